This design comes from an exercise in tuning for small area and a short achievable clock period on the open sky130 flow, not from production work. At most, simulation tests tie the RTL to the original design; equivalence was not proved. The runs stand in the order in which they began. Some may have run side by side, so a run need not build on the results above it, and the first need not be the original design. The series may have gaps, and a smaller design here may also do less where the tests do not look. Function not checked in runs 8, 12 and 15 to 17: the RTL went through the layout flow alone.

<file path="flow/run.sh">
#!/bin/bash
# synth_recipe.tcl (not shown) runs the flow's synth.tcl, then flattens the netlist and writes it again
# the make line also repeats each setting of config.mk as NAME=value (left out here)
make -C /OpenROAD-flow-scripts/flow DESIGN_CONFIG=/design/flow/config.mk WORK_HOME=/design/flow/orfs CLKGATE_MAP_FILE= SYNTH_SCRIPT=/design/flow/synth_recipe.tcl finish
</file>
<file path="flow/config.mk">
export PLATFORM = sky130hd
export DESIGN_NAME = processor
export DESIGN_NICKNAME = processor
export VERILOG_FILES = /design/flow/design.v
export SDC_FILE = /design/flow/constraint.sdc
export NUM_CORES = 4
export LEC_CHECK = 0
export CAP_MARGIN = 20
export CORE_MARGIN = 2
export CORE_UTILIZATION = 40
export SLEW_MARGIN = 20
</file>
<file path="flow/constraint.sdc">
create_clock -name core_clock -period 10.0 [get_ports {clk}]
set_input_delay 2.0000 -clock core_clock [delete_from_list [all_inputs] [get_ports {clk}]]
set_output_delay 2.0000 -clock core_clock [all_outputs]
set_load 0.01 [all_outputs]
</file>
<file path="flow/design.v">
module alumux
#(
	parameter DATA_WIDTH = 32,
	parameter OP_WIDTH	 = 3
)
(
	input 				[  OP_WIDTH-1:0] 	op,
	input 		signed 	[DATA_WIDTH-1:0] 	op1,
	input 		signed 	[DATA_WIDTH-1:0] 	op2,
	input 		signed 	[DATA_WIDTH-1:0] 	sum,
	input 		signed 	[DATA_WIDTH-1:0] 	mul,
	input      								equ,	
	input									grt,
	input 				[DATA_WIDTH-1:0]	inv,
	output	reg	signed	[DATA_WIDTH-1:0]	out_mux
);
always @ (*) begin
	case (op)
		3'd0	: out_mux <= op2;
		3'd1 	: out_mux <= op1;
		3'd2 	: out_mux <= sum;
		3'd3 	: out_mux <= mul;
		3'd4 	: out_mux <= equ;
		3'd5 	: out_mux <= grt;
		3'd6 	: out_mux <= inv;
		default:  out_mux <= {DATA_WIDTH{1'd0}};
	endcase
end
endmodule
module alu
#(
	parameter DATA_WIDTH = 32,
	parameter OP_WIDTH   = 3
)
(
	input             [  OP_WIDTH-1:0] op,
	input      signed [DATA_WIDTH-1:0] in1, in2,
	output reg signed [DATA_WIDTH-1:0] out_alu
);
wire signed [DATA_WIDTH/2-1:0] pr1 = in1[DATA_WIDTH/2-1:0];
wire signed [DATA_WIDTH/2-1:0] pr2 = in2[DATA_WIDTH/2-1:0];
wire signed [DATA_WIDTH-1:0]   sum = in1+in2;
wire signed [DATA_WIDTH-1:0]   mul = pr1*pr2;
wire						   equ = (in1==in2);
wire						   grt = (in1<in2);
wire		[DATA_WIDTH-1:0]   inv = ~in2;
wire signed [DATA_WIDTH-1:0]  w_out_alu;
alumux #(.DATA_WIDTH(DATA_WIDTH), 
		 .OP_WIDTH(OP_WIDTH)) mux(.op(op),
		   						  .op1(in1),.op2(in2),
		   						  .sum(sum),.mul(mul),
		   						  .equ(equ),.grt(grt),
		   						  .inv(inv),
		   						  .out_mux(w_out_alu));
always @ (*) begin
	out_alu <= w_out_alu;
end
endmodule 
module instr_decoder
#(
	parameter DATA_WIDTH   = 32,
	parameter OPCODE_WIDTH = 4,
	parameter ALU_OP_WIDTH = 3
)
(
	input      		[OPCODE_WIDTH-1:0]	opcode,
	input signed	[  DATA_WIDTH-1:0] 	acc,
	output reg 		[ALU_OP_WIDTH-1:0] 	alu_op,
	output reg      					pc_load,
	output reg       					mem_wr,
	output reg 							data_sp_push,
	output reg  						data_sp_pop
);
wire nzero = acc != {DATA_WIDTH{1'b0}};
always @ (*) begin
	case (opcode)
		4'b0000:  begin                     
						alu_op 			<= 3'd0;
						pc_load  		<= 1'b0;
						mem_wr 			<= 1'b0;
						data_sp_push 	<= 1'b0;
						data_sp_pop 	<= 1'b0;
					end
		4'b0001:  begin                     
						alu_op 			<= 3'd1;
						pc_load  		<= 1'b0;
						mem_wr 			<= 1'b0;
						data_sp_push 	<= 1'b0;
						data_sp_pop 	<= 1'b0;						
					end					
		4'b0010:  begin                     
						alu_op 			<= 3'd0;
						pc_load  		<= 1'b0;
						mem_wr 			<= 1'b1;
						data_sp_push 	<= 1'b0;
						data_sp_pop 	<= 1'b0;						
					end				
		4'b0011:  begin                     
						alu_op 			<= 3'd2;
						pc_load  		<= 1'b0;
						mem_wr 			<= 1'b0;
						data_sp_push 	<= 1'b0;
						data_sp_pop 	<= 1'b0;			
					end										
		4'b0100:  begin                     
						alu_op 			<= 3'd3;
						pc_load  		<= 1'b0;
						mem_wr 			<= 1'b0;
						data_sp_push 	<= 1'b0;
						data_sp_pop 	<= 1'b0;						
					end					
		4'b0101:  begin                     
						alu_op 			<= 3'd0;
						pc_load  		<= nzero;
						mem_wr 			<= 1'b0;
						data_sp_push 	<= 1'b0;
						data_sp_pop 	<= 1'b0;						
					end				
		4'b0110:  begin                     
						alu_op 			<= 3'd0;
						pc_load  		<= !nzero;
						mem_wr 			<= 1'b0;
						data_sp_push 	<= 1'b0;
						data_sp_pop 	<= 1'b0;						
					end		
		4'b0111:  begin                     
						alu_op 			<= 3'd0;
						pc_load  		<= 1'b1;
						mem_wr 			<= 1'b0;
						data_sp_push 	<= 1'b0;
						data_sp_pop 	<= 1'b0;						
					end
		4'b1000:  begin                     
						alu_op 			<= 3'd0;
						pc_load  		<= 1'b0;
						mem_wr 			<= 1'b1;
						data_sp_push 	<= 1'b1;
						data_sp_pop 	<= 1'b0;						
					end					
		4'b1001:  begin                     
						alu_op 			<= 3'd1;
						pc_load  		<= 1'b0;
						mem_wr 			<= 1'b0;
						data_sp_push 	<= 1'b0;
						data_sp_pop 	<= 1'b1;						
					end		
		4'b1010:  begin                     
						alu_op 			<= 3'd2;
						pc_load  		<= 1'b0;
						mem_wr 			<= 1'b0;
						data_sp_push 	<= 1'b0;
						data_sp_pop 	<= 1'b1;						
					end
		4'b1011:  begin                     
						alu_op 			<= 3'd3;
						pc_load  		<= 1'b0;
						mem_wr 			<= 1'b0;
						data_sp_push 	<= 1'b0;
						data_sp_pop 	<= 1'b1;						
					end																							
		default:  begin                     
						alu_op 			<= 3'd0;
						pc_load  		<= 1'b0;
						mem_wr 			<= 1'b0;
						data_sp_push 	<= 1'b0;
						data_sp_pop 	<= 1'b0;				
					end					
	endcase
end
endmodule 
module pc
#(
	parameter INSADDR_WIDTH = 32
)
(
	input       			   clk, rst,
	input 		 			   load,
	input  [INSADDR_WIDTH-1:0] data,
	output [INSADDR_WIDTH-1:0] addr
);
reg [INSADDR_WIDTH-1:0] cnt;
always @ (posedge clk or posedge rst) begin
	if (rst)
		cnt <= 0;
	else
		cnt <= (load) ? data : cnt + {{INSADDR_WIDTH-1{1'b0}},{1'b1}};
end
assign addr = cnt;
endmodule 
module stack_pointer
#(
	parameter ADDR_WIDTH = 8
)
(
	input        			clk, rst,
	input        			push, pop,
	output [ADDR_WIDTH-1:0] addr
);
reg         [ADDR_WIDTH-1:0] cnt;
wire signed [ADDR_WIDTH-1:0] pm  = (push) ? -{{ADDR_WIDTH-1{1'b0}},{1'b1}} : {{ADDR_WIDTH{1'b0}},{1'b1}};
always @ (posedge clk or posedge rst) begin
	if (rst)
		cnt <= {ADDR_WIDTH{1'b1}};
	else if (push | pop)
		cnt <= cnt + pm;
end
assign addr = (push) ? cnt : cnt + pm;
endmodule 
module processor
#(
	parameter DATA_WIDTH 	= 32,						    
	parameter OPCODE_WIDTH 	= 4, 						    
	parameter ALU_OP_WIDTH  = 3,						    
	parameter DATAMEM_WIDTH = 8, 						    
	parameter INSADDR_WIDTH	= 8, 						    
	parameter INS_WIDTH		= OPCODE_WIDTH + DATAMEM_WIDTH  
)
(
	input          clk, rst,
	input          [	INS_WIDTH-1:0] 	instr,
	output         [INSADDR_WIDTH-1:0] 	instr_addr,
	output         mem_wr,
	output         [ DATAMEM_WIDTH-1:0]	mem_addr,
	input  signed  [	DATA_WIDTH-1:0] mem_data_in,
	output signed  [	DATA_WIDTH-1:0] mem_data_out
);
wire signed	[  DATA_WIDTH-1:0]	id_nzero = mem_data_out;
wire    	[ALU_OP_WIDTH-1:0] 	id_alu_op;
wire    						id_pc_load;
wire    						id_mem_wr;
wire  							id_data_sp_push;
wire  							id_data_sp_pop;	
instr_decoder #(.DATA_WIDTH(DATA_WIDTH), 
				.OPCODE_WIDTH(OPCODE_WIDTH), 
				.ALU_OP_WIDTH(ALU_OP_WIDTH)) id(.opcode(instr[INS_WIDTH-1:INS_WIDTH-OPCODE_WIDTH]), 
												.acc(id_nzero), 
												.alu_op(id_alu_op),
												.pc_load(id_pc_load), 
												.mem_wr(id_mem_wr),
												.data_sp_push(id_data_sp_push),
												.data_sp_pop(id_data_sp_pop));
wire signed [DATA_WIDTH-1:0] alu_in1 = mem_data_in;
wire signed [DATA_WIDTH-1:0] alu_in2;
wire signed [DATA_WIDTH-1:0] alu_out;
alu #(.DATA_WIDTH(DATA_WIDTH), 
	  .OP_WIDTH(ALU_OP_WIDTH)) alu(.op(id_alu_op), 
	  								.in1(alu_in1), 
									.in2(alu_in2), 
									.out_alu(alu_out));
reg signed [DATA_WIDTH-1:0] acc;
always @ (posedge clk or posedge rst) begin
	if (rst)
		acc <= 0;
	else
		acc <= alu_out;
end
assign alu_in2 = acc;
wire 					  pc_load = id_pc_load;
wire [INSADDR_WIDTH-1:0]  pc_data = instr[INSADDR_WIDTH-1:0];
pc #(.INSADDR_WIDTH(INSADDR_WIDTH)) pc(.clk(clk), 
								 	   .rst(rst), 
								 	   .load(pc_load), 
								 	   .data(pc_data), 
								 	   .addr(instr_addr));
wire       				 data_sp_push = id_data_sp_push;
wire       				 data_sp_pop  = id_data_sp_pop;
wire [DATAMEM_WIDTH-1:0] data_sp_addr;
stack_pointer #(.ADDR_WIDTH(DATAMEM_WIDTH)) data_sp(.clk(clk), 
													.rst(rst), 
					  								.push(data_sp_push), 
													.pop(data_sp_pop), 
					  								.addr(data_sp_addr));
wire 	pup_pop 		= data_sp_push | data_sp_pop;
assign 	mem_data_out 	= acc;
assign 	mem_addr    	= (pup_pop) ? data_sp_addr : instr[DATAMEM_WIDTH-1:0];
assign 	mem_wr       	= id_mem_wr;
endmodule 
</file>
==> results of run 1 <==
-- cell families (layout without fill, tap and decap cells) --
family	count (synthesis)	count (layout)	share of synthesized area (%)
adder cells (fa/ha/maj)	385	385	48.5
XOR/XNOR	79	79	4.93
flip-flops	48	48	8.63
AO/OA/AOI/OAI	291	291	13.3
buffers and inverters	375	440	10.1
AND/OR/NAND/NOR	425	425	14.6
multiplexers	1	1	0.0803
-- routing by layer --
layer | share of wire (%) | global-route usage (%) | up-vias
li1 | - | - | 5198
met1 | 44 | 31.7 | 5728
met2 | 50 | 40.0 | 321
met3 | 4.8 | 1.91 | 51
met4 | 1.8 | 4.59 | 0
met5 | 0 | 0 | -
-- per-stage QoR --
stage	worst slack, ns	instances	cell area (sq um)
4_1_cts	1.24	2124	15700
6_report	1.16	2124	15700
5_1_grt	0.767	2124	15700
2_1_floorplan	1.85	1604	14000
3_5_place_dp	0.951	2116	15500
3_3_place_gp	1.06	2116	15500
-- layout by cell type (no fill, tap or decap), drive strengths merged, types with 3 or more instances in the layout --
master         Yosys  final
a211oi             9      9
a21o              21     21
a21oi             76     76
a221oi             5      5
a31oi             12     12
and2             118    118
and3               5      5
buf                3     20
clkbuf            54      6
clkdlybuf4s50      0     94
dfrtp             40     40
dfstp              8      8
fa               264    264
ha               121    121
inv              318    318
nand2            168    168
nand2b            11     11
nand3             13     13
nand4              6      6
nor2              67     67
nor2b              5      5
nor3              15     15
nor4              10     10
o211ai             9      9
o21a              22     22
o21ai             87     87
o21bai            12     12
o221ai            15     15
o31ai              3      3
xnor2             44     44
xor2              35     35
-- area by class of cell --
cell class / count / share of cell area, %
clock inverter: 2 / 0.248
sequential: 48 / 7.74
multi-input combinational: 1181 / 72.9
tap: 455 / 3.64
inverter: 318 / 7.62
timing repair buffer: 114 / 6.97
clock buffer: 6 / 0.887
-- worst paths after layout --
| kind | cells after the start | from | slack (ns) | end |
|---|---|---|---|---|
| setup / recovery | 22 | mem_data_in[15] | 1.16 | acc[31]$_DFFE_PP0P_ |
| hold / removal | 2 | data_sp.cnt[2]$_DFFE_PP1N_ | 0.49 | data_sp.cnt[2]$_DFFE_PP1N_ |
| setup reg to reg | 21 | acc[6]$_DFFE_PP0P_ | 2.87 | acc[31]$_DFFE_PP0P_ |
| hold reg to reg | 2 | data_sp.cnt[2]$_DFFE_PP1N_ | 0.49 | data_sp.cnt[2]$_DFFE_PP1N_ |
| max in group asynchronous | 3 | rst | 7.36 | acc[23]$_DFFE_PP0P_ |
| min in group asynchronous | 3 | rst | 2.18 | acc[1]$_DFFE_PP0P_ |
-- state kept, by name, summed over array words and instances (netlist names) --
signal and count:
pc.cnt 8, data_sp.cnt 8, acc 32
-- critical path, cell delays in order --
cell	delay, ns
clkdlybuf4s50_1	0.76
nand2_1	0.17
inv_1	0.16
fa_1	0.55
fa_1	0.92
fa_1	0.53
fa_1	0.51
fa_1	0.50
inv_1	0.05
fa_1	0.47
inv_1	0.04
ha_1	0.35
and4_1	0.28
nand4_1	0.19
nor2_1	0.29
o211ai_1	0.29
a31oi_1	0.24
a21oi_1	0.10
xnor2_1	0.17
o21ai_2	0.08
o21a_1	0.19
o22a_1	0.17
==> summary.txt, run 1 <==
CP startpoint kind - primary input
Antenna diodes - 0
Hold_buf cts - 0
Post-DP HPWL - 31,900 um
Synth area leaders - fa_1 (38%), ha_1 (11%), inv_1 (8.5%)
Synth cell types - 58
Sequential area share after synthesis - 8.63%
Mapped Nets - 2,035
Synthesized instance count - 1,604
Grt ovf - 0
WL final - 40,000 um
Largest net degree at the start of global routing - 49
Fin util - 45.3%
Iter 0 DRT Violations - 672
Syn Std Cell Area - 14,000 sq um
Clk slew on worst S/H paths - 0.07 ns
Hold Vio Cnt, Final - 0
#FFs+latches synth - 48
Drc violations - 0
Synth async-reset ratio - 100%
Hold crit path type - flip-flop to flip-flop
Final period util - 88.4%
Die Area - 36,600 sq um
Post-route ant nets - 0
Ports - 95
Setup bufs post-CTS - 0
Top cells by count, synth - inv_1 (318), fa_1 (264), nand2_1 (168), ha_1 (121), and2_1 (117)
Worst setup path class - primary input to flip-flop
Vias in the first global route - 12,100
CTS Buf Count - 5
Clock Path Buffers - 2
Num rows - 68
Fillers - 3,489
EDFF count, synth - 0
Antenna violations before repair - 0
Post-Route Skew - 0.00409 ns
CTS tree - built
WL per Instance - 18.8 um
CTS H-tree depth - 2
Most common cell in the netlist - inv_1
YS warnings - 6
CP Data Required Time - 10.19 ns
# resized after CTS - 0
Synth Flop Type - dfrtp_1
CP Capture Type - flip-flop
Vias - 11,300
Total track usage - 23.1%
Final setup viols - 0
Worst-Margin Slew - 1.00 ns
Num Clock Sinks - 48
First-pass GRT wire length - 65,700 um
Worst-Skew Late Latency - 0.30 ns
Die height - 191 um
Core Area - 34,500 sq um
Slew Limit Headroom - 33.3%
WP data arrival - 9.03 ns
# nets final - 2,099
Run status - finished clean
Largest area contributor in the netlist - fa_1
Fmax - 113 MHz
GPL Wtd Cong - 0.913
Min cycle time layout - 8.84 ns
Routed vias/inst - 5.32
Die width - 191 um
FF+latch area - 1210 sq um
Buffers on Ports - 94
Share of cells above drive strength 1 - 3.30%
Multi-input combinational cell area - 11,400 sq um
Syn avg cell area - 8.75 sq um
Area fraction of the dominant cell type after synthesis - 37.7%
Total negative setup slack - 0 ns
RSZ-0062 raised after global routing - no
Drt pass-1 iters - 5
Area Growth Syn to Fin - 11.6%
Crit Path Max Fanout - 10
Final Max Tran Viols - 0
Starting density of the core - 40.6%
Hold WS - 0.493 ns
Max cap viols - 0
Root Driver - clkbuf_16
Power of run 1 is left out: the tool's default activity adds up to more than one toggle a clock period on the data nets, which glitch-free logic cannot reach.
==> run 2: changes to the inputs <==
==> flow/design.v (replaced) <==
module alu (
    input  [31:0] m,       
    input  [31:0] acc,     
    input         sel_mul,  
    input         sel_m,    
    input         sel_a,    
    output [31:0] result
);
wire [17:0] b = {acc[15:0], 1'b0};
wire [7:0] one, two, ng;
genvar k;
generate for (k = 0; k < 8; k = k + 1) begin : enc
  assign one[k] = b[2*k+1] ^ b[2*k];
  assign two[k] = (b[2*k+2] & ~b[2*k+1] & ~b[2*k]) | (~b[2*k+2] & b[2*k+1] & b[2*k]);
  assign ng[k]  = b[2*k+2];
end endgenerate
wire [17:0] mx = {m[15], m[15:0], 1'b0};
wire pp0_0 = ((one[0] & mx[1]) | (two[0] & mx[0])) ^ ng[0];
wire pp0_1 = ((one[0] & mx[2]) | (two[0] & mx[1])) ^ ng[0];
wire pp0_2 = ((one[0] & mx[3]) | (two[0] & mx[2])) ^ ng[0];
wire pp0_3 = ((one[0] & mx[4]) | (two[0] & mx[3])) ^ ng[0];
wire pp0_4 = ((one[0] & mx[5]) | (two[0] & mx[4])) ^ ng[0];
wire pp0_5 = ((one[0] & mx[6]) | (two[0] & mx[5])) ^ ng[0];
wire pp0_6 = ((one[0] & mx[7]) | (two[0] & mx[6])) ^ ng[0];
wire pp0_7 = ((one[0] & mx[8]) | (two[0] & mx[7])) ^ ng[0];
wire pp0_8 = ((one[0] & mx[9]) | (two[0] & mx[8])) ^ ng[0];
wire pp0_9 = ((one[0] & mx[10]) | (two[0] & mx[9])) ^ ng[0];
wire pp0_10 = ((one[0] & mx[11]) | (two[0] & mx[10])) ^ ng[0];
wire pp0_11 = ((one[0] & mx[12]) | (two[0] & mx[11])) ^ ng[0];
wire pp0_12 = ((one[0] & mx[13]) | (two[0] & mx[12])) ^ ng[0];
wire pp0_13 = ((one[0] & mx[14]) | (two[0] & mx[13])) ^ ng[0];
wire pp0_14 = ((one[0] & mx[15]) | (two[0] & mx[14])) ^ ng[0];
wire pp0_15 = ((one[0] & mx[16]) | (two[0] & mx[15])) ^ ng[0];
wire pp0_16 = ~(((one[0] & mx[17]) | (two[0] & mx[16])) ^ ng[0]);
wire pp1_0 = ((one[1] & mx[1]) | (two[1] & mx[0])) ^ ng[1];
wire pp1_1 = ((one[1] & mx[2]) | (two[1] & mx[1])) ^ ng[1];
wire pp1_2 = ((one[1] & mx[3]) | (two[1] & mx[2])) ^ ng[1];
wire pp1_3 = ((one[1] & mx[4]) | (two[1] & mx[3])) ^ ng[1];
wire pp1_4 = ((one[1] & mx[5]) | (two[1] & mx[4])) ^ ng[1];
wire pp1_5 = ((one[1] & mx[6]) | (two[1] & mx[5])) ^ ng[1];
wire pp1_6 = ((one[1] & mx[7]) | (two[1] & mx[6])) ^ ng[1];
wire pp1_7 = ((one[1] & mx[8]) | (two[1] & mx[7])) ^ ng[1];
wire pp1_8 = ((one[1] & mx[9]) | (two[1] & mx[8])) ^ ng[1];
wire pp1_9 = ((one[1] & mx[10]) | (two[1] & mx[9])) ^ ng[1];
wire pp1_10 = ((one[1] & mx[11]) | (two[1] & mx[10])) ^ ng[1];
wire pp1_11 = ((one[1] & mx[12]) | (two[1] & mx[11])) ^ ng[1];
wire pp1_12 = ((one[1] & mx[13]) | (two[1] & mx[12])) ^ ng[1];
wire pp1_13 = ((one[1] & mx[14]) | (two[1] & mx[13])) ^ ng[1];
wire pp1_14 = ((one[1] & mx[15]) | (two[1] & mx[14])) ^ ng[1];
wire pp1_15 = ((one[1] & mx[16]) | (two[1] & mx[15])) ^ ng[1];
wire pp1_16 = ~(((one[1] & mx[17]) | (two[1] & mx[16])) ^ ng[1]);
wire pp2_0 = ((one[2] & mx[1]) | (two[2] & mx[0])) ^ ng[2];
wire pp2_1 = ((one[2] & mx[2]) | (two[2] & mx[1])) ^ ng[2];
wire pp2_2 = ((one[2] & mx[3]) | (two[2] & mx[2])) ^ ng[2];
wire pp2_3 = ((one[2] & mx[4]) | (two[2] & mx[3])) ^ ng[2];
wire pp2_4 = ((one[2] & mx[5]) | (two[2] & mx[4])) ^ ng[2];
wire pp2_5 = ((one[2] & mx[6]) | (two[2] & mx[5])) ^ ng[2];
wire pp2_6 = ((one[2] & mx[7]) | (two[2] & mx[6])) ^ ng[2];
wire pp2_7 = ((one[2] & mx[8]) | (two[2] & mx[7])) ^ ng[2];
wire pp2_8 = ((one[2] & mx[9]) | (two[2] & mx[8])) ^ ng[2];
wire pp2_9 = ((one[2] & mx[10]) | (two[2] & mx[9])) ^ ng[2];
wire pp2_10 = ((one[2] & mx[11]) | (two[2] & mx[10])) ^ ng[2];
wire pp2_11 = ((one[2] & mx[12]) | (two[2] & mx[11])) ^ ng[2];
wire pp2_12 = ((one[2] & mx[13]) | (two[2] & mx[12])) ^ ng[2];
wire pp2_13 = ((one[2] & mx[14]) | (two[2] & mx[13])) ^ ng[2];
wire pp2_14 = ((one[2] & mx[15]) | (two[2] & mx[14])) ^ ng[2];
wire pp2_15 = ((one[2] & mx[16]) | (two[2] & mx[15])) ^ ng[2];
wire pp2_16 = ~(((one[2] & mx[17]) | (two[2] & mx[16])) ^ ng[2]);
wire pp3_0 = ((one[3] & mx[1]) | (two[3] & mx[0])) ^ ng[3];
wire pp3_1 = ((one[3] & mx[2]) | (two[3] & mx[1])) ^ ng[3];
wire pp3_2 = ((one[3] & mx[3]) | (two[3] & mx[2])) ^ ng[3];
wire pp3_3 = ((one[3] & mx[4]) | (two[3] & mx[3])) ^ ng[3];
wire pp3_4 = ((one[3] & mx[5]) | (two[3] & mx[4])) ^ ng[3];
wire pp3_5 = ((one[3] & mx[6]) | (two[3] & mx[5])) ^ ng[3];
wire pp3_6 = ((one[3] & mx[7]) | (two[3] & mx[6])) ^ ng[3];
wire pp3_7 = ((one[3] & mx[8]) | (two[3] & mx[7])) ^ ng[3];
wire pp3_8 = ((one[3] & mx[9]) | (two[3] & mx[8])) ^ ng[3];
wire pp3_9 = ((one[3] & mx[10]) | (two[3] & mx[9])) ^ ng[3];
wire pp3_10 = ((one[3] & mx[11]) | (two[3] & mx[10])) ^ ng[3];
wire pp3_11 = ((one[3] & mx[12]) | (two[3] & mx[11])) ^ ng[3];
wire pp3_12 = ((one[3] & mx[13]) | (two[3] & mx[12])) ^ ng[3];
wire pp3_13 = ((one[3] & mx[14]) | (two[3] & mx[13])) ^ ng[3];
wire pp3_14 = ((one[3] & mx[15]) | (two[3] & mx[14])) ^ ng[3];
wire pp3_15 = ((one[3] & mx[16]) | (two[3] & mx[15])) ^ ng[3];
wire pp3_16 = ~(((one[3] & mx[17]) | (two[3] & mx[16])) ^ ng[3]);
wire pp4_0 = ((one[4] & mx[1]) | (two[4] & mx[0])) ^ ng[4];
wire pp4_1 = ((one[4] & mx[2]) | (two[4] & mx[1])) ^ ng[4];
wire pp4_2 = ((one[4] & mx[3]) | (two[4] & mx[2])) ^ ng[4];
wire pp4_3 = ((one[4] & mx[4]) | (two[4] & mx[3])) ^ ng[4];
wire pp4_4 = ((one[4] & mx[5]) | (two[4] & mx[4])) ^ ng[4];
wire pp4_5 = ((one[4] & mx[6]) | (two[4] & mx[5])) ^ ng[4];
wire pp4_6 = ((one[4] & mx[7]) | (two[4] & mx[6])) ^ ng[4];
wire pp4_7 = ((one[4] & mx[8]) | (two[4] & mx[7])) ^ ng[4];
wire pp4_8 = ((one[4] & mx[9]) | (two[4] & mx[8])) ^ ng[4];
wire pp4_9 = ((one[4] & mx[10]) | (two[4] & mx[9])) ^ ng[4];
wire pp4_10 = ((one[4] & mx[11]) | (two[4] & mx[10])) ^ ng[4];
wire pp4_11 = ((one[4] & mx[12]) | (two[4] & mx[11])) ^ ng[4];
wire pp4_12 = ((one[4] & mx[13]) | (two[4] & mx[12])) ^ ng[4];
wire pp4_13 = ((one[4] & mx[14]) | (two[4] & mx[13])) ^ ng[4];
wire pp4_14 = ((one[4] & mx[15]) | (two[4] & mx[14])) ^ ng[4];
wire pp4_15 = ((one[4] & mx[16]) | (two[4] & mx[15])) ^ ng[4];
wire pp4_16 = ~(((one[4] & mx[17]) | (two[4] & mx[16])) ^ ng[4]);
wire pp5_0 = ((one[5] & mx[1]) | (two[5] & mx[0])) ^ ng[5];
wire pp5_1 = ((one[5] & mx[2]) | (two[5] & mx[1])) ^ ng[5];
wire pp5_2 = ((one[5] & mx[3]) | (two[5] & mx[2])) ^ ng[5];
wire pp5_3 = ((one[5] & mx[4]) | (two[5] & mx[3])) ^ ng[5];
wire pp5_4 = ((one[5] & mx[5]) | (two[5] & mx[4])) ^ ng[5];
wire pp5_5 = ((one[5] & mx[6]) | (two[5] & mx[5])) ^ ng[5];
wire pp5_6 = ((one[5] & mx[7]) | (two[5] & mx[6])) ^ ng[5];
wire pp5_7 = ((one[5] & mx[8]) | (two[5] & mx[7])) ^ ng[5];
wire pp5_8 = ((one[5] & mx[9]) | (two[5] & mx[8])) ^ ng[5];
wire pp5_9 = ((one[5] & mx[10]) | (two[5] & mx[9])) ^ ng[5];
wire pp5_10 = ((one[5] & mx[11]) | (two[5] & mx[10])) ^ ng[5];
wire pp5_11 = ((one[5] & mx[12]) | (two[5] & mx[11])) ^ ng[5];
wire pp5_12 = ((one[5] & mx[13]) | (two[5] & mx[12])) ^ ng[5];
wire pp5_13 = ((one[5] & mx[14]) | (two[5] & mx[13])) ^ ng[5];
wire pp5_14 = ((one[5] & mx[15]) | (two[5] & mx[14])) ^ ng[5];
wire pp5_15 = ((one[5] & mx[16]) | (two[5] & mx[15])) ^ ng[5];
wire pp5_16 = ~(((one[5] & mx[17]) | (two[5] & mx[16])) ^ ng[5]);
wire pp6_0 = ((one[6] & mx[1]) | (two[6] & mx[0])) ^ ng[6];
wire pp6_1 = ((one[6] & mx[2]) | (two[6] & mx[1])) ^ ng[6];
wire pp6_2 = ((one[6] & mx[3]) | (two[6] & mx[2])) ^ ng[6];
wire pp6_3 = ((one[6] & mx[4]) | (two[6] & mx[3])) ^ ng[6];
wire pp6_4 = ((one[6] & mx[5]) | (two[6] & mx[4])) ^ ng[6];
wire pp6_5 = ((one[6] & mx[6]) | (two[6] & mx[5])) ^ ng[6];
wire pp6_6 = ((one[6] & mx[7]) | (two[6] & mx[6])) ^ ng[6];
wire pp6_7 = ((one[6] & mx[8]) | (two[6] & mx[7])) ^ ng[6];
wire pp6_8 = ((one[6] & mx[9]) | (two[6] & mx[8])) ^ ng[6];
wire pp6_9 = ((one[6] & mx[10]) | (two[6] & mx[9])) ^ ng[6];
wire pp6_10 = ((one[6] & mx[11]) | (two[6] & mx[10])) ^ ng[6];
wire pp6_11 = ((one[6] & mx[12]) | (two[6] & mx[11])) ^ ng[6];
wire pp6_12 = ((one[6] & mx[13]) | (two[6] & mx[12])) ^ ng[6];
wire pp6_13 = ((one[6] & mx[14]) | (two[6] & mx[13])) ^ ng[6];
wire pp6_14 = ((one[6] & mx[15]) | (two[6] & mx[14])) ^ ng[6];
wire pp6_15 = ((one[6] & mx[16]) | (two[6] & mx[15])) ^ ng[6];
wire pp6_16 = ~(((one[6] & mx[17]) | (two[6] & mx[16])) ^ ng[6]);
wire pp7_0 = ((one[7] & mx[1]) | (two[7] & mx[0])) ^ ng[7];
wire pp7_1 = ((one[7] & mx[2]) | (two[7] & mx[1])) ^ ng[7];
wire pp7_2 = ((one[7] & mx[3]) | (two[7] & mx[2])) ^ ng[7];
wire pp7_3 = ((one[7] & mx[4]) | (two[7] & mx[3])) ^ ng[7];
wire pp7_4 = ((one[7] & mx[5]) | (two[7] & mx[4])) ^ ng[7];
wire pp7_5 = ((one[7] & mx[6]) | (two[7] & mx[5])) ^ ng[7];
wire pp7_6 = ((one[7] & mx[7]) | (two[7] & mx[6])) ^ ng[7];
wire pp7_7 = ((one[7] & mx[8]) | (two[7] & mx[7])) ^ ng[7];
wire pp7_8 = ((one[7] & mx[9]) | (two[7] & mx[8])) ^ ng[7];
wire pp7_9 = ((one[7] & mx[10]) | (two[7] & mx[9])) ^ ng[7];
wire pp7_10 = ((one[7] & mx[11]) | (two[7] & mx[10])) ^ ng[7];
wire pp7_11 = ((one[7] & mx[12]) | (two[7] & mx[11])) ^ ng[7];
wire pp7_12 = ((one[7] & mx[13]) | (two[7] & mx[12])) ^ ng[7];
wire pp7_13 = ((one[7] & mx[14]) | (two[7] & mx[13])) ^ ng[7];
wire pp7_14 = ((one[7] & mx[15]) | (two[7] & mx[14])) ^ ng[7];
wire pp7_15 = ((one[7] & mx[16]) | (two[7] & mx[15])) ^ ng[7];
wire pp7_16 = ~(((one[7] & mx[17]) | (two[7] & mx[16])) ^ ng[7]);
wire s5 = ng[2] ^ pp0_4 ^ pp1_2;
wire c6 = (ng[2] & pp0_4) | (ng[2] & pp1_2) | (pp0_4 & pp1_2);
wire s9 = pp0_5 ^ pp1_3 ^ pp2_1;
wire c10 = (pp0_5 & pp1_3) | (pp0_5 & pp2_1) | (pp1_3 & pp2_1);
wire s13 = ng[3] ^ pp0_6 ^ pp1_4;
wire c14 = (ng[3] & pp0_6) | (ng[3] & pp1_4) | (pp0_6 & pp1_4);
wire s15 = pp2_2 ^ pp3_0 ^ c10;
wire c16 = (pp2_2 & pp3_0) | (pp2_2 & c10) | (pp3_0 & c10);
wire s19 = pp0_7 ^ pp1_5 ^ pp2_3;
wire c20 = (pp0_7 & pp1_5) | (pp0_7 & pp2_3) | (pp1_5 & pp2_3);
wire s21 = pp3_1 ^ c14 ^ s19;
wire c22 = (pp3_1 & c14) | (pp3_1 & s19) | (c14 & s19);
wire s25 = ng[4] ^ pp0_8 ^ pp1_6;
wire c26 = (ng[4] & pp0_8) | (ng[4] & pp1_6) | (pp0_8 & pp1_6);
wire s27 = pp2_4 ^ pp3_2 ^ pp4_0;
wire c28 = (pp2_4 & pp3_2) | (pp2_4 & pp4_0) | (pp3_2 & pp4_0);
wire s29 = c20 ^ s25 ^ s27;
wire c30 = (c20 & s25) | (c20 & s27) | (s25 & s27);
wire s33 = pp0_9 ^ pp1_7 ^ pp2_5;
wire c34 = (pp0_9 & pp1_7) | (pp0_9 & pp2_5) | (pp1_7 & pp2_5);
wire s35 = pp3_3 ^ pp4_1 ^ c26;
wire c36 = (pp3_3 & pp4_1) | (pp3_3 & c26) | (pp4_1 & c26);
wire s37 = c28 ^ s33 ^ c30;
wire c38 = (c28 & s33) | (c28 & c30) | (s33 & c30);
wire s41 = ng[5] ^ pp0_10 ^ pp1_8;
wire c42 = (ng[5] & pp0_10) | (ng[5] & pp1_8) | (pp0_10 & pp1_8);
wire s43 = pp2_6 ^ pp3_4 ^ pp4_2;
wire c44 = (pp2_6 & pp3_4) | (pp2_6 & pp4_2) | (pp3_4 & pp4_2);
wire s45 = pp5_0 ^ c34 ^ s41;
wire c46 = (pp5_0 & c34) | (pp5_0 & s41) | (c34 & s41);
wire s47 = s43 ^ c36 ^ s45;
wire c48 = (s43 & c36) | (s43 & s45) | (c36 & s45);
wire s51 = pp0_11 ^ pp1_9 ^ pp2_7;
wire c52 = (pp0_11 & pp1_9) | (pp0_11 & pp2_7) | (pp1_9 & pp2_7);
wire s53 = pp3_5 ^ pp4_3 ^ pp5_1;
wire c54 = (pp3_5 & pp4_3) | (pp3_5 & pp5_1) | (pp4_3 & pp5_1);
wire s55 = c42 ^ c44 ^ s51;
wire c56 = (c42 & c44) | (c42 & s51) | (c44 & s51);
wire s57 = s53 ^ c46 ^ s55;
wire c58 = (s53 & c46) | (s53 & s55) | (c46 & s55);
wire s61 = ng[6] ^ pp0_12 ^ pp1_10;
wire c62 = (ng[6] & pp0_12) | (ng[6] & pp1_10) | (pp0_12 & pp1_10);
wire s63 = pp2_8 ^ pp3_6 ^ pp4_4;
wire c64 = (pp2_8 & pp3_6) | (pp2_8 & pp4_4) | (pp3_6 & pp4_4);
wire s65 = pp5_2 ^ pp6_0 ^ c52;
wire c66 = (pp5_2 & pp6_0) | (pp5_2 & c52) | (pp6_0 & c52);
wire s67 = c54 ^ s61 ^ s63;
wire c68 = (c54 & s61) | (c54 & s63) | (s61 & s63);
wire s69 = c56 ^ s65 ^ s67;
wire c70 = (c56 & s65) | (c56 & s67) | (s65 & s67);
wire s73 = pp0_13 ^ pp1_11 ^ pp2_9;
wire c74 = (pp0_13 & pp1_11) | (pp0_13 & pp2_9) | (pp1_11 & pp2_9);
wire s75 = pp3_7 ^ pp4_5 ^ pp5_3;
wire c76 = (pp3_7 & pp4_5) | (pp3_7 & pp5_3) | (pp4_5 & pp5_3);
wire s77 = pp6_1 ^ c62 ^ c64;
wire c78 = (pp6_1 & c62) | (pp6_1 & c64) | (c62 & c64);
wire s79 = s73 ^ s75 ^ c66;
wire c80 = (s73 & s75) | (s73 & c66) | (s75 & c66);
wire s81 = c68 ^ s77 ^ s79;
wire c82 = (c68 & s77) | (c68 & s79) | (s77 & s79);
wire s85 = ng[7] ^ pp0_14 ^ pp1_12;
wire c86 = (ng[7] & pp0_14) | (ng[7] & pp1_12) | (pp0_14 & pp1_12);
wire s87 = pp2_10 ^ pp3_8 ^ pp4_6;
wire c88 = (pp2_10 & pp3_8) | (pp2_10 & pp4_6) | (pp3_8 & pp4_6);
wire s89 = pp5_4 ^ pp6_2 ^ pp7_0;
wire c90 = (pp5_4 & pp6_2) | (pp5_4 & pp7_0) | (pp6_2 & pp7_0);
wire s91 = c74 ^ c76 ^ s85;
wire c92 = (c74 & c76) | (c74 & s85) | (c76 & s85);
wire s93 = s87 ^ s89 ^ c78;
wire c94 = (s87 & s89) | (s87 & c78) | (s89 & c78);
wire s95 = s91 ^ c80 ^ s93;
wire c96 = (s91 & c80) | (s91 & s93) | (c80 & s93);
wire s99 = pp0_15 ^ pp1_13 ^ pp2_11;
wire c100 = (pp0_15 & pp1_13) | (pp0_15 & pp2_11) | (pp1_13 & pp2_11);
wire s101 = pp3_9 ^ pp4_7 ^ pp5_5;
wire c102 = (pp3_9 & pp4_7) | (pp3_9 & pp5_5) | (pp4_7 & pp5_5);
wire s103 = pp6_3 ^ pp7_1 ^ c86;
wire c104 = (pp6_3 & pp7_1) | (pp6_3 & c86) | (pp7_1 & c86);
wire s105 = c88 ^ c90 ^ s99;
wire c106 = (c88 & c90) | (c88 & s99) | (c90 & s99);
wire s107 = s101 ^ c92 ^ s103;
wire c108 = (s101 & c92) | (s101 & s103) | (c92 & s103);
wire s109 = s105 ^ c94 ^ s107;
wire c110 = (s105 & c94) | (s105 & s107) | (c94 & s107);
wire s113 = 1'b1 ^ pp0_16 ^ pp1_14;
wire c114 = (1'b1 & pp0_16) | (1'b1 & pp1_14) | (pp0_16 & pp1_14);
wire s115 = pp2_12 ^ pp3_10 ^ pp4_8;
wire c116 = (pp2_12 & pp3_10) | (pp2_12 & pp4_8) | (pp3_10 & pp4_8);
wire s117 = pp5_6 ^ pp6_4 ^ pp7_2;
wire c118 = (pp5_6 & pp6_4) | (pp5_6 & pp7_2) | (pp6_4 & pp7_2);
wire s119 = c100 ^ c102 ^ s113;
wire c120 = (c100 & c102) | (c100 & s113) | (c102 & s113);
wire s121 = s115 ^ s117 ^ c104;
wire c122 = (s115 & s117) | (s115 & c104) | (s117 & c104);
wire s123 = c106 ^ s119 ^ c108;
wire c124 = (c106 & s119) | (c106 & c108) | (s119 & c108);
wire s125 = s121 ^ c110 ^ s123;
wire c126 = (s121 & c110) | (s121 & s123) | (c110 & s123);
wire s127 = 1'b1 ^ pp1_15 ^ pp2_13;
wire c128 = (1'b1 & pp1_15) | (1'b1 & pp2_13) | (pp1_15 & pp2_13);
wire s129 = pp3_11 ^ pp4_9 ^ pp5_7;
wire c130 = (pp3_11 & pp4_9) | (pp3_11 & pp5_7) | (pp4_9 & pp5_7);
wire s131 = pp6_5 ^ pp7_3 ^ c114;
wire c132 = (pp6_5 & pp7_3) | (pp6_5 & c114) | (pp7_3 & c114);
wire s133 = c116 ^ c118 ^ s127;
wire c134 = (c116 & c118) | (c116 & s127) | (c118 & s127);
wire s135 = s129 ^ c120 ^ s131;
wire c136 = (s129 & c120) | (s129 & s131) | (c120 & s131);
wire s137 = s133 ^ c122 ^ s135;
wire c138 = (s133 & c122) | (s133 & s135) | (c122 & s135);
wire s141 = pp1_16 ^ pp2_14 ^ pp3_12;
wire c142 = (pp1_16 & pp2_14) | (pp1_16 & pp3_12) | (pp2_14 & pp3_12);
wire s143 = pp4_10 ^ pp5_8 ^ pp6_6;
wire c144 = (pp4_10 & pp5_8) | (pp4_10 & pp6_6) | (pp5_8 & pp6_6);
wire s145 = pp7_4 ^ c128 ^ c130;
wire c146 = (pp7_4 & c128) | (pp7_4 & c130) | (c128 & c130);
wire s147 = s141 ^ s143 ^ c132;
wire c148 = (s141 & s143) | (s141 & c132) | (s143 & c132);
wire s149 = c134 ^ s145 ^ c136;
wire c150 = (c134 & s145) | (c134 & c136) | (s145 & c136);
wire s151 = s147 ^ c138 ^ s149;
wire c152 = (s147 & c138) | (s147 & s149) | (c138 & s149);
wire s153 = 1'b1 ^ pp2_15 ^ pp3_13;
wire c154 = (1'b1 & pp2_15) | (1'b1 & pp3_13) | (pp2_15 & pp3_13);
wire s155 = pp4_11 ^ pp5_9 ^ pp6_7;
wire c156 = (pp4_11 & pp5_9) | (pp4_11 & pp6_7) | (pp5_9 & pp6_7);
wire s157 = pp7_5 ^ c142 ^ c144;
wire c158 = (pp7_5 & c142) | (pp7_5 & c144) | (c142 & c144);
wire s159 = s153 ^ s155 ^ c146;
wire c160 = (s153 & s155) | (s153 & c146) | (s155 & c146);
wire s161 = s157 ^ c148 ^ s159;
wire c162 = (s157 & c148) | (s157 & s159) | (c148 & s159);
wire s165 = pp2_16 ^ pp3_14 ^ pp4_12;
wire c166 = (pp2_16 & pp3_14) | (pp2_16 & pp4_12) | (pp3_14 & pp4_12);
wire s167 = pp5_10 ^ pp6_8 ^ pp7_6;
wire c168 = (pp5_10 & pp6_8) | (pp5_10 & pp7_6) | (pp6_8 & pp7_6);
wire s169 = c154 ^ c156 ^ s165;
wire c170 = (c154 & c156) | (c154 & s165) | (c156 & s165);
wire s171 = s167 ^ c158 ^ s169;
wire c172 = (s167 & c158) | (s167 & s169) | (c158 & s169);
wire s173 = c160 ^ s171 ^ c162;
wire c174 = (c160 & s171) | (c160 & c162) | (s171 & c162);
wire s175 = 1'b1 ^ pp3_15 ^ pp4_13;
wire c176 = (1'b1 & pp3_15) | (1'b1 & pp4_13) | (pp3_15 & pp4_13);
wire s177 = pp5_11 ^ pp6_9 ^ pp7_7;
wire c178 = (pp5_11 & pp6_9) | (pp5_11 & pp7_7) | (pp6_9 & pp7_7);
wire s179 = c166 ^ c168 ^ s175;
wire c180 = (c166 & c168) | (c166 & s175) | (c168 & s175);
wire s181 = s177 ^ c170 ^ s179;
wire c182 = (s177 & c170) | (s177 & s179) | (c170 & s179);
wire s185 = pp3_16 ^ pp4_14 ^ pp5_12;
wire c186 = (pp3_16 & pp4_14) | (pp3_16 & pp5_12) | (pp4_14 & pp5_12);
wire s187 = pp6_10 ^ pp7_8 ^ c176;
wire c188 = (pp6_10 & pp7_8) | (pp6_10 & c176) | (pp7_8 & c176);
wire s189 = c178 ^ s185 ^ c180;
wire c190 = (c178 & s185) | (c178 & c180) | (s185 & c180);
wire s191 = s187 ^ s189 ^ c182;
wire c192 = (s187 & s189) | (s187 & c182) | (s189 & c182);
wire s193 = 1'b1 ^ pp4_15 ^ pp5_13;
wire c194 = (1'b1 & pp4_15) | (1'b1 & pp5_13) | (pp4_15 & pp5_13);
wire s195 = pp6_11 ^ pp7_9 ^ c186;
wire c196 = (pp6_11 & pp7_9) | (pp6_11 & c186) | (pp7_9 & c186);
wire s197 = s193 ^ c188 ^ s195;
wire c198 = (s193 & c188) | (s193 & s195) | (c188 & s195);
wire s201 = pp4_16 ^ pp5_14 ^ pp6_12;
wire c202 = (pp4_16 & pp5_14) | (pp4_16 & pp6_12) | (pp5_14 & pp6_12);
wire s203 = pp7_10 ^ c194 ^ s201;
wire c204 = (pp7_10 & c194) | (pp7_10 & s201) | (c194 & s201);
wire s205 = c196 ^ s203 ^ c198;
wire c206 = (c196 & s203) | (c196 & c198) | (s203 & c198);
wire s207 = 1'b1 ^ pp5_15 ^ pp6_13;
wire c208 = (1'b1 & pp5_15) | (1'b1 & pp6_13) | (pp5_15 & pp6_13);
wire s209 = pp7_11 ^ c202 ^ s207;
wire c210 = (pp7_11 & c202) | (pp7_11 & s207) | (c202 & s207);
wire s213 = pp5_16 ^ pp6_14 ^ pp7_12;
wire c214 = (pp5_16 & pp6_14) | (pp5_16 & pp7_12) | (pp6_14 & pp7_12);
wire s215 = c208 ^ s213 ^ c210;
wire c216 = (c208 & s213) | (c208 & c210) | (s213 & c210);
wire s217 = 1'b1 ^ pp6_15 ^ pp7_13;
wire c218 = (1'b1 & pp6_15) | (1'b1 & pp7_13) | (pp6_15 & pp7_13);
wire s221 = pp6_16 ^ pp7_14 ^ c218;
wire c222 = (pp6_16 & pp7_14) | (pp6_16 & c218) | (pp7_14 & c218);
wire s1 = ng[1] ^ pp0_2;
wire c2 = ng[1] & pp0_2;
wire s3 = pp0_3 ^ pp1_1;
wire c4 = pp0_3 & pp1_1;
wire s7 = pp2_0 ^ c4;
wire c8 = pp2_0 & c4;
wire s11 = c6 ^ s9;
wire c12 = c6 & s9;
wire s17 = s13 ^ c12;
wire c18 = s13 & c12;
wire s23 = c16 ^ s21;
wire c24 = c16 & s21;
wire s31 = c22 ^ s29;
wire c32 = c22 & s29;
wire s39 = s35 ^ c32;
wire c40 = s35 & c32;
wire s49 = c38 ^ s47;
wire c50 = c38 & s47;
wire s59 = c48 ^ s57;
wire c60 = c48 & s57;
wire s71 = c58 ^ s69;
wire c72 = c58 & s69;
wire s83 = c70 ^ c72;
wire c84 = c70 & c72;
wire s97 = c82 ^ s95;
wire c98 = c82 & s95;
wire s111 = c96 ^ s109;
wire c112 = c96 & s109;
wire s139 = c124 ^ s137;
wire c140 = c124 & s137;
wire s163 = c150 ^ s161;
wire c164 = c150 & s161;
wire s183 = c172 ^ s181;
wire c184 = c172 & s181;
wire s199 = c190 ^ s197;
wire c200 = c190 & s197;
wire s211 = c204 ^ s209;
wire c212 = c204 & s209;
wire s219 = c214 ^ s217;
wire c220 = c214 & s217;
wire s223 = 1'b1 ^ pp7_15;
wire c224 = 1'b1 & pp7_15;
wire [31:0] tx = {1'b1, pp7_16, c222, c220, c216, c212, c206, c200, c192, c184, c174, c164, c152, c140, c126, c112, c98, c84, s81, c60, c50, c40, s37, c24, c18, s15, c8, s5, c2, pp1_0, pp0_1, pp0_0};
wire [31:0] ty = {1'b0, c224, s223, s221, s219, s215, s211, s205, s199, s191, s183, s173, s163, s151, s139, s125, s111, s97, s83, s71, s59, s49, s39, s31, s23, s17, s11, s7, s3, s1, 1'b0, ng[0]};
wire [31:0] x = sel_mul ? tx : (m & {32{sel_m}});
wire [31:0] y = sel_mul ? ty : (acc & {32{sel_a}});
assign result = x + y;
endmodule
module instr_decoder
(
	input  [3:0] opcode,
	input        nzero,      
	output       sel_mul,    
	output       sel_m,      
	output       sel_a,      
	output       pc_load,
	output       mem_wr,
	output       push,
	output       pop
);
wire [15:0] d = 16'd1 << opcode;
assign sel_mul = d[4] | d[11];
assign sel_m   = d[1] | d[3] | d[9] | d[10];
assign sel_a   = ~(d[1] | d[9] | d[4] | d[11]);
assign pc_load = d[7] | (d[5] & nzero) | (d[6] & ~nzero);
assign mem_wr  = d[2] | d[8];
assign push    = d[8];
assign pop     = d[9] | d[10] | d[11];
endmodule
module pc
(
	input        clk, rst,
	input        load,
	input  [7:0] data,
	output [7:0] addr
);
reg [7:0] cnt;
always @ (posedge clk or posedge rst) begin
	if (rst)
		cnt <= 8'd0;
	else
		cnt <= load ? data : cnt + 8'd1;
end
assign addr = cnt;
endmodule
module stack_pointer
(
	input        clk, rst,
	input        push, pop,
	output [7:0] addr
);
reg  [7:0] cnt;
wire [7:0] nxt = cnt + (push ? 8'hff : 8'h01);
always @ (posedge clk or posedge rst) begin
	if (rst)
		cnt <= 8'hff;
	else if (push | pop)
		cnt <= nxt;
end
assign addr = push ? cnt : nxt;
endmodule
module processor
#(
	parameter DATA_WIDTH 	= 32,
	parameter OPCODE_WIDTH 	= 4,
	parameter ALU_OP_WIDTH  = 3,
	parameter DATAMEM_WIDTH = 8,
	parameter INSADDR_WIDTH	= 8,
	parameter INS_WIDTH		= OPCODE_WIDTH + DATAMEM_WIDTH
)
(
	input          clk, rst,
	input          [	INS_WIDTH-1:0] 	instr,
	output         [INSADDR_WIDTH-1:0] 	instr_addr,
	output         mem_wr,
	output         [ DATAMEM_WIDTH-1:0]	mem_addr,
	input  signed  [	DATA_WIDTH-1:0] mem_data_in,
	output signed  [	DATA_WIDTH-1:0] mem_data_out
);
wire sel_mul, sel_m, sel_a, pc_load, sp_push, sp_pop;
reg [DATA_WIDTH-1:0] acc;
instr_decoder id (.opcode(instr[11:8]), .nzero(|acc),
                  .sel_mul(sel_mul), .sel_m(sel_m), .sel_a(sel_a),
                  .pc_load(pc_load), .mem_wr(mem_wr),
                  .push(sp_push), .pop(sp_pop));
wire [DATA_WIDTH-1:0] alu_out;
alu alu (.m(mem_data_in), .acc(acc), .sel_mul(sel_mul), .sel_m(sel_m),
         .sel_a(sel_a), .result(alu_out));
always @ (posedge clk or posedge rst) begin
	if (rst)
		acc <= 0;
	else
		acc <= alu_out;
end
pc pc (.clk(clk), .rst(rst), .load(pc_load), .data(instr[7:0]), .addr(instr_addr));
wire [7:0] sp_addr;
stack_pointer data_sp (.clk(clk), .rst(rst), .push(sp_push), .pop(sp_pop), .addr(sp_addr));
assign mem_data_out = acc;
assign mem_addr     = (sp_push | sp_pop) ? sp_addr : instr[7:0];
endmodule
==> summary.txt, run 2 <==
Run status - finished clean
Hold crit path type - flip-flop to flip-flop
Most common cell in the netlist - nand2_1
Total track usage - 26.1% (+3.0 points)
Vias in the first global route - 11,000 (-9.3%)
CP cell instances - clkdlybuf4s50_1 -> nor2_1 -> nand2_1 -> inv_1 -> ha_1 -> a21o_1 -> a21oi_1 -> o21ai_1 -> a2111oi_0 -> nor4_1 -> xnor2_1 -> o21ai_1 -> clkdlybuf4s50_1
Die width - 173 um (-9.7%)
CP delay by family, top - buffers and inverters
Ports - 95 (unchanged)
First-pass GRT wire length - 63,200 um (-3.9%)
Mapped Nets - 1,759 (-14%)
Clk slew on worst S/H paths - 0.07 ns (about the same)
Max FFs per register - 32 (unchanged)
Largest area contributor in the netlist - fa_1
Iter 0 DRT Violations - 1,472 (+120%)
Commonest non-fill, non-tap cells in the layout - nand2_1 (211), a21oi_1 (142), o21ai_0 (112), nor2_1 (103), clkdlybuf4s50_1 (94)
Die height - 173 um (-9.7%)
WL per Instance - 20.7 um (+10%)
Vias - 11,600 (+2.9%)
Num Clock Sinks - 48 (unchanged)
WL final - 39,600 um (-1.1%)
Worst setup path class - primary input to output pin
Antenna violations before repair - 0 (unchanged)
Sequential area share after synthesis - 10.6% (+2.0 points)
#FFs+latches synth - 48 (unchanged)
Synthesized instance count - 1,562 (-2.6%)
Grt ovf - 0 (unchanged)
CP max stage cell - nor2_1
Regs by FF count - acc x32, data_sp.cnt x8, pc.cnt x8
Final setup viols - 0 (unchanged)
Die Area - 29,800 sq um (-18%)
Num rows - 61 (-10%)
Clock Path Buffers - 2 (unchanged)
Share of cells above drive strength 1 - 6.01% (+2.7 points)
Routed vias/inst - 6.10 (+15%)
Area Growth Syn to Fin - 10.6%
Setup bufs post-CTS - 0 (unchanged)
WP data arrival - 6.19 ns (-2.84 ns)
Synth cell types - 74 (+28%)
Crit Path Max Fanout - 16 (+6)
YS warnings - 3 (-3)
CTS Buf Count - 5 (unchanged)
Fmax - 122 MHz (+7.8%)
Syn Std Cell Area - 11,400 sq um (-19%)
CP Capture Type - output pin
Core Area - 27,900 sq um (-19%)
Largest net degree at the start of global routing - 65 (+33%)
Final period util - 81.9% (-6.4 points)
Drc violations - 0 (unchanged)
Syn avg cell area - 7.29 sq um (-17%)
Antenna diodes - 0 (unchanged)
CTS H-tree depth - 2 (unchanged)
Final Max Tran Viols - 0 (unchanged)
Hold_buf cts - 0 (unchanged)
Total negative setup slack - 0 ns (unchanged)
Worst-Skew Late Latency - 0.30 ns (about the same)
Crit path largest cell delay - 0.82 ns (-0.10 ns)
CP startpoint kind - primary input
Top cells by count, synth - nand2_1 (211), a21oi_1 (142), clkbuf_1 (132), o21ai_0 (112), nor2_1 (107)
Starting density of the core - 40.8% (+0.13 points)
Max cap viols - 0 (unchanged)
CP Data Required Time - 8.00 ns (-2.19 ns)
RSZ-0062 raised after global routing - no
Buffers on Ports - 94 (unchanged)
Synth async-reset ratio - 100% (unchanged)
Drt pass-1 iters - 5 (unchanged)
CP Buf/Inv Count - 3 (-1)
Synth area leaders - fa_1 (15%), dfrtp_1 (8.8%), ha_1 (7.1%)
Post-DP HPWL - 28,600 um (-10%)
Post-Route Skew - 0.0111 ns (+0.00704 ns)
Root Driver - clkbuf_16
# resized after CTS - 0 (unchanged)
EDFF count, synth - 0 (unchanged)
# nets final - 1,726 (-18%)
GPL Wtd Cong - 0.918 (+0.60%)
Synth Flop Type - dfrtp_1
Commonest non-fill, non-tap cell in the layout - nand2_1
Hold Vio Cnt, Final - 0 (unchanged)
Area fraction of the dominant cell type after synthesis - 15.1% (-23 points)
CTS tree - built
Largest Register - acc
Post-route ant nets - 0 (unchanged)
Slew Limit Headroom - 29.3% (-4.0 points)
Worst-Margin Slew - 1.06 ns (+0.0570 ns)
Min cycle time layout - 8.19 ns (-0.642 ns)
-- run 2: changes by cell type in the layout (fill, tap and decap cells not counted), sizes merged, moves of 56 or more --
cell,previous run,this run
ha,121,65
inv,318,93
a21oi,76,149
fa,264,86
and2,118,14
a22oi,0,57
-- run 2: kinds of logic (layout without fill, tap and decap cells) --
logic type               after synthesis  count (layout)  synth area share, %
XOR/XNOR                              59              59                 4.54
buffers and inverters                268             236                 9.05
multiplexers                          16              16                 1.43
AND/OR/NAND/NOR                      426             426                 16.5
flip-flops                            48              48                 10.6
adder cells (fa/ha/maj)              186             186                 25.3
AO/OA/AOI/OAI                        559             559                 32.5
-- run 2: area by class of cell --
type,count,area (sq um)
Fill cell,2864,15300
Multi-Input combinational cell,1246,9170
Timing Repair Buffer,133,1230
Sequential cell,48,1210
Tap cell,378,473
Inverter,95,357
Clock buffer,6,129
Clock inverter,2,12.5
-- run 2: metal layers --
layer | vias up | part of all wire [%] | global-route usage, %
met4 | 0 | 1.6 | 6.36
met1 | 5573 | 46 | 38.7
met2 | 535 | 44 | 40.1
li1 | 5473 | - | -
met3 | 50 | 8.3 | 3.52
met5 | - | 0 | 0
-- run 2: per-stage QoR --
stage	setup slack [ns]	util (%)	std cells	hold slack, ns	instance area (sq um)
3_5_place_dp	1.87	44.5	1900	0.485	12400
5_1_grt	1.20	45.1	1908	0.509	12600
4_1_cts	1.85	45.0	1908	0.492	12600
6_report	1.81	45.1	1908	0.490	12600
3_3_place_gp	1.94	44.5	1900	0.478	12400
2_1_floorplan	2.89	-	1562	0.464	11400
-- run 2: worst reg2reg max path: stages, from the launching register on --
cell      delay [ns]
dfrtp_2         0.74
buf_4           0.45
inv_1           0.19
nor2_1          0.54
nand2_1         0.11
a21oi_1         0.15
nor2_1          0.05
a221oi_1        0.44
fa_1            0.53
fa_1            0.59
fa_1            0.43
ha_1            0.29
a22o_1          0.21
ha_1            0.39
a21oi_1         0.24
o221a_2         0.22
o21a_1          0.12
o41ai_2         0.11
a2111o_1        0.45
a2111o_1        0.39
o211ai_2        0.08
-- run 2: path summary, 6_finish.rpt --
| path | from | end | slack [ns] | depth (start not counted) |
|---|---|---|---|---|
| hold / removal | data_sp.cnt[6]$_DFFE_PP1N_ | data_sp.cnt[6]$_DFFE_PP1N_ | 0.49 | 2 |
| setup reg to reg | acc[5]$_DFF_PP0_ | acc[28]$_DFF_PP0_ | 3.18 | 20 |
| min in group asynchronous | rst | acc[1]$_DFF_PP0_ | 2.18 | 3 |
| hold reg to reg | data_sp.cnt[6]$_DFFE_PP1N_ | data_sp.cnt[6]$_DFFE_PP1N_ | 0.49 | 2 |
| setup / recovery | instr[8] | mem_addr[7] | 1.81 | 13 |
| max in group asynchronous | rst | acc[13]$_DFF_PP0_ | 7.31 | 3 |
Power of run 2 is left out for the same reason.
==> run 3: changes to the inputs <==
--- a/flow/design.v
+++ b/flow/design.v
@@ -151,188 +151,279 @@
 wire pp7_14 = ((one[7] & mx[15]) | (two[7] & mx[14])) ^ ng[7];
 wire pp7_15 = ((one[7] & mx[16]) | (two[7] & mx[15])) ^ ng[7];
 wire pp7_16 = ~(((one[7] & mx[17]) | (two[7] & mx[16])) ^ ng[7]);
-wire s5 = ng[2] ^ pp0_4 ^ pp1_2;
-wire c6 = (ng[2] & pp0_4) | (ng[2] & pp1_2) | (pp0_4 & pp1_2);
-wire s9 = pp0_5 ^ pp1_3 ^ pp2_1;
-wire c10 = (pp0_5 & pp1_3) | (pp0_5 & pp2_1) | (pp1_3 & pp2_1);
-wire s13 = ng[3] ^ pp0_6 ^ pp1_4;
-wire c14 = (ng[3] & pp0_6) | (ng[3] & pp1_4) | (pp0_6 & pp1_4);
-wire s15 = pp2_2 ^ pp3_0 ^ c10;
-wire c16 = (pp2_2 & pp3_0) | (pp2_2 & c10) | (pp3_0 & c10);
-wire s19 = pp0_7 ^ pp1_5 ^ pp2_3;
-wire c20 = (pp0_7 & pp1_5) | (pp0_7 & pp2_3) | (pp1_5 & pp2_3);
-wire s21 = pp3_1 ^ c14 ^ s19;
-wire c22 = (pp3_1 & c14) | (pp3_1 & s19) | (c14 & s19);
-wire s25 = ng[4] ^ pp0_8 ^ pp1_6;
-wire c26 = (ng[4] & pp0_8) | (ng[4] & pp1_6) | (pp0_8 & pp1_6);
-wire s27 = pp2_4 ^ pp3_2 ^ pp4_0;
-wire c28 = (pp2_4 & pp3_2) | (pp2_4 & pp4_0) | (pp3_2 & pp4_0);
-wire s29 = c20 ^ s25 ^ s27;
-wire c30 = (c20 & s25) | (c20 & s27) | (s25 & s27);
-wire s33 = pp0_9 ^ pp1_7 ^ pp2_5;
-wire c34 = (pp0_9 & pp1_7) | (pp0_9 & pp2_5) | (pp1_7 & pp2_5);
-wire s35 = pp3_3 ^ pp4_1 ^ c26;
-wire c36 = (pp3_3 & pp4_1) | (pp3_3 & c26) | (pp4_1 & c26);
-wire s37 = c28 ^ s33 ^ c30;
-wire c38 = (c28 & s33) | (c28 & c30) | (s33 & c30);
-wire s41 = ng[5] ^ pp0_10 ^ pp1_8;
-wire c42 = (ng[5] & pp0_10) | (ng[5] & pp1_8) | (pp0_10 & pp1_8);
-wire s43 = pp2_6 ^ pp3_4 ^ pp4_2;
-wire c44 = (pp2_6 & pp3_4) | (pp2_6 & pp4_2) | (pp3_4 & pp4_2);
-wire s45 = pp5_0 ^ c34 ^ s41;
-wire c46 = (pp5_0 & c34) | (pp5_0 & s41) | (c34 & s41);
-wire s47 = s43 ^ c36 ^ s45;
-wire c48 = (s43 & c36) | (s43 & s45) | (c36 & s45);
-wire s51 = pp0_11 ^ pp1_9 ^ pp2_7;
-wire c52 = (pp0_11 & pp1_9) | (pp0_11 & pp2_7) | (pp1_9 & pp2_7);
-wire s53 = pp3_5 ^ pp4_3 ^ pp5_1;
-wire c54 = (pp3_5 & pp4_3) | (pp3_5 & pp5_1) | (pp4_3 & pp5_1);
-wire s55 = c42 ^ c44 ^ s51;
-wire c56 = (c42 & c44) | (c42 & s51) | (c44 & s51);
-wire s57 = s53 ^ c46 ^ s55;
-wire c58 = (s53 & c46) | (s53 & s55) | (c46 & s55);
-wire s61 = ng[6] ^ pp0_12 ^ pp1_10;
-wire c62 = (ng[6] & pp0_12) | (ng[6] & pp1_10) | (pp0_12 & pp1_10);
-wire s63 = pp2_8 ^ pp3_6 ^ pp4_4;
-wire c64 = (pp2_8 & pp3_6) | (pp2_8 & pp4_4) | (pp3_6 & pp4_4);
-wire s65 = pp5_2 ^ pp6_0 ^ c52;
-wire c66 = (pp5_2 & pp6_0) | (pp5_2 & c52) | (pp6_0 & c52);
-wire s67 = c54 ^ s61 ^ s63;
-wire c68 = (c54 & s61) | (c54 & s63) | (s61 & s63);
-wire s69 = c56 ^ s65 ^ s67;
-wire c70 = (c56 & s65) | (c56 & s67) | (s65 & s67);
-wire s73 = pp0_13 ^ pp1_11 ^ pp2_9;
-wire c74 = (pp0_13 & pp1_11) | (pp0_13 & pp2_9) | (pp1_11 & pp2_9);
-wire s75 = pp3_7 ^ pp4_5 ^ pp5_3;
-wire c76 = (pp3_7 & pp4_5) | (pp3_7 & pp5_3) | (pp4_5 & pp5_3);
-wire s77 = pp6_1 ^ c62 ^ c64;
-wire c78 = (pp6_1 & c62) | (pp6_1 & c64) | (c62 & c64);
-wire s79 = s73 ^ s75 ^ c66;
-wire c80 = (s73 & s75) | (s73 & c66) | (s75 & c66);
-wire s81 = c68 ^ s77 ^ s79;
-wire c82 = (c68 & s77) | (c68 & s79) | (s77 & s79);
-wire s85 = ng[7] ^ pp0_14 ^ pp1_12;
-wire c86 = (ng[7] & pp0_14) | (ng[7] & pp1_12) | (pp0_14 & pp1_12);
-wire s87 = pp2_10 ^ pp3_8 ^ pp4_6;
-wire c88 = (pp2_10 & pp3_8) | (pp2_10 & pp4_6) | (pp3_8 & pp4_6);
-wire s89 = pp5_4 ^ pp6_2 ^ pp7_0;
-wire c90 = (pp5_4 & pp6_2) | (pp5_4 & pp7_0) | (pp6_2 & pp7_0);
-wire s91 = c74 ^ c76 ^ s85;
-wire c92 = (c74 & c76) | (c74 & s85) | (c76 & s85);
-wire s93 = s87 ^ s89 ^ c78;
-wire c94 = (s87 & s89) | (s87 & c78) | (s89 & c78);
-wire s95 = s91 ^ c80 ^ s93;
-wire c96 = (s91 & c80) | (s91 & s93) | (c80 & s93);
-wire s99 = pp0_15 ^ pp1_13 ^ pp2_11;
-wire c100 = (pp0_15 & pp1_13) | (pp0_15 & pp2_11) | (pp1_13 & pp2_11);
-wire s101 = pp3_9 ^ pp4_7 ^ pp5_5;
-wire c102 = (pp3_9 & pp4_7) | (pp3_9 & pp5_5) | (pp4_7 & pp5_5);
-wire s103 = pp6_3 ^ pp7_1 ^ c86;
-wire c104 = (pp6_3 & pp7_1) | (pp6_3 & c86) | (pp7_1 & c86);
-wire s105 = c88 ^ c90 ^ s99;
-wire c106 = (c88 & c90) | (c88 & s99) | (c90 & s99);
-wire s107 = s101 ^ c92 ^ s103;
-wire c108 = (s101 & c92) | (s101 & s103) | (c92 & s103);
-wire s109 = s105 ^ c94 ^ s107;
-wire c110 = (s105 & c94) | (s105 & s107) | (c94 & s107);
-wire s113 = 1'b1 ^ pp0_16 ^ pp1_14;
-wire c114 = (1'b1 & pp0_16) | (1'b1 & pp1_14) | (pp0_16 & pp1_14);
-wire s115 = pp2_12 ^ pp3_10 ^ pp4_8;
-wire c116 = (pp2_12 & pp3_10) | (pp2_12 & pp4_8) | (pp3_10 & pp4_8);
-wire s117 = pp5_6 ^ pp6_4 ^ pp7_2;
-wire c118 = (pp5_6 & pp6_4) | (pp5_6 & pp7_2) | (pp6_4 & pp7_2);
-wire s119 = c100 ^ c102 ^ s113;
-wire c120 = (c100 & c102) | (c100 & s113) | (c102 & s113);
-wire s121 = s115 ^ s117 ^ c104;
-wire c122 = (s115 & s117) | (s115 & c104) | (s117 & c104);
-wire s123 = c106 ^ s119 ^ c108;
-wire c124 = (c106 & s119) | (c106 & c108) | (s119 & c108);
-wire s125 = s121 ^ c110 ^ s123;
-wire c126 = (s121 & c110) | (s121 & s123) | (c110 & s123);
-wire s127 = 1'b1 ^ pp1_15 ^ pp2_13;
-wire c128 = (1'b1 & pp1_15) | (1'b1 & pp2_13) | (pp1_15 & pp2_13);
-wire s129 = pp3_11 ^ pp4_9 ^ pp5_7;
-wire c130 = (pp3_11 & pp4_9) | (pp3_11 & pp5_7) | (pp4_9 & pp5_7);
-wire s131 = pp6_5 ^ pp7_3 ^ c114;
-wire c132 = (pp6_5 & pp7_3) | (pp6_5 & c114) | (pp7_3 & c114);
-wire s133 = c116 ^ c118 ^ s127;
-wire c134 = (c116 & c118) | (c116 & s127) | (c118 & s127);
-wire s135 = s129 ^ c120 ^ s131;
-wire c136 = (s129 & c120) | (s129 & s131) | (c120 & s131);
-wire s137 = s133 ^ c122 ^ s135;
-wire c138 = (s133 & c122) | (s133 & s135) | (c122 & s135);
-wire s141 = pp1_16 ^ pp2_14 ^ pp3_12;
-wire c142 = (pp1_16 & pp2_14) | (pp1_16 & pp3_12) | (pp2_14 & pp3_12);
-wire s143 = pp4_10 ^ pp5_8 ^ pp6_6;
-wire c144 = (pp4_10 & pp5_8) | (pp4_10 & pp6_6) | (pp5_8 & pp6_6);
-wire s145 = pp7_4 ^ c128 ^ c130;
-wire c146 = (pp7_4 & c128) | (pp7_4 & c130) | (c128 & c130);
-wire s147 = s141 ^ s143 ^ c132;
-wire c148 = (s141 & s143) | (s141 & c132) | (s143 & c132);
-wire s149 = c134 ^ s145 ^ c136;
-wire c150 = (c134 & s145) | (c134 & c136) | (s145 & c136);
-wire s151 = s147 ^ c138 ^ s149;
-wire c152 = (s147 & c138) | (s147 & s149) | (c138 & s149);
-wire s153 = 1'b1 ^ pp2_15 ^ pp3_13;
-wire c154 = (1'b1 & pp2_15) | (1'b1 & pp3_13) | (pp2_15 & pp3_13);
-wire s155 = pp4_11 ^ pp5_9 ^ pp6_7;
-wire c156 = (pp4_11 & pp5_9) | (pp4_11 & pp6_7) | (pp5_9 & pp6_7);
-wire s157 = pp7_5 ^ c142 ^ c144;
-wire c158 = (pp7_5 & c142) | (pp7_5 & c144) | (c142 & c144);
-wire s159 = s153 ^ s155 ^ c146;
-wire c160 = (s153 & s155) | (s153 & c146) | (s155 & c146);
-wire s161 = s157 ^ c148 ^ s159;
-wire c162 = (s157 & c148) | (s157 & s159) | (c148 & s159);
-wire s165 = pp2_16 ^ pp3_14 ^ pp4_12;
-wire c166 = (pp2_16 & pp3_14) | (pp2_16 & pp4_12) | (pp3_14 & pp4_12);
-wire s167 = pp5_10 ^ pp6_8 ^ pp7_6;
-wire c168 = (pp5_10 & pp6_8) | (pp5_10 & pp7_6) | (pp6_8 & pp7_6);
-wire s169 = c154 ^ c156 ^ s165;
-wire c170 = (c154 & c156) | (c154 & s165) | (c156 & s165);
-wire s171 = s167 ^ c158 ^ s169;
-wire c172 = (s167 & c158) | (s167 & s169) | (c158 & s169);
-wire s173 = c160 ^ s171 ^ c162;
-wire c174 = (c160 & s171) | (c160 & c162) | (s171 & c162);
-wire s175 = 1'b1 ^ pp3_15 ^ pp4_13;
-wire c176 = (1'b1 & pp3_15) | (1'b1 & pp4_13) | (pp3_15 & pp4_13);
-wire s177 = pp5_11 ^ pp6_9 ^ pp7_7;
-wire c178 = (pp5_11 & pp6_9) | (pp5_11 & pp7_7) | (pp6_9 & pp7_7);
-wire s179 = c166 ^ c168 ^ s175;
-wire c180 = (c166 & c168) | (c166 & s175) | (c168 & s175);
-wire s181 = s177 ^ c170 ^ s179;
-wire c182 = (s177 & c170) | (s177 & s179) | (c170 & s179);
-wire s185 = pp3_16 ^ pp4_14 ^ pp5_12;
-wire c186 = (pp3_16 & pp4_14) | (pp3_16 & pp5_12) | (pp4_14 & pp5_12);
-wire s187 = pp6_10 ^ pp7_8 ^ c176;
-wire c188 = (pp6_10 & pp7_8) | (pp6_10 & c176) | (pp7_8 & c176);
-wire s189 = c178 ^ s185 ^ c180;
-wire c190 = (c178 & s185) | (c178 & c180) | (s185 & c180);
-wire s191 = s187 ^ s189 ^ c182;
-wire c192 = (s187 & s189) | (s187 & c182) | (s189 & c182);
-wire s193 = 1'b1 ^ pp4_15 ^ pp5_13;
-wire c194 = (1'b1 & pp4_15) | (1'b1 & pp5_13) | (pp4_15 & pp5_13);
-wire s195 = pp6_11 ^ pp7_9 ^ c186;
-wire c196 = (pp6_11 & pp7_9) | (pp6_11 & c186) | (pp7_9 & c186);
-wire s197 = s193 ^ c188 ^ s195;
-wire c198 = (s193 & c188) | (s193 & s195) | (c188 & s195);
-wire s201 = pp4_16 ^ pp5_14 ^ pp6_12;
-wire c202 = (pp4_16 & pp5_14) | (pp4_16 & pp6_12) | (pp5_14 & pp6_12);
-wire s203 = pp7_10 ^ c194 ^ s201;
-wire c204 = (pp7_10 & c194) | (pp7_10 & s201) | (c194 & s201);
-wire s205 = c196 ^ s203 ^ c198;
-wire c206 = (c196 & s203) | (c196 & c198) | (s203 & c198);
-wire s207 = 1'b1 ^ pp5_15 ^ pp6_13;
-wire c208 = (1'b1 & pp5_15) | (1'b1 & pp6_13) | (pp5_15 & pp6_13);
-wire s209 = pp7_11 ^ c202 ^ s207;
-wire c210 = (pp7_11 & c202) | (pp7_11 & s207) | (c202 & s207);
-wire s213 = pp5_16 ^ pp6_14 ^ pp7_12;
-wire c214 = (pp5_16 & pp6_14) | (pp5_16 & pp7_12) | (pp6_14 & pp7_12);
-wire s215 = c208 ^ s213 ^ c210;
-wire c216 = (c208 & s213) | (c208 & c210) | (s213 & c210);
-wire s217 = 1'b1 ^ pp6_15 ^ pp7_13;
-wire c218 = (1'b1 & pp6_15) | (1'b1 & pp7_13) | (pp6_15 & pp7_13);
-wire s221 = pp6_16 ^ pp7_14 ^ c218;
-wire c222 = (pp6_16 & pp7_14) | (pp6_16 & c218) | (pp7_14 & c218);
+wire ts5 = ng[2] ^ pp0_4;
+wire s5 = ts5 ^ pp1_2;
+wire c6 = (ng[2] & pp0_4) | (ts5 & pp1_2);
+wire ts9 = pp0_5 ^ pp1_3;
+wire s9 = ts9 ^ pp2_1;
+wire c10 = (pp0_5 & pp1_3) | (ts9 & pp2_1);
+wire ts13 = ng[3] ^ pp0_6;
+wire s13 = ts13 ^ pp1_4;
+wire c14 = (ng[3] & pp0_6) | (ts13 & pp1_4);
+wire ts15 = pp2_2 ^ pp3_0;
+wire s15 = ts15 ^ c10;
+wire c16 = (pp2_2 & pp3_0) | (ts15 & c10);
+wire ts19 = pp0_7 ^ pp1_5;
+wire s19 = ts19 ^ pp2_3;
+wire c20 = (pp0_7 & pp1_5) | (ts19 & pp2_3);
+wire ts21 = pp3_1 ^ c14;
+wire s21 = ts21 ^ s19;
+wire c22 = (pp3_1 & c14) | (ts21 & s19);
+wire ts25 = ng[4] ^ pp0_8;
+wire s25 = ts25 ^ pp1_6;
+wire c26 = (ng[4] & pp0_8) | (ts25 & pp1_6);
+wire ts27 = pp2_4 ^ pp3_2;
+wire s27 = ts27 ^ pp4_0;
+wire c28 = (pp2_4 & pp3_2) | (ts27 & pp4_0);
+wire ts29 = c20 ^ s25;
+wire s29 = ts29 ^ s27;
+wire c30 = (c20 & s25) | (ts29 & s27);
+wire ts33 = pp0_9 ^ pp1_7;
+wire s33 = ts33 ^ pp2_5;
+wire c34 = (pp0_9 & pp1_7) | (ts33 & pp2_5);
+wire ts35 = pp3_3 ^ pp4_1;
+wire s35 = ts35 ^ c26;
+wire c36 = (pp3_3 & pp4_1) | (ts35 & c26);
+wire ts37 = c28 ^ s33;
+wire s37 = ts37 ^ c30;
+wire c38 = (c28 & s33) | (ts37 & c30);
+wire ts41 = ng[5] ^ pp0_10;
+wire s41 = ts41 ^ pp1_8;
+wire c42 = (ng[5] & pp0_10) | (ts41 & pp1_8);
+wire ts43 = pp2_6 ^ pp3_4;
+wire s43 = ts43 ^ pp4_2;
+wire c44 = (pp2_6 & pp3_4) | (ts43 & pp4_2);
+wire ts45 = pp5_0 ^ c34;
+wire s45 = ts45 ^ s41;
+wire c46 = (pp5_0 & c34) | (ts45 & s41);
+wire ts47 = s43 ^ c36;
+wire s47 = ts47 ^ s45;
+wire c48 = (s43 & c36) | (ts47 & s45);
+wire ts51 = pp0_11 ^ pp1_9;
+wire s51 = ts51 ^ pp2_7;
+wire c52 = (pp0_11 & pp1_9) | (ts51 & pp2_7);
+wire ts53 = pp3_5 ^ pp4_3;
+wire s53 = ts53 ^ pp5_1;
+wire c54 = (pp3_5 & pp4_3) | (ts53 & pp5_1);
+wire ts55 = c42 ^ c44;
+wire s55 = ts55 ^ s51;
+wire c56 = (c42 & c44) | (ts55 & s51);
+wire ts57 = s53 ^ c46;
+wire s57 = ts57 ^ s55;
+wire c58 = (s53 & c46) | (ts57 & s55);
+wire ts61 = ng[6] ^ pp0_12;
+wire s61 = ts61 ^ pp1_10;
+wire c62 = (ng[6] & pp0_12) | (ts61 & pp1_10);
+wire ts63 = pp2_8 ^ pp3_6;
+wire s63 = ts63 ^ pp4_4;
+wire c64 = (pp2_8 & pp3_6) | (ts63 & pp4_4);
+wire ts65 = pp5_2 ^ pp6_0;
+wire s65 = ts65 ^ c52;
+wire c66 = (pp5_2 & pp6_0) | (ts65 & c52);
+wire ts67 = c54 ^ s61;
+wire s67 = ts67 ^ s63;
+wire c68 = (c54 & s61) | (ts67 & s63);
+wire ts69 = c56 ^ s65;
+wire s69 = ts69 ^ s67;
+wire c70 = (c56 & s65) | (ts69 & s67);
+wire ts73 = pp0_13 ^ pp1_11;
+wire s73 = ts73 ^ pp2_9;
+wire c74 = (pp0_13 & pp1_11) | (ts73 & pp2_9);
+wire ts75 = pp3_7 ^ pp4_5;
+wire s75 = ts75 ^ pp5_3;
+wire c76 = (pp3_7 & pp4_5) | (ts75 & pp5_3);
+wire ts77 = pp6_1 ^ c62;
+wire s77 = ts77 ^ c64;
+wire c78 = (pp6_1 & c62) | (ts77 & c64);
+wire ts79 = s73 ^ s75;
+wire s79 = ts79 ^ c66;
+wire c80 = (s73 & s75) | (ts79 & c66);
+wire ts81 = c68 ^ s77;
+wire s81 = ts81 ^ s79;
+wire c82 = (c68 & s77) | (ts81 & s79);
+wire ts85 = ng[7] ^ pp0_14;
+wire s85 = ts85 ^ pp1_12;
+wire c86 = (ng[7] & pp0_14) | (ts85 & pp1_12);
+wire ts87 = pp2_10 ^ pp3_8;
+wire s87 = ts87 ^ pp4_6;
+wire c88 = (pp2_10 & pp3_8) | (ts87 & pp4_6);
+wire ts89 = pp5_4 ^ pp6_2;
+wire s89 = ts89 ^ pp7_0;
+wire c90 = (pp5_4 & pp6_2) | (ts89 & pp7_0);
+wire ts91 = c74 ^ c76;
+wire s91 = ts91 ^ s85;
+wire c92 = (c74 & c76) | (ts91 & s85);
+wire ts93 = s87 ^ s89;
+wire s93 = ts93 ^ c78;
+wire c94 = (s87 & s89) | (ts93 & c78);
+wire ts95 = s91 ^ c80;
+wire s95 = ts95 ^ s93;
+wire c96 = (s91 & c80) | (ts95 & s93);
+wire ts99 = pp0_15 ^ pp1_13;
+wire s99 = ts99 ^ pp2_11;
+wire c100 = (pp0_15 & pp1_13) | (ts99 & pp2_11);
+wire ts101 = pp3_9 ^ pp4_7;
+wire s101 = ts101 ^ pp5_5;
+wire c102 = (pp3_9 & pp4_7) | (ts101 & pp5_5);
+wire ts103 = pp6_3 ^ pp7_1;
+wire s103 = ts103 ^ c86;
+wire c104 = (pp6_3 & pp7_1) | (ts103 & c86);
+wire ts105 = c88 ^ c90;
+wire s105 = ts105 ^ s99;
+wire c106 = (c88 & c90) | (ts105 & s99);
+wire ts107 = s101 ^ c92;
+wire s107 = ts107 ^ s103;
+wire c108 = (s101 & c92) | (ts107 & s103);
+wire ts109 = s105 ^ c94;
+wire s109 = ts109 ^ s107;
+wire c110 = (s105 & c94) | (ts109 & s107);
+wire ts113 = 1'b1 ^ pp0_16;
+wire s113 = ts113 ^ pp1_14;
+wire c114 = (1'b1 & pp0_16) | (ts113 & pp1_14);
+wire ts115 = pp2_12 ^ pp3_10;
+wire s115 = ts115 ^ pp4_8;
+wire c116 = (pp2_12 & pp3_10) | (ts115 & pp4_8);
+wire ts117 = pp5_6 ^ pp6_4;
+wire s117 = ts117 ^ pp7_2;
+wire c118 = (pp5_6 & pp6_4) | (ts117 & pp7_2);
+wire ts119 = c100 ^ c102;
+wire s119 = ts119 ^ s113;
+wire c120 = (c100 & c102) | (ts119 & s113);
+wire ts121 = s115 ^ s117;
+wire s121 = ts121 ^ c104;
+wire c122 = (s115 & s117) | (ts121 & c104);
+wire ts123 = c106 ^ s119;
+wire s123 = ts123 ^ c108;
+wire c124 = (c106 & s119) | (ts123 & c108);
+wire ts125 = s121 ^ c110;
+wire s125 = ts125 ^ s123;
+wire c126 = (s121 & c110) | (ts125 & s123);
+wire ts127 = 1'b1 ^ pp1_15;
+wire s127 = ts127 ^ pp2_13;
+wire c128 = (1'b1 & pp1_15) | (ts127 & pp2_13);
+wire ts129 = pp3_11 ^ pp4_9;
+wire s129 = ts129 ^ pp5_7;
+wire c130 = (pp3_11 & pp4_9) | (ts129 & pp5_7);
+wire ts131 = pp6_5 ^ pp7_3;
+wire s131 = ts131 ^ c114;
+wire c132 = (pp6_5 & pp7_3) | (ts131 & c114);
+wire ts133 = c116 ^ c118;
+wire s133 = ts133 ^ s127;
+wire c134 = (c116 & c118) | (ts133 & s127);
+wire ts135 = s129 ^ c120;
+wire s135 = ts135 ^ s131;
+wire c136 = (s129 & c120) | (ts135 & s131);
+wire ts137 = s133 ^ c122;
+wire s137 = ts137 ^ s135;
+wire c138 = (s133 & c122) | (ts137 & s135);
+wire ts141 = pp1_16 ^ pp2_14;
+wire s141 = ts141 ^ pp3_12;
+wire c142 = (pp1_16 & pp2_14) | (ts141 & pp3_12);
+wire ts143 = pp4_10 ^ pp5_8;
+wire s143 = ts143 ^ pp6_6;
+wire c144 = (pp4_10 & pp5_8) | (ts143 & pp6_6);
+wire ts145 = pp7_4 ^ c128;
+wire s145 = ts145 ^ c130;
+wire c146 = (pp7_4 & c128) | (ts145 & c130);
+wire ts147 = s141 ^ s143;
+wire s147 = ts147 ^ c132;
+wire c148 = (s141 & s143) | (ts147 & c132);
+wire ts149 = c134 ^ s145;
+wire s149 = ts149 ^ c136;
+wire c150 = (c134 & s145) | (ts149 & c136);
+wire ts151 = s147 ^ c138;
+wire s151 = ts151 ^ s149;
+wire c152 = (s147 & c138) | (ts151 & s149);
+wire ts153 = 1'b1 ^ pp2_15;
+wire s153 = ts153 ^ pp3_13;
+wire c154 = (1'b1 & pp2_15) | (ts153 & pp3_13);
+wire ts155 = pp4_11 ^ pp5_9;
+wire s155 = ts155 ^ pp6_7;
+wire c156 = (pp4_11 & pp5_9) | (ts155 & pp6_7);
+wire ts157 = pp7_5 ^ c142;
+wire s157 = ts157 ^ c144;
+wire c158 = (pp7_5 & c142) | (ts157 & c144);
+wire ts159 = s153 ^ s155;
+wire s159 = ts159 ^ c146;
+wire c160 = (s153 & s155) | (ts159 & c146);
+wire ts161 = s157 ^ c148;
+wire s161 = ts161 ^ s159;
+wire c162 = (s157 & c148) | (ts161 & s159);
+wire ts165 = pp2_16 ^ pp3_14;
+wire s165 = ts165 ^ pp4_12;
+wire c166 = (pp2_16 & pp3_14) | (ts165 & pp4_12);
+wire ts167 = pp5_10 ^ pp6_8;
+wire s167 = ts167 ^ pp7_6;
+wire c168 = (pp5_10 & pp6_8) | (ts167 & pp7_6);
+wire ts169 = c154 ^ c156;
+wire s169 = ts169 ^ s165;
+wire c170 = (c154 & c156) | (ts169 & s165);
+wire ts171 = s167 ^ c158;
+wire s171 = ts171 ^ s169;
+wire c172 = (s167 & c158) | (ts171 & s169);
+wire ts173 = c160 ^ s171;
+wire s173 = ts173 ^ c162;
+wire c174 = (c160 & s171) | (ts173 & c162);
+wire ts175 = 1'b1 ^ pp3_15;
+wire s175 = ts175 ^ pp4_13;
+wire c176 = (1'b1 & pp3_15) | (ts175 & pp4_13);
+wire ts177 = pp5_11 ^ pp6_9;
+wire s177 = ts177 ^ pp7_7;
+wire c178 = (pp5_11 & pp6_9) | (ts177 & pp7_7);
+wire ts179 = c166 ^ c168;
+wire s179 = ts179 ^ s175;
+wire c180 = (c166 & c168) | (ts179 & s175);
+wire ts181 = s177 ^ c170;
+wire s181 = ts181 ^ s179;
+wire c182 = (s177 & c170) | (ts181 & s179);
+wire ts185 = pp3_16 ^ pp4_14;
+wire s185 = ts185 ^ pp5_12;
+wire c186 = (pp3_16 & pp4_14) | (ts185 & pp5_12);
+wire ts187 = pp6_10 ^ pp7_8;
+wire s187 = ts187 ^ c176;
+wire c188 = (pp6_10 & pp7_8) | (ts187 & c176);
+wire ts189 = c178 ^ s185;
+wire s189 = ts189 ^ c180;
+wire c190 = (c178 & s185) | (ts189 & c180);
+wire ts191 = s187 ^ s189;
+wire s191 = ts191 ^ c182;
+wire c192 = (s187 & s189) | (ts191 & c182);
+wire ts193 = 1'b1 ^ pp4_15;
+wire s193 = ts193 ^ pp5_13;
+wire c194 = (1'b1 & pp4_15) | (ts193 & pp5_13);
+wire ts195 = pp6_11 ^ pp7_9;
+wire s195 = ts195 ^ c186;
+wire c196 = (pp6_11 & pp7_9) | (ts195 & c186);
+wire ts197 = s193 ^ c188;
+wire s197 = ts197 ^ s195;
+wire c198 = (s193 & c188) | (ts197 & s195);
+wire ts201 = pp4_16 ^ pp5_14;
+wire s201 = ts201 ^ pp6_12;
+wire c202 = (pp4_16 & pp5_14) | (ts201 & pp6_12);
+wire ts203 = pp7_10 ^ c194;
+wire s203 = ts203 ^ s201;
+wire c204 = (pp7_10 & c194) | (ts203 & s201);
+wire ts205 = c196 ^ s203;
+wire s205 = ts205 ^ c198;
+wire c206 = (c196 & s203) | (ts205 & c198);
+wire ts207 = 1'b1 ^ pp5_15;
+wire s207 = ts207 ^ pp6_13;
+wire c208 = (1'b1 & pp5_15) | (ts207 & pp6_13);
+wire ts209 = pp7_11 ^ c202;
+wire s209 = ts209 ^ s207;
+wire c210 = (pp7_11 & c202) | (ts209 & s207);
+wire ts213 = pp5_16 ^ pp6_14;
+wire s213 = ts213 ^ pp7_12;
+wire c214 = (pp5_16 & pp6_14) | (ts213 & pp7_12);
+wire ts215 = c208 ^ s213;
+wire s215 = ts215 ^ c210;
+wire c216 = (c208 & s213) | (ts215 & c210);
+wire ts217 = 1'b1 ^ pp6_15;
+wire s217 = ts217 ^ pp7_13;
+wire c218 = (1'b1 & pp6_15) | (ts217 & pp7_13);
+wire ts221 = pp6_16 ^ pp7_14;
+wire s221 = ts221 ^ c218;
+wire c222 = (pp6_16 & pp7_14) | (ts221 & c218);
 wire s1 = ng[1] ^ pp0_2;
 wire c2 = ng[1] & pp0_2;
 wire s3 = pp0_3 ^ pp1_1;
@@ -379,7 +470,126 @@
 wire [31:0] ty = {1'b0, c224, s223, s221, s219, s215, s211, s205, s199, s191, s183, s173, s163, s151, s139, s125, s111, s97, s83, s71, s59, s49, s39, s31, s23, s17, s11, s7, s3, s1, 1'b0, ng[0]};
 wire [31:0] x = sel_mul ? tx : (m & {32{sel_m}});
 wire [31:0] y = sel_mul ? ty : (acc & {32{sel_a}});
-assign result = x + y;
+wire [31:0] g = x & y;
+wire [31:0] p = x ^ y;
+wire [32:0] cy;
+assign cy[0] = 1'b0;
+assign cy[1] = g[0] | (p[0] & cy[0]);
+assign cy[2] = g[1] | (p[1] & cy[1]);
+assign cy[3] = g[2] | (p[2] & cy[2]);
+assign cy[4] = g[3] | (p[3] & cy[3]);
+assign cy[5] = g[4] | (p[4] & cy[4]);
+assign cy[6] = g[5] | (p[5] & cy[5]);
+wire G1_0 = g[7] | (p[7] & g[6]);
+wire P1_0 = p[7] & p[6];
+wire G3_2 = g[9] | (p[9] & g[8]);
+wire P3_2 = p[9] & p[8];
+wire G5_4 = g[11] | (p[11] & g[10]);
+wire P5_4 = p[11] & p[10];
+wire G7_6 = g[13] | (p[13] & g[12]);
+wire P7_6 = p[13] & p[12];
+wire G9_8 = g[15] | (p[15] & g[14]);
+wire P9_8 = p[15] & p[14];
+wire G11_10 = g[17] | (p[17] & g[16]);
+wire P11_10 = p[17] & p[16];
+wire G13_12 = g[19] | (p[19] & g[18]);
+wire P13_12 = p[19] & p[18];
+wire G15_14 = g[21] | (p[21] & g[20]);
+wire P15_14 = p[21] & p[20];
+wire G17_16 = g[23] | (p[23] & g[22]);
+wire P17_16 = p[23] & p[22];
+wire G19_18 = g[25] | (p[25] & g[24]);
+wire P19_18 = p[25] & p[24];
+wire G21_20 = g[27] | (p[27] & g[26]);
+wire P21_20 = p[27] & p[26];
+wire G23_22 = g[29] | (p[29] & g[28]);
+wire P23_22 = p[29] & p[28];
+wire G3_0 = G3_2 | (P3_2 & G1_0);
+wire P3_0 = P3_2 & P1_0;
+wire G7_4 = G7_6 | (P7_6 & G5_4);
+wire P7_4 = P7_6 & P5_4;
+wire G11_8 = G11_10 | (P11_10 & G9_8);
+wire P11_8 = P11_10 & P9_8;
+wire G15_12 = G15_14 | (P15_14 & G13_12);
+wire P15_12 = P15_14 & P13_12;
+wire G19_16 = G19_18 | (P19_18 & G17_16);
+wire P19_16 = P19_18 & P17_16;
+wire G23_20 = G23_22 | (P23_22 & G21_20);
+wire P23_20 = P23_22 & P21_20;
+wire G7_0 = G7_4 | (P7_4 & G3_0);
+wire P7_0 = P7_4 & P3_0;
+wire G15_8 = G15_12 | (P15_12 & G11_8);
+wire P15_8 = P15_12 & P11_8;
+wire G23_16 = G23_20 | (P23_20 & G19_16);
+wire P23_16 = P23_20 & P19_16;
+wire G15_0 = G15_8 | (P15_8 & G7_0);
+wire P15_0 = P15_8 & P7_0;
+wire G23_0 = G23_16 | (P23_16 & G15_0);
+wire P23_0 = P23_16 & P15_0;
+wire G11_0 = G11_8 | (P11_8 & G7_0);
+wire P11_0 = P11_8 & P7_0;
+wire G19_0 = G19_16 | (P19_16 & G15_0);
+wire P19_0 = P19_16 & P15_0;
+wire G5_0 = G5_4 | (P5_4 & G3_0);
+wire P5_0 = P5_4 & P3_0;
+wire G9_0 = G9_8 | (P9_8 & G7_0);
+wire P9_0 = P9_8 & P7_0;
+wire G13_0 = G13_12 | (P13_12 & G11_0);
+wire P13_0 = P13_12 & P11_0;
+wire G17_0 = G17_16 | (P17_16 & G15_0);
+wire P17_0 = P17_16 & P15_0;
+wire G21_0 = G21_20 | (P21_20 & G19_0);
+wire P21_0 = P21_20 & P19_0;
+wire G2_0 = g[8] | (p[8] & G1_0);
+wire P2_0 = p[8] & P1_0;
+wire G4_0 = g[10] | (p[10] & G3_0);
+wire P4_0 = p[10] & P3_0;
+wire G6_0 = g[12] | (p[12] & G5_0);
+wire P6_0 = p[12] & P5_0;
+wire G8_0 = g[14] | (p[14] & G7_0);
+wire P8_0 = p[14] & P7_0;
+wire G10_0 = g[16] | (p[16] & G9_0);
+wire P10_0 = p[16] & P9_0;
+wire G12_0 = g[18] | (p[18] & G11_0);
+wire P12_0 = p[18] & P11_0;
+wire G14_0 = g[20] | (p[20] & G13_0);
+wire P14_0 = p[20] & P13_0;
+wire G16_0 = g[22] | (p[22] & G15_0);
+wire P16_0 = p[22] & P15_0;
+wire G18_0 = g[24] | (p[24] & G17_0);
+wire P18_0 = p[24] & P17_0;
+wire G20_0 = g[26] | (p[26] & G19_0);
+wire P20_0 = p[26] & P19_0;
+wire G22_0 = g[28] | (p[28] & G21_0);
+wire P22_0 = p[28] & P21_0;
+wire G24_0 = g[30] | (p[30] & G23_0);
+wire P24_0 = p[30] & P23_0;
+assign cy[7] = g[6] | (p[6] & cy[6]);
+assign cy[8] = G1_0 | (P1_0 & cy[6]);
+assign cy[9] = G2_0 | (P2_0 & cy[6]);
+assign cy[10] = G3_0 | (P3_0 & cy[6]);
+assign cy[11] = G4_0 | (P4_0 & cy[6]);
+assign cy[12] = G5_0 | (P5_0 & cy[6]);
+assign cy[13] = G6_0 | (P6_0 & cy[6]);
+assign cy[14] = G7_0 | (P7_0 & cy[6]);
+assign cy[15] = G8_0 | (P8_0 & cy[6]);
+assign cy[16] = G9_0 | (P9_0 & cy[6]);
+assign cy[17] = G10_0 | (P10_0 & cy[6]);
+assign cy[18] = G11_0 | (P11_0 & cy[6]);
+assign cy[19] = G12_0 | (P12_0 & cy[6]);
+assign cy[20] = G13_0 | (P13_0 & cy[6]);
+assign cy[21] = G14_0 | (P14_0 & cy[6]);
+assign cy[22] = G15_0 | (P15_0 & cy[6]);
+assign cy[23] = G16_0 | (P16_0 & cy[6]);
+assign cy[24] = G17_0 | (P17_0 & cy[6]);
+assign cy[25] = G18_0 | (P18_0 & cy[6]);
+assign cy[26] = G19_0 | (P19_0 & cy[6]);
+assign cy[27] = G20_0 | (P20_0 & cy[6]);
+assign cy[28] = G21_0 | (P21_0 & cy[6]);
+assign cy[29] = G22_0 | (P22_0 & cy[6]);
+assign cy[30] = G23_0 | (P23_0 & cy[6]);
+assign cy[31] = G24_0 | (P24_0 & cy[6]);
+assign result = p ^ cy[31:0];
 endmodule
 module instr_decoder
 (
@@ -424,15 +634,18 @@
 	input        push, pop,
 	output [7:0] addr
 );
-reg  [7:0] cnt;
-wire [7:0] nxt = cnt + (push ? 8'hff : 8'h01);
+reg  [7:0] top;                  
+wire [7:0] top_dec = top - 8'd1;  
+wire [7:0] top_inc = top + 8'd1;  
 always @ (posedge clk or posedge rst) begin
 	if (rst)
-		cnt <= 8'hff;
-	else if (push | pop)
-		cnt <= nxt;
+		top <= 8'd0;             
+	else if (push)
+		top <= top_dec;
+	else if (pop)
+		top <= top_inc;
 end
-assign addr = push ? cnt : nxt;
+assign addr = push ? top_dec : top;
 endmodule
 module processor
 #(
--- a/flow/config.mk
+++ b/flow/config.mk
@@ -5,6 +5,7 @@
 export SDC_FILE = /design/flow/constraint.sdc
 export NUM_CORES = 4
 export LEC_CHECK = 0
+export ABC_AREA = 1
 export CAP_MARGIN = 20
 export CORE_MARGIN = 2
 export CORE_UTILIZATION = 40
==> summary.txt, run 3 <==
Run status - finished clean
Die width - 150 um (-13%)
Synth async-reset ratio - 100% (unchanged)
Commonest non-fill, non-tap cell in the layout - nand2_1
Grt ovf - 0 (unchanged)
Regs by FF count - acc x32, data_sp.top x8, pc.cnt x8
Area Growth Syn to Fin - 15.3%
Top cells by count, synth - nand2_1 (171), xor2_1 (150), inv_1 (141), o22ai_1 (122), fa_1 (90)
Max FFs per register - 32 (unchanged)
Final setup viols - 0 (unchanged)
Worst setup path class - primary input to flip-flop
Root Driver - clkbuf_16
Hold endpoint - pc.cnt[7]$_DFF_PP0_
CTS Buf Count - 5 (unchanged)
EDFF count, synth - 0 (unchanged)
Fin cells - 1,401 (-27%)
Syn Std Cell Area - 8580 sq um (-25%)
Hold crit path type - flip-flop to flip-flop
Largest net degree at the start of global routing - 49 (-25%)
Hold WS - 0.617 ns (+0.126 ns)
CTS H-tree depth - 2 (unchanged)
Met2 WL - 12,500 um (-28%)
Antenna diodes - 0 (unchanged)
Synthesized instance count - 1,074 (-31%)
Starting density of the core - 40.8% (+0.080 points)
Final period util - 74.7% (-7.3 points)
Clock Path Buffers - 2 (unchanged)
CP startpoint kind - primary input
CP max stage cell - inv_1
# nets final - 1,319 (-24%)
Crit Path Max Fanout - 47 (+31)
Most common cell in the netlist - nand2_1
WL per Instance - 19.5 um (-5.7%)
RSZ-0062 raised after global routing - no
Final Max Tran Viols - 0 (unchanged)
Max cap viols - 0 (unchanged)
YS warnings - 3 (unchanged)
Crit path largest cell delay - 0.49 ns (-0.33 ns)
Placed Cells - 1,393 (-27%)
Total track usage - 25.1% (-0.97 points)
First-pass GRT wire length - 44,000 um (-30%)
CP Capture Type - flip-flop
Slew Limit Headroom - 29.3% (+0.043 points)
Most common cell on crit path - nand2_1
Routed vias/inst - 5.66 (-7.2%)
Antenna violations before repair - 0 (unchanged)
CP Data Required Time - 10.20 ns (+2.20 ns)
Post-DP HPWL - 20,000 um (-30%)
Die Area - 22,600 sq um (-24%)
Drt pass-1 iters - 5 (unchanged)
Buffers on Ports - 94 (unchanged)
Vias in the first global route - 7,916 (-28%)
Synth Flop Type - dfrtp_1
Metal3 WL - 2310 um (-29%)
Crit Reg-Reg Startpoint - acc[13]$_DFF_PP0_
Syn avg cell area - 7.99 sq um (+9.7%)
Worst R2R Path Depth - 24 (+20%)
Num rows - 53 (-13%)
# resized after CTS - 0 (unchanged)
WL final - 27,400 um (-31%)
Ports - 95 (unchanged)
Hold Path Cell Cnt - 3 (+1)
#FFs+latches synth - 48 (unchanged)
Mapped Nets - 1,268 (-28%)
Iter 0 DRT Violations - 821 (-44%)
Worst-Skew Late Latency - 0.30 ns (about the same)
Fmax - 134 MHz (+9.8%)
Uppermost layer routed - met4
WP data arrival - 7.66 ns (+1.47 ns)
Commonest non-fill, non-tap cells in the layout - nand2_1 (171), xor2_1 (150), inv_1 (140), o22ai_1 (122), clkdlybuf4s50_1 (94)
WL met1 - 12,000 um (-34%)
Die height - 150 um (-13%)
R2R setup slack - 3.73 ns (+0.55 ns)
Largest area contributor in the netlist - fa_1
Hold_buf cts - 0 (unchanged)
Num Clock Sinks - 48 (unchanged)
Vias - 7,923 (-32%)
Hold Vio Cnt, Final - 0 (unchanged)
GPL Wtd Cong - 0.880 (-4.2%)
Sequential area share after synthesis - 14.0% (+3.4 points)
Post-route ant nets - 0 (unchanged)
Fillers - 2,082 (-27%)
Clk slew on worst S/H paths - 0.07 ns (about the same)
Post-Route Skew - 0.00689 ns (-0.00424 ns)
Drc violations - 0 (unchanged)
Area fraction of the dominant cell type after synthesis - 21.0% (+5.9 points)
Core Area - 21,000 sq um (-25%)
Worst-Margin Slew - 1.06 ns (+0.00149 ns)
Share of cells above drive strength 1 - 3.91% (-2.1 points)
Reg-to-Reg End - acc[31]$_DFF_PP0_
Total negative setup slack - 0 ns (unchanged)
Min cycle time layout - 7.47 ns (-0.729 ns)
Synth area leaders - fa_1 (21%), xor2_1 (15%), dfrtp_1 (14%)
CTS tree - built
Setup bufs post-CTS - 0 (unchanged)
Largest Register - acc
Hold_sp - pc.cnt[7]$_DFF_PP0_
Synth cell types - 44 (-41%)
## run 3: cell count changes in the layout (fill, tap and decap cells not counted), moves of 18 or more
cell	previous run	this run
a21oi_1	142	17
xor2_1	34	150
o22ai_1	45	122
nor2_1	103	30
o21ai_0	112	55
a22oi_1	57	2
inv_1	91	140
nand2_1	211	171
a22o_1	50	12
maj3_1	35	0
a221oi_1	34	0
buf_4	39	11
nor2b_1	24	0
a21o_1	19	1
## run 3: cell families after synthesis
kind of cell             synth area share (%)
buffers and inverters                    10.2
flip-flops                               14.0
adder cells (fa/ha/maj)                  29.4
XOR/XNOR                                 16.2
AO/OA/AOI/OAI                            18.1
AND/OR/NAND/NOR                          12.0
## run 3: final cells by class
class,instances,area [sq um],share of cell area [%]
Multi-Input combinational cell,803,6520,65.9
Sequential cell,48,1200,12.1
Timing Repair Buffer,105,1020,10.3
Inverter,162,616,6.22
Tap cell,275,344,3.48
Clock buffer,5,125,1.26
Clock inverter,3,68.8,0.695
## run 3: critical path: cells and delay by family
family | cells | cell delay (ns)
fa+ha+maj | 6 | 1.66
buf+inv | 8 | 1.75
simple gates | 16 | 1.52
compound gates | 3 | 0.67
## run 3: how the worst max path moves through the flow
stage                     from                 to  cells past startpoint  slack [ns]
4_1_cts              instr[10]  acc[29]$_DFF_PP0_                     33        2.60
5_1_grt              instr[10]  acc[29]$_DFF_PP0_                     33        2.12
3_5_place_dp         instr[10]  acc[29]$_DFF_PP0_                     33        2.29
6_report             instr[10]  acc[31]$_DFF_PP0_                     33        2.53
2_1_floorplan  mem_data_in[13]  acc[31]$_DFF_PP0_                     23        3.60
3_3_place_gp         instr[10]  acc[31]$_DFF_PP0_                     33        2.32
## run 3: per-stage QoR
step | setup WS [ns] | instance area, sq um | utilization (%)
floorplan | 3.60 | 8580 | -
global route | 2.12 | 9900 | 47.1
finish | 2.53 | 9900 | 47.1
global placement | 2.32 | 9700 | 46.2
detailed placement | 2.29 | 9700 | 46.2
CTS | 2.60 | 9900 | 47.1
## run 3: routing by layer
metal	vias up	global-route usage, %
met5	-	0
met4	0	6.65
met3	49	3.33
met2	387	39.6
met1	3822	36.4
li1	3665	-
Power of run 3 is left out for the same reason.
==> run 4: changes to the inputs <==
--- a/flow/config.mk
+++ b/flow/config.mk
@@ -9,4 +9,5 @@
 export CAP_MARGIN = 20
 export CORE_MARGIN = 2
 export CORE_UTILIZATION = 40
+export SETUP_SLACK_MARGIN = 3
 export SLEW_MARGIN = 20
==> summary.txt, run 4 <==
Total track usage - 25.2% (+0.097 points)
Fillers - 2,081 (-0.048%)
Worst-Skew Late Latency - 0.30 ns (about the same)
Post-DP HPWL - 20,000 um (unchanged)
WL final - 27,700 um (+1.3%)
Clock Path Buffers - 2 (unchanged)
Starting density of the core - 40.8% (unchanged)
Regs by FF count - acc x32, data_sp.top x8, pc.cnt x8
WP data arrival - 6.92 ns (-0.74 ns)
CP Data Required Time - 10.19 ns (about the same)
RSZ-0062 raised after global routing - no
Total negative setup slack - 0 ns (unchanged)
CP startpoint kind - primary input
Hold crit path type - flip-flop to flip-flop
Worst setup path class - primary input to flip-flop
Largest Register - acc
Slew Limit Headroom - 28.0% (-1.4 points)
CP Capture Type - flip-flop
Area fraction of the dominant cell type after synthesis - 21.0% (unchanged)
Fmax - 149 MHz (+11%)
Drt pass-1 iters - 5 (unchanged)
Max FFs per register - 32 (unchanged)
Final period util - 67.2% (-7.4 points)
Synthesized instance count - 1,074 (unchanged)
Hold Vio Cnt, Final - 0 (unchanged)
Area Growth Syn to Fin - 18.0%
Synth Flop Type - dfrtp_1
Mapped Nets - 1,268 (unchanged)
Top cells by count, synth - nand2_1 (171), xor2_1 (150), inv_1 (141), o22ai_1 (122), fa_1 (90)
Root Driver - clkbuf_16
Worst-Margin Slew - 1.08 ns (+0.0204 ns)
Hold WS - 0.616 ns (-0.000446 ns)
# nets final - 1,335 (+1.2%)
EDFF count, synth - 0 (unchanged)
Ports - 95 (unchanged)
Drc violations - 0 (unchanged)
Min cycle time layout - 6.72 ns (-0.743 ns)
Syn avg cell area - 7.99 sq um (unchanged)
Synth async-reset ratio - 100% (unchanged)
Largest net degree at the start of global routing - 49 (unchanged)
Grt ovf - 0 (unchanged)
Syn Std Cell Area - 8580 sq um (unchanged)
#FFs+latches synth - 48 (unchanged)
Core Area - 21,000 sq um (unchanged)
Share of cells above drive strength 1 - 7.36% (+3.4 points)
Num rows - 53 (unchanged)
Buffers on Ports - 94 (unchanged)
Crit Path Max Fanout - 17 (-64%)
Hold_buf cts - 0 (unchanged)
GPL Wtd Cong - 0.880 (unchanged)
Synth cell types - 44 (unchanged)
Sequential area share after synthesis - 14.0% (unchanged)
YS warnings - 3 (unchanged)
Fin cells - 1,417 (+1.1%)
WL per Instance - 19.6 um (+0.16%)
Vias in the first global route - 7,931 (+0.19%)
Die height - 150 um (unchanged)
First-pass GRT wire length - 44,200 um (+0.34%)
Die Area - 22,600 sq um (unchanged)
Die width - 150 um (unchanged)
Commonest non-fill, non-tap cell in the layout - nand2_1
Final setup viols - 0 (unchanged)
CTS tree - built
Post-route ant nets - 0 (unchanged)
Routed vias/inst - 5.62 (-0.67%)
Antenna violations before repair - 0 (unchanged)
Largest area contributor in the netlist - fa_1
Vias - 7,960 (+0.47%)
Placed Cells - 1,393 (unchanged)
CTS H-tree depth - 2 (unchanged)
Post-Route Skew - 0.00841 ns (+0.00152 ns)
Run status - finished clean
Clk slew on worst S/H paths - 0.07 ns (about the same)
Final Max Tran Viols - 0 (unchanged)
Antenna diodes - 0 (unchanged)
Commonest non-fill, non-tap cells in the layout - nand2_1 (169), xor2_1 (150), inv_1 (138), o22ai_1 (120), clkdlybuf4s50_1 (93)
Iter 0 DRT Violations - 878 (+6.9%)
Num Clock Sinks - 48 (unchanged)
Max cap viols - 0 (unchanged)
Synth area leaders - fa_1 (21%), xor2_1 (15%), dfrtp_1 (14%)
CTS Buf Count - 5 (unchanged)
Most common cell in the netlist - nand2_1
==> run 4: cell types whose count changed in the layout (fill, tap and decap cells not counted), moves of 3 or more <==
cell        previous run  this run
fa_1                  90        87
fa_2                   0         3
clkinv_1              16         1
o21ai_0               55        52
inv_4                  1        14
o21ai_1                3         6
buf_4                 11        23
clkinvlp_4             0         3
==> run 4: final timing paths <==
check	startpoint	end	slack, ns	depth (start not counted)
max	mem_data_in[14]	acc[31]$_DFF_PP0_	3.28	26
min	pc.cnt[7]$_DFF_PP0_	pc.cnt[7]$_DFF_PP0_	0.62	3
max reg2reg	acc[3]$_DFF_PP0_	acc[31]$_DFF_PP0_	3.86	29
min reg2reg	pc.cnt[7]$_DFF_PP0_	pc.cnt[7]$_DFF_PP0_	0.62	3
max in group asynchronous	rst	acc[22]$_DFF_PP0_	7.34	3
min in group asynchronous	rst	data_sp.top[1]$_DFFE_PP0N_	2.19	3
==> run 4: final cells by class <==
cell class	count	area, sq um	share of cell area [%]
Clock buffer	5	125	1.24
Clock inverter	3	68.8	0.679
Inverter	162	664	6.56
Multi-Input combinational cell	803	6550	64.7
Sequential cell	48	1200	11.9
Tap cell	275	344	3.40
Timing Repair Buffer	120	1170	11.6
Timing Repair inverter	1	5.00	0.0494
==> run 4: worst max-delay path: stages <==
cell	delay [ns]
clkdlybuf4s50_1	0.49
inv_4	0.20
o22ai_2	0.12
xor2_1	0.18
fa_1	0.54
inv_1	0.05
fa_1	0.41
fa_1	0.50
fa_2	0.54
inv_1	0.06
ha_1	0.27
nand2_1	0.06
o21ai_0	0.08
ha_1	0.32
buf_4	0.12
nand4_1	0.11
nor3_1	0.16
nand2_1	0.09
nand2_2	0.12
nand2_1	0.07
nand2_2	0.10
nand2_1	0.06
nand2_1	0.08
nand2_1	0.07
nand3_1	0.07
nand2_1	0.05
==> run 4: cell families after synthesis <==
family	Yosys count	share of synthesized area [%]
buffers and inverters	223	10.2
and+or+nand+nor	250	12.0
AOI/OAI and AO/OA	246	18.1
xor gates and xnor gates	159	16.2
adders and majority gates	148	29.4
DFF	48	14.0
==> run 4: timing repair <==
action                     in CTS  in global routing
setup endpoints to repair      18                 16
pin swaps                       0                  3
gates resized for setup        16                 33
setup buffers                   2                 12
cloned                          0                  2
==> run 4: stage by stage <==
stage / instance area (sq um) / utilization [%] / setup WS, ns
2_1_floorplan: 8580 / - / 3.60
3_3_place_gp: 9700 / 46.2 / 2.32
3_5_place_dp: 9700 / 46.2 / 2.29
4_1_cts: 9940 / 47.3 / 3.00
5_1_grt: 10100 / 48.2 / 3.00
6_report: 10100 / 48.2 / 3.28
==> run 4: per-layer routing <==
metal  wire length, um  share of wire [%]  vias up  global-route usage [%]
met5                 0                  0        -                       0
met4               571                2.1        0                    6.89
met3              2100                7.6       43                    3.45
met2             12700                 46      364                    39.5
met1             12400                 45     3863                    36.5
li1                  -                  -     3690                       -
Power of run 4 is left out for the same reason.
==> run 5: changes to the inputs <==
--- a/flow/config.mk
+++ b/flow/config.mk
@@ -9,5 +9,5 @@
 export CAP_MARGIN = 20
 export CORE_MARGIN = 2
 export CORE_UTILIZATION = 40
-export SETUP_SLACK_MARGIN = 3
+export SETUP_SLACK_MARGIN = 5
 export SLEW_MARGIN = 20
==> summary.txt, run 5 <==
Placed Cells - 1,392 (-0.072%)
Hold crit path type - flip-flop to flip-flop
Hold WS - 0.601 ns (-0.0155 ns)
Post-route ant nets - 0 (unchanged)
Hold_sp - pc.cnt[7]$_DFF_PP0_
Commonest non-fill, non-tap cell in the layout - xor2_1
Synth async-reset ratio - 100% (unchanged)
Grt ovf - 0 (unchanged)
Clock Path Buffers - 2 (unchanged)
RSZ-0062 raised after global routing - yes
Crit path largest cell delay - 0.55 ns (about the same)
Iter 0 DRT Violations - 693 (-21%)
Total negative setup slack - 0 ns (unchanged)
WL per Instance - 20.1 um (+2.8%)
CP Buf/Inv Count - 5 (unchanged)
Vias - 8,578 (+7.8%)
Crit Path Max Fanout - 5 (-12)
YS warnings - 3 (unchanged)
Area fraction of the dominant cell type after synthesis - 21.0% (unchanged)
Starting density of the core - 40.8% (unchanged)
Area Growth Syn to Fin - 40.8%
Regs by FF count - acc x32, data_sp.top x8, pc.cnt x8
Largest Register - acc
Run status - finished clean
R2R setup slack - 3.92 ns (+0.06 ns)
CP startpoint kind - primary input
Routed vias/inst - 5.60 (-0.26%)
Final setup viols - 0 (unchanged)
Worst-Skew Late Latency - 0.31 ns (about the same)
Vias in the first global route - 8,659 (+9.2%)
Buffers on Ports - 94 (unchanged)
Final period util - 61.3% (-5.9 points)
Max FFs per register - 32 (unchanged)
Post-Route Skew - 0.0115 ns (+0.00313 ns)
# nets final - 1,449 (+8.5%)
Slew Limit Headroom - 35.5% (+7.5 points)
Core Area - 21,000 sq um (unchanged)
Worst-Margin Slew - 0.965 ns (-0.114 ns)
Drt pass-1 iters - 5 (unchanged)
Synth Flop Type - dfrtp_1
CP Data Required Time - 10.19 ns (about the same)
CTS Buf Count - 5 (unchanged)
Syn avg cell area - 7.99 sq um (unchanged)
Synthesized instance count - 1,074 (unchanged)
Most common cell on crit path - nand2_2
CP Capture Type - flip-flop
CP cell instances - clkdlybuf4s15_2 -> clkinv_4 -> buf_4 -> buf_4 -> o22ai_2 -> xor2_1 -> fa_1 -> fa_1 -> fa_2 -> inv_2 -> ha_4 -> a22o_1 -> ha_4 -> nand4_1 -> nor3_4 -> nand2_2 -> nand2_4 -> nand2_2 -> nand2_4 -> nand2_2 -> nand2_2 -> nand2_2 -> nand3_2 -> nand2_1
Ports - 95 (unchanged)
Hold Path Cell Cnt - 3 (unchanged)
WL met1 - 12,900 um (+4.4%)
CP delay by family, top - adder cells
Crit Reg-Reg Startpoint - acc[3]$_DFF_PP0_
Antenna violations before repair - 1 (+1)
Largest area contributor in the netlist - fa_1
Syn Std Cell Area - 8580 sq um (unchanged)
Metal3 WL - 2750 um (+31%)
Clk slew on worst S/H paths - 0.07 ns (about the same)
Die height - 150 um (unchanged)
First-pass GRT wire length - 47,000 um (+6.4%)
CTS tree - built
Synth cell types - 44 (unchanged)
Hold endpoint - pc.cnt[7]$_DFF_PP0_
Final Max Tran Viols - 0 (unchanged)
GPL Wtd Cong - 0.892 (+1.4%)
Die Area - 22,600 sq um (unchanged)
Synth area leaders - fa_1 (21%), xor2_1 (15%), dfrtp_1 (14%)
Worst setup path class - primary input to flip-flop
Num rows - 53 (unchanged)
WL final - 30,800 um (+11%)
Top cells by count, synth - nand2_1 (171), xor2_1 (150), inv_1 (141), o22ai_1 (122), fa_1 (90)
Drc violations - 0 (unchanged)
Most common cell in the netlist - nand2_1
Fin cells - 1,531 (+8.0%)
Root Driver - clkbuf_16
Total track usage - 27.0% (+1.7 points)
Min cycle time layout - 6.13 ns (-0.590 ns)
Post-DP HPWL - 19,500 um (-2.4%)
Reg-to-Reg End - acc[29]$_DFF_PP0_
CTS H-tree depth - 2 (unchanged)
Share of cells above drive strength 1 - 31.9% (+25 points)
Met2 WL - 14,200 um (+12%)
CP max stage cell - fa_2
Commonest non-fill, non-tap cells in the layout - xor2_1 (141), nand2_1 (132), inv_1 (122), buf_4 (98), o22ai_1 (86)
WP data arrival - 6.33 ns (-0.59 ns)
Uppermost layer routed - met5
#FFs+latches synth - 48 (unchanged)
Num Clock Sinks - 48 (unchanged)
Fmax - 163 MHz (+9.6%)
Mapped Nets - 1,268 (unchanged)
Largest net degree at the start of global routing - 49 (unchanged)
Fillers - 1,890 (-9.2%)
Hold Vio Cnt, Final - 0 (unchanged)
Die width - 150 um (unchanged)
EDFF count, synth - 0 (unchanged)
Worst R2R Path Depth - 26 (-10%)
Antenna diodes - 0 (unchanged)
Sequential area share after synthesis - 14.0% (unchanged)
Max cap viols - 0 (unchanged)
run 5: worst reg2reg max path, delay by kind of cell (launching register included):
family,cells,cell delay (ns)
AO/OA/AOI/OAI,2,0.36
XOR/XNOR,1,0.13
adder cells (fa/ha/maj),6,2.56
buffers and inverters,2,0.58
flip-flops,1,0.38
AND/OR/NAND/NOR,15,1.96
run 5: stage by stage:
stage / utilization (%) / setup slack [ns] / instance area [sq um]
global placement: 46.9 / 2.71 / 9870
CTS: 54.5 / 3.91 / 11500
floorplan: - / 3.95 / 8910
global route: 57.5 / 3.66 / 12100
detailed placement: 46.9 / 2.69 / 9870
finish: 57.5 / 3.87 / 12100
run 5: worst max path at each step:
stage	startpoint	endpoint	slack (ns)	cells past startpoint
global placement	mem_data_in[15]	acc[29]$_DFF_PP0_	2.71	25
global route	mem_data_in[8]	acc[29]$_DFF_PP0_	3.66	26
detailed placement	instr[10]	acc[29]$_DFF_PP0_	2.69	33
CTS	mem_data_in[8]	acc[31]$_DFF_PP0_	3.91	25
finish	mem_data_in[3]	acc[29]$_DFF_PP0_	3.87	24
floorplan	mem_data_in[9]	acc[29]$_DFF_PP0_	3.95	27
run 5: layer usage:
metal | global-route usage (%) | vias to the layer above
li1 | - | 3905
met1 | 36.6 | 4215
met2 | 42.8 | 381
met4 | 8.44 | 2
met3 | 6.06 | 75
met5 | 0 | -
run 5: what timing repair did:
item,in CTS,in global routing
resized for setup,265,107
buffers inserted,104,21
hold buffers,0,0
endpoints found under the setup margin,39,35
gates cloned,5,1
pin swaps,94,70
run 5: logic make-up (layout without fill, tap and decap cells):
family                     count (synthesis)  after routing  share of synthesized area (%)
AOI/OAI and AO/OA                        246            246                           18.1
xor gates and xnor gates                 159            159                           16.2
DFF                                       48             48                           14.0
and+or+nand+nor                          250            250                           12.0
adders and majority gates                148            148                           29.4
buffers and inverters                    223            405                           10.2
run 5: cell type report:
class | instances | area [sq um] | share of cell area (%)
Multi-Input combinational cell | 803 | 7460 | 61.7
Timing Repair inverter | 3 | 18.8 | 0.155
Sequential cell | 48 | 1200 | 9.95
Inverter | 162 | 754 | 6.24
Clock buffer | 6 | 139 | 1.15
Timing Repair Buffer | 232 | 2150 | 17.8
Tap cell | 275 | 344 | 2.85
Clock inverter | 2 | 15.0 | 0.124
Power of run 5 is left out for the same reason.
==> run 6: changes to the inputs <==
--- a/flow/design.v
+++ b/flow/design.v
@@ -151,323 +151,323 @@
 wire pp7_14 = ((one[7] & mx[15]) | (two[7] & mx[14])) ^ ng[7];
 wire pp7_15 = ((one[7] & mx[16]) | (two[7] & mx[15])) ^ ng[7];
 wire pp7_16 = ~(((one[7] & mx[17]) | (two[7] & mx[16])) ^ ng[7]);
-wire ts5 = ng[2] ^ pp0_4;
-wire s5 = ts5 ^ pp1_2;
-wire c6 = (ng[2] & pp0_4) | (ts5 & pp1_2);
-wire ts9 = pp0_5 ^ pp1_3;
-wire s9 = ts9 ^ pp2_1;
-wire c10 = (pp0_5 & pp1_3) | (ts9 & pp2_1);
-wire ts13 = ng[3] ^ pp0_6;
-wire s13 = ts13 ^ pp1_4;
-wire c14 = (ng[3] & pp0_6) | (ts13 & pp1_4);
-wire ts15 = pp2_2 ^ pp3_0;
-wire s15 = ts15 ^ c10;
-wire c16 = (pp2_2 & pp3_0) | (ts15 & c10);
-wire ts19 = pp0_7 ^ pp1_5;
-wire s19 = ts19 ^ pp2_3;
-wire c20 = (pp0_7 & pp1_5) | (ts19 & pp2_3);
-wire ts21 = pp3_1 ^ c14;
-wire s21 = ts21 ^ s19;
-wire c22 = (pp3_1 & c14) | (ts21 & s19);
-wire ts25 = ng[4] ^ pp0_8;
-wire s25 = ts25 ^ pp1_6;
-wire c26 = (ng[4] & pp0_8) | (ts25 & pp1_6);
-wire ts27 = pp2_4 ^ pp3_2;
-wire s27 = ts27 ^ pp4_0;
-wire c28 = (pp2_4 & pp3_2) | (ts27 & pp4_0);
-wire ts29 = c20 ^ s25;
-wire s29 = ts29 ^ s27;
-wire c30 = (c20 & s25) | (ts29 & s27);
-wire ts33 = pp0_9 ^ pp1_7;
-wire s33 = ts33 ^ pp2_5;
-wire c34 = (pp0_9 & pp1_7) | (ts33 & pp2_5);
-wire ts35 = pp3_3 ^ pp4_1;
-wire s35 = ts35 ^ c26;
-wire c36 = (pp3_3 & pp4_1) | (ts35 & c26);
-wire ts37 = c28 ^ s33;
-wire s37 = ts37 ^ c30;
-wire c38 = (c28 & s33) | (ts37 & c30);
-wire ts41 = ng[5] ^ pp0_10;
-wire s41 = ts41 ^ pp1_8;
-wire c42 = (ng[5] & pp0_10) | (ts41 & pp1_8);
-wire ts43 = pp2_6 ^ pp3_4;
-wire s43 = ts43 ^ pp4_2;
-wire c44 = (pp2_6 & pp3_4) | (ts43 & pp4_2);
-wire ts45 = pp5_0 ^ c34;
-wire s45 = ts45 ^ s41;
-wire c46 = (pp5_0 & c34) | (ts45 & s41);
-wire ts47 = s43 ^ c36;
-wire s47 = ts47 ^ s45;
-wire c48 = (s43 & c36) | (ts47 & s45);
-wire ts51 = pp0_11 ^ pp1_9;
-wire s51 = ts51 ^ pp2_7;
-wire c52 = (pp0_11 & pp1_9) | (ts51 & pp2_7);
-wire ts53 = pp3_5 ^ pp4_3;
-wire s53 = ts53 ^ pp5_1;
-wire c54 = (pp3_5 & pp4_3) | (ts53 & pp5_1);
-wire ts55 = c42 ^ c44;
-wire s55 = ts55 ^ s51;
-wire c56 = (c42 & c44) | (ts55 & s51);
-wire ts57 = s53 ^ c46;
-wire s57 = ts57 ^ s55;
-wire c58 = (s53 & c46) | (ts57 & s55);
-wire ts61 = ng[6] ^ pp0_12;
-wire s61 = ts61 ^ pp1_10;
-wire c62 = (ng[6] & pp0_12) | (ts61 & pp1_10);
-wire ts63 = pp2_8 ^ pp3_6;
-wire s63 = ts63 ^ pp4_4;
-wire c64 = (pp2_8 & pp3_6) | (ts63 & pp4_4);
-wire ts65 = pp5_2 ^ pp6_0;
-wire s65 = ts65 ^ c52;
-wire c66 = (pp5_2 & pp6_0) | (ts65 & c52);
-wire ts67 = c54 ^ s61;
-wire s67 = ts67 ^ s63;
-wire c68 = (c54 & s61) | (ts67 & s63);
-wire ts69 = c56 ^ s65;
-wire s69 = ts69 ^ s67;
-wire c70 = (c56 & s65) | (ts69 & s67);
-wire ts73 = pp0_13 ^ pp1_11;
-wire s73 = ts73 ^ pp2_9;
-wire c74 = (pp0_13 & pp1_11) | (ts73 & pp2_9);
-wire ts75 = pp3_7 ^ pp4_5;
-wire s75 = ts75 ^ pp5_3;
-wire c76 = (pp3_7 & pp4_5) | (ts75 & pp5_3);
-wire ts77 = pp6_1 ^ c62;
-wire s77 = ts77 ^ c64;
-wire c78 = (pp6_1 & c62) | (ts77 & c64);
-wire ts79 = s73 ^ s75;
-wire s79 = ts79 ^ c66;
-wire c80 = (s73 & s75) | (ts79 & c66);
-wire ts81 = c68 ^ s77;
-wire s81 = ts81 ^ s79;
-wire c82 = (c68 & s77) | (ts81 & s79);
-wire ts85 = ng[7] ^ pp0_14;
-wire s85 = ts85 ^ pp1_12;
-wire c86 = (ng[7] & pp0_14) | (ts85 & pp1_12);
-wire ts87 = pp2_10 ^ pp3_8;
-wire s87 = ts87 ^ pp4_6;
-wire c88 = (pp2_10 & pp3_8) | (ts87 & pp4_6);
-wire ts89 = pp5_4 ^ pp6_2;
-wire s89 = ts89 ^ pp7_0;
-wire c90 = (pp5_4 & pp6_2) | (ts89 & pp7_0);
-wire ts91 = c74 ^ c76;
-wire s91 = ts91 ^ s85;
-wire c92 = (c74 & c76) | (ts91 & s85);
-wire ts93 = s87 ^ s89;
-wire s93 = ts93 ^ c78;
-wire c94 = (s87 & s89) | (ts93 & c78);
-wire ts95 = s91 ^ c80;
-wire s95 = ts95 ^ s93;
-wire c96 = (s91 & c80) | (ts95 & s93);
-wire ts99 = pp0_15 ^ pp1_13;
-wire s99 = ts99 ^ pp2_11;
-wire c100 = (pp0_15 & pp1_13) | (ts99 & pp2_11);
-wire ts101 = pp3_9 ^ pp4_7;
-wire s101 = ts101 ^ pp5_5;
-wire c102 = (pp3_9 & pp4_7) | (ts101 & pp5_5);
-wire ts103 = pp6_3 ^ pp7_1;
-wire s103 = ts103 ^ c86;
-wire c104 = (pp6_3 & pp7_1) | (ts103 & c86);
-wire ts105 = c88 ^ c90;
-wire s105 = ts105 ^ s99;
-wire c106 = (c88 & c90) | (ts105 & s99);
-wire ts107 = s101 ^ c92;
-wire s107 = ts107 ^ s103;
-wire c108 = (s101 & c92) | (ts107 & s103);
-wire ts109 = s105 ^ c94;
-wire s109 = ts109 ^ s107;
-wire c110 = (s105 & c94) | (ts109 & s107);
-wire ts113 = 1'b1 ^ pp0_16;
-wire s113 = ts113 ^ pp1_14;
-wire c114 = (1'b1 & pp0_16) | (ts113 & pp1_14);
-wire ts115 = pp2_12 ^ pp3_10;
-wire s115 = ts115 ^ pp4_8;
-wire c116 = (pp2_12 & pp3_10) | (ts115 & pp4_8);
-wire ts117 = pp5_6 ^ pp6_4;
-wire s117 = ts117 ^ pp7_2;
-wire c118 = (pp5_6 & pp6_4) | (ts117 & pp7_2);
-wire ts119 = c100 ^ c102;
-wire s119 = ts119 ^ s113;
-wire c120 = (c100 & c102) | (ts119 & s113);
-wire ts121 = s115 ^ s117;
-wire s121 = ts121 ^ c104;
-wire c122 = (s115 & s117) | (ts121 & c104);
-wire ts123 = c106 ^ s119;
-wire s123 = ts123 ^ c108;
-wire c124 = (c106 & s119) | (ts123 & c108);
-wire ts125 = s121 ^ c110;
-wire s125 = ts125 ^ s123;
-wire c126 = (s121 & c110) | (ts125 & s123);
-wire ts127 = 1'b1 ^ pp1_15;
-wire s127 = ts127 ^ pp2_13;
-wire c128 = (1'b1 & pp1_15) | (ts127 & pp2_13);
-wire ts129 = pp3_11 ^ pp4_9;
-wire s129 = ts129 ^ pp5_7;
-wire c130 = (pp3_11 & pp4_9) | (ts129 & pp5_7);
-wire ts131 = pp6_5 ^ pp7_3;
-wire s131 = ts131 ^ c114;
-wire c132 = (pp6_5 & pp7_3) | (ts131 & c114);
-wire ts133 = c116 ^ c118;
-wire s133 = ts133 ^ s127;
-wire c134 = (c116 & c118) | (ts133 & s127);
-wire ts135 = s129 ^ c120;
-wire s135 = ts135 ^ s131;
-wire c136 = (s129 & c120) | (ts135 & s131);
-wire ts137 = s133 ^ c122;
-wire s137 = ts137 ^ s135;
-wire c138 = (s133 & c122) | (ts137 & s135);
-wire ts141 = pp1_16 ^ pp2_14;
-wire s141 = ts141 ^ pp3_12;
-wire c142 = (pp1_16 & pp2_14) | (ts141 & pp3_12);
-wire ts143 = pp4_10 ^ pp5_8;
-wire s143 = ts143 ^ pp6_6;
-wire c144 = (pp4_10 & pp5_8) | (ts143 & pp6_6);
-wire ts145 = pp7_4 ^ c128;
-wire s145 = ts145 ^ c130;
-wire c146 = (pp7_4 & c128) | (ts145 & c130);
-wire ts147 = s141 ^ s143;
-wire s147 = ts147 ^ c132;
-wire c148 = (s141 & s143) | (ts147 & c132);
-wire ts149 = c134 ^ s145;
-wire s149 = ts149 ^ c136;
-wire c150 = (c134 & s145) | (ts149 & c136);
-wire ts151 = s147 ^ c138;
-wire s151 = ts151 ^ s149;
-wire c152 = (s147 & c138) | (ts151 & s149);
-wire ts153 = 1'b1 ^ pp2_15;
-wire s153 = ts153 ^ pp3_13;
-wire c154 = (1'b1 & pp2_15) | (ts153 & pp3_13);
-wire ts155 = pp4_11 ^ pp5_9;
-wire s155 = ts155 ^ pp6_7;
-wire c156 = (pp4_11 & pp5_9) | (ts155 & pp6_7);
-wire ts157 = pp7_5 ^ c142;
-wire s157 = ts157 ^ c144;
-wire c158 = (pp7_5 & c142) | (ts157 & c144);
-wire ts159 = s153 ^ s155;
-wire s159 = ts159 ^ c146;
-wire c160 = (s153 & s155) | (ts159 & c146);
-wire ts161 = s157 ^ c148;
-wire s161 = ts161 ^ s159;
-wire c162 = (s157 & c148) | (ts161 & s159);
-wire ts165 = pp2_16 ^ pp3_14;
-wire s165 = ts165 ^ pp4_12;
-wire c166 = (pp2_16 & pp3_14) | (ts165 & pp4_12);
-wire ts167 = pp5_10 ^ pp6_8;
-wire s167 = ts167 ^ pp7_6;
-wire c168 = (pp5_10 & pp6_8) | (ts167 & pp7_6);
-wire ts169 = c154 ^ c156;
-wire s169 = ts169 ^ s165;
-wire c170 = (c154 & c156) | (ts169 & s165);
-wire ts171 = s167 ^ c158;
-wire s171 = ts171 ^ s169;
-wire c172 = (s167 & c158) | (ts171 & s169);
-wire ts173 = c160 ^ s171;
-wire s173 = ts173 ^ c162;
-wire c174 = (c160 & s171) | (ts173 & c162);
-wire ts175 = 1'b1 ^ pp3_15;
-wire s175 = ts175 ^ pp4_13;
-wire c176 = (1'b1 & pp3_15) | (ts175 & pp4_13);
-wire ts177 = pp5_11 ^ pp6_9;
-wire s177 = ts177 ^ pp7_7;
-wire c178 = (pp5_11 & pp6_9) | (ts177 & pp7_7);
-wire ts179 = c166 ^ c168;
-wire s179 = ts179 ^ s175;
-wire c180 = (c166 & c168) | (ts179 & s175);
-wire ts181 = s177 ^ c170;
-wire s181 = ts181 ^ s179;
-wire c182 = (s177 & c170) | (ts181 & s179);
-wire ts185 = pp3_16 ^ pp4_14;
-wire s185 = ts185 ^ pp5_12;
-wire c186 = (pp3_16 & pp4_14) | (ts185 & pp5_12);
-wire ts187 = pp6_10 ^ pp7_8;
-wire s187 = ts187 ^ c176;
-wire c188 = (pp6_10 & pp7_8) | (ts187 & c176);
-wire ts189 = c178 ^ s185;
-wire s189 = ts189 ^ c180;
-wire c190 = (c178 & s185) | (ts189 & c180);
-wire ts191 = s187 ^ s189;
-wire s191 = ts191 ^ c182;
-wire c192 = (s187 & s189) | (ts191 & c182);
-wire ts193 = 1'b1 ^ pp4_15;
-wire s193 = ts193 ^ pp5_13;
-wire c194 = (1'b1 & pp4_15) | (ts193 & pp5_13);
-wire ts195 = pp6_11 ^ pp7_9;
-wire s195 = ts195 ^ c186;
-wire c196 = (pp6_11 & pp7_9) | (ts195 & c186);
-wire ts197 = s193 ^ c188;
-wire s197 = ts197 ^ s195;
-wire c198 = (s193 & c188) | (ts197 & s195);
-wire ts201 = pp4_16 ^ pp5_14;
-wire s201 = ts201 ^ pp6_12;
-wire c202 = (pp4_16 & pp5_14) | (ts201 & pp6_12);
-wire ts203 = pp7_10 ^ c194;
-wire s203 = ts203 ^ s201;
-wire c204 = (pp7_10 & c194) | (ts203 & s201);
-wire ts205 = c196 ^ s203;
-wire s205 = ts205 ^ c198;
-wire c206 = (c196 & s203) | (ts205 & c198);
-wire ts207 = 1'b1 ^ pp5_15;
-wire s207 = ts207 ^ pp6_13;
-wire c208 = (1'b1 & pp5_15) | (ts207 & pp6_13);
-wire ts209 = pp7_11 ^ c202;
-wire s209 = ts209 ^ s207;
-wire c210 = (pp7_11 & c202) | (ts209 & s207);
-wire ts213 = pp5_16 ^ pp6_14;
-wire s213 = ts213 ^ pp7_12;
-wire c214 = (pp5_16 & pp6_14) | (ts213 & pp7_12);
-wire ts215 = c208 ^ s213;
-wire s215 = ts215 ^ c210;
-wire c216 = (c208 & s213) | (ts215 & c210);
-wire ts217 = 1'b1 ^ pp6_15;
-wire s217 = ts217 ^ pp7_13;
-wire c218 = (1'b1 & pp6_15) | (ts217 & pp7_13);
+wire ts5 = ng[6] ^ pp0_12;
+wire s5 = ts5 ^ pp1_10;
+wire c6 = (ng[6] & pp0_12) | (ts5 & pp1_10);
+wire ts9 = pp0_13 ^ pp1_11;
+wire s9 = ts9 ^ pp2_9;
+wire c10 = (pp0_13 & pp1_11) | (ts9 & pp2_9);
+wire ts13 = ng[7] ^ pp0_14;
+wire s13 = ts13 ^ pp1_12;
+wire c14 = (ng[7] & pp0_14) | (ts13 & pp1_12);
+wire ts15 = pp2_10 ^ pp3_8;
+wire s15 = ts15 ^ pp4_6;
+wire c16 = (pp2_10 & pp3_8) | (ts15 & pp4_6);
+wire ts19 = pp0_15 ^ pp1_13;
+wire s19 = ts19 ^ pp2_11;
+wire c20 = (pp0_15 & pp1_13) | (ts19 & pp2_11);
+wire ts21 = pp3_9 ^ pp4_7;
+wire s21 = ts21 ^ pp5_5;
+wire c22 = (pp3_9 & pp4_7) | (ts21 & pp5_5);
+wire ts25 = 1'b1 ^ pp0_16;
+wire s25 = ts25 ^ pp1_14;
+wire c26 = (1'b1 & pp0_16) | (ts25 & pp1_14);
+wire ts27 = pp2_12 ^ pp3_10;
+wire s27 = ts27 ^ pp4_8;
+wire c28 = (pp2_12 & pp3_10) | (ts27 & pp4_8);
+wire ts29 = pp5_6 ^ pp6_4;
+wire s29 = ts29 ^ pp7_2;
+wire c30 = (pp5_6 & pp6_4) | (ts29 & pp7_2);
+wire ts31 = 1'b1 ^ pp1_15;
+wire s31 = ts31 ^ pp2_13;
+wire c32 = (1'b1 & pp1_15) | (ts31 & pp2_13);
+wire ts33 = pp3_11 ^ pp4_9;
+wire s33 = ts33 ^ pp5_7;
+wire c34 = (pp3_11 & pp4_9) | (ts33 & pp5_7);
+wire ts37 = pp1_16 ^ pp2_14;
+wire s37 = ts37 ^ pp3_12;
+wire c38 = (pp1_16 & pp2_14) | (ts37 & pp3_12);
+wire ts39 = pp4_10 ^ pp5_8;
+wire s39 = ts39 ^ pp6_6;
+wire c40 = (pp4_10 & pp5_8) | (ts39 & pp6_6);
+wire ts41 = 1'b1 ^ pp2_15;
+wire s41 = ts41 ^ pp3_13;
+wire c42 = (1'b1 & pp2_15) | (ts41 & pp3_13);
+wire ts45 = pp2_16 ^ pp3_14;
+wire s45 = ts45 ^ pp4_12;
+wire c46 = (pp2_16 & pp3_14) | (ts45 & pp4_12);
+wire ts53 = ng[4] ^ pp0_8;
+wire s53 = ts53 ^ pp1_6;
+wire c54 = (ng[4] & pp0_8) | (ts53 & pp1_6);
+wire ts57 = pp0_9 ^ pp1_7;
+wire s57 = ts57 ^ pp2_5;
+wire c58 = (pp0_9 & pp1_7) | (ts57 & pp2_5);
+wire ts61 = pp1_8 ^ pp2_6;
+wire s61 = ts61 ^ pp3_4;
+wire c62 = (pp1_8 & pp2_6) | (ts61 & pp3_4);
+wire ts63 = pp4_2 ^ pp5_0;
+wire s63 = ts63 ^ s1;
+wire c64 = (pp4_2 & pp5_0) | (ts63 & s1);
+wire ts65 = pp2_7 ^ pp3_5;
+wire s65 = ts65 ^ pp4_3;
+wire c66 = (pp2_7 & pp3_5) | (ts65 & pp4_3);
+wire ts67 = pp5_1 ^ c2;
+wire s67 = ts67 ^ s3;
+wire c68 = (pp5_1 & c2) | (ts67 & s3);
+wire ts69 = pp4_4 ^ pp5_2;
+wire s69 = ts69 ^ pp6_0;
+wire c70 = (pp4_4 & pp5_2) | (ts69 & pp6_0);
+wire ts71 = c4 ^ s7;
+wire s71 = ts71 ^ s5;
+wire c72 = (c4 & s7) | (ts71 & s5);
+wire ts73 = pp5_3 ^ pp6_1;
+wire s73 = ts73 ^ c8;
+wire c74 = (pp5_3 & pp6_1) | (ts73 & c8);
+wire ts75 = s11 ^ c6;
+wire s75 = ts75 ^ s9;
+wire c76 = (s11 & c6) | (ts75 & s9);
+wire ts77 = pp7_0 ^ c12;
+wire s77 = ts77 ^ s17;
+wire c78 = (pp7_0 & c12) | (ts77 & s17);
+wire ts79 = c10 ^ s13;
+wire s79 = ts79 ^ s15;
+wire c80 = (c10 & s13) | (ts79 & s15);
+wire ts81 = c18 ^ s23;
+wire s81 = ts81 ^ c14;
+wire c82 = (c18 & s23) | (ts81 & c14);
+wire ts83 = c16 ^ s19;
+wire s83 = ts83 ^ s21;
+wire c84 = (c16 & s19) | (ts83 & s21);
+wire ts85 = c24 ^ c20;
+wire s85 = ts85 ^ c22;
+wire c86 = (c24 & c20) | (ts85 & c22);
+wire ts87 = s25 ^ s27;
+wire s87 = ts87 ^ s29;
+wire c88 = (s25 & s27) | (ts87 & s29);
+wire ts89 = s35 ^ c26;
+wire s89 = ts89 ^ c28;
+wire c90 = (s35 & c26) | (ts89 & c28);
+wire ts91 = c30 ^ s31;
+wire s91 = ts91 ^ s33;
+wire c92 = (c30 & s31) | (ts91 & s33);
+wire ts93 = pp7_4 ^ c36;
+wire s93 = ts93 ^ c32;
+wire c94 = (pp7_4 & c36) | (ts93 & c32);
+wire ts95 = c34 ^ s37;
+wire s95 = ts95 ^ s39;
+wire c96 = (c34 & s37) | (ts95 & s39);
+wire ts97 = pp6_7 ^ pp7_5;
+wire s97 = ts97 ^ s43;
+wire c98 = (pp6_7 & pp7_5) | (ts97 & s43);
+wire ts99 = c38 ^ c40;
+wire s99 = ts99 ^ s41;
+wire c100 = (c38 & c40) | (ts99 & s41);
+wire ts101 = pp5_10 ^ pp6_8;
+wire s101 = ts101 ^ pp7_6;
+wire c102 = (pp5_10 & pp6_8) | (ts101 & pp7_6);
+wire ts103 = c44 ^ c42;
+wire s103 = ts103 ^ s45;
+wire c104 = (c44 & c42) | (ts103 & s45);
+wire ts105 = pp4_13 ^ pp5_11;
+wire s105 = ts105 ^ pp6_9;
+wire c106 = (pp4_13 & pp5_11) | (ts105 & pp6_9);
+wire ts107 = pp7_7 ^ s47;
+wire s107 = ts107 ^ c46;
+wire c108 = (pp7_7 & s47) | (ts107 & c46);
+wire ts109 = pp3_16 ^ pp4_14;
+wire s109 = ts109 ^ pp5_12;
+wire c110 = (pp3_16 & pp4_14) | (ts109 & pp5_12);
+wire ts111 = pp6_10 ^ pp7_8;
+wire s111 = ts111 ^ c48;
+wire c112 = (pp6_10 & pp7_8) | (ts111 & c48);
+wire ts113 = 1'b1 ^ pp4_15;
+wire s113 = ts113 ^ pp5_13;
+wire c114 = (1'b1 & pp4_15) | (ts113 & pp5_13);
+wire ts117 = pp4_16 ^ pp5_14;
+wire s117 = ts117 ^ pp6_12;
+wire c118 = (pp4_16 & pp5_14) | (ts117 & pp6_12);
+wire ts125 = pp1_4 ^ pp2_2;
+wire s125 = ts125 ^ pp3_0;
+wire c126 = (pp1_4 & pp2_2) | (ts125 & pp3_0);
+wire ts127 = pp2_3 ^ pp3_1;
+wire s127 = ts127 ^ c50;
+wire c128 = (pp2_3 & pp3_1) | (ts127 & c50);
+wire ts129 = pp4_0 ^ c52;
+wire s129 = ts129 ^ s55;
+wire c130 = (pp4_0 & c52) | (ts129 & s55);
+wire ts131 = c56 ^ s59;
+wire s131 = ts131 ^ c54;
+wire c132 = (c56 & s59) | (ts131 & c54);
+wire ts133 = c60 ^ c58;
+wire s133 = ts133 ^ s61;
+wire c134 = (c60 & c58) | (ts133 & s61);
+wire ts135 = c62 ^ s65;
+wire s135 = ts135 ^ c64;
+wire c136 = (c62 & s65) | (ts135 & c64);
+wire ts137 = c66 ^ s69;
+wire s137 = ts137 ^ c68;
+wire c138 = (c66 & s69) | (ts137 & c68);
+wire ts139 = c70 ^ s73;
+wire s139 = ts139 ^ c72;
+wire c140 = (c70 & s73) | (ts139 & c72);
+wire ts141 = c74 ^ s77;
+wire s141 = ts141 ^ c76;
+wire c142 = (c74 & s77) | (ts141 & c76);
+wire ts143 = c78 ^ c80;
+wire s143 = ts143 ^ s81;
+wire c144 = (c78 & c80) | (ts143 & s81);
+wire ts145 = c82 ^ c84;
+wire s145 = ts145 ^ s85;
+wire c146 = (c82 & c84) | (ts145 & s85);
+wire ts147 = c86 ^ c88;
+wire s147 = ts147 ^ s89;
+wire c148 = (c86 & c88) | (ts147 & s89);
+wire ts149 = c90 ^ c92;
+wire s149 = ts149 ^ s93;
+wire c150 = (c90 & c92) | (ts149 & s93);
+wire ts151 = s97 ^ c94;
+wire s151 = ts151 ^ c96;
+wire c152 = (s97 & c94) | (ts151 & c96);
+wire ts153 = s101 ^ c98;
+wire s153 = ts153 ^ c100;
+wire c154 = (s101 & c98) | (ts153 & c100);
+wire ts155 = c102 ^ s105;
+wire s155 = ts155 ^ c104;
+wire c156 = (c102 & s105) | (ts155 & c104);
+wire ts157 = c106 ^ s109;
+wire s157 = ts157 ^ s111;
+wire c158 = (c106 & s109) | (ts157 & s111);
+wire ts159 = s115 ^ c110;
+wire s159 = ts159 ^ s113;
+wire c160 = (s115 & c110) | (ts159 & s113);
+wire ts161 = pp7_10 ^ c116;
+wire s161 = ts161 ^ c114;
+wire c162 = (pp7_10 & c116) | (ts161 & c114);
+wire ts163 = pp6_13 ^ pp7_11;
+wire s163 = ts163 ^ s119;
+wire c164 = (pp6_13 & pp7_11) | (ts163 & s119);
+wire ts165 = pp5_16 ^ pp6_14;
+wire s165 = ts165 ^ pp7_12;
+wire c166 = (pp5_16 & pp6_14) | (ts165 & pp7_12);
+wire ts173 = pp1_2 ^ pp2_0;
+wire s173 = ts173 ^ s121;
+wire c174 = (pp1_2 & pp2_0) | (ts173 & s121);
+wire ts175 = pp2_1 ^ c122;
+wire s175 = ts175 ^ s123;
+wire c176 = (pp2_1 & c122) | (ts175 & s123);
+wire ts177 = c124 ^ s49;
+wire s177 = ts177 ^ s125;
+wire c178 = (c124 & s49) | (ts177 & s125);
+wire ts179 = s51 ^ c126;
+wire s179 = ts179 ^ s127;
+wire c180 = (s51 & c126) | (ts179 & s127);
+wire ts181 = s53 ^ c128;
+wire s181 = ts181 ^ s129;
+wire c182 = (s53 & c128) | (ts181 & s129);
+wire ts183 = s57 ^ c130;
+wire s183 = ts183 ^ s131;
+wire c184 = (s57 & c130) | (ts183 & s131);
+wire ts185 = s63 ^ c132;
+wire s185 = ts185 ^ s133;
+wire c186 = (s63 & c132) | (ts185 & s133);
+wire ts187 = s67 ^ c134;
+wire s187 = ts187 ^ s135;
+wire c188 = (s67 & c134) | (ts187 & s135);
+wire ts189 = s71 ^ c136;
+wire s189 = ts189 ^ s137;
+wire c190 = (s71 & c136) | (ts189 & s137);
+wire ts191 = s75 ^ c138;
+wire s191 = ts191 ^ s139;
+wire c192 = (s75 & c138) | (ts191 & s139);
+wire ts193 = s79 ^ c140;
+wire s193 = ts193 ^ s141;
+wire c194 = (s79 & c140) | (ts193 & s141);
+wire ts195 = s83 ^ c142;
+wire s195 = ts195 ^ s143;
+wire c196 = (s83 & c142) | (ts195 & s143);
+wire ts197 = s87 ^ c144;
+wire s197 = ts197 ^ s145;
+wire c198 = (s87 & c144) | (ts197 & s145);
+wire ts199 = s91 ^ c146;
+wire s199 = ts199 ^ s147;
+wire c200 = (s91 & c146) | (ts199 & s147);
+wire ts201 = s95 ^ c148;
+wire s201 = ts201 ^ s149;
+wire c202 = (s95 & c148) | (ts201 & s149);
+wire ts203 = s99 ^ c150;
+wire s203 = ts203 ^ s151;
+wire c204 = (s99 & c150) | (ts203 & s151);
+wire ts205 = s103 ^ c152;
+wire s205 = ts205 ^ s153;
+wire c206 = (s103 & c152) | (ts205 & s153);
+wire ts207 = s107 ^ c154;
+wire s207 = ts207 ^ s155;
+wire c208 = (s107 & c154) | (ts207 & s155);
+wire ts209 = c108 ^ s157;
+wire s209 = ts209 ^ c156;
+wire c210 = (c108 & s157) | (ts209 & c156);
+wire ts211 = c112 ^ s159;
+wire s211 = ts211 ^ c158;
+wire c212 = (c112 & s159) | (ts211 & c158);
+wire ts213 = s117 ^ c160;
+wire s213 = ts213 ^ s161;
+wire c214 = (s117 & c160) | (ts213 & s161);
+wire ts215 = c118 ^ s163;
+wire s215 = ts215 ^ c162;
+wire c216 = (c118 & s163) | (ts215 & c162);
+wire ts217 = c120 ^ s165;
+wire s217 = ts217 ^ c164;
+wire c218 = (c120 & s165) | (ts217 & c164);
+wire ts219 = pp7_13 ^ s167;
+wire s219 = ts219 ^ c166;
+wire c220 = (pp7_13 & s167) | (ts219 & c166);
 wire ts221 = pp6_16 ^ pp7_14;
-wire s221 = ts221 ^ c218;
-wire c222 = (pp6_16 & pp7_14) | (ts221 & c218);
-wire s1 = ng[1] ^ pp0_2;
-wire c2 = ng[1] & pp0_2;
-wire s3 = pp0_3 ^ pp1_1;
-wire c4 = pp0_3 & pp1_1;
-wire s7 = pp2_0 ^ c4;
-wire c8 = pp2_0 & c4;
-wire s11 = c6 ^ s9;
-wire c12 = c6 & s9;
-wire s17 = s13 ^ c12;
-wire c18 = s13 & c12;
-wire s23 = c16 ^ s21;
-wire c24 = c16 & s21;
-wire s31 = c22 ^ s29;
-wire c32 = c22 & s29;
-wire s39 = s35 ^ c32;
-wire c40 = s35 & c32;
-wire s49 = c38 ^ s47;
-wire c50 = c38 & s47;
-wire s59 = c48 ^ s57;
-wire c60 = c48 & s57;
-wire s71 = c58 ^ s69;
-wire c72 = c58 & s69;
-wire s83 = c70 ^ c72;
-wire c84 = c70 & c72;
-wire s97 = c82 ^ s95;
-wire c98 = c82 & s95;
-wire s111 = c96 ^ s109;
-wire c112 = c96 & s109;
-wire s139 = c124 ^ s137;
-wire c140 = c124 & s137;
-wire s163 = c150 ^ s161;
-wire c164 = c150 & s161;
-wire s183 = c172 ^ s181;
-wire c184 = c172 & s181;
-wire s199 = c190 ^ s197;
-wire c200 = c190 & s197;
-wire s211 = c204 ^ s209;
-wire c212 = c204 & s209;
-wire s219 = c214 ^ s217;
-wire c220 = c214 & s217;
+wire s221 = ts221 ^ c168;
+wire c222 = (pp6_16 & pp7_14) | (ts221 & c168);
+wire s1 = ng[5] ^ pp0_10;
+wire c2 = ng[5] & pp0_10;
+wire s3 = pp0_11 ^ pp1_9;
+wire c4 = pp0_11 & pp1_9;
+wire s7 = pp2_8 ^ pp3_6;
+wire c8 = pp2_8 & pp3_6;
+wire s11 = pp3_7 ^ pp4_5;
+wire c12 = pp3_7 & pp4_5;
+wire s17 = pp5_4 ^ pp6_2;
+wire c18 = pp5_4 & pp6_2;
+wire s23 = pp6_3 ^ pp7_1;
+wire c24 = pp6_3 & pp7_1;
+wire s35 = pp6_5 ^ pp7_3;
+wire c36 = pp6_5 & pp7_3;
+wire s43 = pp4_11 ^ pp5_9;
+wire c44 = pp4_11 & pp5_9;
+wire s47 = 1'b1 ^ pp3_15;
+wire c48 = 1'b1 & pp3_15;
+wire s49 = ng[3] ^ pp0_6;
+wire c50 = ng[3] & pp0_6;
+wire s51 = pp0_7 ^ pp1_5;
+wire c52 = pp0_7 & pp1_5;
+wire s55 = pp2_4 ^ pp3_2;
+wire c56 = pp2_4 & pp3_2;
+wire s59 = pp3_3 ^ pp4_1;
+wire c60 = pp3_3 & pp4_1;
+wire s115 = pp6_11 ^ pp7_9;
+wire c116 = pp6_11 & pp7_9;
+wire s119 = 1'b1 ^ pp5_15;
+wire c120 = 1'b1 & pp5_15;
+wire s121 = ng[2] ^ pp0_4;
+wire c122 = ng[2] & pp0_4;
+wire s123 = pp0_5 ^ pp1_3;
+wire c124 = pp0_5 & pp1_3;
+wire s167 = 1'b1 ^ pp6_15;
+wire c168 = 1'b1 & pp6_15;
+wire s169 = ng[1] ^ pp0_2;
+wire c170 = ng[1] & pp0_2;
+wire s171 = pp0_3 ^ pp1_1;
+wire c172 = pp0_3 & pp1_1;
 wire s223 = 1'b1 ^ pp7_15;
 wire c224 = 1'b1 & pp7_15;
-wire [31:0] tx = {1'b1, pp7_16, c222, c220, c216, c212, c206, c200, c192, c184, c174, c164, c152, c140, c126, c112, c98, c84, s81, c60, c50, c40, s37, c24, c18, s15, c8, s5, c2, pp1_0, pp0_1, pp0_0};
-wire [31:0] ty = {1'b0, c224, s223, s221, s219, s215, s211, s205, s199, s191, s183, s173, s163, s151, s139, s125, s111, s97, s83, s71, s59, s49, s39, s31, s23, s17, s11, s7, s3, s1, 1'b0, ng[0]};
+wire [31:0] tx = {1'b1, c224, c222, c220, c218, c216, c214, c212, c210, c208, c206, c204, c202, c200, c198, c196, c194, c192, c190, c188, c186, c184, c182, c180, c178, c176, c174, c172, c170, s169, pp0_1, ng[0]};
+wire [31:0] ty = {1'b0, pp7_16, s223, s221, s219, s217, s215, s213, s211, s209, s207, s205, s203, s201, s199, s197, s195, s193, s191, s189, s187, s185, s183, s181, s179, s177, s175, s173, s171, pp1_0, 1'b0, pp0_0};
 wire [31:0] x = sel_mul ? tx : (m & {32{sel_m}});
 wire [31:0] y = sel_mul ? ty : (acc & {32{sel_a}});
 wire [31:0] g = x & y;
==> flow/flow/run.sh (new file) <==
#!/bin/bash
# Layout flow: the standard flow (standard.sh: ORFS synthesis to final
# layout, unchanged), with the port buffers made of plain buffers
# (sky130_fd_sc_hd__buf_N) instead of the delay buffer the resizer picks by
# default. Every input and output port still gets its own buffer.
export BUFFER_PORTS_ARGS="-buffer_cell sky130_fd_sc_hd__buf_${PORT_BUF:-2}"
bash standard.sh > standard.log 2>&1
==> flow/standard.sh (new file) <==
#!/bin/bash
# synth_recipe.tcl (not shown) runs the flow's synth.tcl, then flattens the netlist and writes it again
# the make line also repeats each setting of config.mk as NAME=value (left out here)
make -C /OpenROAD-flow-scripts/flow DESIGN_CONFIG=/design/flow/config.mk WORK_HOME=/design/flow/orfs CLKGATE_MAP_FILE= SYNTH_SCRIPT=/design/flow/synth_recipe.tcl "${@:-finish}"
--- a/flow/config.mk
+++ b/flow/config.mk
@@ -9,5 +9,6 @@
 export CAP_MARGIN = 20
 export CORE_MARGIN = 2
 export CORE_UTILIZATION = 40
-export SETUP_SLACK_MARGIN = 5
+export CTS_BUF_LIST = sky130_fd_sc_hd__clkbuf_4 sky130_fd_sc_hd__clkbuf_8
+export SETUP_SLACK_MARGIN = 3
 export SLEW_MARGIN = 20
removed: flow/run.sh
==> summary.txt, run 6 <==
Post-DP HPWL - 19,500 um (about the same)
EDFF count, synth - 0 (unchanged)
Num Clock Sinks - 48 (unchanged)
Crit path largest cell delay - 0.54 ns (about the same)
CP startpoint kind - primary input
Drc violations - 0 (unchanged)
Starting density of the core - 40.7% (-0.12 points)
Area Growth Syn to Fin - 8.89%
Die width - 150 um (-0.29%)
Top cells by count, synth - o22ai_1 (150), xor2_1 (150), nand2_1 (147), inv_1 (130), fa_1 (93)
Total track usage - 23.9% (-3.1 points)
Worst-Margin Slew - 0.901 ns (-0.0636 ns)
Synth async-reset ratio - 100% (unchanged)
Synthesized instance count - 1,047 (-2.5%)
Commonest non-fill, non-tap cells in the layout - o22ai_1 (150), xor2_1 (150), nand2_1 (147), inv_1 (129), buf_2 (94)
Syn Std Cell Area - 8530 sq um (-0.60%)
# nets final - 1,285 (-11%)
Largest area contributor in the netlist - fa_1
CTS tree - built
Root Driver - clkbuf_8
Final period util - 66.4% (+5.1 points)
CTS Buf Count - 5 (unchanged)
Vias - 7,739 (-9.8%)
Run status - finished clean
Min cycle time layout - 6.64 ns (+0.508 ns)
RSZ-0062 raised after global routing - no
Fmax - 151 MHz (-7.7%)
Die height - 150 um (-0.29%)
Crit Reg-Reg Startpoint - acc[3]$_DFF_PP0_
Post-Route Skew - 0.0219 ns (+0.0103 ns)
Mapped Nets - 1,238 (-2.4%)
WP data arrival - 6.91 ns (+0.58 ns)
GPL Wtd Cong - 0.881 (-1.2%)
Grt ovf - 0 (unchanged)
Worst setup path class - primary input to flip-flop
Crit Path Max Fanout - 17 (+12)
WL final - 26,000 um (-15%)
Clock Path Buffers - 2 (unchanged)
Max cap viols - 0 (unchanged)
Vias in the first global route - 7,626 (-12%)
CP Data Required Time - 10.27 ns (+0.08 ns)
Hold_sp - pc.cnt[7]$_DFF_PP0_
Buffers on Ports - 94 (unchanged)
Regs by FF count - acc x32, data_sp.top x8, pc.cnt x8
Total negative setup slack - 0 ns (unchanged)
Routed vias/inst - 5.65 (+0.82%)
Hold crit path type - flip-flop to flip-flop
Synth area leaders - fa_1 (22%), xor2_1 (15%), dfrtp_1 (14%)
Synth Flop Type - dfrtp_1
Worst-Skew Late Latency - 0.36 ns (+0.05 ns)
Drt pass-1 iters - 7 (+2)
Synth cell types - 42 (-4.5%)
CP Launch Point - mem_data_in[12]
First-pass GRT wire length - 41,700 um (-11%)
Die Area - 22,500 sq um (-0.58%)
#FFs+latches synth - 48 (unchanged)
Iter 0 DRT Violations - 695 (+0.29%)
Antenna diodes - 0 (unchanged)
Core Area - 21,000 sq um (-0.32%)
CTS H-tree depth - 2 (unchanged)
Final Max Tran Viols - 0 (unchanged)
Most common cell on crit path - nand2_1
Final setup viols - 0 (unchanged)
Ports - 95 (unchanged)
Post-route ant nets - 0 (unchanged)
YS warnings - 3 (unchanged)
Sequential area share after synthesis - 14.1% (+0.084 points)
Area fraction of the dominant cell type after synthesis - 21.8% (+0.83 points)
WL per Instance - 19.0 um (-5.5%)
Slew Limit Headroom - 39.9% (+4.4 points)
Antenna violations before repair - 0 (-1)
Largest net degree at the start of global routing - 49 (unchanged)
Num rows - 53 (unchanged)
Syn avg cell area - 8.15 sq um (+2.0%)
Clk slew on worst S/H paths - 0.12 ns (+0.05 ns)
Largest Register - acc
CP max stage cell - fa_1
CP cell instances - buf_2 -> clkinv_1 -> o22ai_1 -> xor2_1 -> fa_1 -> inv_1 -> fa_1 -> fa_1 -> fa_1 -> o22ai_1 -> ha_1 -> nand2_1 -> nor2_1 -> nand2_1 -> nand3_1 -> nand2_1 -> nand2_1 -> nand2_1 -> nand2_1 -> nand2_1 -> nand2_1 -> nand2_1 -> nand3_1 -> nand2_1
CP Capture Type - flip-flop
Hold Vio Cnt, Final - 0 (unchanged)
Max FFs per register - 32 (unchanged)
Share of cells above drive strength 1 - 13.1% (-19 points)
## run 6: cell types whose count changed in the layout (fill, tap and decap cells not counted), moves of 25 or more
cell / before / now
buf_4: 98 / 8
buf_2: 21 / 94
clkdlybuf4s50_1: 65 / 0
o22ai_1: 86 / 150
nand2_2: 38 / 4
buf_6: 32 / 1
o22ai_2: 30 / 0
fa_1: 65 / 93
fa_2: 25 / 0
## run 6: critical path, delay by kind of cell
| kind | cells | cell delay, ns |
|---|---|---|
| and+or+nand+nor | 13 | 1.37 |
| AOI/OAI and AO/OA | 2 | 0.48 |
| buffers and inverters | 3 | 0.62 |
| xor gates and xnor gates | 1 | 0.13 |
| adders and majority gates | 5 | 2.28 |
## run 6: worst paths after layout
| kind | endpoint | slack [ns] | cells after the start |
|---|---|---|---|
| setup / recovery | acc[31]$_DFF_PP0_ | 3.36 | 24 |
| hold / removal | pc.cnt[7]$_DFF_PP0_ | 0.60 | 3 |
| setup reg to reg | acc[29]$_DFF_PP0_ | 3.67 | 24 |
| hold reg to reg | pc.cnt[7]$_DFF_PP0_ | 0.60 | 3 |
| max in group asynchronous | acc[9]$_DFF_PP0_ | 7.71 | 3 |
| min in group asynchronous | acc[25]$_DFF_PP0_ | 1.80 | 3 |
## run 6: timing repair
item,4_1_cts,5_1_grt
endpoints found under the setup margin,18,17
buffers inserted,0,3
hold buffers,0,0
gates resized for setup,2,3
endpoints found under the hold margin,0,0
pin swaps,1,1
## run 6: kinds of logic (layout without fill, tap and decap cells)
group	after synthesis	after routing	share of synthesized area, %
and+or+nand+nor	231	231	11.6
adders and majority gates	145	145	29.4
DFF	48	48	14.1
buffers and inverters	216	264	10.4
xor gates and xnor gates	160	160	16.4
AOI/OAI and AO/OA	247	247	18.1
## run 6: final cells by class
| cell class | count | area, sq um |
|---|---|---|
| Inverter | 153 | 603 |
| Sequential cell | 48 | 1200 |
| Fill cell | 2201 | 11700 |
| Multi-Input combinational cell | 783 | 6460 |
| Tap cell | 275 | 344 |
| Timing Repair Buffer | 103 | 542 |
| Clock inverter | 3 | 68.8 |
| Clock buffer | 5 | 68.8 |
## run 6: metrics by stage
step | utilization [%] | instances | hold WS [ns] | worst slack, ns | area (sq um)
floorplan | - | 1047 | 0.563 | 3.94 | 8530
global placement | 43.5 | 1359 | 0.574 | 2.26 | 9100
detailed placement | 43.5 | 1359 | 0.584 | 2.14 | 9100
CTS | 44.2 | 1367 | 0.610 | 3.01 | 9250
global route | 44.3 | 1370 | 0.671 | 3.02 | 9290
finish | 44.3 | 1370 | 0.604 | 3.36 | 9290
## run 6: routing by layer
metal | global-route usage, % | part of all wire, % | wire length (um)
met4 | 6.56 | 2.0 | 508
met3 | 4.39 | 8.4 | 2200
met1 | 34.0 | 44 | 11600
met2 | 37.1 | 45 | 11800
met5 | 0 | 0 | 0
Power of run 6 is left out for the same reason.
==> run 7: changes to the inputs <==
==> flow/flow/run.sh (replaced) <==
#!/bin/bash
# Layout flow: the standard flow (standard.sh: ORFS synthesis to final
# layout, unchanged), with the port buffers made of plain buffers
# (sky130_fd_sc_hd__buf_N) instead of the delay buffer the resizer picks by
# default. Every input and output port still gets its own buffer.
export BUFFER_PORTS_ARGS="-buffer_cell sky130_fd_sc_hd__buf_1"
bash standard.sh > standard.log 2>&1
==> summary.txt, run 7 <==
Run status - finished clean
CP startpoint kind - primary input
Share of cells above drive strength 1 - 4.21% (-8.9 points)
Regs by FF count - acc x32, data_sp.top x8, pc.cnt x8
Iter 0 DRT Violations - 719 (+3.5%)
WP data arrival - 6.89 ns (-0.02 ns)
Area fraction of the dominant cell type after synthesis - 21.8% (unchanged)
Hold Vio Cnt, Final - 0 (unchanged)
Starting density of the core - 40.7% (unchanged)
CTS tree - built
Die width - 150 um (unchanged)
Post-DP HPWL - 19,400 um (-0.36%)
Max cap viols - 0 (unchanged)
Ports - 95 (unchanged)
Worst R2R Path Depth - 22 (-8.3%)
Vias - 7,723 (-0.21%)
Clock Path Buffers - 2 (unchanged)
Clk slew on worst S/H paths - 0.11 ns (about the same)
Area Growth Syn to Fin - 6.89%
Hold_buf cts - 0 (unchanged)
GPL Wtd Cong - 0.911 (+3.3%)
Post-route ant nets - 0 (unchanged)
WL final - 26,000 um (-0.28%)
Syn avg cell area - 8.15 sq um (unchanged)
Mapped Nets - 1,238 (unchanged)
Hold_sp - pc.cnt[7]$_DFF_PP0_
CP Data Required Time - 10.26 ns (about the same)
Synth cell types - 42 (unchanged)
Root Driver - clkbuf_8
Core Area - 21,000 sq um (unchanged)
Routed vias/inst - 5.64 (-0.13%)
Largest net degree at the start of global routing - 49 (unchanged)
CP Capture Type - flip-flop
Commonest non-fill, non-tap cells in the layout - o22ai_1 (150), xor2_1 (150), nand2_1 (147), inv_1 (129), buf_1 (94)
YS warnings - 3 (unchanged)
Placed Cells - 1,359 (unchanged)
Hold crit path type - flip-flop to flip-flop
Fin cells - 1,369 (-0.073%)
Buffers on Ports - 94 (unchanged)
Synth area leaders - fa_1 (22%), xor2_1 (15%), dfrtp_1 (14%)
First-pass GRT wire length - 41,700 um (+0.13%)
Reg-to-Reg End - acc[29]$_DFF_PP0_
Synth async-reset ratio - 100% (unchanged)
Slew Limit Headroom - 35.0% (-4.9 points)
CTS Buf Count - 5 (unchanged)
Num Clock Sinks - 48 (unchanged)
Crit Reg-Reg Startpoint - acc[3]$_DFF_PP0_
CP endpoint - acc[29]$_DFF_PP0_
WL per Instance - 19.0 um (-0.21%)
Min cycle time layout - 6.63 ns (-0.0146 ns)
CTS H-tree depth - 2 (unchanged)
Die height - 150 um (unchanged)
Synthesized instance count - 1,047 (unchanged)
#FFs+latches synth - 48 (unchanged)
Top cells by count, synth - o22ai_1 (150), xor2_1 (150), nand2_1 (147), inv_1 (130), fa_1 (93)
Crit Path Max Fanout - 15 (-2)
Max FFs per register - 32 (unchanged)
Final setup viols - 0 (unchanged)
Total negative setup slack - 0 ns (unchanged)
Drt pass-1 iters - 5 (-2)
Syn Std Cell Area - 8530 sq um (unchanged)
Antenna violations before repair - 0 (unchanged)
# nets final - 1,283 (-0.16%)
Fmax - 151 MHz (+0.22%)
Synth Flop Type - dfrtp_1
Grt ovf - 0 (unchanged)
RSZ-0062 raised after global routing - no
Die Area - 22,500 sq um (unchanged)
Final Max Tran Viols - 0 (unchanged)
Worst-Margin Slew - 0.975 ns (+0.0734 ns)
Num rows - 53 (unchanged)
CP Launch Point - mem_data_in[15]
Sequential area share after synthesis - 14.1% (unchanged)
R2R setup slack - 3.66 ns (about the same)
Worst setup path class - primary input to flip-flop
Final period util - 66.3% (-0.15 points)
Largest area contributor in the netlist - fa_1
Post-Route Skew - 0.0183 ns (-0.00355 ns)
Drc violations - 0 (unchanged)
EDFF count, synth - 0 (unchanged)
Total track usage - 24.0% (+0.093 points)
Largest Register - acc
Vias in the first global route - 7,608 (-0.24%)
Worst-Skew Late Latency - 0.36 ns (about the same)
-- run 7: cell type report --
cell class | count | area, sq um
fillers | 2211 | 11800
multi-input cells | 783 | 6450
flip-flops and latches | 48 | 1200
inverters | 153 | 597
repair buffers | 101 | 405
well taps | 275 | 344
clock buffers | 5 | 68.8
clock inverters | 3 | 46.3
diodes | 1 | 2.50
-- run 7: worst max-delay path, stage by stage --
cell and delay [ns]:
buf_1 0.47, clkinv_1 0.51, o21ai_0 0.36, inv_1 0.09, ha_1 0.34, fa_1 0.46, fa_1 0.49, fa_1 0.49
o22ai_1 0.09, ha_1 0.41, nand4_1 0.13, nor3_1 0.16, nand2_1 0.08, nand2_1 0.20, nand2_1 0.08, nand2_1 0.15
nand2_1 0.08, nand2_1 0.09, nand2_1 0.07, nand3_1 0.07, nand2_1 0.05
-- run 7: how the worst min path moves through the flow --
stage / endpoint / slack (ns) / depth (start not counted)
after global routing: data_sp.top[7]$_DFFE_PP0N_ / 0.66 / 3
after detailed placement: pc.cnt[7]$_DFF_PP0_ / 0.59 / 3
after floorplan: data_sp.top[7]$_DFFE_PP0N_ / 0.56 / 3
final: pc.cnt[7]$_DFF_PP0_ / 0.60 / 3
after CTS: pc.cnt[7]$_DFF_PP0_ / 0.61 / 3
after global placement: pc.cnt[7]$_DFF_PP0_ / 0.58 / 3
-- run 7: repair_timing --
action,CTS,global route
setup buffers,0,1
gates resized for setup,0,1
setup endpoints to repair,0,7
-- run 7: logic make-up (layout without fill, tap and decap cells) --
kind of cell,after synthesis,count (layout),synth area share [%]
fa+ha+maj,145,145,29.4
simple gates,231,231,11.6
flops,48,48,14.1
xor+xnor,160,160,16.4
buf+inv,216,262,10.4
compound gates,247,247,18.1
other cells,0,1,0
-- run 7: through the flow --
stage	setup WS (ns)	cell area (sq um)	util [%]	hold slack, ns
2_1_floorplan	3.94	8530	-	0.563
3_3_place_gp	2.82	8990	42.9	0.576
3_5_place_dp	2.76	8990	42.9	0.588
4_1_cts	3.14	9100	43.4	0.612
5_1_grt	3.08	9120	43.5	0.659
6_report	3.37	9120	43.5	0.600
-- run 7: layer usage --
| layer | track usage (%) | vias up | routed length, um |
|---|---|---|---|
| met1 | 34.3 | 3735 | 11600 |
| li1 | - | 3580 | - |
| met3 | 4.66 | 30 | 2300 |
| met2 | 37.1 | 378 | 11600 |
| met5 | 0 | - | 0 |
| met4 | 5.99 | 0 | 397 |
Power of run 7 is left out for the same reason.
==> run 8: changes to the inputs <==
--- a/flow/design.v
+++ b/flow/design.v
@@ -504,66 +504,90 @@
 wire P21_20 = p[27] & p[26];
 wire G23_22 = g[29] | (p[29] & g[28]);
 wire P23_22 = p[29] & p[28];
+wire G2_0 = g[8] | (p[8] & G1_0);
+wire P2_0 = p[8] & P1_0;
 wire G3_0 = G3_2 | (P3_2 & G1_0);
 wire P3_0 = P3_2 & P1_0;
+wire G6_4 = g[12] | (p[12] & G5_4);
+wire P6_4 = p[12] & P5_4;
 wire G7_4 = G7_6 | (P7_6 & G5_4);
 wire P7_4 = P7_6 & P5_4;
+wire G10_8 = g[16] | (p[16] & G9_8);
+wire P10_8 = p[16] & P9_8;
 wire G11_8 = G11_10 | (P11_10 & G9_8);
 wire P11_8 = P11_10 & P9_8;
+wire G14_12 = g[20] | (p[20] & G13_12);
+wire P14_12 = p[20] & P13_12;
 wire G15_12 = G15_14 | (P15_14 & G13_12);
 wire P15_12 = P15_14 & P13_12;
+wire G18_16 = g[24] | (p[24] & G17_16);
+wire P18_16 = p[24] & P17_16;
 wire G19_16 = G19_18 | (P19_18 & G17_16);
 wire P19_16 = P19_18 & P17_16;
+wire G22_20 = g[28] | (p[28] & G21_20);
+wire P22_20 = p[28] & P21_20;
 wire G23_20 = G23_22 | (P23_22 & G21_20);
 wire P23_20 = P23_22 & P21_20;
+wire G4_0 = g[10] | (p[10] & G3_0);
+wire P4_0 = p[10] & P3_0;
+wire G5_0 = G5_4 | (P5_4 & G3_0);
+wire P5_0 = P5_4 & P3_0;
+wire G6_0 = G6_4 | (P6_4 & G3_0);
+wire P6_0 = P6_4 & P3_0;
 wire G7_0 = G7_4 | (P7_4 & G3_0);
 wire P7_0 = P7_4 & P3_0;
+wire G12_8 = g[18] | (p[18] & G11_8);
+wire P12_8 = p[18] & P11_8;
+wire G13_8 = G13_12 | (P13_12 & G11_8);
+wire P13_8 = P13_12 & P11_8;
+wire G14_8 = G14_12 | (P14_12 & G11_8);
+wire P14_8 = P14_12 & P11_8;
 wire G15_8 = G15_12 | (P15_12 & G11_8);
 wire P15_8 = P15_12 & P11_8;
+wire G20_16 = g[26] | (p[26] & G19_16);
+wire P20_16 = p[26] & P19_16;
+wire G21_16 = G21_20 | (P21_20 & G19_16);
+wire P21_16 = P21_20 & P19_16;
+wire G22_16 = G22_20 | (P22_20 & G19_16);
+wire P22_16 = P22_20 & P19_16;
 wire G23_16 = G23_20 | (P23_20 & G19_16);
 wire P23_16 = P23_20 & P19_16;
-wire G15_0 = G15_8 | (P15_8 & G7_0);
-wire P15_0 = P15_8 & P7_0;
-wire G23_0 = G23_16 | (P23_16 & G15_0);
-wire P23_0 = P23_16 & P15_0;
-wire G11_0 = G11_8 | (P11_8 & G7_0);
-wire P11_0 = P11_8 & P7_0;
-wire G19_0 = G19_16 | (P19_16 & G15_0);
-wire P19_0 = P19_16 & P15_0;
-wire G5_0 = G5_4 | (P5_4 & G3_0);
-wire P5_0 = P5_4 & P3_0;
-wire G9_0 = G9_8 | (P9_8 & G7_0);
-wire P9_0 = P9_8 & P7_0;
-wire G13_0 = G13_12 | (P13_12 & G11_0);
-wire P13_0 = P13_12 & P11_0;
-wire G17_0 = G17_16 | (P17_16 & G15_0);
-wire P17_0 = P17_16 & P15_0;
-wire G21_0 = G21_20 | (P21_20 & G19_0);
-wire P21_0 = P21_20 & P19_0;
-wire G2_0 = g[8] | (p[8] & G1_0);
-wire P2_0 = p[8] & P1_0;
-wire G4_0 = g[10] | (p[10] & G3_0);
-wire P4_0 = p[10] & P3_0;
-wire G6_0 = g[12] | (p[12] & G5_0);
-wire P6_0 = p[12] & P5_0;
 wire G8_0 = g[14] | (p[14] & G7_0);
 wire P8_0 = p[14] & P7_0;
-wire G10_0 = g[16] | (p[16] & G9_0);
-wire P10_0 = p[16] & P9_0;
-wire G12_0 = g[18] | (p[18] & G11_0);
-wire P12_0 = p[18] & P11_0;
-wire G14_0 = g[20] | (p[20] & G13_0);
-wire P14_0 = p[20] & P13_0;
+wire G9_0 = G9_8 | (P9_8 & G7_0);
+wire P9_0 = P9_8 & P7_0;
+wire G10_0 = G10_8 | (P10_8 & G7_0);
+wire P10_0 = P10_8 & P7_0;
+wire G11_0 = G11_8 | (P11_8 & G7_0);
+wire P11_0 = P11_8 & P7_0;
+wire G12_0 = G12_8 | (P12_8 & G7_0);
+wire P12_0 = P12_8 & P7_0;
+wire G13_0 = G13_8 | (P13_8 & G7_0);
+wire P13_0 = P13_8 & P7_0;
+wire G14_0 = G14_8 | (P14_8 & G7_0);
+wire P14_0 = P14_8 & P7_0;
+wire G15_0 = G15_8 | (P15_8 & G7_0);
+wire P15_0 = P15_8 & P7_0;
+wire G24_16 = g[30] | (p[30] & G23_16);
+wire P24_16 = p[30] & P23_16;
 wire G16_0 = g[22] | (p[22] & G15_0);
 wire P16_0 = p[22] & P15_0;
-wire G18_0 = g[24] | (p[24] & G17_0);
-wire P18_0 = p[24] & P17_0;
-wire G20_0 = g[26] | (p[26] & G19_0);
-wire P20_0 = p[26] & P19_0;
-wire G22_0 = g[28] | (p[28] & G21_0);
-wire P22_0 = p[28] & P21_0;
-wire G24_0 = g[30] | (p[30] & G23_0);
-wire P24_0 = p[30] & P23_0;
+wire G17_0 = G17_16 | (P17_16 & G15_0);
+wire P17_0 = P17_16 & P15_0;
+wire G18_0 = G18_16 | (P18_16 & G15_0);
+wire P18_0 = P18_16 & P15_0;
+wire G19_0 = G19_16 | (P19_16 & G15_0);
+wire P19_0 = P19_16 & P15_0;
+wire G20_0 = G20_16 | (P20_16 & G15_0);
+wire P20_0 = P20_16 & P15_0;
+wire G21_0 = G21_16 | (P21_16 & G15_0);
+wire P21_0 = P21_16 & P15_0;
+wire G22_0 = G22_16 | (P22_16 & G15_0);
+wire P22_0 = P22_16 & P15_0;
+wire G23_0 = G23_16 | (P23_16 & G15_0);
+wire P23_0 = P23_16 & P15_0;
+wire G24_0 = G24_16 | (P24_16 & G15_0);
+wire P24_0 = P24_16 & P15_0;
 assign cy[7] = g[6] | (p[6] & cy[6]);
 assign cy[8] = G1_0 | (P1_0 & cy[6]);
 assign cy[9] = G2_0 | (P2_0 & cy[6]);
==> flow/flow/run.sh (replaced) <==
#!/bin/bash
# Layout flow: the standard flow (standard.sh: ORFS synthesis to final
# layout, unchanged), with the port buffers made of plain buffers
# (sky130_fd_sc_hd__buf_N) instead of the delay buffer the resizer picks by
# default. Every input and output port still gets its own buffer.
export BUFFER_PORTS_ARGS="-buffer_cell sky130_fd_sc_hd__buf_${PORT_BUF:-2}"
bash standard.sh > standard.log 2>&1
==> summary.txt, run 8 <==
CP max stage cell - clkinv_1
Worst-Margin Slew - 0.844 ns (-0.131 ns)
#FFs+latches synth - 48 (unchanged)
Mapped Nets - 1,350 (+9.0%)
Fillers - 2,170 (-1.9%)
Total track usage - 24.9% (+0.97 points)
Slew Limit Headroom - 43.7% (+8.7 points)
Setup bufs post-CTS - 0 (unchanged)
Largest net degree at the start of global routing - 49 (unchanged)
Die height - 154 um (+2.8%)
# nets final - 1,392 (+8.5%)
Hold_sp - pc.cnt[0]$_DFF_PP0_
Drt pass-1 iters - 7 (+2)
Buffers on Ports - 94 (unchanged)
Final period util - 65.3% (-0.96 points)
Num rows - 54 (+1.9%)
CTS H-tree depth - 2 (unchanged)
Worst R2R Path Depth - 21 (-4.5%)
Synth async-reset ratio - 100% (unchanged)
R2R setup slack - 3.78 ns (+0.12 ns)
CP delay by family, top - adder cells
Die Area - 23,800 sq um (+5.7%)
Post-DP HPWL - 21,500 um (+11%)
Iter 0 DRT Violations - 669 (-7.0%)
Total negative setup slack - 0 ns (unchanged)
Hold endpoint - pc.cnt[0]$_DFF_PP0_
Ports - 95 (unchanged)
Clock Path Buffers - 2 (unchanged)
Fmax - 153 MHz (+1.5%)
Core Area - 22,000 sq um (+4.8%)
Starting density of the core - 41.1% (+0.41 points)
Area fraction of the dominant cell type after synthesis - 20.6% (-1.2 points)
YS warnings - 3 (unchanged)
Worst setup path class - primary input to flip-flop
Synthesized instance count - 1,159 (+11%)
Reg-to-Reg End - acc[24]$_DFF_PP0_
Die width - 154 um (+2.8%)
CP Capture Type - flip-flop
Grt ovf - 0 (unchanged)
Max cap viols - 0 (unchanged)
WP data arrival - 6.76 ns (-0.13 ns)
Largest Register - acc
Crit path largest cell delay - 0.52 ns (about the same)
Worst-Skew Late Latency - 0.33 ns (-0.03 ns)
Post-Route Skew - 0.0109 ns (-0.00738 ns)
Antenna diodes - 0 (-1)
Hold_buf cts - 0 (unchanged)
Clk slew on worst S/H paths - 0.10 ns (about the same)
CP Buf/Inv Count - 5 (+2)
Vias in the first global route - 8,565 (+13%)
Final Max Tran Viols - 0 (unchanged)
Top cells by count, synth - nand2_1 (184), o22ai_1 (143), xor2_1 (141), inv_1 (138), fa_1 (93)
Most common cell in the netlist - nand2_1
Sequential area share after synthesis - 13.3% (-0.78 points)
Run status - finished clean
Most common cell on crit path - nand2_1
Hold crit path type - flip-flop to flip-flop
Syn Std Cell Area - 9030 sq um (+5.8%)
WL per Instance - 19.3 um (+1.8%)
CTS Buf Count - 5 (unchanged)
Antenna violations before repair - 0 (unchanged)
Regs by FF count - acc x32, data_sp.top x8, pc.cnt x8
Share of cells above drive strength 1 - 12.6% (+8.4 points)
GPL Wtd Cong - 0.891 (-2.1%)
# resized after CTS - 0 (unchanged)
CP cell instances - buf_2 -> clkinv_1 -> o22ai_1 -> xor2_1 -> fa_1 -> inv_1 -> fa_1 -> fa_1 -> inv_1 -> fa_1 -> nand2_1 -> o21ai_0 -> ha_1 -> nand2_1 -> inv_1 -> a21oi_1 -> nand2_1 -> nand2_1 -> nand3_4 -> nand2_1 -> nand2_1 -> nand2_1 -> nand2_1
CP Data Required Time - 10.22 ns (-0.04 ns)
Synth Flop Type - dfrtp_1
WL final - 28,600 um (+10%)
Crit Path Max Fanout - 17 (+2)
Commonest non-fill, non-tap cells in the layout - nand2_1 (184), o22ai_1 (143), xor2_1 (141), inv_1 (137), buf_2 (94)
Num Clock Sinks - 48 (unchanged)
Synth cell types - 47 (+12%)
Hold Vio Cnt, Final - 0 (unchanged)
Commonest non-fill, non-tap cell in the layout - nand2_1
Area Growth Syn to Fin - 7.15%
EDFF count, synth - 0 (unchanged)
CP Launch Point - mem_data_in[12]
First-pass GRT wire length - 47,000 um (+13%)
Largest area contributor in the netlist - fa_1
Routed vias/inst - 5.71 (+1.2%)
CTS tree - built
Final setup viols - 0 (unchanged)
Drc violations - 0 (unchanged)
CP startpoint kind - primary input
Vias - 8,458 (+9.5%)
Root Driver - clkbuf_8
Post-route ant nets - 0 (unchanged)
Min cycle time layout - 6.53 ns (-0.0963 ns)
Syn avg cell area - 7.79 sq um (-4.4%)
RSZ-0062 raised after global routing - no
Synth area leaders - fa_1 (21%), xor2_1 (14%), dfrtp_1 (13%)
Crit Reg-Reg Startpoint - acc[13]$_DFF_PP0_
Hold Path Cell Cnt - 3 (unchanged)
Max FFs per register - 32 (unchanged)
[run 8: cell types whose count changed in the layout (fill, tap and decap cells not counted), sizes merged, moves of 11 or more]
cell	previous run	this run
nor2	31	59
a21oi	20	31
nand2	154	199
inv	138	149
nand3	25	59
o221ai	12	1
[run 8: worst register-to-register path, delay by kind of cell, from the launching register on]
family / cells / cell delay (ns)
AO/OA/AOI/OAI: 3 / 1.11
XOR/XNOR: 1 / 0.26
adder cells (fa/ha/maj): 5 / 2.22
buffers and inverters: 2 / 0.61
flip-flops: 1 / 0.86
AND/OR/NAND/NOR: 10 / 1.06
[run 8: layer usage]
layer | vias to the layer above | part of all wire, % | track usage (%)
met4 | 0 | 2.9 | 7.41
met5 | - | 0 | 0
met1 | 4072 | 43 | 34.3
met3 | 53 | 8.7 | 4.76
li1 | 3920 | - | -
met2 | 413 | 46 | 40.1
[run 8: logic make-up (layout without fill, tap and decap cells)]
family                   count (synthesis)  count (layout)  share of synthesized area (%)
multiplexers                             1               1                          0.111
AO/OA/AOI/OAI                          254             254                           17.0
XOR/XNOR                               148             148                           14.4
adder cells (fa/ha/maj)                145             145                           27.8
buffers and inverters                  227             270                           10.4
flip-flops                              48              48                           13.3
AND/OR/NAND/NOR                        336             336                           17.0
[run 8: how the worst max path moves through the flow]
| stage | to | slack (ns) | depth (start not counted) |
|---|---|---|---|
| after global routing | acc[30]$_DFF_PP0_ | 3.15 | 23 |
| after global placement | acc[28]$_DFF_PP0_ | 3.23 | 21 |
| after floorplan | acc[24]$_DFF_PP0_ | 4.05 | 21 |
| after detailed placement | acc[28]$_DFF_PP0_ | 3.21 | 21 |
| final | acc[24]$_DFF_PP0_ | 3.47 | 23 |
| after CTS | acc[28]$_DFF_PP0_ | 3.55 | 21 |
[run 8: layout make-up]
type | instances | area, sq um | area share (%)
clock inverter | 3 | 47.5 | 0.491
inverter | 165 | 627 | 6.48
tap | 280 | 350 | 3.62
multi-input combinational | 884 | 6890 | 71.2
sequential | 48 | 1200 | 12.4
clock buffer | 5 | 68.8 | 0.711
timing repair buffer | 97 | 493 | 5.10
[run 8: stage by stage]
stage          utilization [%]  instance area [sq um]  hold slack, ns  instances  worst slack (ns)
2_1_floorplan                -                   9030           0.565       1159              4.05
3_3_place_gp              43.5                   9560           0.562       1474              3.23
3_5_place_dp              43.5                   9560           0.568       1474              3.21
4_1_cts                   44.1                   9680           0.585       1482              3.55
5_1_grt                   44.1                   9680           0.657       1482              3.15
6_report                  44.1                   9680           0.578       1482              3.47
Power of run 8 is left out for the same reason.
==> run 9: changes to the inputs <==
==> flow/design.v: back to that of run 6 <==
--- a/flow/config.mk
+++ b/flow/config.mk
@@ -10,5 +10,5 @@
 export CORE_MARGIN = 2
 export CORE_UTILIZATION = 40
 export CTS_BUF_LIST = sky130_fd_sc_hd__clkbuf_4 sky130_fd_sc_hd__clkbuf_8
-export SETUP_SLACK_MARGIN = 3
+export SETUP_SLACK_MARGIN = 4.5
 export SLEW_MARGIN = 20
==> summary.txt, run 9 <==
CP Buf/Inv Count - 5 (unchanged)
Hold crit path type - flip-flop to flip-flop
Drt pass-1 iters - 5 (-2)
Area Growth Syn to Fin - 30.3%
Regs by FF count - acc x32, data_sp.top x8, pc.cnt x8
Post-Route Skew - 0.00853 ns (-0.00241 ns)
CTS H-tree depth - 2 (unchanged)
Post-route cell area - 11,100 sq um (+15%)
Hold Path Cell Cnt - 3 (unchanged)
CTS Buf Count - 5 (unchanged)
Slew Limit Headroom - 37.2% (-6.6 points)
YS warnings - 3 (unchanged)
Mapped Nets - 1,238 (-8.3%)
Sequential area share after synthesis - 14.1% (+0.78 points)
CP max stage cell - fa_1
Worst setup path class - primary input to flip-flop
Max cap viols - 0 (unchanged)
Total track usage - 26.6% (+1.7 points)
Busiest layer in global routing - met2
Crit Path Max Fanout - 7 (-10)
Iter 0 DRT Violations - 709 (+6.0%)
Worst-Margin Slew - 0.940 ns (+0.0963 ns)
Final Max Tran Viols - 0 (unchanged)
Hold_sp - pc.cnt[7]$_DFF_PP0_
Fmax - 175 MHz (+14%)
Grt ovf - 0 (unchanged)
Core Area - 21,000 sq um (-4.6%)
Fillers - 2,023 (-6.8%)
Synth cell types - 42 (-11%)
RSZ-0062 raised after global routing - yes
Run status - finished clean
Synthesized instance count - 1,047 (-9.7%)
Syn avg cell area - 8.15 sq um (+4.6%)
Final period util - 57.1% (-8.2 points)
WP data arrival - 5.92 ns (-0.84 ns)
First-pass GRT wire length - 46,300 um (-1.4%)
Hold Vio Cnt, Final - 0 (unchanged)
Synth area leaders - fa_1 (22%), xor2_1 (15%), dfrtp_1 (14%)
R2R setup slack - 4.36 ns (+0.58 ns)
Crit Reg-Reg Startpoint - acc[0]$_DFF_PP0_
Commonest non-fill, non-tap cell in the layout - xor2_1
Largest area contributor in the netlist - fa_1
Post-DP HPWL - 19,200 um (-11%)
Worst-Skew Late Latency - 0.32 ns (about the same)
GPL Wtd Cong - 0.904 (+1.5%)
Min cycle time layout - 5.71 ns (-0.824 ns)
Die Area - 22,500 sq um (-5.4%)
Fin util - 53.0% (+9.0 points)
Syn Std Cell Area - 8530 sq um (-5.5%)
Post-route ant nets - 0 (unchanged)
Num rows - 53 (-1.9%)
Die height - 150 um (-2.7%)
Drc violations - 0 (unchanged)
Total negative setup slack - 0 ns (unchanged)
Routed vias/inst - 5.75 (+0.70%)
EDFF count, synth - 0 (unchanged)
Crit path largest cell delay - 0.58 ns (+0.06 ns)
Largest Register - acc
Synth Flop Type - dfrtp_1
Placed inst area - 9460 sq um (-1.0%)
Root Driver - clkbuf_8
Clock Path Buffers - 2 (unchanged)
CP startpoint kind - primary input
Commonest non-fill, non-tap cells in the layout - xor2_1 (131), nand2_1 (119), inv_1 (119), o22ai_1 (100), buf_2 (82)
CP Data Required Time - 10.22 ns (about the same)
Vias - 8,310 (-1.7%)
Num Clock Sinks - 48 (unchanged)
Antenna violations before repair - 0 (unchanged)
Global-route met1 utilization - 36.6% (+2.3 points)
Top cells by count, synth - o22ai_1 (150), xor2_1 (150), nand2_1 (147), inv_1 (130), fa_1 (93)
Reg-to-Reg End - acc[21]$_DFF_PP0_
# nets final - 1,362 (-2.2%)
#FFs+latches synth - 48 (unchanged)
Buffers on Ports - 94 (unchanged)
CTS tree - built
Met2 Usage GRT - 42.2% (+2.1 points)
Most common cell on crit path - nand2_1
Largest net degree at the start of global routing - 49 (unchanged)
Hold_buf cts - 0 (unchanged)
Area fraction of the dominant cell type after synthesis - 21.8% (+1.2 points)
CP delay by family, top - adder cells
Final setup viols - 0 (unchanged)
WL final - 29,400 um (+2.6%)
Clk slew on worst S/H paths - 0.11 ns (about the same)
Met3 Use GR - 5.34% (+0.57 points)
Ports - 95 (unchanged)
Share of cells above drive strength 1 - 34.0% (+21 points)
Starting density of the core - 40.7% (-0.41 points)
Worst R2R Path Depth - 21 (unchanged)
Hold endpoint - pc.cnt[7]$_DFF_PP0_
Antenna diodes - 0 (unchanged)
WL per Instance - 20.3 um (+5.2%)
Max FFs per register - 32 (unchanged)
CP Capture Type - flip-flop
Vias in the first global route - 8,236 (-3.8%)
Synth async-reset ratio - 100% (unchanged)
Die width - 150 um (-2.7%)
[run 9: cell count changes after synthesis, moves of 9 or more]
cell / delta
nand3_1: -33
buf_2: -19
nor2_1: -17
clkbuf_1: +17
xor2_1: +9
nand2_1: -37
o221ai_1: +11
a21oi_1: -11
[run 9: worst max-delay path by stage]
stage / from / to / slack (ns) / depth (start not counted)
detailed placement: instr[10] / acc[29]$_DFF_PP0_ / 2.97 / 30
finish: mem_data_in[8] / acc[31]$_DFF_PP0_ / 4.29 / 25
floorplan: mem_data_in[9] / acc[29]$_DFF_PP0_ / 4.24 / 25
CTS: mem_data_in[10] / acc[31]$_DFF_PP0_ / 4.26 / 25
global route: mem_data_in[9] / acc[31]$_DFF_PP0_ / 4.13 / 22
global placement: instr[10] / acc[29]$_DFF_PP0_ / 3.07 / 30
[run 9: layout make-up]
type | count | area [sq um] | area share (%)
inverters | 153 | 826 | 7.43
multi-input cells | 783 | 7330 | 65.9
clock buffers | 5 | 68.8 | 0.619
flip-flops and latches | 48 | 1210 | 10.9
repair inverters | 5 | 42.5 | 0.383
well taps | 275 | 344 | 3.10
clock inverters | 2 | 12.5 | 0.113
repair buffers | 175 | 1290 | 11.6
[run 9: layer usage]
metal,vias up,share of wire [%]
met5,-,0
met4,0,3.4
met3,62,9.5
met2,427,47
met1,4100,41
li1,3721,-
[run 9: cells by family (layout without fill, tap and decap cells)]
logic type	Yosys count	after routing	share of synthesized area, %
xor+xnor	160	160	16.4
compound gates	247	247	18.1
simple gates	231	231	11.6
buf+inv	216	340	10.4
fa+ha+maj	145	145	29.4
flops	48	48	14.1
[run 9: worst register-to-register path, cell delays in order, from the launching register on]
cell and delay [ns]:
dfrtp_1 0.72, clkinvlp_4 0.57, nand2_2 0.49, o22ai_4 0.13
xor2_2 0.17, fa_1 0.51, inv_1 0.06, fa_2 0.33
fa_1 0.46, fa_1 0.52, o22ai_2 0.08, ha_1 0.35
nand2_2 0.13, a21oi_2 0.05, nor2_2 0.15, nand3_4 0.14
buf_6 0.16, a21oi_4 0.16, o21bai_1 0.12, nand2_1 0.07
nand2_1 0.06, xor2_1 0.13
[run 9: what timing repair did]
item	CTS	global route
setup endpoints to repair	34	22
pin swaps	67	55
gates cloned	6	0
buffers inserted	53	23
resized for setup	102	100
[run 9: stage by stage]
step	hold slack, ns	setup WS [ns]	std cells
after global placement	0.575	3.07	1357
final	0.591	4.29	1446
after CTS	0.598	4.26	1423
after floorplan	0.563	4.24	1047
after detailed placement	0.583	2.97	1357
after global routing	0.631	4.13	1446
Power of run 9 is left out for the same reason.
==> run 10: changes to the inputs <==
--- a/flow/config.mk
+++ b/flow/config.mk
@@ -8,7 +8,7 @@
 export ABC_AREA = 1
 export CAP_MARGIN = 20
 export CORE_MARGIN = 2
-export CORE_UTILIZATION = 40
+export CORE_UTILIZATION = 60
 export CTS_BUF_LIST = sky130_fd_sc_hd__clkbuf_4 sky130_fd_sc_hd__clkbuf_8
-export SETUP_SLACK_MARGIN = 4.5
+export SETUP_SLACK_MARGIN = 4
 export SLEW_MARGIN = 20
==> summary.txt, run 10 <==
Min cycle time layout - 5.97 ns (+0.266 ns)
Placed Cells - 1,262 (-7.0%)
Max FFs per register - 32 (unchanged)
First-pass GRT wire length - 40,900 um (-12%)
Die Area - 15,200 sq um (-33%)
Total negative setup slack - 0 ns (unchanged)
Synth area leaders - fa_1 (22%), xor2_1 (15%), dfrtp_1 (14%)
Run status - finished clean
Syn Std Cell Area - 8530 sq um (unchanged)
Antenna violations before repair - 0 (unchanged)
Crit path largest cell delay - 0.56 ns (-0.02 ns)
Post-route ant nets - 0 (unchanged)
Fillers - 1,122 (-45%)
WL met1 - 11,500 um (-3.3%)
Crit Reg-Reg Startpoint - acc[5]$_DFF_PP0_
Post-DP HPWL - 18,500 um (-3.8%)
Worst R2R Path Depth - 25 (+19%)
Clock Path Buffers - 2 (unchanged)
Synthesized instance count - 1,047 (unchanged)
Worst-Margin Slew - 0.947 ns (+0.00672 ns)
CP cell instances - buf_2 -> inv_8 -> o22ai_2 -> xor2_1 -> fa_1 -> fa_2 -> fa_1 -> fa_1 -> o22ai_1 -> ha_1 -> buf_4 -> nand3_1 -> nand2_1 -> a21oi_2 -> nand2_2 -> nand2_1 -> nand2_2 -> nand2_1 -> nand2_2 -> nand2_1 -> nand2_1 -> nand2_1 -> nand2_1
Share of cells above drive strength 1 - 24.6% (-9.4 points)
Clk slew on worst S/H paths - 0.10 ns (about the same)
Buffers on Ports - 94 (unchanged)
Vias in the first global route - 7,424 (-9.9%)
CP delay by family, top - adder cells
Hold Vio Cnt, Final - 0 (unchanged)
Sequential area share after synthesis - 14.1% (unchanged)
Routed vias/inst - 6.22 (+8.3%)
Vias - 8,288 (-0.26%)
YS warnings - 3 (unchanged)
Final Max Tran Viols - 0 (unchanged)
Synth cell types - 42 (unchanged)
Die width - 123 um (-18%)
CP Capture Type - flip-flop
Synth async-reset ratio - 100% (unchanged)
Metal3 WL - 2880 um (+2.9%)
Regs by FF count - acc x32, data_sp.top x8, pc.cnt x8
CP Data Required Time - 10.21 ns (about the same)
Reg-to-Reg End - acc[29]$_DFF_PP0_
Num Clock Sinks - 48 (unchanged)
RSZ-0062 raised after global routing - yes
Met2 WL - 12,000 um (-12%)
CTS tree - built
Antenna diodes - 0 (unchanged)
Commonest non-fill, non-tap cell in the layout - xor2_1
Worst path depth - 23 (-8.0%)
Fin cells - 1,332 (-7.9%)
WL per Instance - 20.6 um (+1.6%)
Commonest non-fill, non-tap cells in the layout - xor2_1 (142), nand2_1 (137), inv_1 (125), o22ai_1 (123), buf_2 (90)
Starting density of the core - 61.5% (+21 points)
Worst setup path class - primary input to flip-flop
Die height - 123 um (-18%)
Final setup viols - 0 (unchanged)
Hold Path Cell Cnt - 3 (unchanged)
Mapped Nets - 1,238 (unchanged)
Post-Route Skew - 0.0112 ns (+0.00264 ns)
Iter 0 DRT Violations - 927 (+31%)
WL final - 27,500 um (-6.4%)
Uppermost layer routed - met4
Total track usage - 35.3% (+8.7 points)
R2R setup slack - 4.11 ns (-0.25 ns)
Drt pass-1 iters - 6 (+1)
EDFF count, synth - 0 (unchanged)
Root Driver - clkbuf_8
Area Growth Syn to Fin - 18.5%
Drc violations - 0 (unchanged)
#FFs+latches synth - 48 (unchanged)
Crit Path Max Fanout - 17 (+10)
Area fraction of the dominant cell type after synthesis - 21.8% (unchanged)
FF+latch area - 1200 sq um (-0.21%)
Hold_sp - pc.cnt[0]$_DFF_PP0_
Core Area - 13,900 sq um (-34%)
Synth Flop Type - dfrtp_1
# nets final - 1,342 (-1.5%)
Slew Limit Headroom - 36.7% (-0.45 points)
Hold endpoint - pc.cnt[0]$_DFF_PP0_
CP max stage cell - fa_1
Worst-Skew Late Latency - 0.32 ns (about the same)
Final period util - 59.7% (+2.7 points)
GPL Wtd Cong - 0.881 (-2.6%)
CP Buf/Inv Count - 3 (-2)
Multi-input combinational cell area - 6800 sq um (-7.2%)
Largest area contributor in the netlist - fa_1
Top cells by count, synth - o22ai_1 (150), xor2_1 (150), nand2_1 (147), inv_1 (130), fa_1 (93)
Grt ovf - 0 (unchanged)
Fmax - 167 MHz (-4.4%)
WP data arrival - 6.18 ns (+0.26 ns)
Most common cell on crit path - nand2_1
Hold_buf cts - 0 (unchanged)
CTS H-tree depth - 2 (unchanged)
Num rows - 43 (-19%)
CTS Buf Count - 5 (unchanged)
Hold crit path type - flip-flop to flip-flop
Largest Register - acc
CP startpoint kind - primary input
Max cap viols - 0 (unchanged)
Largest net degree at the start of global routing - 49 (unchanged)
Ports - 95 (unchanged)
Syn avg cell area - 8.15 sq um (unchanged)
run 10: cell counts after synthesis:
No cell type changed its count.
run 10: layout make-up:
cell class                      instances  area share, %
Timing Repair Buffer                  158           9.99
Timing Repair inverter                  2          0.136
Clock buffer                            6          0.817
Sequential cell                        48           11.9
Multi-Input combinational cell        783           67.2
Inverter                              153           7.53
Tap cell                              180           2.23
Clock inverter                          2          0.136
run 10: metal layers:
layer	global-route usage, %	up-vias
met5	0	-
met4	12.4	0
met3	5.90	104
met2	52.4	551
met1	52.2	3941
li1	-	3692
run 10: repair_timing:
item,in CTS,in global routing
gates resized for setup,48,97
setup endpoints to repair,20,17
pin swaps,5,38
cloned,1,2
buffers inserted,4,55
run 10: worst reg2reg max path: stages, from the launching register on:
cell and delay, ns:
dfrtp_1 0.71, inv_6 0.21, nand2_2 0.16, nand2_1 0.06
nand2_1 0.70, o22ai_4 0.16, xor2_2 0.23, fa_1 0.51
fa_2 0.43, fa_1 0.50, fa_1 0.56, o22ai_1 0.11
ha_1 0.35, buf_4 0.17, nand3_1 0.08, nand2_1 0.10
a21oi_2 0.15, nand2_2 0.08, nand2_1 0.07, nand2_2 0.07
nand2_1 0.09, nand2_2 0.06, nand2_1 0.08, nand2_1 0.06
nand2_1 0.05, nand2_1 0.04
run 10: cell families after synthesis:
family / count (synthesis) / share of synthesized area, %
AOI/OAI and AO/OA: 247 / 18.1
xor gates and xnor gates: 160 / 16.4
adders and majority gates: 145 / 29.4
buffers and inverters: 216 / 10.4
DFF: 48 / 14.1
and+or+nand+nor: 231 / 11.6
run 10: stage by stage:
step	hold WS [ns]	worst slack (ns)	area [sq um]	utilization, %
final	0.603	4.03	10100	72.8
after global routing	0.636	3.88	10100	72.8
after CTS	0.600	4.00	9260	66.7
after detailed placement	0.583	3.12	8970	64.6
after global placement	0.574	3.17	8970	64.6
after floorplan	0.563	4.01	8540	-
run 10: worst max path at each step:
stage | endpoint | from
after CTS | acc[29]$_DFF_PP0_ | mem_data_in[8]
after floorplan | acc[29]$_DFF_PP0_ | mem_data_in[10]
after detailed placement | acc[29]$_DFF_PP0_ | instr[11]
final | acc[29]$_DFF_PP0_ | mem_data_in[2]
after global routing | acc[29]$_DFF_PP0_ | mem_data_in[2]
after global placement | acc[29]$_DFF_PP0_ | instr[11]
Power of run 10 is left out for the same reason.
==> run 11: changes to the inputs <==
--- a/flow/config.mk
+++ b/flow/config.mk
@@ -8,7 +8,7 @@
 export ABC_AREA = 1
 export CAP_MARGIN = 20
 export CORE_MARGIN = 2
-export CORE_UTILIZATION = 60
+export CORE_UTILIZATION = 40
 export CTS_BUF_LIST = sky130_fd_sc_hd__clkbuf_4 sky130_fd_sc_hd__clkbuf_8
 export SETUP_SLACK_MARGIN = 4
 export SLEW_MARGIN = 20
==> summary.txt, run 11 <==
Iter 0 DRT Violations - 700 (-24%)
Hold_buf cts - 0 (unchanged)
Crit Reg-Reg Startpoint - acc[13]$_DFF_PP0_
Final worst slack - 4.16 ns (+0.133 ns)
Synth cell types - 42 (unchanged)
Worst-Margin Slew - 1.05 ns (+0.108 ns)
Hold Path Cell Cnt - 3 (unchanged)
CP startpoint kind - primary input
Most common cell on crit path - nand2_1
CTS Buf Count - 5 (unchanged)
Mapped Nets - 1,238 (unchanged)
Commonest non-fill, non-tap cells in the layout - xor2_1 (145), nand2_1 (139), inv_1 (126), o22ai_1 (126), buf_2 (92)
WL per Instance - 19.5 um (-5.7%)
Largest net degree at the start of global routing - 49 (unchanged)
Reg-to-Reg End - acc[25]$_DFF_PP0_
Die height - 150 um (+22%)
Sequential area share after synthesis - 14.1% (unchanged)
Num rows - 53 (+23%)
Synth area leaders - fa_1 (22%), xor2_1 (15%), dfrtp_1 (14%)
Commonest non-fill, non-tap cell in the layout - xor2_1
Vias - 7,923 (-4.4%)
Metal3 WL - 2180 um (-24%)
Run status - finished clean
Syn avg cell area - 8.15 sq um (unchanged)
Total track usage - 24.5% (-11 points)
Uppermost layer routed - met4
Worst-Skew Late Latency - 0.35 ns (+0.03 ns)
Drt pass-1 iters - 5 (-1)
WP data arrival - 6.07 ns (-0.11 ns)
CP Buf/Inv Count - 5 (+2)
YS warnings - 3 (unchanged)
Antenna violations before repair - 0 (unchanged)
CP delay by family, top - adder cells
Slew Limit Headroom - 29.2% (-7.5 points)
Antenna diodes - 0 (unchanged)
Regs by FF count - acc x32, data_sp.top x8, pc.cnt x8
CP max stage cell - fa_1
CP Capture Type - flip-flop
WL met1 - 11,800 um (+2.9%)
Die width - 150 um (+22%)
Root Driver - clkbuf_8
Min cycle time layout - 5.84 ns (-0.133 ns)
Fin cells - 1,389 (+4.3%)
Fmax - 171 MHz (+2.3%)
Worst setup path class - primary input to flip-flop
CTS H-tree depth - 2 (unchanged)
Placed Cells - 1,360 (+7.8%)
Post-route ant nets - 0 (unchanged)
WL final - 27,000 um (-1.7%)
Share of cells above drive strength 1 - 21.0% (-3.6 points)
Largest Register - acc
Clock Path Buffers - 2 (unchanged)
#FFs+latches synth - 48 (unchanged)
R2R setup slack - 4.30 ns (+0.19 ns)
Multi-input combinational cell area - 6740 sq um (-0.88%)
Post-Route Skew - 0.0200 ns (+0.00881 ns)
Hold endpoint - pc.cnt[7]$_DFF_PP0_
Final period util - 58.4% (-1.3 points)
Max cap viols - 0 (unchanged)
Fillers - 2,130 (+90%)
Post-route cell area - 9880 sq um (-2.3%)
Routed vias/inst - 5.70 (-8.3%)
Vias in the first global route - 7,836 (+5.5%)
FF+latch area - 1200 sq um (-0.10%)
Post-DP HPWL - 19,200 um (+4.0%)
CP cell instances - buf_2 -> inv_8 -> o22ai_2 -> xor2_1 -> fa_1 -> inv_1 -> fa_2 -> fa_1 -> fa_1 -> o22ai_2 -> ha_1 -> nand2_2 -> a21oi_1 -> nor2_1 -> nand3_2 -> buf_4 -> nand2_1 -> inv_1 -> o21ai_0 -> nand2_1 -> nand2_1 -> a21o_1 -> nand2_1
Synthesized instance count - 1,047 (unchanged)
Largest area contributor in the netlist - fa_1
Post-Place Setup Slack - 2.47 ns (-0.656 ns)
Worst R2R Path Depth - 22 (-12%)
Final Max Tran Viols - 0 (unchanged)
Crit Path Max Fanout - 16 (-1)
EDFF count, synth - 0 (unchanged)
Ports - 95 (unchanged)
Clk slew on worst S/H paths - 0.11 ns (about the same)
Total negative setup slack - 0 ns (unchanged)
Crit path largest cell delay - 0.51 ns (-0.05 ns)
Hold_sp - pc.cnt[7]$_DFF_PP0_
Top cells by count, synth - o22ai_1 (150), xor2_1 (150), nand2_1 (147), inv_1 (130), fa_1 (93)
Max FFs per register - 32 (unchanged)
Final setup viols - 0 (unchanged)
Synth async-reset ratio - 100% (unchanged)
First-pass GRT wire length - 43,000 um (+5.1%)
Drc violations - 0 (unchanged)
Area fraction of the dominant cell type after synthesis - 21.8% (unchanged)
Synth Flop Type - dfrtp_1
Syn Std Cell Area - 8530 sq um (unchanged)
Hold Vio Cnt, Final - 0 (unchanged)
Buffers on Ports - 94 (unchanged)
Starting density of the core - 40.7% (-21 points)
Area Growth Syn to Fin - 15.8%
RSZ-0062 raised after global routing - yes
Num Clock Sinks - 48 (unchanged)
GPL Wtd Cong - 0.930 (+5.6%)
Grt ovf - 0 (unchanged)
Die Area - 22,500 sq um (+48%)
# nets final - 1,304 (-2.8%)
Core Area - 21,000 sq um (+51%)
CP Data Required Time - 10.23 ns (+0.02 ns)
CTS tree - built
Placed inst area - 9110 sq um (+1.6%)
Met2 WL - 12,500 um (+4.2%)
Hold crit path type - flip-flop to flip-flop
run 11: cell types whose count changed in the layout (fill, tap and decap cells not counted), moves of 3 or more:
cell	delta
xor2_2	-3
clkinv_4	+3
xor2_1	+3
clkinv_8	-5
o21ai_0	+4
o22ai_4	-3
buf_4	-41
o22ai_1	+3
clkbuf_4	-3
inv_4	+3
o21ai_1	-4
run 11: what timing repair did:
action	in CTS	in global routing
cloned	3	2
buffers inserted	3	13
setup endpoints to repair	26	15
resized for setup	42	74
pin swaps	1	28
run 11: cell families after synthesis:
kind of cell | count (synthesis) | share of synthesized area, %
AO/OA/AOI/OAI | 247 | 18.1
AND/OR/NAND/NOR | 231 | 11.6
buffers and inverters | 216 | 10.4
XOR/XNOR | 160 | 16.4
adder cells (fa/ha/maj) | 145 | 29.4
flip-flops | 48 | 14.1
run 11: worst max path at each step:
stage	to	cells after the start	start
3_5_place_dp	acc[31]$_DFF_PP0_	30	instr[10]
5_1_grt	acc[31]$_DFF_PP0_	24	mem_data_in[7]
6_report	acc[17]$_DFF_PP0_	23	mem_data_in[11]
4_1_cts	acc[29]$_DFF_PP0_	30	instr[10]
2_1_floorplan	acc[29]$_DFF_PP0_	23	mem_data_in[10]
3_3_place_gp	acc[31]$_DFF_PP0_	30	instr[10]
run 11: worst register-to-register path: stages (launching register included):
cell	delay (ns)
dfrtp_1	0.40
inv_1	0.58
nand2_1	0.27
nand2_1	0.64
o22ai_4	0.15
xor2_2	0.20
fa_1	0.44
fa_1	0.46
fa_1	0.42
fa_1	0.52
o22ai_2	0.08
ha_1	0.34
a21o_1	0.20
nand2_1	0.05
nand2_1	0.07
a21oi_2	0.13
nand2_2	0.11
buf_4	0.16
nand3_1	0.06
nand2_1	0.08
nand2_1	0.07
nand2_1	0.06
xor2_1	0.13
run 11: final cells by class:
class / instances / area share, %
clock buffers: 5 / 0.697
well taps: 275 / 3.48
clock inverters: 3 / 0.697
repair inverters: 4 / 0.266
inverters: 153 / 7.20
multi-input cells: 783 / 68.2
flip-flops and latches: 48 / 12.2
repair buffers: 118 / 7.26
run 11: metrics by stage:
stage	utilization (%)	hold slack [ns]
after floorplan	-	0.563
after global placement	43.5	0.576
after detailed placement	43.5	0.579
after CTS	45.0	0.602
after global routing	47.1	0.636
final	47.1	0.602
run 11: metal layers:
layer	global-route usage, %	up-vias
li1	-	3622
met1	34.3	3881
met2	39.6	370
met3	3.87	50
met4	6.56	0
met5	0	-
Power of run 11 is left out for the same reason.
==> run 12: changes to the inputs <==
==> flow/design.v: back to that of run 8 <==
==> summary.txt, run 12 <==
Largest net degree at the start of global routing - 49 (unchanged)
Vias in the first global route - 8,648 (+10%)
Synth async-reset ratio - 100% (unchanged)
Buffers on Ports - 94 (unchanged)
Placed inst area - 9560 sq um (+4.9%)
Die height - 154 um (+2.8%)
CTS H-tree depth - 2 (unchanged)
WL final - 30,100 um (+11%)
Final setup viols - 0 (unchanged)
Area Growth Syn to Fin - 14.4%
Vias - 8,640 (+9.0%)
CTS Buf Count - 5 (unchanged)
Final worst slack - 4.16 ns (-0.00352 ns)
Hold Vio Cnt, Final - 0 (unchanged)
# nets final - 1,421 (+9.0%)
GPL Wtd Cong - 0.891 (-4.2%)
Num rows - 54 (+1.9%)
RSZ-0062 raised after global routing - no
Final period util - 58.4% (about the same)
CP endpoint - acc[29]$_DFF_PP0_
Share of cells above drive strength 1 - 19.8% (-1.2 points)
Total negative setup slack - 0 ns (unchanged)
Regs by FF count - acc x32, data_sp.top x8, pc.cnt x8
Min cycle time layout - 5.84 ns (+0.00352 ns)
Largest area contributor in the netlist - fa_1
Grt ovf - 0 (unchanged)
Post-Synth Simple-Gate Area - 17.0% (+5.4 points)
Synth Area in Compound Gates - 17.0% (-1.1 points)
Syn avg cell area - 7.79 sq um (-4.4%)
Crit Path Max Fanout - 17 (+1)
Crit Reg-Reg Startpoint - acc[7]$_DFF_PP0_
Synth Flop Type - dfrtp_1
Drc violations - 0 (unchanged)
CTS tree - built
Crit path largest cell delay - 0.53 ns (+0.02 ns)
Post-DP HPWL - 21,500 um (+12%)
Mapped Nets - 1,350 (+9.0%)
Total track usage - 25.4% (+0.84 points)
Clk slew on worst S/H paths - 0.10 ns (about the same)
Post-Route Skew - 0.0147 ns (-0.00528 ns)
Synth cell types - 47 (+12%)
Commonest non-fill, non-tap cells in the layout - nand2_1 (173), xor2_1 (135), inv_1 (134), o22ai_1 (125), buf_2 (92)
Placed Cells - 1,474 (+8.4%)
Worst-Margin Slew - 0.925 ns (-0.130 ns)
Drt pass-1 iters - 5 (unchanged)
Post-route cell area - 10,300 sq um (+4.6%)
Largest family of logic cells by synthesized area - adder cells
Run status - finished clean
Num Clock Sinks - 48 (unchanged)
Adder-Cell Fraction of Synth Area - 27.8% (-1.6 points)
Worst-Skew Late Latency - 0.33 ns (-0.02 ns)
Syn Std Cell Area - 9030 sq um (+5.8%)
CP delay by family, top - adder cells
CP max stage cell - fa_1
CP Data Required Time - 10.21 ns (-0.02 ns)
Fmax - 171 MHz (about the same)
Worst path depth - 21 (-8.7%)
Routed vias/inst - 5.72 (+0.24%)
Slew Limit Headroom - 38.4% (+9.2 points)
Max FFs per register - 32 (unchanged)
Antenna diodes - 0 (unchanged)
Clock Path Buffers - 2 (unchanged)
Most common cell in the netlist - nand2_1
Largest Register - acc
Ports - 95 (unchanged)
Multiplexer share of the synthesized area - 0.111% (+0.11 points)
EDFF count, synth - 0 (unchanged)
Die Area - 23,800 sq um (+5.7%)
Max cap viols - 0 (unchanged)
Area fraction of the dominant cell type after synthesis - 20.6% (-1.2 points)
Die width - 154 um (+2.8%)
Post-route ant nets - 0 (unchanged)
Reg-to-Reg End - acc[29]$_DFF_PP0_
Xor and xnor area share after synthesis - 14.4% (-2.1 points)
Core Area - 22,000 sq um (+4.8%)
CP Launch Point - mem_data_in[8]
First-pass GRT wire length - 47,800 um (+11%)
CP startpoint kind - primary input
Most common cell on crit path - nand2_1
Top cells by count, synth - nand2_1 (184), o22ai_1 (143), xor2_1 (141), inv_1 (138), fa_1 (93)
Final Max Tran Viols - 0 (unchanged)
Synthesized instance count - 1,159 (+11%)
Hold crit path type - flip-flop to flip-flop
Iter 0 DRT Violations - 739 (+5.6%)
Sequential area share after synthesis - 13.3% (-0.78 points)
YS warnings - 3 (unchanged)
Fin cells - 1,511 (+8.8%)
CP cell instances - buf_2 -> inv_8 -> o22ai_1 -> xor2_1 -> fa_1 -> fa_1 -> fa_1 -> inv_1 -> fa_1 -> a22o_1 -> ha_1 -> nand2_2 -> nor2_4 -> nand2_1 -> nor2_2 -> nor2_4 -> nand3_4 -> nand2_1 -> nand2_1 -> nand2_1 -> nand2_1
WL per Instance - 19.9 um (+2.4%)
Post-Place Setup Slack - 3.21 ns (+0.745 ns)
#FFs+latches synth - 48 (unchanged)
Worst setup path class - primary input to flip-flop
WP data arrival - 6.06 ns (about the same)
Starting density of the core - 41.1% (+0.41 points)
CP Buf/Inv Count - 3 (-2)
Worst R2R Path Depth - 22 (unchanged)
Antenna violations before repair - 0 (unchanged)
R2R setup slack - 4.23 ns (-0.07 ns)
CP Capture Type - flip-flop
Synth area leaders - fa_1 (21%), xor2_1 (14%), dfrtp_1 (13%)
Root Driver - clkbuf_8
Commonest non-fill, non-tap cell in the layout - nand2_1
run 12: through the flow:
step | hold slack [ns] | util [%]
detailed placement | 0.568 | 43.5
global placement | 0.562 | 43.5
global route | 0.657 | 47.1
CTS | 0.585 | 44.7
floorplan | 0.565 | -
finish | 0.579 | 47.1
run 12: logic make-up after synthesis:
logic type | Yosys count
AO/OA/AOI/OAI | 254
adder cells (fa/ha/maj) | 145
AND/OR/NAND/NOR | 336
flip-flops | 48
XOR/XNOR | 148
multiplexers | 1
buffers and inverters | 227
run 12: tightest hold or removal path, delay by kind of cell (launching register included):
family	cells	cell delay, ns
buffers and inverters	1	0.06
flip-flops	1	0.40
AND/OR/NAND/NOR	2	0.10
run 12: repair_timing:
action | in CTS | in global routing
cloned | 2 | 3
hold buffers | 0 | 0
endpoints found under the hold margin | 0 | 0
resized for setup | 33 | 80
setup buffers | 2 | 22
endpoints found under the setup margin | 19 | 19
pin swaps | 2 | 23
run 12: how the worst min path moves through the flow:
stage          cells after the start  slack (ns)                         end                  startpoint
3_3_place_gp                       3        0.56         pc.cnt[7]$_DFF_PP0_         pc.cnt[7]$_DFF_PP0_
3_5_place_dp                       3        0.57         pc.cnt[7]$_DFF_PP0_         pc.cnt[7]$_DFF_PP0_
2_1_floorplan                      2        0.57  data_sp.top[1]$_DFFE_PP0N_  data_sp.top[1]$_DFFE_PP0N_
4_1_cts                            3        0.58         pc.cnt[7]$_DFF_PP0_         pc.cnt[7]$_DFF_PP0_
5_1_grt                            3        0.66         pc.cnt[7]$_DFF_PP0_         pc.cnt[7]$_DFF_PP0_
6_report                           3        0.58         pc.cnt[0]$_DFF_PP0_         pc.cnt[0]$_DFF_PP0_
run 12: final cells by class:
type	count	area (sq um)
timing repair inverter	1	5.00
fill	2126	11600
clock inverter	3	47.5
clock buffer	5	68.8
multi-input combinational	888	7250
tap	280	350
sequential	48	1200
timing repair buffer	121	687
inverter	165	726
run 12: metal layers:
| layer | up-vias | global-route usage, % | share of wire, % |
|---|---|---|---|
| li1 | 3974 | - | - |
| met1 | 4182 | 34.8 | 42 |
| met2 | 426 | 41.0 | 47 |
| met3 | 58 | 4.93 | 8.4 |
| met4 | 0 | 7.58 | 2.8 |
| met5 | - | 0 | 0 |
Power of run 12 is left out for the same reason.
==> run 13: changes to the inputs <==
==> flow/design.v: back to that of run 6 <==
--- a/flow/config.mk
+++ b/flow/config.mk
@@ -10,5 +10,5 @@
 export CORE_MARGIN = 2
 export CORE_UTILIZATION = 40
 export CTS_BUF_LIST = sky130_fd_sc_hd__clkbuf_4 sky130_fd_sc_hd__clkbuf_8
-export SETUP_SLACK_MARGIN = 4
+export SETUP_SLACK_MARGIN = 3.6
 export SLEW_MARGIN = 20
==> summary.txt, run 13 <==
Mapped Nets - 1,238 (-8.3%)
Core Area - 21,000 sq um (-4.6%)
Share of cells above drive strength 1 - 16.8% (-3.0 points)
Hold_sp - pc.cnt[7]$_DFF_PP0_
CP Buf/Inv Count - 2 (-1)
Hold endpoint - pc.cnt[7]$_DFF_PP0_
Crit path largest cell delay - 0.50 ns (-0.03 ns)
Hold_buf cts - 0 (unchanged)
Ports - 95 (unchanged)
YS warnings - 3 (unchanged)
Sequential area share after synthesis - 14.1% (+0.78 points)
Iter 0 DRT Violations - 623 (-16%)
Post-DP HPWL - 19,500 um (-9.4%)
Hold crit path type - flip-flop to flip-flop
Largest area contributor in the netlist - fa_1
Hold Vio Cnt, Final - 0 (unchanged)
Starting density of the core - 40.7% (-0.41 points)
Post-route ant nets - 0 (unchanged)
Drc violations - 0 (unchanged)
Post-Place Setup Slack - 2.14 ns (-1.07 ns)
Vias - 7,858 (-9.1%)
GPL Wtd Cong - 0.881 (-1.1%)
Clock Path Buffers - 2 (unchanged)
Synth cell types - 42 (-11%)
Worst R2R Path Depth - 25 (+14%)
Die Area - 22,500 sq um (-5.4%)
Slew Limit Headroom - 40.8% (+2.4 points)
Reg-to-Reg End - acc[29]$_DFF_PP0_
Top cells by count, synth - o22ai_1 (150), xor2_1 (150), nand2_1 (147), inv_1 (130), fa_1 (93)
Routed vias/inst - 5.64 (-1.4%)
Max cap viols - 0 (unchanged)
WL final - 26,600 um (-12%)
Die height - 150 um (-2.7%)
Most common cell on crit path - nand2_1
# nets final - 1,309 (-7.9%)
First-pass GRT wire length - 41,800 um (-13%)
WP data arrival - 6.36 ns (+0.30 ns)
Fmax - 164 MHz (-4.0%)
CP max stage cell - fa_1
CP Launch Point - mem_data_in[5]
Max FFs per register - 32 (unchanged)
CTS Buf Count - 5 (unchanged)
Root Driver - clkbuf_8
Final Max Tran Viols - 0 (unchanged)
CP Data Required Time - 10.27 ns (+0.06 ns)
Largest net degree at the start of global routing - 49 (unchanged)
CTS tree - built
Total track usage - 23.9% (-1.5 points)
Die width - 150 um (-2.7%)
R2R setup slack - 4.06 ns (-0.17 ns)
Total negative setup slack - 0 ns (unchanged)
Vias in the first global route - 7,682 (-11%)
#FFs+latches synth - 48 (unchanged)
Syn avg cell area - 8.15 sq um (+4.6%)
CP Capture Type - flip-flop
Num rows - 53 (-1.9%)
Final worst slack - 3.91 ns (-0.245 ns)
Antenna violations before repair - 0 (unchanged)
Worst-Skew Late Latency - 0.36 ns (+0.03 ns)
Grt ovf - 0 (unchanged)
Final period util - 60.9% (+2.5 points)
Largest Register - acc
Post-Route Skew - 0.0253 ns (+0.0106 ns)
CP startpoint kind - primary input
Worst setup path class - primary input to flip-flop
Synth area leaders - fa_1 (22%), xor2_1 (15%), dfrtp_1 (14%)
Fin util - 45.6% (-1.4 points)
Antenna diodes - 0 (unchanged)
RSZ-0062 raised after global routing - no
Run status - finished clean
CP cell instances - buf_2 -> clkinvlp_4 -> o22ai_1 -> xor2_1 -> fa_1 -> fa_1 -> fa_1 -> fa_1 -> o22ai_1 -> ha_1 -> nand2_1 -> nand2_1 -> nand3_1 -> nand2_1 -> a21oi_1 -> nand2_2 -> nand2_1 -> nand2_1 -> nand2_1 -> nand2_1 -> nand2_1 -> nand2_1 -> nand2_1 -> nand2_1
Synth async-reset ratio - 100% (unchanged)
Drt pass-1 iters - 5 (unchanged)
Hold WS - 0.602 ns (+0.0237 ns)
Final setup viols - 0 (unchanged)
CTS H-tree depth - 2 (unchanged)
Synthesized instance count - 1,047 (-9.7%)
Hold Path Cell Cnt - 3 (unchanged)
Clk slew on worst S/H paths - 0.13 ns (+0.03 ns)
Worst-Margin Slew - 0.886 ns (-0.0387 ns)
EDFF count, synth - 0 (unchanged)
Syn Std Cell Area - 8530 sq um (-5.5%)
Crit Reg-Reg Startpoint - acc[13]$_DFF_PP0_
Worst path depth - 24 (+14%)
Num Clock Sinks - 48 (unchanged)
Crit Path Max Fanout - 14 (-3)
Buffers on Ports - 94 (unchanged)
Area Growth Syn to Fin - 12.1%
WL per Instance - 19.1 um (-4.4%)
Min cycle time layout - 6.09 ns (+0.245 ns)
Area fraction of the dominant cell type after synthesis - 21.8% (+1.2 points)
Regs by FF count - acc x32, data_sp.top x8, pc.cnt x8
Commonest non-fill, non-tap cells in the layout - o22ai_1 (150), xor2_1 (150), nand2_1 (146), inv_1 (126), buf_2 (94)
Synth Flop Type - dfrtp_1
CP delay by family, top - adder cells
run 13: changes by cell type in the layout (fill, tap and decap cells not counted), moves of 11 or more:
cell | previous run | this run
nand3_1 | 58 | 24
nand2_1 | 173 | 146
o22ai_1 | 125 | 150
o22ai_2 | 16 | 0
xor2_1 | 135 | 150
nand2_2 | 18 | 5
nor2_1 | 43 | 30
nor2_4 | 11 | 0
o221ai_1 | 1 | 12
run 13: timing repair:
action                     4_1_cts  5_1_grt
pin swaps                        1        0
setup endpoints to repair       26       13
resized for setup               12       25
cloned                           0        1
setup buffers                    2       24
hold endpoints to repair         0        0
run 13: worst min-delay path: cells and delay by family, from the launching register on:
family,cells,cell delay [ns]
xor+xnor,1,0.08
simple gates,1,0.07
flops,1,0.38
compound gates,1,0.05
run 13: final cells by class:
class                      instances  area [sq um]
fill                            2182         11400
inverter                         153           659
clock inverter                     3          68.8
timing repair buffer             126           743
timing repair inverter             1          5.00
sequential                        48          1200
multi-input combinational        783          6470
tap                              275           344
clock buffer                       5          68.8
run 13: worst max-delay path by stage:
stage	endpoint	slack, ns
finish	acc[29]$_DFF_PP0_	3.91
global route	acc[31]$_DFF_PP0_	3.62
CTS	acc[31]$_DFF_PP0_	3.60
detailed placement	acc[31]$_DFF_PP0_	2.14
global placement	acc[29]$_DFF_PP0_	2.26
floorplan	acc[31]$_DFF_PP0_	3.94
run 13: cell families after synthesis:
logic type | share of synthesized area (%)
compound gates | 18.1
xor+xnor | 16.4
fa+ha+maj | 29.4
buf+inv | 10.4
flops | 14.1
simple gates | 11.6
run 13: through the flow:
stage / area [sq um] / std cells
2_1_floorplan: 8530 / 1047
5_1_grt: 9570 / 1394
3_5_place_dp: 9100 / 1359
3_3_place_gp: 9100 / 1359
4_1_cts: 9290 / 1369
6_report: 9570 / 1394
run 13: layer usage:
layer / wire length (um) / vias to the layer above / GRT usage, %
met3: 2330 / 40 / 4.66
li1: - / 3627 / -
met4: 552 / 0 / 6.79
met1: 11600 / 3835 / 33.8
met5: 0 / - / 0
met2: 12000 / 356 / 37.1
Power of run 13 is left out for the same reason.
==> run 14: changes to the inputs <==
==> flow/flow/run.sh (replaced) <==
#!/bin/bash
# Layout flow: the standard flow (standard.sh: ORFS synthesis to final
# layout, unchanged), with the port buffers made of plain buffers
# (sky130_fd_sc_hd__buf_N) instead of the delay buffer the resizer picks by
# default. Every input and output port still gets its own buffer.
export BUFFER_PORTS_ARGS="-buffer_cell sky130_fd_sc_hd__buf_1"
bash standard.sh > standard.log 2>&1
--- a/flow/config.mk
+++ b/flow/config.mk
@@ -10,5 +10,5 @@
 export CORE_MARGIN = 2
 export CORE_UTILIZATION = 40
 export CTS_BUF_LIST = sky130_fd_sc_hd__clkbuf_4 sky130_fd_sc_hd__clkbuf_8
-export SETUP_SLACK_MARGIN = 3.6
+export SETUP_SLACK_MARGIN = 4
 export SLEW_MARGIN = 20
==> summary.txt, run 14 <==
Run status - finished clean
Largest net degree at the start of global routing - 49 (unchanged)
CP Buf/Inv Count - 3 (+1)
Starting density of the core - 40.7% (unchanged)
Mapped Nets - 1,238 (unchanged)
Worst-Margin Slew - 0.984 ns (+0.0981 ns)
Max FFs per register - 32 (unchanged)
Crit Reg-Reg Startpoint - acc[5]$_DFF_PP0_
Synth Flop Type - dfrtp_1
Post-route ant nets - 0 (unchanged)
Ports - 95 (unchanged)
Worst setup path class - primary input to flip-flop
YS warnings - 3 (unchanged)
Num rows - 53 (unchanged)
Area fraction of the dominant cell type after synthesis - 21.8% (unchanged)
Vias in the first global route - 7,848 (+2.2%)
Post-Route Skew - 0.0171 ns (-0.00821 ns)
Clk slew on worst S/H paths - 0.11 ns (-0.02 ns)
CP Capture Type - flip-flop
Uppermost layer routed - met4
Num Clock Sinks - 48 (unchanged)
Worst-Skew Late Latency - 0.36 ns (about the same)
WL met1 - 12,100 um (+4.2%)
Drc violations - 0 (unchanged)
Commonest non-fill, non-tap cells in the layout - xor2_1 (147), nand2_1 (138), inv_1 (124), o22ai_1 (120), buf_4 (79)
Final period util - 58.0% (-2.9 points)
Fillers - 2,065 (-5.4%)
Die width - 150 um (unchanged)
Vias - 8,339 (+6.1%)
Hold crit path type - flip-flop to flip-flop
Iter 0 DRT Violations - 1,008 (+62%)
Synth async-reset ratio - 100% (unchanged)
Syn Std Cell Area - 8530 sq um (unchanged)
Grt ovf - 0 (unchanged)
Antenna diodes - 0 (unchanged)
Hold Vio Cnt, Final - 0 (unchanged)
Met2 WL - 13,400 um (+11%)
Commonest non-fill, non-tap cell in the layout - xor2_1
CP Data Required Time - 10.25 ns (-0.02 ns)
Metal3 WL - 2810 um (+21%)
Total track usage - 24.8% (+0.95 points)
EDFF count, synth - 0 (unchanged)
Clock Path Buffers - 2 (unchanged)
Fmax - 173 MHz (+5.0%)
CTS H-tree depth - 2 (unchanged)
Synth cell types - 42 (unchanged)
Crit path largest cell delay - 0.55 ns (+0.05 ns)
Share of cells above drive strength 1 - 20.2% (+3.4 points)
Area Growth Syn to Fin - 21.6%
Drt pass-1 iters - 6 (+1)
Regs by FF count - acc x32, data_sp.top x8, pc.cnt x8
WP data arrival - 6.05 ns (-0.31 ns)
Crit Path Max Fanout - 8 (-6)
CTS tree - built
CP max stage cell - fa_2
First-pass GRT wire length - 43,200 um (+3.5%)
CP delay by family, top - adder cells
CP startpoint kind - primary input
Sequential area share after synthesis - 14.1% (unchanged)
Hold WS - 0.597 ns (-0.00576 ns)
Die height - 150 um (unchanged)
Syn avg cell area - 8.15 sq um (unchanged)
Fin cells - 1,455 (+4.4%)
GPL Wtd Cong - 0.933 (+5.9%)
Largest area contributor in the netlist - fa_1
# nets final - 1,370 (+4.7%)
Antenna violations before repair - 0 (unchanged)
RSZ-0062 raised after global routing - no
Hold_buf cts - 0 (unchanged)
#FFs+latches synth - 48 (unchanged)
Synthesized instance count - 1,047 (unchanged)
CP cell instances - clkbuf_2 -> clkinv_4 -> buf_4 -> o22ai_2 -> xor2_1 -> fa_2 -> fa_2 -> fa_2 -> fa_1 -> o22ai_1 -> ha_1 -> nand3_1 -> nand2_2 -> a21oi_2 -> nand2_2 -> nand2_2 -> nand2_2 -> nand2_1 -> nand2_1 -> nand2_1 -> nand2_1 -> nand2_1 -> nand2_1
Placed Cells - 1,359 (unchanged)
Final Max Tran Viols - 0 (unchanged)
Min cycle time layout - 5.80 ns (-0.291 ns)
Total negative setup slack - 0 ns (unchanged)
Buffers on Ports - 94 (unchanged)
Routed vias/inst - 5.73 (+1.7%)
Top cells by count, synth - o22ai_1 (150), xor2_1 (150), nand2_1 (147), inv_1 (130), fa_1 (93)
Synth area leaders - fa_1 (22%), xor2_1 (15%), dfrtp_1 (14%)
WL per Instance - 20.1 um (+5.5%)
Final setup viols - 0 (unchanged)
WL final - 29,300 um (+10%)
Hold_sp - pc.cnt[7]$_DFF_PP0_
Largest Register - acc
Slew Limit Headroom - 34.0% (-6.8 points)
Core Area - 21,000 sq um (unchanged)
Die Area - 22,500 sq um (unchanged)
CP Launch Point - mem_data_in[6]
Root Driver - clkbuf_8
Most common cell on crit path - nand2_1
CTS Buf Count - 5 (unchanged)
Post-DP HPWL - 19,200 um (-1.3%)
Max cap viols - 0 (unchanged)
[run 14: metal layers]
layer | up-vias | GRT usage (%)
met5 | - | 0
met4 | 0 | 7.55
met3 | 71 | 5.24
met2 | 456 | 39.0
met1 | 4049 | 34.3
li1 | 3763 | -
[run 14: path summary, 6_finish.rpt]
| kind | cells after the start | slack, ns | to |
|---|---|---|---|
| setup / recovery | 23 | 4.20 | acc[29]$_DFF_PP0_ |
| hold / removal | 3 | 0.60 | pc.cnt[7]$_DFF_PP0_ |
| setup reg to reg | 28 | 4.32 | acc[29]$_DFF_PP0_ |
| hold reg to reg | 3 | 0.60 | pc.cnt[7]$_DFF_PP0_ |
| max in group asynchronous | 3 | 7.70 | acc[3]$_DFF_PP0_ |
| min in group asynchronous | 3 | 1.80 | acc[31]$_DFF_PP0_ |
[run 14: final cells by class]
cell class	instances	area (sq um)	area share (%)
tap	275	344	3.32
multi-input combinational	783	6810	65.6
timing repair buffer	176	1080	10.4
clock buffer	5	68.8	0.663
inverter	153	728	7.02
sequential	48	1200	11.6
timing repair inverter	12	71.3	0.687
clock inverter	3	68.8	0.663
[run 14: repair_timing]
action,in CTS,in global routing
setup endpoints to repair,26,17
pin swaps,1,47
cloned,1,12
buffers inserted,12,63
gates resized for setup,44,138
[run 14: worst reg2reg max path, delay by kind of cell, from the launching register on]
family / cells / cell delay [ns]
AND/OR/NAND/NOR: 15 / 1.74
buffers and inverters: 4 / 0.38
flip-flops: 1 / 0.78
adder cells (fa/ha/maj): 5 / 2.04
XOR/XNOR: 1 / 0.19
AO/OA/AOI/OAI: 3 / 0.44
[run 14: logic make-up after synthesis]
logic type,Yosys count,share of synthesized area (%)
simple gates,231,11.6
xor+xnor,160,16.4
flops,48,14.1
fa+ha+maj,145,29.4
buf+inv,216,10.4
compound gates,247,18.1
[run 14: through the flow]
step / util, % / setup WS [ns] / instance area, sq um
after global routing: 49.5 / 3.95 / 10400
after detailed placement: 42.9 / 2.42 / 8990
final: 49.5 / 4.20 / 10400
after floorplan: - / 4.01 / 8540
after global placement: 42.9 / 2.49 / 8990
after CTS: 44.7 / 4.00 / 9370
Power of run 14 is left out for the same reason.
==> run 15: changes to the inputs <==
--- a/flow/design.v
+++ b/flow/design.v
@@ -480,30 +480,31 @@
 assign cy[4] = g[3] | (p[3] & cy[3]);
 assign cy[5] = g[4] | (p[4] & cy[4]);
 assign cy[6] = g[5] | (p[5] & cy[5]);
-wire G1_0 = g[7] | (p[7] & g[6]);
-wire P1_0 = p[7] & p[6];
-wire G3_2 = g[9] | (p[9] & g[8]);
-wire P3_2 = p[9] & p[8];
-wire G5_4 = g[11] | (p[11] & g[10]);
-wire P5_4 = p[11] & p[10];
-wire G7_6 = g[13] | (p[13] & g[12]);
-wire P7_6 = p[13] & p[12];
-wire G9_8 = g[15] | (p[15] & g[14]);
-wire P9_8 = p[15] & p[14];
-wire G11_10 = g[17] | (p[17] & g[16]);
-wire P11_10 = p[17] & p[16];
-wire G13_12 = g[19] | (p[19] & g[18]);
-wire P13_12 = p[19] & p[18];
-wire G15_14 = g[21] | (p[21] & g[20]);
-wire P15_14 = p[21] & p[20];
-wire G17_16 = g[23] | (p[23] & g[22]);
-wire P17_16 = p[23] & p[22];
-wire G19_18 = g[25] | (p[25] & g[24]);
-wire P19_18 = p[25] & p[24];
-wire G21_20 = g[27] | (p[27] & g[26]);
-wire P21_20 = p[27] & p[26];
-wire G23_22 = g[29] | (p[29] & g[28]);
-wire P23_22 = p[29] & p[28];
+assign cy[7] = g[6] | (p[6] & cy[6]);
+assign cy[8] = g[7] | (p[7] & cy[7]);
+assign cy[9] = g[8] | (p[8] & cy[8]);
+wire G1_0 = g[10] | (p[10] & g[9]);
+wire P1_0 = p[10] & p[9];
+wire G3_2 = g[12] | (p[12] & g[11]);
+wire P3_2 = p[12] & p[11];
+wire G5_4 = g[14] | (p[14] & g[13]);
+wire P5_4 = p[14] & p[13];
+wire G7_6 = g[16] | (p[16] & g[15]);
+wire P7_6 = p[16] & p[15];
+wire G9_8 = g[18] | (p[18] & g[17]);
+wire P9_8 = p[18] & p[17];
+wire G11_10 = g[20] | (p[20] & g[19]);
+wire P11_10 = p[20] & p[19];
+wire G13_12 = g[22] | (p[22] & g[21]);
+wire P13_12 = p[22] & p[21];
+wire G15_14 = g[24] | (p[24] & g[23]);
+wire P15_14 = p[24] & p[23];
+wire G17_16 = g[26] | (p[26] & g[25]);
+wire P17_16 = p[26] & p[25];
+wire G19_18 = g[28] | (p[28] & g[27]);
+wire P19_18 = p[28] & p[27];
+wire G21_20 = g[30] | (p[30] & g[29]);
+wire P21_20 = p[30] & p[29];
 wire G3_0 = G3_2 | (P3_2 & G1_0);
 wire P3_0 = P3_2 & P1_0;
 wire G7_4 = G7_6 | (P7_6 & G5_4);
@@ -514,18 +515,12 @@
 wire P15_12 = P15_14 & P13_12;
 wire G19_16 = G19_18 | (P19_18 & G17_16);
 wire P19_16 = P19_18 & P17_16;
-wire G23_20 = G23_22 | (P23_22 & G21_20);
-wire P23_20 = P23_22 & P21_20;
 wire G7_0 = G7_4 | (P7_4 & G3_0);
 wire P7_0 = P7_4 & P3_0;
 wire G15_8 = G15_12 | (P15_12 & G11_8);
 wire P15_8 = P15_12 & P11_8;
-wire G23_16 = G23_20 | (P23_20 & G19_16);
-wire P23_16 = P23_20 & P19_16;
 wire G15_0 = G15_8 | (P15_8 & G7_0);
 wire P15_0 = P15_8 & P7_0;
-wire G23_0 = G23_16 | (P23_16 & G15_0);
-wire P23_0 = P23_16 & P15_0;
 wire G11_0 = G11_8 | (P11_8 & G7_0);
 wire P11_0 = P11_8 & P7_0;
 wire G19_0 = G19_16 | (P19_16 & G15_0);
@@ -540,55 +535,48 @@
 wire P17_0 = P17_16 & P15_0;
 wire G21_0 = G21_20 | (P21_20 & G19_0);
 wire P21_0 = P21_20 & P19_0;
-wire G2_0 = g[8] | (p[8] & G1_0);
-wire P2_0 = p[8] & P1_0;
-wire G4_0 = g[10] | (p[10] & G3_0);
-wire P4_0 = p[10] & P3_0;
-wire G6_0 = g[12] | (p[12] & G5_0);
-wire P6_0 = p[12] & P5_0;
-wire G8_0 = g[14] | (p[14] & G7_0);
-wire P8_0 = p[14] & P7_0;
-wire G10_0 = g[16] | (p[16] & G9_0);
-wire P10_0 = p[16] & P9_0;
-wire G12_0 = g[18] | (p[18] & G11_0);
-wire P12_0 = p[18] & P11_0;
-wire G14_0 = g[20] | (p[20] & G13_0);
-wire P14_0 = p[20] & P13_0;
-wire G16_0 = g[22] | (p[22] & G15_0);
-wire P16_0 = p[22] & P15_0;
-wire G18_0 = g[24] | (p[24] & G17_0);
-wire P18_0 = p[24] & P17_0;
-wire G20_0 = g[26] | (p[26] & G19_0);
-wire P20_0 = p[26] & P19_0;
-wire G22_0 = g[28] | (p[28] & G21_0);
-wire P22_0 = p[28] & P21_0;
-wire G24_0 = g[30] | (p[30] & G23_0);
-wire P24_0 = p[30] & P23_0;
-assign cy[7] = g[6] | (p[6] & cy[6]);
-assign cy[8] = G1_0 | (P1_0 & cy[6]);
-assign cy[9] = G2_0 | (P2_0 & cy[6]);
-assign cy[10] = G3_0 | (P3_0 & cy[6]);
-assign cy[11] = G4_0 | (P4_0 & cy[6]);
-assign cy[12] = G5_0 | (P5_0 & cy[6]);
-assign cy[13] = G6_0 | (P6_0 & cy[6]);
-assign cy[14] = G7_0 | (P7_0 & cy[6]);
-assign cy[15] = G8_0 | (P8_0 & cy[6]);
-assign cy[16] = G9_0 | (P9_0 & cy[6]);
-assign cy[17] = G10_0 | (P10_0 & cy[6]);
-assign cy[18] = G11_0 | (P11_0 & cy[6]);
-assign cy[19] = G12_0 | (P12_0 & cy[6]);
-assign cy[20] = G13_0 | (P13_0 & cy[6]);
-assign cy[21] = G14_0 | (P14_0 & cy[6]);
-assign cy[22] = G15_0 | (P15_0 & cy[6]);
-assign cy[23] = G16_0 | (P16_0 & cy[6]);
-assign cy[24] = G17_0 | (P17_0 & cy[6]);
-assign cy[25] = G18_0 | (P18_0 & cy[6]);
-assign cy[26] = G19_0 | (P19_0 & cy[6]);
-assign cy[27] = G20_0 | (P20_0 & cy[6]);
-assign cy[28] = G21_0 | (P21_0 & cy[6]);
-assign cy[29] = G22_0 | (P22_0 & cy[6]);
-assign cy[30] = G23_0 | (P23_0 & cy[6]);
-assign cy[31] = G24_0 | (P24_0 & cy[6]);
+wire G2_0 = g[11] | (p[11] & G1_0);
+wire P2_0 = p[11] & P1_0;
+wire G4_0 = g[13] | (p[13] & G3_0);
+wire P4_0 = p[13] & P3_0;
+wire G6_0 = g[15] | (p[15] & G5_0);
+wire P6_0 = p[15] & P5_0;
+wire G8_0 = g[17] | (p[17] & G7_0);
+wire P8_0 = p[17] & P7_0;
+wire G10_0 = g[19] | (p[19] & G9_0);
+wire P10_0 = p[19] & P9_0;
+wire G12_0 = g[21] | (p[21] & G11_0);
+wire P12_0 = p[21] & P11_0;
+wire G14_0 = g[23] | (p[23] & G13_0);
+wire P14_0 = p[23] & P13_0;
+wire G16_0 = g[25] | (p[25] & G15_0);
+wire P16_0 = p[25] & P15_0;
+wire G18_0 = g[27] | (p[27] & G17_0);
+wire P18_0 = p[27] & P17_0;
+wire G20_0 = g[29] | (p[29] & G19_0);
+wire P20_0 = p[29] & P19_0;
+assign cy[10] = g[9] | (p[9] & cy[9]);
+assign cy[11] = G1_0 | (P1_0 & cy[9]);
+assign cy[12] = G2_0 | (P2_0 & cy[9]);
+assign cy[13] = G3_0 | (P3_0 & cy[9]);
+assign cy[14] = G4_0 | (P4_0 & cy[9]);
+assign cy[15] = G5_0 | (P5_0 & cy[9]);
+assign cy[16] = G6_0 | (P6_0 & cy[9]);
+assign cy[17] = G7_0 | (P7_0 & cy[9]);
+assign cy[18] = G8_0 | (P8_0 & cy[9]);
+assign cy[19] = G9_0 | (P9_0 & cy[9]);
+assign cy[20] = G10_0 | (P10_0 & cy[9]);
+assign cy[21] = G11_0 | (P11_0 & cy[9]);
+assign cy[22] = G12_0 | (P12_0 & cy[9]);
+assign cy[23] = G13_0 | (P13_0 & cy[9]);
+assign cy[24] = G14_0 | (P14_0 & cy[9]);
+assign cy[25] = G15_0 | (P15_0 & cy[9]);
+assign cy[26] = G16_0 | (P16_0 & cy[9]);
+assign cy[27] = G17_0 | (P17_0 & cy[9]);
+assign cy[28] = G18_0 | (P18_0 & cy[9]);
+assign cy[29] = G19_0 | (P19_0 & cy[9]);
+assign cy[30] = G20_0 | (P20_0 & cy[9]);
+assign cy[31] = G21_0 | (P21_0 & cy[9]);
 assign result = p ^ cy[31:0];
 endmodule
 module instr_decoder
==> flow/flow/run.sh (replaced) <==
#!/bin/bash
# Layout flow: the standard flow (standard.sh: ORFS synthesis to final
# layout, unchanged), with the port buffers made of plain buffers
# (sky130_fd_sc_hd__buf_N) instead of the delay buffer the resizer picks by
# default. Every input and output port still gets its own buffer.
export BUFFER_PORTS_ARGS="-buffer_cell sky130_fd_sc_hd__buf_${PORT_BUF:-2}"
bash standard.sh > standard.log 2>&1
==> summary.txt, run 15 <==
First-pass GRT wire length - 44,800 um (+3.7%)
Syn Std Cell Area - 8610 sq um (+0.89%)
Drt pass-1 iters - 5 (-1)
Synth cell types - 48 (+14%)
Max FFs per register - 32 (unchanged)
CP startpoint kind - primary input
Die height - 151 um (+0.44%)
Worst setup path class - primary input to flip-flop
RSZ-0062 raised after global routing - yes
# nets final - 1,345 (-1.8%)
Slew Limit Headroom - 39.7% (+5.8 points)
Hold crit path type - flip-flop to flip-flop
Area fraction of the dominant cell type after synthesis - 22.3% (+0.50 points)
Final Max Tran Viols - 0 (unchanged)
Ports - 95 (unchanged)
Post-Route Skew - 0.0104 ns (-0.00675 ns)
Largest net degree at the start of global routing - 49 (unchanged)
Global-route met1 utilization - 35.8% (+1.5 points)
Synth area leaders - fa_1 (22%), xor2_1 (15%), dfrtp_1 (14%)
WL per Instance - 20.1 um (about the same)
Regs by FF count - acc x32, data_sp.top x8, pc.cnt x8
#FFs+latches synth - 48 (unchanged)
Synthesized instance count - 1,068 (+2.0%)
Commonest non-fill, non-tap cell in the layout - nand2_1
Antenna diodes - 0 (unchanged)
Mapped Nets - 1,259 (+1.7%)
Starting density of the core - 40.8% (+0.11 points)
CP Data Required Time - 10.20 ns (-0.05 ns)
CTS Buf Count - 5 (unchanged)
Synth async-reset ratio - 100% (unchanged)
YS warnings - 3 (unchanged)
Buffers on Ports - 94 (unchanged)
Iter 0 DRT Violations - 723 (-28%)
Met3 Use GR - 3.48% (-1.8 points)
CP Capture Type - flip-flop
Clock Path Buffers - 2 (unchanged)
Num Clock Sinks - 48 (unchanged)
Final period util - 60.2% (+2.2 points)
Worst R2R Path Depth - 23 (-18%)
Die Area - 22,700 sq um (+0.88%)
Fmax - 166 MHz (-3.7%)
Hold WS - 0.596 ns (-0.00108 ns)
Largest Register - acc
Area Growth Syn to Fin - 17.0%
Total negative setup slack - 0 ns (unchanged)
Routed vias/inst - 5.67 (-1.1%)
Hold Path Cell Cnt - 3 (unchanged)
Hold Vio Cnt, Final - 0 (unchanged)
Busiest layer in global routing - met2
Most common cell in the netlist - nand2_1
Run status - finished clean
Commonest non-fill, non-tap cells in the layout - nand2_1 (148), xor2_1 (144), o22ai_1 (139), inv_1 (109), buf_2 (89)
GPL Wtd Cong - 0.884 (-5.3%)
Sequential area share after synthesis - 14.0% (-0.12 points)
Clk slew on worst S/H paths - 0.08 ns (-0.03 ns)
CTS tree - built
Antenna violations before repair - 0 (unchanged)
Num rows - 53 (unchanged)
Share of cells above drive strength 1 - 21.6% (+1.4 points)
EDFF count, synth - 0 (unchanged)
Top cells by count, synth - nand2_1 (164), xor2_1 (145), o22ai_1 (141), inv_1 (117), fa_1 (96)
Total track usage - 25.8% (+0.97 points)
Synth Flop Type - dfrtp_1
Largest area contributor in the netlist - fa_1
Met2 Usage GRT - 42.3% (+3.3 points)
Vias in the first global route - 8,073 (+2.9%)
Crit path largest cell delay - 0.37 ns (-0.18 ns)
Most common cell on crit path - fa_2
Drc violations - 0 (unchanged)
CP max stage cell - fa_2
Grt ovf - 0 (unchanged)
Final setup viols - 0 (unchanged)
WP data arrival - 6.22 ns (+0.17 ns)
Root Driver - clkbuf_8
WL final - 28,800 um (-1.7%)
Syn avg cell area - 8.06 sq um (-1.1%)
CTS H-tree depth - 2 (unchanged)
Worst-Skew Late Latency - 0.31 ns (-0.05 ns)
Max cap viols - 0 (unchanged)
Post-DP HPWL - 20,200 um (+4.9%)
Min cycle time layout - 6.02 ns (+0.224 ns)
Post-route ant nets - 0 (unchanged)
Worst-Margin Slew - 0.904 ns (-0.0800 ns)
Die width - 151 um (+0.44%)
Vias - 8,104 (-2.8%)
Placed Cells - 1,381 (+1.6%)
Fin cells - 1,430 (-1.7%)
Core Area - 21,100 sq um (+0.63%)
Crit Path Max Fanout - 6 (-2)
==> run 15: cells by family after synthesis <==
| family | count (synthesis) | share of synthesized area (%) |
|---|---|---|
| AND/OR/NAND/NOR | 271 | 14.1 |
| AO/OA/AOI/OAI | 245 | 17.2 |
| buffers and inverters | 207 | 9.90 |
| XOR/XNOR | 152 | 15.5 |
| adder cells (fa/ha/maj) | 145 | 29.4 |
| flip-flops | 48 | 14.0 |
==> run 15: stage by stage <==
stage,cell area [sq um],util [%],worst slack (ns)
3_3_place_gp,9250,43.9,2.85
2_1_floorplan,8720,-,3.65
3_5_place_dp,9250,43.9,2.83
4_1_cts,9790,46.4,4.00
6_report,10100,47.8,3.98
5_1_grt,10100,47.8,3.81
==> run 15: final cells by class <==
cell class	instances	area, sq um
inverter	145	657
fill	2091	11000
sequential	48	1200
clock buffer	8	97.6
timing repair buffer	140	968
multi-input combinational	814	6800
tap	275	344
==> run 15: final timing paths <==
path                                startpoint                         end  slack [ns]
max                                   instr[9]           acc[31]$_DFF_PP0_        3.98
min                        pc.cnt[7]$_DFF_PP0_         pc.cnt[7]$_DFF_PP0_        0.60
max reg2reg                   acc[5]$_DFF_PP0_           acc[31]$_DFF_PP0_        4.25
min reg2reg                pc.cnt[7]$_DFF_PP0_         pc.cnt[7]$_DFF_PP0_        0.60
max in group asynchronous                  rst           acc[13]$_DFF_PP0_        7.59
min in group asynchronous                  rst  data_sp.top[6]$_DFFE_PP0N_        1.83
==> run 15: worst max-delay path, delay by kind of cell <==
| family | cells | cell delay [ns] |
|---|---|---|
| AOI/OAI and AO/OA | 1 | 0.06 |
| adders and majority gates | 9 | 2.64 |
| buffers and inverters | 5 | 0.39 |
| and+or+nand+nor | 14 | 1.12 |
==> run 15: what timing repair did <==
item | in CTS | in global routing
gates resized for setup | 60 | 41
pin swaps | 11 | 15
setup endpoints to repair | 24 | 18
hold buffers | 0 | 0
setup buffers | 21 | 17
gates cloned | 3 | 0
==> run 15: per-layer routing <==
metal	routed length (um)	up-vias
met2	13600	353
met5	0	-
met3	1980	53
met4	798	0
met1	12400	3965
li1	-	3733
Power of run 15 is left out for the same reason.
==> run 16: changes to the inputs <==
--- a/flow/design.v
+++ b/flow/design.v
@@ -1,10 +1,10 @@
 module alu (
-    input  [31:0] m,       
-    input  [31:0] acc,     
+    input  [31:0] m,        
+    input  [31:0] acc,      
     input         sel_mul,  
     input         sel_m,    
     input         sel_a,    
-    output [31:0] result
+    output [31:0] nx, ny
 );
 wire [17:0] b = {acc[15:0], 1'b0};
 wire [7:0] one, two, ng;
@@ -468,172 +468,177 @@
 wire c224 = 1'b1 & pp7_15;
 wire [31:0] tx = {1'b1, c224, c222, c220, c218, c216, c214, c212, c210, c208, c206, c204, c202, c200, c198, c196, c194, c192, c190, c188, c186, c184, c182, c180, c178, c176, c174, c172, c170, s169, pp0_1, ng[0]};
 wire [31:0] ty = {1'b0, pp7_16, s223, s221, s219, s217, s215, s213, s211, s209, s207, s205, s203, s201, s199, s197, s195, s193, s191, s189, s187, s185, s183, s181, s179, s177, s175, s173, s171, pp1_0, 1'b0, pp0_0};
-wire [31:0] x = sel_mul ? tx : (m & {32{sel_m}});
-wire [31:0] y = sel_mul ? ty : (acc & {32{sel_a}});
-wire [31:0] g = x & y;
-wire [31:0] p = x ^ y;
-wire [32:0] cy;
+assign nx = sel_mul ? tx : (m & {32{sel_m}});
+assign ny = sel_mul ? ty : (acc & {32{sel_a}});
+endmodule
+module add32 (
+    input  [31:0] a, b,
+    output [31:0] s
+);
+wire [31:0] g = a & b;
+wire [31:0] p = a ^ b;
+wire [31:0] cy;    
 assign cy[0] = 1'b0;
-assign cy[1] = g[0] | (p[0] & cy[0]);
-assign cy[2] = g[1] | (p[1] & cy[1]);
-assign cy[3] = g[2] | (p[2] & cy[2]);
-assign cy[4] = g[3] | (p[3] & cy[3]);
-assign cy[5] = g[4] | (p[4] & cy[4]);
-assign cy[6] = g[5] | (p[5] & cy[5]);
-assign cy[7] = g[6] | (p[6] & cy[6]);
-assign cy[8] = g[7] | (p[7] & cy[7]);
-assign cy[9] = g[8] | (p[8] & cy[8]);
-wire G1_0 = g[10] | (p[10] & g[9]);
-wire P1_0 = p[10] & p[9];
-wire G3_2 = g[12] | (p[12] & g[11]);
-wire P3_2 = p[12] & p[11];
-wire G5_4 = g[14] | (p[14] & g[13]);
-wire P5_4 = p[14] & p[13];
-wire G7_6 = g[16] | (p[16] & g[15]);
-wire P7_6 = p[16] & p[15];
-wire G9_8 = g[18] | (p[18] & g[17]);
-wire P9_8 = p[18] & p[17];
-wire G11_10 = g[20] | (p[20] & g[19]);
-wire P11_10 = p[20] & p[19];
-wire G13_12 = g[22] | (p[22] & g[21]);
-wire P13_12 = p[22] & p[21];
-wire G15_14 = g[24] | (p[24] & g[23]);
-wire P15_14 = p[24] & p[23];
-wire G17_16 = g[26] | (p[26] & g[25]);
-wire P17_16 = p[26] & p[25];
-wire G19_18 = g[28] | (p[28] & g[27]);
-wire P19_18 = p[28] & p[27];
-wire G21_20 = g[30] | (p[30] & g[29]);
-wire P21_20 = p[30] & p[29];
-wire G3_0 = G3_2 | (P3_2 & G1_0);
-wire P3_0 = P3_2 & P1_0;
-wire G7_4 = G7_6 | (P7_6 & G5_4);
-wire P7_4 = P7_6 & P5_4;
+wire G14_13 = g[14] | (p[14] & g[13]);
+wire P14_13 = p[14] & p[13];
+wire G13_12 = g[13] | (p[13] & g[12]);
+wire P13_12 = p[13] & p[12];
+wire G12_11 = g[12] | (p[12] & g[11]);
+wire P12_11 = p[12] & p[11];
+wire G11_10 = g[11] | (p[11] & g[10]);
+wire P11_10 = p[11] & p[10];
+wire G10_9 = g[10] | (p[10] & g[9]);
+wire P10_9 = p[10] & p[9];
+wire G9_8 = g[9] | (p[9] & g[8]);
+wire P9_8 = p[9] & p[8];
+wire G8_7 = g[8] | (p[8] & g[7]);
+wire P8_7 = p[8] & p[7];
+wire G7_6 = g[7] | (p[7] & g[6]);
+wire P7_6 = p[7] & p[6];
+wire G6_5 = g[6] | (p[6] & g[5]);
+wire P6_5 = p[6] & p[5];
+wire G5_4 = g[5] | (p[5] & g[4]);
+wire P5_4 = p[5] & p[4];
+wire G4_3 = g[4] | (p[4] & g[3]);
+wire P4_3 = p[4] & p[3];
+wire G3_2 = g[3] | (p[3] & g[2]);
+wire P3_2 = p[3] & p[2];
+wire G2_1 = g[2] | (p[2] & g[1]);
+wire P2_1 = p[2] & p[1];
+wire G1_0 = g[1] | (p[1] & g[0]);
+wire G14_11 = G14_13 | (P14_13 & G12_11);
+wire P14_11 = P14_13 & P12_11;
+wire G13_10 = G13_12 | (P13_12 & G11_10);
+wire P13_10 = P13_12 & P11_10;
+wire G12_9 = G12_11 | (P12_11 & G10_9);
+wire P12_9 = P12_11 & P10_9;
 wire G11_8 = G11_10 | (P11_10 & G9_8);
 wire P11_8 = P11_10 & P9_8;
-wire G15_12 = G15_14 | (P15_14 & G13_12);
-wire P15_12 = P15_14 & P13_12;
-wire G19_16 = G19_18 | (P19_18 & G17_16);
-wire P19_16 = P19_18 & P17_16;
+wire G10_7 = G10_9 | (P10_9 & G8_7);
+wire P10_7 = P10_9 & P8_7;
+wire G9_6 = G9_8 | (P9_8 & G7_6);
+wire P9_6 = P9_8 & P7_6;
+wire G8_5 = G8_7 | (P8_7 & G6_5);
+wire P8_5 = P8_7 & P6_5;
+wire G7_4 = G7_6 | (P7_6 & G5_4);
+wire P7_4 = P7_6 & P5_4;
+wire G6_3 = G6_5 | (P6_5 & G4_3);
+wire P6_3 = P6_5 & P4_3;
+wire G5_2 = G5_4 | (P5_4 & G3_2);
+wire P5_2 = P5_4 & P3_2;
+wire G4_1 = G4_3 | (P4_3 & G2_1);
+wire P4_1 = P4_3 & P2_1;
+wire G3_0 = G3_2 | (P3_2 & G1_0);
+wire G2_0 = G2_1 | (P2_1 & g[0]);
+wire G14_7 = G14_11 | (P14_11 & G10_7);
+wire P14_7 = P14_11 & P10_7;
+wire G13_6 = G13_10 | (P13_10 & G9_6);
+wire P13_6 = P13_10 & P9_6;
+wire G12_5 = G12_9 | (P12_9 & G8_5);
+wire P12_5 = P12_9 & P8_5;
+wire G11_4 = G11_8 | (P11_8 & G7_4);
+wire P11_4 = P11_8 & P7_4;
+wire G10_3 = G10_7 | (P10_7 & G6_3);
+wire P10_3 = P10_7 & P6_3;
+wire G9_2 = G9_6 | (P9_6 & G5_2);
+wire P9_2 = P9_6 & P5_2;
+wire G8_1 = G8_5 | (P8_5 & G4_1);
+wire P8_1 = P8_5 & P4_1;
 wire G7_0 = G7_4 | (P7_4 & G3_0);
-wire P7_0 = P7_4 & P3_0;
-wire G15_8 = G15_12 | (P15_12 & G11_8);
-wire P15_8 = P15_12 & P11_8;
-wire G15_0 = G15_8 | (P15_8 & G7_0);
-wire P15_0 = P15_8 & P7_0;
-wire G11_0 = G11_8 | (P11_8 & G7_0);
-wire P11_0 = P11_8 & P7_0;
-wire G19_0 = G19_16 | (P19_16 & G15_0);
-wire P19_0 = P19_16 & P15_0;
-wire G5_0 = G5_4 | (P5_4 & G3_0);
-wire P5_0 = P5_4 & P3_0;
-wire G9_0 = G9_8 | (P9_8 & G7_0);
-wire P9_0 = P9_8 & P7_0;
-wire G13_0 = G13_12 | (P13_12 & G11_0);
-wire P13_0 = P13_12 & P11_0;
-wire G17_0 = G17_16 | (P17_16 & G15_0);
-wire P17_0 = P17_16 & P15_0;
-wire G21_0 = G21_20 | (P21_20 & G19_0);
-wire P21_0 = P21_20 & P19_0;
-wire G2_0 = g[11] | (p[11] & G1_0);
-wire P2_0 = p[11] & P1_0;
-wire G4_0 = g[13] | (p[13] & G3_0);
-wire P4_0 = p[13] & P3_0;
-wire G6_0 = g[15] | (p[15] & G5_0);
-wire P6_0 = p[15] & P5_0;
-wire G8_0 = g[17] | (p[17] & G7_0);
-wire P8_0 = p[17] & P7_0;
-wire G10_0 = g[19] | (p[19] & G9_0);
-wire P10_0 = p[19] & P9_0;
-wire G12_0 = g[21] | (p[21] & G11_0);
-wire P12_0 = p[21] & P11_0;
-wire G14_0 = g[23] | (p[23] & G13_0);
-wire P14_0 = p[23] & P13_0;
-wire G16_0 = g[25] | (p[25] & G15_0);
-wire P16_0 = p[25] & P15_0;
-wire G18_0 = g[27] | (p[27] & G17_0);
-wire P18_0 = p[27] & P17_0;
-wire G20_0 = g[29] | (p[29] & G19_0);
-wire P20_0 = p[29] & P19_0;
-assign cy[10] = g[9] | (p[9] & cy[9]);
-assign cy[11] = G1_0 | (P1_0 & cy[9]);
-assign cy[12] = G2_0 | (P2_0 & cy[9]);
-assign cy[13] = G3_0 | (P3_0 & cy[9]);
-assign cy[14] = G4_0 | (P4_0 & cy[9]);
-assign cy[15] = G5_0 | (P5_0 & cy[9]);
-assign cy[16] = G6_0 | (P6_0 & cy[9]);
-assign cy[17] = G7_0 | (P7_0 & cy[9]);
-assign cy[18] = G8_0 | (P8_0 & cy[9]);
-assign cy[19] = G9_0 | (P9_0 & cy[9]);
-assign cy[20] = G10_0 | (P10_0 & cy[9]);
-assign cy[21] = G11_0 | (P11_0 & cy[9]);
-assign cy[22] = G12_0 | (P12_0 & cy[9]);
-assign cy[23] = G13_0 | (P13_0 & cy[9]);
-assign cy[24] = G14_0 | (P14_0 & cy[9]);
-assign cy[25] = G15_0 | (P15_0 & cy[9]);
-assign cy[26] = G16_0 | (P16_0 & cy[9]);
-assign cy[27] = G17_0 | (P17_0 & cy[9]);
-assign cy[28] = G18_0 | (P18_0 & cy[9]);
-assign cy[29] = G19_0 | (P19_0 & cy[9]);
-assign cy[30] = G20_0 | (P20_0 & cy[9]);
-assign cy[31] = G21_0 | (P21_0 & cy[9]);
-assign result = p ^ cy[31:0];
-endmodule
-module instr_decoder
-(
-	input  [3:0] opcode,
-	input        nzero,      
-	output       sel_mul,    
-	output       sel_m,      
-	output       sel_a,      
-	output       pc_load,
-	output       mem_wr,
-	output       push,
-	output       pop
-);
-wire [15:0] d = 16'd1 << opcode;
-assign sel_mul = d[4] | d[11];
-assign sel_m   = d[1] | d[3] | d[9] | d[10];
-assign sel_a   = ~(d[1] | d[9] | d[4] | d[11]);
-assign pc_load = d[7] | (d[5] & nzero) | (d[6] & ~nzero);
-assign mem_wr  = d[2] | d[8];
-assign push    = d[8];
-assign pop     = d[9] | d[10] | d[11];
-endmodule
-module pc
-(
-	input        clk, rst,
-	input        load,
-	input  [7:0] data,
-	output [7:0] addr
-);
-reg [7:0] cnt;
-always @ (posedge clk or posedge rst) begin
-	if (rst)
-		cnt <= 8'd0;
-	else
-		cnt <= load ? data : cnt + 8'd1;
-end
-assign addr = cnt;
-endmodule
-module stack_pointer
-(
-	input        clk, rst,
-	input        push, pop,
-	output [7:0] addr
-);
-reg  [7:0] top;                  
-wire [7:0] top_dec = top - 8'd1;  
-wire [7:0] top_inc = top + 8'd1;  
-always @ (posedge clk or posedge rst) begin
-	if (rst)
-		top <= 8'd0;             
-	else if (push)
-		top <= top_dec;
-	else if (pop)
-		top <= top_inc;
-end
-assign addr = push ? top_dec : top;
+wire G6_0 = G6_3 | (P6_3 & G2_0);
+wire G5_0 = G5_2 | (P5_2 & G1_0);
+wire G4_0 = G4_1 | (P4_1 & g[0]);
+wire G14_0 = G14_7 | (P14_7 & G6_0);
+wire G13_0 = G13_6 | (P13_6 & G5_0);
+wire G12_0 = G12_5 | (P12_5 & G4_0);
+wire G11_0 = G11_4 | (P11_4 & G3_0);
+wire G10_0 = G10_3 | (P10_3 & G2_0);
+wire G9_0 = G9_2 | (P9_2 & G1_0);
+wire G8_0 = G8_1 | (P8_1 & g[0]);
+assign cy[1] = g[0];
+assign cy[2] = G1_0;
+assign cy[3] = G2_0;
+assign cy[4] = G3_0;
+assign cy[5] = G4_0;
+assign cy[6] = G5_0;
+assign cy[7] = G6_0;
+assign cy[8] = G7_0;
+assign cy[9] = G8_0;
+assign cy[10] = G9_0;
+assign cy[11] = G10_0;
+assign cy[12] = G11_0;
+assign cy[13] = G12_0;
+assign cy[14] = G13_0;
+assign cy[15] = G14_0;
+wire H1_0 = g[16] | (p[16] & g[15]);
+wire Q1_0 = p[16] & p[15];
+wire H3_2 = g[18] | (p[18] & g[17]);
+wire Q3_2 = p[18] & p[17];
+wire H5_4 = g[20] | (p[20] & g[19]);
+wire Q5_4 = p[20] & p[19];
+wire H7_6 = g[22] | (p[22] & g[21]);
+wire Q7_6 = p[22] & p[21];
+wire H9_8 = g[24] | (p[24] & g[23]);
+wire Q9_8 = p[24] & p[23];
+wire H11_10 = g[26] | (p[26] & g[25]);
+wire Q11_10 = p[26] & p[25];
+wire H13_12 = g[28] | (p[28] & g[27]);
+wire Q13_12 = p[28] & p[27];
+wire H15_14 = g[30] | (p[30] & g[29]);
+wire Q15_14 = p[30] & p[29];
+wire H3_0 = H3_2 | (Q3_2 & H1_0);
+wire Q3_0 = Q3_2 & Q1_0;
+wire H7_4 = H7_6 | (Q7_6 & H5_4);
+wire Q7_4 = Q7_6 & Q5_4;
+wire H11_8 = H11_10 | (Q11_10 & H9_8);
+wire Q11_8 = Q11_10 & Q9_8;
+wire H15_12 = H15_14 | (Q15_14 & H13_12);
+wire Q15_12 = Q15_14 & Q13_12;
+wire H7_0 = H7_4 | (Q7_4 & H3_0);
+wire Q7_0 = Q7_4 & Q3_0;
+wire H15_8 = H15_12 | (Q15_12 & H11_8);
+wire Q15_8 = Q15_12 & Q11_8;
+wire H15_0 = H15_8 | (Q15_8 & H7_0);
+wire Q15_0 = Q15_8 & Q7_0;
+wire H11_0 = H11_8 | (Q11_8 & H7_0);
+wire Q11_0 = Q11_8 & Q7_0;
+wire H5_0 = H5_4 | (Q5_4 & H3_0);
+wire Q5_0 = Q5_4 & Q3_0;
+wire H9_0 = H9_8 | (Q9_8 & H7_0);
+wire Q9_0 = Q9_8 & Q7_0;
+wire H13_0 = H13_12 | (Q13_12 & H11_0);
+wire Q13_0 = Q13_12 & Q11_0;
+wire H2_0 = g[17] | (p[17] & H1_0);
+wire Q2_0 = p[17] & Q1_0;
+wire H4_0 = g[19] | (p[19] & H3_0);
+wire Q4_0 = p[19] & Q3_0;
+wire H6_0 = g[21] | (p[21] & H5_0);
+wire Q6_0 = p[21] & Q5_0;
+wire H8_0 = g[23] | (p[23] & H7_0);
+wire Q8_0 = p[23] & Q7_0;
+wire H10_0 = g[25] | (p[25] & H9_0);
+wire Q10_0 = p[25] & Q9_0;
+wire H12_0 = g[27] | (p[27] & H11_0);
+wire Q12_0 = p[27] & Q11_0;
+wire H14_0 = g[29] | (p[29] & H13_0);
+wire Q14_0 = p[29] & Q13_0;
+assign cy[16] = g[15] | (p[15] & cy[15]);
+assign cy[17] = H1_0 | (Q1_0 & cy[15]);
+assign cy[18] = H2_0 | (Q2_0 & cy[15]);
+assign cy[19] = H3_0 | (Q3_0 & cy[15]);
+assign cy[20] = H4_0 | (Q4_0 & cy[15]);
+assign cy[21] = H5_0 | (Q5_0 & cy[15]);
+assign cy[22] = H6_0 | (Q6_0 & cy[15]);
+assign cy[23] = H7_0 | (Q7_0 & cy[15]);
+assign cy[24] = H8_0 | (Q8_0 & cy[15]);
+assign cy[25] = H9_0 | (Q9_0 & cy[15]);
+assign cy[26] = H10_0 | (Q10_0 & cy[15]);
+assign cy[27] = H11_0 | (Q11_0 & cy[15]);
+assign cy[28] = H12_0 | (Q12_0 & cy[15]);
+assign cy[29] = H13_0 | (Q13_0 & cy[15]);
+assign cy[30] = H14_0 | (Q14_0 & cy[15]);
+assign cy[31] = H15_0 | (Q15_0 & cy[15]);
+assign s = p ^ cy;
 endmodule
 module processor
 #(
@@ -653,24 +658,51 @@
 	input  signed  [	DATA_WIDTH-1:0] mem_data_in,
 	output signed  [	DATA_WIDTH-1:0] mem_data_out
 );
-wire sel_mul, sel_m, sel_a, pc_load, sp_push, sp_pop;
-reg [DATA_WIDTH-1:0] acc;
-instr_decoder id (.opcode(instr[11:8]), .nzero(|acc),
-                  .sel_mul(sel_mul), .sel_m(sel_m), .sel_a(sel_a),
-                  .pc_load(pc_load), .mem_wr(mem_wr),
-                  .push(sp_push), .pop(sp_pop));
-wire [DATA_WIDTH-1:0] alu_out;
+wire [3:0]  op      = instr[11:8];
+wire [7:0]  operand = instr[7:0];
+wire [15:0] d = 16'd1 << op;
+wire sel_mul = d[4] | d[11];
+wire sel_m   = d[1] | d[3] | d[9] | d[10];
+wire sel_a   = ~(d[1] | d[9] | d[4] | d[11]);
+wire push    = d[8];
+wire pop     = d[9] | d[10] | d[11];
+reg  [DATA_WIDTH-1:0] acc_x, acc_y;    
+wire [DATA_WIDTH-1:0] acc;
+wire [DATA_WIDTH-1:0] nx, ny;
+add32 acc_add (.a(acc_x), .b(acc_y), .s(acc));
 alu alu (.m(mem_data_in), .acc(acc), .sel_mul(sel_mul), .sel_m(sel_m),
-         .sel_a(sel_a), .result(alu_out));
+         .sel_a(sel_a), .nx(nx), .ny(ny));
+always @ (posedge clk or posedge rst) begin
+	if (rst) begin
+		acc_x <= 0;
+		acc_y <= 0;
+	end else begin
+		acc_x <= nx;
+		acc_y <= ny;
+	end
+end
+wire nzero   = |acc;
+wire pc_load = d[7] | (d[5] & nzero) | (d[6] & ~nzero);
+reg [7:0] pc;
 always @ (posedge clk or posedge rst) begin
 	if (rst)
-		acc <= 0;
+		pc <= 8'd0;
 	else
-		acc <= alu_out;
+		pc <= pc_load ? operand : pc + 8'd1;
+end
+reg  [7:0] top;                   
+wire [7:0] top_dec = top - 8'd1;  
+wire [7:0] top_inc = top + 8'd1;  
+always @ (posedge clk or posedge rst) begin
+	if (rst)
+		top <= 8'd0;              
+	else if (push)
+		top <= top_dec;
+	else if (pop)
+		top <= top_inc;
 end
-pc pc (.clk(clk), .rst(rst), .load(pc_load), .data(instr[7:0]), .addr(instr_addr));
-wire [7:0] sp_addr;
-stack_pointer data_sp (.clk(clk), .rst(rst), .push(sp_push), .pop(sp_pop), .addr(sp_addr));
+assign instr_addr   = pc;
 assign mem_data_out = acc;
-assign mem_addr     = (sp_push | sp_pop) ? sp_addr : instr[7:0];
+assign mem_wr       = d[2] | d[8];
+assign mem_addr     = op[3] ? ((op[1] | op[0]) ? top : top_dec) : operand;
 endmodule
--- a/flow/config.mk
+++ b/flow/config.mk
@@ -10,5 +10,5 @@
 export CORE_MARGIN = 2
 export CORE_UTILIZATION = 40
 export CTS_BUF_LIST = sky130_fd_sc_hd__clkbuf_4 sky130_fd_sc_hd__clkbuf_8
-export SETUP_SLACK_MARGIN = 4
+export SETUP_SLACK_MARGIN = 5
 export SLEW_MARGIN = 20
==> summary.txt, run 16 <==
Run status - finished clean
Die height - 165 um (+9.3%)
Regs by FF count - acc_x x32, acc_y x32
Worst path depth - 7 (-76%)
Crit Reg-Reg Startpoint - acc_y[0]$_DFF_PP0_
Die Area - 27,100 sq um (+19%)
CTS tree - built
Routed vias/inst - 5.58 (-1.5%)
Share of cells above drive strength 1 - 23.0% (+1.4 points)
CP max stage cell - buf_4
Post-route cell area - 12,200 sq um (+21%)
RSZ-0062 raised after global routing - yes
CTS Buf Count - 9 (+4)
Area Growth Syn to Fin - 18.4%
Hold endpoint - top[0]$_DFFE_PP0P_
Drc violations - 0 (unchanged)
Min cycle time layout - 4.96 ns (-1.06 ns)
CP startpoint kind - primary input
Sequential area share after synthesis - 19.4% (+5.4 points)
WP data arrival - 2.96 ns (-3.26 ns)
#FFs+latches synth - 80 (+67%)
Most common cell on crit path - buf_2
Metal3 WL - 2750 um (+39%)
WL final - 33,700 um (+17%)
Synthesized instance count - 1,267 (+19%)
Worst-Margin Slew - 0.813 ns (-0.0913 ns)
Met2 WL - 15,400 um (+14%)
Die width - 165 um (+9.3%)
Hold crit path type - flip-flop to flip-flop
Most common cell in the netlist - nand2_1
Fmax - 202 MHz (+21%)
Final period util - 49.6% (-11 points)
Uppermost layer routed - met4
Synth cell types - 54 (+13%)
CTS H-tree depth - 3 (+1)
EDFF count, synth - 0 (unchanged)
Largest area contributor in the netlist - dfrtp_1
Iter 0 DRT Violations - 827 (+14%)
Root Driver - clkbuf_8
Reg-to-Reg End - acc_y[15]$_DFF_PP0_
Hold_sp - top[0]$_DFFE_PP0P_
Core Area - 25,300 sq um (+20%)
Total track usage - 25.1% (-0.70 points)
Vias in the first global route - 9,383 (+16%)
CP delay by family, top - buffers and inverters
CP Data Required Time - 8.00 ns (-2.20 ns)
Worst R2R Path Depth - 19 (-17%)
Post-Route Skew - 0.0298 ns (+0.0194 ns)
Drt pass-1 iters - 5 (unchanged)
Total negative setup slack - 0 ns (unchanged)
Vias - 9,619 (+19%)
Max cap viols - 0 (unchanged)
Crit path largest cell delay - 0.22 ns (-0.15 ns)
Area fraction of the dominant cell type after synthesis - 19.4% (-2.9 points)
Worst-Skew Late Latency - 0.39 ns (+0.08 ns)
Post-DP HPWL - 24,100 um (+20%)
Clk slew on worst S/H paths - 0.10 ns (+0.02 ns)
Fin cells - 1,724 (+21%)
Largest net degree at the start of global routing - 61 (+24%)
Syn avg cell area - 8.15 sq um (+1.1%)
CP cell instances - buf_2 -> nor2_4 -> buf_4 -> nand3_1 -> o211ai_1 -> nand2_1 -> buf_2
Final setup viols - 0 (unchanged)
Placed inst area - 11,000 sq um (+19%)
Clock Path Buffers - 2 (unchanged)
Final Max Tran Viols - 0 (unchanged)
Synth area leaders - dfrtp_1 (19%), fa_1 (17%), xor2_1 (12%)
# nets final - 1,586 (+18%)
Antenna violations before repair - 0 (unchanged)
Hold_buf cts - 0 (unchanged)
Commonest non-fill, non-tap cell in the layout - nand2_1
Num Clock Sinks - 80 (+67%)
Slew Limit Headroom - 45.8% (+6.1 points)
CP Capture Type - output pin
Syn Std Cell Area - 10,300 sq um (+20%)
Synth Flop Type - dfrtp_1
Commonest non-fill, non-tap cells in the layout - nand2_1 (234), xor2_1 (139), inv_1 (136), o22ai_1 (115), buf_2 (94)
YS warnings - 1 (-2)
Starting density of the core - 40.9% (+0.053 points)
Top cells by count, synth - nand2_1 (238), inv_1 (146), xor2_1 (144), o22ai_1 (117), fa_1 (89)
Post-Place Setup Slack - 3.81 ns (+0.986 ns)
Crit Path Max Fanout - 16 (+10)
Synth async-reset ratio - 100% (unchanged)
CP Buf/Inv Count - 3 (-2)
WL met1 - 14,100 um (+14%)
Num rows - 58 (+9.4%)
Placed Cells - 1,638 (+19%)
Mapped Nets - 1,464 (+16%)
Worst setup path class - primary input to output pin
Final worst slack - 5.04 ns (+1.06 ns)
GPL Wtd Cong - 0.884 (about the same)
Antenna diodes - 0 (unchanged)
Ports - 95 (unchanged)
Grt ovf - 0 (unchanged)
First-pass GRT wire length - 51,700 um (+15%)
Post-route ant nets - 0 (unchanged)
Hold Vio Cnt, Final - 0 (unchanged)
WL per Instance - 19.5 um (-2.9%)
Buffers on Ports - 94 (unchanged)
Hold Path Cell Cnt - 1 (-2)
R2R setup slack - 5.14 ns (+0.89 ns)
## run 16: cell count changes after synthesis, moves of 13 or more
cell     change
nand2_1     +74
inv_1       +29
buf_2       -14
nor2_1      +14
o22ai_1     -24
nand2_2     +17
o22ai_2     +15
nand3_1     +36
dfrtp_1     +32
ha_1        +13
## run 16: through the flow
step / utilization [%] / hold WS (ns)
floorplan: - / 0.506
global placement: 43.6 / 0.547
detailed placement: 43.6 / 0.538
CTS: 46.5 / 0.556
global route: 48.4 / 0.588
finish: 48.4 / 0.553
## run 16: timing repair
item / in CTS / in global routing
gates resized for setup: 42 / 41
setup buffers: 38 / 31
endpoints found under the setup margin: 49 / 24
pin swaps: 13 / 17
gates cloned: 0 / 1
## run 16: how the worst max path moves through the flow
stage	endpoint	slack (ns)	start
2_1_floorplan	mem_addr[1]	5.02	instr[9]
3_3_place_gp	acc_y[17]$_DFF_PP0_	3.97	acc_y[2]$_DFF_PP0_
3_5_place_dp	acc_y[17]$_DFF_PP0_	3.81	acc_y[2]$_DFF_PP0_
4_1_cts	mem_wr	5.02	instr[11]
5_1_grt	acc_y[14]$_DFF_PP0_	4.95	acc_y[1]$_DFF_PP0_
6_report	mem_addr[5]	5.04	instr[8]
## run 16: final cells by class
cell class | instances | area (sq um)
multi-input combinational | 965 | 7790
timing repair inverter | 1 | 5.00
inverter | 159 | 641
timing repair buffer | 173 | 1120
fill | 2475 | 13000
clock inverter | 7 | 128
clock buffer | 9 | 124
sequential | 80 | 2000
tap | 330 | 413
## run 16: routing by layer
metal | vias up | track usage [%]
li1 | 4421 | -
met1 | 4677 | 34.5
met2 | 433 | 39.9
met3 | 88 | 3.34
met4 | 0 | 10.5
met5 | - | 0
## run 16: kinds of logic (layout without fill, tap and decap cells)
logic type	count (synthesis)	count (layout)	share of synthesized area (%)
AOI/OAI and AO/OA	246	246	15.4
xor gates and xnor gates	159	159	14.4
adders and majority gates	151	151	24.8
buffers and inverters	222	349	8.56
DFF	80	80	19.4
and+or+nand+nor	409	409	17.5
Power of run 16 is left out for the same reason.
==> run 17: changes to the inputs <==
--- a/flow/config.mk
+++ b/flow/config.mk
@@ -8,7 +8,7 @@
 export ABC_AREA = 1
 export CAP_MARGIN = 20
 export CORE_MARGIN = 2
-export CORE_UTILIZATION = 40
+export CORE_UTILIZATION = 55
 export CTS_BUF_LIST = sky130_fd_sc_hd__clkbuf_4 sky130_fd_sc_hd__clkbuf_8
 export SETUP_SLACK_MARGIN = 5
 export SLEW_MARGIN = 20
==> summary.txt, run 17 <==
Run status - finished clean
YS warnings - 1 (unchanged)
Area fraction of the dominant cell type after synthesis - 19.4% (unchanged)
WL final - 32,500 um (-3.4%)
Syn Std Cell Area - 10,300 sq um (unchanged)
Vias - 9,610 (-0.094%)
Synthesized instance count - 1,267 (unchanged)
Final setup viols - 0 (unchanged)
Worst-Margin Slew - 0.884 ns (+0.0712 ns)
# nets final - 1,606 (+1.3%)
WP data arrival - 2.95 ns (about the same)
Iter 0 DRT Violations - 874 (+5.7%)
Grt ovf - 0 (unchanged)
Top cells by count, synth - nand2_1 (238), inv_1 (146), xor2_1 (144), o22ai_1 (117), fa_1 (89)
CTS tree - built
Sequential area share after synthesis - 19.4% (unchanged)
CTS H-tree depth - 3 (unchanged)
Die width - 141 um (-14%)
CP startpoint kind - primary input
Max cap viols - 0 (unchanged)
Synth area leaders - dfrtp_1 (19%), fa_1 (17%), xor2_1 (12%)
CP Capture Type - output pin
Final Max Tran Viols - 0 (unchanged)
Final period util - 49.5% (-0.11 points)
Clk slew on worst S/H paths - 0.10 ns (about the same)
Largest family of logic cells by synthesized area - adder cells
FF+latch area - 2000 sq um (unchanged)
Final worst slack - 5.05 ns (+0.0115 ns)
Synth Area in Compound Gates - 15.4% (unchanged)
GPL Wtd Cong - 0.861 (-2.5%)
Total track usage - 32.9% (+7.8 points)
Xor and xnor area share after synthesis - 14.4% (unchanged)
#FFs+latches synth - 80 (unchanged)
Regs by FF count - acc_x x32, acc_y x32
First-pass GRT wire length - 50,300 um (-2.6%)
Antenna violations before repair - 0 (unchanged)
Share of cells above drive strength 1 - 24.4% (+1.4 points)
Fmax - 202 MHz (+0.23%)
Worst setup path class - primary input to output pin
Post-Route Skew - 0.0203 ns (-0.00954 ns)
Starting density of the core - 55.6% (+15 points)
Buffers on Ports - 94 (unchanged)
Fillers - 1,639 (-34%)
Mapped Nets - 1,464 (unchanged)
Commonest non-fill, non-tap cells in the layout - nand2_1 (234), xor2_1 (138), inv_1 (135), o22ai_1 (113), buf_2 (94)
Total negative setup slack - 0 ns (unchanged)
Drt pass-1 iters - 5 (unchanged)
Worst-Skew Late Latency - 0.39 ns (about the same)
Slew Limit Headroom - 41.1% (-4.7 points)
EDFF count, synth - 0 (unchanged)
Hold_buf cts - 0 (unchanged)
Post-route ant nets - 0 (unchanged)
Post-DP HPWL - 22,900 um (-5.1%)
Post-Synth Simple-Gate Area - 17.5% (unchanged)
WL per Instance - 19.7 um (+1.0%)
Post-Place Setup Slack - 3.77 ns (-0.0459 ns)
Syn avg cell area - 8.15 sq um (unchanged)
Commonest non-fill, non-tap cell in the layout - nand2_1
Adder-Cell Fraction of Synth Area - 24.8% (unchanged)
Synth cell types - 54 (unchanged)
Die Area - 19,900 sq um (-27%)
Die height - 141 um (-14%)
Largest net degree at the start of global routing - 70 (+15%)
Num Clock Sinks - 80 (unchanged)
Routed vias/inst - 5.83 (+4.5%)
Num rows - 50 (-14%)
Drc violations - 0 (unchanged)
Fin util - 66.1% (+18 points)
Synth Flop Type - dfrtp_1
Synth async-reset ratio - 100% (unchanged)
Clock Path Buffers - 2 (unchanged)
Area Growth Syn to Fin - 19.0%
Min cycle time layout - 4.95 ns (-0.0115 ns)
Multiplexer share of the synthesized area - 0% (unchanged)
Root Driver - clkbuf_8
Hold crit path type - flip-flop to flip-flop
Multi-input combinational cell area - 7870 sq um (+1.1%)
Ports - 95 (unchanged)
RSZ-0062 raised after global routing - yes
Hold Vio Cnt, Final - 0 (unchanged)
Antenna diodes - 0 (unchanged)
Largest area contributor in the netlist - dfrtp_1
Core Area - 18,600 sq um (-26%)
Crit Path Max Fanout - 16 (unchanged)
CP Data Required Time - 8.00 ns (about the same)
Vias in the first global route - 9,197 (-2.0%)
Most common cell in the netlist - nand2_1
CTS Buf Count - 9 (unchanged)
-- run 17: changes by cell type in the layout (fill, tap and decap cells not counted), moves of 3 or more --
cell,delta
o22ai_2,+3
buf_4,+21
clkinv_4,-3
clkinvlp_4,+5
ha_4,+4
-- run 17: cell families (layout without fill, tap and decap cells) --
group,Yosys count,after routing
adder cells (fa/ha/maj),151,151
AO/OA/AOI/OAI,246,247
buffers and inverters,222,368
flip-flops,80,80
AND/OR/NAND/NOR,409,409
XOR/XNOR,159,159
-- run 17: timing repair --
item | 4_1_cts | 5_1_grt
gates cloned | 1 | 2
endpoints found under the setup margin | 50 | 33
setup buffers | 35 | 53
pin swaps | 10 | 19
gates resized for setup | 37 | 59
-- run 17: layer usage --
metal	part of all wire [%]	vias up	track usage, %
met3	8.0	84	5.60
met5	0	-	0
met1	42	4608	45.6
met2	46	471	52.4
li1	-	4447	-
met4	3.6	0	12.2
-- run 17: worst max-delay path, cell delays in order --
cell,delay [ns]
buf_2,0.15
nor2_4,0.13
buf_4,0.22
nand3_1,0.13
a22o_1,0.19
buf_2,0.14
-- run 17: per-stage QoR --
stage | hold slack [ns] | cell area (sq um) | cells
floorplan | 0.506 | 10300 | 1267
global placement | 0.536 | 10900 | 1541
detailed placement | 0.546 | 10900 | 1541
CTS | 0.567 | 11600 | 1593
global route | 0.589 | 12300 | 1648
finish | 0.566 | 12300 | 1648
-- run 17: path summary, 6_finish.rpt --
check	startpoint	endpoint	slack, ns	depth (start not counted)
min in group asynchronous	rst	acc_x[11]$_DFF_PP0_	1.51	2
worst min-delay path	top[0]$_DFFE_PP0P_	top[0]$_DFFE_PP0P_	0.57	1
worst min register to register	top[0]$_DFFE_PP0P_	top[0]$_DFFE_PP0P_	0.57	1
worst max-delay path	instr[8]	mem_addr[3]	5.05	6
max in group asynchronous	rst	acc_x[26]$_DFF_PP0_	7.37	3
worst max register to register	acc_y[0]$_DFF_PP0_	acc_y[21]$_DFF_PP0_	5.17	18
-- run 17: cell type report --
type,count,share of cell area [%]
multi-input cells,966,64.1
flip-flops and latches,80,16.3
repair buffers,191,9.91
inverters,159,5.31
well taps,234,2.38
clock buffers,9,1.01
clock inverters,7,0.896
repair inverters,2,0.122
Power of run 17 is left out for the same reason.
==> run 18: changes to the inputs <==
--- a/flow/design.v
+++ b/flow/design.v
@@ -471,14 +471,15 @@
 assign nx = sel_mul ? tx : (m & {32{sel_m}});
 assign ny = sel_mul ? ty : (acc & {32{sel_a}});
 endmodule
-module add32 (
-    input  [31:0] a, b,
-    output [31:0] s
+module add16 (
+    input  [15:0] a, b,
+    output [15:0] s,
+    output        co
 );
-wire [31:0] g = a & b;
-wire [31:0] p = a ^ b;
-wire [31:0] cy;    
-assign cy[0] = 1'b0;
+wire [15:0] g = a & b;
+wire [15:0] p = a ^ b;
+wire G15_14 = g[15] | (p[15] & g[14]);
+wire P15_14 = p[15] & p[14];
 wire G14_13 = g[14] | (p[14] & g[13]);
 wire P14_13 = p[14] & p[13];
 wire G13_12 = g[13] | (p[13] & g[12]);
@@ -506,6 +507,9 @@
 wire G2_1 = g[2] | (p[2] & g[1]);
 wire P2_1 = p[2] & p[1];
 wire G1_0 = g[1] | (p[1] & g[0]);
+wire P1_0 = p[1] & p[0];
+wire G15_12 = G15_14 | (P15_14 & G13_12);
+wire P15_12 = P15_14 & P13_12;
 wire G14_11 = G14_13 | (P14_13 & G12_11);
 wire P14_11 = P14_13 & P12_11;
 wire G13_10 = G13_12 | (P13_12 & G11_10);
@@ -529,7 +533,11 @@
 wire G4_1 = G4_3 | (P4_3 & G2_1);
 wire P4_1 = P4_3 & P2_1;
 wire G3_0 = G3_2 | (P3_2 & G1_0);
+wire P3_0 = P3_2 & P1_0;
 wire G2_0 = G2_1 | (P2_1 & g[0]);
+wire P2_0 = P2_1 & p[0];
+wire G15_8 = G15_12 | (P15_12 & G11_8);
+wire P15_8 = P15_12 & P11_8;
 wire G14_7 = G14_11 | (P14_11 & G10_7);
 wire P14_7 = P14_11 & P10_7;
 wire G13_6 = G13_10 | (P13_10 & G9_6);
@@ -545,16 +553,31 @@
 wire G8_1 = G8_5 | (P8_5 & G4_1);
 wire P8_1 = P8_5 & P4_1;
 wire G7_0 = G7_4 | (P7_4 & G3_0);
+wire P7_0 = P7_4 & P3_0;
 wire G6_0 = G6_3 | (P6_3 & G2_0);
+wire P6_0 = P6_3 & P2_0;
 wire G5_0 = G5_2 | (P5_2 & G1_0);
+wire P5_0 = P5_2 & P1_0;
 wire G4_0 = G4_1 | (P4_1 & g[0]);
+wire P4_0 = P4_1 & p[0];
+wire G15_0 = G15_8 | (P15_8 & G7_0);
+wire P15_0 = P15_8 & P7_0;
 wire G14_0 = G14_7 | (P14_7 & G6_0);
+wire P14_0 = P14_7 & P6_0;
 wire G13_0 = G13_6 | (P13_6 & G5_0);
+wire P13_0 = P13_6 & P5_0;
 wire G12_0 = G12_5 | (P12_5 & G4_0);
+wire P12_0 = P12_5 & P4_0;
 wire G11_0 = G11_4 | (P11_4 & G3_0);
+wire P11_0 = P11_4 & P3_0;
 wire G10_0 = G10_3 | (P10_3 & G2_0);
+wire P10_0 = P10_3 & P2_0;
 wire G9_0 = G9_2 | (P9_2 & G1_0);
+wire P9_0 = P9_2 & P1_0;
 wire G8_0 = G8_1 | (P8_1 & g[0]);
+wire P8_0 = P8_1 & p[0];
+wire [16:0] cy;
+assign cy[0] = 1'b0;
 assign cy[1] = g[0];
 assign cy[2] = G1_0;
 assign cy[3] = G2_0;
@@ -570,75 +593,88 @@
 assign cy[13] = G12_0;
 assign cy[14] = G13_0;
 assign cy[15] = G14_0;
-wire H1_0 = g[16] | (p[16] & g[15]);
-wire Q1_0 = p[16] & p[15];
-wire H3_2 = g[18] | (p[18] & g[17]);
-wire Q3_2 = p[18] & p[17];
-wire H5_4 = g[20] | (p[20] & g[19]);
-wire Q5_4 = p[20] & p[19];
-wire H7_6 = g[22] | (p[22] & g[21]);
-wire Q7_6 = p[22] & p[21];
-wire H9_8 = g[24] | (p[24] & g[23]);
-wire Q9_8 = p[24] & p[23];
-wire H11_10 = g[26] | (p[26] & g[25]);
-wire Q11_10 = p[26] & p[25];
-wire H13_12 = g[28] | (p[28] & g[27]);
-wire Q13_12 = p[28] & p[27];
-wire H15_14 = g[30] | (p[30] & g[29]);
-wire Q15_14 = p[30] & p[29];
-wire H3_0 = H3_2 | (Q3_2 & H1_0);
-wire Q3_0 = Q3_2 & Q1_0;
-wire H7_4 = H7_6 | (Q7_6 & H5_4);
-wire Q7_4 = Q7_6 & Q5_4;
-wire H11_8 = H11_10 | (Q11_10 & H9_8);
-wire Q11_8 = Q11_10 & Q9_8;
-wire H15_12 = H15_14 | (Q15_14 & H13_12);
-wire Q15_12 = Q15_14 & Q13_12;
-wire H7_0 = H7_4 | (Q7_4 & H3_0);
-wire Q7_0 = Q7_4 & Q3_0;
-wire H15_8 = H15_12 | (Q15_12 & H11_8);
-wire Q15_8 = Q15_12 & Q11_8;
-wire H15_0 = H15_8 | (Q15_8 & H7_0);
-wire Q15_0 = Q15_8 & Q7_0;
-wire H11_0 = H11_8 | (Q11_8 & H7_0);
-wire Q11_0 = Q11_8 & Q7_0;
-wire H5_0 = H5_4 | (Q5_4 & H3_0);
-wire Q5_0 = Q5_4 & Q3_0;
-wire H9_0 = H9_8 | (Q9_8 & H7_0);
-wire Q9_0 = Q9_8 & Q7_0;
-wire H13_0 = H13_12 | (Q13_12 & H11_0);
-wire Q13_0 = Q13_12 & Q11_0;
-wire H2_0 = g[17] | (p[17] & H1_0);
-wire Q2_0 = p[17] & Q1_0;
-wire H4_0 = g[19] | (p[19] & H3_0);
-wire Q4_0 = p[19] & Q3_0;
-wire H6_0 = g[21] | (p[21] & H5_0);
-wire Q6_0 = p[21] & Q5_0;
-wire H8_0 = g[23] | (p[23] & H7_0);
-wire Q8_0 = p[23] & Q7_0;
-wire H10_0 = g[25] | (p[25] & H9_0);
-wire Q10_0 = p[25] & Q9_0;
-wire H12_0 = g[27] | (p[27] & H11_0);
-wire Q12_0 = p[27] & Q11_0;
-wire H14_0 = g[29] | (p[29] & H13_0);
-wire Q14_0 = p[29] & Q13_0;
-assign cy[16] = g[15] | (p[15] & cy[15]);
-assign cy[17] = H1_0 | (Q1_0 & cy[15]);
-assign cy[18] = H2_0 | (Q2_0 & cy[15]);
-assign cy[19] = H3_0 | (Q3_0 & cy[15]);
-assign cy[20] = H4_0 | (Q4_0 & cy[15]);
-assign cy[21] = H5_0 | (Q5_0 & cy[15]);
-assign cy[22] = H6_0 | (Q6_0 & cy[15]);
-assign cy[23] = H7_0 | (Q7_0 & cy[15]);
-assign cy[24] = H8_0 | (Q8_0 & cy[15]);
-assign cy[25] = H9_0 | (Q9_0 & cy[15]);
-assign cy[26] = H10_0 | (Q10_0 & cy[15]);
-assign cy[27] = H11_0 | (Q11_0 & cy[15]);
-assign cy[28] = H12_0 | (Q12_0 & cy[15]);
-assign cy[29] = H13_0 | (Q13_0 & cy[15]);
-assign cy[30] = H14_0 | (Q14_0 & cy[15]);
-assign cy[31] = H15_0 | (Q15_0 & cy[15]);
-assign s = p ^ cy;
+assign cy[16] = G15_0;
+assign s = p ^ cy[15:0];
+assign co = cy[16];
+endmodule
+module add16c (
+    input  [15:0] a, b,
+    input         ci,
+    output [15:0] s
+);
+wire [15:0] g = a & b;
+wire [15:0] p = a ^ b;
+wire G1_0 = g[1] | (p[1] & g[0]);
+wire P1_0 = p[1] & p[0];
+wire G3_2 = g[3] | (p[3] & g[2]);
+wire P3_2 = p[3] & p[2];
+wire G5_4 = g[5] | (p[5] & g[4]);
+wire P5_4 = p[5] & p[4];
+wire G7_6 = g[7] | (p[7] & g[6]);
+wire P7_6 = p[7] & p[6];
+wire G9_8 = g[9] | (p[9] & g[8]);
+wire P9_8 = p[9] & p[8];
+wire G11_10 = g[11] | (p[11] & g[10]);
+wire P11_10 = p[11] & p[10];
+wire G13_12 = g[13] | (p[13] & g[12]);
+wire P13_12 = p[13] & p[12];
+wire G15_14 = g[15] | (p[15] & g[14]);
+wire P15_14 = p[15] & p[14];
+wire G3_0 = G3_2 | (P3_2 & G1_0);
+wire P3_0 = P3_2 & P1_0;
+wire G7_4 = G7_6 | (P7_6 & G5_4);
+wire P7_4 = P7_6 & P5_4;
+wire G11_8 = G11_10 | (P11_10 & G9_8);
+wire P11_8 = P11_10 & P9_8;
+wire G15_12 = G15_14 | (P15_14 & G13_12);
+wire P15_12 = P15_14 & P13_12;
+wire G7_0 = G7_4 | (P7_4 & G3_0);
+wire P7_0 = P7_4 & P3_0;
+wire G15_8 = G15_12 | (P15_12 & G11_8);
+wire P15_8 = P15_12 & P11_8;
+wire G15_0 = G15_8 | (P15_8 & G7_0);
+wire P15_0 = P15_8 & P7_0;
+wire G11_0 = G11_8 | (P11_8 & G7_0);
+wire P11_0 = P11_8 & P7_0;
+wire G5_0 = G5_4 | (P5_4 & G3_0);
+wire P5_0 = P5_4 & P3_0;
+wire G9_0 = G9_8 | (P9_8 & G7_0);
+wire P9_0 = P9_8 & P7_0;
+wire G13_0 = G13_12 | (P13_12 & G11_0);
+wire P13_0 = P13_12 & P11_0;
+wire G2_0 = g[2] | (p[2] & G1_0);
+wire P2_0 = p[2] & P1_0;
+wire G4_0 = g[4] | (p[4] & G3_0);
+wire P4_0 = p[4] & P3_0;
+wire G6_0 = g[6] | (p[6] & G5_0);
+wire P6_0 = p[6] & P5_0;
+wire G8_0 = g[8] | (p[8] & G7_0);
+wire P8_0 = p[8] & P7_0;
+wire G10_0 = g[10] | (p[10] & G9_0);
+wire P10_0 = p[10] & P9_0;
+wire G12_0 = g[12] | (p[12] & G11_0);
+wire P12_0 = p[12] & P11_0;
+wire G14_0 = g[14] | (p[14] & G13_0);
+wire P14_0 = p[14] & P13_0;
+wire [16:0] cy;
+assign cy[0] = ci;
+assign cy[1] = g[0] | (p[0] & ci);
+assign cy[2] = G1_0 | (P1_0 & ci);
+assign cy[3] = G2_0 | (P2_0 & ci);
+assign cy[4] = G3_0 | (P3_0 & ci);
+assign cy[5] = G4_0 | (P4_0 & ci);
+assign cy[6] = G5_0 | (P5_0 & ci);
+assign cy[7] = G6_0 | (P6_0 & ci);
+assign cy[8] = G7_0 | (P7_0 & ci);
+assign cy[9] = G8_0 | (P8_0 & ci);
+assign cy[10] = G9_0 | (P9_0 & ci);
+assign cy[11] = G10_0 | (P10_0 & ci);
+assign cy[12] = G11_0 | (P11_0 & ci);
+assign cy[13] = G12_0 | (P12_0 & ci);
+assign cy[14] = G13_0 | (P13_0 & ci);
+assign cy[15] = G14_0 | (P14_0 & ci);
+assign cy[16] = G15_0 | (P15_0 & ci);
+assign s = p ^ cy[15:0];
 endmodule
 module processor
 #(
@@ -666,19 +702,29 @@
 wire sel_a   = ~(d[1] | d[9] | d[4] | d[11]);
 wire push    = d[8];
 wire pop     = d[9] | d[10] | d[11];
-reg  [DATA_WIDTH-1:0] acc_x, acc_y;    
-wire [DATA_WIDTH-1:0] acc;
+reg  [15:0] acc_lo;            
+reg  [15:0] acc_hx, acc_hy;    
+reg         acc_hc;
+wire [15:0] acc_hi;
+wire [DATA_WIDTH-1:0] acc = {acc_hi, acc_lo};
+add16c acc_add (.a(acc_hx), .b(acc_hy), .ci(acc_hc), .s(acc_hi));
 wire [DATA_WIDTH-1:0] nx, ny;
-add32 acc_add (.a(acc_x), .b(acc_y), .s(acc));
 alu alu (.m(mem_data_in), .acc(acc), .sel_mul(sel_mul), .sel_m(sel_m),
          .sel_a(sel_a), .nx(nx), .ny(ny));
+wire [15:0] lo_sum;
+wire        lo_carry;
+add16 lo_add (.a(nx[15:0]), .b(ny[15:0]), .s(lo_sum), .co(lo_carry));
 always @ (posedge clk or posedge rst) begin
 	if (rst) begin
-		acc_x <= 0;
-		acc_y <= 0;
+		acc_lo <= 16'd0;
+		acc_hx <= 16'd0;
+		acc_hy <= 16'd0;
+		acc_hc <= 1'b0;
 	end else begin
-		acc_x <= nx;
-		acc_y <= ny;
+		acc_lo <= lo_sum;
+		acc_hx <= nx[31:16];
+		acc_hy <= ny[31:16];
+		acc_hc <= lo_carry;
 	end
 end
 wire nzero   = |acc;
--- a/flow/config.mk
+++ b/flow/config.mk
@@ -8,7 +8,7 @@
 export ABC_AREA = 1
 export CAP_MARGIN = 20
 export CORE_MARGIN = 2
-export CORE_UTILIZATION = 55
+export CORE_UTILIZATION = 40
 export CTS_BUF_LIST = sky130_fd_sc_hd__clkbuf_4 sky130_fd_sc_hd__clkbuf_8
-export SETUP_SLACK_MARGIN = 5
+export SETUP_SLACK_MARGIN = 4.5
 export SLEW_MARGIN = 20
==> summary.txt, run 18 <==
Run status - finished clean
Syn Std Cell Area - 9290 sq um (-10%)
Slew Limit Headroom - 44.9% (+3.9 points)
Final worst slack - 4.55 ns (-0.499 ns)
Num Clock Sinks - 65 (-19%)
Synth Flop Type - dfrtp_1
Sequential area share after synthesis - 17.5% (-1.9 points)
Vias in the first global route - 8,285 (-9.9%)
Area Growth Syn to Fin - 12.8%
# nets final - 1,398 (-13%)
Fmax - 184 MHz (-9.2%)
Worst setup path class - primary input to flip-flop
Antenna diodes - 0 (unchanged)
R2R setup slack - 4.72 ns (-0.45 ns)
CP startpoint kind - primary input
Worst-Skew Late Latency - 0.36 ns (-0.03 ns)
Largest area contributor in the netlist - fa_1
Reg-to-Reg End - acc_lo[15]$_DFF_PP0_
GPL Wtd Cong - 0.913 (+5.9%)
WL final - 30,500 um (-6.3%)
Fin cells - 1,498 (-9.1%)
Vias - 8,529 (-11%)
Starting density of the core - 40.9% (-15 points)
Hold Vio Cnt, Final - 0 (unchanged)
CP Data Required Time - 10.24 ns (+2.24 ns)
Crit path largest cell delay - 0.54 ns (+0.32 ns)
Synth async-reset ratio - 100% (unchanged)
Routed vias/inst - 5.69 (-2.4%)
Hold_sp - top[0]$_DFFE_PP0P_
Antenna violations before repair - 0 (unchanged)
Root Driver - clkbuf_8
Die Area - 24,500 sq um (+23%)
CP Buf/Inv Count - 4 (+1)
Multi-input combinational cell area - 6920 sq um (-12%)
WP data arrival - 5.69 ns (+2.74 ns)
Crit Reg-Reg Startpoint - acc_lo[3]$_DFF_PP0_
Area fraction of the dominant cell type after synthesis - 19.2% (-0.21 points)
EDFF count, synth - 0 (unchanged)
Syn avg cell area - 8.11 sq um (-0.51%)
Most common cell on crit path - fa_1
Die width - 156 um (+11%)
Final period util - 54.5% (+5.0 points)
Buffers on Ports - 94 (unchanged)
Post-route ant nets - 0 (unchanged)
CTS Buf Count - 9 (unchanged)
CP cell instances - buf_2 -> clkinv_8 -> o22ai_2 -> xor2_1 -> fa_1 -> inv_1 -> fa_1 -> fa_1 -> inv_1 -> fa_1 -> a22o_1 -> ha_4 -> nand2_1 -> nor2_2 -> nand2_1 -> nand3_1 -> a31oi_2 -> xnor2_1
Largest net degree at the start of global routing - 66 (-5.7%)
Crit Path Max Fanout - 8 (-8)
Ports - 95 (unchanged)
Final Max Tran Viols - 0 (unchanged)
Fillers - 2,282 (+39%)
Most common cell in the netlist - nand2_1
Drc violations - 0 (unchanged)
Final setup viols - 0 (unchanged)
Post-DP HPWL - 22,200 um (-2.9%)
Hold crit path type - flip-flop to flip-flop
CTS H-tree depth - 3 (unchanged)
Clk slew on worst S/H paths - 0.07 ns (-0.03 ns)
FF+latch area - 1630 sq um (-19%)
Worst R2R Path Depth - 19 (+1)
CP delay by family, top - adder cells
Commonest non-fill, non-tap cell in the layout - nand2_1
YS warnings - 1 (unchanged)
Clock Path Buffers - 2 (unchanged)
Synth area leaders - fa_1 (19%), dfrtp_1 (18%), xor2_1 (14%)
#FFs+latches synth - 65 (-19%)
Synthesized instance count - 1,146 (-9.6%)
Max cap viols - 0 (unchanged)
Worst-Margin Slew - 0.826 ns (-0.0581 ns)
CP max stage cell - fa_1
Hold endpoint - top[0]$_DFFE_PP0P_
Commonest non-fill, non-tap cells in the layout - nand2_1 (157), xor2_1 (147), o22ai_1 (141), inv_1 (122), buf_2 (93)
First-pass GRT wire length - 46,900 um (-6.7%)
Regs by FF count - acc_hx x16, acc_hy x16, acc_lo x16
Core Area - 22,700 sq um (+22%)
Total negative setup slack - 0 ns (unchanged)
Iter 0 DRT Violations - 797 (-8.8%)
Synth cell types - 45 (-17%)
Total track usage - 25.1% (-7.8 points)
WL per Instance - 20.3 um (+3.1%)
CP Capture Type - flip-flop
Placed Cells - 1,470 (-4.6%)
Post-Route Skew - 0.0137 ns (-0.00656 ns)
Post-Place Setup Slack - 3.03 ns (-0.741 ns)
Hold Path Cell Cnt - 1 (unchanged)
RSZ-0062 raised after global routing - yes
Top cells by count, synth - nand2_1 (160), xor2_1 (148), o22ai_1 (147), inv_1 (126), fa_1 (89)
Drt pass-1 iters - 5 (unchanged)
Share of cells above drive strength 1 - 17.6% (-6.8 points)
Die height - 156 um (+11%)
Grt ovf - 0 (unchanged)
CTS tree - built
Min cycle time layout - 5.45 ns (+0.499 ns)
Num rows - 55 (+10%)
Mapped Nets - 1,336 (-8.7%)
[run 18: repair_timing]
| item | in CTS | in global routing |
|---|---|---|
| setup endpoints to repair | 19 | 8 |
| resized for setup | 33 | 47 |
| pin swaps | 0 | 8 |
| hold buffers | 0 | 0 |
| buffers inserted | 1 | 11 |
[run 18: final cells by class]
type	instances	share of cell area [%]
Inverter	151	6.69
Timing Repair Buffer	116	6.28
Sequential cell	65	15.5
Clock buffer	12	1.58
Multi-Input combinational cell	865	66.0
Clock inverter	4	0.478
Tap cell	285	3.40
[run 18: routing by layer]
layer / vias up / GRT usage [%] / part of all wire [%]
met3: 54 / 3.96 / 8.6
met1: 4118 / 37.0 / 45
li1: 3957 / - / -
met5: - / 0 / 0
met4: 0 / 6.29 / 2.1
met2: 400 / 38.4 / 44
[run 18: stage by stage]
step                      cell area, sq um  hold slack, ns  utilization (%)
after floorplan                       9340           0.489                -
after global placement                9920           0.550             43.7
after detailed placement              9920           0.550             43.7
after CTS                            10200           0.561             45.0
after global routing                 10500           0.575             46.1
final                                10500           0.569             46.1
[run 18: worst max path at each step]
stage,startpoint,to,slack [ns],depth (start not counted)
after floorplan,mem_data_in[11],acc_lo[15]$_DFF_PP0_,4.52,17
after global placement,instr[9],acc_lo[14]$_DFF_PP0_,3.17,24
after detailed placement,instr[11],acc_lo[14]$_DFF_PP0_,3.03,25
after CTS,mem_data_in[0],acc_lo[13]$_DFF_PP0_,4.51,14
after global routing,mem_data_in[12],acc_lo[15]$_DFF_PP0_,4.39,18
final,mem_data_in[12],acc_lo[15]$_DFF_PP0_,4.55,18
[run 18: cells by family (layout without fill, tap and decap cells)]
family                     count (synthesis)  after routing  share of synthesized area [%]
adders and majority gates                144            144                           26.6
DFF                                       65             65                           17.5
xor gates and xnor gates                 157            157                           14.8
buffers and inverters                    216            283                           9.32
and+or+nand+nor                          301            301                           14.8
AOI/OAI and AO/OA                        263            263                           17.0
Power of run 18 is left out for the same reason.
==> run 19: changes to the inputs <==
--- a/flow/config.mk
+++ b/flow/config.mk
@@ -10,5 +10,5 @@
 export CORE_MARGIN = 2
 export CORE_UTILIZATION = 40
 export CTS_BUF_LIST = sky130_fd_sc_hd__clkbuf_4 sky130_fd_sc_hd__clkbuf_8
-export SETUP_SLACK_MARGIN = 4.5
+export SETUP_SLACK_MARGIN = 4.75
 export SLEW_MARGIN = 20
==> summary.txt, run 19 <==
Worst setup path class - primary input to flip-flop
Area fraction of the dominant cell type after synthesis - 19.2% (unchanged)
Synth cell types - 45 (unchanged)
Core Area - 22,700 sq um (unchanged)
Vias - 8,750 (+2.6%)
CP Data Required Time - 10.24 ns (about the same)
Grt ovf - 0 (unchanged)
WL final - 31,000 um (+1.8%)
Drc violations - 0 (unchanged)
Mapped Nets - 1,336 (unchanged)
Drt pass-1 iters - 5 (unchanged)
Clock Path Buffers - 2 (unchanged)
Synth Flop Type - dfrtp_1
Fillers - 2,214 (-3.0%)
Hold WS - 0.561 ns (-0.00735 ns)
Crit Path Max Fanout - 17 (+9)
Hold crit path type - flip-flop to flip-flop
Antenna violations before repair - 2 (+2)
Synthesized instance count - 1,146 (unchanged)
Share of cells above drive strength 1 - 22.2% (+4.7 points)
Num rows - 55 (unchanged)
Starting density of the core - 40.9% (unchanged)
Syn avg cell area - 8.11 sq um (unchanged)
CP Capture Type - flip-flop
Total negative setup slack - 0 ns (unchanged)
CP max stage cell - fa_1
Ports - 95 (unchanged)
Fmax - 191 MHz (+3.8%)
Min cycle time layout - 5.25 ns (-0.198 ns)
Die Area - 24,500 sq um (unchanged)
Run status - finished clean
Max cap viols - 0 (unchanged)
CP startpoint kind - primary input
Final setup viols - 0 (unchanged)
Crit path largest cell delay - 0.52 ns (-0.02 ns)
Iter 0 DRT Violations - 777 (-2.5%)
Synth area leaders - fa_1 (19%), dfrtp_1 (18%), xor2_1 (14%)
Commonest non-fill, non-tap cells in the layout - nand2_1 (153), xor2_1 (144), o22ai_1 (131), inv_1 (119), fa_1 (85)
Die width - 156 um (unchanged)
Antenna diodes - 0 (unchanged)
YS warnings - 1 (unchanged)
Routed vias/inst - 5.72 (+0.38%)
Syn Std Cell Area - 9290 sq um (unchanged)
WL per Instance - 20.3 um (-0.41%)
Post-route ant nets - 0 (unchanged)
Buffers on Ports - 94 (unchanged)
Final period util - 52.5% (-2.0 points)
Commonest non-fill, non-tap cell in the layout - nand2_1
#FFs+latches synth - 65 (unchanged)
RSZ-0062 raised after global routing - yes
Vias in the first global route - 8,612 (+3.9%)
Regs by FF count - acc_hx x16, acc_hy x16, acc_lo x16
Worst-Skew Late Latency - 0.35 ns (about the same)
Post-DP HPWL - 22,300 um (+0.37%)
Num Clock Sinks - 65 (unchanged)
EDFF count, synth - 0 (unchanged)
GPL Wtd Cong - 0.937 (+2.7%)
Most common cell on crit path - fa_1
# nets final - 1,431 (+2.4%)
First-pass GRT wire length - 47,900 um (+2.1%)
Die height - 156 um (unchanged)
CTS Buf Count - 9 (unchanged)
Sequential area share after synthesis - 17.5% (unchanged)
Worst-Margin Slew - 0.839 ns (+0.0132 ns)
Top cells by count, synth - nand2_1 (160), xor2_1 (148), o22ai_1 (147), inv_1 (126), fa_1 (89)
Post-Route Skew - 0.0115 ns (-0.00218 ns)
Area Growth Syn to Fin - 19.4%
Most common cell in the netlist - nand2_1
CTS tree - built
Largest net degree at the start of global routing - 66 (unchanged)
Total track usage - 25.8% (+0.66 points)
WP data arrival - 5.49 ns (-0.20 ns)
Largest area contributor in the netlist - fa_1
Slew Limit Headroom - 44.1% (-0.88 points)
CP cell instances - buf_2 -> inv_8 -> o22ai_2 -> xor2_1 -> ha_1 -> fa_1 -> inv_2 -> fa_1 -> inv_2 -> fa_1 -> a22o_1 -> ha_4 -> nand2_2 -> nor2_2 -> nand2_1 -> nand3_1 -> a31oi_1 -> xnor2_1
CTS H-tree depth - 3 (unchanged)
Hold_buf cts - 0 (unchanged)
Final Max Tran Viols - 0 (unchanged)
Synth async-reset ratio - 100% (unchanged)
Root Driver - clkbuf_8
Hold Vio Cnt, Final - 0 (unchanged)
Clk slew on worst S/H paths - 0.07 ns (about the same)
-- run 19: cell counts after synthesis --
No cell type changed its count.
-- run 19: logic make-up after synthesis --
group,Yosys count,synth area share (%)
and+or+nand+nor,301,14.8
xor gates and xnor gates,157,14.8
adders and majority gates,144,26.6
AOI/OAI and AO/OA,263,17.0
buffers and inverters,216,9.32
DFF,65,17.5
-- run 19: path summary, 6_finish.rpt --
path | startpoint | end | slack [ns] | cells past startpoint
worst max register to register | acc_lo[11]$_DFF_PP0_ | acc_lo[15]$_DFF_PP0_ | 4.90 | 19
worst min-delay path | top[0]$_DFFE_PP0P_ | top[0]$_DFFE_PP0P_ | 0.56 | 1
max in group asynchronous | rst | acc_lo[7]$_DFF_PP0_ | 7.54 | 3
worst min register to register | top[0]$_DFFE_PP0P_ | top[0]$_DFFE_PP0P_ | 0.56 | 1
min in group asynchronous | rst | acc_lo[5]$_DFF_PP0_ | 1.89 | 3
worst max-delay path | mem_data_in[7] | acc_lo[15]$_DFF_PP0_ | 4.75 | 18
-- run 19: area by class of cell --
class	count	area (sq um)	area share, %
multi-input combinational	865	7100	64.0
sequential	65	1630	14.7
timing repair buffer	149	1020	9.23
inverter	151	776	6.99
tap	285	357	3.22
clock buffer	11	151	1.37
clock inverter	5	53.8	0.485
-- run 19: routing by layer --
layer / GRT usage [%] / vias to the layer above / part of all wire [%]
met3: 4.90 / 50 / 9.0
met2: 39.9 / 411 / 45
met1: 36.6 / 4264 / 44
li1: - / 4021 / -
met4: 7.60 / 4 / 2.1
met5: 0 / - / 0.077
-- run 19: repair_timing --
item / 4_1_cts / 5_1_grt
endpoints found under the setup margin: 22 / 7
gates resized for setup: 54 / 75
buffers inserted: 30 / 12
gates cloned: 0 / 2
pin swaps: 13 / 18
-- run 19: worst max-delay path: cells and delay by family --
kind            cells  cell delay, ns
simple gates        4            0.29
fa+ha+maj           5            2.08
buf+inv             4            0.35
compound gates      3            0.45
xor+xnor            2            0.31
-- run 19: metrics by stage --
stage               setup slack (ns)  std cells  cell area, sq um  utilization (%)
floorplan                       4.59       1146              9490                -
global placement                3.21       1471             10000             44.0
detailed placement              3.07       1471             10000             44.0
CTS                             4.74       1517             10700             46.9
global route                    4.63       1531             11100             48.8
finish                          4.75       1531             11100             48.8
Power of run 19 is left out for the same reason.
==> run 20: changes to the inputs <==
--- a/flow/design.v
+++ b/flow/design.v
@@ -471,21 +471,13 @@
 assign nx = sel_mul ? tx : (m & {32{sel_m}});
 assign ny = sel_mul ? ty : (acc & {32{sel_a}});
 endmodule
-module add16 (
-    input  [15:0] a, b,
-    output [15:0] s,
+module add12 (
+    input  [11:0] a, b,
+    output [11:0] s,
     output        co
 );
-wire [15:0] g = a & b;
-wire [15:0] p = a ^ b;
-wire G15_14 = g[15] | (p[15] & g[14]);
-wire P15_14 = p[15] & p[14];
-wire G14_13 = g[14] | (p[14] & g[13]);
-wire P14_13 = p[14] & p[13];
-wire G13_12 = g[13] | (p[13] & g[12]);
-wire P13_12 = p[13] & p[12];
-wire G12_11 = g[12] | (p[12] & g[11]);
-wire P12_11 = p[12] & p[11];
+wire [11:0] g = a & b;
+wire [11:0] p = a ^ b;
 wire G11_10 = g[11] | (p[11] & g[10]);
 wire P11_10 = p[11] & p[10];
 wire G10_9 = g[10] | (p[10] & g[9]);
@@ -508,14 +500,6 @@
 wire P2_1 = p[2] & p[1];
 wire G1_0 = g[1] | (p[1] & g[0]);
 wire P1_0 = p[1] & p[0];
-wire G15_12 = G15_14 | (P15_14 & G13_12);
-wire P15_12 = P15_14 & P13_12;
-wire G14_11 = G14_13 | (P14_13 & G12_11);
-wire P14_11 = P14_13 & P12_11;
-wire G13_10 = G13_12 | (P13_12 & G11_10);
-wire P13_10 = P13_12 & P11_10;
-wire G12_9 = G12_11 | (P12_11 & G10_9);
-wire P12_9 = P12_11 & P10_9;
 wire G11_8 = G11_10 | (P11_10 & G9_8);
 wire P11_8 = P11_10 & P9_8;
 wire G10_7 = G10_9 | (P10_9 & G8_7);
@@ -536,14 +520,6 @@
 wire P3_0 = P3_2 & P1_0;
 wire G2_0 = G2_1 | (P2_1 & g[0]);
 wire P2_0 = P2_1 & p[0];
-wire G15_8 = G15_12 | (P15_12 & G11_8);
-wire P15_8 = P15_12 & P11_8;
-wire G14_7 = G14_11 | (P14_11 & G10_7);
-wire P14_7 = P14_11 & P10_7;
-wire G13_6 = G13_10 | (P13_10 & G9_6);
-wire P13_6 = P13_10 & P9_6;
-wire G12_5 = G12_9 | (P12_9 & G8_5);
-wire P12_5 = P12_9 & P8_5;
 wire G11_4 = G11_8 | (P11_8 & G7_4);
 wire P11_4 = P11_8 & P7_4;
 wire G10_3 = G10_7 | (P10_7 & G6_3);
@@ -560,14 +536,6 @@
 wire P5_0 = P5_2 & P1_0;
 wire G4_0 = G4_1 | (P4_1 & g[0]);
 wire P4_0 = P4_1 & p[0];
-wire G15_0 = G15_8 | (P15_8 & G7_0);
-wire P15_0 = P15_8 & P7_0;
-wire G14_0 = G14_7 | (P14_7 & G6_0);
-wire P14_0 = P14_7 & P6_0;
-wire G13_0 = G13_6 | (P13_6 & G5_0);
-wire P13_0 = P13_6 & P5_0;
-wire G12_0 = G12_5 | (P12_5 & G4_0);
-wire P12_0 = P12_5 & P4_0;
 wire G11_0 = G11_4 | (P11_4 & G3_0);
 wire P11_0 = P11_4 & P3_0;
 wire G10_0 = G10_3 | (P10_3 & G2_0);
@@ -576,7 +544,7 @@
 wire P9_0 = P9_2 & P1_0;
 wire G8_0 = G8_1 | (P8_1 & g[0]);
 wire P8_0 = P8_1 & p[0];
-wire [16:0] cy;
+wire [12:0] cy;
 assign cy[0] = 1'b0;
 assign cy[1] = g[0];
 assign cy[2] = G1_0;
@@ -590,20 +558,16 @@
 assign cy[10] = G9_0;
 assign cy[11] = G10_0;
 assign cy[12] = G11_0;
-assign cy[13] = G12_0;
-assign cy[14] = G13_0;
-assign cy[15] = G14_0;
-assign cy[16] = G15_0;
-assign s = p ^ cy[15:0];
-assign co = cy[16];
+assign s = p ^ cy[11:0];
+assign co = cy[12];
 endmodule
-module add16c (
-    input  [15:0] a, b,
+module add20c (
+    input  [19:0] a, b,
     input         ci,
-    output [15:0] s
+    output [19:0] s
 );
-wire [15:0] g = a & b;
-wire [15:0] p = a ^ b;
+wire [19:0] g = a & b;
+wire [19:0] p = a ^ b;
 wire G1_0 = g[1] | (p[1] & g[0]);
 wire P1_0 = p[1] & p[0];
 wire G3_2 = g[3] | (p[3] & g[2]);
@@ -620,6 +584,10 @@
 wire P13_12 = p[13] & p[12];
 wire G15_14 = g[15] | (p[15] & g[14]);
 wire P15_14 = p[15] & p[14];
+wire G17_16 = g[17] | (p[17] & g[16]);
+wire P17_16 = p[17] & p[16];
+wire G19_18 = g[19] | (p[19] & g[18]);
+wire P19_18 = p[19] & p[18];
 wire G3_0 = G3_2 | (P3_2 & G1_0);
 wire P3_0 = P3_2 & P1_0;
 wire G7_4 = G7_6 | (P7_6 & G5_4);
@@ -628,6 +596,8 @@
 wire P11_8 = P11_10 & P9_8;
 wire G15_12 = G15_14 | (P15_14 & G13_12);
 wire P15_12 = P15_14 & P13_12;
+wire G19_16 = G19_18 | (P19_18 & G17_16);
+wire P19_16 = P19_18 & P17_16;
 wire G7_0 = G7_4 | (P7_4 & G3_0);
 wire P7_0 = P7_4 & P3_0;
 wire G15_8 = G15_12 | (P15_12 & G11_8);
@@ -636,12 +606,16 @@
 wire P15_0 = P15_8 & P7_0;
 wire G11_0 = G11_8 | (P11_8 & G7_0);
 wire P11_0 = P11_8 & P7_0;
+wire G19_0 = G19_16 | (P19_16 & G15_0);
+wire P19_0 = P19_16 & P15_0;
 wire G5_0 = G5_4 | (P5_4 & G3_0);
 wire P5_0 = P5_4 & P3_0;
 wire G9_0 = G9_8 | (P9_8 & G7_0);
 wire P9_0 = P9_8 & P7_0;
 wire G13_0 = G13_12 | (P13_12 & G11_0);
 wire P13_0 = P13_12 & P11_0;
+wire G17_0 = G17_16 | (P17_16 & G15_0);
+wire P17_0 = P17_16 & P15_0;
 wire G2_0 = g[2] | (p[2] & G1_0);
 wire P2_0 = p[2] & P1_0;
 wire G4_0 = g[4] | (p[4] & G3_0);
@@ -656,7 +630,11 @@
 wire P12_0 = p[12] & P11_0;
 wire G14_0 = g[14] | (p[14] & G13_0);
 wire P14_0 = p[14] & P13_0;
-wire [16:0] cy;
+wire G16_0 = g[16] | (p[16] & G15_0);
+wire P16_0 = p[16] & P15_0;
+wire G18_0 = g[18] | (p[18] & G17_0);
+wire P18_0 = p[18] & P17_0;
+wire [20:0] cy;
 assign cy[0] = ci;
 assign cy[1] = g[0] | (p[0] & ci);
 assign cy[2] = G1_0 | (P1_0 & ci);
@@ -674,7 +652,11 @@
 assign cy[14] = G13_0 | (P13_0 & ci);
 assign cy[15] = G14_0 | (P14_0 & ci);
 assign cy[16] = G15_0 | (P15_0 & ci);
-assign s = p ^ cy[15:0];
+assign cy[17] = G16_0 | (P16_0 & ci);
+assign cy[18] = G17_0 | (P17_0 & ci);
+assign cy[19] = G18_0 | (P18_0 & ci);
+assign cy[20] = G19_0 | (P19_0 & ci);
+assign s = p ^ cy[19:0];
 endmodule
 module processor
 #(
@@ -702,28 +684,28 @@
 wire sel_a   = ~(d[1] | d[9] | d[4] | d[11]);
 wire push    = d[8];
 wire pop     = d[9] | d[10] | d[11];
-reg  [15:0] acc_lo;            
-reg  [15:0] acc_hx, acc_hy;    
+reg  [11:0] acc_lo;            
+reg  [19:0] acc_hx, acc_hy;    
 reg         acc_hc;
-wire [15:0] acc_hi;
+wire [19:0] acc_hi;
 wire [DATA_WIDTH-1:0] acc = {acc_hi, acc_lo};
-add16c acc_add (.a(acc_hx), .b(acc_hy), .ci(acc_hc), .s(acc_hi));
+add20c acc_add (.a(acc_hx), .b(acc_hy), .ci(acc_hc), .s(acc_hi));
 wire [DATA_WIDTH-1:0] nx, ny;
 alu alu (.m(mem_data_in), .acc(acc), .sel_mul(sel_mul), .sel_m(sel_m),
          .sel_a(sel_a), .nx(nx), .ny(ny));
-wire [15:0] lo_sum;
+wire [11:0] lo_sum;
 wire        lo_carry;
-add16 lo_add (.a(nx[15:0]), .b(ny[15:0]), .s(lo_sum), .co(lo_carry));
+add12 lo_add (.a(nx[11:0]), .b(ny[11:0]), .s(lo_sum), .co(lo_carry));
 always @ (posedge clk or posedge rst) begin
 	if (rst) begin
-		acc_lo <= 16'd0;
-		acc_hx <= 16'd0;
-		acc_hy <= 16'd0;
+		acc_lo <= 12'd0;
+		acc_hx <= 20'd0;
+		acc_hy <= 20'd0;
 		acc_hc <= 1'b0;
 	end else begin
 		acc_lo <= lo_sum;
-		acc_hx <= nx[31:16];
-		acc_hy <= ny[31:16];
+		acc_hx <= nx[31:12];
+		acc_hy <= ny[31:12];
 		acc_hc <= lo_carry;
 	end
 end
--- a/flow/config.mk
+++ b/flow/config.mk
@@ -10,5 +10,5 @@
 export CORE_MARGIN = 2
 export CORE_UTILIZATION = 40
 export CTS_BUF_LIST = sky130_fd_sc_hd__clkbuf_4 sky130_fd_sc_hd__clkbuf_8
-export SETUP_SLACK_MARGIN = 4.75
+export SETUP_SLACK_MARGIN = 4.8
 export SLEW_MARGIN = 20
==> summary.txt, run 20 <==
Die height - 157 um (+0.19%)
Adder-Cell Fraction of Synth Area - 26.5% (-0.10 points)
Synth area leaders - fa_1 (19%), dfrtp_1 (19%), xor2_1 (14%)
Synth cell types - 43 (-4.4%)
Starting density of the core - 40.9% (about the same)
Buffers on Ports - 94 (unchanged)
CTS tree - built
Area Growth Syn to Fin - 12.2%
Syn Std Cell Area - 9330 sq um (+0.39%)
Regs by FF count - acc_hx x20, acc_hy x20, acc_lo x12
Post-Synth Simple-Gate Area - 15.3% (+0.53 points)
YS warnings - 1 (unchanged)
Final worst slack - 4.92 ns (+0.170 ns)
Placed inst area - 10,000 sq um (+0.36%)
Largest family of logic cells by synthesized area - adder cells
Largest area contributor in the netlist - fa_1
First-pass GRT wire length - 46,200 um (-3.5%)
Drt pass-1 iters - 5 (unchanged)
Clock Path Buffers - 2 (unchanged)
Post-Place Setup Slack - 3.03 ns (-0.0408 ns)
Ports - 95 (unchanged)
Reg-to-Reg End - acc_hy[5]$_DFF_PP0_
Routed vias/inst - 5.52 (-3.4%)
Crit Reg-Reg Startpoint - acc_hc$_DFF_PP0_
Root Driver - clkbuf_8
Antenna violations before repair - 0 (-2)
Final period util - 50.8% (-1.7 points)
Min cycle time layout - 5.08 ns (-0.170 ns)
Most common cell in the netlist - nand2_1
Worst setup path class - primary input to flip-flop
Synth async-reset ratio - 100% (unchanged)
Hold Vio Cnt, Final - 0 (unchanged)
Num rows - 55 (unchanged)
Post-route ant nets - 0 (unchanged)
WL final - 29,200 um (-5.9%)
Slew Limit Headroom - 40.2% (-3.9 points)
Max cap viols - 0 (unchanged)
Vias - 8,568 (-2.1%)
CP startpoint kind - primary input
Grt ovf - 0 (unchanged)
Largest net degree at the start of global routing - 70 (+6.1%)
Final Max Tran Viols - 0 (unchanged)
Worst-Margin Slew - 0.897 ns (+0.0579 ns)
Clk slew on worst S/H paths - 0.08 ns (about the same)
Total negative setup slack - 0 ns (unchanged)
Hold endpoint - top[0]$_DFFE_PP0P_
Die Area - 24,600 sq um (+0.38%)
Worst R2R Path Depth - 13 (-6)
Syn avg cell area - 8.00 sq um (-1.2%)
Total track usage - 24.4% (-1.4 points)
R2R setup slack - 5.19 ns (+0.29 ns)
Hold Path Cell Cnt - 1 (unchanged)
RSZ-0062 raised after global routing - yes
Run status - finished clean
WL per Instance - 18.8 um (-7.2%)
Post-route cell area - 10,500 sq um (-5.6%)
Sequential area share after synthesis - 18.5% (+1.0 points)
EDFF count, synth - 0 (unchanged)
Hold crit path type - flip-flop to flip-flop
Drc violations - 0 (unchanged)
Antenna diodes - 0 (unchanged)
Hold_sp - top[0]$_DFFE_PP0P_
Multiplexer share of the synthesized area - 0% (unchanged)
Iter 0 DRT Violations - 835 (+7.5%)
Die width - 157 um (+0.19%)
Worst-Skew Late Latency - 0.36 ns (about the same)
WP data arrival - 5.36 ns (-0.13 ns)
Area fraction of the dominant cell type after synthesis - 19.1% (-0.075 points)
GPL Wtd Cong - 0.905 (-3.5%)
Xor and xnor area share after synthesis - 14.3% (-0.46 points)
Synth Area in Compound Gates - 16.6% (-0.40 points)
Top cells by count, synth - nand2_1 (188), xor2_1 (145), o22ai_1 (137), inv_1 (128), fa_1 (89)
Vias in the first global route - 8,454 (-1.8%)
Synth Flop Type - dfrtp_1
Commonest non-fill, non-tap cells in the layout - nand2_1 (187), xor2_1 (145), o22ai_1 (137), inv_1 (124), buf_2 (93)
CP Capture Type - flip-flop
#FFs+latches synth - 69 (+6.2%)
CP Data Required Time - 10.28 ns (+0.04 ns)
Num Clock Sinks - 69 (+6.2%)
Mapped Nets - 1,355 (+1.4%)
Synthesized instance count - 1,165 (+1.7%)
Core Area - 22,800 sq um (+0.30%)
Post-Route Skew - 0.0157 ns (+0.00415 ns)
# nets final - 1,424 (-0.49%)
Fmax - 197 MHz (+3.3%)
Post-DP HPWL - 21,300 um (-4.5%)
Final setup viols - 0 (unchanged)
CTS H-tree depth - 3 (unchanged)
Crit Path Max Fanout - 17 (unchanged)
Commonest non-fill, non-tap cell in the layout - nand2_1
CTS Buf Count - 9 (unchanged)
Share of cells above drive strength 1 - 15.8% (-6.4 points)
run 20: how the worst max path moves through the flow:
| stage | from | end | slack (ns) | cells after the start |
|---|---|---|---|---|
| final | mem_data_in[12] | acc_hy[5]$_DFF_PP0_ | 4.92 | 9 |
| after global routing | instr[11] | acc_hc$_DFF_PP0_ | 4.75 | 23 |
| after floorplan | mem_data_in[3] | acc_lo[11]$_DFF_PP0_ | 4.80 | 18 |
| after CTS | mem_data_in[10] | acc_lo[11]$_DFF_PP0_ | 4.80 | 14 |
| after global placement | instr[11] | acc_lo[11]$_DFF_PP0_ | 3.22 | 22 |
| after detailed placement | instr[11] | acc_lo[11]$_DFF_PP0_ | 3.03 | 22 |
run 20: repair_timing:
item / in CTS / in global routing
buffers inserted: 8 / 7
resized for setup: 16 / 25
cloned: 0 / 0
endpoints found under the setup margin: 27 / 9
pin swaps: 2 / 0
hold buffers: 0 / 0
run 20: worst max-delay path, cell delays in order:
cell and delay [ns]:
buf_2 0.08, clkinv_1 0.53, o22ai_1 0.41, xor2_1 0.24, fa_1 0.49, fa_1 0.46, fa_1 0.54, fa_1 0.43
o22ai_1 0.17
run 20: routing by layer:
layer	global-route usage, %	vias to the layer above	wire length [um]
li1	-	4010	-
met1	34.4	4082	12900
met2	37.3	428	12800
met3	5.04	48	2730
met4	8.13	0	756
met5	0	-	0
run 20: layout make-up:
class	count	area [sq um]
Sequential cell	69	1730
Clock buffer	13	173
Tap cell	313	392
Clock inverter	3	42.5
Multi-Input combinational cell	881	6820
Timing Repair Buffer	121	696
Inverter	152	622
Fill cell	2287	12300
run 20: cell families after synthesis:
logic type               Yosys count
AO/OA/AOI/OAI                    259
XOR/XNOR                         151
adder cells (fa/ha/maj)          144
buffers and inverters            215
flip-flops                        69
AND/OR/NAND/NOR                  327
run 20: metrics by stage:
| stage | cells | hold slack (ns) | util [%] |
|---|---|---|---|
| after CTS | 1545 | 0.552 | 45.4 |
| after floorplan | 1165 | 0.489 | - |
| final | 1552 | 0.555 | 45.9 |
| after global routing | 1552 | 0.589 | 45.9 |
| after detailed placement | 1521 | 0.540 | 44.1 |
| after global placement | 1521 | 0.539 | 44.1 |
Power of run 20 is left out for the same reason.
==> run 21: changes to the inputs <==
--- a/flow/config.mk
+++ b/flow/config.mk
@@ -10,5 +10,5 @@
 export CORE_MARGIN = 2
 export CORE_UTILIZATION = 40
 export CTS_BUF_LIST = sky130_fd_sc_hd__clkbuf_4 sky130_fd_sc_hd__clkbuf_8
-export SETUP_SLACK_MARGIN = 4.8
+export SETUP_SLACK_MARGIN = 5
 export SLEW_MARGIN = 20
==> summary.txt, run 21 <==
Slew Limit Headroom - 39.2% (-0.96 points)
Worst-Margin Slew - 0.911 ns (+0.0144 ns)
Run status - finished clean
Final Max Tran Viols - 0 (unchanged)
WL per Instance - 18.8 um (about the same)
Total negative setup slack - 0 ns (unchanged)
Synthesized instance count - 1,165 (unchanged)
Syn avg cell area - 8.00 sq um (unchanged)
CTS H-tree depth - 3 (unchanged)
CP startpoint kind - primary input
Post-Route Skew - 0.0106 ns (-0.00503 ns)
Root Driver - clkbuf_8
Post-route ant nets - 0 (unchanged)
Grt ovf - 0 (unchanged)
Vias in the first global route - 8,340 (-1.3%)
WP data arrival - 2.92 ns (-2.44 ns)
YS warnings - 1 (unchanged)
Ports - 95 (unchanged)
Share of cells above drive strength 1 - 16.7% (+0.89 points)
Largest net degree at the start of global routing - 70 (unchanged)
Core Area - 22,800 sq um (unchanged)
Commonest non-fill, non-tap cell in the layout - nand2_1
Regs by FF count - acc_hx x20, acc_hy x20, acc_lo x12
Fillers - 2,269 (-0.79%)
Mapped Nets - 1,355 (unchanged)
Sequential area share after synthesis - 18.5% (unchanged)
Most common cell on crit path - buf_2
Commonest non-fill, non-tap cells in the layout - nand2_1 (185), xor2_1 (144), o22ai_1 (135), inv_1 (122), buf_2 (93)
Hold WS - 0.550 ns (-0.00470 ns)
Die width - 157 um (unchanged)
Placed Cells - 1,520 (-0.066%)
Min cycle time layout - 4.92 ns (-0.163 ns)
CP Buf/Inv Count - 3 (+1)
Final period util - 49.2% (-1.6 points)
WL final - 29,200 um (+0.15%)
# nets final - 1,424 (unchanged)
Hold crit path type - flip-flop to flip-flop
Fin cells - 1,553 (+0.064%)
Area Growth Syn to Fin - 13.2%
Vias - 8,542 (-0.30%)
Final setup viols - 0 (unchanged)
CP Data Required Time - 8.00 ns (-2.28 ns)
Post-DP HPWL - 21,400 um (+0.36%)
Antenna violations before repair - 0 (unchanged)
Syn Std Cell Area - 9330 sq um (unchanged)
CTS Buf Count - 9 (unchanged)
Most common cell in the netlist - nand2_1
Largest area contributor in the netlist - fa_1
Clock Path Buffers - 2 (unchanged)
First-pass GRT wire length - 46,200 um (about the same)
Total track usage - 24.3% (-0.051 points)
Drt pass-1 iters - 7 (+2)
CP max stage cell - buf_8
Synth area leaders - fa_1 (19%), dfrtp_1 (19%), xor2_1 (14%)
Drc violations - 0 (unchanged)
EDFF count, synth - 0 (unchanged)
CP delay by family, top - buffers and inverters
Worst-Skew Late Latency - 0.36 ns (about the same)
Worst path depth - 7 (-2)
Crit Path Max Fanout - 15 (-2)
Iter 0 DRT Violations - 799 (-4.3%)
Die Area - 24,600 sq um (unchanged)
Synth Flop Type - dfrtp_1
Starting density of the core - 40.9% (unchanged)
RSZ-0062 raised after global routing - yes
#FFs+latches synth - 69 (unchanged)
Max cap viols - 0 (unchanged)
Fmax - 203 MHz (+3.3%)
Synth async-reset ratio - 100% (unchanged)
CP cell instances - buf_2 -> nor2_4 -> buf_8 -> nand3_1 -> o211ai_1 -> nand2_1 -> buf_2
Buffers on Ports - 94 (unchanged)
CTS tree - built
Worst setup path class - primary input to output pin
Num Clock Sinks - 69 (unchanged)
Crit path largest cell delay - 0.16 ns (-0.38 ns)
Hold Vio Cnt, Final - 0 (unchanged)
Top cells by count, synth - nand2_1 (188), xor2_1 (145), o22ai_1 (137), inv_1 (128), fa_1 (89)
Die height - 157 um (unchanged)
GPL Wtd Cong - 0.921 (+1.8%)
CP Capture Type - output pin
Routed vias/inst - 5.50 (-0.37%)
Area fraction of the dominant cell type after synthesis - 19.1% (unchanged)
Synth cell types - 43 (unchanged)
Worst R2R Path Depth - 18 (+5)
Num rows - 55 (unchanged)
Clk slew on worst S/H paths - 0.09 ns (about the same)
Hold Path Cell Cnt - 1 (unchanged)
## run 21: cell counts after synthesis
No cell type changed its count.
## run 21: final cells by class
class                           instances  area [sq um]  area share, %
Tap cell                              313           392           3.71
Multi-Input combinational cell        881          6850           64.9
Clock buffer                            9           124           1.17
Inverter                              152           656           6.21
Sequential cell                        69          1730           16.4
Antenna cell                            1          2.50         0.0237
Timing Repair Buffer                  121           703           6.66
Clock inverter                          7           100          0.948
## run 21: stage by stage
stage               setup slack (ns)  cell area [sq um]  util (%)
floorplan                       4.97               9350         -
global placement                3.18              10000      44.0
detailed placement              3.03              10000      44.0
CTS                             4.92              10400      45.6
global route                    4.88              10600      46.3
finish                          5.08              10600      46.3
## run 21: routing by layer
layer / GRT usage, % / up-vias / share of wire (%)
met3: 4.29 / 42 / 8.7
li1: - / 4007 / -
met2: 37.9 / 380 / 45
met4: 6.12 / 0 / 1.5
met1: 35.0 / 4113 / 45
met5: 0 / - / 0
## run 21: worst paths after layout
path	startpoint	to	slack (ns)
worst max register to register	acc_lo[5]$_DFF_PP0_	acc_lo[11]$_DFF_PP0_	5.19
worst max-delay path	instr[8]	mem_addr[5]	5.08
worst min-delay path	top[0]$_DFFE_PP0P_	top[0]$_DFFE_PP0P_	0.55
min in group asynchronous	rst	acc_lo[7]$_DFF_PP0_	1.89
worst min register to register	top[0]$_DFFE_PP0P_	top[0]$_DFFE_PP0P_	0.55
max in group asynchronous	rst	acc_hx[6]$_DFF_PP0_	7.49
## run 21: cell families (layout without fill, tap and decap cells)
logic type | after synthesis | after routing | share of synthesized area, %
flops | 69 | 69 | 18.5
buf+inv | 215 | 289 | 8.75
other cells | 0 | 1 | 0
fa+ha+maj | 144 | 144 | 26.5
compound gates | 259 | 259 | 16.6
simple gates | 327 | 327 | 15.3
xor+xnor | 151 | 151 | 14.3
## run 21: what timing repair did
item	CTS	global route
buffers inserted	8	8
setup endpoints to repair	34	20
resized for setup	25	37
pin swaps	2	2
gates cloned	0	0
hold buffers	0	0
Power of run 21 is left out for the same reason.
==> run 22: changes to the inputs <==
--- a/flow/design.v
+++ b/flow/design.v
@@ -471,21 +471,13 @@
 assign nx = sel_mul ? tx : (m & {32{sel_m}});
 assign ny = sel_mul ? ty : (acc & {32{sel_a}});
 endmodule
-module add12 (
-    input  [11:0] a, b,
-    output [11:0] s,
+module add8 (
+    input  [7:0] a, b,
+    output [7:0] s,
     output        co
 );
-wire [11:0] g = a & b;
-wire [11:0] p = a ^ b;
-wire G11_10 = g[11] | (p[11] & g[10]);
-wire P11_10 = p[11] & p[10];
-wire G10_9 = g[10] | (p[10] & g[9]);
-wire P10_9 = p[10] & p[9];
-wire G9_8 = g[9] | (p[9] & g[8]);
-wire P9_8 = p[9] & p[8];
-wire G8_7 = g[8] | (p[8] & g[7]);
-wire P8_7 = p[8] & p[7];
+wire [7:0] g = a & b;
+wire [7:0] p = a ^ b;
 wire G7_6 = g[7] | (p[7] & g[6]);
 wire P7_6 = p[7] & p[6];
 wire G6_5 = g[6] | (p[6] & g[5]);
@@ -500,14 +492,6 @@
 wire P2_1 = p[2] & p[1];
 wire G1_0 = g[1] | (p[1] & g[0]);
 wire P1_0 = p[1] & p[0];
-wire G11_8 = G11_10 | (P11_10 & G9_8);
-wire P11_8 = P11_10 & P9_8;
-wire G10_7 = G10_9 | (P10_9 & G8_7);
-wire P10_7 = P10_9 & P8_7;
-wire G9_6 = G9_8 | (P9_8 & G7_6);
-wire P9_6 = P9_8 & P7_6;
-wire G8_5 = G8_7 | (P8_7 & G6_5);
-wire P8_5 = P8_7 & P6_5;
 wire G7_4 = G7_6 | (P7_6 & G5_4);
 wire P7_4 = P7_6 & P5_4;
 wire G6_3 = G6_5 | (P6_5 & G4_3);
@@ -520,14 +504,6 @@
 wire P3_0 = P3_2 & P1_0;
 wire G2_0 = G2_1 | (P2_1 & g[0]);
 wire P2_0 = P2_1 & p[0];
-wire G11_4 = G11_8 | (P11_8 & G7_4);
-wire P11_4 = P11_8 & P7_4;
-wire G10_3 = G10_7 | (P10_7 & G6_3);
-wire P10_3 = P10_7 & P6_3;
-wire G9_2 = G9_6 | (P9_6 & G5_2);
-wire P9_2 = P9_6 & P5_2;
-wire G8_1 = G8_5 | (P8_5 & G4_1);
-wire P8_1 = P8_5 & P4_1;
 wire G7_0 = G7_4 | (P7_4 & G3_0);
 wire P7_0 = P7_4 & P3_0;
 wire G6_0 = G6_3 | (P6_3 & G2_0);
@@ -536,15 +512,7 @@
 wire P5_0 = P5_2 & P1_0;
 wire G4_0 = G4_1 | (P4_1 & g[0]);
 wire P4_0 = P4_1 & p[0];
-wire G11_0 = G11_4 | (P11_4 & G3_0);
-wire P11_0 = P11_4 & P3_0;
-wire G10_0 = G10_3 | (P10_3 & G2_0);
-wire P10_0 = P10_3 & P2_0;
-wire G9_0 = G9_2 | (P9_2 & G1_0);
-wire P9_0 = P9_2 & P1_0;
-wire G8_0 = G8_1 | (P8_1 & g[0]);
-wire P8_0 = P8_1 & p[0];
-wire [12:0] cy;
+wire [8:0] cy;
 assign cy[0] = 1'b0;
 assign cy[1] = g[0];
 assign cy[2] = G1_0;
@@ -554,20 +522,16 @@
 assign cy[6] = G5_0;
 assign cy[7] = G6_0;
 assign cy[8] = G7_0;
-assign cy[9] = G8_0;
-assign cy[10] = G9_0;
-assign cy[11] = G10_0;
-assign cy[12] = G11_0;
-assign s = p ^ cy[11:0];
-assign co = cy[12];
+assign s = p ^ cy[7:0];
+assign co = cy[8];
 endmodule
-module add20c (
-    input  [19:0] a, b,
+module add24c (
+    input  [23:0] a, b,
     input         ci,
-    output [19:0] s
+    output [23:0] s
 );
-wire [19:0] g = a & b;
-wire [19:0] p = a ^ b;
+wire [23:0] g = a & b;
+wire [23:0] p = a ^ b;
 wire G1_0 = g[1] | (p[1] & g[0]);
 wire P1_0 = p[1] & p[0];
 wire G3_2 = g[3] | (p[3] & g[2]);
@@ -588,6 +552,10 @@
 wire P17_16 = p[17] & p[16];
 wire G19_18 = g[19] | (p[19] & g[18]);
 wire P19_18 = p[19] & p[18];
+wire G21_20 = g[21] | (p[21] & g[20]);
+wire P21_20 = p[21] & p[20];
+wire G23_22 = g[23] | (p[23] & g[22]);
+wire P23_22 = p[23] & p[22];
 wire G3_0 = G3_2 | (P3_2 & G1_0);
 wire P3_0 = P3_2 & P1_0;
 wire G7_4 = G7_6 | (P7_6 & G5_4);
@@ -598,12 +566,18 @@
 wire P15_12 = P15_14 & P13_12;
 wire G19_16 = G19_18 | (P19_18 & G17_16);
 wire P19_16 = P19_18 & P17_16;
+wire G23_20 = G23_22 | (P23_22 & G21_20);
+wire P23_20 = P23_22 & P21_20;
 wire G7_0 = G7_4 | (P7_4 & G3_0);
 wire P7_0 = P7_4 & P3_0;
 wire G15_8 = G15_12 | (P15_12 & G11_8);
 wire P15_8 = P15_12 & P11_8;
+wire G23_16 = G23_20 | (P23_20 & G19_16);
+wire P23_16 = P23_20 & P19_16;
 wire G15_0 = G15_8 | (P15_8 & G7_0);
 wire P15_0 = P15_8 & P7_0;
+wire G23_0 = G23_16 | (P23_16 & G15_0);
+wire P23_0 = P23_16 & P15_0;
 wire G11_0 = G11_8 | (P11_8 & G7_0);
 wire P11_0 = P11_8 & P7_0;
 wire G19_0 = G19_16 | (P19_16 & G15_0);
@@ -616,6 +590,8 @@
 wire P13_0 = P13_12 & P11_0;
 wire G17_0 = G17_16 | (P17_16 & G15_0);
 wire P17_0 = P17_16 & P15_0;
+wire G21_0 = G21_20 | (P21_20 & G19_0);
+wire P21_0 = P21_20 & P19_0;
 wire G2_0 = g[2] | (p[2] & G1_0);
 wire P2_0 = p[2] & P1_0;
 wire G4_0 = g[4] | (p[4] & G3_0);
@@ -634,7 +610,11 @@
 wire P16_0 = p[16] & P15_0;
 wire G18_0 = g[18] | (p[18] & G17_0);
 wire P18_0 = p[18] & P17_0;
-wire [20:0] cy;
+wire G20_0 = g[20] | (p[20] & G19_0);
+wire P20_0 = p[20] & P19_0;
+wire G22_0 = g[22] | (p[22] & G21_0);
+wire P22_0 = p[22] & P21_0;
+wire [24:0] cy;
 assign cy[0] = ci;
 assign cy[1] = g[0] | (p[0] & ci);
 assign cy[2] = G1_0 | (P1_0 & ci);
@@ -656,7 +636,11 @@
 assign cy[18] = G17_0 | (P17_0 & ci);
 assign cy[19] = G18_0 | (P18_0 & ci);
 assign cy[20] = G19_0 | (P19_0 & ci);
-assign s = p ^ cy[19:0];
+assign cy[21] = G20_0 | (P20_0 & ci);
+assign cy[22] = G21_0 | (P21_0 & ci);
+assign cy[23] = G22_0 | (P22_0 & ci);
+assign cy[24] = G23_0 | (P23_0 & ci);
+assign s = p ^ cy[23:0];
 endmodule
 module processor
 #(
@@ -684,28 +668,28 @@
 wire sel_a   = ~(d[1] | d[9] | d[4] | d[11]);
 wire push    = d[8];
 wire pop     = d[9] | d[10] | d[11];
-reg  [11:0] acc_lo;            
-reg  [19:0] acc_hx, acc_hy;    
+reg  [7:0] acc_lo;            
+reg  [23:0] acc_hx, acc_hy;    
 reg         acc_hc;
-wire [19:0] acc_hi;
+wire [23:0] acc_hi;
 wire [DATA_WIDTH-1:0] acc = {acc_hi, acc_lo};
-add20c acc_add (.a(acc_hx), .b(acc_hy), .ci(acc_hc), .s(acc_hi));
+add24c acc_add (.a(acc_hx), .b(acc_hy), .ci(acc_hc), .s(acc_hi));
 wire [DATA_WIDTH-1:0] nx, ny;
 alu alu (.m(mem_data_in), .acc(acc), .sel_mul(sel_mul), .sel_m(sel_m),
          .sel_a(sel_a), .nx(nx), .ny(ny));
-wire [11:0] lo_sum;
+wire [7:0] lo_sum;
 wire        lo_carry;
-add12 lo_add (.a(nx[11:0]), .b(ny[11:0]), .s(lo_sum), .co(lo_carry));
+add8 lo_add (.a(nx[7:0]), .b(ny[7:0]), .s(lo_sum), .co(lo_carry));
 always @ (posedge clk or posedge rst) begin
 	if (rst) begin
-		acc_lo <= 12'd0;
-		acc_hx <= 20'd0;
-		acc_hy <= 20'd0;
+		acc_lo <= 8'd0;
+		acc_hx <= 24'd0;
+		acc_hy <= 24'd0;
 		acc_hc <= 1'b0;
 	end else begin
 		acc_lo <= lo_sum;
-		acc_hx <= nx[31:12];
-		acc_hy <= ny[31:12];
+		acc_hx <= nx[31:8];
+		acc_hy <= ny[31:8];
 		acc_hc <= lo_carry;
 	end
 end
==> summary.txt, run 22 <==
CP startpoint kind - primary input
Post-route cell area - 10,700 sq um (+1.8%)
Post-Route Skew - 0.0225 ns (+0.0119 ns)
EDFF count, synth - 0 (unchanged)
Top cells by count, synth - nand2_1 (196), o22ai_1 (156), inv_1 (139), xor2_1 (138), fa_1 (89)
Synth area leaders - dfrtp_1 (19%), fa_1 (19%), xor2_1 (13%)
Total track usage - 24.2% (-0.15 points)
Total negative setup slack - 0 ns (unchanged)
Clk slew on worst S/H paths - 0.09 ns (about the same)
Placed inst area - 10,200 sq um (+1.6%)
Die Area - 25,000 sq um (+1.9%)
CTS H-tree depth - 3 (unchanged)
Synth Flop Type - dfrtp_1
Hold_buf cts - 0 (unchanged)
Post-route ant nets - 0 (unchanged)
Area Growth Syn to Fin - 13.0%
Drc violations - 0 (unchanged)
CP Capture Type - output pin
#FFs+latches synth - 73 (+5.8%)
Share of cells above drive strength 1 - 16.0% (-0.70 points)
Routed vias/inst - 5.59 (+1.7%)
Largest net degree at the start of global routing - 74 (+5.7%)
Run status - finished clean
Mapped Nets - 1,377 (+1.6%)
Max cap viols - 0 (unchanged)
Fin util - 45.9% (-0.41 points)
Num rows - 56 (+1.8%)
RSZ-0062 raised after global routing - yes
First-pass GRT wire length - 46,200 um (-0.11%)
# nets final - 1,441 (+1.2%)
Antenna violations before repair - 0 (unchanged)
Syn avg cell area - 8.01 sq um (+0.11%)
Vias - 8,807 (+3.1%)
Drt pass-1 iters - 7 (unchanged)
Worst setup path class - primary input to output pin
Most common cell in the netlist - nand2_1
Starting density of the core - 40.6% (-0.30 points)
Syn Std Cell Area - 9510 sq um (+2.0%)
Regs by FF count - acc_hx x24, acc_hy x24
YS warnings - 1 (unchanged)
Crit Path Max Fanout - 14 (-1)
Clock Path Buffers - 2 (unchanged)
Ports - 95 (unchanged)
Hold Vio Cnt, Final - 0 (unchanged)
Post-DP HPWL - 21,500 um (+0.55%)
WL final - 30,400 um (+4.0%)
Commonest non-fill, non-tap cells in the layout - nand2_1 (191), o22ai_1 (156), inv_1 (138), xor2_1 (138), buf_2 (91)
Fin cells - 1,575 (+1.4%)
WP data arrival - 2.96 ns (+0.04 ns)
Final Max Tran Viols - 0 (unchanged)
CTS tree - built
Core Area - 23,400 sq um (+2.7%)
Commonest non-fill, non-tap cell in the layout - nand2_1
Hold crit path type - flip-flop to flip-flop
CP Data Required Time - 8.00 ns (about the same)
Antenna diodes - 0 (-1)
Placed Cells - 1,545 (+1.6%)
Worst-Skew Late Latency - 0.39 ns (+0.03 ns)
Largest area contributor in the netlist - dfrtp_1
WL per Instance - 19.3 um (+2.5%)
Fillers - 2,391 (+5.4%)
Sequential area share after synthesis - 19.2% (+0.69 points)
Vias in the first global route - 8,452 (+1.3%)
Final period util - 49.6% (+0.44 points)
Synth async-reset ratio - 100% (unchanged)
Grt ovf - 0 (unchanged)
Worst-Margin Slew - 0.972 ns (+0.0607 ns)
Slew Limit Headroom - 35.2% (-4.0 points)
Final setup viols - 0 (unchanged)
Root Driver - clkbuf_8
Area fraction of the dominant cell type after synthesis - 19.2% (+0.099 points)
Die height - 158 um (+0.97%)
Die width - 158 um (+0.97%)
Synth cell types - 44 (+2.3%)
Num Clock Sinks - 73 (+5.8%)
Synthesized instance count - 1,187 (+1.9%)
Iter 0 DRT Violations - 810 (+1.4%)
Fmax - 202 MHz (-0.88%)
Min cycle time layout - 4.96 ns (+0.0437 ns)
CTS Buf Count - 9 (unchanged)
Buffers on Ports - 94 (unchanged)
GPL Wtd Cong - 0.889 (-3.4%)
run 22: cell types whose count changed after synthesis, moves of 6 or more:
cell,before,now
xor2_1,145,138
o21ai_0,67,40
inv_1,128,139
nand3_1,31,41
nand2_1,188,196
o22ai_1,137,156
nor2_1,57,46
nand3b_1,3,9
run 22: logic make-up (layout without fill, tap and decap cells):
| group | after synthesis | count (layout) | share of synthesized area [%] |
|---|---|---|---|
| AO/OA/AOI/OAI | 254 | 254 | 16.2 |
| XOR/XNOR | 140 | 140 | 12.9 |
| adder cells (fa/ha/maj) | 144 | 144 | 26.0 |
| buffers and inverters | 234 | 303 | 9.51 |
| flip-flops | 73 | 73 | 19.2 |
| AND/OR/NAND/NOR | 342 | 342 | 16.2 |
run 22: stage by stage:
stage                     hold slack [ns]  worst slack, ns
after global placement              0.549             4.00
after CTS                           0.564             4.98
after floorplan                     0.507             5.05
after detailed placement            0.547             3.82
final                               0.560             5.04
after global routing                0.574             4.98
run 22: worst paths after layout:
check	slack, ns	cells after the start	to	start
max	5.04	8	mem_addr[3]	instr[8]
max in group asynchronous	7.40	3	acc_lo[1]$_DFF_PP0_	rst
min reg2reg	0.56	1	top[0]$_DFFE_PP0P_	top[0]$_DFFE_PP0P_
min	0.56	1	top[0]$_DFFE_PP0P_	top[0]$_DFFE_PP0P_
min in group asynchronous	1.89	3	acc_hy[3]$_DFF_PP0_	rst
max reg2reg	5.19	14	acc_hy[11]$_DFF_PP0_	acc_hc$_DFF_PP0_
run 22: critical path, stage by stage:
cell	delay, ns
buf_4	0.14
nor2_4	0.08
buf_6	0.13
buf_12	0.13
nand3_1	0.12
o211ai_1	0.13
nand2_1	0.08
buf_2	0.14
run 22: cell type report:
cell class | count | area, sq um | area share (%)
clock buffer | 10 | 131 | 1.22
clock inverter | 6 | 115 | 1.07
inverter | 169 | 718 | 6.68
multi-input combinational | 880 | 6840 | 63.7
sequential | 73 | 1830 | 17.0
tap | 319 | 399 | 3.71
timing repair buffer | 117 | 704 | 6.55
timing repair inverter | 1 | 8.76 | 0.0815
run 22: routing by layer:
| metal | part of all wire (%) | vias up | GRT usage, % |
|---|---|---|---|
| li1 | - | 4072 | - |
| met2 | 46 | 424 | 38.0 |
| met3 | 8.1 | 71 | 4.05 |
| met1 | 43 | 4240 | 33.3 |
| met4 | 2.9 | 0 | 9.35 |
| met5 | 0 | - | 0 |
run 22: what timing repair did:
action / CTS / global route
setup buffers: 3 / 9
gates resized for setup: 18 / 39
pin swaps: 1 / 4
setup endpoints to repair: 24 / 29
cloned: 0 / 2
Power of run 22 is left out for the same reason.
==> run 23: changes to the inputs <==
==> flow/flow/run.sh (replaced) <==
#!/bin/bash
# Layout flow: the standard flow (standard.sh: ORFS synthesis to final
# layout, unchanged), with the port buffers made of plain buffers
# (sky130_fd_sc_hd__buf_N) instead of the delay buffer the resizer picks by
# default. Every input and output port still gets its own buffer.
export BUFFER_PORTS_ARGS="-buffer_cell sky130_fd_sc_hd__buf_1"
bash standard.sh > standard.log 2>&1
==> summary.txt, run 23 <==
Regs by FF count - acc_hx x24, acc_hy x24
Root Driver - clkbuf_8
Multiplexer share of the synthesized area - 0% (unchanged)
Worst setup path class - primary input to output pin
First-pass GRT wire length - 46,700 um (+1.1%)
Most common cell in the netlist - nand2_1
WL final - 30,300 um (-0.46%)
Synth cell types - 44 (unchanged)
CP Data Required Time - 8.00 ns (about the same)
Mapped Nets - 1,377 (unchanged)
Vias in the first global route - 8,581 (+1.5%)
CTS Buf Count - 9 (unchanged)
Area Growth Syn to Fin - 11.2%
Vias - 8,774 (-0.37%)
# nets final - 1,442 (+0.069%)
Worst-Skew Late Latency - 0.39 ns (about the same)
Num rows - 56 (unchanged)
Largest net degree at the start of global routing - 74 (unchanged)
Post-DP HPWL - 21,500 um (about the same)
YS warnings - 1 (unchanged)
Synth area leaders - dfrtp_1 (19%), fa_1 (19%), xor2_1 (13%)
Worst-Margin Slew - 0.884 ns (-0.0885 ns)
Commonest non-fill, non-tap cell in the layout - nand2_1
CTS H-tree depth - 3 (unchanged)
Clock Path Buffers - 2 (unchanged)
Ports - 95 (unchanged)
WP data arrival - 2.96 ns (about the same)
Post-route cell area - 10,600 sq um (-1.5%)
Final Max Tran Viols - 0 (unchanged)
Top cells by count, synth - nand2_1 (196), o22ai_1 (156), inv_1 (139), xor2_1 (138), fa_1 (89)
Sequential area share after synthesis - 19.2% (unchanged)
Min cycle time layout - 4.96 ns (+0.00480 ns)
Starting density of the core - 40.6% (unchanged)
Area fraction of the dominant cell type after synthesis - 19.2% (unchanged)
Hold crit path type - flip-flop to flip-flop
RSZ-0062 raised after global routing - yes
Total negative setup slack - 0 ns (unchanged)
Antenna violations before repair - 0 (unchanged)
Crit Path Max Fanout - 10 (-4)
Post-Synth Simple-Gate Area - 16.2% (unchanged)
Adder-Cell Fraction of Synth Area - 26.0% (unchanged)
Slew Limit Headroom - 40.7% (+5.5 points)
Synthesized instance count - 1,187 (unchanged)
Share of cells above drive strength 1 - 9.31% (-6.7 points)
Hold_buf cts - 0 (unchanged)
Max cap viols - 0 (unchanged)
Final setup viols - 0 (unchanged)
Commonest non-fill, non-tap cells in the layout - nand2_1 (191), o22ai_1 (156), inv_1 (138), xor2_1 (138), fa_1 (89)
Fmax - 201 MHz (about the same)
Core Area - 23,400 sq um (unchanged)
Drt pass-1 iters - 6 (-1)
Drc violations - 0 (unchanged)
Synth Flop Type - dfrtp_1
GPL Wtd Cong - 0.894 (+0.54%)
Clk slew on worst S/H paths - 0.09 ns (about the same)
Final period util - 49.6% (about the same)
Hold Vio Cnt, Final - 0 (unchanged)
Largest family of logic cells by synthesized area - adder cells
Syn avg cell area - 8.01 sq um (unchanged)
Synth async-reset ratio - 100% (unchanged)
Xor and xnor area share after synthesis - 12.9% (unchanged)
Grt ovf - 0 (unchanged)
Final worst slack - 5.04 ns (-0.00480 ns)
Iter 0 DRT Violations - 738 (-8.9%)
Post-Place Setup Slack - 3.36 ns (-0.465 ns)
#FFs+latches synth - 73 (unchanged)
CP Capture Type - output pin
Die height - 158 um (unchanged)
Run status - finished clean
Num Clock Sinks - 73 (unchanged)
Hold WS - 0.574 ns (+0.0141 ns)
Routed vias/inst - 5.56 (-0.50%)
Total track usage - 24.3% (+0.12 points)
EDFF count, synth - 0 (unchanged)
Placed inst area - 10,100 sq um (-1.1%)
WL per Instance - 19.2 um (-0.58%)
Syn Std Cell Area - 9510 sq um (unchanged)
Synth Area in Compound Gates - 16.2% (unchanged)
CP startpoint kind - primary input
Die Area - 25,000 sq um (unchanged)
Largest area contributor in the netlist - dfrtp_1
Fillers - 2,417 (+1.1%)
CTS tree - built
Post-route ant nets - 0 (unchanged)
Post-Route Skew - 0.0182 ns (-0.00432 ns)
Die width - 158 um (unchanged)
Buffers on Ports - 94 (unchanged)
## run 23: cell counts after synthesis
Identical to the previous run, type by type.
## run 23: metrics by stage
step	utilization (%)	std cells
2_1_floorplan	-	1187
3_3_place_gp	43.1	1546
3_5_place_dp	43.1	1546
4_1_cts	44.2	1564
5_1_grt	45.2	1576
6_report	45.2	1577
## run 23: kinds of logic (layout without fill, tap and decap cells)
group / Yosys count / in the layout
AND/OR/NAND/NOR: 342 / 342
AO/OA/AOI/OAI: 254 / 254
buffers and inverters: 234 / 304
adder cells (fa/ha/maj): 144 / 144
XOR/XNOR: 140 / 140
flip-flops: 73 / 73
other: 0 / 1
## run 23: layout make-up
cell class / instances / area (sq um) / share of cell area [%]
clock inverter: 6 / 43.8 / 0.414
timing repair buffer: 118 / 614 / 5.81
timing repair inverter: 1 / 8.76 / 0.0828
inverter: 169 / 711 / 6.72
multi-input combinational: 880 / 6840 / 64.7
tap: 319 / 399 / 3.77
clock buffer: 10 / 131 / 1.24
antenna: 1 / 2.50 / 0.0236
sequential: 73 / 1830 / 17.3
## run 23: worst paths after layout
kind | from | to | slack, ns | cells after the start
min in group asynchronous | rst | acc_hy[4]$_DFF_PP0_ | 1.62 | 3
worst min register to register | top[0]$_DFFE_PP0P_ | top[0]$_DFFE_PP0P_ | 0.57 | 1
worst max register to register | acc_hc$_DFF_PP0_ | acc_hy[8]$_DFF_PP0_ | 5.17 | 14
max in group asynchronous | rst | acc_lo[1]$_DFF_PP0_ | 7.80 | 4
worst max-delay path | instr[8] | mem_addr[2] | 5.04 | 9
worst min-delay path | top[0]$_DFFE_PP0P_ | top[0]$_DFFE_PP0P_ | 0.57 | 1
## run 23: what timing repair did
item                                   in CTS  in global routing
setup buffers                               2                  9
gates cloned                                0                  2
pin swaps                                   3                  3
setup endpoints to repair                  30                 22
endpoints found under the hold margin       0                  0
resized for setup                          30                 31
## run 23: critical path, cell delays in order
cell and delay, ns:
buf_6 0.11, nor2_4 0.10, buf_6 0.12, inv_6 0.05, a21oi_2 0.13, o21ai_2 0.08, o211ai_1 0.13, nand2_1 0.09
buf_2 0.14
## run 23: layer usage
layer  share of wire (%)  wire length, um  global-route usage [%]
met1                  44            13200                    33.0
met2                  46            13800                    39.0
met3                 7.6             2310                    3.81
met4                 3.0              897                    9.14
met5                   0                0                       0
Power of run 23 is left out for the same reason.
==> run 24: changes to the inputs <==
==> flow/design.v: back to that of run 20 <==
==> summary.txt, run 24 <==
EDFF count, synth - 0 (unchanged)
Drt pass-1 iters - 5 (-1)
CTS tree - built
Root Driver - clkbuf_8
Most common cell in the netlist - nand2_1
Min cycle time layout - 4.93 ns (-0.0355 ns)
Top cells by count, synth - nand2_1 (188), xor2_1 (145), o22ai_1 (137), inv_1 (128), fa_1 (89)
Commonest non-fill, non-tap cells in the layout - nand2_1 (185), xor2_1 (144), o22ai_1 (134), inv_1 (122), fa_1 (89)
Multi-input combinational cell area - 6880 sq um (+0.55%)
Antenna violations before repair - 0 (unchanged)
Clk slew on worst S/H paths - 0.07 ns (-0.02 ns)
Fmax - 203 MHz (+0.72%)
Post-DP HPWL - 21,400 um (-0.43%)
Ports - 95 (unchanged)
Core Area - 22,800 sq um (-2.7%)
WL final - 29,800 um (-1.4%)
Crit path largest cell delay - 0.17 ns (+0.03 ns)
Total track usage - 24.5% (+0.27 points)
Total negative setup slack - 0 ns (unchanged)
Worst-Skew Late Latency - 0.36 ns (-0.03 ns)
YS warnings - 1 (unchanged)
Met2 Usage GRT - 36.7% (-2.3 points)
Synth area leaders - fa_1 (19%), dfrtp_1 (19%), xor2_1 (14%)
Area Growth Syn to Fin - 13.5%
Fillers - 2,307 (-4.6%)
Mapped Nets - 1,355 (-1.6%)
Iter 0 DRT Violations - 822 (+11%)
Final period util - 49.3% (-0.35 points)
Largest area contributor in the netlist - fa_1
#FFs+latches synth - 69 (-5.5%)
Hold_sp - top[0]$_DFFE_PP0P_
Die height - 157 um (-0.96%)
Hold endpoint - top[0]$_DFFE_PP0P_
Fin util - 46.4% (+1.2 points)
CTS Buf Count - 9 (unchanged)
Largest net degree at the start of global routing - 70 (-5.4%)
CP Capture Type - output pin
Area fraction of the dominant cell type after synthesis - 19.1% (-0.099 points)
CP max stage cell - nor2_4
WP data arrival - 2.93 ns (-0.03 ns)
Hold crit path type - flip-flop to flip-flop
Vias - 8,694 (-0.91%)
Commonest non-fill, non-tap cell in the layout - nand2_1
Clock Path Buffers - 2 (unchanged)
Routed vias/inst - 5.53 (-0.53%)
R2R setup slack - 5.28 ns (+0.11 ns)
Worst R2R Path Depth - 19 (+5)
Busiest layer in global routing - met2
Synth cell types - 43 (-2.3%)
RSZ-0062 raised after global routing - yes
Num Clock Sinks - 69 (-5.5%)
CTS H-tree depth - 3 (unchanged)
Worst setup path class - primary input to output pin
Met3 Use GR - 5.57% (+1.8 points)
Sequential area share after synthesis - 18.5% (-0.69 points)
CP Data Required Time - 8.00 ns (about the same)
Starting density of the core - 40.9% (+0.30 points)
Drc violations - 0 (unchanged)
CP startpoint kind - primary input
Hold_buf cts - 0 (unchanged)
Crit Path Max Fanout - 15 (+5)
Global-route met1 utilization - 35.8% (+2.8 points)
Die width - 157 um (-0.96%)
Vias in the first global route - 8,289 (-3.4%)
Syn Std Cell Area - 9330 sq um (-2.0%)
FF+latch area - 1730 sq um (-5.4%)
GPL Wtd Cong - 0.884 (-1.1%)
WL per Instance - 19.0 um (-1.1%)
Antenna diodes - 0 (-1)
Buffers on Ports - 94 (unchanged)
Share of cells above drive strength 1 - 11.5% (+2.2 points)
Run status - finished clean
Slew Limit Headroom - 41.3% (+0.59 points)
Grt ovf - 0 (unchanged)
Hold Vio Cnt, Final - 0 (unchanged)
Post-Route Skew - 0.0137 ns (-0.00451 ns)
Synth Flop Type - dfrtp_1
Num rows - 55 (-1.8%)
Final Max Tran Viols - 0 (unchanged)
Syn avg cell area - 8.00 sq um (-0.11%)
Max cap viols - 0 (unchanged)
CP cell instances - buf_6 -> clkinv_4 -> nor2_4 -> buf_4 -> nand2_1 -> nand2_1 -> buf_1
Synthesized instance count - 1,165 (-1.9%)
Hold Path Cell Cnt - 1 (unchanged)
Regs by FF count - acc_hx x20, acc_hy x20, acc_lo x12
Synth async-reset ratio - 100% (unchanged)
Die Area - 24,600 sq um (-1.9%)
Most common cell on crit path - nand2_1
First-pass GRT wire length - 46,400 um (-0.56%)
Worst-Margin Slew - 0.881 ns (-0.00296 ns)
Crit Reg-Reg Startpoint - acc_lo[3]$_DFF_PP0_
Post-route ant nets - 0 (unchanged)
Hold WS - 0.542 ns (-0.0318 ns)
Reg-to-Reg End - acc_lo[11]$_DFF_PP0_
# nets final - 1,443 (+0.069%)
Final setup viols - 0 (unchanged)
## run 24: cell types whose count changed after synthesis, sizes merged, moves of 4 or more
| cell | change |
|---|---|
| nor2 | +9 |
| a21oi | -5 |
| a22o | +5 |
| nand3b | -5 |
| o21ai | +27 |
| nand2 | -4 |
| buf | -6 |
| o22ai | -19 |
| xor2 | +8 |
| inv | -14 |
| clkbuf | +4 |
| nand3 | -13 |
| dfrtp | -4 |
## run 24: cell type report
type	instances	share of cell area, %
Timing Repair Buffer	139	6.88
Timing Repair inverter	1	0.0473
Inverter	152	6.10
Clock buffer	12	1.44
Sequential cell	69	16.3
Tap cell	313	3.70
Clock inverter	4	0.449
Multi-Input combinational cell	881	65.0
## run 24: worst max-delay path by stage
stage                         from                   end  slack (ns)
global route             instr[10]      acc_hc$_DFF_PP0_        4.82
finish                   instr[11]                mem_wr        5.07
floorplan                 instr[9]      acc_hc$_DFF_PP0_        4.97
detailed placement       instr[11]  acc_lo[11]$_DFF_PP0_        2.67
global placement         instr[11]      acc_hc$_DFF_PP0_        2.80
CTS                 mem_data_in[3]  acc_lo[11]$_DFF_PP0_        4.95
## run 24: repair_timing
| item | CTS | global route |
|---|---|---|
| pin swaps | 2 | 7 |
| gates resized for setup | 29 | 46 |
| setup endpoints to repair | 38 | 30 |
| gates cloned | 0 | 1 |
| setup buffers | 12 | 23 |
## run 24: cells by family (layout without fill, tap and decap cells)
family                   Yosys count  after routing  synth area share, %
flip-flops                        69             69                 18.5
adder cells (fa/ha/maj)          144            144                 26.5
XOR/XNOR                         151            151                 14.3
AO/OA/AOI/OAI                    259            259                 16.6
AND/OR/NAND/NOR                  327            327                 15.3
buffers and inverters            215            308                 8.75
## run 24: worst max-delay path: cells and delay by family
kind / cells / cell delay (ns)
simple gates: 3 / 0.37
buf+inv: 4 / 0.55
## run 24: stage by stage
step / area [sq um] / cells / setup WS, ns
global placement: 9900 / 1519 / 2.80
detailed placement: 9900 / 1519 / 2.67
floorplan: 9350 / 1165 / 4.97
finish: 10600 / 1571 / 5.07
global route: 10600 / 1571 / 4.82
CTS: 10300 / 1547 / 4.95
## run 24: metal layers
layer / vias to the layer above / wire (um)
met5: - / 0
met4: 0 / 527
met3: 35 / 2720
met2: 431 / 13300
met1: 4175 / 13200
li1: 4053 / -
Power of run 24 is left out for the same reason.
==> run 25: changes to the inputs <==
==> flow/flow/run.sh (replaced) <==
#!/bin/bash
# Layout flow: the standard flow (standard.sh: ORFS synthesis to final
# layout, unchanged), with the port buffers made of plain buffers
# (sky130_fd_sc_hd__buf_N) instead of the delay buffer the resizer picks by
# default. Every input and output port still gets its own buffer.
export BUFFER_PORTS_ARGS="-buffer_cell sky130_fd_sc_hd__buf_${PORT_BUF:-2}"
bash standard.sh > standard.log 2>&1
--- a/flow/config.mk
+++ b/flow/config.mk
@@ -8,7 +8,7 @@
 export ABC_AREA = 1
 export CAP_MARGIN = 20
 export CORE_MARGIN = 2
-export CORE_UTILIZATION = 40
+export CORE_UTILIZATION = 50
 export CTS_BUF_LIST = sky130_fd_sc_hd__clkbuf_4 sky130_fd_sc_hd__clkbuf_8
 export SETUP_SLACK_MARGIN = 5
 export SLEW_MARGIN = 20
==> summary.txt, run 25 <==
Run status - finished clean
Die width - 141 um (-10%)
Hold crit path type - flip-flop to flip-flop
Antenna diodes - 0 (unchanged)
Die Area - 19,800 sq um (-20%)
Met2 WL - 13,100 um (-2.0%)
WL met1 - 12,800 um (-3.5%)
Max cap viols - 0 (unchanged)
Post-Place Setup Slack - 3.05 ns (+0.378 ns)
Min cycle time layout - 4.97 ns (+0.0424 ns)
Grt ovf - 0 (unchanged)
Iter 0 DRT Violations - 698 (-15%)
Hold_buf cts - 0 (unchanged)
Largest family of logic cells by synthesized area - adder cells
Hold_sp - top[0]$_DFFE_PP0P_
Hold endpoint - top[0]$_DFFE_PP0P_
Drc violations - 0 (unchanged)
Post-route cell area - 10,400 sq um (-1.6%)
Num rows - 49 (-11%)
Worst R2R Path Depth - 17 (-2)
Synth Flop Type - dfrtp_1
Commonest non-fill, non-tap cell in the layout - nand2_1
Multiplexer share of the synthesized area - 0% (unchanged)
Reg-to-Reg End - acc_hc$_DFF_PP0_
Most common cell in the netlist - nand2_1
Regs by FF count - acc_hx x20, acc_hy x20, acc_lo x12
Routed vias/inst - 5.84 (+5.5%)
# nets final - 1,425 (-1.2%)
CP delay by family, top - buffers and inverters
Syn Std Cell Area - 9330 sq um (unchanged)
YS warnings - 1 (unchanged)
Share of cells above drive strength 1 - 16.7% (+5.2 points)
CP Buf/Inv Count - 3 (-1)
Area fraction of the dominant cell type after synthesis - 19.1% (unchanged)
Uppermost layer routed - met4
Crit path largest cell delay - 0.25 ns (+0.08 ns)
Post-route ant nets - 0 (unchanged)
Starting density of the core - 51.4% (+10 points)
WL final - 28,700 um (-3.8%)
Crit Path Max Fanout - 15 (unchanged)
Vias in the first global route - 8,359 (+0.84%)
CP max stage cell - a31oi_1
Largest net degree at the start of global routing - 70 (unchanged)
Metal3 WL - 2400 um (-12%)
Fillers - 1,728 (-25%)
Worst-Skew Late Latency - 0.35 ns (about the same)
Synth cell types - 43 (unchanged)
Area Growth Syn to Fin - 11.6%
First-pass GRT wire length - 46,000 um (-0.92%)
#FFs+latches synth - 69 (unchanged)
Syn avg cell area - 8.00 sq um (unchanged)
Final worst slack - 5.03 ns (-0.0424 ns)
Final Max Tran Viols - 0 (unchanged)
Num Clock Sinks - 69 (unchanged)
WP data arrival - 2.97 ns (+0.04 ns)
CP startpoint kind - primary input
Post-Synth Simple-Gate Area - 15.3% (unchanged)
Antenna violations before repair - 0 (unchanged)
Largest area contributor in the netlist - fa_1
Root Driver - clkbuf_8
Hold Path Cell Cnt - 1 (unchanged)
Total track usage - 29.7% (+5.2 points)
Final period util - 49.7% (+0.42 points)
Die height - 141 um (-10%)
Synth async-reset ratio - 100% (unchanged)
Synthesized instance count - 1,165 (unchanged)
Most common cell on crit path - buf_2
Xor and xnor area share after synthesis - 14.3% (unchanged)
Hold Vio Cnt, Final - 0 (unchanged)
Ports - 95 (unchanged)
Core Area - 18,100 sq um (-20%)
Fin util - 57.4% (+11 points)
Commonest non-fill, non-tap cells in the layout - nand2_1 (185), xor2_1 (145), o22ai_1 (135), inv_1 (123), buf_2 (93)
GPL Wtd Cong - 0.921 (+4.1%)
EDFF count, synth - 0 (unchanged)
Synth Area in Compound Gates - 16.6% (unchanged)
Fmax - 201 MHz (-0.85%)
Worst setup path class - primary input to output pin
R2R setup slack - 5.19 ns (-0.09 ns)
RSZ-0062 raised after global routing - yes
Placed inst area - 9920 sq um (+0.20%)
Worst-Margin Slew - 0.883 ns (+0.00234 ns)
Post-Route Skew - 0.0160 ns (+0.00229 ns)
Adder-Cell Fraction of Synth Area - 26.5% (unchanged)
CP Data Required Time - 8.00 ns (about the same)
Post-DP HPWL - 20,900 um (-2.3%)
CTS H-tree depth - 3 (unchanged)
CTS Buf Count - 9 (unchanged)
Total negative setup slack - 0 ns (unchanged)
Clk slew on worst S/H paths - 0.08 ns (about the same)
Synth area leaders - fa_1 (19%), dfrtp_1 (19%), xor2_1 (14%)
CP Capture Type - output pin
Sequential area share after synthesis - 18.5% (unchanged)
Mapped Nets - 1,355 (unchanged)
Crit Reg-Reg Startpoint - acc_lo[7]$_DFF_PP0_
Drt pass-1 iters - 5 (unchanged)
WL per Instance - 19.5 um (+3.0%)
Final setup viols - 0 (unchanged)
Vias - 8,573 (-1.4%)
Top cells by count, synth - nand2_1 (188), xor2_1 (145), o22ai_1 (137), inv_1 (128), fa_1 (89)
Buffers on Ports - 94 (unchanged)
CTS tree - built
CP cell instances - buf_2 -> nor2_4 -> buf_6 -> nand2_1 -> a31oi_1 -> buf_2
Slew Limit Headroom - 41.1% (-0.16 points)
Clock Path Buffers - 2 (unchanged)
-- run 25: cell counts after synthesis --
No cell type changed its count.
-- run 25: worst max path at each step --
| stage | start | end | slack (ns) | cells after the start |
|---|---|---|---|---|
| finish | instr[8] | mem_addr[0] | 5.03 | 6 |
| global route | mem_data_in[8] | acc_hc$_DFF_PP0_ | 4.90 | 16 |
| CTS | mem_data_in[4] | acc_lo[11]$_DFF_PP0_ | 4.96 | 18 |
| detailed placement | instr[11] | acc_lo[11]$_DFF_PP0_ | 3.05 | 22 |
| global placement | instr[11] | acc_hc$_DFF_PP0_ | 3.16 | 23 |
| floorplan | instr[9] | acc_hc$_DFF_PP0_ | 4.97 | 22 |
-- run 25: layout make-up --
cell class / count / area [sq um] / share of cell area, %
clock buffer: 12 / 159 / 1.53
clock inverter: 3 / 21.3 / 0.204
inverter: 152 / 658 / 6.32
multi-input combinational: 881 / 6840 / 65.7
sequential: 69 / 1730 / 16.6
tap: 229 / 287 / 2.75
timing repair buffer: 122 / 716 / 6.87
-- run 25: timing repair --
| action | in CTS | in global routing |
|---|---|---|
| endpoints found under the setup margin | 32 | 20 |
| pin swaps | 2 | 2 |
| resized for setup | 21 | 40 |
| hold endpoints to repair | 0 | 0 |
| buffers inserted | 12 | 5 |
-- run 25: worst register-to-register path, stage by stage (launching register included) --
cell and delay [ns]:
dfrtp_1 0.75, clkinv_2 0.50, o21ai_2 0.49, buf_4 0.26, o22ai_1 0.09, xor2_1 0.17, ha_1 0.30, inv_1 0.05
fa_1 0.53, fa_1 0.42, o22ai_1 0.25, ha_1 0.32, a21oi_1 0.12, o21ai_0 0.11, nand2_1 0.07, inv_1 0.04
o21ai_0 0.14, nand2_1 0.06
-- run 25: logic make-up (layout without fill, tap and decap cells) --
kind of cell / count (synthesis) / after routing
AND/OR/NAND/NOR: 327 / 327
flip-flops: 69 / 69
buffers and inverters: 215 / 289
XOR/XNOR: 151 / 151
adder cells (fa/ha/maj): 144 / 144
AO/OA/AOI/OAI: 259 / 259
-- run 25: per-layer routing --
layer / GRT usage [%] / up-vias
met4: 7.05 / 0
met3: 5.95 / 42
met1: 42.8 / 4143
met5: 0 / -
li1: - / 4007
met2: 46.4 / 381
-- run 25: per-stage QoR --
step	hold WS, ns	instances
4_1_cts	0.548	1463
5_1_grt	0.566	1468
2_1_floorplan	0.489	1165
3_3_place_gp	0.516	1436
6_report	0.547	1468
3_5_place_dp	0.533	1436
Power of run 25 is left out for the same reason.

-- static timing again, ports no longer ideal --
How much do the figures lean on ideal ports? The routed layouts below were timed once more, with nothing changed but the port constraints.
Step 1, drivers: a clkbuf_16 drives clk and a buf_2 each remaining input, both assumed.
Step 2 adds t to the input delays and takes it off the output delays; t is the mean of the earliest and latest rising clock arrival at the registers after step 1. Input paths then give back, and output paths get back, about the clock's delay inside the block.
Slacks: ideal / step 1 / step 2; pairs: ideal / step 1.
| run | shift t [ns] | setup WS [ns] | hold slack, ns | slew at the worst register clock pin (ns) |
|---|---|---|---|---|
| run 1 | 0.337 | 1.163 / 1.143 / 0.806 | 0.493 / 0.493 / 0.493 | 0.07 / 0.07 |
| run 2 | 0.336 | 1.805 / 1.784 / 1.784 | 0.490 / 0.490 / 0.490 | 0.07 / 0.07 |
| run 3 | 0.335 | 2.534 / 2.542 / 2.208 | 0.617 / 0.617 / 0.617 | 0.08 / 0.08 |
| run 4 | 0.332 | 3.277 / 3.294 / 2.962 | 0.616 / 0.616 / 0.616 | 0.08 / 0.08 |
| run 5 | 0.341 | 3.867 / 3.872 / 3.531 | 0.601 / 0.601 / 0.601 | 0.08 / 0.08 |
| run 6 | 0.388 | 3.359 / 3.382 / 2.994 | 0.604 / 0.604 / 0.604 | 0.12 / 0.12 |
| run 7 | 0.392 | 3.373 / 3.339 / 2.947 | 0.600 / 0.600 / 0.600 | 0.12 / 0.12 |
| run 8 | 0.358 | 3.470 / 3.470 / 3.112 | 0.578 / 0.578 / 0.578 | 0.11 / 0.11 |
| run 9 | 0.356 | 4.294 / 4.269 / 3.913 | 0.591 / 0.591 / 0.591 | 0.11 / 0.11 |
| run 10 | 0.353 | 4.029 / 4.045 / 3.692 | 0.603 / 0.603 / 0.603 | 0.10 / 0.10 |
| run 11 | 0.381 | 4.162 / 4.186 / 3.805 | 0.602 / 0.602 / 0.602 | 0.12 / 0.12 |
| run 12 | 0.354 | 4.158 / 4.171 / 3.817 | 0.579 / 0.579 / 0.579 | 0.12 / 0.12 |
| run 13 | 0.390 | 3.913 / 3.936 / 3.546 | 0.602 / 0.602 / 0.602 | 0.13 / 0.13 |
| run 14 | 0.390 | 4.204 / 4.224 / 3.834 | 0.597 / 0.597 / 0.597 | 0.12 / 0.12 |
| run 15 | 0.342 | 3.980 / 3.959 / 3.618 | 0.596 / 0.596 / 0.596 | 0.09 / 0.09 |
| run 16 | 0.422 | 5.040 / 5.018 / 4.733 | 0.553 / 0.553 / 0.553 | 0.11 / 0.11 |
| run 17 | 0.421 | 5.052 / 5.033 / 4.678 | 0.566 / 0.566 / 0.566 | 0.11 / 0.11 |
| run 18 | 0.398 | 4.553 / 4.579 / 4.181 | 0.569 / 0.569 / 0.569 | 0.08 / 0.08 |
| run 19 | 0.391 | 4.751 / 4.749 / 4.358 | 0.561 / 0.561 / 0.561 | 0.08 / 0.08 |
| run 20 | 0.393 | 4.921 / 4.947 / 4.554 | 0.555 / 0.555 / 0.555 | 0.08 / 0.08 |
| run 21 | 0.401 | 5.084 / 5.053 / 4.712 | 0.550 / 0.550 / 0.550 | 0.09 / 0.09 |
| run 22 | 0.417 | 5.041 / 5.015 / 4.738 | 0.560 / 0.560 / 0.560 | 0.10 / 0.10 |
| run 23 | 0.421 | 5.036 / 5.002 / 4.735 | 0.574 / 0.574 / 0.574 | 0.09 / 0.09 |
| run 24 | 0.392 | 5.071 / 5.029 / 4.730 | 0.542 / 0.542 / 0.542 | 0.08 / 0.08 |
| run 25 | 0.385 | 5.029 / 5.005 / 4.707 | 0.547 / 0.547 / 0.547 | 0.08 / 0.08 |
After both steps setup and hold are still met in every run listed. The setup slack of run 7, which loses most, moves by -0.034 ns with the drivers and by -0.426 ns with both steps.
